What follows belongs to an exercise in optimizing a design on an open flow for small area and a short achievable clock period; a production flow would make more cautious choices. Where RTL was checked, it was by simulation tests only, not by an equivalence proof against the original. The runs stand in the order in which they began. Some may have run side by side, so a run need not build on the results above it, and the first need not be the original design. Some runs may be left out. An edit can pass the tests and still lose a function that they never use. The RTL of runs 3 to 5, 7 to 9, 11, 12, 33, 34, 39 and 40 was laid out without a check of its function.

$ cat flow/config.mk
export PLATFORM = sky130hd
export DESIGN_NAME = divider
export DESIGN_NICKNAME = divider
export VERILOG_FILES = /design/flow/design.v
export SDC_FILE = /design/flow/constraint.sdc
export NUM_CORES = 4
export LEC_CHECK = 0
export CAP_MARGIN = 20
export CORE_MARGIN = 2
export CORE_UTILIZATION = 40
export SLEW_MARGIN = 20
$ cat flow/constraint.sdc
create_clock -name core_clock -period 18.0 [get_ports {clk}]
set_input_delay 3.6000 -clock core_clock [delete_from_list [all_inputs] [get_ports {clk}]]
set_output_delay 3.6000 -clock core_clock [all_outputs]
set_load 0.01 [all_outputs]
$ cat flow/design.v
module mux4(input  logic [15:0] d0, d1, d2, d3,
            input  logic [1:0] s,
            output logic [15:0] y);
   assign y = s[1] ? (s[0] ? d3 : d2)
                   : (s[0] ? d1 : d0);
endmodule
module mux2(input  logic [15:0] d0, d1,
            input  logic s,
            output logic [15:0] y);
   assign y = s ? d1 : d0;
endmodule
module reg16(input logic [15:0] D,
             input logic clk, reset, store,
             output logic [15:0] Y);
    always @(posedge clk)
      if (reset)
        Y <= 16'b0;
      else if (store)
        Y <= D;
endmodule
module onesComp(input logic [15:0] A, output logic [15:0] out);
    logic Cin, Cout;
    assign out = ~A;
endmodule
module half_adder (Cout, Sum, A, B);
   input logic A,B;
   output logic Sum,Cout;
   xor xor1(Sum,A,B);
   and and1(Cout,A,B);
endmodule  
module full_adder (Cout, Sum, A, B, Cin);
   input logic A,B,Cin;
   output logic Sum,Cout;
   wire S1,C1,C2;
   half_adder ha1(C1,S1,A,B);
   half_adder ha2(C2,Sum,S1,Cin);
   or or1(Cout,C1,C2);
endmodule  
module xor16(input logic [15:0] A, B, output logic [15:0] result);
  assign result[0] = A[0] ^ B[0];
  assign result[1] = A[1] ^ B[1];
  assign result[2] = A[2] ^ B[2];
  assign result[3] = A[3] ^ B[3];
  assign result[4] = A[4] ^ B[4];
  assign result[5] = A[5] ^ B[5];
  assign result[6] = A[6] ^ B[6];
  assign result[7] = A[7] ^ B[7];
  assign result[8] = A[8] ^ B[8];
  assign result[9] = A[9] ^ B[9];
  assign result[10] = A[10] ^ B[10];
  assign result[11] = A[11] ^ B[11];
  assign result[12] = A[12] ^ B[12];
  assign result[13] = A[13] ^ B[13];
  assign result[14] = A[14] ^ B[14];
  assign result[15] = A[15] ^ B[15];
endmodule
module sixteenbitrca (input logic [16:0] A, B, input logic Cin, output logic Cout, output logic [15:0] sum);
  logic c1,c2,c3,c4,c5,c6,c7,c8,c9,c10,c11,c12,c13,c14,c15, c16;
  full_adder add1(c1, sum[0],A[0],B[0],Cin);
  full_adder add2(c2, sum[1],A[1],B[1],c1);
  full_adder add3(c3, sum[2],A[2],B[2],c2);
  full_adder add4(c4, sum[3],A[3],B[3],c3);
  full_adder add5(c5, sum[4],A[4],B[4],c4);
  full_adder add6(c6, sum[5],A[5],B[5],c5);
  full_adder add7(c7, sum[6],A[6],B[6],c6);
  full_adder add8(c8, sum[7],A[7],B[7],c7);
  full_adder add9(c9, sum[8],A[8],B[8],c8);
  full_adder add10(c10, sum[9],A[9],B[9],c9);
  full_adder add11(c11, sum[10],A[10],B[10],c10);
  full_adder add12(c12, sum[11],A[11],B[11],c11);
  full_adder add13(c13, sum[12],A[12],B[12],c12);
  full_adder add14(c14, sum[13],A[13],B[13],c13);
  full_adder add15(c15, sum[14],A[14],B[14],c14);
  full_adder add16(c16, sum[15],A[15],B[15],c15);
  full_adder add17(Cout, sum[16],A[16],B[16],c16);
endmodule  
module multiplier (Z, X, Y);
	input logic [15:0] Y;
	input logic [15:0] X;
	output logic [31:0] Z;
	logic [15:0] P0;
	logic [15:0] carry1;
	logic [15:0] sum1;
	logic [15:0] P1;
	logic [15:0] carry2;
	logic [15:0] sum2;
	logic [15:0] P2;
	logic [15:0] carry3;
	logic [15:0] sum3;
	logic [15:0] P3;
	logic [15:0] carry4;
	logic [15:0] sum4;
	logic [15:0] P4;
	logic [15:0] carry5;
	logic [15:0] sum5;
	logic [15:0] P5;
	logic [15:0] carry6;
	logic [15:0] sum6;
	logic [15:0] P6;
	logic [15:0] carry7;
	logic [15:0] sum7;
	logic [15:0] P7;
	logic [15:0] carry8;
	logic [15:0] sum8;
	logic [15:0] P8;
	logic [15:0] carry9;
	logic [15:0] sum9;
	logic [15:0] P9;
	logic [15:0] carry10;
	logic [15:0] sum10;
	logic [15:0] P10;
	logic [15:0] carry11;
	logic [15:0] sum11;
	logic [15:0] P11;
	logic [15:0] carry12;
	logic [15:0] sum12;
	logic [15:0] P12;
	logic [15:0] carry13;
	logic [15:0] sum13;
	logic [15:0] P13;
	logic [15:0] carry14;
	logic [15:0] sum14;
	logic [15:0] P14;
	logic [15:0] carry15;
	logic [15:0] sum15;
	logic [15:0] P15;
	logic [15:0] carry16;
	logic [15:0] sum16;
	logic [30:0] carry17;
	and pp1(P0[15], X[15], Y[0]);
	and pp2(P0[14], X[14], Y[0]);
	and pp3(P0[13], X[13], Y[0]);
	and pp4(P0[12], X[12], Y[0]);
	and pp5(P0[11], X[11], Y[0]);
	and pp6(P0[10], X[10], Y[0]);
	and pp7(P0[9], X[9], Y[0]);
	and pp8(P0[8], X[8], Y[0]);
	and pp9(P0[7], X[7], Y[0]);
	and pp10(P0[6], X[6], Y[0]);
	and pp11(P0[5], X[5], Y[0]);
	and pp12(P0[4], X[4], Y[0]);
	and pp13(P0[3], X[3], Y[0]);
	and pp14(P0[2], X[2], Y[0]);
	and pp15(P0[1], X[1], Y[0]);
	and pp16(P0[0], X[0], Y[0]);
	and pp17(sum1[15], X[15], Y[1]);
	and pp18(P1[14], X[14], Y[1]);
	and pp19(P1[13], X[13], Y[1]);
	and pp20(P1[12], X[12], Y[1]);
	and pp21(P1[11], X[11], Y[1]);
	and pp22(P1[10], X[10], Y[1]);
	and pp23(P1[9], X[9], Y[1]);
	and pp24(P1[8], X[8], Y[1]);
	and pp25(P1[7], X[7], Y[1]);
	and pp26(P1[6], X[6], Y[1]);
	and pp27(P1[5], X[5], Y[1]);
	and pp28(P1[4], X[4], Y[1]);
	and pp29(P1[3], X[3], Y[1]);
	and pp30(P1[2], X[2], Y[1]);
	and pp31(P1[1], X[1], Y[1]);
	and pp32(P1[0], X[0], Y[1]);
	and pp33(sum2[15], X[15], Y[2]);
	and pp34(P2[14], X[14], Y[2]);
	and pp35(P2[13], X[13], Y[2]);
	and pp36(P2[12], X[12], Y[2]);
	and pp37(P2[11], X[11], Y[2]);
	and pp38(P2[10], X[10], Y[2]);
	and pp39(P2[9], X[9], Y[2]);
	and pp40(P2[8], X[8], Y[2]);
	and pp41(P2[7], X[7], Y[2]);
	and pp42(P2[6], X[6], Y[2]);
	and pp43(P2[5], X[5], Y[2]);
	and pp44(P2[4], X[4], Y[2]);
	and pp45(P2[3], X[3], Y[2]);
	and pp46(P2[2], X[2], Y[2]);
	and pp47(P2[1], X[1], Y[2]);
	and pp48(P2[0], X[0], Y[2]);
	and pp49(sum3[15], X[15], Y[3]);
	and pp50(P3[14], X[14], Y[3]);
	and pp51(P3[13], X[13], Y[3]);
	and pp52(P3[12], X[12], Y[3]);
	and pp53(P3[11], X[11], Y[3]);
	and pp54(P3[10], X[10], Y[3]);
	and pp55(P3[9], X[9], Y[3]);
	and pp56(P3[8], X[8], Y[3]);
	and pp57(P3[7], X[7], Y[3]);
	and pp58(P3[6], X[6], Y[3]);
	and pp59(P3[5], X[5], Y[3]);
	and pp60(P3[4], X[4], Y[3]);
	and pp61(P3[3], X[3], Y[3]);
	and pp62(P3[2], X[2], Y[3]);
	and pp63(P3[1], X[1], Y[3]);
	and pp64(P3[0], X[0], Y[3]);
	and pp65(sum4[15], X[15], Y[4]);
	and pp66(P4[14], X[14], Y[4]);
	and pp67(P4[13], X[13], Y[4]);
	and pp68(P4[12], X[12], Y[4]);
	and pp69(P4[11], X[11], Y[4]);
	and pp70(P4[10], X[10], Y[4]);
	and pp71(P4[9], X[9], Y[4]);
	and pp72(P4[8], X[8], Y[4]);
	and pp73(P4[7], X[7], Y[4]);
	and pp74(P4[6], X[6], Y[4]);
	and pp75(P4[5], X[5], Y[4]);
	and pp76(P4[4], X[4], Y[4]);
	and pp77(P4[3], X[3], Y[4]);
	and pp78(P4[2], X[2], Y[4]);
	and pp79(P4[1], X[1], Y[4]);
	and pp80(P4[0], X[0], Y[4]);
	and pp81(sum5[15], X[15], Y[5]);
	and pp82(P5[14], X[14], Y[5]);
	and pp83(P5[13], X[13], Y[5]);
	and pp84(P5[12], X[12], Y[5]);
	and pp85(P5[11], X[11], Y[5]);
	and pp86(P5[10], X[10], Y[5]);
	and pp87(P5[9], X[9], Y[5]);
	and pp88(P5[8], X[8], Y[5]);
	and pp89(P5[7], X[7], Y[5]);
	and pp90(P5[6], X[6], Y[5]);
	and pp91(P5[5], X[5], Y[5]);
	and pp92(P5[4], X[4], Y[5]);
	and pp93(P5[3], X[3], Y[5]);
	and pp94(P5[2], X[2], Y[5]);
	and pp95(P5[1], X[1], Y[5]);
	and pp96(P5[0], X[0], Y[5]);
	and pp97(sum6[15], X[15], Y[6]);
	and pp98(P6[14], X[14], Y[6]);
	and pp99(P6[13], X[13], Y[6]);
	and pp100(P6[12], X[12], Y[6]);
	and pp101(P6[11], X[11], Y[6]);
	and pp102(P6[10], X[10], Y[6]);
	and pp103(P6[9], X[9], Y[6]);
	and pp104(P6[8], X[8], Y[6]);
	and pp105(P6[7], X[7], Y[6]);
	and pp106(P6[6], X[6], Y[6]);
	and pp107(P6[5], X[5], Y[6]);
	and pp108(P6[4], X[4], Y[6]);
	and pp109(P6[3], X[3], Y[6]);
	and pp110(P6[2], X[2], Y[6]);
	and pp111(P6[1], X[1], Y[6]);
	and pp112(P6[0], X[0], Y[6]);
	and pp113(sum7[15], X[15], Y[7]);
	and pp114(P7[14], X[14], Y[7]);
	and pp115(P7[13], X[13], Y[7]);
	and pp116(P7[12], X[12], Y[7]);
	and pp117(P7[11], X[11], Y[7]);
	and pp118(P7[10], X[10], Y[7]);
	and pp119(P7[9], X[9], Y[7]);
	and pp120(P7[8], X[8], Y[7]);
	and pp121(P7[7], X[7], Y[7]);
	and pp122(P7[6], X[6], Y[7]);
	and pp123(P7[5], X[5], Y[7]);
	and pp124(P7[4], X[4], Y[7]);
	and pp125(P7[3], X[3], Y[7]);
	and pp126(P7[2], X[2], Y[7]);
	and pp127(P7[1], X[1], Y[7]);
	and pp128(P7[0], X[0], Y[7]);
	and pp129(sum8[15], X[15], Y[8]);
	and pp130(P8[14], X[14], Y[8]);
	and pp131(P8[13], X[13], Y[8]);
	and pp132(P8[12], X[12], Y[8]);
	and pp133(P8[11], X[11], Y[8]);
	and pp134(P8[10], X[10], Y[8]);
	and pp135(P8[9], X[9], Y[8]);
	and pp136(P8[8], X[8], Y[8]);
	and pp137(P8[7], X[7], Y[8]);
	and pp138(P8[6], X[6], Y[8]);
	and pp139(P8[5], X[5], Y[8]);
	and pp140(P8[4], X[4], Y[8]);
	and pp141(P8[3], X[3], Y[8]);
	and pp142(P8[2], X[2], Y[8]);
	and pp143(P8[1], X[1], Y[8]);
	and pp144(P8[0], X[0], Y[8]);
	and pp145(sum9[15], X[15], Y[9]);
	and pp146(P9[14], X[14], Y[9]);
	and pp147(P9[13], X[13], Y[9]);
	and pp148(P9[12], X[12], Y[9]);
	and pp149(P9[11], X[11], Y[9]);
	and pp150(P9[10], X[10], Y[9]);
	and pp151(P9[9], X[9], Y[9]);
	and pp152(P9[8], X[8], Y[9]);
	and pp153(P9[7], X[7], Y[9]);
	and pp154(P9[6], X[6], Y[9]);
	and pp155(P9[5], X[5], Y[9]);
	and pp156(P9[4], X[4], Y[9]);
	and pp157(P9[3], X[3], Y[9]);
	and pp158(P9[2], X[2], Y[9]);
	and pp159(P9[1], X[1], Y[9]);
	and pp160(P9[0], X[0], Y[9]);
	and pp161(sum10[15], X[15], Y[10]);
	and pp162(P10[14], X[14], Y[10]);
	and pp163(P10[13], X[13], Y[10]);
	and pp164(P10[12], X[12], Y[10]);
	and pp165(P10[11], X[11], Y[10]);
	and pp166(P10[10], X[10], Y[10]);
	and pp167(P10[9], X[9], Y[10]);
	and pp168(P10[8], X[8], Y[10]);
	and pp169(P10[7], X[7], Y[10]);
	and pp170(P10[6], X[6], Y[10]);
	and pp171(P10[5], X[5], Y[10]);
	and pp172(P10[4], X[4], Y[10]);
	and pp173(P10[3], X[3], Y[10]);
	and pp174(P10[2], X[2], Y[10]);
	and pp175(P10[1], X[1], Y[10]);
	and pp176(P10[0], X[0], Y[10]);
	and pp177(sum11[15], X[15], Y[11]);
	and pp178(P11[14], X[14], Y[11]);
	and pp179(P11[13], X[13], Y[11]);
	and pp180(P11[12], X[12], Y[11]);
	and pp181(P11[11], X[11], Y[11]);
	and pp182(P11[10], X[10], Y[11]);
	and pp183(P11[9], X[9], Y[11]);
	and pp184(P11[8], X[8], Y[11]);
	and pp185(P11[7], X[7], Y[11]);
	and pp186(P11[6], X[6], Y[11]);
	and pp187(P11[5], X[5], Y[11]);
	and pp188(P11[4], X[4], Y[11]);
	and pp189(P11[3], X[3], Y[11]);
	and pp190(P11[2], X[2], Y[11]);
	and pp191(P11[1], X[1], Y[11]);
	and pp192(P11[0], X[0], Y[11]);
	and pp193(sum12[15], X[15], Y[12]);
	and pp194(P12[14], X[14], Y[12]);
	and pp195(P12[13], X[13], Y[12]);
	and pp196(P12[12], X[12], Y[12]);
	and pp197(P12[11], X[11], Y[12]);
	and pp198(P12[10], X[10], Y[12]);
	and pp199(P12[9], X[9], Y[12]);
	and pp200(P12[8], X[8], Y[12]);
	and pp201(P12[7], X[7], Y[12]);
	and pp202(P12[6], X[6], Y[12]);
	and pp203(P12[5], X[5], Y[12]);
	and pp204(P12[4], X[4], Y[12]);
	and pp205(P12[3], X[3], Y[12]);
	and pp206(P12[2], X[2], Y[12]);
	and pp207(P12[1], X[1], Y[12]);
	and pp208(P12[0], X[0], Y[12]);
	and pp209(sum13[15], X[15], Y[13]);
	and pp210(P13[14], X[14], Y[13]);
	and pp211(P13[13], X[13], Y[13]);
	and pp212(P13[12], X[12], Y[13]);
	and pp213(P13[11], X[11], Y[13]);
	and pp214(P13[10], X[10], Y[13]);
	and pp215(P13[9], X[9], Y[13]);
	and pp216(P13[8], X[8], Y[13]);
	and pp217(P13[7], X[7], Y[13]);
	and pp218(P13[6], X[6], Y[13]);
	and pp219(P13[5], X[5], Y[13]);
	and pp220(P13[4], X[4], Y[13]);
	and pp221(P13[3], X[3], Y[13]);
	and pp222(P13[2], X[2], Y[13]);
	and pp223(P13[1], X[1], Y[13]);
	and pp224(P13[0], X[0], Y[13]);
	and pp225(sum14[15], X[15], Y[14]);
	and pp226(P14[14], X[14], Y[14]);
	and pp227(P14[13], X[13], Y[14]);
	and pp228(P14[12], X[12], Y[14]);
	and pp229(P14[11], X[11], Y[14]);
	and pp230(P14[10], X[10], Y[14]);
	and pp231(P14[9], X[9], Y[14]);
	and pp232(P14[8], X[8], Y[14]);
	and pp233(P14[7], X[7], Y[14]);
	and pp234(P14[6], X[6], Y[14]);
	and pp235(P14[5], X[5], Y[14]);
	and pp236(P14[4], X[4], Y[14]);
	and pp237(P14[3], X[3], Y[14]);
	and pp238(P14[2], X[2], Y[14]);
	and pp239(P14[1], X[1], Y[14]);
	and pp240(P14[0], X[0], Y[14]);
	and pp241(sum15[15], X[15], Y[15]);
	and pp242(P15[14], X[14], Y[15]);
	and pp243(P15[13], X[13], Y[15]);
	and pp244(P15[12], X[12], Y[15]);
	and pp245(P15[11], X[11], Y[15]);
	and pp246(P15[10], X[10], Y[15]);
	and pp247(P15[9], X[9], Y[15]);
	and pp248(P15[8], X[8], Y[15]);
	and pp249(P15[7], X[7], Y[15]);
	and pp250(P15[6], X[6], Y[15]);
	and pp251(P15[5], X[5], Y[15]);
	and pp252(P15[4], X[4], Y[15]);
	and pp253(P15[3], X[3], Y[15]);
	and pp254(P15[2], X[2], Y[15]);
	and pp255(P15[1], X[1], Y[15]);
	and pp256(P15[0], X[0], Y[15]);
	half_adder  HA1(carry1[14],sum1[14],P1[14],P0[15]);
	half_adder  HA2(carry1[13],sum1[13],P1[13],P0[14]);
	half_adder  HA3(carry1[12],sum1[12],P1[12],P0[13]);
	half_adder  HA4(carry1[11],sum1[11],P1[11],P0[12]);
	half_adder  HA5(carry1[10],sum1[10],P1[10],P0[11]);
	half_adder  HA6(carry1[9],sum1[9],P1[9],P0[10]);
	half_adder  HA7(carry1[8],sum1[8],P1[8],P0[9]);
	half_adder  HA8(carry1[7],sum1[7],P1[7],P0[8]);
	half_adder  HA9(carry1[6],sum1[6],P1[6],P0[7]);
	half_adder  HA10(carry1[5],sum1[5],P1[5],P0[6]);
	half_adder  HA11(carry1[4],sum1[4],P1[4],P0[5]);
	half_adder  HA12(carry1[3],sum1[3],P1[3],P0[4]);
	half_adder  HA13(carry1[2],sum1[2],P1[2],P0[3]);
	half_adder  HA14(carry1[1],sum1[1],P1[1],P0[2]);
	half_adder  HA15(carry1[0],sum1[0],P1[0],P0[1]);
	full_adder  FA1(carry2[14],sum2[14],P2[14],sum1[15],carry1[14]);
	full_adder  FA2(carry2[13],sum2[13],P2[13],sum1[14],carry1[13]);
	full_adder  FA3(carry2[12],sum2[12],P2[12],sum1[13],carry1[12]);
	full_adder  FA4(carry2[11],sum2[11],P2[11],sum1[12],carry1[11]);
	full_adder  FA5(carry2[10],sum2[10],P2[10],sum1[11],carry1[10]);
	full_adder  FA6(carry2[9],sum2[9],P2[9],sum1[10],carry1[9]);
	full_adder  FA7(carry2[8],sum2[8],P2[8],sum1[9],carry1[8]);
	full_adder  FA8(carry2[7],sum2[7],P2[7],sum1[8],carry1[7]);
	full_adder  FA9(carry2[6],sum2[6],P2[6],sum1[7],carry1[6]);
	full_adder  FA10(carry2[5],sum2[5],P2[5],sum1[6],carry1[5]);
	full_adder  FA11(carry2[4],sum2[4],P2[4],sum1[5],carry1[4]);
	full_adder  FA12(carry2[3],sum2[3],P2[3],sum1[4],carry1[3]);
	full_adder  FA13(carry2[2],sum2[2],P2[2],sum1[3],carry1[2]);
	full_adder  FA14(carry2[1],sum2[1],P2[1],sum1[2],carry1[1]);
	full_adder  FA15(carry2[0],sum2[0],P2[0],sum1[1],carry1[0]);
	full_adder  FA16(carry3[14],sum3[14],P3[14],sum2[15],carry2[14]);
	full_adder  FA17(carry3[13],sum3[13],P3[13],sum2[14],carry2[13]);
	full_adder  FA18(carry3[12],sum3[12],P3[12],sum2[13],carry2[12]);
	full_adder  FA19(carry3[11],sum3[11],P3[11],sum2[12],carry2[11]);
	full_adder  FA20(carry3[10],sum3[10],P3[10],sum2[11],carry2[10]);
	full_adder  FA21(carry3[9],sum3[9],P3[9],sum2[10],carry2[9]);
	full_adder  FA22(carry3[8],sum3[8],P3[8],sum2[9],carry2[8]);
	full_adder  FA23(carry3[7],sum3[7],P3[7],sum2[8],carry2[7]);
	full_adder  FA24(carry3[6],sum3[6],P3[6],sum2[7],carry2[6]);
	full_adder  FA25(carry3[5],sum3[5],P3[5],sum2[6],carry2[5]);
	full_adder  FA26(carry3[4],sum3[4],P3[4],sum2[5],carry2[4]);
	full_adder  FA27(carry3[3],sum3[3],P3[3],sum2[4],carry2[3]);
	full_adder  FA28(carry3[2],sum3[2],P3[2],sum2[3],carry2[2]);
	full_adder  FA29(carry3[1],sum3[1],P3[1],sum2[2],carry2[1]);
	full_adder  FA30(carry3[0],sum3[0],P3[0],sum2[1],carry2[0]);
	full_adder  FA31(carry4[14],sum4[14],P4[14],sum3[15],carry3[14]);
	full_adder  FA32(carry4[13],sum4[13],P4[13],sum3[14],carry3[13]);
	full_adder  FA33(carry4[12],sum4[12],P4[12],sum3[13],carry3[12]);
	full_adder  FA34(carry4[11],sum4[11],P4[11],sum3[12],carry3[11]);
	full_adder  FA35(carry4[10],sum4[10],P4[10],sum3[11],carry3[10]);
	full_adder  FA36(carry4[9],sum4[9],P4[9],sum3[10],carry3[9]);
	full_adder  FA37(carry4[8],sum4[8],P4[8],sum3[9],carry3[8]);
	full_adder  FA38(carry4[7],sum4[7],P4[7],sum3[8],carry3[7]);
	full_adder  FA39(carry4[6],sum4[6],P4[6],sum3[7],carry3[6]);
	full_adder  FA40(carry4[5],sum4[5],P4[5],sum3[6],carry3[5]);
	full_adder  FA41(carry4[4],sum4[4],P4[4],sum3[5],carry3[4]);
	full_adder  FA42(carry4[3],sum4[3],P4[3],sum3[4],carry3[3]);
	full_adder  FA43(carry4[2],sum4[2],P4[2],sum3[3],carry3[2]);
	full_adder  FA44(carry4[1],sum4[1],P4[1],sum3[2],carry3[1]);
	full_adder  FA45(carry4[0],sum4[0],P4[0],sum3[1],carry3[0]);
	full_adder  FA46(carry5[14],sum5[14],P5[14],sum4[15],carry4[14]);
	full_adder  FA47(carry5[13],sum5[13],P5[13],sum4[14],carry4[13]);
	full_adder  FA48(carry5[12],sum5[12],P5[12],sum4[13],carry4[12]);
	full_adder  FA49(carry5[11],sum5[11],P5[11],sum4[12],carry4[11]);
	full_adder  FA50(carry5[10],sum5[10],P5[10],sum4[11],carry4[10]);
	full_adder  FA51(carry5[9],sum5[9],P5[9],sum4[10],carry4[9]);
	full_adder  FA52(carry5[8],sum5[8],P5[8],sum4[9],carry4[8]);
	full_adder  FA53(carry5[7],sum5[7],P5[7],sum4[8],carry4[7]);
	full_adder  FA54(carry5[6],sum5[6],P5[6],sum4[7],carry4[6]);
	full_adder  FA55(carry5[5],sum5[5],P5[5],sum4[6],carry4[5]);
	full_adder  FA56(carry5[4],sum5[4],P5[4],sum4[5],carry4[4]);
	full_adder  FA57(carry5[3],sum5[3],P5[3],sum4[4],carry4[3]);
	full_adder  FA58(carry5[2],sum5[2],P5[2],sum4[3],carry4[2]);
	full_adder  FA59(carry5[1],sum5[1],P5[1],sum4[2],carry4[1]);
	full_adder  FA60(carry5[0],sum5[0],P5[0],sum4[1],carry4[0]);
	full_adder  FA61(carry6[14],sum6[14],P6[14],sum5[15],carry5[14]);
	full_adder  FA62(carry6[13],sum6[13],P6[13],sum5[14],carry5[13]);
	full_adder  FA63(carry6[12],sum6[12],P6[12],sum5[13],carry5[12]);
	full_adder  FA64(carry6[11],sum6[11],P6[11],sum5[12],carry5[11]);
	full_adder  FA65(carry6[10],sum6[10],P6[10],sum5[11],carry5[10]);
	full_adder  FA66(carry6[9],sum6[9],P6[9],sum5[10],carry5[9]);
	full_adder  FA67(carry6[8],sum6[8],P6[8],sum5[9],carry5[8]);
	full_adder  FA68(carry6[7],sum6[7],P6[7],sum5[8],carry5[7]);
	full_adder  FA69(carry6[6],sum6[6],P6[6],sum5[7],carry5[6]);
	full_adder  FA70(carry6[5],sum6[5],P6[5],sum5[6],carry5[5]);
	full_adder  FA71(carry6[4],sum6[4],P6[4],sum5[5],carry5[4]);
	full_adder  FA72(carry6[3],sum6[3],P6[3],sum5[4],carry5[3]);
	full_adder  FA73(carry6[2],sum6[2],P6[2],sum5[3],carry5[2]);
	full_adder  FA74(carry6[1],sum6[1],P6[1],sum5[2],carry5[1]);
	full_adder  FA75(carry6[0],sum6[0],P6[0],sum5[1],carry5[0]);
	full_adder  FA76(carry7[14],sum7[14],P7[14],sum6[15],carry6[14]);
	full_adder  FA77(carry7[13],sum7[13],P7[13],sum6[14],carry6[13]);
	full_adder  FA78(carry7[12],sum7[12],P7[12],sum6[13],carry6[12]);
	full_adder  FA79(carry7[11],sum7[11],P7[11],sum6[12],carry6[11]);
	full_adder  FA80(carry7[10],sum7[10],P7[10],sum6[11],carry6[10]);
	full_adder  FA81(carry7[9],sum7[9],P7[9],sum6[10],carry6[9]);
	full_adder  FA82(carry7[8],sum7[8],P7[8],sum6[9],carry6[8]);
	full_adder  FA83(carry7[7],sum7[7],P7[7],sum6[8],carry6[7]);
	full_adder  FA84(carry7[6],sum7[6],P7[6],sum6[7],carry6[6]);
	full_adder  FA85(carry7[5],sum7[5],P7[5],sum6[6],carry6[5]);
	full_adder  FA86(carry7[4],sum7[4],P7[4],sum6[5],carry6[4]);
	full_adder  FA87(carry7[3],sum7[3],P7[3],sum6[4],carry6[3]);
	full_adder  FA88(carry7[2],sum7[2],P7[2],sum6[3],carry6[2]);
	full_adder  FA89(carry7[1],sum7[1],P7[1],sum6[2],carry6[1]);
	full_adder  FA90(carry7[0],sum7[0],P7[0],sum6[1],carry6[0]);
	full_adder  FA91(carry8[14],sum8[14],P8[14],sum7[15],carry7[14]);
	full_adder  FA92(carry8[13],sum8[13],P8[13],sum7[14],carry7[13]);
	full_adder  FA93(carry8[12],sum8[12],P8[12],sum7[13],carry7[12]);
	full_adder  FA94(carry8[11],sum8[11],P8[11],sum7[12],carry7[11]);
	full_adder  FA95(carry8[10],sum8[10],P8[10],sum7[11],carry7[10]);
	full_adder  FA96(carry8[9],sum8[9],P8[9],sum7[10],carry7[9]);
	full_adder  FA97(carry8[8],sum8[8],P8[8],sum7[9],carry7[8]);
	full_adder  FA98(carry8[7],sum8[7],P8[7],sum7[8],carry7[7]);
	full_adder  FA99(carry8[6],sum8[6],P8[6],sum7[7],carry7[6]);
	full_adder  FA100(carry8[5],sum8[5],P8[5],sum7[6],carry7[5]);
	full_adder  FA101(carry8[4],sum8[4],P8[4],sum7[5],carry7[4]);
	full_adder  FA102(carry8[3],sum8[3],P8[3],sum7[4],carry7[3]);
	full_adder  FA103(carry8[2],sum8[2],P8[2],sum7[3],carry7[2]);
	full_adder  FA104(carry8[1],sum8[1],P8[1],sum7[2],carry7[1]);
	full_adder  FA105(carry8[0],sum8[0],P8[0],sum7[1],carry7[0]);
	full_adder  FA106(carry9[14],sum9[14],P9[14],sum8[15],carry8[14]);
	full_adder  FA107(carry9[13],sum9[13],P9[13],sum8[14],carry8[13]);
	full_adder  FA108(carry9[12],sum9[12],P9[12],sum8[13],carry8[12]);
	full_adder  FA109(carry9[11],sum9[11],P9[11],sum8[12],carry8[11]);
	full_adder  FA110(carry9[10],sum9[10],P9[10],sum8[11],carry8[10]);
	full_adder  FA111(carry9[9],sum9[9],P9[9],sum8[10],carry8[9]);
	full_adder  FA112(carry9[8],sum9[8],P9[8],sum8[9],carry8[8]);
	full_adder  FA113(carry9[7],sum9[7],P9[7],sum8[8],carry8[7]);
	full_adder  FA114(carry9[6],sum9[6],P9[6],sum8[7],carry8[6]);
	full_adder  FA115(carry9[5],sum9[5],P9[5],sum8[6],carry8[5]);
	full_adder  FA116(carry9[4],sum9[4],P9[4],sum8[5],carry8[4]);
	full_adder  FA117(carry9[3],sum9[3],P9[3],sum8[4],carry8[3]);
	full_adder  FA118(carry9[2],sum9[2],P9[2],sum8[3],carry8[2]);
	full_adder  FA119(carry9[1],sum9[1],P9[1],sum8[2],carry8[1]);
	full_adder  FA120(carry9[0],sum9[0],P9[0],sum8[1],carry8[0]);
	full_adder  FA121(carry10[14],sum10[14],P10[14],sum9[15],carry9[14]);
	full_adder  FA122(carry10[13],sum10[13],P10[13],sum9[14],carry9[13]);
	full_adder  FA123(carry10[12],sum10[12],P10[12],sum9[13],carry9[12]);
	full_adder  FA124(carry10[11],sum10[11],P10[11],sum9[12],carry9[11]);
	full_adder  FA125(carry10[10],sum10[10],P10[10],sum9[11],carry9[10]);
	full_adder  FA126(carry10[9],sum10[9],P10[9],sum9[10],carry9[9]);
	full_adder  FA127(carry10[8],sum10[8],P10[8],sum9[9],carry9[8]);
	full_adder  FA128(carry10[7],sum10[7],P10[7],sum9[8],carry9[7]);
	full_adder  FA129(carry10[6],sum10[6],P10[6],sum9[7],carry9[6]);
	full_adder  FA130(carry10[5],sum10[5],P10[5],sum9[6],carry9[5]);
	full_adder  FA131(carry10[4],sum10[4],P10[4],sum9[5],carry9[4]);
	full_adder  FA132(carry10[3],sum10[3],P10[3],sum9[4],carry9[3]);
	full_adder  FA133(carry10[2],sum10[2],P10[2],sum9[3],carry9[2]);
	full_adder  FA134(carry10[1],sum10[1],P10[1],sum9[2],carry9[1]);
	full_adder  FA135(carry10[0],sum10[0],P10[0],sum9[1],carry9[0]);
	full_adder  FA136(carry11[14],sum11[14],P11[14],sum10[15],carry10[14]);
	full_adder  FA137(carry11[13],sum11[13],P11[13],sum10[14],carry10[13]);
	full_adder  FA138(carry11[12],sum11[12],P11[12],sum10[13],carry10[12]);
	full_adder  FA139(carry11[11],sum11[11],P11[11],sum10[12],carry10[11]);
	full_adder  FA140(carry11[10],sum11[10],P11[10],sum10[11],carry10[10]);
	full_adder  FA141(carry11[9],sum11[9],P11[9],sum10[10],carry10[9]);
	full_adder  FA142(carry11[8],sum11[8],P11[8],sum10[9],carry10[8]);
	full_adder  FA143(carry11[7],sum11[7],P11[7],sum10[8],carry10[7]);
	full_adder  FA144(carry11[6],sum11[6],P11[6],sum10[7],carry10[6]);
	full_adder  FA145(carry11[5],sum11[5],P11[5],sum10[6],carry10[5]);
	full_adder  FA146(carry11[4],sum11[4],P11[4],sum10[5],carry10[4]);
	full_adder  FA147(carry11[3],sum11[3],P11[3],sum10[4],carry10[3]);
	full_adder  FA148(carry11[2],sum11[2],P11[2],sum10[3],carry10[2]);
	full_adder  FA149(carry11[1],sum11[1],P11[1],sum10[2],carry10[1]);
	full_adder  FA150(carry11[0],sum11[0],P11[0],sum10[1],carry10[0]);
	full_adder  FA151(carry12[14],sum12[14],P12[14],sum11[15],carry11[14]);
	full_adder  FA152(carry12[13],sum12[13],P12[13],sum11[14],carry11[13]);
	full_adder  FA153(carry12[12],sum12[12],P12[12],sum11[13],carry11[12]);
	full_adder  FA154(carry12[11],sum12[11],P12[11],sum11[12],carry11[11]);
	full_adder  FA155(carry12[10],sum12[10],P12[10],sum11[11],carry11[10]);
	full_adder  FA156(carry12[9],sum12[9],P12[9],sum11[10],carry11[9]);
	full_adder  FA157(carry12[8],sum12[8],P12[8],sum11[9],carry11[8]);
	full_adder  FA158(carry12[7],sum12[7],P12[7],sum11[8],carry11[7]);
	full_adder  FA159(carry12[6],sum12[6],P12[6],sum11[7],carry11[6]);
	full_adder  FA160(carry12[5],sum12[5],P12[5],sum11[6],carry11[5]);
	full_adder  FA161(carry12[4],sum12[4],P12[4],sum11[5],carry11[4]);
	full_adder  FA162(carry12[3],sum12[3],P12[3],sum11[4],carry11[3]);
	full_adder  FA163(carry12[2],sum12[2],P12[2],sum11[3],carry11[2]);
	full_adder  FA164(carry12[1],sum12[1],P12[1],sum11[2],carry11[1]);
	full_adder  FA165(carry12[0],sum12[0],P12[0],sum11[1],carry11[0]);
	full_adder  FA166(carry13[14],sum13[14],P13[14],sum12[15],carry12[14]);
	full_adder  FA167(carry13[13],sum13[13],P13[13],sum12[14],carry12[13]);
	full_adder  FA168(carry13[12],sum13[12],P13[12],sum12[13],carry12[12]);
	full_adder  FA169(carry13[11],sum13[11],P13[11],sum12[12],carry12[11]);
	full_adder  FA170(carry13[10],sum13[10],P13[10],sum12[11],carry12[10]);
	full_adder  FA171(carry13[9],sum13[9],P13[9],sum12[10],carry12[9]);
	full_adder  FA172(carry13[8],sum13[8],P13[8],sum12[9],carry12[8]);
	full_adder  FA173(carry13[7],sum13[7],P13[7],sum12[8],carry12[7]);
	full_adder  FA174(carry13[6],sum13[6],P13[6],sum12[7],carry12[6]);
	full_adder  FA175(carry13[5],sum13[5],P13[5],sum12[6],carry12[5]);
	full_adder  FA176(carry13[4],sum13[4],P13[4],sum12[5],carry12[4]);
	full_adder  FA177(carry13[3],sum13[3],P13[3],sum12[4],carry12[3]);
	full_adder  FA178(carry13[2],sum13[2],P13[2],sum12[3],carry12[2]);
	full_adder  FA179(carry13[1],sum13[1],P13[1],sum12[2],carry12[1]);
	full_adder  FA180(carry13[0],sum13[0],P13[0],sum12[1],carry12[0]);
	full_adder  FA181(carry14[14],sum14[14],P14[14],sum13[15],carry13[14]);
	full_adder  FA182(carry14[13],sum14[13],P14[13],sum13[14],carry13[13]);
	full_adder  FA183(carry14[12],sum14[12],P14[12],sum13[13],carry13[12]);
	full_adder  FA184(carry14[11],sum14[11],P14[11],sum13[12],carry13[11]);
	full_adder  FA185(carry14[10],sum14[10],P14[10],sum13[11],carry13[10]);
	full_adder  FA186(carry14[9],sum14[9],P14[9],sum13[10],carry13[9]);
	full_adder  FA187(carry14[8],sum14[8],P14[8],sum13[9],carry13[8]);
	full_adder  FA188(carry14[7],sum14[7],P14[7],sum13[8],carry13[7]);
	full_adder  FA189(carry14[6],sum14[6],P14[6],sum13[7],carry13[6]);
	full_adder  FA190(carry14[5],sum14[5],P14[5],sum13[6],carry13[5]);
	full_adder  FA191(carry14[4],sum14[4],P14[4],sum13[5],carry13[4]);
	full_adder  FA192(carry14[3],sum14[3],P14[3],sum13[4],carry13[3]);
	full_adder  FA193(carry14[2],sum14[2],P14[2],sum13[3],carry13[2]);
	full_adder  FA194(carry14[1],sum14[1],P14[1],sum13[2],carry13[1]);
	full_adder  FA195(carry14[0],sum14[0],P14[0],sum13[1],carry13[0]);
	full_adder  FA196(carry15[14],sum15[14],P15[14],sum14[15],carry14[14]);
	full_adder  FA197(carry15[13],sum15[13],P15[13],sum14[14],carry14[13]);
	full_adder  FA198(carry15[12],sum15[12],P15[12],sum14[13],carry14[12]);
	full_adder  FA199(carry15[11],sum15[11],P15[11],sum14[12],carry14[11]);
	full_adder  FA200(carry15[10],sum15[10],P15[10],sum14[11],carry14[10]);
	full_adder  FA201(carry15[9],sum15[9],P15[9],sum14[10],carry14[9]);
	full_adder  FA202(carry15[8],sum15[8],P15[8],sum14[9],carry14[8]);
	full_adder  FA203(carry15[7],sum15[7],P15[7],sum14[8],carry14[7]);
	full_adder  FA204(carry15[6],sum15[6],P15[6],sum14[7],carry14[6]);
	full_adder  FA205(carry15[5],sum15[5],P15[5],sum14[6],carry14[5]);
	full_adder  FA206(carry15[4],sum15[4],P15[4],sum14[5],carry14[4]);
	full_adder  FA207(carry15[3],sum15[3],P15[3],sum14[4],carry14[3]);
	full_adder  FA208(carry15[2],sum15[2],P15[2],sum14[3],carry14[2]);
	full_adder  FA209(carry15[1],sum15[1],P15[1],sum14[2],carry14[1]);
	full_adder  FA210(carry15[0],sum15[0],P15[0],sum14[1],carry14[0]);
	buf b1(Z[0], P0[0]);
	assign Z[1] = sum1[0];
	assign Z[2] = sum2[0];
	assign Z[3] = sum3[0];
	assign Z[4] = sum4[0];
	assign Z[5] = sum5[0];
	assign Z[6] = sum6[0];
	assign Z[7] = sum7[0];
	assign Z[8] = sum8[0];
	assign Z[9] = sum9[0];
	assign Z[10] = sum10[0];
	assign Z[11] = sum11[0];
	assign Z[12] = sum12[0];
	assign Z[13] = sum13[0];
	assign Z[14] = sum14[0];
	assign Z[15] = sum15[0];
	half_adder CPA1(carry16[0],Z[16],carry15[0],sum15[1]);
	full_adder CPA2(carry16[1],Z[17],carry15[1],carry16[0],sum15[2]);
	full_adder CPA3(carry16[2],Z[18],carry15[2],carry16[1],sum15[3]);
	full_adder CPA4(carry16[3],Z[19],carry15[3],carry16[2],sum15[4]);
	full_adder CPA5(carry16[4],Z[20],carry15[4],carry16[3],sum15[5]);
	full_adder CPA6(carry16[5],Z[21],carry15[5],carry16[4],sum15[6]);
	full_adder CPA7(carry16[6],Z[22],carry15[6],carry16[5],sum15[7]);
	full_adder CPA8(carry16[7],Z[23],carry15[7],carry16[6],sum15[8]);
	full_adder CPA9(carry16[8],Z[24],carry15[8],carry16[7],sum15[9]);
	full_adder CPA10(carry16[9],Z[25],carry15[9],carry16[8],sum15[10]);
	full_adder CPA11(carry16[10],Z[26],carry15[10],carry16[9],sum15[11]);
	full_adder CPA12(carry16[11],Z[27],carry15[11],carry16[10],sum15[12]);
	full_adder CPA13(carry16[12],Z[28],carry15[12],carry16[11],sum15[13]);
	full_adder CPA14(carry16[13],Z[29],carry15[13],carry16[12],sum15[14]);
	full_adder CPA15(Z[31],Z[30],carry15[14],carry16[13],sum15[15]);
endmodule
module divider (input logic [15:0] N,D,IA0,IA1,IA2,IA3,
                input logic clk, reset, kSave, nSave, dSave, kNextSel,
                input logic [1:0] muxSelB,
                output logic [15:0] quotient, remainder);
  logic [31:0] multOut;
  logic [15:0] kNext, IA, kn, multRight, nNext, dNext, onesOut;
  logic regA, regB, regC, muxSelA;
  mux4 iaMux(IA0, IA1, IA2, IA3, D[14:13], IA);
  mux2 knextMux(kNext, IA, kNextSel, kn);
  mux4 NorDSel(N, D, nNext, dNext, muxSelB, multRight);
  multiplier mult(multOut, kn, multRight);
  reg16 nNextReg(multOut[30:15], clk, reset, nSave, nNext);
  reg16 outputReg(nNext, clk, reset, nSave, quotient);
  reg16 dNextReg(multOut[30:15], clk, reset, dSave, dNext);
  onesComp onesConv(multOut[30:15],onesOut);
  assign remainder = 16'b0;
  reg16 kNextReg(onesOut, clk, reset, kSave, kNext);
endmodule  
$ cat flow/run.sh
#!/bin/bash
# synth_recipe.tcl (not shown) runs the flow's synth.tcl, then flattens the netlist and writes it again
# the make line also repeats each setting of config.mk as NAME=value (left out here)
make -C /OpenROAD-flow-scripts/flow DESIGN_CONFIG=/design/flow/config.mk WORK_HOME=/design/flow/orfs CLKGATE_MAP_FILE= SYNTH_SCRIPT=/design/flow/synth_recipe.tcl finish
==> results of run 1 <==
worst max-delay path, delay by kind of cell:
kind,cells,cell delay (ns)
buffers and inverters,5,0.62
AO/OA/AOI/OAI,3,0.66
XOR/XNOR,1,0.17
multiplexers,2,0.77
AND/OR/NAND/NOR,5,0.78
adder cells (fa/ha/maj),29,11.18
cells by family (layout without fill, tap and decap cells):
| kind of cell | count (synthesis) | after routing | share of synthesized area, % |
|---|---|---|---|
| other | 1 | 16 | 0.0393 |
| muxes | 86 | 87 | 13.5 |
| DFF | 64 | 64 | 13.4 |
| adders and majority gates | 238 | 238 | 47.8 |
| xor gates and xnor gates | 1 | 1 | 0.0919 |
| and+or+nand+nor | 332 | 332 | 15.1 |
| AOI/OAI and AO/OA | 46 | 46 | 3.44 |
| buffers and inverters | 122 | 241 | 6.61 |
cell usage after synthesis (all sizes together):
cell type	n
o21ai	6
nand4	1
mux2i	41
nor4b	1
xor2	1
nor3	1
o221ai	1
and2b	18
a2111oi	1
mux2	17
nand2	199
nand4b	1
a21oi	5
a211oi	27
mux4	28
conb	1
dfxtp	64
nor2	64
clkbuf	25
fa	210
o31ai	1
inv	47
nand3	4
a21o	3
ha	28
nand2b	6
a311oi	1
nor2b	37
a21boi	1
buf	50
through the flow:
step                      std cells  setup TNS [ns]  hold slack, ns
after floorplan                 905               0           0.443
after global placement         1317           -4.17           0.468
after detailed placement       1317           -5.24           0.469
after CTS                      1339               0           0.477
after global routing           1344        -0.00198           0.498
final                          1344               0           0.478
worst paths after layout:
check | start | to | slack [ns]
max | IA0[13] | kNextReg.Y[15] | 0.44
min | dNextReg.Y[7] | dNextReg.Y[7] | 0.48
max reg2reg | nNextReg.Y[0] | kNextReg.Y[15] | 3.82
min reg2reg | dNextReg.Y[7] | dNextReg.Y[7] | 0.48
repair_timing:
item                       4_1_cts  5_1_grt
setup endpoints to repair        6        6
resized for setup               27       19
hold buffers                     0        0
pin swaps                       20       41
gates cloned                     0        1
buffers inserted                 6        4
cell type report:
cell class | count | area [µm²] | share of cell area, %
clock inverter | 6 | 92.6 | 0.790
tap | 319 | 399 | 3.41
inverter | 47 | 176 | 1.51
sequential | 64 | 1280 | 10.9
timing repair buffer | 178 | 1690 | 14.4
clock buffer | 10 | 239 | 2.04
multi-input combinational | 720 | 7850 | 66.9
routing by layer:
metal  GRT usage [%]  part of all wire (%)  up-vias
met2            33.1                    52      101
li1                -                     -     3077
met1            23.7                    43     3559
met3            2.42                   3.7       13
met4            2.23                  0.74        0
met5               0                     0        -
cell usage in the layout (no fill, tap or decap), types with 16 or more instances in the layout:
master / n
a211oi_1: 26
and2b_1: 18
buf_4: 52
clkdlybuf4s50_1: 113
conb_1: 16
dfxtp_1: 64
fa_1: 183
fa_2: 27
ha_1: 25
inv_1: 47
mux2i_1: 40
mux4_2: 25
nand2_1: 198
nor2_1: 64
nor2b_1: 36
sequential cells by signal, summed over array words and instances (netlist names):
| register | flops |
|---|---|
| outputReg.Y | 16 |
| kNextReg.Y | 16 |
| nNextReg.Y | 16 |
| dNextReg.Y | 16 |
==> run summary, run 1 <==
average vias per placed instance 5.02; Clock Sinks 64; Avg Synthesized Cell Area between 10 and 15 µm²; final worst-path cycle share approximately 98%; maximum clock insertion buffer count 2; Routed WL roughly 22 mm; Rel. slew slack between 20% and 30%; Num CTS Buffers 9; DR pass1 iterations 6; Hold/Removal Path Class reg -> reg; Filler cells ~2200; drt wl/cell 16.1 µm; drt drc 0; hold path cells 2; CTS tree built; GP Congestion 0.802; Die Y ~160 µm; Slowest-stage cell, CP fa_2; largest net degree at the start of global routing 65; min Tclk post-route about 18 ns; post-DP HPWL ~18 mm; outcome finished clean; Synth top area share about 44%; Global Route Usage Sum 18.1%; share of cells above drive strength 1 around 16%; WP data arrival 17.81 ns; Netlist cell types 39; final slew viol count 0; CP most frequent cell fa_2; Clk Latency, worst-skew pair ~0.34 ns; CP endpoint kind flop; post-route cell area 0.0117 mm²; Die X approximately 160 µm; vias in the first global route between 7000 and 8000; Root Buffer clkbuf_16; critical path type in -> reg; Slew @ Worst Pin about 1.1 ns; cells on worst reg2reg path 46; H-tree depth 3; skew final between 0.01 and 0.015 ns; initial antenna violation count 0; register area share after synthesis between 10% and 20%; grt ovf 0; WP data required about 18 ns; maxcap violations 0; synth warn 1; Cell Area, Synth ~0.0095 mm²; global-route wire length before repair 35.2 mm; Place WS -0.942 ns; cell taking the most area after synthesis fa_1; CP Max Fanout 8; Starting Density 40.7%; setup violators final 0; row cnt 56; Placement Cell Area between 0.01 and 0.015 mm²; Ant. Diodes 0; Port Buffers 119; top achievable clock speed around 0.057 GHz; largest cells by area after synthesis fa_1 44%, dfxtp_1 13%, nand2_1 7.8%; final worst-path setup slack 0.445 ns; Critical Path Start Type input port; DIE AREA 0.0251 mm²; clock transition at the registers of the reported paths approximately 0.06 ns; Initial DRC Count ~240; Syn Inst Count 890; # IOs 136; final core occ 50.1%; Via Count 6750; final-stage net count ~1400; Antenna Nets Post-Route 0; P&R area growth vs syn 22.9%; CP peak stage delay 0.57 ns; core area ~0.023 mm²; Final Hold Fails 0; register bit total from synthesis between 60 and 70
Power of run 1 is not shown: default switching activity piles up to over one toggle a cycle in this logic, so the estimate is an artifact.
==> run 2: changes to the inputs <==
==> flow/design.v (replaced) <==
module multiplier (input logic [15:0] x, y, output logic [15:0] p);
  logic b1_1;
  logic b2_2;
  logic bn_3;
  logic pp4;
  logic pp5;
  logic pp6;
  logic pp7;
  logic pp8;
  logic pp9;
  logic pp10;
  logic pp11;
  logic pp12;
  logic pp13;
  logic pp14;
  logic pp15;
  logic pp16;
  logic pp17;
  logic pp18;
  logic pp19;
  logic pp20;
  logic pp21;
  logic b1_22;
  logic b2_23;
  logic bn_24;
  logic pp25;
  logic pp26;
  logic pp27;
  logic pp28;
  logic pp29;
  logic pp30;
  logic pp31;
  logic pp32;
  logic pp33;
  logic pp34;
  logic pp35;
  logic pp36;
  logic pp37;
  logic pp38;
  logic pp39;
  logic pp40;
  logic pp41;
  logic pp42;
  logic b1_43;
  logic b2_44;
  logic bn_45;
  logic pp46;
  logic pp47;
  logic pp48;
  logic pp49;
  logic pp50;
  logic pp51;
  logic pp52;
  logic pp53;
  logic pp54;
  logic pp55;
  logic pp56;
  logic pp57;
  logic pp58;
  logic pp59;
  logic pp60;
  logic pp61;
  logic pp62;
  logic pp63;
  logic b1_64;
  logic b2_65;
  logic bn_66;
  logic pp67;
  logic pp68;
  logic pp69;
  logic pp70;
  logic pp71;
  logic pp72;
  logic pp73;
  logic pp74;
  logic pp75;
  logic pp76;
  logic pp77;
  logic pp78;
  logic pp79;
  logic pp80;
  logic pp81;
  logic pp82;
  logic pp83;
  logic pp84;
  logic b1_85;
  logic b2_86;
  logic bn_87;
  logic pp88;
  logic pp89;
  logic pp90;
  logic pp91;
  logic pp92;
  logic pp93;
  logic pp94;
  logic pp95;
  logic pp96;
  logic pp97;
  logic pp98;
  logic pp99;
  logic pp100;
  logic pp101;
  logic pp102;
  logic pp103;
  logic pp104;
  logic pp105;
  logic b1_106;
  logic b2_107;
  logic bn_108;
  logic pp109;
  logic pp110;
  logic pp111;
  logic pp112;
  logic pp113;
  logic pp114;
  logic pp115;
  logic pp116;
  logic pp117;
  logic pp118;
  logic pp119;
  logic pp120;
  logic pp121;
  logic pp122;
  logic pp123;
  logic pp124;
  logic pp125;
  logic pp126;
  logic b1_127;
  logic b2_128;
  logic bn_129;
  logic pp130;
  logic pp131;
  logic pp132;
  logic pp133;
  logic pp134;
  logic pp135;
  logic pp136;
  logic pp137;
  logic pp138;
  logic pp139;
  logic pp140;
  logic pp141;
  logic pp142;
  logic pp143;
  logic pp144;
  logic pp145;
  logic pp146;
  logic pp147;
  logic b1_148;
  logic b2_149;
  logic bn_150;
  logic pp151;
  logic pp152;
  logic pp153;
  logic pp154;
  logic pp155;
  logic pp156;
  logic pp157;
  logic pp158;
  logic pp159;
  logic pp160;
  logic pp161;
  logic pp162;
  logic pp163;
  logic pp164;
  logic pp165;
  logic pp166;
  logic pp167;
  logic pp168;
  logic pp169;
  logic pp170;
  logic pp171;
  logic pp172;
  logic pp173;
  logic pp174;
  logic pp175;
  logic pp176;
  logic pp177;
  logic pp178;
  logic pp179;
  logic pp180;
  logic pp181;
  logic pp182;
  logic pp183;
  logic pp184;
  logic s185;
  logic c186;
  logic s187;
  logic c188;
  logic s189;
  logic c190;
  logic s191;
  logic c192;
  logic s193;
  logic c194;
  logic s195;
  logic c196;
  logic s197;
  logic c198;
  logic s199;
  logic c200;
  logic s201;
  logic c202;
  logic s203;
  logic c204;
  logic s205;
  logic c206;
  logic s207;
  logic c208;
  logic s209;
  logic c210;
  logic s211;
  logic c212;
  logic s213;
  logic c214;
  logic s215;
  logic c216;
  logic s217;
  logic c218;
  logic s219;
  logic c220;
  logic s221;
  logic c222;
  logic s223;
  logic c224;
  logic s225;
  logic c226;
  logic s227;
  logic c228;
  logic s229;
  logic c230;
  logic s231;
  logic c232;
  logic s233;
  logic c234;
  logic s235;
  logic c236;
  logic s237;
  logic c238;
  logic s239;
  logic c240;
  logic s241;
  logic c242;
  logic s243;
  logic c244;
  logic s245;
  logic c246;
  logic s247;
  logic c248;
  logic s249;
  logic c250;
  logic s251;
  logic c252;
  logic s253;
  logic c254;
  logic s255;
  logic c256;
  logic s257;
  logic c258;
  logic s259;
  logic c260;
  logic s261;
  logic c262;
  logic s263;
  logic c264;
  logic s265;
  logic c266;
  logic s267;
  logic c268;
  logic s269;
  logic c270;
  logic s271;
  logic c272;
  logic s273;
  logic c274;
  logic s275;
  logic c276;
  logic s277;
  logic c278;
  logic s279;
  logic c280;
  logic s281;
  logic c282;
  logic s283;
  logic c284;
  logic s285;
  logic c286;
  logic s287;
  logic c288;
  logic s289;
  logic c290;
  logic s291;
  logic c292;
  logic s293;
  logic c294;
  logic s295;
  logic c296;
  logic s297;
  logic c298;
  logic s299;
  logic c300;
  logic s301;
  logic c302;
  logic s303;
  logic c304;
  logic s305;
  logic c306;
  logic s307;
  logic c308;
  logic s309;
  logic c310;
  logic s311;
  logic c312;
  logic s313;
  logic c314;
  logic s315;
  logic c316;
  logic s317;
  logic c318;
  logic s319;
  logic c320;
  logic s321;
  logic c322;
  logic s323;
  logic c324;
  logic s325;
  logic c326;
  logic s327;
  logic c328;
  logic s329;
  logic c330;
  logic s331;
  logic c332;
  logic s333;
  logic c334;
  logic s335;
  logic c336;
  logic s337;
  logic c338;
  logic s339;
  logic c340;
  logic s341;
  logic c342;
  logic s343;
  logic c344;
  logic s345;
  logic c346;
  logic s347;
  logic c348;
  logic s349;
  logic c350;
  logic s351;
  logic c352;
  logic s353;
  logic c354;
  logic s355;
  logic c356;
  logic s357;
  logic c358;
  logic s359;
  logic c360;
  logic s361;
  logic c362;
  logic s363;
  logic c364;
  logic s365;
  logic c366;
  logic s367;
  logic c368;
  logic s369;
  logic c370;
  logic s371;
  logic c372;
  logic s373;
  logic c374;
  logic s375;
  logic c376;
  logic s377;
  logic c378;
  logic s379;
  logic c380;
  logic s381;
  logic c382;
  logic s383;
  logic c384;
  logic s385;
  logic c386;
  logic s387;
  logic c388;
  logic s389;
  logic c390;
  logic s391;
  logic c392;
  logic s393;
  logic c394;
  logic s395;
  logic c396;
  logic s397;
  logic c398;
  logic s399;
  logic c400;
  logic s401;
  logic c402;
  logic s403;
  logic c404;
  logic s405;
  logic c406;
  logic s407;
  logic c408;
  logic s409;
  logic c410;
  logic s411;
  logic c412;
  logic s413;
  logic c414;
  logic s415;
  logic c416;
  logic s417;
  logic c418;
  logic s419;
  logic c420;
  logic s421;
  logic c422;
  logic s423;
  logic c424;
  logic s425;
  logic c426;
  logic s427;
  logic c428;
  logic s429;
  logic c430;
  logic s431;
  logic c432;
  logic s433;
  logic c434;
  logic s435;
  logic c436;
  logic s437;
  logic c438;
  logic s439;
  logic c440;
  logic s441;
  logic c442;
  logic s443;
  logic c444;
  logic s445;
  logic c446;
  logic s447;
  logic c448;
  logic s449;
  logic c450;
  logic s451;
  logic c452;
  assign b1_1 = y[0] ^ 1'b0;
  assign b2_2 = (y[1] & ~y[0] & ~1'b0) | (~y[1] & y[0] & 1'b0);
  assign bn_3 = y[1];
  assign pp4 = ((b1_1 & x[0]) | (b2_2 & 1'b0)) ^ bn_3;
  assign pp5 = ((b1_1 & x[1]) | (b2_2 & x[0])) ^ bn_3;
  assign pp6 = ((b1_1 & x[2]) | (b2_2 & x[1])) ^ bn_3;
  assign pp7 = ((b1_1 & x[3]) | (b2_2 & x[2])) ^ bn_3;
  assign pp8 = ((b1_1 & x[4]) | (b2_2 & x[3])) ^ bn_3;
  assign pp9 = ((b1_1 & x[5]) | (b2_2 & x[4])) ^ bn_3;
  assign pp10 = ((b1_1 & x[6]) | (b2_2 & x[5])) ^ bn_3;
  assign pp11 = ((b1_1 & x[7]) | (b2_2 & x[6])) ^ bn_3;
  assign pp12 = ((b1_1 & x[8]) | (b2_2 & x[7])) ^ bn_3;
  assign pp13 = ((b1_1 & x[9]) | (b2_2 & x[8])) ^ bn_3;
  assign pp14 = ((b1_1 & x[10]) | (b2_2 & x[9])) ^ bn_3;
  assign pp15 = ((b1_1 & x[11]) | (b2_2 & x[10])) ^ bn_3;
  assign pp16 = ((b1_1 & x[12]) | (b2_2 & x[11])) ^ bn_3;
  assign pp17 = ((b1_1 & x[13]) | (b2_2 & x[12])) ^ bn_3;
  assign pp18 = ((b1_1 & x[14]) | (b2_2 & x[13])) ^ bn_3;
  assign pp19 = ((b1_1 & x[15]) | (b2_2 & x[14])) ^ bn_3;
  assign pp20 = ((b1_1 & 1'b0) | (b2_2 & x[15])) ^ bn_3;
  assign pp21 = ~bn_3;
  assign b1_22 = y[2] ^ y[1];
  assign b2_23 = (y[3] & ~y[2] & ~y[1]) | (~y[3] & y[2] & y[1]);
  assign bn_24 = y[3];
  assign pp25 = ((b1_22 & x[0]) | (b2_23 & 1'b0)) ^ bn_24;
  assign pp26 = ((b1_22 & x[1]) | (b2_23 & x[0])) ^ bn_24;
  assign pp27 = ((b1_22 & x[2]) | (b2_23 & x[1])) ^ bn_24;
  assign pp28 = ((b1_22 & x[3]) | (b2_23 & x[2])) ^ bn_24;
  assign pp29 = ((b1_22 & x[4]) | (b2_23 & x[3])) ^ bn_24;
  assign pp30 = ((b1_22 & x[5]) | (b2_23 & x[4])) ^ bn_24;
  assign pp31 = ((b1_22 & x[6]) | (b2_23 & x[5])) ^ bn_24;
  assign pp32 = ((b1_22 & x[7]) | (b2_23 & x[6])) ^ bn_24;
  assign pp33 = ((b1_22 & x[8]) | (b2_23 & x[7])) ^ bn_24;
  assign pp34 = ((b1_22 & x[9]) | (b2_23 & x[8])) ^ bn_24;
  assign pp35 = ((b1_22 & x[10]) | (b2_23 & x[9])) ^ bn_24;
  assign pp36 = ((b1_22 & x[11]) | (b2_23 & x[10])) ^ bn_24;
  assign pp37 = ((b1_22 & x[12]) | (b2_23 & x[11])) ^ bn_24;
  assign pp38 = ((b1_22 & x[13]) | (b2_23 & x[12])) ^ bn_24;
  assign pp39 = ((b1_22 & x[14]) | (b2_23 & x[13])) ^ bn_24;
  assign pp40 = ((b1_22 & x[15]) | (b2_23 & x[14])) ^ bn_24;
  assign pp41 = ((b1_22 & 1'b0) | (b2_23 & x[15])) ^ bn_24;
  assign pp42 = ~bn_24;
  assign b1_43 = y[4] ^ y[3];
  assign b2_44 = (y[5] & ~y[4] & ~y[3]) | (~y[5] & y[4] & y[3]);
  assign bn_45 = y[5];
  assign pp46 = ((b1_43 & x[0]) | (b2_44 & 1'b0)) ^ bn_45;
  assign pp47 = ((b1_43 & x[1]) | (b2_44 & x[0])) ^ bn_45;
  assign pp48 = ((b1_43 & x[2]) | (b2_44 & x[1])) ^ bn_45;
  assign pp49 = ((b1_43 & x[3]) | (b2_44 & x[2])) ^ bn_45;
  assign pp50 = ((b1_43 & x[4]) | (b2_44 & x[3])) ^ bn_45;
  assign pp51 = ((b1_43 & x[5]) | (b2_44 & x[4])) ^ bn_45;
  assign pp52 = ((b1_43 & x[6]) | (b2_44 & x[5])) ^ bn_45;
  assign pp53 = ((b1_43 & x[7]) | (b2_44 & x[6])) ^ bn_45;
  assign pp54 = ((b1_43 & x[8]) | (b2_44 & x[7])) ^ bn_45;
  assign pp55 = ((b1_43 & x[9]) | (b2_44 & x[8])) ^ bn_45;
  assign pp56 = ((b1_43 & x[10]) | (b2_44 & x[9])) ^ bn_45;
  assign pp57 = ((b1_43 & x[11]) | (b2_44 & x[10])) ^ bn_45;
  assign pp58 = ((b1_43 & x[12]) | (b2_44 & x[11])) ^ bn_45;
  assign pp59 = ((b1_43 & x[13]) | (b2_44 & x[12])) ^ bn_45;
  assign pp60 = ((b1_43 & x[14]) | (b2_44 & x[13])) ^ bn_45;
  assign pp61 = ((b1_43 & x[15]) | (b2_44 & x[14])) ^ bn_45;
  assign pp62 = ((b1_43 & 1'b0) | (b2_44 & x[15])) ^ bn_45;
  assign pp63 = ~bn_45;
  assign b1_64 = y[6] ^ y[5];
  assign b2_65 = (y[7] & ~y[6] & ~y[5]) | (~y[7] & y[6] & y[5]);
  assign bn_66 = y[7];
  assign pp67 = ((b1_64 & x[0]) | (b2_65 & 1'b0)) ^ bn_66;
  assign pp68 = ((b1_64 & x[1]) | (b2_65 & x[0])) ^ bn_66;
  assign pp69 = ((b1_64 & x[2]) | (b2_65 & x[1])) ^ bn_66;
  assign pp70 = ((b1_64 & x[3]) | (b2_65 & x[2])) ^ bn_66;
  assign pp71 = ((b1_64 & x[4]) | (b2_65 & x[3])) ^ bn_66;
  assign pp72 = ((b1_64 & x[5]) | (b2_65 & x[4])) ^ bn_66;
  assign pp73 = ((b1_64 & x[6]) | (b2_65 & x[5])) ^ bn_66;
  assign pp74 = ((b1_64 & x[7]) | (b2_65 & x[6])) ^ bn_66;
  assign pp75 = ((b1_64 & x[8]) | (b2_65 & x[7])) ^ bn_66;
  assign pp76 = ((b1_64 & x[9]) | (b2_65 & x[8])) ^ bn_66;
  assign pp77 = ((b1_64 & x[10]) | (b2_65 & x[9])) ^ bn_66;
  assign pp78 = ((b1_64 & x[11]) | (b2_65 & x[10])) ^ bn_66;
  assign pp79 = ((b1_64 & x[12]) | (b2_65 & x[11])) ^ bn_66;
  assign pp80 = ((b1_64 & x[13]) | (b2_65 & x[12])) ^ bn_66;
  assign pp81 = ((b1_64 & x[14]) | (b2_65 & x[13])) ^ bn_66;
  assign pp82 = ((b1_64 & x[15]) | (b2_65 & x[14])) ^ bn_66;
  assign pp83 = ((b1_64 & 1'b0) | (b2_65 & x[15])) ^ bn_66;
  assign pp84 = ~bn_66;
  assign b1_85 = y[8] ^ y[7];
  assign b2_86 = (y[9] & ~y[8] & ~y[7]) | (~y[9] & y[8] & y[7]);
  assign bn_87 = y[9];
  assign pp88 = ((b1_85 & x[0]) | (b2_86 & 1'b0)) ^ bn_87;
  assign pp89 = ((b1_85 & x[1]) | (b2_86 & x[0])) ^ bn_87;
  assign pp90 = ((b1_85 & x[2]) | (b2_86 & x[1])) ^ bn_87;
  assign pp91 = ((b1_85 & x[3]) | (b2_86 & x[2])) ^ bn_87;
  assign pp92 = ((b1_85 & x[4]) | (b2_86 & x[3])) ^ bn_87;
  assign pp93 = ((b1_85 & x[5]) | (b2_86 & x[4])) ^ bn_87;
  assign pp94 = ((b1_85 & x[6]) | (b2_86 & x[5])) ^ bn_87;
  assign pp95 = ((b1_85 & x[7]) | (b2_86 & x[6])) ^ bn_87;
  assign pp96 = ((b1_85 & x[8]) | (b2_86 & x[7])) ^ bn_87;
  assign pp97 = ((b1_85 & x[9]) | (b2_86 & x[8])) ^ bn_87;
  assign pp98 = ((b1_85 & x[10]) | (b2_86 & x[9])) ^ bn_87;
  assign pp99 = ((b1_85 & x[11]) | (b2_86 & x[10])) ^ bn_87;
  assign pp100 = ((b1_85 & x[12]) | (b2_86 & x[11])) ^ bn_87;
  assign pp101 = ((b1_85 & x[13]) | (b2_86 & x[12])) ^ bn_87;
  assign pp102 = ((b1_85 & x[14]) | (b2_86 & x[13])) ^ bn_87;
  assign pp103 = ((b1_85 & x[15]) | (b2_86 & x[14])) ^ bn_87;
  assign pp104 = ((b1_85 & 1'b0) | (b2_86 & x[15])) ^ bn_87;
  assign pp105 = ~bn_87;
  assign b1_106 = y[10] ^ y[9];
  assign b2_107 = (y[11] & ~y[10] & ~y[9]) | (~y[11] & y[10] & y[9]);
  assign bn_108 = y[11];
  assign pp109 = ((b1_106 & x[0]) | (b2_107 & 1'b0)) ^ bn_108;
  assign pp110 = ((b1_106 & x[1]) | (b2_107 & x[0])) ^ bn_108;
  assign pp111 = ((b1_106 & x[2]) | (b2_107 & x[1])) ^ bn_108;
  assign pp112 = ((b1_106 & x[3]) | (b2_107 & x[2])) ^ bn_108;
  assign pp113 = ((b1_106 & x[4]) | (b2_107 & x[3])) ^ bn_108;
  assign pp114 = ((b1_106 & x[5]) | (b2_107 & x[4])) ^ bn_108;
  assign pp115 = ((b1_106 & x[6]) | (b2_107 & x[5])) ^ bn_108;
  assign pp116 = ((b1_106 & x[7]) | (b2_107 & x[6])) ^ bn_108;
  assign pp117 = ((b1_106 & x[8]) | (b2_107 & x[7])) ^ bn_108;
  assign pp118 = ((b1_106 & x[9]) | (b2_107 & x[8])) ^ bn_108;
  assign pp119 = ((b1_106 & x[10]) | (b2_107 & x[9])) ^ bn_108;
  assign pp120 = ((b1_106 & x[11]) | (b2_107 & x[10])) ^ bn_108;
  assign pp121 = ((b1_106 & x[12]) | (b2_107 & x[11])) ^ bn_108;
  assign pp122 = ((b1_106 & x[13]) | (b2_107 & x[12])) ^ bn_108;
  assign pp123 = ((b1_106 & x[14]) | (b2_107 & x[13])) ^ bn_108;
  assign pp124 = ((b1_106 & x[15]) | (b2_107 & x[14])) ^ bn_108;
  assign pp125 = ((b1_106 & 1'b0) | (b2_107 & x[15])) ^ bn_108;
  assign pp126 = ~bn_108;
  assign b1_127 = y[12] ^ y[11];
  assign b2_128 = (y[13] & ~y[12] & ~y[11]) | (~y[13] & y[12] & y[11]);
  assign bn_129 = y[13];
  assign pp130 = ((b1_127 & x[0]) | (b2_128 & 1'b0)) ^ bn_129;
  assign pp131 = ((b1_127 & x[1]) | (b2_128 & x[0])) ^ bn_129;
  assign pp132 = ((b1_127 & x[2]) | (b2_128 & x[1])) ^ bn_129;
  assign pp133 = ((b1_127 & x[3]) | (b2_128 & x[2])) ^ bn_129;
  assign pp134 = ((b1_127 & x[4]) | (b2_128 & x[3])) ^ bn_129;
  assign pp135 = ((b1_127 & x[5]) | (b2_128 & x[4])) ^ bn_129;
  assign pp136 = ((b1_127 & x[6]) | (b2_128 & x[5])) ^ bn_129;
  assign pp137 = ((b1_127 & x[7]) | (b2_128 & x[6])) ^ bn_129;
  assign pp138 = ((b1_127 & x[8]) | (b2_128 & x[7])) ^ bn_129;
  assign pp139 = ((b1_127 & x[9]) | (b2_128 & x[8])) ^ bn_129;
  assign pp140 = ((b1_127 & x[10]) | (b2_128 & x[9])) ^ bn_129;
  assign pp141 = ((b1_127 & x[11]) | (b2_128 & x[10])) ^ bn_129;
  assign pp142 = ((b1_127 & x[12]) | (b2_128 & x[11])) ^ bn_129;
  assign pp143 = ((b1_127 & x[13]) | (b2_128 & x[12])) ^ bn_129;
  assign pp144 = ((b1_127 & x[14]) | (b2_128 & x[13])) ^ bn_129;
  assign pp145 = ((b1_127 & x[15]) | (b2_128 & x[14])) ^ bn_129;
  assign pp146 = ((b1_127 & 1'b0) | (b2_128 & x[15])) ^ bn_129;
  assign pp147 = ~bn_129;
  assign b1_148 = y[14] ^ y[13];
  assign b2_149 = (y[15] & ~y[14] & ~y[13]) | (~y[15] & y[14] & y[13]);
  assign bn_150 = y[15];
  assign pp151 = ((b1_148 & x[0]) | (b2_149 & 1'b0)) ^ bn_150;
  assign pp152 = ((b1_148 & x[1]) | (b2_149 & x[0])) ^ bn_150;
  assign pp153 = ((b1_148 & x[2]) | (b2_149 & x[1])) ^ bn_150;
  assign pp154 = ((b1_148 & x[3]) | (b2_149 & x[2])) ^ bn_150;
  assign pp155 = ((b1_148 & x[4]) | (b2_149 & x[3])) ^ bn_150;
  assign pp156 = ((b1_148 & x[5]) | (b2_149 & x[4])) ^ bn_150;
  assign pp157 = ((b1_148 & x[6]) | (b2_149 & x[5])) ^ bn_150;
  assign pp158 = ((b1_148 & x[7]) | (b2_149 & x[6])) ^ bn_150;
  assign pp159 = ((b1_148 & x[8]) | (b2_149 & x[7])) ^ bn_150;
  assign pp160 = ((b1_148 & x[9]) | (b2_149 & x[8])) ^ bn_150;
  assign pp161 = ((b1_148 & x[10]) | (b2_149 & x[9])) ^ bn_150;
  assign pp162 = ((b1_148 & x[11]) | (b2_149 & x[10])) ^ bn_150;
  assign pp163 = ((b1_148 & x[12]) | (b2_149 & x[11])) ^ bn_150;
  assign pp164 = ((b1_148 & x[13]) | (b2_149 & x[12])) ^ bn_150;
  assign pp165 = ((b1_148 & x[14]) | (b2_149 & x[13])) ^ bn_150;
  assign pp166 = ((b1_148 & x[15]) | (b2_149 & x[14])) ^ bn_150;
  assign pp167 = ((b1_148 & 1'b0) | (b2_149 & x[15])) ^ bn_150;
  assign pp168 = ~bn_150;
  assign pp169 = x[0] & y[15];
  assign pp170 = x[1] & y[15];
  assign pp171 = x[2] & y[15];
  assign pp172 = x[3] & y[15];
  assign pp173 = x[4] & y[15];
  assign pp174 = x[5] & y[15];
  assign pp175 = x[6] & y[15];
  assign pp176 = x[7] & y[15];
  assign pp177 = x[8] & y[15];
  assign pp178 = x[9] & y[15];
  assign pp179 = x[10] & y[15];
  assign pp180 = x[11] & y[15];
  assign pp181 = x[12] & y[15];
  assign pp182 = x[13] & y[15];
  assign pp183 = x[14] & y[15];
  assign pp184 = x[15] & y[15];
  assign s185 = 1'b1 ^ pp170;
  assign c186 = 1'b1 & pp170;
  assign s187 = 1'b1 ^ pp171;
  assign c188 = 1'b1 & pp171;
  assign s189 = bn_108 ^ pp109;
  assign c190 = bn_108 & pp109;
  assign s191 = pp110 ^ pp15;
  assign c192 = pp110 & pp15;
  assign s193 = bn_129 ^ pp111 ^ pp130;
  assign c194 = (bn_129 & pp111) | (bn_129 & pp130) | (pp111 & pp130);
  assign s195 = pp16 ^ pp35;
  assign c196 = pp16 & pp35;
  assign s197 = pp112 ^ pp131 ^ pp17;
  assign c198 = (pp112 & pp131) | (pp112 & pp17) | (pp131 & pp17);
  assign s199 = pp36 ^ pp55;
  assign c200 = pp36 & pp55;
  assign s201 = bn_150 ^ pp113 ^ pp132;
  assign c202 = (bn_150 & pp113) | (bn_150 & pp132) | (pp113 & pp132);
  assign s203 = pp151 ^ pp18 ^ pp37;
  assign c204 = (pp151 & pp18) | (pp151 & pp37) | (pp18 & pp37);
  assign s205 = pp56 ^ pp75;
  assign c206 = pp56 & pp75;
  assign s207 = pp114 ^ pp133 ^ pp152;
  assign c208 = (pp114 & pp133) | (pp114 & pp152) | (pp133 & pp152);
  assign s209 = pp19 ^ pp38 ^ pp57;
  assign c210 = (pp19 & pp38) | (pp19 & pp57) | (pp38 & pp57);
  assign s211 = pp76 ^ pp95;
  assign c212 = pp76 & pp95;
  assign s213 = pp169 ^ pp115 ^ pp134;
  assign c214 = (pp169 & pp115) | (pp169 & pp134) | (pp115 & pp134);
  assign s215 = pp153 ^ pp20 ^ pp39;
  assign c216 = (pp153 & pp20) | (pp153 & pp39) | (pp20 & pp39);
  assign s217 = pp58 ^ pp77 ^ pp96;
  assign c218 = (pp58 & pp77) | (pp58 & pp96) | (pp77 & pp96);
  assign s219 = pp21 ^ s185 ^ pp116;
  assign c220 = (pp21 & s185) | (pp21 & pp116) | (s185 & pp116);
  assign s221 = pp135 ^ pp154 ^ pp40;
  assign c222 = (pp135 & pp154) | (pp135 & pp40) | (pp154 & pp40);
  assign s223 = pp59 ^ pp78 ^ pp97;
  assign c224 = (pp59 & pp78) | (pp59 & pp97) | (pp78 & pp97);
  assign s225 = c186 ^ s187 ^ pp117;
  assign c226 = (c186 & s187) | (c186 & pp117) | (s187 & pp117);
  assign s227 = pp136 ^ pp155 ^ pp41;
  assign c228 = (pp136 & pp155) | (pp136 & pp41) | (pp155 & pp41);
  assign s229 = pp60 ^ pp79 ^ pp98;
  assign c230 = (pp60 & pp79) | (pp60 & pp98) | (pp79 & pp98);
  assign s231 = pp172 ^ pp42 ^ c188;
  assign c232 = (pp172 & pp42) | (pp172 & c188) | (pp42 & c188);
  assign s233 = pp118 ^ pp137 ^ pp156;
  assign c234 = (pp118 & pp137) | (pp118 & pp156) | (pp137 & pp156);
  assign s235 = pp61 ^ pp80 ^ pp99;
  assign c236 = (pp61 & pp80) | (pp61 & pp99) | (pp80 & pp99);
  assign s237 = 1'b1 ^ pp173 ^ pp100;
  assign c238 = (1'b1 & pp173) | (1'b1 & pp100) | (pp173 & pp100);
  assign s239 = pp119 ^ pp138 ^ pp157;
  assign c240 = (pp119 & pp138) | (pp119 & pp157) | (pp138 & pp157);
  assign s241 = pp62 ^ pp81;
  assign c242 = pp62 & pp81;
  assign s243 = pp174 ^ pp63 ^ pp101;
  assign c244 = (pp174 & pp63) | (pp174 & pp101) | (pp63 & pp101);
  assign s245 = pp120 ^ pp139 ^ pp158;
  assign c246 = (pp120 & pp139) | (pp120 & pp158) | (pp139 & pp158);
  assign s247 = 1'b1 ^ pp175 ^ pp102;
  assign c248 = (1'b1 & pp175) | (1'b1 & pp102) | (pp175 & pp102);
  assign s249 = pp121 ^ pp140;
  assign c250 = pp121 & pp140;
  assign s251 = pp176 ^ pp84 ^ pp103;
  assign c252 = (pp176 & pp84) | (pp176 & pp103) | (pp84 & pp103);
  assign s253 = 1'b1 ^ pp177;
  assign c254 = 1'b1 & pp177;
  assign s255 = bn_66 ^ pp10;
  assign c256 = bn_66 & pp10;
  assign s257 = pp11 ^ pp30;
  assign c258 = pp11 & pp30;
  assign s259 = bn_87 ^ pp12 ^ pp31;
  assign c260 = (bn_87 & pp12) | (bn_87 & pp31) | (pp12 & pp31);
  assign s261 = pp50 ^ pp69;
  assign c262 = pp50 & pp69;
  assign s263 = pp13 ^ pp32 ^ pp51;
  assign c264 = (pp13 & pp32) | (pp13 & pp51) | (pp32 & pp51);
  assign s265 = pp70 ^ pp89;
  assign c266 = pp70 & pp89;
  assign s267 = pp14 ^ pp33 ^ pp52;
  assign c268 = (pp14 & pp33) | (pp14 & pp52) | (pp33 & pp52);
  assign s269 = pp71 ^ pp90 ^ s189;
  assign c270 = (pp71 & pp90) | (pp71 & s189) | (pp90 & s189);
  assign s271 = pp34 ^ pp53 ^ pp72;
  assign c272 = (pp34 & pp53) | (pp34 & pp72) | (pp53 & pp72);
  assign s273 = pp91 ^ c190 ^ s191;
  assign c274 = (pp91 & c190) | (pp91 & s191) | (c190 & s191);
  assign s275 = pp54 ^ pp73 ^ pp92;
  assign c276 = (pp54 & pp73) | (pp54 & pp92) | (pp73 & pp92);
  assign s277 = c192 ^ s195 ^ s193;
  assign c278 = (c192 & s195) | (c192 & s193) | (s195 & s193);
  assign s279 = pp74 ^ pp93 ^ c196;
  assign c280 = (pp74 & pp93) | (pp74 & c196) | (pp93 & c196);
  assign s281 = s199 ^ c194 ^ s197;
  assign c282 = (s199 & c194) | (s199 & s197) | (c194 & s197);
  assign s283 = pp94 ^ c200 ^ s205;
  assign c284 = (pp94 & c200) | (pp94 & s205) | (c200 & s205);
  assign s285 = c198 ^ s201 ^ s203;
  assign c286 = (c198 & s201) | (c198 & s203) | (s201 & s203);
  assign s287 = c206 ^ s211 ^ c202;
  assign c288 = (c206 & s211) | (c206 & c202) | (s211 & c202);
  assign s289 = c204 ^ s207 ^ s209;
  assign c290 = (c204 & s207) | (c204 & s209) | (s207 & s209);
  assign s291 = c212 ^ c208 ^ c210;
  assign c292 = (c212 & c208) | (c212 & c210) | (c208 & c210);
  assign s293 = s213 ^ s215 ^ s217;
  assign c294 = (s213 & s215) | (s213 & s217) | (s215 & s217);
  assign s295 = c214 ^ c216 ^ c218;
  assign c296 = (c214 & c216) | (c214 & c218) | (c216 & c218);
  assign s297 = s219 ^ s221 ^ s223;
  assign c298 = (s219 & s221) | (s219 & s223) | (s221 & s223);
  assign s299 = c220 ^ c222 ^ c224;
  assign c300 = (c220 & c222) | (c220 & c224) | (c222 & c224);
  assign s301 = s225 ^ s227 ^ s229;
  assign c302 = (s225 & s227) | (s225 & s229) | (s227 & s229);
  assign s303 = s231 ^ c226 ^ c228;
  assign c304 = (s231 & c226) | (s231 & c228) | (c226 & c228);
  assign s305 = c230 ^ s233 ^ s235;
  assign c306 = (c230 & s233) | (c230 & s235) | (s233 & s235);
  assign s307 = c232 ^ s241 ^ c234;
  assign c308 = (c232 & s241) | (c232 & c234) | (s241 & c234);
  assign s309 = c236 ^ s237 ^ s239;
  assign c310 = (c236 & s237) | (c236 & s239) | (s237 & s239);
  assign s311 = pp82 ^ c242 ^ c238;
  assign c312 = (pp82 & c242) | (pp82 & c238) | (c242 & c238);
  assign s313 = c240 ^ s243 ^ s245;
  assign c314 = (c240 & s243) | (c240 & s245) | (s243 & s245);
  assign s315 = pp159 ^ pp83 ^ s249;
  assign c316 = (pp159 & pp83) | (pp159 & s249) | (pp83 & s249);
  assign s317 = c244 ^ c246 ^ s247;
  assign c318 = (c244 & c246) | (c244 & s247) | (c246 & s247);
  assign s319 = pp122 ^ pp141 ^ pp160;
  assign c320 = (pp122 & pp141) | (pp122 & pp160) | (pp141 & pp160);
  assign s321 = c250 ^ c248 ^ s251;
  assign c322 = (c250 & c248) | (c250 & s251) | (c248 & s251);
  assign s323 = s253 ^ pp104 ^ pp123;
  assign c324 = (s253 & pp104) | (s253 & pp123) | (pp104 & pp123);
  assign s325 = pp142 ^ pp161 ^ c252;
  assign c326 = (pp142 & pp161) | (pp142 & c252) | (pp161 & c252);
  assign s327 = pp178 ^ pp105 ^ c254;
  assign c328 = (pp178 & pp105) | (pp178 & c254) | (pp105 & c254);
  assign s329 = pp124 ^ pp143 ^ pp162;
  assign c330 = (pp124 & pp143) | (pp124 & pp162) | (pp143 & pp162);
  assign s331 = 1'b1 ^ pp179 ^ pp125;
  assign c332 = (1'b1 & pp179) | (1'b1 & pp125) | (pp179 & pp125);
  assign s333 = pp144 ^ pp163;
  assign c334 = pp144 & pp163;
  assign s335 = pp180 ^ pp126 ^ pp145;
  assign c336 = (pp180 & pp126) | (pp180 & pp145) | (pp126 & pp145);
  assign s337 = 1'b1 ^ pp181;
  assign c338 = 1'b1 & pp181;
  assign s339 = bn_45 ^ pp27;
  assign c340 = bn_45 & pp27;
  assign s341 = pp28 ^ pp47;
  assign c342 = pp28 & pp47;
  assign s343 = pp29 ^ pp48 ^ pp67;
  assign c344 = (pp29 & pp48) | (pp29 & pp67) | (pp48 & pp67);
  assign s345 = pp49 ^ pp68 ^ c256;
  assign c346 = (pp49 & pp68) | (pp49 & c256) | (pp68 & c256);
  assign s347 = pp88 ^ c258 ^ s261;
  assign c348 = (pp88 & c258) | (pp88 & s261) | (c258 & s261);
  assign s349 = c262 ^ s265 ^ c260;
  assign c350 = (c262 & s265) | (c262 & c260) | (s265 & c260);
  assign s351 = c266 ^ c264 ^ s267;
  assign c352 = (c266 & c264) | (c266 & s267) | (c264 & s267);
  assign s353 = c268 ^ s271 ^ c270;
  assign c354 = (c268 & s271) | (c268 & c270) | (s271 & c270);
  assign s355 = c272 ^ s275 ^ c274;
  assign c356 = (c272 & s275) | (c272 & c274) | (s275 & c274);
  assign s357 = c276 ^ s279 ^ c278;
  assign c358 = (c276 & s279) | (c276 & c278) | (s279 & c278);
  assign s359 = c280 ^ s283 ^ c282;
  assign c360 = (c280 & s283) | (c280 & c282) | (s283 & c282);
  assign s361 = c284 ^ c286 ^ s287;
  assign c362 = (c284 & c286) | (c284 & s287) | (c286 & s287);
  assign s363 = c288 ^ c290 ^ s291;
  assign c364 = (c288 & c290) | (c288 & s291) | (c290 & s291);
  assign s365 = c292 ^ c294 ^ s295;
  assign c366 = (c292 & c294) | (c292 & s295) | (c294 & s295);
  assign s367 = c296 ^ c298 ^ s299;
  assign c368 = (c296 & c298) | (c296 & s299) | (c298 & s299);
  assign s369 = c300 ^ c302 ^ s303;
  assign c370 = (c300 & c302) | (c300 & s303) | (c302 & s303);
  assign s371 = c304 ^ c306 ^ s307;
  assign c372 = (c304 & c306) | (c304 & s307) | (c306 & s307);
  assign s373 = c308 ^ c310 ^ s311;
  assign c374 = (c308 & c310) | (c308 & s311) | (c310 & s311);
  assign s375 = s315 ^ c312 ^ c314;
  assign c376 = (s315 & c312) | (s315 & c314) | (c312 & c314);
  assign s377 = s319 ^ c316 ^ c318;
  assign c378 = (s319 & c316) | (s319 & c318) | (c316 & c318);
  assign s379 = c320 ^ s323 ^ c322;
  assign c380 = (c320 & s323) | (c320 & c322) | (s323 & c322);
  assign s381 = s327 ^ c324 ^ s329;
  assign c382 = (s327 & c324) | (s327 & s329) | (c324 & s329);
  assign s383 = c328 ^ s333 ^ c330;
  assign c384 = (c328 & s333) | (c328 & c330) | (s333 & c330);
  assign s385 = pp164 ^ c334 ^ c332;
  assign c386 = (pp164 & c334) | (pp164 & c332) | (c334 & c332);
  assign s387 = s337 ^ pp146 ^ pp165;
  assign c388 = (s337 & pp146) | (s337 & pp165) | (pp146 & pp165);
  assign s389 = pp182 ^ pp147 ^ c338;
  assign c390 = (pp182 & pp147) | (pp182 & c338) | (pp147 & c338);
  assign s391 = 1'b1 ^ pp183;
  assign c392 = 1'b1 & pp183;
  assign s393 = bn_24 ^ pp25;
  assign c394 = bn_24 & pp25;
  assign s395 = pp26 ^ pp7;
  assign c396 = pp26 & pp7;
  assign s397 = pp46 ^ pp8 ^ s339;
  assign c398 = (pp46 & pp8) | (pp46 & s339) | (pp8 & s339);
  assign s399 = pp9 ^ c340 ^ s341;
  assign c400 = (pp9 & c340) | (pp9 & s341) | (c340 & s341);
  assign s401 = c342 ^ s255 ^ s343;
  assign c402 = (c342 & s255) | (c342 & s343) | (s255 & s343);
  assign s403 = s257 ^ c344 ^ s345;
  assign c404 = (s257 & c344) | (s257 & s345) | (c344 & s345);
  assign s405 = s259 ^ c346 ^ s347;
  assign c406 = (s259 & c346) | (s259 & s347) | (c346 & s347);
  assign s407 = s263 ^ c348 ^ s349;
  assign c408 = (s263 & c348) | (s263 & s349) | (c348 & s349);
  assign s409 = s269 ^ c350 ^ s351;
  assign c410 = (s269 & c350) | (s269 & s351) | (c350 & s351);
  assign s411 = s273 ^ c352 ^ s353;
  assign c412 = (s273 & c352) | (s273 & s353) | (c352 & s353);
  assign s413 = s277 ^ c354 ^ s355;
  assign c414 = (s277 & c354) | (s277 & s355) | (c354 & s355);
  assign s415 = s281 ^ c356 ^ s357;
  assign c416 = (s281 & c356) | (s281 & s357) | (c356 & s357);
  assign s417 = s285 ^ c358 ^ s359;
  assign c418 = (s285 & c358) | (s285 & s359) | (c358 & s359);
  assign s419 = s289 ^ c360 ^ s361;
  assign c420 = (s289 & c360) | (s289 & s361) | (c360 & s361);
  assign s421 = s293 ^ c362 ^ s363;
  assign c422 = (s293 & c362) | (s293 & s363) | (c362 & s363);
  assign s423 = s297 ^ c364 ^ s365;
  assign c424 = (s297 & c364) | (s297 & s365) | (c364 & s365);
  assign s425 = s301 ^ c366 ^ s367;
  assign c426 = (s301 & c366) | (s301 & s367) | (c366 & s367);
  assign s427 = s305 ^ c368 ^ s369;
  assign c428 = (s305 & c368) | (s305 & s369) | (c368 & s369);
  assign s429 = s309 ^ c370 ^ s371;
  assign c430 = (s309 & c370) | (s309 & s371) | (c370 & s371);
  assign s431 = s313 ^ c372 ^ s373;
  assign c432 = (s313 & c372) | (s313 & s373) | (c372 & s373);
  assign s433 = s317 ^ c374 ^ s375;
  assign c434 = (s317 & c374) | (s317 & s375) | (c374 & s375);
  assign s435 = s321 ^ c376 ^ s377;
  assign c436 = (s321 & c376) | (s321 & s377) | (c376 & s377);
  assign s437 = s325 ^ c378 ^ s379;
  assign c438 = (s325 & c378) | (s325 & s379) | (c378 & s379);
  assign s439 = c326 ^ s381 ^ c380;
  assign c440 = (c326 & s381) | (c326 & c380) | (s381 & c380);
  assign s441 = s331 ^ c382 ^ s383;
  assign c442 = (s331 & c382) | (s331 & s383) | (c382 & s383);
  assign s443 = s335 ^ c384 ^ s385;
  assign c444 = (s335 & c384) | (s335 & s385) | (c384 & s385);
  assign s445 = c336 ^ s387 ^ c386;
  assign c446 = (c336 & s387) | (c336 & c386) | (s387 & c386);
  assign s447 = pp166 ^ s389 ^ c388;
  assign c448 = (pp166 & s389) | (pp166 & c388) | (s389 & c388);
  assign s449 = s391 ^ pp167 ^ c390;
  assign c450 = (s391 & pp167) | (s391 & c390) | (pp167 & c390);
  assign s451 = pp184 ^ pp168 ^ c392;
  assign c452 = (pp184 & pp168) | (pp184 & c392) | (pp168 & c392);
  logic [31:0] ra, rb, sum;
  assign ra = {s451, s449, s447, s445, c442, s441, c438, c436, c434, c432, c430, c428, c426, c424, c422, c420, c418, c416, c414, c412, c410, c408, c406, c404, c402, c400, c398, c396, c394, pp6, pp5, bn_3};
  assign rb = {c450, c448, c446, c444, s443, c440, s439, s437, s435, s433, s431, s429, s427, s425, s423, s421, s419, s417, s415, s413, s411, s409, s407, s405, s403, s401, s399, s397, s395, s393, 1'b0, pp4};
  assign sum = ra + rb;
  assign p = sum[30:15];
endmodule
module divider (input logic [15:0] N,D,IA0,IA1,IA2,IA3,
                input logic clk, reset, kSave, nSave, dSave, kNextSel,
                input logic [1:0] muxSelB,
                output logic [15:0] quotient, remainder);
  logic [15:0] n, d, k, ia, left, right, p;
  logic [31:0] prod;
  always_comb begin
    case (D[14:13])
      2'd0: ia = IA0;
      2'd1: ia = IA1;
      2'd2: ia = IA2;
      default: ia = IA3;
    endcase
    left = kNextSel ? ia : k;
    case (muxSelB)
      2'd0: right = N;
      2'd1: right = D;
      2'd2: right = n;
      default: right = d;
    endcase
  end
  multiplier mult(.x(left), .y(right), .p(p));
  always_ff @(posedge clk) begin
    if (reset) begin
      n <= '0; quotient <= '0; d <= '0; k <= '0;
    end else begin
      if (nSave) begin n <= p; quotient <= n; end
      if (dSave) d <= p;
      if (kSave) k <= ~p;
    end
  end
  assign remainder = 16'b0;
endmodule
==> run 2 against run 1 <==
Still clean. Die area is 9.7% higher. Critical path depth is 23 lower. Count of clock-buffer cells in the layout is 1 lower. Critical endpoint is now d[10]. Largest cell class unchanged. Highest routed layer unchanged.
==> run summary, run 2 <==
Synth Area in Simple Gates roughly 9%; average vias per placed instance ~5.8; hold_buf cts 0; core area 0.0259 mm²; Clk Latency, worst-skew pair about 0.34 ns; Rel. slew slack around a quarter; Root Buffer clkbuf_16; CTS tree built; share of cells above drive strength 1 8.71%; Via Count ~9000; Avg Synthesized Cell Area between 9 and 10 µm²; DR pass1 iterations 5; top achievable clock speed 0.0898 GHz; Clock Sinks 64; cell taking the most area after synthesis fa_1; Port Buffers roughly 120; WP data arrival 11.32 ns; synth cell count leaders 144 x inv_1, 112 x xnor2_1, 109 x a22oi_1; Hold/Removal Path Class reg -> reg; compound-cell area share of the yosys netlist around a fifth; maxcap violations 0; Critical Path Start Type input port; CP most frequent cell fa_1; grt ovf 0; DIE AREA roughly 0.028 mm²; Initial DRC Count 715; Die X 166 µm; post-DP HPWL between 20 and 25 mm; Slew @ Worst Pin 1.12 ns; Starting Density 40.4%; register bit total from synthesis 64; Post-Synth Adder-Cell Area 25.8%; post-cts repair resize count 0; mux cell area share after synthesis about an eighth; final worst-path cycle share 61.9%; register area share after synthesis 12.2%; drt wl/cell approximately 21 µm; clock transition at the registers of the reported paths around 0.06 ns; # IOs about 140; largest net degree at the start of global routing 74; cells on worst reg2reg path 20; CP Cell Sequence clkdlybuf4s50_1 > buf_4 > mux4_2 > clkinv_1 > o22ai_1 > buf_2 > buf_4 > a22oi_1 > xnor2_1 > fa_1 > fa_1 > inv_1 > fa_1 > fa_1 > ha_1 > nand2_1 > o21ai_0 > o21bai_1 > o2111ai_1 > o211ai_2 > o311ai_0 > o22ai_1; outcome finished clean; vias in the first global route between 8000 and 9000; most frequent cells in the layout 144 x inv_1, 116 x clkdlybuf4s50_1, 112 x xnor2_1, 109 x a22oi_1, 104 x fa_1; skew final 0.00918 ns; count leader, synth inv_1; hold path cells 2; Die Y 166 µm; initial antenna violation count 0; Cell Area, Synth between 0.01 and 0.015 mm²; Routed WL between 30 and 40 mm; synth warn 1; final setup TNS 0 ns; Antenna Nets Post-Route 0; largest cells by area after synthesis fa_1 20%, dfxtp_1 12%, xnor2_1 9.4%; Netlist cell types between 80 and 90; WP data required 18.18 ns; RSZ-0062 raised after global routing false; critical path type in -> reg; GP Congestion 0.898; Setup Buffers After CTS 0; H-tree depth 3; Post-synth EDFFs 0; Synth top area share 19.9%; dominant synthesized flop cell dfxtp_1; Async SR Flop Fraction 0%; global-route wire length before repair just over 50 mm; Global Route Usage Sum between 20% and 30%; min Tclk post-route ~11 ns; CP endpoint kind flop; CP Max Fanout 17; main combinational cell family by area after synthesis adder cells; XOR/XNOR Fraction of Synth Area between 10 and 15%; final-stage net count 1480; Num CTS Buffers 9; drt drc 0; most common cell after layout, fill and taps aside inv_1; row cnt 59; P&R area growth vs syn 15.9%; Final Hold Fails 0; Ant. Diodes 0; Slowest-stage cell, CP o311ai_0; final slew viol count 0; Syn Inst Count roughly 1200; setup violators final 0; maximum clock insertion buffer count 2; CP peak stage delay between 0.7 and 0.8 ns
==> run 2: cell types whose count changed after synthesis, sizes merged, moves of 24 or more <==
cell / change
xnor2: +114
nand2: -155
fa: -106
a22oi: +110
inv: +102
a21oi: +33
nor2b: -36
o21ai: +24
==> run 2: area by class of cell <==
class | count | area, µm²
timing repair buffer | 137 | 1310
sequential | 64 | 1280
clock buffer | 9 | 225
tap | 335 | 419
clock inverter | 7 | 128
multi-input combinational | 861 | 8210
inverter | 150 | 571
fill | 2527 | 13800
==> run 2: worst max-delay path: cells and delay by family <==
family / cells / cell delay (ns)
adder cells (fa/ha/maj): 5 / 2.30
buffers and inverters: 6 / 1.89
multiplexers: 1 / 0.55
AND/OR/NAND/NOR: 1 / 0.08
XOR/XNOR: 1 / 0.23
AO/OA/AOI/OAI: 8 / 2.64
==> run 2: kinds of logic after synthesis <==
kind of cell | Yosys count
AO/OA/AOI/OAI | 286
AND/OR/NAND/NOR | 189
flip-flops | 64
multiplexers | 84
adder cells (fa/ha/maj) | 154
other | 1
buffers and inverters | 251
XOR/XNOR | 132
==> run 2: through the flow <==
step           worst slack (ns)  hold slack [ns]  utilization (%)  cell area, µm²  cells
2_1_floorplan              8.49            0.443                -           10500   1176
3_3_place_gp               6.35            0.457             45.5           11800   1545
3_5_place_dp               6.51            0.463             45.5           11800   1547
4_1_cts                    6.86            0.474             46.9           12100   1563
5_1_grt                    6.43            0.497             46.9           12100   1563
6_report                   6.86            0.473             46.9           12100   1563
==> run 2: per-layer routing <==
| layer | global-route usage, % | up-vias | share of wire (%) |
|---|---|---|---|
| li1 | - | 4119 | - |
| met1 | 32.4 | 4466 | 43 |
| met2 | 39.3 | 356 | 48 |
| met3 | 4.65 | 52 | 6.5 |
| met4 | 6.39 | 0 | 2.6 |
| met5 | 0 | - | 0 |
==> run 2: path summary, 6_finish.rpt <==
check	from	endpoint	slack (ns)
setup / recovery	muxSelB[0]	d[10]	6.86
setup reg to reg	n[11]	d[10]	10.56
hold reg to reg	d[5]	d[5]	0.47
hold / removal	d[5]	d[5]	0.47
Power of run 2 is left out for the same reason.
==> run 3: too many edits to list; what changed since run 2 <==
flow/design.v: 944 -> 818 lines; modules unchanged: 1
  fa: new, 4 lines
  ha: new, 4 lines
  multiplier: edited, 911 -> 777 lines, shown in part
==> module fa as of run 3 <==
module fa (input logic a, b, c, output logic s, co);
  assign s = a ^ b ^ c;
  assign co = (a & b) | (a & c) | (b & c);
endmodule
==> module ha as of run 3 <==
module ha (input logic a, b, output logic s, co);
  assign s = a ^ b;
  assign co = a & b;
endmodule
==> module multiplier as of run 3, first 122 of 777 lines <==
module multiplier (input logic [15:0] x, y, output logic [15:0] p);
  logic b1_1;
  logic b2_2;
  logic bn_3;
  logic pp4;
  logic pp5;
  logic pp6;
  logic pp7;
  logic pp8;
  logic pp9;
  logic pp10;
  logic pp11;
  logic pp12;
  logic pp13;
  logic pp14;
  logic pp15;
  logic pp16;
  logic pp17;
  logic pp18;
  logic pp19;
  logic pp20;
  logic pp21;
  logic b1_22;
  logic b2_23;
  logic bn_24;
  logic pp25;
  logic pp26;
  logic pp27;
  logic pp28;
  logic pp29;
  logic pp30;
  logic pp31;
  logic pp32;
  logic pp33;
  logic pp34;
  logic pp35;
  logic pp36;
  logic pp37;
  logic pp38;
  logic pp39;
  logic pp40;
  logic pp41;
  logic pp42;
  logic b1_43;
  logic b2_44;
  logic bn_45;
  logic pp46;
  logic pp47;
  logic pp48;
  logic pp49;
  logic pp50;
  logic pp51;
  logic pp52;
  logic pp53;
  logic pp54;
  logic pp55;
  logic pp56;
  logic pp57;
  logic pp58;
  logic pp59;
  logic pp60;
  logic pp61;
  logic pp62;
  logic pp63;
  logic b1_64;
  logic b2_65;
  logic bn_66;
  logic pp67;
  logic pp68;
  logic pp69;
  logic pp70;
  logic pp71;
  logic pp72;
  logic pp73;
  logic pp74;
  logic pp75;
  logic pp76;
  logic pp77;
  logic pp78;
  logic pp79;
  logic pp80;
  logic pp81;
  logic pp82;
  logic pp83;
  logic pp84;
  logic b1_85;
  logic b2_86;
  logic bn_87;
  logic pp88;
  logic pp89;
  logic pp90;
  logic pp91;
  logic pp92;
  logic pp93;
  logic pp94;
  logic pp95;
  logic pp96;
  logic pp97;
  logic pp98;
  logic pp99;
  logic pp100;
  logic pp101;
  logic pp102;
  logic pp103;
  logic pp104;
  logic pp105;
  logic b1_106;
  logic b2_107;
  logic bn_108;
  logic pp109;
  logic pp110;
  logic pp111;
  logic pp112;
  logic pp113;
  logic pp114;
  logic pp115;
  logic pp116;
  logic pp117;
  logic pp118;
  logic pp119;
  logic pp120;
  logic pp121;
removed: flow/run.sh
==> flow/flow/run.sh (new file) <==
#!/bin/bash
# Own layout flow: the standard flow (standard.sh) with two changes:
#  - the full-adder and half-adder modules (fa, ha) are kept as their own modules through
#    synthesis, so each becomes one sky130 fa/ha cell, and the netlist is flattened at the end
#    as the standard synthesis does;
#  - port buffers are buf_2 cells instead of the default delay-buffer cell.
set -euo pipefail
W=$PWD
export SYNTH_KEEP_MODULES="fa ha"
export BUFFER_PORTS_ARGS="-buffer_cell sky130_fd_sc_hd__buf_2"
bash "$W/standard.sh" > "$W/standard_flow.log" 2>&1
==> flow/standard.sh (new file) <==
#!/bin/bash
# synth_recipe.tcl (not shown) runs the flow's synth.tcl, then flattens the netlist and writes it again
# the make line also repeats each setting of config.mk as NAME=value (left out here)
make -C /OpenROAD-flow-scripts/flow DESIGN_CONFIG=/design/flow/config.mk WORK_HOME=/design/flow/orfs CLKGATE_MAP_FILE= SYNTH_SCRIPT=/design/flow/synth_recipe.tcl "${@:-finish}"
==> run 3 against run 2 <==
Critical endpoint is now d[8]. Count of clock-buffer cells in the layout increased by 1. Final area decreased by 6.4%. Die area decreased by 1.8%. Critical path depth decreased by 2. Sequential share of layout area increased by 0.72 points.
==> run summary, run 3 <==
Routed WL 33.6 mm; DR pass1 iterations 5; # IOs roughly 140; setup violators final 0; Clk Latency, worst-skew pair 0.34 ns; register bit total from synthesis 64; min Tclk post-route between 10 and 15 ns; hold_buf cts 0; Syn Inst Count 1109; Crit path max-delay family adder cells; drt wl/cell between 20 and 25 µm; Die X about 160 µm; CTS tree built; P&R area growth vs syn 10.5%; Slowest-stage cell, CP mux4_2; most frequent cells in the layout 119 x buf_2, 111 x fa_1, 100 x xnor2_1, 92 x a22oi_1, 69 x nor2_1; clock transition at the registers of the reported paths 0.06 ns; Post-synth EDFFs 0; Critical Path Start muxSelB[0]; drt drc 0; mux cell area share after synthesis roughly an eighth; grt ovf 0; post-route cell area ~0.011 mm²; CP Cell Sequence buf_2 > mux4_2 > inv_1 > or3_1 > o21ai_1 > a22oi_1 > xnor2_1 > fa_1 > fa_1 > fa_1 > fa_1 > ha_1 > a21oi_1 > nand2_1 > a21oi_1 > o32a_1 > nand2_1 > a311oi_1 > xor2_1 > o22ai_1; dominant synthesized flop cell dfxtp_1; share of cells above drive strength 1 18.1%; Post-Synth Adder-Cell Area between 20% and 30%; skew final between 0.007 and 0.008 ns; count leader, synth fa_1; CP endpoint kind flop; Synth top area share between 20% and 30%; maximum clock insertion buffer count 2; Critical Path Start Type input port; core area around 0.025 mm²; Synth Area in Simple Gates around 11%; largest cells by area after synthesis fa_1 22%, dfxtp_1 12%, xnor2_1 8.5%; Clock Sinks 64; GP Congestion 0.928; initial antenna violation count 1; Async SR Flop Fraction 0%; Port Buffers between 100 and 150; main combinational cell family by area after synthesis adder cells; Antenna Nets Post-Route 0; Rel. slew slack a little under a quarter; Filler cells 2438; cells on worst reg2reg path 19; final-stage net count between 1000 and 1500; Die Y between 150 and 200 µm; CP peak stage delay around 0.85 ns; Ant. Diodes 0; Final Hold Fails 0; Netlist cell types 59; cell taking the most area after synthesis fa_1; DIE AREA 0.0270 mm²; fin cells 1498; Initial DRC Count 714; maxcap violations 0; placed insts 1482; row cnt 58; CP Max Fanout 24; global-route wire length before repair between 50 and 60 mm; synth cell count leaders 111 x fa_1, 100 x xnor2_1, 92 x a22oi_1; register area share after synthesis approximately an eighth; worst reg2reg endpoint d[8]; CP most frequent cell fa_1; Via Count 9135; Hold Path Origin d[1]; Cell Area, Synth just over 0.01 mm²; crit path capture d[8]; Global Route Usage Sum 25.2%; outcome finished clean; synth warn 1; vias in the first global route about 8600; critical path type in -> reg; Hold/Removal Path Class reg -> reg; R2R setup slack 10.90 ns; final worst-path cycle share between 50% and 60%; CP Buf/Inv Count 2; Slew @ Worst Pin between 1 and 1.5 ns; Placement Cell Area ~0.011 mm²; post-cts repair resize count 0; WP data arrival ~11 ns; critical register-to-register path startpoint n[7]; average vias per placed instance between 6 and 7; largest net degree at the start of global routing 72; Avg Synthesized Cell Area 9.27 µm²; XOR/XNOR Fraction of Synth Area between 9 and 10%; most common cell after layout, fill and taps aside buf_2; compound-cell area share of the yosys netlist about 22%; final setup TNS 0 ns; WP depth 20; RSZ-0062 raised after global routing false; final slew viol count 0; H-tree depth 3; Root Buffer clkbuf_16; top achievable clock speed 0.0946 GHz; Starting Density roughly two fifths; post-DP HPWL between 20 and 30 mm; WP data required around 18 ns; Setup Buffers After CTS 0; Num CTS Buffers 9
## run 3: routing by layer
metal | vias up | track usage, % | share of wire [%]
met5 | - | 0 | 0
met4 | 0 | 5.78 | 1.9
met3 | 44 | 4.70 | 7.9
met2 | 420 | 38.5 | 45
met1 | 4543 | 36.8 | 45
li1 | 4128 | - | -
## run 3: final cells by class
type	instances	area (µm²)	share of cell area, %
clock inverter	6	92.6	0.815
sequential	64	1280	11.3
tap	330	413	3.63
multi-input combinational	943	8600	75.6
inverter	13	48.8	0.429
timing repair buffer	132	693	6.10
clock buffer	10	239	2.10
## run 3: worst min path at each step
stage	endpoint	slack [ns]	cells after the start
6_report	d[1]	0.47	2
5_1_grt	d[2]	0.49	2
4_1_cts	d[1]	0.48	2
3_5_place_dp	d[1]	0.46	2
3_3_place_gp	d[2]	0.46	2
2_1_floorplan	d[1]	0.44	2
## run 3: kinds of logic (layout without fill, tap and decap cells)
group                      Yosys count  in the layout
AOI/OAI and AO/OA                  340            340
and+or+nand+nor                    218            218
adders and majority gates          161            161
buffers and inverters              124            161
xor gates and xnor gates           115            115
muxes                               85             85
DFF                                 64             64
other                                2             24
## run 3: Yosys stat by module (local to each module, per instance)
module | times used | cells inside | area (µm²) | flops+latches
divider | 1 | 976 | 7790 | 64
fa | 111 | 1 | 20.0 | 0
ha | 22 | 1 | 12.5 | 0
## run 3: metrics by stage
step | hold WS (ns) | util [%] | setup WS (ns)
3_5_place_dp | 0.464 | 43.8 | 7.17
5_1_grt | 0.495 | 45.1 | 6.98
2_1_floorplan | 0.442 | - | 8.43
4_1_cts | 0.475 | 45.1 | 7.49
3_3_place_gp | 0.458 | 43.7 | 6.85
6_report | 0.466 | 45.1 | 7.43
## run 3: worst min-delay path, delay by kind of cell (launching register included)
family	cells	cell delay, ns
flip-flops	1	0.30
AND/OR/NAND/NOR	1	0.06
AO/OA/AOI/OAI	1	0.05
Power of run 3 is left out for the same reason.
==> run 4: changes to the inputs <==
--- a/flow/flow/run.sh
+++ b/flow/flow/run.sh
@@ -10,2 +10,3 @@
 export BUFFER_PORTS_ARGS="-buffer_cell sky130_fd_sc_hd__buf_2"
+export SETUP_SLACK_MARGIN=8
 bash "$W/standard.sh" > "$W/standard_flow.log" 2>&1
==> run 4 against run 3 <==
Sequential cell count did not move. Synthesized area unchanged. Critical endpoint is now n[8]. Non-clock buffer count grew 12. Highest routed layer is now met5. Die area unchanged. Hold slack got worse by 0.0011 ns. Still clean. Clock skew fell by 0.0013 ns. Maximum frequency rose by 8.9%. Via count increased by 3.3%. Setup slack improved by 0.87 ns.
==> run summary, run 4 <==
Num CTS Buffers 9; Cell Area, Synth ~0.01 mm²; min Tclk post-route around 9.7 ns; Placement Cell Area approximately 0.011 mm²; Global Route Usage Sum 27.3%; Via Count about 9400; Die X between 150 and 200 µm; CP Cell Sequence buf_6 > mux2_2 > mux2i_4 > buf_4 > nand2_1 > o22ai_1 > o21ai_0 > o221ai_1 > fa_1 > fa_1 > fa_1 > fa_1 > ha_1 > a21oi_1 > nand2_1 > a21oi_1 > o32a_1 > nand2_1 > a311oi_1 > xor2_1 > buf_4 > o22ai_1; Avg Synthesized Cell Area approximately 9.3 µm²; cell taking the most area after synthesis fa_1; Syn Inst Count roughly 1100; Critical Path Start Type input port; maximum clock insertion buffer count 2; dominant synthesized flop cell dfxtp_1; DIE AREA 0.0270 mm²; top achievable clock speed 0.103 GHz; Port Buffers approximately 120; Die Y ~160 µm; CP endpoint kind flop; drt drc 0; Routed WL approximately 37 mm; Hold/Removal Path Class reg -> reg; clock transition at the registers of the reported paths about 0.06 ns; row cnt 58; vias in the first global route 8861; Antenna Nets Post-Route 0; Post-synth EDFFs 0; hold_buf cts 0; skew final around 0.0065 ns; Clock Sinks 64; CP Max Fanout 36; largest net degree at the start of global routing a little over 70; register bit total from synthesis 64; share of cells above drive strength 1 around 19%; count leader, synth fa_1; final worst-path cycle share 53.9%; Slowest-stage cell, CP fa_1; setup violators final 0; most frequent cells in the layout 116 x buf_2, 111 x fa_1, 99 x xnor2_1, 92 x a22oi_1, 69 x nor2_1; critical path type in -> reg; H-tree depth 3; Initial DRC Count around 950; Rel. slew slack about 47%; drt wl/cell ~24 µm; P&R area growth vs syn 13.6%; average vias per placed instance 6.22; Slew @ Worst Pin 0.795 ns; maxcap violations 0; largest cells by area after synthesis fa_1 22%, dfxtp_1 12%, xnor2_1 8.5%; outcome finished clean; CTS tree built; register area share after synthesis approximately an eighth; Synth top area share roughly 22%; synth cell count leaders 111 x fa_1, 100 x xnor2_1, 92 x a22oi_1; post-DP HPWL around 25 mm; Clk Latency, worst-skew pair ~0.34 ns; final slew viol count 0; synth warn 1; Starting Density between 40% and 50%; CP peak stage delay about 0.55 ns; most common cell after layout, fill and taps aside buf_2; RSZ-0062 raised after global routing false; initial antenna violation count 2; # IOs between 100 and 150; WP data arrival roughly 10 ns; CP most frequent cell fa_1; final setup TNS 0 ns; tightest hold margin around 0.47 ns; Root Buffer clkbuf_16; Filler cells 2417; post-route cell area 0.0117 mm²; grt ovf 0; GP Congestion ~0.93; final-stage net count roughly 1400; DR pass1 iterations 6; Async SR Flop Fraction 0%; global-route wire length before repair between 50 and 60 mm; core area between 0.02 and 0.03 mm²; WP data required 18.18 ns; Final Hold Fails 0; Netlist cell types 59
==> run 4: cell families (layout without fill, tap and decap cells) <==
| family | after synthesis | in the layout | share of synthesized area (%) |
|---|---|---|---|
| fa+ha+maj | 161 | 161 | 27.7 |
| mux | 85 | 90 | 11.9 |
| simple gates | 218 | 218 | 10.9 |
| other cells | 2 | 25 | 0.0730 |
| flops | 64 | 64 | 12.5 |
| xor+xnor | 115 | 115 | 9.79 |
| compound gates | 340 | 340 | 22.0 |
| buf+inv | 124 | 173 | 5.26 |
==> run 4: stage by stage <==
stage,setup slack (ns),utilization [%],std cells
after floorplan,8.43,-,1131
after detailed placement,7.17,43.8,1482
after global placement,6.85,43.7,1482
final,8.29,46.4,1516
after global routing,8.01,46.4,1516
after CTS,8.06,45.9,1507
==> run 4: final timing paths <==
path              start  endpoint  slack [ns]  cells after the start
max          muxSelB[0]      n[8]        8.29                     22
min                d[1]      d[1]        0.47                      2
max reg2reg        n[7]      n[8]       11.52                     20
min reg2reg        d[1]      d[1]        0.47                      2
==> run 4: what timing repair did <==
action	4_1_cts	5_1_grt
resized for setup	6	11
setup endpoints to repair	41	39
gates cloned	5	0
pin swaps	0	1
setup buffers	4	8
==> run 4: area by class of cell <==
class,instances,area [µm²],area share [%]
diodes,1,2.50,0.0214
flip-flops and latches,64,1280,11.0
clock inverters,6,92.6,0.792
inverters,13,48.8,0.418
clock buffers,10,239,2.05
well taps,330,413,3.53
multi-input cells,948,8810,75.4
repair buffers,144,795,6.80
==> run 4: layer usage <==
layer | vias up | share of wire [%] | track usage [%]
met5 | - | 0.15 | 1.52
li1 | 4186 | - | -
met3 | 70 | 10 | 6.72
met2 | 507 | 44 | 41.3
met1 | 4667 | 43 | 39.0
met4 | 2 | 2.4 | 6.82
==> run 4: per-module statistics from Yosys, one instance, submodules excluded <==
module	area (µm²)	flip-flops and latches	copies in the design
divider	7790	64	1
fa	20.0	0	111
ha	12.5	0	22
==> run 4: worst max-delay path, delay by kind of cell <==
| family | cells | cell delay, ns |
|---|---|---|
| mux | 2 | 0.56 |
| xor+xnor | 1 | 0.18 |
| simple gates | 3 | 0.72 |
| compound gates | 8 | 1.62 |
| fa+ha+maj | 5 | 2.29 |
| buf+inv | 3 | 0.86 |
Power of run 4 is left out for the same reason.
==> run 5: changes to the inputs <==
--- a/flow/flow/run.sh
+++ b/flow/flow/run.sh
@@ -10,3 +10,3 @@
 export BUFFER_PORTS_ARGS="-buffer_cell sky130_fd_sc_hd__buf_2"
-export SETUP_SLACK_MARGIN=8
+export SETUP_SLACK_MARGIN=9
 bash "$W/standard.sh" > "$W/standard_flow.log" 2>&1
==> run 5 against run 4 <==
Still clean on timing, DRC and antenna. Synthesized area is the same. Count of clock-buffer cells in the layout down 1. Setup slack better by 0.62 ns. Non-clock buffer count increased by 59. Cell count is 4.0% higher. Maximum frequency rose by 6.8%. First-iteration DRC count rose by 1.7%. Global-route usage increased by 1.0 points. Clock skew is 0.0025 ns lower. Die area unchanged. Hold slack better by 0.010 ns. Wire length rose by 4.6%. Critical path type unchanged. Highest routed layer is now met4.
==> run summary, run 5 <==
initial antenna violation count 1; met2 WL about 18 mm; register bit total from synthesis 64; Die Y 164 µm; largest cells by area after synthesis fa_1 22%, dfxtp_1 12%, xnor2_1 8.5%; final worst-path cycle share 50.5%; met3 wire length between 4 and 5 mm; critical path type in -> reg; core area 0.0252 mm²; Cell Area, Synth about 0.01 mm²; row cnt just under 60; global-route wire length before repair 57.9 mm; CP Cell Sequence buf_16 > mux4_2 > buf_12 > or3_4 > o21ai_4 > a22oi_2 > xnor2_2 > fa_2 > fa_2 > fa_1 > fa_1 > ha_4 > a21oi_2 > nand2_1 > a21oi_2 > o32a_1 > buf_4 > nand3b_4 > a21oi_1 > xor2_2 > o22ai_1; Die X between 150 and 200 µm; DIE AREA ~0.027 mm²; Root Buffer clkbuf_16; Clk Latency, worst-skew pair 0.33 ns; Critical Path Start Type input port; Hold/Removal Path Class reg -> reg; final setup TNS 0 ns; WP data required between 15 and 20 ns; WP data arrival 9.27 ns; final-stage net count around 1500; R2R setup slack roughly 12 ns; Avg Synthesized Cell Area 9.27 µm²; Top Layer Used met4; CP peak stage delay approximately 0.63 ns; count leader, synth fa_1; share of cells above drive strength 1 29.7%; vias in the first global route roughly 9400; min Tclk post-route slightly above 9 ns; crit path capture d[7]; Syn Inst Count 1109; Final Hold Fails 0; Post-synth EDFFs 0; Routed WL between 30 and 40 mm; drt wl/cell roughly 24 µm; CP Max Fanout 7; Clock Sinks 64; Via Count 9912; post-DP HPWL about 25 mm; P&R area growth vs syn 26.1%; top achievable clock speed 0.110 GHz; synth cell count leaders 111 x fa_1, 100 x xnor2_1, 92 x a22oi_1; maximum clock insertion buffer count 2; dominant synthesized flop cell dfxtp_1; hold_buf cts 0; Rel. slew slack between 30% and 40%; Placement Cell Area about 0.011 mm²; drt drc 0; Global Route Usage Sum around 28%; cells on worst reg2reg path 20; CP endpoint kind flop; synth warn 1; Port Buffers about 120; RSZ-0062 raised after global routing true; Antenna Nets Post-Route 0; most common cell after layout, fill and taps aside buf_2; setup violators final 0; most frequent cells in the layout 114 x buf_2, 96 x xnor2_1, 90 x fa_1, 82 x a22oi_1, 69 x nor2_1; Async SR Flop Fraction 0%; cell taking the most area after synthesis fa_1; Slew @ Worst Pin between 0.9 and 1 ns; # IOs around 140; Critical Path Start muxSelB[0]; GP Congestion 0.893; H-tree depth 3; post-route cell area between 0.01 and 0.015 mm²; Ant. Diodes 0; DR pass1 iterations 5; Num CTS Buffers 9; post-route met1 wirelength between 15 and 20 mm; skew final between 0.003 and 0.004 ns; final slew viol count 0; clock transition at the registers of the reported paths approximately 0.06 ns; Synth top area share between 20% and 30%; register area share after synthesis between 10% and 20%; outcome finished clean; largest net degree at the start of global routing 72; critical register-to-register path startpoint d[11]; Netlist cell types between 50 and 60; Slowest-stage cell, CP mux4_2; Starting Density 40.8%; maxcap violations 0; average vias per placed instance ~6.3; CTS tree built; grt ovf 0; worst reg2reg endpoint d[7]; Initial DRC Count approximately 960
==> run 5: cell count changes in the layout (fill, tap and decap cells not counted), sizes merged <==
cell | before | now
inv | 12 | 13
clkbuf | 12 | 11
buf | 142 | 200
bufinv | 2 | 1
mux4 | 33 | 35
o21ai | 50 | 51
diode | 1 | 0
clkinvlp | 2 | 3
bufbuf | 0 | 1
==> run 5: final cells by class <==
class | instances | area [µm²]
Clock inverter | 7 | 71.3
Sequential cell | 64 | 1280
Tap cell | 330 | 413
Fill cell | 2247 | 12200
Timing Repair Buffer | 203 | 1470
Clock buffer | 9 | 225
Multi-Input combinational cell | 951 | 9460
Inverter | 13 | 48.8
==> run 5: worst min-delay path by stage <==
stage,start,to,slack (ns),cells after the start
finish,d[1],d[1],0.48,2
global route,d[1],d[1],0.49,2
CTS,d[1],d[1],0.48,2
detailed placement,d[1],d[1],0.47,2
global placement,d[1],d[1],0.46,2
floorplan,d[1],d[1],0.44,2
==> run 5: critical path: cells and delay by family <==
kind | cells | cell delay (ns)
multiplexers | 1 | 0.63
buffers and inverters | 3 | 0.47
adder cells (fa/ha/maj) | 5 | 2.17
XOR/XNOR | 2 | 0.49
AND/OR/NAND/NOR | 3 | 0.57
AO/OA/AOI/OAI | 7 | 1.32
==> run 5: Yosys stat by module (local to each module, per instance) <==
module / cells / flip-flops and latches / times used
divider: 976 / 64 / 1
ha: 1 / 0 / 22
fa: 1 / 0 / 111
==> run 5: cells by family after synthesis <==
logic type | count (synthesis) | synth area share, %
AO/OA/AOI/OAI | 340 | 22.0
XOR/XNOR | 115 | 9.79
adder cells (fa/ha/maj) | 161 | 27.7
buffers and inverters | 124 | 5.26
flip-flops | 64 | 12.5
multiplexers | 85 | 11.9
other | 2 | 0.0730
AND/OR/NAND/NOR | 218 | 10.9
==> run 5: routing by layer <==
layer,track usage (%),up-vias
li1,-,4327
met1,40.2,4902
met2,44.2,601
met3,5.83,82
met4,7.22,0
met5,0,-
==> run 5: through the flow <==
step	std cells	utilization, %	setup WS [ns]	hold WS, ns
floorplan	1131	-	8.93	0.442
global placement	1479	44.2	6.95	0.460
detailed placement	1479	44.2	7.05	0.471
CTS	1560	49.6	9.00	0.479
global route	1577	51.5	8.77	0.487
finish	1577	51.5	8.91	0.475
==> run 5: what timing repair did <==
action | in CTS | in global routing
setup endpoints to repair | 48 | 42
pin swaps | 23 | 39
gates resized for setup | 61 | 63
cloned | 9 | 2
setup buffers | 56 | 15
Power of run 5 is left out for the same reason.
==> run 6: changes to the inputs <==
--- a/flow/design.v
+++ b/flow/design.v
@@ -645,4 +645,6 @@
   assign pp184 = x[15] & y[15];
-  ha us185 (.a(1'b1), .b(pp170), .s(s185), .co(c186));
-  ha us187 (.a(1'b1), .b(pp171), .s(s187), .co(c188));
+  assign s185 = ~pp170;
+  assign c186 = pp170;
+  assign s187 = ~pp171;
+  assign c188 = pp171;
   ha us189 (.a(bn_108), .b(pp109), .s(s189), .co(c190));
@@ -671,3 +673,4 @@
   fa us235 (.a(pp61), .b(pp80), .c(pp99), .s(s235), .co(c236));
-  fa us237 (.a(1'b1), .b(pp173), .c(pp100), .s(s237), .co(c238));
+  assign s237 = ~(pp173 ^ pp100);
+  assign c238 = pp173 | pp100;
   fa us239 (.a(pp119), .b(pp138), .c(pp157), .s(s239), .co(c240));
@@ -676,6 +679,8 @@
   fa us245 (.a(pp120), .b(pp139), .c(pp158), .s(s245), .co(c246));
-  fa us247 (.a(1'b1), .b(pp175), .c(pp102), .s(s247), .co(c248));
+  assign s247 = ~(pp175 ^ pp102);
+  assign c248 = pp175 | pp102;
   ha us249 (.a(pp121), .b(pp140), .s(s249), .co(c250));
   fa us251 (.a(pp176), .b(pp84), .c(pp103), .s(s251), .co(c252));
-  ha us253 (.a(1'b1), .b(pp177), .s(s253), .co(c254));
+  assign s253 = ~pp177;
+  assign c254 = pp177;
   ha us255 (.a(bn_66), .b(pp10), .s(s255), .co(c256));
@@ -718,6 +723,8 @@
   fa us329 (.a(pp124), .b(pp143), .c(pp162), .s(s329), .co(c330));
-  fa us331 (.a(1'b1), .b(pp179), .c(pp125), .s(s331), .co(c332));
+  assign s331 = ~(pp179 ^ pp125);
+  assign c332 = pp179 | pp125;
   ha us333 (.a(pp144), .b(pp163), .s(s333), .co(c334));
   fa us335 (.a(pp180), .b(pp126), .c(pp145), .s(s335), .co(c336));
-  ha us337 (.a(1'b1), .b(pp181), .s(s337), .co(c338));
+  assign s337 = ~pp181;
+  assign c338 = pp181;
   ha us339 (.a(bn_45), .b(pp27), .s(s339), .co(c340));
@@ -748,3 +755,4 @@
   fa us389 (.a(pp182), .b(pp147), .c(c338), .s(s389), .co(c390));
-  ha us391 (.a(1'b1), .b(pp183), .s(s391), .co(c392));
+  assign s391 = ~pp183;
+  assign c392 = pp183;
   ha us393 (.a(bn_24), .b(pp25), .s(s393), .co(c394));
--- a/flow/flow/run.sh
+++ b/flow/flow/run.sh
@@ -10,3 +10,3 @@
 export BUFFER_PORTS_ARGS="-buffer_cell sky130_fd_sc_hd__buf_2"
-export SETUP_SLACK_MARGIN=9
+export SETUP_SLACK_MARGIN=8
 bash "$W/standard.sh" > "$W/standard_flow.log" 2>&1
==> run 6 against run 5 <==
Sequential share of layout area grew 1.3 points. Final area down 12%. Non-clock buffer count is 55 lower. Sequential cell count did not move. First-iteration DRC count down 7.6%. Register-to-register slack worse by 0.50 ns. Critical path depth did not move. Via count fell by 9.2%. Maximum frequency fell by 7.0%. Largest cell class unchanged.
==> run summary, run 6 <==
DR pass1 iterations 6; Ant. Diodes 0; register area share after synthesis between 10 and 15%; setup violators final 0; cell taking the most area after synthesis fa_1; Async SR Flop Fraction 0%; CP peak stage delay between 0.5 and 0.6 ns; clock transition at the registers of the reported paths 0.06 ns; CP most frequent cell fa_1; RSZ-0062 raised after global routing false; Critical Path Start Type input port; met2 WL 15.1 mm; Initial DRC Count 891; row cnt 57; WP data arrival 10.01 ns; Global Route Usage Sum 27.0%; Critical Path Start muxSelB[0]; Clk Latency, worst-skew pair between 0.3 and 0.4 ns; placed insts roughly 1400; top achievable clock speed approximately 0.10 GHz; CP Cell Sequence buf_8 > mux4_2 > buf_6 > or3_1 > o21ai_1 > buf_4 > a22oi_1 > xnor2_1 > ha_1 > fa_1 > fa_1 > fa_1 > ha_2 > and3_1 > and3_1 > inv_1 > a211o_1 > a211o_1 > a311oi_4 > o31ai_1 > a311oi_1; # IOs 136; CP Max Fanout 24; share of cells above drive strength 1 about a fifth; Port Buffers roughly 120; met3 wire length around 4.2 mm; drt drc 0; Synth top area share a little over a fifth; most frequent cells in the layout 127 x xnor2_1, 115 x buf_2, 108 x fa_1, 105 x a22oi_1, 64 x dfxtp_1; Die X about 160 µm; CP endpoint kind flop; most common cell after layout, fill and taps aside xnor2_1; largest cells by area after synthesis fa_1 22%, dfxtp_1 13%, xnor2_1 11%; count leader, synth xnor2_1; outcome finished clean; P&R area growth vs syn 14.0%; drt wl/cell roughly 24 µm; final slew viol count 0; average vias per placed instance ~6.1; largest net degree at the start of global routing 74; critical register-to-register path startpoint n[7]; critical path type in -> reg; vias in the first global route about 9000; post-route cell area around 0.011 mm²; min Tclk post-route a little under 10 ns; initial antenna violation count 0; Root Buffer clkbuf_16; CTS tree built; dominant synthesized flop cell dfxtp_1; Via Count approximately 9000; grt ovf 0; maxcap violations 0; Rel. slew slack 30.2%; Clock Sinks between 60 and 70; H-tree depth 3; WP data required 18.24 ns; final core occ 46.7%; Syn Inst Count ~1100; Starting Density between 40% and 50%; Top Layer Used met5; Hold Path Origin d[6]; Hold/Removal Path Class reg -> reg; register bit total from synthesis 64; Die Y ~160 µm; DIE AREA between 0.02 and 0.03 mm²; Avg Synthesized Cell Area 9.42 µm²; final-stage net count 1404; Slowest-stage cell, CP mux4_2; Placement Cell Area 0.0108 mm²; GP Congestion between 0.8 and 0.9; maximum clock insertion buffer count 2; synth cell count leaders 128 x xnor2_1, 108 x fa_1, 106 x a22oi_1; post-DP HPWL about 24 mm; Cell Area, Synth 0.0100 mm²; core area ~0.024 mm²; fin cells between 1000 and 1500; final setup TNS 0 ns; Routed WL 35.3 mm; Final Hold Fails 0; Netlist cell types approximately 70; final worst-path cycle share roughly 54%; Antenna Nets Post-Route 0; Num CTS Buffers 9; synth warn 1; skew final between 0.006 and 0.007 ns; post-route met1 wirelength 14.8 mm; global-route wire length before repair approximately 54 mm; Post-synth EDFFs 0; Slew @ Worst Pin between 1 and 1.5 ns
run 6: path summary, 6_finish.rpt:
kind	to	slack, ns	depth (start not counted)
setup / recovery	d[15]	8.23	21
hold / removal	d[6]	0.48	2
setup reg to reg	d[15]	11.42	20
hold reg to reg	d[6]	0.48	2
run 6: cell families (layout without fill, tap and decap cells):
family,count (synthesis),count (layout),synth area share (%)
AO/OA/AOI/OAI,279,279,19.6
XOR/XNOR,139,139,12.1
other,1,16,0.0374
multiplexers,73,79,11.3
AND/OR/NAND/NOR,211,211,10.5
flip-flops,64,64,12.8
buffers and inverters,141,205,6.09
adder cells (fa/ha/maj),156,156,27.6
run 6: layout make-up:
type	instances	area (µm²)
fillers	2358	13000
multi-input cells	880	8460
flip-flops and latches	64	1280
repair buffers	148	835
well taps	324	405
clock buffers	14	274
inverters	41	160
clock inverters	2	12.5
run 6: metal layers:
layer | global-route usage [%] | up-vias
li1 | - | 3989
met1 | 38.1 | 4407
met2 | 39.1 | 537
met3 | 7.94 | 70
met4 | 9.61 | 2
met5 | 2.08 | -
run 6: per-module statistics from Yosys, one instance, submodules excluded:
| module | flops+latches | cells inside |
|---|---|---|
| fa | 0 | 1 |
| ha | 0 | 1 |
| divider | 64 | 939 |
run 6: critical path, delay by kind of cell:
family                   cells  cell delay (ns)
AND/OR/NAND/NOR              3             0.85
AO/OA/AOI/OAI                7             1.77
buffers and inverters        4             0.79
adder cells (fa/ha/maj)      5             2.10
multiplexers                 1             0.57
XOR/XNOR                     1             0.27
run 6: through the flow:
step | setup slack, ns | hold WS [ns]
after global placement | 7.31 | 0.465
after detailed placement | 7.21 | 0.464
after CTS | 8.00 | 0.480
after floorplan | 8.02 | 0.447
after global routing | 8.01 | 0.501
final | 8.23 | 0.484
run 6: repair_timing:
item | CTS | global route
buffers inserted | 2 | 11
pin swaps | 0 | 0
setup endpoints to repair | 39 | 39
hold buffers | 0 | 0
gates resized for setup | 8 | 16
gates cloned | 5 | 1
Power of run 6 is left out for the same reason.
==> run 7: changes to the inputs <==
--- a/flow/design.v
+++ b/flow/design.v
@@ -797,12 +797,12 @@
                 output logic [15:0] quotient, remainder);
-  logic [15:0] n, d, k, ia, left, right, p;
-  logic [31:0] prod;
-  always_comb begin
-    case (D[14:13])
-      2'd0: ia = IA0;
-      2'd1: ia = IA1;
-      2'd2: ia = IA2;
-      default: ia = IA3;
-    endcase
-    left = kNextSel ? ia : k;
+  logic [15:0] n, d, k, left, right, p;
+  logic s0, s1, s2, s3, sk;
+  assign s0 = ~reset & kNextSel & (D[14:13] == 2'd0);
+  assign s1 = ~reset & kNextSel & (D[14:13] == 2'd1);
+  assign s2 = ~reset & kNextSel & (D[14:13] == 2'd2);
+  assign s3 = ~reset & kNextSel & (D[14:13] == 2'd3);
+  assign sk = ~reset & ~kNextSel;
+  assign left = ({16{s0}} & IA0) | ({16{s1}} & IA1) | ({16{s2}} & IA2) | ({16{s3}} & IA3)
+              | ({16{sk}} & k);
+  always_comb
     case (muxSelB)
@@ -813,12 +813,8 @@
     endcase
-  end
   multiplier mult(.x(left), .y(right), .p(p));
   always_ff @(posedge clk) begin
-    if (reset) begin
-      n <= '0; quotient <= '0; d <= '0; k <= '0;
-    end else begin
-      if (nSave) begin n <= p; quotient <= n; end
-      if (dSave) d <= p;
-      if (kSave) k <= ~p;
-    end
+    if (nSave | reset) n <= p;
+    if (dSave | reset) d <= p;
+    if (kSave | reset) k <= ~(p | {16{reset}});
+    if (nSave | reset) quotient <= n & {16{~reset}};
   end
--- a/flow/flow/run.sh
+++ b/flow/flow/run.sh
@@ -10,3 +10,4 @@
 export BUFFER_PORTS_ARGS="-buffer_cell sky130_fd_sc_hd__buf_2"
-export SETUP_SLACK_MARGIN=8
+export SETUP_SLACK_MARGIN=9
+export ABC_AREA=1
 bash "$W/standard.sh" > "$W/standard_flow.log" 2>&1
==> run 7 against run 6 <==
Critical path depth up 4. Hold slack better by 0.095 ns. Count of clock-buffer cells in the layout down 5. Critical path type unchanged.
==> run summary, run 7 <==
outcome finished clean; min Tclk post-route roughly 9 ns; Num CTS Buffers 9; Hold Path Origin n[12]; register bit total from synthesis between 60 and 70; Root Buffer clkbuf_16; Via Count 9732; CP endpoint kind flop; Async SR Flop Fraction 0%; vias in the first global route roughly 9000; hold worst-path end quotient[12]; initial antenna violation count 0; Global Route Usage Sum between 20% and 30%; global-route wire length before repair 52.2 mm; Slowest-stage cell, CP fa_1; Initial DRC Count 890; worst reg2reg endpoint n[5]; setup violators final 0; synth warn 1; Routed WL roughly 35 mm; Die X ~170 µm; tightest hold margin between 0.5 and 0.6 ns; drt drc 0; H-tree depth 3; Final Hold Fails 0; WP data required around 18 ns; Syn Inst Count about 1200; most frequent cells in the layout 201 x nand2_1, 126 x xor2_1, 116 x buf_2, 105 x fa_1, 104 x inv_1; hold path cells 2; final worst-path cycle share around half; Avg Synthesized Cell Area 8.35 µm²; drt wl/cell 20.0 µm; final-stage net count around 1700; core area 0.0258 mm²; R2R setup slack roughly 12 ns; register area share after synthesis between 10% and 20%; average vias per placed instance ~5.6; cells on worst reg2reg path 21; critical path type in -> reg; clock transition at the registers of the reported paths 0.05 ns; CP Max Fanout 19; skew final 0.00676 ns; Clock Sinks 64; Antenna Nets Post-Route 0; final worst-path setup slack 9.14 ns; final slew viol count 0; DR pass1 iterations 6; Place WS between 7 and 8 ns; Ant. Diodes 0; Die Y between 150 and 200 µm; grt ovf 0; Netlist cell types 55; Rel. slew slack around 47%; maxcap violations 0; final setup TNS 0 ns; DIE AREA between 0.02 and 0.03 mm²; # IOs 136; dominant synthesized flop cell edfxtp_1; largest cells by area after synthesis fa_1 21%, edfxtp_1 18%, xor2_1 11%; Port Buffers roughly 120; top achievable clock speed roughly 0.11 GHz; WP data arrival 8.96 ns; Cell Area, Synth 0.0104 mm²; Synth top area share 20.8%; post-DP HPWL approximately 26 mm; CP most frequent cell fa_1; row cnt a little under 60; hold_buf cts 0; RSZ-0062 raised after global routing false; critical register-to-register path startpoint n[13]; Slew @ Worst Pin 0.799 ns; most common cell after layout, fill and taps aside nand2_1; CP peak stage delay around 0.57 ns; share of cells above drive strength 1 26.5%; count leader, synth nand2_1; Clk Latency, worst-skew pair around 0.33 ns; largest net degree at the start of global routing 39; synth cell count leaders 213 x nand2_1, 133 x xor2_1, 117 x inv_1; Critical Path Start Type input port; Hold/Removal Path Class reg -> reg; Starting Density around two fifths; maximum clock insertion buffer count 2; GP Congestion about 0.94; P&R area growth vs syn 21.9%; cell taking the most area after synthesis fa_1; CTS tree built; Post-synth EDFFs 64
==> run 7: modules after synthesis (local to each module, per instance) <==
module,times used,cells inside
divider,1,1121
fa,108,1
ha,17,1
==> run 7: worst max-delay path by stage <==
| stage | cells after the start | endpoint | start |
|---|---|---|---|
| 2_1_floorplan | 26 | k[11] | muxSelB[0] |
| 3_3_place_gp | 23 | k[4] | muxSelB[1] |
| 3_5_place_dp | 23 | k[4] | muxSelB[1] |
| 4_1_cts | 25 | k[12] | reset |
| 5_1_grt | 24 | k[12] | kNextSel |
| 6_report | 25 | n[4] | muxSelB[1] |
==> run 7: worst max-delay path, delay by kind of cell <==
kind	cells	cell delay [ns]
adders and majority gates	5	2.27
and+or+nand+nor	4	0.46
xor gates and xnor gates	2	0.41
AOI/OAI and AO/OA	8	1.43
buffers and inverters	6	0.76
==> run 7: what timing repair did <==
| item | CTS | global route |
|---|---|---|
| endpoints found under the setup margin | 48 | 44 |
| pin swaps | 8 | 15 |
| buffers inserted | 48 | 32 |
| cloned | 2 | 4 |
| gates resized for setup | 78 | 76 |
==> run 7: per-stage QoR <==
| step | area [µm²] | util [%] | cells |
|---|---|---|---|
| after floorplan | 10500 | - | 1261 |
| after global placement | 11100 | 43.0 | 1650 |
| after detailed placement | 11100 | 43.0 | 1650 |
| after CTS | 12100 | 46.9 | 1716 |
| after global routing | 12700 | 49.2 | 1752 |
| final | 12700 | 49.2 | 1752 |
==> run 7: routing by layer <==
metal	track usage, %	up-vias	wire length (µm)
met1	34.4	4746	14800
met3	4.20	60	2850
met4	6.35	0	961
li1	-	4480	-
met5	0	-	0
met2	41.2	446	16400
==> run 7: cell type report <==
| class | count | area (µm²) |
|---|---|---|
| clock inverters | 7 | 72.6 |
| inverters | 125 | 554 |
| multi-input cells | 1001 | 8100 |
| repair buffers | 208 | 1380 |
| clock buffers | 9 | 225 |
| flip-flops and latches | 64 | 1920 |
| repair inverters | 3 | 15.0 |
| fillers | 2446 | 13100 |
| well taps | 335 | 419 |
==> run 7: cells by family (layout without fill, tap and decap cells) <==
logic type | count (synthesis) | after routing | synth area share (%)
compound gates | 257 | 258 | 16.1
xor+xnor | 134 | 134 | 11.3
fa+ha+maj | 156 | 156 | 26.5
buf+inv | 199 | 352 | 9.13
flops | 64 | 64 | 18.5
other cells | 1 | 16 | 0.0360
simple gates | 435 | 437 | 18.5
Power of run 7 is left out for the same reason.
==> run 8: changes to the inputs <==
--- a/flow/flow/run.sh
+++ b/flow/flow/run.sh
@@ -10,3 +10,3 @@
 export BUFFER_PORTS_ARGS="-buffer_cell sky130_fd_sc_hd__buf_2"
-export SETUP_SLACK_MARGIN=9
+export SETUP_SLACK_MARGIN=8
 export ABC_AREA=1
==> run 8 against run 7 <==
Critical path depth decreased by 4. Setup slack got worse by 0.85 ns. Sequential share of layout area increased by 1.6 points. Clock skew about the same. Hold slack about the same. Synthesized cell count unchanged. Cell count decreased by 4.7%. Maximum frequency decreased by 8.7%. Wire length decreased by 5.6%. Via count decreased by 4.8%. Non-clock buffer count decreased by 79. Utilization decreased by 4.8 points.
==> run summary, run 8 <==
Starting Density 40.4%; skew final around 0.007 ns; share of cells above drive strength 1 between 10% and 20%; most common cell after layout, fill and taps aside nand2_1; outcome finished clean; Via Count between 9000 and 10000; global-route wire length before repair a little over 50 mm; final core occ 44.5%; core area around 0.026 mm²; Initial DRC Count ~820; CP Max Fanout 38; vias in the first global route 8903; Avg Synthesized Cell Area between 8 and 9 µm²; clock transition at the registers of the reported paths 0.06 ns; average vias per placed instance 5.55; Post-Synth Adder-Cell Area 26.5%; final setup TNS 0 ns; Rel. slew slack 46.9%; WP data arrival roughly 9.8 ns; P&R area growth vs syn 10.1%; CTS tree built; GR met3 Demand/Resource under 10%; Most Crowded Layer GR met2; most frequent cells in the layout 210 x nand2_1, 133 x xor2_1, 118 x buf_2, 115 x inv_1, 109 x nor2_1; largest net degree at the start of global routing 38; initial antenna violation count 0; met2 usage between 30% and 40%; Hold/Removal Path Class reg -> reg; Die X approximately 170 µm; min Tclk post-route 9.71 ns; Netlist cell types between 50 and 60; Async SR Flop Fraction 0%; final worst-path cycle share between 50% and 60%; Post-synth EDFFs between 60 and 70; drt drc 0; top achievable clock speed between 0.1 and 0.15 GHz; cell taking the most area after synthesis fa_1; grt ovf 0; WP data required about 18 ns; Cell Area, Synth ~0.010 mm²; Die Y 165 µm; compound-cell area share of the yosys netlist between 10% and 20%; Num CTS Buffers 9; drt wl/cell between 15 and 20 µm; dominant synthesized flop cell edfxtp_1; final-stage net count roughly 1600; Ant. Diodes 0; largest cells by area after synthesis fa_1 21%, edfxtp_1 18%, xor2_1 11%; setup violators final 0; maximum clock insertion buffer count 2; Synth top area share around a fifth; main combinational cell family by area after synthesis adder cells; register area share after synthesis around 18%; RSZ-0062 raised after global routing true; Routed WL approximately 33 mm; # IOs approximately 140; DIE AREA between 0.02 and 0.03 mm²; GP Congestion about 0.94; synth warn 1; XOR/XNOR Fraction of Synth Area a little under an eighth; Root Buffer clkbuf_16; Global Route Usage Sum roughly a quarter; Antenna Nets Post-Route 0; H-tree depth 3; Port Buffers about 120; tightest hold margin approximately 0.58 ns; synth cell count leaders 213 x nand2_1, 133 x xor2_1, 117 x inv_1; Final Hold Fails 0; Filler cells ~2600; count leader, synth nand2_1; CP endpoint kind flop; Global Route met1 Usage 33.9%; row cnt 59; mux cell area share after synthesis 0%; maxcap violations 0; final slew viol count 0; post-DP HPWL between 20 and 30 mm; register bit total from synthesis 64; Syn Inst Count 1246; DR pass1 iterations 5; Critical Path Start Type input port; Clock Sinks 64; critical path type in -> reg; Synth Area in Simple Gates 18.5%; Clk Latency, worst-skew pair 0.33 ns; Slew @ Worst Pin 0.797 ns
run 8: cell counts after synthesis:
Identical to the previous run, type by type.
run 8: logic make-up after synthesis:
family	count (synthesis)
and+or+nand+nor	435
AOI/OAI and AO/OA	257
buffers and inverters	199
adders and majority gates	156
xor gates and xnor gates	134
DFF	64
other	1
run 8: routing by layer:
layer | vias up | share of wire (%) | wire [µm]
met5 | - | 0 | 0
met4 | 0 | 1.9 | 624
met3 | 50 | 8.8 | 2900
met2 | 421 | 46 | 15300
met1 | 4475 | 43 | 14200
li1 | 4316 | - | -
run 8: through the flow:
stage               cells  worst slack [ns]  cell area (µm²)
global route         1669              7.97            11500
floorplan            1261              9.48            10500
detailed placement   1650              7.61            11100
finish               1669              8.29            11500
global placement     1650              7.63            11100
CTS                  1666              8.00            11400
run 8: what timing repair did:
item | in CTS | in global routing
setup buffers | 0 | 1
cloned | 0 | 2
setup endpoints to repair | 2 | 41
resized for setup | 1 | 17
pin swaps | 0 | 1
hold buffers | 0 | 0
run 8: layout make-up:
| cell class | count | area [µm²] | area share (%) |
|---|---|---|---|
| clock inverter | 7 | 72.6 | 0.633 |
| timing repair buffer | 129 | 673 | 5.87 |
| multi-input combinational | 999 | 7660 | 66.8 |
| timing repair inverter | 1 | 5.00 | 0.0437 |
| clock buffer | 9 | 225 | 1.97 |
| tap | 335 | 419 | 3.66 |
| inverter | 125 | 488 | 4.26 |
| sequential | 64 | 1920 | 16.8 |
run 8: path summary, 6_finish.rpt:
kind / endpoint / slack, ns / cells past startpoint / from
worst min register to register: quotient[10] / 0.58 / 2 / n[10]
worst min-delay path: quotient[10] / 0.58 / 2 / n[10]
worst max-delay path: k[4] / 8.29 / 21 / reset
worst max register to register: k[4] / 11.80 / 20 / n[11]
run 8: Yosys stat by module, one instance, submodules excluded:
module   cells inside  times used
divider          1121           1
fa                  1         108
ha                  1          17
run 8: worst max-delay path: stages:
cell	delay [ns]
clkbuf_4	0.42
nor2_4	0.15
nand2_2	0.15
inv_1	0.19
a21oi_1	0.28
nand3_2	0.15
inv_1	0.58
o22ai_1	0.21
xor2_1	0.25
fa_1	0.47
fa_1	0.41
fa_1	0.56
fa_1	0.42
ha_1	0.37
a21oi_1	0.25
o21ai_0	0.22
a21oi_1	0.25
a21boi_0	0.20
o21ai_1	0.15
xor2_1	0.38
nor2_1	0.09
Power of run 8 is left out for the same reason.
==> run 9: too many edits to list; what changed since run 8 <==
flow/design.v: 822 -> 1094 lines; modules unchanged: 3
  multiplier: edited, 785 -> 1057 lines, shown in part
==> module multiplier, changes in run 9, first 118 of 1447 lines <==
@@ -4,23 +4,23 @@
   logic bn_3;
-  logic pp4;
-  logic pp5;
-  logic pp6;
-  logic pp7;
-  logic pp8;
-  logic pp9;
-  logic pp10;
-  logic pp11;
-  logic pp12;
-  logic pp13;
-  logic pp14;
-  logic pp15;
-  logic pp16;
-  logic pp17;
-  logic pp18;
-  logic pp19;
-  logic pp20;
+  logic xn4;
+  logic xn5;
+  logic xn6;
+  logic xn7;
+  logic xn8;
+  logic xn9;
+  logic xn10;
+  logic xn11;
+  logic xn12;
+  logic xn13;
+  logic xn14;
+  logic xn15;
+  logic xn16;
+  logic xn17;
+  logic xn18;
+  logic xn19;
+  logic xn20;
   logic pp21;
-  logic b1_22;
-  logic b2_23;
-  logic bn_24;
+  logic pp22;
+  logic pp23;
+  logic pp24;
   logic pp25;
@@ -39,22 +39,22 @@
   logic pp38;
-  logic pp39;
-  logic pp40;
-  logic pp41;
-  logic pp42;
-  logic b1_43;
-  logic b2_44;
-  logic bn_45;
-  logic pp46;
-  logic pp47;
-  logic pp48;
-  logic pp49;
-  logic pp50;
-  logic pp51;
-  logic pp52;
-  logic pp53;
-  logic pp54;
-  logic pp55;
-  logic pp56;
-  logic pp57;
-  logic pp58;
+  logic b1_39;
+  logic b2_40;
+  logic bn_41;
+  logic xn42;
+  logic xn43;
+  logic xn44;
+  logic xn45;
+  logic xn46;
+  logic xn47;
+  logic xn48;
+  logic xn49;
+  logic xn50;
+  logic xn51;
+  logic xn52;
+  logic xn53;
+  logic xn54;
+  logic xn55;
+  logic xn56;
+  logic xn57;
+  logic xn58;
   logic pp59;
@@ -64,5 +64,5 @@
   logic pp63;
-  logic b1_64;
-  logic b2_65;
-  logic bn_66;
+  logic pp64;
+  logic pp65;
+  logic pp66;
   logic pp67;
@@ -77,22 +77,22 @@
   logic pp76;
-  logic pp77;
-  logic pp78;
-  logic pp79;
-  logic pp80;
-  logic pp81;
-  logic pp82;
-  logic pp83;
-  logic pp84;
-  logic b1_85;
-  logic b2_86;
-  logic bn_87;
-  logic pp88;
-  logic pp89;
-  logic pp90;
-  logic pp91;
-  logic pp92;
-  logic pp93;
-  logic pp94;
-  logic pp95;
-  logic pp96;
==> run 9 against run 8 <==
Sequential cell count unchanged. Global-route usage grew 0.94 points. Synthesized cell count is 3.5% lower. Maximum frequency grew 1.1%.
==> run summary, run 9 <==
outcome finished clean; vias in the first global route 8864; core area roughly 0.025 mm²; Place WS approximately 7.3 ns; Critical Path Start muxSelB[1]; CP Max Fanout 18; synth cell count leaders 238 x nand2_1, 120 x o22ai_1, 108 x fa_1; final setup TNS 0 ns; Slowest-stage cell, CP nor2_4; P&R area growth vs syn 10.6%; CP peak stage delay between 0.5 and 0.6 ns; register bit total from synthesis 64; Post-synth EDFFs 64; Routed WL ~34 mm; Hold Path Origin n[4]; dominant synthesized flop cell edfxtp_1; most frequent cells in the layout 237 x nand2_1, 120 x o22ai_1, 118 x buf_2, 108 x fa_1, 89 x nor2_1; Filler cells between 2000 and 3000; setup violators final 0; critical register-to-register path startpoint n[6]; DR pass1 iterations 8; top achievable clock speed 0.104 GHz; Global Route Usage Sum between 20% and 30%; Antenna Nets Post-Route 0; CP endpoint kind flop; Initial DRC Count ~950; largest cells by area after synthesis fa_1 21%, edfxtp_1 19%, nand2_1 8.7%; Root Buffer clkbuf_16; DIE AREA around 0.027 mm²; synth warn 1; critical path type in -> reg; Avg Synthesized Cell Area 8.54 µm²; global-route wire length before repair just over 50 mm; drt drc 0; initial antenna violation count 0; maximum clock insertion buffer count 2; count leader, synth nand2_1; Slew @ Worst Pin between 0.9 and 1 ns; Hold/Removal Path Class reg -> reg; Multi-input gate area ~0.0077 mm²; min Tclk post-route ~9.6 ns; cell taking the most area after synthesis fa_1; average vias per placed instance roughly 5.7; most common cell after layout, fill and taps aside nand2_1; final worst-path setup slack about 8.4 ns; Placement Cell Area between 0.01 and 0.015 mm²; Clock Sinks 64; Critical Path Start Type input port; CTS tree built; final slew viol count 0; register area share after synthesis between 10% and 20%; grt ovf 0; # IOs around 140; Cell Area, Synth roughly 0.01 mm²; final-stage net count 1564; H-tree depth 3; Starting Density roughly two fifths; RSZ-0062 raised after global routing false; post-route cell area about 0.011 mm²; drt wl/cell a little over 20 µm; Async SR Flop Fraction 0%; Num CTS Buffers 9; Clk Latency, worst-skew pair 0.33 ns; maxcap violations 0; WP data arrival between 9 and 10 ns; Via Count just over 9000; Die X ~160 µm; Port Buffers ~120; Ant. Diodes 0; GP Congestion approximately 0.95; Register Area ~0.0019 mm²; largest net degree at the start of global routing 39; skew final roughly 0.0067 ns; Netlist cell types 48; final worst-path cycle share about 53%; Syn Inst Count between 1000 and 1500; clock transition at the registers of the reported paths ~0.05 ns; Synth top area share between 20% and 30%; Rel. slew slack between 30% and 40%; WP data required about 18 ns; row cnt 58; post-DP HPWL 27.6 mm; Die Y ~160 µm; Final Hold Fails 0; share of cells above drive strength 1 16.1%
run 9: changes by cell type in the layout (fill, tap and decap cells not counted), sizes merged, moves of 6 or more:
cell     previous run  this run
a21oi              37        56
a22oi              15         0
ha                 48        55
inv               121        97
nand2             220       245
nand3              60        42
nand4               1         7
nor2              127       105
o2111ai             2        11
o22ai              97       120
or2                10         4
xnor2               1        42
xor2              133        75
run 9: what timing repair did:
item / 4_1_cts / 5_1_grt
buffers inserted: 0 / 6
pin swaps: 0 / 1
gates resized for setup: 3 / 7
endpoints found under the setup margin: 31 / 28
hold buffers: 0 / 0
run 9: path summary, 6_finish.rpt:
| path | endpoint | slack [ns] | cells after the start |
|---|---|---|---|
| max | k[15] | 8.40 | 25 |
| min reg2reg | quotient[4] | 0.55 | 2 |
| max reg2reg | k[15] | 11.75 | 23 |
| min | quotient[4] | 0.55 | 2 |
run 9: per-module statistics from Yosys (local to each module, per instance):
module   flip-flops and latches  copies in the design
divider                      64                     1
ha                            0                    17
fa                            0                   108
run 9: cells by family (layout without fill, tap and decap cells):
family                   after synthesis  count (layout)  share of synthesized area, %
flip-flops                            64              64                          18.7
XOR/XNOR                             117             117                          9.98
AND/OR/NAND/NOR                      413             413                          18.1
buffers and inverters                161             245                          7.51
other                                  1              16                        0.0365
adder cells (fa/ha/maj)              163             163                          27.8
AO/OA/AOI/OAI                        284             284                          17.9
run 9: per-layer routing:
layer  GRT usage [%]  vias up  wire [µm]
met5               0        -          0
met4            9.53        0       1250
met3            4.04       66       2770
met2            41.0      445      15600
met1            33.5     4472      13900
li1                -     4299          -
run 9: worst max-delay path: cells and delay by family:
| family | cells | cell delay [ns] |
|---|---|---|
| AO/OA/AOI/OAI | 5 | 0.83 |
| XOR/XNOR | 1 | 0.25 |
| adder cells (fa/ha/maj) | 6 | 2.57 |
| buffers and inverters | 5 | 0.95 |
| AND/OR/NAND/NOR | 8 | 1.45 |
run 9: layout make-up:
class	instances	area share, %
sequential	64	16.9
timing repair buffer	126	5.84
clock buffer	12	2.08
multi-input combinational	993	67.5
tap	330	3.63
inverter	103	3.47
clock inverter	4	0.606
run 9: through the flow:
step           util, %  cells  hold WS, ns
4_1_cts           44.8   1626        0.558
3_3_place_gp      43.5   1610        0.536
6_report          45.1   1632        0.552
2_1_floorplan        -   1218        0.516
5_1_grt           45.1   1632        0.583
3_5_place_dp      43.5   1610        0.545
Power of run 9 is left out for the same reason.
==> run 10: changes to the inputs <==
==> flow/design.v: back to that of run 6 <==
--- a/flow/flow/run.sh
+++ b/flow/flow/run.sh
@@ -10,4 +10,4 @@
 export BUFFER_PORTS_ARGS="-buffer_cell sky130_fd_sc_hd__buf_2"
+export ABC_AREA=1
 export SETUP_SLACK_MARGIN=8
-export ABC_AREA=1
 bash "$W/standard.sh" > "$W/standard_flow.log" 2>&1
==> run 10 against run 9 <==
Synthesized area up 2.0%. Final area about the same. Synthesized cell count up 19%. Via count up 11%. Clock skew up 0.0034 ns. Register-to-register slack better by 0.13 ns. Global-route usage up 0.77 points. Sequential cell count unchanged. Wire length up 8.5%. Critical path depth down 6. Setup slack worse by 0.13 ns. Largest cell class unchanged. Cell count up 12%.
==> run summary, run 10 <==
setup violators final 0; Cell Area, Synth 0.0105 mm²; core area roughly 0.026 mm²; top achievable clock speed roughly 0.1 GHz; drt wl/cell approximately 20 µm; hold_buf cts 0; CP endpoint kind flop; WP data required between 15 and 20 ns; cells on worst reg2reg path 19; maximum clock insertion buffer count 2; Clock Sinks 64; maxcap violations 0; Starting Density between 40% and 50%; Ant. Diodes 0; final-stage net count between 1500 and 2000; final worst-path cycle share about 54%; Async SR Flop Fraction 0%; Setup Buffers After CTS 0; grt ovf 0; Critical Path Start Type input port; H-tree depth 3; Initial DRC Count ~870; DIE AREA 0.0275 mm²; fin cells ~1800; share of cells above drive strength 1 between 10% and 20%; dominant synthesized flop cell dfxtp_1; DR pass1 iterations 5; most common cell after layout, fill and taps aside nand2_1; most frequent cells in the layout 222 x nand2_1, 138 x inv_1, 129 x xor2_1, 119 x nor2_1, 119 x buf_2; RSZ-0062 raised after global routing false; final worst-path setup slack slightly above 8 ns; # IOs roughly 140; synth cell count leaders 222 x nand2_1, 138 x inv_1, 129 x xor2_1; GP Congestion a little under 1; Root Buffer clkbuf_16; crit path capture n[15]; Register Area ~0.0013 mm²; critical path type in -> reg; final slew viol count 0; vias in the first global route approximately 10000; Rel. slew slack ~36%; final setup TNS 0 ns; P&R area growth vs syn 8.37%; Via Count 10300; post-DP HPWL 28.2 mm; Antenna Nets Post-Route 0; largest net degree at the start of global routing 48; Clk Latency, worst-skew pair 0.33 ns; placed insts between 1500 and 2000; R2R setup slack between 10 and 15 ns; Netlist cell types 53; Critical Path Start muxSelB[0]; clock transition at the registers of the reported paths 0.06 ns; Avg Synthesized Cell Area between 7 and 8 µm²; drt drc 0; Multi-input gate area ~0.0081 mm²; CP Max Fanout 18; register bit total from synthesis between 60 and 70; CTS tree built; Hold/Removal Path Class reg -> reg; Die Y roughly 170 µm; outcome finished clean; cell taking the most area after synthesis fa_1; WP data arrival slightly below 10 ns; worst reg2reg endpoint n[15]; initial antenna violation count 0; Global Route Usage Sum about a quarter; post-cts repair resize count 0; Slew @ Worst Pin 0.962 ns; min Tclk post-route approximately 9.7 ns; global-route wire length before repair roughly 57 mm; average vias per placed instance 5.63; critical register-to-register path startpoint n[8]; Post-synth EDFFs 0; Num CTS Buffers 9; Routed WL roughly 36 mm; largest cells by area after synthesis fa_1 21%, dfxtp_1 12%, xor2_1 11%; synth warn 1; Port Buffers approximately 120; Place WS about 8 ns; skew final between 0.01 and 0.015 ns; count leader, synth nand2_1; row cnt roughly 60; Synth top area share approximately a fifth; register area share after synthesis between 10 and 15%; Die X 166 µm; Syn Inst Count around 1400; Filler cells 2689; tightest hold margin roughly 0.49 ns; Final Hold Fails 0
## run 10: changes by cell type after synthesis, sizes merged, moves of 35 or more
cell / before / now
nand3: 42 / 91
edfxtp: 64 / 0
dfxtp: 0 / 64
o21ai: 76 / 111
inv: 98 / 159
xor2: 75 / 129
xnor2: 42 / 1
## run 10: metrics by stage
| stage | utilization (%) | cell area (µm²) |
|---|---|---|
| finish | 43.8 | 11400 |
| CTS | 43.8 | 11400 |
| global route | 43.8 | 11400 |
| global placement | 42.7 | 11100 |
| floorplan | - | 10500 |
| detailed placement | 42.7 | 11100 |
## run 10: worst min path at each step
| stage | slack, ns | start | to | cells past startpoint |
|---|---|---|---|---|
| after global placement | 0.48 | n[6] | quotient[6] | 2 |
| after global routing | 0.51 | n[11] | quotient[11] | 2 |
| after floorplan | 0.45 | n[0] | quotient[0] | 2 |
| final | 0.49 | n[6] | quotient[6] | 2 |
| after detailed placement | 0.48 | n[6] | quotient[6] | 2 |
| after CTS | 0.49 | n[1] | quotient[1] | 2 |
## run 10: critical path, cell delays in order
cell	delay, ns
buf_2	0.35
nand2_4	0.27
o21ai_0	0.66
or2_1	0.23
nand2_1	0.39
o22ai_1	0.36
xor2_1	0.22
fa_1	0.46
fa_1	0.42
fa_1	0.51
fa_1	0.43
ha_1	0.42
nand4_1	0.22
nor4_1	0.57
nand4_1	0.38
nand3_1	0.20
nand3_1	0.11
nand2_1	0.10
inv_1	0.04
## run 10: cells by family (layout without fill, tap and decap cells)
logic type      Yosys count  in the layout  share of synthesized area (%)
other cells               1             16                         0.0358
flops                    64             64                           12.2
buf+inv                 258            303                           10.9
fa+ha+maj               156            156                           26.4
simple gates            465            465                           18.8
compound gates          358            358                           20.8
xor+xnor                130            130                           10.9
## run 10: per-layer routing
metal  wire (µm)  global-route usage (%)  part of all wire, %
met5           0                       0                    0
met4        1180                    8.39                  3.2
met3        2480                    1.98                  6.8
met2       16800                    41.5                   46
met1       16000                    37.1                   44
## run 10: Yosys stat by module (local to each module, per instance)
| module | cells inside | flip-flops and latches | cell area [µm²] |
|---|---|---|---|
| fa | 1 | 0 | 20.0 |
| divider | 1307 | 64 | 8100 |
| ha | 1 | 0 | 12.5 |
## run 10: cell type report
| type | instances | area share, % |
|---|---|---|
| multi-input combinational | 1125 | 71.5 |
| sequential | 64 | 11.3 |
| timing repair buffer | 125 | 5.64 |
| inverter | 162 | 5.40 |
| tap | 335 | 3.69 |
| clock buffer | 10 | 2.11 |
| clock inverter | 6 | 0.386 |
Power of run 10 is left out for the same reason.
## Run 11: large edit since run 10, in outline
flow/design.v: 826 -> 1269 lines; modules unchanged: 2
  multiplier: edited, 785 -> 1232 lines, shown in part
  divider: edited, 33 -> 29 lines
==> module multiplier, changes in run 11, first 118 of 1624 lines <==
@@ -4,23 +4,23 @@
   logic bn_3;
-  logic pp4;
-  logic pp5;
-  logic pp6;
-  logic pp7;
-  logic pp8;
-  logic pp9;
-  logic pp10;
-  logic pp11;
-  logic pp12;
-  logic pp13;
-  logic pp14;
-  logic pp15;
-  logic pp16;
-  logic pp17;
-  logic pp18;
-  logic pp19;
-  logic pp20;
+  logic xn4;
+  logic xn5;
+  logic xn6;
+  logic xn7;
+  logic xn8;
+  logic xn9;
+  logic xn10;
+  logic xn11;
+  logic xn12;
+  logic xn13;
+  logic xn14;
+  logic xn15;
+  logic xn16;
+  logic xn17;
+  logic xn18;
+  logic xn19;
+  logic xn20;
   logic pp21;
-  logic b1_22;
-  logic b2_23;
-  logic bn_24;
+  logic pp22;
+  logic pp23;
+  logic pp24;
   logic pp25;
@@ -39,22 +39,22 @@
   logic pp38;
-  logic pp39;
-  logic pp40;
-  logic pp41;
-  logic pp42;
-  logic b1_43;
-  logic b2_44;
-  logic bn_45;
-  logic pp46;
-  logic pp47;
-  logic pp48;
-  logic pp49;
-  logic pp50;
-  logic pp51;
-  logic pp52;
-  logic pp53;
-  logic pp54;
-  logic pp55;
-  logic pp56;
-  logic pp57;
-  logic pp58;
+  logic b1_39;
+  logic b2_40;
+  logic bn_41;
+  logic xn42;
+  logic xn43;
+  logic xn44;
+  logic xn45;
+  logic xn46;
+  logic xn47;
+  logic xn48;
+  logic xn49;
+  logic xn50;
+  logic xn51;
+  logic xn52;
+  logic xn53;
+  logic xn54;
+  logic xn55;
+  logic xn56;
+  logic xn57;
+  logic xn58;
   logic pp59;
@@ -64,5 +64,5 @@
   logic pp63;
-  logic b1_64;
-  logic b2_65;
-  logic bn_66;
+  logic pp64;
+  logic pp65;
+  logic pp66;
   logic pp67;
@@ -77,22 +77,22 @@
   logic pp76;
-  logic pp77;
-  logic pp78;
-  logic pp79;
-  logic pp80;
-  logic pp81;
-  logic pp82;
-  logic pp83;
-  logic pp84;
-  logic b1_85;
-  logic b2_86;
-  logic bn_87;
-  logic pp88;
-  logic pp89;
-  logic pp90;
-  logic pp91;
-  logic pp92;
-  logic pp93;
-  logic pp94;
-  logic pp95;
-  logic pp96;
==> module divider as of run 11 <==
module divider (input logic [15:0] N,D,IA0,IA1,IA2,IA3,
                input logic clk, reset, kSave, nSave, dSave, kNextSel,
                input logic [1:0] muxSelB,
                output logic [15:0] quotient, remainder);
  logic [15:0] n, d, k, left, right, p;
  logic s0, s1, s2, s3, sk;
  assign s0 = ~reset & kNextSel & (D[14:13] == 2'd0);
  assign s1 = ~reset & kNextSel & (D[14:13] == 2'd1);
  assign s2 = ~reset & kNextSel & (D[14:13] == 2'd2);
  assign s3 = ~reset & kNextSel & (D[14:13] == 2'd3);
  assign sk = ~reset & ~kNextSel;
  assign left = ({16{s0}} & IA0) | ({16{s1}} & IA1) | ({16{s2}} & IA2) | ({16{s3}} & IA3)
              | ({16{sk}} & k);
  always_comb
    case (muxSelB)
      2'd0: right = N;
      2'd1: right = D;
      2'd2: right = n;
      default: right = d;
    endcase
  multiplier mult(.x(left), .y(right), .p(p));
  always_ff @(posedge clk) begin
    if (nSave | reset) n <= p;
    if (dSave | reset) d <= p;
    if (kSave | reset) k <= ~(p | {16{reset}});
    if (nSave | reset) quotient <= n & {16{~reset}};
  end
  assign remainder = 16'b0;
endmodule
--- a/flow/flow/run.sh
+++ b/flow/flow/run.sh
@@ -10,4 +10,4 @@
 export BUFFER_PORTS_ARGS="-buffer_cell sky130_fd_sc_hd__buf_2"
+export SETUP_SLACK_MARGIN=8
 export ABC_AREA=1
-export SETUP_SLACK_MARGIN=8
 bash "$W/standard.sh" > "$W/standard_flow.log" 2>&1
==> run 11 against run 10 <==
Still clean. Count of clock-buffer cells in the layout grew 2. First-iteration DRC count shrank 39%. Clock skew shrank 0.0056 ns. Maximum frequency grew 0.67%. Register-to-register slack lost 0.15 ns. Setup slack gained 0.064 ns. Hold slack gained 0.062 ns. Synthesized area shrank 10%. Critical endpoint is now k[14].
==> run summary, run 11 <==
outcome finished clean; CP Max Fanout 16; Num CTS Buffers 9; Avg Synthesized Cell Area about 9.5 µm²; Die Y between 150 and 200 µm; global-route wire length before repair ~42 mm; Via Count 7859; Async SR Flop Fraction 0%; largest cells by area after synthesis fa_1 24%, edfxtp_1 20%, xor2_1 12%; post-DP HPWL 22.0 mm; Clk Latency, worst-skew pair roughly 0.32 ns; Slew @ Worst Pin just over 0.9 ns; maximum clock insertion buffer count 2; # IOs roughly 140; crit path capture k[14]; final-stage net count roughly 1400; clock transition at the registers of the reported paths 0.05 ns; initial antenna violation count 0; dominant synthesized flop cell edfxtp_1; Initial DRC Count around 530; Clock Sinks 64; critical register-to-register path startpoint n[5]; final setup TNS 0 ns; Port Buffers between 100 and 150; grt ovf 0; WP data required around 18 ns; Die X around 160 µm; synth warn 1; Post-synth EDFFs between 60 and 70; CP most frequent cell fa_1; most common cell after layout, fill and taps aside o22ai_1; largest net degree at the start of global routing 39; Global Route Usage Sum between 20 and 25%; worst reg2reg endpoint k[14]; RSZ-0062 raised after global routing false; Root Buffer clkbuf_16; average vias per placed instance between 5 and 6; CP peak stage delay between 0.5 and 0.6 ns; GP Congestion 0.871; Critical Path Start Type input port; Syn Inst Count between 900 and 1000; skew final ~0.0045 ns; top achievable clock speed around 0.10 GHz; Hold/Removal Path Class reg -> reg; final worst-path cycle share 53.7%; min Tclk post-route about 9.7 ns; maxcap violations 0; count leader, synth o22ai_1; DIE AREA around 0.025 mm²; critical path type in -> reg; Antenna Nets Post-Route 0; vias in the first global route a little under 8000; register area share after synthesis 20.4%; Slowest-stage cell, CP fa_1; Netlist cell types 41; Starting Density slightly above 40%; cell taking the most area after synthesis fa_1; drt wl/cell approximately 19 µm; Rel. slew slack 39.0%; Final Hold Fails 0; drt drc 0; share of cells above drive strength 1 between 20% and 30%; H-tree depth 3; most frequent cells in the layout 127 x o22ai_1, 125 x xor2_1, 124 x nand2_1, 116 x buf_2, 115 x fa_1; core area 0.0233 mm²; R2R setup slack ~12 ns; row cnt 56; final slew viol count 0; register bit total from synthesis 64; Synth top area share around a quarter; WP data arrival 9.72 ns; DR pass1 iterations 5; CP endpoint kind flop; Routed WL between 20 and 30 mm; synth cell count leaders 129 x o22ai_1, 127 x nand2_1, 127 x xor2_1; P&R area growth vs syn 15.3%; Ant. Diodes 0; CTS tree built; Critical Path Start muxSelB[1]; setup violators final 0; cells on worst reg2reg path 27; Cell Area, Synth 0.00943 mm²
[run 11: cell count changes after synthesis, moves of 48 or more]
cell	change
edfxtp_1	+64
nor2_1	-48
dfxtp_1	-64
a21oi_1	-61
nand2_1	-95
inv_1	-50
o21ai_0	-65
nand3_1	-70
[run 11: what timing repair did]
action / CTS / global route
gates cloned: 0 / 1
pin swaps: 2 / 7
endpoints found under the setup margin: 45 / 40
gates resized for setup: 10 / 39
setup buffers: 4 / 25
hold buffers: 0 / 0
[run 11: cells by family after synthesis]
group	share of synthesized area, %
compound gates	15.8
xor+xnor	11.9
fa+ha+maj	31.7
buf+inv	7.96
flops	20.4
other cells	0.0398
simple gates	12.2
[run 11: worst min path at each step]
stage	startpoint	end	cells past startpoint
floorplan	n[13]	quotient[13]	2
global placement	n[4]	quotient[4]	2
detailed placement	n[5]	quotient[5]	2
CTS	n[4]	quotient[4]	2
global route	n[4]	quotient[4]	2
finish	n[4]	quotient[4]	2
[run 11: area by class of cell]
cell class                 count  area (µm²)
clock inverter                 2        8.76
tap                          319         399
fill                        2222       12500
timing repair buffer         157         908
inverter                     109         453
sequential                    64        1920
clock buffer                  12         236
multi-input combinational    783        6940
[run 11: metrics by stage]
| step | setup slack (ns) | hold WS [ns] | util (%) | instance area (µm²) | instances |
|---|---|---|---|---|---|
| final | 8.34 | 0.547 | 46.6 | 10900 | 1446 |
| after global placement | 7.06 | 0.538 | 43.7 | 10200 | 1402 |
| after floorplan | 8.44 | 0.516 | - | 9490 | 1010 |
| after global routing | 7.97 | 0.572 | 46.6 | 10900 | 1446 |
| after detailed placement | 6.83 | 0.543 | 43.7 | 10200 | 1402 |
| after CTS | 8.01 | 0.553 | 45.1 | 10500 | 1420 |
[run 11: critical path, delay by kind of cell]
| family | cells | cell delay [ns] |
|---|---|---|
| compound gates | 6 | 1.07 |
| simple gates | 6 | 0.49 |
| fa+ha+maj | 7 | 2.97 |
| xor+xnor | 2 | 0.43 |
| buf+inv | 8 | 1.15 |
[run 11: Yosys stat by module, one instance, submodules excluded]
module	flops+latches	times used
fa	0	108
ha	0	17
divider	64	1
[run 11: per-layer routing]
layer / vias to the layer above / global-route usage (%) / wire length [µm]
li1: 3662 / - / -
met1: 3827 / 28.6 / 11500
met2: 317 / 38.1 / 13500
met3: 53 / 3.58 / 1890
met4: 0 / 7.23 / 779
met5: - / 0 / 0
Power of run 11 is left out for the same reason.
==> run 12: changes to the inputs <==
--- a/flow/design.v
+++ b/flow/design.v
@@ -1113,2 +1113,5 @@
   assign pp1_31 = p0[31] & p0[30];
+  logic gg2_2, pp2_2;
+  assign gg2_2 = g0[2] | (p0[2] & gg1_1);
+  assign pp2_2 = p0[2] & pp1_1;
   logic gg2_3, pp2_3;
@@ -1116,2 +1119,5 @@
   assign pp2_3 = pp1_3 & pp1_1;
+  logic gg2_6, pp2_6;
+  assign gg2_6 = g0[6] | (p0[6] & gg1_5);
+  assign pp2_6 = p0[6] & pp1_5;
   logic gg2_7, pp2_7;
@@ -1119,2 +1125,5 @@
   assign pp2_7 = pp1_7 & pp1_5;
+  logic gg2_10, pp2_10;
+  assign gg2_10 = g0[10] | (p0[10] & gg1_9);
+  assign pp2_10 = p0[10] & pp1_9;
   logic gg2_11, pp2_11;
@@ -1122,2 +1131,5 @@
   assign pp2_11 = pp1_11 & pp1_9;
+  logic gg2_14, pp2_14;
+  assign gg2_14 = g0[14] | (p0[14] & gg1_13);
+  assign pp2_14 = p0[14] & pp1_13;
   logic gg2_15, pp2_15;
@@ -1125,2 +1137,5 @@
   assign pp2_15 = pp1_15 & pp1_13;
+  logic gg2_18, pp2_18;
+  assign gg2_18 = g0[18] | (p0[18] & gg1_17);
+  assign pp2_18 = p0[18] & pp1_17;
   logic gg2_19, pp2_19;
@@ -1128,2 +1143,5 @@
   assign pp2_19 = pp1_19 & pp1_17;
+  logic gg2_22, pp2_22;
+  assign gg2_22 = g0[22] | (p0[22] & gg1_21);
+  assign pp2_22 = p0[22] & pp1_21;
   logic gg2_23, pp2_23;
@@ -1131,2 +1149,5 @@
   assign pp2_23 = pp1_23 & pp1_21;
+  logic gg2_26, pp2_26;
+  assign gg2_26 = g0[26] | (p0[26] & gg1_25);
+  assign pp2_26 = p0[26] & pp1_25;
   logic gg2_27, pp2_27;
@@ -1134,2 +1155,5 @@
   assign pp2_27 = pp1_27 & pp1_25;
+  logic gg2_30, pp2_30;
+  assign gg2_30 = g0[30] | (p0[30] & gg1_29);
+  assign pp2_30 = p0[30] & pp1_29;
   logic gg2_31, pp2_31;
@@ -1137,2 +1161,11 @@
   assign pp2_31 = pp1_31 & pp1_29;
+  logic gg3_4, pp3_4;
+  assign gg3_4 = g0[4] | (p0[4] & gg2_3);
+  assign pp3_4 = p0[4] & pp2_3;
+  logic gg3_5, pp3_5;
+  assign gg3_5 = gg1_5 | (pp1_5 & gg2_3);
+  assign pp3_5 = pp1_5 & pp2_3;
+  logic gg3_6, pp3_6;
+  assign gg3_6 = gg2_6 | (pp2_6 & gg2_3);
+  assign pp3_6 = pp2_6 & pp2_3;
   logic gg3_7, pp3_7;
@@ -1140,2 +1173,11 @@
   assign pp3_7 = pp2_7 & pp2_3;
+  logic gg3_12, pp3_12;
+  assign gg3_12 = g0[12] | (p0[12] & gg2_11);
+  assign pp3_12 = p0[12] & pp2_11;
+  logic gg3_13, pp3_13;
+  assign gg3_13 = gg1_13 | (pp1_13 & gg2_11);
+  assign pp3_13 = pp1_13 & pp2_11;
+  logic gg3_14, pp3_14;
+  assign gg3_14 = gg2_14 | (pp2_14 & gg2_11);
+  assign pp3_14 = pp2_14 & pp2_11;
   logic gg3_15, pp3_15;
@@ -1143,2 +1185,11 @@
   assign pp3_15 = pp2_15 & pp2_11;
+  logic gg3_20, pp3_20;
+  assign gg3_20 = g0[20] | (p0[20] & gg2_19);
+  assign pp3_20 = p0[20] & pp2_19;
+  logic gg3_21, pp3_21;
+  assign gg3_21 = gg1_21 | (pp1_21 & gg2_19);
+  assign pp3_21 = pp1_21 & pp2_19;
+  logic gg3_22, pp3_22;
+  assign gg3_22 = gg2_22 | (pp2_22 & gg2_19);
+  assign pp3_22 = pp2_22 & pp2_19;
   logic gg3_23, pp3_23;
@@ -1146,2 +1197,11 @@
   assign pp3_23 = pp2_23 & pp2_19;
+  logic gg3_28, pp3_28;
+  assign gg3_28 = g0[28] | (p0[28] & gg2_27);
+  assign pp3_28 = p0[28] & pp2_27;
+  logic gg3_29, pp3_29;
+  assign gg3_29 = gg1_29 | (pp1_29 & gg2_27);
+  assign pp3_29 = pp1_29 & pp2_27;
+  logic gg3_30, pp3_30;
+  assign gg3_30 = gg2_30 | (pp2_30 & gg2_27);
+  assign pp3_30 = pp2_30 & pp2_27;
   logic gg3_31, pp3_31;
@@ -1149,2 +1209,23 @@
   assign pp3_31 = pp2_31 & pp2_27;
+  logic gg4_8, pp4_8;
+  assign gg4_8 = g0[8] | (p0[8] & gg3_7);
+  assign pp4_8 = p0[8] & pp3_7;
+  logic gg4_9, pp4_9;
+  assign gg4_9 = gg1_9 | (pp1_9 & gg3_7);
+  assign pp4_9 = pp1_9 & pp3_7;
+  logic gg4_10, pp4_10;
+  assign gg4_10 = gg2_10 | (pp2_10 & gg3_7);
+  assign pp4_10 = pp2_10 & pp3_7;
+  logic gg4_11, pp4_11;
+  assign gg4_11 = gg2_11 | (pp2_11 & gg3_7);
+  assign pp4_11 = pp2_11 & pp3_7;
+  logic gg4_12, pp4_12;
+  assign gg4_12 = gg3_12 | (pp3_12 & gg3_7);
+  assign pp4_12 = pp3_12 & pp3_7;
+  logic gg4_13, pp4_13;
+  assign gg4_13 = gg3_13 | (pp3_13 & gg3_7);
+  assign pp4_13 = pp3_13 & pp3_7;
+  logic gg4_14, pp4_14;
+  assign gg4_14 = gg3_14 | (pp3_14 & gg3_7);
+  assign pp4_14 = pp3_14 & pp3_7;
   logic gg4_15, pp4_15;
@@ -1152,2 +1233,23 @@
   assign pp4_15 = pp3_15 & pp3_7;
+  logic gg4_24, pp4_24;
+  assign gg4_24 = g0[24] | (p0[24] & gg3_23);
+  assign pp4_24 = p0[24] & pp3_23;
+  logic gg4_25, pp4_25;
+  assign gg4_25 = gg1_25 | (pp1_25 & gg3_23);
+  assign pp4_25 = pp1_25 & pp3_23;
+  logic gg4_26, pp4_26;
+  assign gg4_26 = gg2_26 | (pp2_26 & gg3_23);
+  assign pp4_26 = pp2_26 & pp3_23;
+  logic gg4_27, pp4_27;
+  assign gg4_27 = gg2_27 | (pp2_27 & gg3_23);
+  assign pp4_27 = pp2_27 & pp3_23;
+  logic gg4_28, pp4_28;
+  assign gg4_28 = gg3_28 | (pp3_28 & gg3_23);
+  assign pp4_28 = pp3_28 & pp3_23;
+  logic gg4_29, pp4_29;
+  assign gg4_29 = gg3_29 | (pp3_29 & gg3_23);
+  assign pp4_29 = pp3_29 & pp3_23;
+  logic gg4_30, pp4_30;
+  assign gg4_30 = gg3_30 | (pp3_30 & gg3_23);
+  assign pp4_30 = pp3_30 & pp3_23;
   logic gg4_31, pp4_31;
@@ -1155,2 +1257,47 @@
   assign pp4_31 = pp3_31 & pp3_23;
+  logic gg5_16, pp5_16;
+  assign gg5_16 = g0[16] | (p0[16] & gg4_15);
+  assign pp5_16 = p0[16] & pp4_15;
+  logic gg5_17, pp5_17;
+  assign gg5_17 = gg1_17 | (pp1_17 & gg4_15);
+  assign pp5_17 = pp1_17 & pp4_15;
+  logic gg5_18, pp5_18;
+  assign gg5_18 = gg2_18 | (pp2_18 & gg4_15);
+  assign pp5_18 = pp2_18 & pp4_15;
+  logic gg5_19, pp5_19;
+  assign gg5_19 = gg2_19 | (pp2_19 & gg4_15);
+  assign pp5_19 = pp2_19 & pp4_15;
+  logic gg5_20, pp5_20;
+  assign gg5_20 = gg3_20 | (pp3_20 & gg4_15);
+  assign pp5_20 = pp3_20 & pp4_15;
+  logic gg5_21, pp5_21;
+  assign gg5_21 = gg3_21 | (pp3_21 & gg4_15);
+  assign pp5_21 = pp3_21 & pp4_15;
+  logic gg5_22, pp5_22;
+  assign gg5_22 = gg3_22 | (pp3_22 & gg4_15);
+  assign pp5_22 = pp3_22 & pp4_15;
+  logic gg5_23, pp5_23;
+  assign gg5_23 = gg3_23 | (pp3_23 & gg4_15);
+  assign pp5_23 = pp3_23 & pp4_15;
+  logic gg5_24, pp5_24;
+  assign gg5_24 = gg4_24 | (pp4_24 & gg4_15);
+  assign pp5_24 = pp4_24 & pp4_15;
+  logic gg5_25, pp5_25;
+  assign gg5_25 = gg4_25 | (pp4_25 & gg4_15);
+  assign pp5_25 = pp4_25 & pp4_15;
+  logic gg5_26, pp5_26;
+  assign gg5_26 = gg4_26 | (pp4_26 & gg4_15);
+  assign pp5_26 = pp4_26 & pp4_15;
+  logic gg5_27, pp5_27;
+  assign gg5_27 = gg4_27 | (pp4_27 & gg4_15);
+  assign pp5_27 = pp4_27 & pp4_15;
+  logic gg5_28, pp5_28;
+  assign gg5_28 = gg4_28 | (pp4_28 & gg4_15);
+  assign pp5_28 = pp4_28 & pp4_15;
+  logic gg5_29, pp5_29;
+  assign gg5_29 = gg4_29 | (pp4_29 & gg4_15);
+  assign pp5_29 = pp4_29 & pp4_15;
+  logic gg5_30, pp5_30;
+  assign gg5_30 = gg4_30 | (pp4_30 & gg4_15);
+  assign pp5_30 = pp4_30 & pp4_15;
   logic gg5_31, pp5_31;
@@ -1158,82 +1305,4 @@
   assign pp5_31 = pp4_31 & pp4_15;
-  logic gg7_23, pp7_23;
-  assign gg7_23 = gg3_23 | (pp3_23 & gg4_15);
-  assign pp7_23 = pp3_23 & pp4_15;
-  logic gg8_11, pp8_11;
-  assign gg8_11 = gg2_11 | (pp2_11 & gg3_7);
-  assign pp8_11 = pp2_11 & pp3_7;
-  logic gg8_19, pp8_19;
-  assign gg8_19 = gg2_19 | (pp2_19 & gg4_15);
-  assign pp8_19 = pp2_19 & pp4_15;
-  logic gg8_27, pp8_27;
-  assign gg8_27 = gg2_27 | (pp2_27 & gg7_23);
-  assign pp8_27 = pp2_27 & pp7_23;
-  logic gg9_5, pp9_5;
-  assign gg9_5 = gg1_5 | (pp1_5 & gg2_3);
-  assign pp9_5 = pp1_5 & pp2_3;
-  logic gg9_9, pp9_9;
-  assign gg9_9 = gg1_9 | (pp1_9 & gg3_7);
-  assign pp9_9 = pp1_9 & pp3_7;
-  logic gg9_13, pp9_13;
-  assign gg9_13 = gg1_13 | (pp1_13 & gg8_11);
-  assign pp9_13 = pp1_13 & pp8_11;
-  logic gg9_17, pp9_17;
-  assign gg9_17 = gg1_17 | (pp1_17 & gg4_15);
-  assign pp9_17 = pp1_17 & pp4_15;
-  logic gg9_21, pp9_21;
-  assign gg9_21 = gg1_21 | (pp1_21 & gg8_19);
-  assign pp9_21 = pp1_21 & pp8_19;
-  logic gg9_25, pp9_25;
-  assign gg9_25 = gg1_25 | (pp1_25 & gg7_23);
-  assign pp9_25 = pp1_25 & pp7_23;
-  logic gg9_29, pp9_29;
-  assign gg9_29 = gg1_29 | (pp1_29 & gg8_27);
-  assign pp9_29 = pp1_29 & pp8_27;
-  logic gg10_2, pp10_2;
-  assign gg10_2 = g0[2] | (p0[2] & gg1_1);
-  assign pp10_2 = p0[2] & pp1_1;
-  logic gg10_4, pp10_4;
-  assign gg10_4 = g0[4] | (p0[4] & gg2_3);
-  assign pp10_4 = p0[4] & pp2_3;
-  logic gg10_6, pp10_6;
-  assign gg10_6 = g0[6] | (p0[6] & gg9_5);
-  assign pp10_6 = p0[6] & pp9_5;
-  logic gg10_8, pp10_8;
-  assign gg10_8 = g0[8] | (p0[8] & gg3_7);
-  assign pp10_8 = p0[8] & pp3_7;
-  logic gg10_10, pp10_10;
-  assign gg10_10 = g0[10] | (p0[10] & gg9_9);
-  assign pp10_10 = p0[10] & pp9_9;
-  logic gg10_12, pp10_12;
-  assign gg10_12 = g0[12] | (p0[12] & gg8_11);
-  assign pp10_12 = p0[12] & pp8_11;
-  logic gg10_14, pp10_14;
-  assign gg10_14 = g0[14] | (p0[14] & gg9_13);
-  assign pp10_14 = p0[14] & pp9_13;
-  logic gg10_16, pp10_16;
-  assign gg10_16 = g0[16] | (p0[16] & gg4_15);
-  assign pp10_16 = p0[16] & pp4_15;
-  logic gg10_18, pp10_18;
-  assign gg10_18 = g0[18] | (p0[18] & gg9_17);
-  assign pp10_18 = p0[18] & pp9_17;
-  logic gg10_20, pp10_20;
-  assign gg10_20 = g0[20] | (p0[20] & gg8_19);
-  assign pp10_20 = p0[20] & pp8_19;
-  logic gg10_22, pp10_22;
-  assign gg10_22 = g0[22] | (p0[22] & gg9_21);
-  assign pp10_22 = p0[22] & pp9_21;
-  logic gg10_24, pp10_24;
-  assign gg10_24 = g0[24] | (p0[24] & gg7_23);
-  assign pp10_24 = p0[24] & pp7_23;
-  logic gg10_26, pp10_26;
-  assign gg10_26 = g0[26] | (p0[26] & gg9_25);
-  assign pp10_26 = p0[26] & pp9_25;
-  logic gg10_28, pp10_28;
-  assign gg10_28 = g0[28] | (p0[28] & gg8_27);
-  assign pp10_28 = p0[28] & pp8_27;
-  logic gg10_30, pp10_30;
-  assign gg10_30 = g0[30] | (p0[30] & gg9_29);
-  assign pp10_30 = p0[30] & pp9_29;
   assign sum[0] = p0[0];
-  assign sum[31:1] = p0[31:1] ^ {gg10_30, gg9_29, gg10_28, gg8_27, gg10_26, gg9_25, gg10_24, gg7_23, gg10_22, gg9_21, gg10_20, gg8_19, gg10_18, gg9_17, gg10_16, gg4_15, gg10_14, gg9_13, gg10_12, gg8_11, gg10_10, gg9_9, gg10_8, gg3_7, gg10_6, gg9_5, gg10_4, gg2_3, gg10_2, gg1_1, g0[0]};
+  assign sum[31:1] = p0[31:1] ^ {gg5_30, gg5_29, gg5_28, gg5_27, gg5_26, gg5_25, gg5_24, gg5_23, gg5_22, gg5_21, gg5_20, gg5_19, gg5_18, gg5_17, gg5_16, gg4_15, gg4_14, gg4_13, gg4_12, gg4_11, gg4_10, gg4_9, gg4_8, gg3_7, gg3_6, gg3_5, gg3_4, gg2_3, gg2_2, gg1_1, g0[0]};
   assign p = sum[30:15];
==> run 12 against run 11 <==
Still clean on timing, DRC and antenna. Synthesized area rose by 1.6%. Critical path depth fell by 3. Wire length rose by 8.5%. Die area rose by 1.6%. Clock skew barely moved.
==> run summary, run 12 <==
outcome finished clean; average vias per placed instance roughly 5.5; dominant synthesized flop cell edfxtp_1; final slew viol count 0; Rel. slew slack a little under half; main combinational cell family by area after synthesis adder cells; Synth top area share 22.8%; Netlist cell types 46; Critical Path Start Type input port; drt wl/cell 19.2 µm; Slowest-stage cell, CP fa_1; count leader, synth nand2_1; Antenna Nets Post-Route 0; share of cells above drive strength 1 around a fifth; maximum clock insertion buffer count 2; WP data arrival 9.68 ns; compound-cell area share of the yosys netlist 15.1%; # IOs between 100 and 150; fin cells approximately 1600; Critical Path Start muxSelB[1]; initial antenna violation count 0; Post-synth EDFFs between 60 and 70; Slew @ Worst Pin between 0.8 and 0.9 ns; Clock Sinks 64; final setup TNS 0 ns; cell taking the most area after synthesis fa_1; Num CTS Buffers 9; grt ovf 0; clock transition at the registers of the reported paths approximately 0.05 ns; Cell Area, Synth around 0.0096 mm²; drt drc 0; setup violators final 0; Hold/Removal Path Class reg -> reg; Post-Synth Adder-Cell Area approximately 30%; mux cell area share after synthesis 0%; skew final 0.00460 ns; RSZ-0062 raised after global routing false; Die Y ~160 µm; final worst-path cycle share a little over half; final-stage net count around 1500; CP peak stage delay about 0.54 ns; Synth Area in Simple Gates between 15 and 20%; H-tree depth 3; register area share after synthesis about 20%; critical path type in -> reg; Hold Path Origin n[9]; Crit path max-delay family adder cells; top achievable clock speed 0.104 GHz; Avg Synthesized Cell Area about 8.6 µm²; Port Buffers approximately 120; Filler cells ~2300; Syn Inst Count about 1100; vias in the first global route approximately 8300; most common cell after layout, fill and taps aside nand2_1; core area between 0.02 and 0.025 mm²; Async SR Flop Fraction 0%; synth warn 1; hold path cells 2; Global Route Usage Sum a little under a quarter; cells on worst reg2reg path 27; DIE AREA between 0.02 and 0.03 mm²; Initial DRC Count between 600 and 700; WP depth 26; CP most frequent cell nor2_1; Root Buffer clkbuf_16; critical register-to-register path startpoint n[1]; CP endpoint kind flop; CP Max Fanout 26; placed insts 1501; post-route cell area ~0.011 mm²; maxcap violations 0; Via Count 8549; CP Buf/Inv Count 5; P&R area growth vs syn 16.1%; post-DP HPWL about 24 mm; GP Congestion just over 0.9; most frequent cells in the layout 197 x nand2_1, 118 x buf_2, 116 x o22ai_1, 109 x fa_1, 91 x nor2_1; Routed WL roughly 30 mm; WP data required around 18 ns; DR pass1 iterations 6; Placement Cell Area approximately 0.01 mm²; hold_buf cts 0; XOR/XNOR Fraction of Synth Area a little over a tenth; row cnt 56; global-route wire length before repair about 45 mm; CTS tree built; largest cells by area after synthesis fa_1 23%, edfxtp_1 20%, nand2_1 7.8%; largest net degree at the start of global routing 39; register bit total from synthesis between 60 and 70; Clk Latency, worst-skew pair 0.33 ns; Starting Density 40.8%; Final Hold Fails 0; synth cell count leaders 199 x nand2_1, 116 x o22ai_1, 109 x fa_1; min Tclk post-route 9.61 ns; Ant. Diodes 0; Die X about 160 µm
[run 12: changes by cell type in the layout (fill, tap and decap cells not counted), sizes merged, moves of 12 or more]
cell,before,now
o22ai,129,116
nand2,136,211
xor2,127,29
nor2,83,103
o21ai,31,43
xnor2,1,85
nand3,18,38
a21oi,16,42
[run 12: per-module statistics from Yosys (local to each module, per instance)]
module   flops+latches  cells inside
divider             64           984
ha                   0             1
fa                   0             1
[run 12: routing by layer]
metal | track usage (%) | part of all wire, %
met4 | 8.01 | 3.1
met5 | 0 | 0
met1 | 30.4 | 42
met3 | 5.17 | 8.2
met2 | 37.5 | 47
[run 12: final cells by class]
class | count | area (µm²) | share of cell area (%)
multi-input combinational | 890 | 7030 | 63.2
sequential | 64 | 1920 | 17.3
timing repair buffer | 162 | 983 | 8.84
inverter | 107 | 423 | 3.80
tap | 319 | 399 | 3.59
clock buffer | 9 | 225 | 2.02
clock inverter | 7 | 144 | 1.29
[run 12: cells by family (layout without fill, tap and decap cells)]
group	Yosys count	after routing
flip-flops	64	64
XOR/XNOR	114	114
buffers and inverters	170	285
AND/OR/NAND/NOR	362	362
adder cells (fa/ha/maj)	164	164
other	1	16
AO/OA/AOI/OAI	234	234
[run 12: worst paths after layout]
| kind | to | slack, ns |
|---|---|---|
| setup / recovery | k[15] | 8.39 |
| hold / removal | quotient[9] | 0.54 |
| setup reg to reg | k[15] | 11.72 |
| hold reg to reg | quotient[9] | 0.54 |
[run 12: worst min-delay path: stages (launching register included)]
cell and delay [ns]:
edfxtp_1 0.31, inv_1 0.04, nor2_1 0.07
[run 12: per-stage QoR]
step           hold slack [ns]  utilization, %  setup slack (ns)
2_1_floorplan            0.516               -              8.87
3_3_place_gp             0.533            43.8              7.27
3_5_place_dp             0.532            43.8              7.07
4_1_cts                  0.545            45.9              8.05
5_1_grt                  0.579            47.4              8.00
6_report                 0.541            47.4              8.39
[run 12: timing repair]
action,CTS,global route
buffers inserted,11,30
pin swaps,2,6
resized for setup,5,22
endpoints found under the setup margin,39,38
hold endpoints to repair,0,0
Power of run 12 is left out for the same reason.
## Run 13: large edit since run 12, in outline
flow/design.v: 1338 -> 1261 lines; modules unchanged: 3
  multiplier: edited, 1301 -> 1224 lines, shown in part
==> module multiplier as of run 13, first 122 of 1224 lines <==
module multiplier (input logic [15:0] x, y, output logic [15:0] p);
  logic b1_1;
  logic b2_2;
  logic bn_3;
  logic xn4;
  logic xn5;
  logic xn6;
  logic xn7;
  logic xn8;
  logic xn9;
  logic xn10;
  logic xn11;
  logic xn12;
  logic xn13;
  logic xn14;
  logic xn15;
  logic xn16;
  logic xn17;
  logic xn18;
  logic xn19;
  logic xn20;
  logic pp21;
  logic pp22;
  logic pp23;
  logic pp24;
  logic pp25;
  logic pp26;
  logic pp27;
  logic pp28;
  logic pp29;
  logic pp30;
  logic pp31;
  logic pp32;
  logic pp33;
  logic pp34;
  logic pp35;
  logic pp36;
  logic pp37;
  logic pp38;
  logic b1_39;
  logic b2_40;
  logic bn_41;
  logic xn42;
  logic xn43;
  logic xn44;
  logic xn45;
  logic xn46;
  logic xn47;
  logic xn48;
  logic xn49;
  logic xn50;
  logic xn51;
  logic xn52;
  logic xn53;
  logic xn54;
  logic xn55;
  logic xn56;
  logic xn57;
  logic xn58;
  logic pp59;
  logic pp60;
  logic pp61;
  logic pp62;
  logic pp63;
  logic pp64;
  logic pp65;
  logic pp66;
  logic pp67;
  logic pp68;
  logic pp69;
  logic pp70;
  logic pp71;
  logic pp72;
  logic pp73;
  logic pp74;
  logic pp75;
  logic pp76;
  logic b1_77;
  logic b2_78;
  logic bn_79;
  logic xn80;
  logic xn81;
  logic xn82;
  logic xn83;
  logic xn84;
  logic xn85;
  logic xn86;
  logic xn87;
  logic xn88;
  logic xn89;
  logic xn90;
  logic xn91;
  logic xn92;
  logic xn93;
  logic xn94;
  logic xn95;
  logic xn96;
  logic pp97;
  logic pp98;
  logic pp99;
  logic pp100;
  logic pp101;
  logic pp102;
  logic pp103;
  logic pp104;
  logic pp105;
  logic pp106;
  logic pp107;
  logic pp108;
  logic pp109;
  logic pp110;
  logic pp111;
  logic pp112;
  logic pp113;
  logic pp114;
  logic b1_115;
  logic b2_116;
  logic bn_117;
  logic xn118;
  logic xn119;
  logic xn120;
  logic xn121;
--- a/flow/flow/run.sh
+++ b/flow/flow/run.sh
@@ -10,2 +10,3 @@
 export BUFFER_PORTS_ARGS="-buffer_cell sky130_fd_sc_hd__buf_2"
+export CTS_BUF_LIST=sky130_fd_sc_hd__clkbuf_4
 export SETUP_SLACK_MARGIN=8
==> run 13 against run 12 <==
Still clean on timing, DRC and antenna. Setup slack better by 0.011 ns. Cell count down 8.1%. Final area down 4.9%. Wire length down 7.2%. Highest routed layer unchanged.
==> run summary, run 13 <==
most common cell after layout, fill and taps aside o22ai_1; Slowest-stage cell, CP fa_1; Antenna Nets Post-Route 0; Cell Area, Synth about 0.0094 mm²; H-tree depth 3; min Tclk post-route 9.60 ns; GR met3 Demand/Resource ~4.5%; synth warn 1; Root Buffer clkbuf_4; skew final between 0.009 and 0.01 ns; Die X 157 µm; Initial DRC Count 548; setup violators final 0; synth cell count leaders 129 x o22ai_1, 127 x xor2_1, 123 x nand2_1; GP Congestion between 0.8 and 0.9; global-route wire length before repair ~42 mm; top achievable clock speed ~0.10 GHz; row cnt 56; Global Route met1 Usage between 20 and 30%; Critical Path Start Type input port; Netlist cell types 43; vias in the first global route about 8000; # IOs 136; outcome finished clean; final slew viol count 0; WP data required ~18 ns; dominant synthesized flop cell edfxtp_1; final setup TNS 0 ns; final-stage net count between 1000 and 1500; Ant. Diodes 0; WP data arrival around 9.8 ns; Most Crowded Layer GR met2; initial antenna violation count 0; placed insts 1393; CTS tree built; CP endpoint kind flop; critical path type in -> reg; Num CTS Buffers 9; Clk Latency, worst-skew pair ~0.4 ns; drt drc 0; post-DP HPWL between 20 and 25 mm; register bit total from synthesis 64; DR pass1 iterations 5; hold_buf cts 0; clock transition at the registers of the reported paths between 0.1 and 0.15 ns; Global Route Usage Sum a little under a quarter; final worst-path cycle share 53.3%; CP most frequent cell fa_1; Syn Inst Count between 900 and 1000; Post-synth EDFFs 64; grt ovf 0; register area share after synthesis slightly above 20%; P&R area growth vs syn 12.8%; average vias per placed instance 5.46; Filler cells 2296; Via Count just under 8000; Synth top area share roughly a quarter; Clock Sinks between 60 and 70; Die Y 157 µm; Rel. slew slack a little over two fifths; cell taking the most area after synthesis fa_1; share of cells above drive strength 1 a little over a fifth; Routed WL 27.8 mm; largest cells by area after synthesis fa_1 25%, edfxtp_1 20%, xor2_1 12%; Starting Density between 40 and 50%; Async SR Flop Fraction 0%; maximum clock insertion buffer count 2; RSZ-0062 raised after global routing false; most frequent cells in the layout 129 x o22ai_1, 127 x xor2_1, 119 x nand2_1, 117 x buf_2, 115 x fa_1; Port Buffers approximately 120; CP peak stage delay 0.53 ns; R2R setup slack about 12 ns; count leader, synth o22ai_1; Slew @ Worst Pin approximately 0.86 ns; Final Hold Fails 0; core area 0.0233 mm²; CP Max Fanout 15; met2 usage a little under two fifths; largest net degree at the start of global routing 39; DIE AREA 0.0247 mm²; fin cells between 1000 and 1500; Hold/Removal Path Class reg -> reg; drt wl/cell between 15 and 20 µm; maxcap violations 0; Avg Synthesized Cell Area between 9 and 10 µm²
==> run 13: per-layer routing <==
layer | vias to the layer above | share of wire [%]
li1 | 3621 | -
met1 | 3805 | 41
met2 | 334 | 48
met3 | 55 | 8.6
met4 | 0 | 2.6
met5 | - | 0
==> run 13: what timing repair did <==
| action | 4_1_cts | 5_1_grt |
|---|---|---|
| endpoints found under the setup margin | 43 | 38 |
| cloned | 0 | 1 |
| resized for setup | 4 | 24 |
| setup buffers | 4 | 18 |
| pin swaps | 1 | 5 |
==> run 13: worst paths after layout <==
check,start,endpoint,cells after the start
worst max-delay path,muxSelB[0],k[8],29
worst min-delay path,n[8],quotient[8],2
worst max register to register,n[5],k[8],27
worst min register to register,n[8],quotient[8],2
==> run 13: metrics by stage <==
| step | hold slack [ns] | instance area, µm² | setup slack (ns) | util (%) |
|---|---|---|---|---|
| after floorplan | 0.516 | 9440 | 8.50 | - |
| after global placement | 0.532 | 10200 | 7.22 | 43.7 |
| after detailed placement | 0.535 | 10200 | 6.98 | 43.7 |
| after CTS | 0.561 | 10300 | 8.03 | 44.5 |
| after global routing | 0.589 | 10600 | 8.02 | 45.5 |
| final | 0.562 | 10600 | 8.40 | 45.5 |
==> run 13: area by class of cell <==
type	count	area, µm²	share of cell area [%]
Tap cell	319	399	3.77
Sequential cell	64	1920	18.2
Clock inverter	7	62.6	0.591
Multi-Input combinational cell	780	6880	65.0
Timing Repair Buffer	149	838	7.92
Timing Repair inverter	1	7.51	0.0709
Clock buffer	9	67.6	0.638
Inverter	103	404	3.82
==> run 13: critical path: cells and delay by family <==
family | cells | cell delay [ns]
AO/OA/AOI/OAI | 5 | 0.74
adder cells (fa/ha/maj) | 7 | 2.86
AND/OR/NAND/NOR | 9 | 1.06
XOR/XNOR | 2 | 0.47
buffers and inverters | 6 | 0.99
==> run 13: Yosys stat by module, one instance, submodules excluded <==
module   times used  flops+latches
fa              108              0
ha               17              0
divider           1             64
==> run 13: cell families after synthesis <==
logic type	synth area share, %
other	0.0400
buffers and inverters	7.63
AOI/OAI and AO/OA	15.8
DFF	20.5
and+or+nand+nor	12.1
adders and majority gates	31.9
xor gates and xnor gates	12.1
Power of run 13 is left out for the same reason.
==> run 14: changes to the inputs <==
--- a/flow/flow/run.sh
+++ b/flow/flow/run.sh
@@ -9,3 +9,3 @@
 export SYNTH_KEEP_MODULES="fa ha"
-export BUFFER_PORTS_ARGS="-buffer_cell sky130_fd_sc_hd__buf_2"
+export BUFFER_PORTS_ARGS="-buffer_cell sky130_fd_sc_hd__buf_1"
 export CTS_BUF_LIST=sky130_fd_sc_hd__clkbuf_4
==> run 14 against run 13 <==
Hold slack gained 0.0069 ns. Non-clock buffer count shrank 4. Via count grew 0.15%. Still clean. Highest routed layer unchanged. First-iteration DRC count grew 30%. Cell count shrank 0.28%. Synthesized area is the same. Sequential share of layout area grew 0.30 points. Wire length shrank 0.97%.
==> run summary, run 14 <==
CP peak stage delay around 0.51 ns; CP most frequent cell fa_1; Slew @ Worst Pin 0.822 ns; Clk Latency, worst-skew pair approximately 0.43 ns; maxcap violations 0; count leader, synth o22ai_1; Final Hold Fails 0; P&R area growth vs syn 11.0%; final setup TNS 0 ns; largest net degree at the start of global routing 39; drt wl/cell just under 20 µm; hold_buf cts 0; Routed WL ~28 mm; top achievable clock speed 0.104 GHz; hold path cells 2; Slowest-stage cell, CP fa_1; Via Count between 7000 and 8000; Initial DRC Count 710; Crit path max-delay family adder cells; Antenna Nets Post-Route 0; average vias per placed instance around 5.5; synth cell count leaders 129 x o22ai_1, 127 x xor2_1, 123 x nand2_1; Num CTS Buffers 9; final worst-path cycle share 53.5%; most frequent cells in the layout 129 x o22ai_1, 127 x xor2_1, 120 x nand2_1, 116 x buf_1, 115 x fa_1; Async SR Flop Fraction 0%; Filler cells roughly 2300; cell taking the most area after synthesis fa_1; skew final 0.0123 ns; Ant. Diodes 0; initial antenna violation count 1; Global Route met1 Usage between 20% and 30%; critical register-to-register path startpoint n[5]; Netlist cell types 43; vias in the first global route between 7000 and 8000; outcome finished clean; synth warn 1; final-stage net count 1378; dominant synthesized flop cell edfxtp_1; CP Max Fanout 16; WP data arrival between 9 and 10 ns; Synth top area share between 20% and 30%; Critical Path Start Type input port; DIE AREA approximately 0.025 mm²; CP endpoint kind flop; Syn Inst Count 988; post-DP HPWL ~22 mm; Rel. slew slack a little under half; critical path type in -> reg; GR met3 Demand/Resource under 10%; CTS tree built; drt drc 0; Clock Sinks 64; clock transition at the registers of the reported paths about 0.11 ns; Global Route Usage Sum between 20% and 30%; Port Buffers around 120; Cell Area, Synth between 0.009 and 0.01 mm²; Most Crowded Layer GR met2; Hold/Removal Path Class reg -> reg; Avg Synthesized Cell Area roughly 9.5 µm²; final slew viol count 0; Post-synth EDFFs 64; most common cell after layout, fill and taps aside o22ai_1; met2 usage a little under two fifths; min Tclk post-route around 9.6 ns; R2R setup slack about 12 ns; DR pass1 iterations 5; row cnt 56; Starting Density 40.3%; grt ovf 0; Root Buffer clkbuf_4; cells on worst reg2reg path 27; # IOs between 100 and 150; worst reg2reg endpoint k[8]; register area share after synthesis a little over 20%; H-tree depth 3; hold worst-path end quotient[7]; setup violators final 0; global-route wire length before repair between 40 and 50 mm; Die X ~160 µm; core area between 0.02 and 0.025 mm²; maximum clock insertion buffer count 2; RSZ-0062 raised after global routing false; share of cells above drive strength 1 between 9 and 10%; Hold Path Origin n[7]; Die Y between 150 and 200 µm; largest cells by area after synthesis fa_1 25%, edfxtp_1 20%, xor2_1 12%; register bit total from synthesis 64; CP Buf/Inv Count 5; GP Congestion 0.911; WP data required around 18 ns
-- run 14: cell counts after synthesis --
Identical to the previous run, type by type.
-- run 14: per-layer routing --
metal  wire [µm]  vias up
li1            -     3635
met1       11500     3832
met5           0        -
met4         632        0
met2       13300      316
met3        2040       44
-- run 14: through the flow --
step / setup WS [ns] / cells / hold slack (ns) / instance area [µm²] / utilization, %
floorplan: 8.50 / 1003 / 0.516 / 9440 / -
global placement: 7.05 / 1393 / 0.534 / 10000 / 43.1
detailed placement: 6.80 / 1393 / 0.541 / 10000 / 43.1
CTS: 8.06 / 1412 / 0.567 / 10200 / 44.0
global route: 8.00 / 1428 / 0.589 / 10400 / 44.8
finish: 8.37 / 1428 / 0.569 / 10400 / 44.8
-- run 14: repair_timing --
action,4_1_cts,5_1_grt
endpoints found under the setup margin,45,36
gates resized for setup,8,17
pin swaps,1,5
buffers inserted,3,15
cloned,0,1
-- run 14: layout make-up --
cell class                      count  area, µm²  share of cell area [%]
Inverter                          103        398                    3.82
Tap cell                          319        399                    3.83
Sequential cell                    64       1920                    18.5
Timing Repair inverter              1       7.51                  0.0721
Timing Repair Buffer              145        654                    6.28
Multi-Input combinational cell    780       6870                    66.0
Clock buffer                        9       67.6                   0.649
Clock inverter                      7       96.3                   0.925
-- run 14: per-module statistics from Yosys (local to each module, per instance) --
module,cells,copies in the design,flops+latches,cell area [µm²]
ha,1,17,0,12.5
fa,1,108,0,20.0
divider,863,1,64,7010
-- run 14: kinds of logic (layout without fill, tap and decap cells) --
kind of cell / after synthesis / after routing / synth area share [%]
flip-flops: 64 / 64 / 20.5
AO/OA/AOI/OAI: 213 / 213 / 15.8
buffers and inverters: 159 / 265 / 7.63
AND/OR/NAND/NOR: 251 / 251 / 12.1
other: 1 / 16 / 0.0400
adder cells (fa/ha/maj): 170 / 170 / 31.9
XOR/XNOR: 130 / 130 / 12.1
-- run 14: worst max path at each step --
stage               startpoint    end  slack, ns  cells after the start
finish              muxSelB[0]   k[8]       8.37                     29
global route        muxSelB[0]  k[14]       8.00                     30
CTS                 muxSelB[1]   k[8]       8.06                     28
detailed placement  muxSelB[0]  k[12]       6.80                     27
global placement    muxSelB[0]  k[12]       7.05                     27
floorplan           muxSelB[1]  k[12]       8.50                     28
-- run 14: worst min-delay path, cell delays in order, from the launching register on --
cell and delay [ns]:
edfxtp_1 0.34, inv_1 0.05, nor2_1 0.07
Power of run 14 is left out for the same reason.
==> run 15: changes to the inputs <==
--- a/flow/flow/run.sh
+++ b/flow/flow/run.sh
@@ -10,3 +10,4 @@
 export BUFFER_PORTS_ARGS="-buffer_cell sky130_fd_sc_hd__buf_1"
-export CTS_BUF_LIST=sky130_fd_sc_hd__clkbuf_4
+export CORE_UTILIZATION=60
+export CTS_BUF_LIST="sky130_fd_sc_hd__clkbuf_4 sky130_fd_sc_hd__clkbuf_8"
 export SETUP_SLACK_MARGIN=8
==> run 15 against run 14 <==
Critical path depth stayed put. Register-to-register slack improved by 0.17 ns. Still clean. Setup slack better by 0.028 ns. Critical path type unchanged. Clock skew fell by 0.0049 ns. Largest cell class unchanged. Utilization increased by 0.66 points. Maximum frequency up 0.29%. Synthesized cell count unchanged. Synthesized area stayed put. Count of clock-buffer cells in the layout stayed put. Die area did not move. Final area is 1.5% higher. Wire length rose by 0.63%.
==> run summary, run 15 <==
synth cell count leaders 129 x o22ai_1, 127 x xor2_1, 123 x nand2_1; Clock Sinks 64; cell taking the most area after synthesis fa_1; Starting Density about 40%; Clk Latency, worst-skew pair approximately 0.35 ns; global-route wire length before repair ~42 mm; Die Y 157 µm; drt wl/cell ~19 µm; vias in the first global route approximately 8000; top achievable clock speed ~0.10 GHz; core area roughly 0.023 mm²; Hold/Removal Path Class reg -> reg; count leader, synth o22ai_1; clock transition at the registers of the reported paths ~0.070 ns; Critical Path Start Type input port; dominant synthesized flop cell edfxtp_1; Global Route Usage Sum between 20% and 30%; setup violators final 0; most frequent cells in the layout 128 x o22ai_1, 127 x xor2_1, 119 x nand2_1, 116 x buf_1, 115 x fa_1; Synth top area share 24.5%; outcome finished clean; Root Buffer clkbuf_8; synth warn 1; min Tclk post-route approximately 9.6 ns; Die X between 150 and 200 µm; initial antenna violation count 1; Netlist cell types 43; maxcap violations 0; share of cells above drive strength 1 10.9%; RSZ-0062 raised after global routing false; Num CTS Buffers 9; post-DP HPWL around 22 mm; maximum clock insertion buffer count 2; Rel. slew slack about 44%; DIE AREA approximately 0.025 mm²; Syn Inst Count just under 1000; Initial DRC Count between 600 and 700; final slew viol count 0; CTS tree built; largest cells by area after synthesis fa_1 25%, edfxtp_1 20%, xor2_1 12%; Slowest-stage cell, CP fa_1; Crit path max-delay family adder cells; final setup TNS 0 ns; grt ovf 0; P&R area growth vs syn 12.6%; row cnt 56; GP Congestion roughly 0.91; CP most frequent cell fa_1; most common cell after layout, fill and taps aside o22ai_1; Ant. Diodes 0; drt drc 0; Final Hold Fails 0; WP data arrival a little under 10 ns; CP endpoint kind flop; Async SR Flop Fraction 0%; Antenna Nets Post-Route 0; # IOs around 140; hold_buf cts 0; CP Max Fanout 16; largest net degree at the start of global routing 39; WP data required 18.09 ns; H-tree depth 3; Avg Synthesized Cell Area roughly 9.5 µm²; CP Buf/Inv Count 5; DR pass1 iterations 5; CP peak stage delay 0.51 ns; critical path type in -> reg; Port Buffers approximately 120; final-stage net count about 1400; Routed WL between 20 and 30 mm; Post-synth EDFFs between 60 and 70; tightest hold margin around 0.56 ns; Slew @ Worst Pin 0.837 ns; final worst-path cycle share 53.3%; register area share after synthesis roughly a fifth; Cell Area, Synth approximately 0.0094 mm²; register bit total from synthesis between 60 and 70; skew final between 0.007 and 0.008 ns; Via Count between 7000 and 8000; average vias per placed instance approximately 5.5
==> run 15: cell counts after synthesis <==
Identical to the previous run, type by type.
==> run 15: worst paths after layout <==
kind / endpoint / from / cells after the start / slack [ns]
min: quotient[13] / n[13] / 2 / 0.56
max reg2reg: k[8] / n[5] / 27 / 11.69
min reg2reg: quotient[13] / n[13] / 2 / 0.56
max: k[8] / muxSelB[1] / 29 / 8.40
==> run 15: per-layer routing <==
metal / up-vias / wire length [µm] / track usage [%]
met5: - / 0 / 0
met1: 3868 / 11600 / 29.3
li1: 3644 / - / -
met4: 0 / 591 / 5.97
met2: 333 / 13500 / 38.0
met3: 39 / 2000 / 4.10
==> run 15: metrics by stage <==
step	util [%]	cells	area [µm²]	worst slack [ns]
floorplan	-	1003	9440	8.50
global placement	43.1	1393	10000	7.05
detailed placement	43.1	1393	10000	6.80
CTS	44.3	1412	10300	8.12
global route	45.4	1434	10600	7.99
finish	45.4	1434	10600	8.40
==> run 15: kinds of logic (layout without fill, tap and decap cells) <==
group           count (synthesis)  after routing  synth area share [%]
simple gates                  251            252                  12.1
compound gates                213            213                  15.8
fa+ha+maj                     170            170                  31.9
buf+inv                       159            270                  7.63
xor+xnor                      130            130                  12.1
flops                          64             64                  20.5
other cells                     1             16                0.0400
==> run 15: final cells by class <==
class	instances	area [µm²]
timing repair buffer	151	724
sequential	64	1920
clock inverter	7	96.3
inverter	103	410
fill	2294	12700
multi-input combinational	781	6890
clock buffer	9	124
tap	319	399
==> run 15: per-module statistics from Yosys, one instance, submodules excluded <==
module,cell area [µm²],flip-flops and latches,times used,cells inside
fa,20.0,0,108,1
divider,7010,64,1,863
ha,12.5,0,17,1
==> run 15: worst reg2reg max path, delay by kind of cell (launching register included) <==
| family | cells | cell delay [ns] |
|---|---|---|
| compound gates | 6 | 0.99 |
| fa+ha+maj | 7 | 2.77 |
| simple gates | 7 | 0.80 |
| flops | 1 | 0.38 |
| buf+inv | 5 | 0.70 |
| xor+xnor | 2 | 0.43 |
==> run 15: what timing repair did <==
item,in CTS,in global routing
cloned,0,1
pin swaps,1,5
endpoints found under the setup margin,45,28
resized for setup,10,27
buffers inserted,3,21
Power of run 15 is left out for the same reason.
==> run 16: changes to the inputs <==
--- a/flow/flow/run.sh
+++ b/flow/flow/run.sh
@@ -10,4 +10,3 @@
 export BUFFER_PORTS_ARGS="-buffer_cell sky130_fd_sc_hd__buf_1"
-export CORE_UTILIZATION=60
-export CTS_BUF_LIST="sky130_fd_sc_hd__clkbuf_4 sky130_fd_sc_hd__clkbuf_8"
+export CTS_BUF_LIST=sky130_fd_sc_hd__clkbuf_8
 export SETUP_SLACK_MARGIN=8
==> run 16 against run 15 <==
Clock skew unchanged. Highest routed layer unchanged. Hold slack unchanged. Critical endpoint unchanged. Critical path depth unchanged. First-iteration DRC count unchanged. Synthesized area unchanged. Maximum frequency unchanged. Setup slack unchanged. Synthesized cell count unchanged. Via count unchanged. Wire length unchanged. Cell count unchanged.
==> run summary, run 16 <==
outcome finished clean; H-tree depth 3; RSZ-0062 raised after global routing false; largest cells by area after synthesis fa_1 25%, edfxtp_1 20%, xor2_1 12%; register bit total from synthesis 64; Via Count 7884; cell taking the most area after synthesis fa_1; Die Y about 160 µm; setup violators final 0; vias in the first global route 7951; largest net degree at the start of global routing 39; Placement Cell Area roughly 0.010 mm²; CTS tree built; CP Max Fanout 16; Synth top area share 24.5%; post-DP HPWL 22.1 mm; Hold/Removal Path Class reg -> reg; final worst-path setup slack 8.40 ns; drt wl/cell 19.3 µm; Port Buffers ~120; DIE AREA 0.0247 mm²; most frequent cells in the layout 128 x o22ai_1, 127 x xor2_1, 119 x nand2_1, 116 x buf_1, 115 x fa_1; Die X ~160 µm; grt ovf 0; Final Hold Fails 0; Slowest-stage cell, CP fa_1; Most Crowded Layer GR met2; DR pass1 iterations 5; register area share after synthesis around a fifth; WP data required 18.09 ns; share of cells above drive strength 1 10.9%; Clk Latency, worst-skew pair 0.35 ns; Slew @ Worst Pin about 0.84 ns; synth warn 1; Post-synth EDFFs 64; Clock Sinks 64; Routed WL 27.7 mm; Initial DRC Count 666; post-route cell area between 0.01 and 0.015 mm²; maxcap violations 0; top achievable clock speed 0.104 GHz; Rel. slew slack roughly 44%; # IOs around 140; clock transition at the registers of the reported paths about 0.07 ns; final setup TNS 0 ns; CP most frequent cell fa_1; P&R area growth vs syn 12.6%; CP peak stage delay slightly above 0.5 ns; hold_buf cts 0; initial antenna violation count 1; Netlist cell types 43; skew final about 0.0074 ns; count leader, synth o22ai_1; Critical Path Start Type input port; GR met3 Demand/Resource 4.10%; final-stage net count ~1400; Num CTS Buffers 9; final worst-path cycle share a little over half; final core occ ~45%; most common cell after layout, fill and taps aside o22ai_1; Place WS 6.80 ns; Global Route met1 Usage 29.3%; critical path type in -> reg; row cnt 56; dominant synthesized flop cell edfxtp_1; min Tclk post-route roughly 9.6 ns; WP data arrival 9.69 ns; core area 0.0233 mm²; Filler cells roughly 2300; CP endpoint kind flop; maximum clock insertion buffer count 2; Cell Area, Synth 0.00938 mm²; final slew viol count 0; synth cell count leaders 129 x o22ai_1, 127 x xor2_1, 123 x nand2_1; GP Congestion 0.911; Async SR Flop Fraction 0%; Ant. Diodes 0; average vias per placed instance 5.50; global-route wire length before repair between 40 and 50 mm; Starting Density roughly two fifths; drt drc 0; Avg Synthesized Cell Area about 9.5 µm²; Global Route Usage Sum between 20% and 30%; Root Buffer clkbuf_8; met2 usage a little under two fifths; Syn Inst Count 988; Antenna Nets Post-Route 0
## run 16: cell counts after synthesis
Identical to the previous run, type by type.
## run 16: worst paths after layout
check | from | slack, ns | endpoint | cells after the start
worst min-delay path | n[13] | 0.56 | quotient[13] | 2
worst max-delay path | muxSelB[1] | 8.40 | k[8] | 29
worst min register to register | n[13] | 0.56 | quotient[13] | 2
worst max register to register | n[5] | 11.69 | k[8] | 27
## run 16: area by class of cell
cell class	instances	area, µm²	share of cell area, %
clock buffers	9	124	1.17
multi-input cells	781	6890	65.2
flip-flops and latches	64	1920	18.2
well taps	319	399	3.78
repair buffers	151	724	6.86
inverters	103	410	3.88
clock inverters	7	96.3	0.912
## run 16: per-module statistics from Yosys, one instance, submodules excluded
module | cells inside | flip-flops and latches | times used | cell area, µm²
ha | 1 | 0 | 17 | 12.5
divider | 863 | 64 | 1 | 7010
fa | 1 | 0 | 108 | 20.0
## run 16: logic make-up after synthesis
group / synth area share (%)
AOI/OAI and AO/OA: 15.8
xor gates and xnor gates: 12.1
adders and majority gates: 31.9
buffers and inverters: 7.63
DFF: 20.5
other: 0.0400
and+or+nand+nor: 12.1
## run 16: through the flow
stage          hold WS, ns  instances
2_1_floorplan        0.516       1003
3_3_place_gp         0.534       1393
3_5_place_dp         0.541       1393
4_1_cts              0.558       1412
5_1_grt              0.579       1434
6_report             0.562       1434
## run 16: routing by layer
metal,vias to the layer above,share of wire (%)
met5,-,0
met4,0,2.1
met3,39,7.2
met2,333,49
met1,3868,42
li1,3644,-
## run 16: critical path, delay by kind of cell
family | cells | cell delay (ns)
compound gates | 6 | 0.99
buf+inv | 5 | 0.86
xor+xnor | 2 | 0.43
simple gates | 9 | 1.03
fa+ha+maj | 7 | 2.77
## run 16: what timing repair did
action | in CTS | in global routing
pin swaps | 1 | 5
endpoints found under the setup margin | 45 | 28
gates cloned | 0 | 1
buffers inserted | 3 | 21
resized for setup | 10 | 27
Power of run 16 is left out for the same reason.
==> run 17: changes to the inputs <==
--- a/flow/flow/run.sh
+++ b/flow/flow/run.sh
@@ -10,3 +10,2 @@
 export BUFFER_PORTS_ARGS="-buffer_cell sky130_fd_sc_hd__buf_1"
-export CTS_BUF_LIST=sky130_fd_sc_hd__clkbuf_8
 export SETUP_SLACK_MARGIN=8
--- a/flow/config.mk
+++ b/flow/config.mk
@@ -9,3 +9,4 @@
 export CORE_MARGIN = 2
-export CORE_UTILIZATION = 40
+export CORE_UTILIZATION = 60
+export CTS_BUF_LIST = sky130_fd_sc_hd__clkbuf_8
 export SLEW_MARGIN = 20
==> run 17 against run 16 <==
Critical path depth decreased by 4. Clock skew decreased by 0.0021 ns. Sequential cell count unchanged. Die area decreased by 33%. Global-route usage increased by 10 points. Via count increased by 0.47%. Register-to-register slack got worse by 0.03 ns. Final area decreased by 0.14%. Maximum frequency decreased by 0.78%. Non-clock buffer count increased by 13. Cell count decreased by 6.6%. Highest routed layer unchanged.
==> run summary, run 17 <==
DR pass1 iterations 5; Final Hold Fails 0; GP Congestion ~0.92; setup violators final 0; Synth top area share about 25%; Register Area 0.00192 mm²; final setup TNS 0 ns; hold_buf cts 0; core area 0.0153 mm²; cells on worst reg2reg path 27; row cnt between 40 and 50; Die Y ~130 µm; synth warn 1; Die X around 130 µm; Clk Latency, worst-skew pair between 0.3 and 0.4 ns; Starting Density approximately three fifths; final worst-path cycle share 53.8%; most frequent cells in the layout 129 x o22ai_1, 127 x xor2_1, 119 x nand2_1, 116 x buf_1, 115 x fa_1; P&R area growth vs syn 12.4%; Multi-input gate area around 0.0069 mm²; final slew viol count 0; CP Max Fanout 38; hold path cells 2; Via Count roughly 8000; Global Route Usage Sum 32.8%; Syn Inst Count 988; Antenna Nets Post-Route 0; largest net degree at the start of global routing 39; largest cells by area after synthesis fa_1 25%, edfxtp_1 20%, xor2_1 12%; maximum clock insertion buffer count 2; average vias per placed instance around 5.9; Rel. slew slack about 40%; Slew @ Worst Pin 0.899 ns; H-tree depth 3; outcome finished clean; Root Buffer clkbuf_8; Filler cells ~1300; register area share after synthesis 20.5%; Ant. Diodes 0; CTS tree built; Initial DRC Count 596; Clock Sinks 64; count leader, synth o22ai_1; Hold Path Origin n[7]; Post-synth EDFFs between 60 and 70; Hold/Removal Path Class reg -> reg; post-DP HPWL 21.0 mm; WP data arrival between 9 and 10 ns; WP data required roughly 18 ns; critical path type in -> reg; vias in the first global route 7597; Num CTS Buffers 9; DIE AREA ~0.017 mm²; Async SR Flop Fraction 0%; critical register-to-register path startpoint n[3]; initial antenna violation count 0; Netlist cell types between 40 and 50; skew final 0.00528 ns; register bit total from synthesis between 60 and 70; hold worst-path end quotient[7]; clock transition at the registers of the reported paths about 0.07 ns; CP endpoint kind flop; dominant synthesized flop cell edfxtp_1; final-stage net count around 1400; drt drc 0; Cell Area, Synth about 0.0094 mm²; share of cells above drive strength 1 12.0%; grt ovf 0; synth cell count leaders 129 x o22ai_1, 127 x xor2_1, 123 x nand2_1; worst reg2reg endpoint k[12]; drt wl/cell 20.0 µm; global-route wire length before repair ~41 mm; R2R setup slack 11.66 ns; top achievable clock speed approximately 0.10 GHz; Port Buffers 119; min Tclk post-route between 9 and 10 ns; Critical Path Start Type input port; RSZ-0062 raised after global routing false; maxcap violations 0; cell taking the most area after synthesis fa_1; most common cell after layout, fill and taps aside o22ai_1; # IOs around 140; Avg Synthesized Cell Area about 9.5 µm²; Routed WL approximately 27 mm
run 17: modules after synthesis, one instance, submodules excluded:
module | cells | flip-flops and latches
fa | 1 | 0
ha | 1 | 0
divider | 863 | 64
run 17: critical path: stages:
cell      delay (ns)
clkbuf_4        0.43
inv_2           0.06
nand2_2         0.13
nor3_4          0.08
buf_4           0.22
buf_4           0.17
a221oi_4        0.71
xor2_1          0.27
o22ai_1         0.14
fa_1            0.49
fa_1            0.46
fa_1            0.55
fa_1            0.44
ha_1            0.35
nand3_1         0.12
nor2_1          0.05
nor3_1          0.18
nand2_2         0.17
inv_1           0.08
o21ai_0         0.13
nand3_1         0.10
nand2_1         0.07
fa_1            0.43
xor2_1          0.23
nor2_1          0.07
run 17: kinds of logic after synthesis:
family | Yosys count | synth area share, %
buffers and inverters | 159 | 7.63
and+or+nand+nor | 251 | 12.1
AOI/OAI and AO/OA | 213 | 15.8
other | 1 | 0.0400
adders and majority gates | 170 | 31.9
DFF | 64 | 20.5
xor gates and xnor gates | 130 | 12.1
run 17: area by class of cell:
type | count | share of cell area (%)
repair buffers | 164 | 7.76
flip-flops and latches | 64 | 18.2
clock inverters | 7 | 0.818
multi-input cells | 781 | 65.6
inverters | 103 | 3.91
repair inverters | 1 | 0.0711
well taps | 211 | 2.50
clock buffers | 9 | 1.17
run 17: worst max path at each step:
stage,depth (start not counted),end,start,slack (ns)
after floorplan,28,k[12],muxSelB[1],8.50
after global placement,27,k[12],muxSelB[0],7.10
after detailed placement,27,k[12],muxSelB[0],6.83
after CTS,29,k[12],muxSelB[1],8.10
after global routing,27,k[12],muxSelB[1],7.98
final,25,k[8],reset,8.32
run 17: through the flow:
| step | utilization (%) | setup slack [ns] | instance area [µm²] | cells | hold slack, ns |
|---|---|---|---|---|---|
| 6_report | 69.2 | 8.32 | 10600 | 1340 | 0.549 |
| 3_3_place_gp | 64.8 | 7.10 | 9880 | 1284 | 0.539 |
| 3_5_place_dp | 64.8 | 6.83 | 9880 | 1284 | 0.535 |
| 5_1_grt | 69.2 | 7.98 | 10600 | 1340 | 0.585 |
| 4_1_cts | 66.7 | 8.10 | 10200 | 1306 | 0.552 |
| 2_1_floorplan | - | 8.50 | 9440 | 1003 | 0.516 |
run 17: timing repair:
action                                  in CTS  in global routing
pin swaps                                    4                  7
resized for setup                           13                 24
gates cloned                                 0                  2
endpoints found under the setup margin      45                 24
buffers inserted                             6                 32
run 17: layer usage:
| layer | track usage (%) | vias to the layer above | share of wire (%) |
|---|---|---|---|
| met5 | 0 | - | 0 |
| met4 | 10.8 | 0 | 3.8 |
| met3 | 5.70 | 66 | 8.8 |
| met2 | 53.5 | 404 | 47 |
| met1 | 44.9 | 3789 | 41 |
| li1 | - | 3662 | - |
Power of run 17 is left out for the same reason.
==> run 18: changes to the inputs <==
--- a/flow/flow/run.sh
+++ b/flow/flow/run.sh
@@ -10,3 +10,4 @@
 export BUFFER_PORTS_ARGS="-buffer_cell sky130_fd_sc_hd__buf_1"
-export SETUP_SLACK_MARGIN=8
+export CTS_BUF_LIST=sky130_fd_sc_hd__clkbuf_8
+export SETUP_SLACK_MARGIN=8.5
 export ABC_AREA=1
--- a/flow/config.mk
+++ b/flow/config.mk
@@ -9,4 +9,3 @@
 export CORE_MARGIN = 2
-export CORE_UTILIZATION = 60
-export CTS_BUF_LIST = sky130_fd_sc_hd__clkbuf_8
+export CORE_UTILIZATION = 40
 export SLEW_MARGIN = 20
==> run 18 against run 17 <==
Still clean. Setup slack better by 0.41 ns. Sequential cell count is the same. Hold slack improved by 0.0034 ns. Critical endpoint is now k[12].
==> run summary, run 18 <==
outcome finished clean; Initial DRC Count approximately 640; final-stage net count between 1000 and 1500; WP data required around 18 ns; Global Route Usage Sum between 20% and 30%; Die Y approximately 160 µm; vias in the first global route about 8000; Num CTS Buffers 9; Netlist cell types 43; Slowest-stage cell, CP fa_1; Crit path max-delay family adder cells; most common cell after layout, fill and taps aside o22ai_1; min Tclk post-route 9.27 ns; Routed WL about 28 mm; core area 0.0233 mm²; drt drc 0; skew final 0.00849 ns; share of cells above drive strength 1 approximately 17%; Placement Cell Area about 0.01 mm²; Syn Inst Count roughly 990; Place WS ~7 ns; CP Max Fanout 10; global-route wire length before repair between 40 and 50 mm; Starting Density between 40% and 50%; final slew viol count 0; Die X about 160 µm; RSZ-0062 raised after global routing true; Hold/Removal Path Class reg -> reg; Avg Synthesized Cell Area 9.50 µm²; fin cells 1477; placed insts between 1000 and 1500; final setup TNS 0 ns; Critical Path Start Type input port; GP Congestion between 0.9 and 1; drt wl/cell between 15 and 20 µm; final worst-path cycle share 51.5%; maximum clock insertion buffer count 2; register area share after synthesis about a fifth; CTS tree built; top achievable clock speed roughly 0.11 GHz; # IOs roughly 140; cell taking the most area after synthesis fa_1; most frequent cells in the layout 124 x o22ai_1, 118 x xor2_1, 116 x nand2_1, 114 x buf_1, 111 x fa_1; Slew @ Worst Pin 0.812 ns; row cnt between 50 and 60; P&R area growth vs syn 17.8%; maxcap violations 0; critical register-to-register path startpoint n[7]; Final Hold Fails 0; worst reg2reg endpoint k[12]; CP Buf/Inv Count 6; Post-synth EDFFs 64; hold worst-path end quotient[12]; critical path type in -> reg; Rel. slew slack roughly 46%; Hold Path Origin n[12]; largest cells by area after synthesis fa_1 25%, edfxtp_1 20%, xor2_1 12%; H-tree depth 3; synth warn 1; grt ovf 0; Ant. Diodes 0; post-route cell area between 0.01 and 0.015 mm²; CP peak stage delay around 0.5 ns; clock transition at the registers of the reported paths about 0.06 ns; WP data arrival 9.36 ns; DIE AREA 0.0247 mm²; DR pass1 iterations 5; R2R setup slack 12.01 ns; Synth top area share 24.5%; initial antenna violation count 0; Clk Latency, worst-skew pair approximately 0.34 ns; hold path cells 2; Port Buffers ~120; register bit total from synthesis 64; Antenna Nets Post-Route 0; Root Buffer clkbuf_8; Clock Sinks 64; dominant synthesized flop cell edfxtp_1; synth cell count leaders 129 x o22ai_1, 127 x xor2_1, 123 x nand2_1; post-DP HPWL roughly 22 mm; largest net degree at the start of global routing 39; average vias per placed instance roughly 5.4; setup violators final 0; Via Count 8009; cells on worst reg2reg path 26; Async SR Flop Fraction 0%; CP endpoint kind flop; count leader, synth o22ai_1; final worst-path setup slack ~8.7 ns; Cell Area, Synth about 0.0094 mm²
## run 18: cell counts after synthesis
Identical to the previous run, type by type.
## run 18: how the worst max path moves through the flow
stage | to | cells after the start | slack, ns | start
3_5_place_dp | k[12] | 26 | 6.97 | muxSelB[0]
4_1_cts | k[12] | 27 | 8.50 | D[14]
2_1_floorplan | k[12] | 27 | 8.53 | muxSelB[1]
6_report | k[12] | 31 | 8.73 | muxSelB[0]
3_3_place_gp | k[12] | 27 | 7.18 | muxSelB[0]
5_1_grt | k[12] | 31 | 8.47 | muxSelB[0]
## run 18: area by class of cell
cell class	count	area, µm²
fill	2211	12200
inverter	103	412
sequential	64	1920
multi-input combinational	781	7070
clock inverter	7	30.0
timing repair buffer	194	1100
tap	319	399
clock buffer	9	124
## run 18: worst register-to-register path: cells and delay by family (launching register included)
| family | cells | cell delay (ns) |
|---|---|---|
| buf+inv | 4 | 0.53 |
| simple gates | 10 | 1.08 |
| xor+xnor | 2 | 0.38 |
| fa+ha+maj | 7 | 2.87 |
| compound gates | 3 | 0.52 |
| flops | 1 | 0.36 |
## run 18: logic make-up after synthesis
kind of cell / synth area share (%)
XOR/XNOR: 12.1
other: 0.0400
buffers and inverters: 7.63
flip-flops: 20.5
adder cells (fa/ha/maj): 31.9
AO/OA/AOI/OAI: 15.8
AND/OR/NAND/NOR: 12.1
## run 18: metal layers
layer | share of wire (%) | vias to the layer above | GRT usage (%)
li1 | - | 3704 | -
met1 | 42 | 3903 | 30.7
met2 | 47 | 363 | 37.2
met3 | 8.5 | 39 | 4.24
met4 | 2.1 | 0 | 5.93
met5 | 0 | - | 0
## run 18: per-module statistics from Yosys (local to each module, per instance)
module / flip-flops and latches / cell area [µm²] / cells inside / times used
divider: 64 / 7010 / 863 / 1
fa: 0 / 20.0 / 1 / 108
ha: 0 / 12.5 / 1 / 17
## run 18: stage by stage
step	hold slack, ns	utilization [%]
global route	0.584	47.5
detailed placement	0.542	43.1
floorplan	0.516	-
CTS	0.556	45.4
global placement	0.528	43.1
finish	0.553	47.5
## run 18: timing repair
item	4_1_cts	5_1_grt
resized for setup	43	45
cloned	0	1
hold buffers	0	0
pin swaps	14	10
setup buffers	30	37
endpoints found under the setup margin	48	39
Power of run 18 is left out for the same reason.
==> run 19: changes to the inputs <==
==> flow/flow/run.sh (replaced) <==
#!/bin/bash
# Own layout flow: the standard flow (standard.sh) with these changes:
#  - synthesis keeps the full-adder and half-adder modules (fa, ha) as their own modules so
#    each becomes one sky130 fa/ha cell, and extracts adders only inside them (not in the rest
#    of the logic, e.g. the final carry-lookahead adder); the netlist is then flattened and
#    renamed exactly as the standard synthesis script does;
#  - port buffers are small buf cells instead of the default delay-buffer cell;
#  - timing repair aims for extra setup margin (SETUP_SLACK_MARGIN).
set -euo pipefail
W=$PWD
export SYNTH_KEEP_MODULES="fa ha"
export BUFFER_PORTS_ARGS="-buffer_cell sky130_fd_sc_hd__buf_1"
export ABC_AREA=1
export SETUP_SLACK_MARGIN=8
sed 's#^  extract_fa {\*}\[dont_use_extract_fa_args\]$#  extract_fa {*}[dont_use_extract_fa_args] fa ha#' \
  "$FLOW_HOME/scripts/synth.tcl" > "$W/synth_mod.tcl"
grep -q 'extract_fa {\*}\[dont_use_extract_fa_args\] fa ha' "$W/synth_mod.tcl"
sed "s#\$::env(SCRIPTS_DIR)/synth.tcl#$W/synth_mod.tcl#" "$W/synth_recipe.tcl" > "$W/own_synth.tcl"
grep -q "source $W/synth_mod.tcl" "$W/own_synth.tcl"
sed "s#SYNTH_SCRIPT=[^ ]*#SYNTH_SCRIPT=$W/own_synth.tcl#" "$W/standard.sh" > "$W/own_standard.sh"
grep -q "SYNTH_SCRIPT=$W/own_synth.tcl" "$W/own_standard.sh"
bash "$W/own_standard.sh" > "$W/standard_flow.log" 2>&1
--- a/flow/config.mk
+++ b/flow/config.mk
@@ -10,2 +10,3 @@
 export CORE_UTILIZATION = 40
+export CTS_BUF_LIST = sky130_fd_sc_hd__clkbuf_8
 export SLEW_MARGIN = 20
==> run 19 against run 18 <==
Cell count is 2.4% higher. Clock skew rose by 0.0020 ns. Non-clock buffer count down 59. Synthesized area increased by 1.5%. Wire length is 1.1% lower. Via count grew 1.2%. Final area down 5.4%. Synthesized cell count increased by 9.8%. Largest cell class unchanged. Highest routed layer unchanged.
==> run summary, run 19 <==
outcome finished clean; Cell Area, Synth between 0.009 and 0.01 mm²; hold path cells 2; GP Congestion about 0.90; Root Buffer clkbuf_8; hold_buf cts 0; most common cell after layout, fill and taps aside nand2_1; CP endpoint kind flop; Ant. Diodes 0; final-stage net count roughly 1400; P&R area growth vs syn 9.80%; Final Hold Fails 0; final slew viol count 0; DR pass1 iterations 5; setup violators final 0; Rel. slew slack between 20 and 30%; Netlist cell types 46; dominant synthesized flop cell edfxtp_1; Die Y 158 µm; critical register-to-register path startpoint n[9]; Async SR Flop Fraction 0%; register area share after synthesis approximately a fifth; skew final about 0.011 ns; drt wl/cell between 15 and 20 µm; row cnt 56; Filler cells roughly 2400; critical path type in -> reg; Num CTS Buffers 9; Clock Sinks 64; largest net degree at the start of global routing 39; final setup TNS 0 ns; synth cell count leaders 146 x nand2_1, 124 x o22ai_1, 124 x xor2_1; min Tclk post-route slightly below 10 ns; Routed WL roughly 28 mm; # IOs between 100 and 150; worst reg2reg endpoint k[15]; Port Buffers around 120; Clk Latency, worst-skew pair 0.34 ns; CP Max Fanout 26; H-tree depth 3; Syn Inst Count 1085; Multi-input gate area 0.00688 mm²; Avg Synthesized Cell Area between 8 and 9 µm²; Starting Density about 41%; WP data arrival between 9 and 10 ns; Via Count ~8100; RSZ-0062 raised after global routing false; initial antenna violation count 0; R2R setup slack 12.00 ns; WP data required approximately 18 ns; Hold/Removal Path Class reg -> reg; cells on worst reg2reg path 22; Synth top area share 22.7%; most frequent cells in the layout 145 x nand2_1, 124 x xor2_1, 124 x o22ai_1, 117 x inv_1, 117 x buf_1; Die X 158 µm; Initial DRC Count 600; Critical Path Start Type input port; largest cells by area after synthesis fa_1 23%, edfxtp_1 20%, xor2_1 11%; grt ovf 0; Global Route Usage Sum between 20% and 30%; cell taking the most area after synthesis fa_1; maximum clock insertion buffer count 2; core area about 0.023 mm²; CTS tree built; count leader, synth nand2_1; vias in the first global route between 8000 and 9000; Register Area between 0.0015 and 0.002 mm²; synth warn 1; drt drc 0; share of cells above drive strength 1 around a tenth; clock transition at the registers of the reported paths 0.07 ns; average vias per placed instance 5.36; DIE AREA 0.0251 mm²; register bit total from synthesis between 60 and 70; maxcap violations 0; top achievable clock speed 0.103 GHz; Slew @ Worst Pin 1.11 ns; final worst-path cycle share 54.0%; hold worst-path end quotient[7]; Antenna Nets Post-Route 0; Post-synth EDFFs 64; post-DP HPWL roughly 22 mm; Hold Path Origin n[7]; global-route wire length before repair roughly 42 mm
## run 19: changes by cell type in the layout (fill, tap and decap cells not counted), sizes merged, moves of 8 or more
cell and delta:
a22o +8, buf -59, clkinv -10, ha -38, inv +37, nand2 +39, nand3 +16, nor2 +40
nor4 +10, xnor2 +12
## run 19: area by class of cell
type / count / share of cell area (%)
repair buffers: 135 / 5.71
clock buffers: 9 / 1.18
clock inverters: 7 / 0.538
well taps: 319 / 3.82
inverters: 129 / 4.65
multi-input cells: 849 / 65.7
flip-flops and latches: 64 / 18.4
## run 19: how the worst max path moves through the flow
stage	start	slack (ns)	cells past startpoint	to
after floorplan	muxSelB[1]	9.31	27	k[12]
after global placement	muxSelB[1]	7.55	23	k[15]
after detailed placement	muxSelB[0]	7.51	23	k[15]
after CTS	reset	8.20	25	k[15]
after global routing	muxSelB[1]	8.01	24	k[4]
final	muxSelB[1]	8.28	22	k[15]
## run 19: metal layers
metal | GRT usage, % | up-vias | wire, µm
met4 | 7.72 | 0 | 907
met5 | 0 | - | 0
met1 | 28.6 | 3896 | 11800
met2 | 37.9 | 319 | 13200
met3 | 4.08 | 58 | 1920
li1 | - | 3835 | -
## run 19: what timing repair did
action	4_1_cts	5_1_grt
pin swaps	0	2
hold endpoints to repair	0	0
gates resized for setup	1	7
setup buffers	0	9
setup endpoints to repair	15	31
## run 19: logic make-up (layout without fill, tap and decap cells)
group	after synthesis	after routing	share of synthesized area, %
AO/OA/AOI/OAI	211	211	14.4
XOR/XNOR	139	139	12.8
adder cells (fa/ha/maj)	125	125	24.9
buffers and inverters	187	280	8.61
flip-flops	64	64	20.2
other	1	16	0.0394
AND/OR/NAND/NOR	358	358	19.1
## run 19: Yosys stat by module (local to each module, per instance)
module	flip-flops and latches	area (µm²)	copies in the design	cells inside
fa	0	20.0	108	1
ha	0	12.5	17	1
divider	64	7150	1	960
## run 19: critical path, cell delays in order
cell	delay [ns]
buf_1	0.46
nand2_4	0.32
o21ai_1	0.63
nor2_1	0.20
nor2_4	0.59
xor2_1	0.19
o22ai_1	0.33
fa_1	0.50
fa_1	0.44
fa_1	0.45
fa_1	0.50
xor2_1	0.22
a31oi_1	0.41
o221ai_1	0.19
nor2_1	0.19
nand2_4	0.11
nand2_4	0.07
nand2_4	0.06
nand2_2	0.07
nand3_1	0.07
nand2_2	0.12
nor2_2	0.03
## run 19: through the flow
stage / worst slack, ns / hold slack (ns) / cell area, µm² / instances / utilization (%)
3_3_place_gp: 7.55 / 0.533 / 10200 / 1487 / 43.5
6_report: 8.28 / 0.549 / 10500 / 1512 / 44.7
3_5_place_dp: 7.51 / 0.543 / 10200 / 1487 / 43.5
4_1_cts: 8.20 / 0.558 / 10400 / 1503 / 44.2
2_1_floorplan: 9.31 / 0.513 / 9580 / 1100 / -
5_1_grt: 8.01 / 0.562 / 10500 / 1512 / 44.7
Power of run 19 is left out for the same reason.
==> run 20: changes to the inputs <==
--- a/flow/flow/run.sh
+++ b/flow/flow/run.sh
@@ -13,3 +13,3 @@
 export ABC_AREA=1
-export SETUP_SLACK_MARGIN=8
+export SETUP_SLACK_MARGIN=8.7
 sed 's#^  extract_fa {\*}\[dont_use_extract_fa_args\]$#  extract_fa {*}[dont_use_extract_fa_args] fa ha#' \
==> run 20 against run 19 <==
Setup slack better by 0.69 ns. Utilization grew 2.6 points. Hold slack improved by 0.0011 ns. Count of clock-buffer cells in the layout is the same. Still clean. Synthesized area unchanged. Largest cell class unchanged. Sequential share of layout area decreased by 1.0 points. First-iteration DRC count grew 2.2%. Sequential cell count unchanged. Wire length is 3.3% higher.
==> run summary, run 20 <==
Die Y between 150 and 200 µm; Clock Sinks 64; Hold Path Origin n[7]; # IOs between 100 and 150; initial antenna violation count 0; Post-synth EDFFs 64; Num CTS Buffers 9; Port Buffers between 100 and 150; skew final around 0.012 ns; CP endpoint kind flop; final setup TNS 0 ns; core area around 0.023 mm²; DIE AREA between 0.02 and 0.03 mm²; Hold/Removal Path Class reg -> reg; synth cell count leaders 146 x nand2_1, 124 x o22ai_1, 124 x xor2_1; final slew viol count 0; CP Max Fanout 10; maxcap violations 0; post-DP HPWL roughly 22 mm; Starting Density ~40%; outcome finished clean; vias in the first global route between 8000 and 9000; WP data required between 15 and 20 ns; hold path cells 2; Clk Latency, worst-skew pair roughly 0.35 ns; Die X ~160 µm; Initial DRC Count approximately 610; count leader, synth nand2_1; Ant. Diodes 0; CP peak stage delay 0.53 ns; largest net degree at the start of global routing 39; Critical Path Start Type input port; CP Buf/Inv Count 2; maximum clock insertion buffer count 2; dominant synthesized flop cell edfxtp_1; share of cells above drive strength 1 16.0%; Cell Area, Synth roughly 0.0095 mm²; final worst-path cycle share 50.1%; setup violators final 0; Via Count around 8400; DR pass1 iterations 5; clock transition at the registers of the reported paths approximately 0.070 ns; final-stage net count 1471; drt drc 0; most frequent cells in the layout 138 x nand2_1, 124 x o22ai_1, 123 x xor2_1, 116 x buf_1, 111 x inv_1; critical path type in -> reg; Slowest-stage cell, CP fa_1; Async SR Flop Fraction 0%; global-route wire length before repair around 43 mm; GP Congestion approximately 0.90; drt wl/cell 18.3 µm; RSZ-0062 raised after global routing false; cell taking the most area after synthesis fa_1; register bit total from synthesis 64; R2R setup slack 12.43 ns; H-tree depth 3; row cnt 56; register area share after synthesis between 20% and 30%; Routed WL 28.7 mm; CTS tree built; min Tclk post-route 9.03 ns; critical register-to-register path startpoint n[5]; Critical Path Start D[13]; Rel. slew slack between 40% and 50%; Antenna Nets Post-Route 0; top achievable clock speed about 0.11 GHz; most common cell after layout, fill and taps aside nand2_1; Syn Inst Count around 1100; cells on worst reg2reg path 24; WP data arrival 9.12 ns; grt ovf 0; final core occ between 40% and 50%; synth warn 1; Netlist cell types 46; Slew @ Worst Pin 0.815 ns; CP most frequent cell fa_1; tightest hold margin roughly 0.55 ns; Avg Synthesized Cell Area approximately 8.8 µm²; Final Hold Fails 0; worst reg2reg endpoint k[15]; Synth top area share between 20% and 30%; Global Route Usage Sum between 20 and 25%; largest cells by area after synthesis fa_1 23%, edfxtp_1 20%, xor2_1 11%; Crit path max-delay family adder cells; P&R area growth vs syn 16.3%; hold worst-path end quotient[7]; average vias per placed instance ~5.4; Root Buffer clkbuf_8
run 20: cell counts after synthesis:
Identical to the previous run, type by type.
run 20: cells by family after synthesis:
kind of cell	synth area share, %
AOI/OAI and AO/OA	14.4
xor gates and xnor gates	12.8
other	0.0394
adders and majority gates	24.9
and+or+nand+nor	19.1
buffers and inverters	8.61
DFF	20.2
run 20: worst max-delay path by stage:
stage | cells past startpoint | end | slack [ns]
after global placement | 23 | k[15] | 7.55
after CTS | 26 | k[15] | 8.72
after detailed placement | 23 | k[15] | 7.51
final | 25 | k[15] | 8.97
after floorplan | 27 | k[12] | 9.31
after global routing | 32 | k[8] | 8.60
run 20: final cells by class:
type	instances	area (µm²)
clock buffers	9	124
clock inverters	7	56.3
fillers	2301	12300
inverters	129	494
multi-input cells	850	6970
flip-flops and latches	64	1920
well taps	319	399
repair buffers	188	1110
run 20: stage by stage:
step | cell area (µm²) | cells | worst slack [ns]
after floorplan | 9580 | 1100 | 9.31
after global placement | 10200 | 1487 | 7.55
after detailed placement | 10200 | 1487 | 7.51
after CTS | 10600 | 1523 | 8.72
after global routing | 11100 | 1566 | 8.60
final | 11100 | 1566 | 8.97
run 20: Yosys stat by module, one instance, submodules excluded:
module	flops+latches	times used
divider	64	1
fa	0	108
ha	0	17
run 20: worst reg2reg max path: cells and delay by family, from the launching register on:
| family | cells | cell delay (ns) |
|---|---|---|
| AO/OA/AOI/OAI | 6 | 1.48 |
| AND/OR/NAND/NOR | 9 | 0.92 |
| adder cells (fa/ha/maj) | 4 | 1.91 |
| flip-flops | 1 | 0.32 |
| XOR/XNOR | 1 | 0.22 |
| buffers and inverters | 4 | 0.46 |
run 20: routing by layer:
layer	up-vias	wire [µm]	global-route usage, %
li1	3945	-	-
met1	4058	12000	28.9
met2	358	13600	38.2
met3	61	2170	4.19
met4	0	964	8.32
met5	-	0	0
run 20: repair_timing:
item,CTS,global route
resized for setup,12,35
cloned,0,1
hold buffers,0,0
endpoints found under the hold margin,0,0
setup buffers,20,42
setup endpoints to repair,48,46
pin swaps,6,10
Power of run 20 is left out for the same reason.
==> run 21: changes to the inputs <==
--- a/flow/flow/run.sh
+++ b/flow/flow/run.sh
@@ -13,3 +13,3 @@
 export ABC_AREA=1
-export SETUP_SLACK_MARGIN=8.7
+export SETUP_SLACK_MARGIN=8.4
 sed 's#^  extract_fa {\*}\[dont_use_extract_fa_args\]$#  extract_fa {*}[dont_use_extract_fa_args] fa ha#' \
==> run 21 against run 20 <==
Utilization down 1.6 points. Clock skew up 0.00055 ns. Critical path depth shrank 2. Sequential share of layout area up 0.62 points. Sequential cell count is the same. Global-route usage down 0.27 points. Final area fell by 3.4%. Setup slack got worse by 0.18 ns. Critical path type unchanged. Critical endpoint unchanged. Highest routed layer unchanged.
==> run summary, run 21 <==
register area share after synthesis ~20%; average vias per placed instance between 5 and 6; register bit total from synthesis 64; post-route cell area ~0.011 mm²; largest cells by area after synthesis fa_1 23%, edfxtp_1 20%, xor2_1 11%; RSZ-0062 raised after global routing true; Via Count 8217; count leader, synth nand2_1; cell taking the most area after synthesis fa_1; outcome finished clean; Syn Inst Count approximately 1100; DIE AREA between 0.02 and 0.03 mm²; # IOs roughly 140; synth cell count leaders 146 x nand2_1, 124 x o22ai_1, 124 x xor2_1; P&R area growth vs syn 12.3%; worst reg2reg endpoint k[15]; Netlist cell types between 40 and 50; Post-synth EDFFs between 60 and 70; maxcap violations 0; WP data required 18.09 ns; Critical Path Start Type input port; vias in the first global route ~8000; synth warn 1; Die Y 158 µm; Initial DRC Count 626; final worst-path setup slack 8.79 ns; hold worst-path end quotient[7]; CTS tree built; Avg Synthesized Cell Area 8.78 µm²; setup violators final 0; post-DP HPWL about 22 mm; global-route wire length before repair ~42 mm; critical path type in -> reg; cells on worst reg2reg path 22; grt ovf 0; H-tree depth 3; Root Buffer clkbuf_8; top achievable clock speed around 0.11 GHz; critical register-to-register path startpoint n[15]; Ant. Diodes 0; dominant synthesized flop cell edfxtp_1; maximum clock insertion buffer count 2; Starting Density ~40%; Place WS between 7 and 8 ns; Rel. slew slack between 40 and 50%; drt wl/cell ~18 µm; Placement Cell Area 0.0102 mm²; final-stage net count 1444; R2R setup slack between 10 and 15 ns; most common cell after layout, fill and taps aside nand2_1; Cell Area, Synth 0.00953 mm²; Antenna Nets Post-Route 0; Hold/Removal Path Class reg -> reg; Async SR Flop Fraction 0%; Clock Sinks 64; Hold Path Origin n[7]; share of cells above drive strength 1 roughly an eighth; Slew @ Worst Pin 0.822 ns; fin cells about 1500; final slew viol count 0; Routed WL 28.2 mm; largest net degree at the start of global routing 39; hold path cells 2; Clk Latency, worst-skew pair between 0.3 and 0.4 ns; core area roughly 0.023 mm²; Port Buffers 119; most frequent cells in the layout 140 x nand2_1, 124 x xor2_1, 124 x o22ai_1, 116 x buf_1, 112 x inv_1; final worst-path cycle share between 50% and 60%; hold_buf cts 0; initial antenna violation count 0; Critical Path Start muxSelB[1]; clock transition at the registers of the reported paths 0.07 ns; skew final ~0.013 ns; Global Route Usage Sum around 22%; DR pass1 iterations 5; row cnt between 50 and 60; min Tclk post-route roughly 9.2 ns; placed insts 1487; Final Hold Fails 0; WP data arrival a little over 9 ns; CP endpoint kind flop; Synth top area share between 20% and 30%; Num CTS Buffers 9; drt drc 0; CP Max Fanout 26; Die X 158 µm; GP Congestion about 0.90; final setup TNS 0 ns
-- run 21: cell counts after synthesis --
No cell type changed its count.
-- run 21: worst max path at each step --
stage               endpoint  cells past startpoint
CTS                     k[8]                     27
finish                 k[15]                     23
floorplan              k[12]                     27
global placement       k[15]                     23
global route            k[4]                     28
detailed placement     k[15]                     23
-- run 21: final cells by class --
type / count / area [µm²]
clock buffer: 9 / 124
inverter: 129 / 494
timing repair buffer: 162 / 801
fill: 2351 / 12700
sequential: 64 / 1920
tap: 319 / 399
clock inverter: 7 / 56.3
multi-input combinational: 849 / 6900
-- run 21: Yosys stat by module (local to each module, per instance) --
module   area (µm²)  times used
fa             20.0         108
divider        7150           1
ha             12.5          17
-- run 21: kinds of logic after synthesis --
| logic type | count (synthesis) | synth area share (%) |
|---|---|---|
| buffers and inverters | 187 | 8.61 |
| DFF | 64 | 20.2 |
| and+or+nand+nor | 358 | 19.1 |
| adders and majority gates | 125 | 24.9 |
| AOI/OAI and AO/OA | 211 | 14.4 |
| other | 1 | 0.0394 |
| xor gates and xnor gates | 139 | 12.8 |
-- run 21: per-layer routing --
metal / vias up / part of all wire [%] / GRT usage [%]
li1: 3896 / - / -
met1: 3931 / 42 / 28.7
met2: 328 / 48 / 37.8
met3: 62 / 6.8 / 4.00
met4: 0 / 3.2 / 7.98
met5: - / 0 / 0
-- run 21: what timing repair did --
item / CTS / global route
setup buffers: 2 / 34
gates cloned: 0 / 0
setup endpoints to repair: 45 / 46
gates resized for setup: 4 / 20
pin swaps: 1 / 8
-- run 21: through the flow --
| step | util [%] | hold slack (ns) |
|---|---|---|
| global route | 45.7 | 0.562 |
| finish | 45.7 | 0.548 |
| global placement | 43.5 | 0.533 |
| CTS | 44.3 | 0.558 |
| detailed placement | 43.5 | 0.543 |
| floorplan | - | 0.513 |
-- run 21: worst max-delay path, cell delays in order --
cell and delay (ns):
clkbuf_2 0.20, nand2_4 0.29, o2111ai_1 0.21, o21ai_1 0.37, nor2_2 0.11, nor2_4 0.54, xor2_1 0.27, o22ai_1 0.13
fa_1 0.56, fa_1 0.43, fa_1 0.53, fa_1 0.44, xor2_1 0.22, a31oi_1 0.42, o221ai_1 0.19, nor2_1 0.19
nand2_4 0.11, nand2_4 0.07, nand2_4 0.06, nand2_2 0.07, nand3_1 0.07, nand2_2 0.11, nor2_2 0.03
Power of run 21 is left out for the same reason.
==> run 22: changes to the inputs <==
--- a/flow/flow/run.sh
+++ b/flow/flow/run.sh
@@ -13,3 +13,3 @@
 export ABC_AREA=1
-export SETUP_SLACK_MARGIN=8.4
+export SETUP_SLACK_MARGIN=9.3
 sed 's#^  extract_fa {\*}\[dont_use_extract_fa_args\]$#  extract_fa {*}[dont_use_extract_fa_args] fa ha#' \
==> run 22 against run 21 <==
Still clean. Critical endpoint unchanged. Maximum frequency up 7.0%. Synthesized area unchanged. Global-route usage is 0.93 points higher. Count of clock-buffer cells in the layout is the same. First-iteration DRC count down 2.6%. Die area stayed put. Register-to-register slack better by 0.49 ns. Setup slack gained 0.60 ns. Wire length is 9.6% higher. Via count grew 6.5%.
==> run summary, run 22 <==
outcome finished clean; average vias per placed instance ~5.4; Clk Latency, worst-skew pair ~0.35 ns; Final Hold Fails 0; Cell Area, Synth approximately 0.0095 mm²; Clock Sinks between 60 and 70; post-route cell area around 0.012 mm²; Place WS between 7 and 8 ns; synth cell count leaders 146 x nand2_1, 124 x o22ai_1, 124 x xor2_1; critical path type in -> reg; final worst-path cycle share 47.8%; CTS tree built; CP endpoint kind flop; GP Congestion approximately 0.90; CP Max Fanout 10; register area share after synthesis 20.2%; WP data arrival 8.71 ns; largest net degree at the start of global routing 39; RSZ-0062 raised after global routing true; Routed WL around 31 mm; Filler cells roughly 2100; Placement Cell Area 0.0102 mm²; count leader, synth nand2_1; Most Crowded Layer GR met2; Starting Density 40.7%; Slowest-stage cell, CP fa_1; maximum clock insertion buffer count 2; final slew viol count 0; DR pass1 iterations 5; share of cells above drive strength 1 between 20% and 30%; Via Count 8752; Post-synth EDFFs 64; grt ovf 0; top achievable clock speed between 0.1 and 0.15 GHz; Avg Synthesized Cell Area 8.78 µm²; CP peak stage delay 0.55 ns; Die Y 158 µm; hold_buf cts 0; cell taking the most area after synthesis fa_1; dominant synthesized flop cell edfxtp_1; Ant. Diodes 0; initial antenna violation count 0; Synth top area share a little under a quarter; GR met3 Demand/Resource 4.60%; # IOs about 140; Initial DRC Count 610; skew final about 0.0093 ns; Num CTS Buffers 9; vias in the first global route ~8600; core area between 0.02 and 0.025 mm²; register bit total from synthesis 64; most common cell after layout, fill and taps aside nand2_1; Netlist cell types 46; Antenna Nets Post-Route 0; drt drc 0; post-DP HPWL roughly 22 mm; maxcap violations 0; Hold/Removal Path Class reg -> reg; final-stage net count ~1500; Async SR Flop Fraction 0%; WP data required 18.11 ns; Multi-input gate area approximately 0.0078 mm²; Port Buffers around 120; Rel. slew slack between 40% and 50%; Syn Inst Count about 1100; Slew @ Worst Pin about 0.84 ns; most frequent cells in the layout 132 x nand2_1, 113 x buf_1, 105 x inv_1, 102 x o22ai_1, 97 x fa_1; final worst-path setup slack 9.39 ns; Global Route met1 Usage 28.8%; CP most frequent cell nand2_1; H-tree depth 3; row cnt 56; met2 usage between 40% and 50%; Root Buffer clkbuf_8; P&R area growth vs syn 30.7%; Register Area just under 0.002 mm²; setup violators final 0; global-route wire length before repair approximately 44 mm; DIE AREA approximately 0.025 mm²; min Tclk post-route roughly 8.6 ns; largest cells by area after synthesis fa_1 23%, edfxtp_1 20%, xor2_1 11%; Die X 158 µm; final setup TNS 0 ns; Critical Path Start Type input port; clock transition at the registers of the reported paths around 0.07 ns; synth warn 1; Global Route Usage Sum between 20% and 30%; drt wl/cell ~19 µm
==> run 22: cell counts after synthesis <==
No cell type changed its count.
==> run 22: cell type report <==
class,count,share of cell area (%)
multi-input cells,849,63.0
well taps,319,3.21
inverters,129,4.07
repair buffers,234,12.7
clock inverters,7,0.452
clock buffers,9,0.995
flip-flops and latches,64,15.4
repair inverters,2,0.100
==> run 22: per-module statistics from Yosys, one instance, submodules excluded <==
module,area [µm²],times used,flops+latches
ha,12.5,17,0
divider,7150,1,64
fa,20.0,108,0
==> run 22: critical path, delay by kind of cell <==
kind	cells	cell delay (ns)
adders and majority gates	4	1.94
and+or+nand+nor	17	1.64
buffers and inverters	7	0.84
AOI/OAI and AO/OA	3	0.45
xor gates and xnor gates	1	0.18
==> run 22: worst paths after layout <==
check / startpoint / endpoint / slack, ns / cells past startpoint
min reg2reg: n[14] / quotient[14] / 0.55 / 2
max: muxSelB[0] / k[15] / 9.39 / 32
min: n[14] / quotient[14] / 0.55 / 2
max reg2reg: n[5] / k[15] / 12.64 / 28
==> run 22: through the flow <==
step | hold WS, ns | util [%] | std cells
2_1_floorplan | 0.513 | - | 1100
3_3_place_gp | 0.533 | 43.5 | 1487
3_5_place_dp | 0.543 | 43.5 | 1487
4_1_cts | 0.558 | 47.6 | 1566
5_1_grt | 0.573 | 53.2 | 1613
6_report | 0.551 | 53.2 | 1613
==> run 22: kinds of logic (layout without fill, tap and decap cells) <==
logic type / Yosys count / count (layout) / share of synthesized area, %
fa+ha+maj: 125 / 125 / 24.9
xor+xnor: 139 / 139 / 12.8
compound gates: 211 / 211 / 14.4
simple gates: 358 / 358 / 19.1
other cells: 1 / 16 / 0.0394
buf+inv: 187 / 381 / 8.61
flops: 64 / 64 / 20.2
==> run 22: what timing repair did <==
item | 4_1_cts | 5_1_grt
pin swaps | 17 | 60
setup buffers | 62 | 45
setup endpoints to repair | 48 | 48
gates resized for setup | 58 | 181
gates cloned | 1 | 2
hold endpoints to repair | 0 | 0
==> run 22: layer usage <==
layer	vias up	part of all wire, %
met5	-	0
met1	4245	40
met3	84	7.9
met4	0	3.7
met2	401	49
li1	4022	-
Power of run 22 is left out for the same reason.
==> run 23: changes to the inputs <==
--- a/flow/flow/run.sh
+++ b/flow/flow/run.sh
@@ -6,2 +6,3 @@
 #    renamed exactly as the standard synthesis script does;
+#  - the remaining logic is mapped with flow/abc.script (area-oriented &nf mapping);
 #  - port buffers are small buf cells instead of the default delay-buffer cell;
@@ -13,3 +14,3 @@
 export ABC_AREA=1
-export SETUP_SLACK_MARGIN=9.3
+export SETUP_SLACK_MARGIN=8.7
 sed 's#^  extract_fa {\*}\[dont_use_extract_fa_args\]$#  extract_fa {*}[dont_use_extract_fa_args] fa ha#' \
@@ -17,2 +18,6 @@
 grep -q 'extract_fa {\*}\[dont_use_extract_fa_args\] fa ha' "$W/synth_mod.tcl"
+# abc: our own mapping script (flow/abc.script) in place of ORFS's
+sed -i 's#^  log_cmd abc {\*}\$abc_args$#  set abc_args [lreplace $abc_args 1 1 $::env(OWN_ABC_SCRIPT)]\n&#' "$W/synth_mod.tcl"
+grep -q 'OWN_ABC_SCRIPT' "$W/synth_mod.tcl"
+export OWN_ABC_SCRIPT="$W/flow/abc.script"
 sed "s#\$::env(SCRIPTS_DIR)/synth.tcl#$W/synth_mod.tcl#" "$W/synth_recipe.tcl" > "$W/own_synth.tcl"
==> flow/flow/abc.script (new file) <==
strash
&get -n
&dch -f
&nf -R 1000
&put
topo
stime -c
buffer -c
upsize -c
dnsize -c
==> run 23 against run 22 <==
Die area shrank 9.0%. Via count shrank 6.7%. First-iteration DRC count rose by 21%. Setup slack worse by 0.73 ns. Clock skew is 0.0033 ns lower. Register-to-register slack lost 0.90 ns. Synthesized area fell by 9.3%. Sequential cell count did not move.
==> run summary, run 23 <==
outcome finished clean; crit path capture k[14]; largest cells by area after synthesis fa_1 25%, edfxtp_1 22%, xnor2_1 15%; setup violators final 0; most common cell after layout, fill and taps aside buf_1; DR pass1 iterations 7; DIE AREA approximately 0.023 mm²; Clk Latency, worst-skew pair ~0.34 ns; hold_buf cts 0; GP Congestion 0.879; Num CTS Buffers 9; Synth top area share 25.0%; Final Hold Fails 0; Critical Path Start muxSelB[0]; initial antenna violation count 0; most frequent cells in the layout 116 x buf_1, 110 x o22ai_1, 108 x xnor2_1, 108 x buf_4, 81 x fa_1; final-stage net count approximately 1300; H-tree depth 3; synth warn 1; drt wl/cell ~23 µm; WP data required ~18 ns; post-DP HPWL 21.4 mm; WP data arrival between 9 and 10 ns; R2R setup slack around 12 ns; largest net degree at the start of global routing 33; register bit total from synthesis between 60 and 70; share of cells above drive strength 1 a little under a third; Post-synth EDFFs between 60 and 70; Clock Sinks between 60 and 70; Antenna Nets Post-Route 0; grt ovf 0; RSZ-0062 raised after global routing true; Avg Synthesized Cell Area roughly 10 µm²; Port Buffers 119; clock transition at the registers of the reported paths 0.07 ns; skew final 0.00604 ns; average vias per placed instance between 5 and 6; # IOs approximately 140; hold path cells 1; Rel. slew slack a little under half; core area 0.0211 mm²; count leader, synth xnor2_1; CTS tree built; worst reg2reg endpoint k[14]; Critical Path Start Type input port; Cell Area, Synth 0.00865 mm²; Die X 151 µm; dominant synthesized flop cell edfxtp_1; Slew @ Worst Pin 0.801 ns; synth cell count leaders 148 x xnor2_1, 136 x o22ai_1, 108 x fa_1; maxcap violations 0; Root Buffer clkbuf_8; min Tclk post-route a little over 9 ns; CP endpoint kind flop; Starting Density about two fifths; final slew viol count 0; global-route wire length before repair 43.7 mm; Global Route Usage Sum between 20 and 30%; Syn Inst Count roughly 870; vias in the first global route 7855; cells on worst reg2reg path 24; Netlist cell types 53; top achievable clock speed approximately 0.11 GHz; Hold/Removal Path Class reg -> reg; Routed WL between 30 and 40 mm; row cnt 53; Ant. Diodes 0; Die Y roughly 150 µm; critical register-to-register path startpoint n[5]; maximum clock insertion buffer count 2; CP Max Fanout 7; Via Count between 8000 and 9000; final setup TNS 0 ns; Filler cells ~1800; final worst-path cycle share 51.9%; cell taking the most area after synthesis fa_1; P&R area growth vs syn 38.3%; Initial DRC Count 738; critical path type in -> reg; drt drc 0; Async SR Flop Fraction 0%; register area share after synthesis between 20% and 30%
run 23: cell types whose count changed after synthesis, sizes merged, moves of 14 or more:
cell,change
buf,-14
xor2,-114
nor2b,+18
nand3,-29
inv,-117
xnor2,+133
nand2,-97
clkbuf,+23
a222oi,+30
a22oi,+18
nor2,-63
run 23: cells by family (layout without fill, tap and decap cells):
kind of cell / count (synthesis) / count (layout) / synth area share [%]
buf+inv: 78 / 279 / 4.23
xor+xnor: 158 / 158 / 16.0
fa+ha+maj: 128 / 128 / 27.8
simple gates: 186 / 189 / 9.74
flops: 64 / 64 / 22.2
compound gates: 253 / 254 / 19.9
other cells: 1 / 16 / 0.0434
run 23: repair_timing:
action,CTS,global route
gates resized for setup,97,120
setup endpoints to repair,48,24
endpoints found under the hold margin,0,0
cloned,3,3
buffers inserted,77,49
pin swaps,54,61
run 23: cell type report:
class,count,area [µm²],share of cell area [%]
Clock buffer,9,124,1.04
Tap cell,275,344,2.88
Sequential cell,64,1920,16.1
Timing Repair Buffer,255,1770,14.8
Clock inverter,4,15.0,0.126
Multi-Input combinational cell,745,7720,64.6
Inverter,11,56.3,0.471
run 23: stage by stage:
stage	utilization, %	hold WS [ns]	cell area (µm²)	setup WS [ns]	std cells
5_1_grt	56.7	0.594	12000	8.58	1363
4_1_cts	51.4	0.573	10800	8.61	1311
3_3_place_gp	45.0	0.541	9500	6.96	1218
6_report	56.7	0.569	12000	8.67	1363
2_1_floorplan	-	0.531	9140	8.66	883
3_5_place_dp	45.0	0.558	9500	6.81	1218
run 23: layer usage:
metal | wire length (µm) | track usage [%]
met1 | 12400 | 34.9
met2 | 15000 | 42.8
met3 | 2680 | 4.28
met4 | 963 | 7.52
met5 | 0 | 0
run 23: worst min-delay path by stage:
stage | start | endpoint | slack [ns]
CTS | n[9] | quotient[9] | 0.57
global placement | n[8] | quotient[8] | 0.54
floorplan | n[1] | quotient[1] | 0.53
global route | n[8] | quotient[8] | 0.59
finish | n[9] | quotient[9] | 0.57
detailed placement | n[8] | quotient[8] | 0.56
run 23: per-module statistics from Yosys (local to each module, per instance):
module / copies in the design / cell area, µm²
divider: 1 / 6270
fa: 108 / 20.0
ha: 17 / 12.5
run 23: worst max-delay path, cell delays in order:
cell	delay, ns
buf_12	0.12
nor2b_4	0.15
a222oi_1	0.48
nand2_1	0.19
o21ai_4	0.16
nor2_4	0.07
nor2_4	0.11
buf_12	0.13
buf_12	0.10
buf_12	0.10
xnor2_4	0.07
o22ai_2	0.24
fa_2	0.49
fa_2	0.41
fa_1	0.56
fa_2	0.51
xnor2_4	0.18
nor4_4	0.42
nand2b_4	0.09
o2111ai_4	0.08
a41oi_4	0.08
or4_4	0.47
o2111ai_4	0.09
maj3_2	0.25
xor2_2	0.18
nor2_1	0.07
Power of run 23 is left out for the same reason.
==> run 24: changes to the inputs <==
==> flow/flow/abc.script (replaced) <==
strash
dch
map -B 0.9
topo
stime -c
==> run 24 against run 23 <==
Hold slack better by 0.017 ns. Maximum frequency increased by 4.4%. Largest cell class unchanged. Synthesized cell count increased by 20%. Still clean. Global-route usage decreased by 0.91 points. Die area is 3.3% higher. Count of clock-buffer cells in the layout unchanged. Highest routed layer unchanged.
==> run summary, run 24 <==
outcome finished clean; post-DP HPWL between 20 and 25 mm; DR pass1 iterations 5; Most Crowded Layer GR met2; drt wl/cell slightly below 20 µm; cell taking the most area after synthesis fa_1; cells on worst reg2reg path 25; Placement Cell Area a little under 0.01 mm²; top achievable clock speed 0.112 GHz; Die X 153 µm; Num CTS Buffers 9; average vias per placed instance 5.59; dominant synthesized flop cell edfxtp_1; Global Route Usage Sum approximately 25%; R2R setup slack between 10 and 15 ns; setup violators final 0; Slew @ Worst Pin 0.812 ns; CP peak stage delay 0.54 ns; RSZ-0062 raised after global routing false; Via Count roughly 8500; Critical Path Start Type input port; GP Congestion around 0.91; vias in the first global route between 8000 and 9000; P&R area growth vs syn 21.9%; Cell Area, Synth slightly below 0.009 mm²; largest net degree at the start of global routing 39; synth cell count leaders 175 x nand2_1, 129 x clkinv_1, 124 x o22ai_1, 124 x xor2_1, 121 x nor2_1; most frequent cells in the layout 159 x nand2_1, 121 x o22ai_1, 120 x xor2_1, 116 x buf_1, 114 x clkinv_1; critical path type in -> reg; GR met3 Demand/Resource around 3.2%; WP data arrival 9.04 ns; Die Y 153 µm; final-stage net count between 1000 and 1500; clock transition at the registers of the reported paths 0.07 ns; initial antenna violation count 0; Routed WL about 30 mm; Avg Synthesized Cell Area 8.57 µm²; DIE AREA approximately 0.024 mm²; share of cells above drive strength 1 roughly 14%; hold path cells 2; maximum clock insertion buffer count 2; register area share after synthesis a little over a fifth; final slew viol count 0; Slowest-stage cell, CP fa_1; Initial DRC Count 748; Port Buffers around 120; Syn Inst Count roughly 1000; most common cell after layout, fill and taps aside nand2_1; Filler cells 2111; Async SR Flop Fraction 0%; Antenna Nets Post-Route 0; min Tclk post-route about 9 ns; hold_buf cts 0; core area around 0.022 mm²; WP data required between 15 and 20 ns; drt drc 0; CP most frequent cell nand2_1; Clock Sinks 64; met2 usage 42.2%; CTS tree built; # IOs approximately 140; final worst-path cycle share about half; synth warn 1; Starting Density 40.8%; global-route wire length before repair around 46 mm; CP endpoint kind flop; register bit total from synthesis 64; Ant. Diodes 0; CP Max Fanout 12; Clk Latency, worst-skew pair 0.35 ns; count leader, synth nand2_1; row cnt between 50 and 60; final setup TNS 0 ns; Global Route met1 Usage 33.7%; H-tree depth 3; Rel. slew slack between 40% and 50%; Netlist cell types 27; skew final 0.0114 ns; maxcap violations 0; largest cells by area after synthesis fa_1 24%, edfxtp_1 22%, xor2_1 12%; Post-synth EDFFs 64; Hold/Removal Path Class reg -> reg; post-route cell area ~0.011 mm²; grt ovf 0; Final Hold Fails 0; Synth top area share 24.2%; Root Buffer clkbuf_8
## run 24: cell types whose count changed after synthesis, sizes merged, moves of 18 or more
cell,change
nand3,+29
a222oi,-30
xnor2,-133
clkbuf,-44
clkinv,+129
a22oi,-18
nor2b,-18
nor2,+63
xor2,+114
nand2,+97
## run 24: what timing repair did
item	in CTS	in global routing
setup endpoints to repair	48	46
resized for setup	52	53
gates cloned	0	1
buffers inserted	26	23
pin swaps	6	4
## run 24: kinds of logic after synthesis
group,Yosys count,synth area share (%)
XOR/XNOR,139,13.6
other,1,0.0420
adder cells (fa/ha/maj),125,26.6
AO/OA/AOI/OAI,211,15.2
buffers and inverters,145,6.76
flip-flops,64,21.5
AND/OR/NAND/NOR,358,16.2
## run 24: metrics by stage
step	hold slack, ns	std cells	util, %	setup slack [ns]
global route	0.631	1527	49.8	8.69
floorplan	0.546	1058	-	8.70
finish	0.586	1527	49.8	9.06
CTS	0.591	1503	47.8	8.70
global placement	0.570	1460	45.2	7.24
detailed placement	0.574	1461	45.2	7.01
## run 24: worst paths after layout
kind	startpoint	end
worst max register to register	n[5]	k[4]
worst min register to register	n[10]	quotient[10]
worst max-delay path	muxSelB[0]	k[15]
worst min-delay path	n[10]	quotient[10]
## run 24: cell type report
cell class | count | area [µm²] | share of cell area, %
multi-input cells | 849 | 6770 | 62.1
flip-flops and latches | 64 | 1920 | 17.6
repair buffers | 189 | 1120 | 10.3
inverters | 129 | 552 | 5.06
well taps | 280 | 350 | 3.22
clock buffers | 9 | 124 | 1.14
clock inverters | 7 | 56.3 | 0.517
## run 24: metal layers
metal | vias up | wire, µm
met5 | - | 0
met4 | 0 | 713
met3 | 59 | 2120
met2 | 405 | 14400
met1 | 4116 | 12400
li1 | 3955 | -
## run 24: modules after synthesis (local to each module, per instance)
module,cells inside,flops+latches,area [µm²]
divider,918,64,6560
ha,1,0,12.5
fa,1,0,20.0
## run 24: worst max-delay path: cells and delay by family
kind                     cells  cell delay (ns)
AO/OA/AOI/OAI                4             0.78
adder cells (fa/ha/maj)      4             1.88
buffers and inverters        7             0.97
AND/OR/NAND/NOR             16             1.79
Power of run 24 is left out for the same reason.
==> run 25: changes to the inputs <==
--- a/flow/flow/run.sh
+++ b/flow/flow/run.sh
@@ -14,3 +14,3 @@
 export ABC_AREA=1
-export SETUP_SLACK_MARGIN=8.7
+export SETUP_SLACK_MARGIN=9.0
 sed 's#^  extract_fa {\*}\[dont_use_extract_fa_args\]$#  extract_fa {*}[dont_use_extract_fa_args] fa ha#' \
==> run 25 against run 24 <==
Maximum frequency is 1.3% higher. Die area stayed put. Highest routed layer unchanged. Critical endpoint is now k[10]. Hold slack better by 0.0076 ns. Still clean.
==> run summary, run 25 <==
outcome finished clean; Filler cells approximately 2000; cell taking the most area after synthesis fa_1; P&R area growth vs syn 30.2%; H-tree depth 3; Avg Synthesized Cell Area between 8 and 9 µm²; Crit path max-delay family adder cells; WP data required roughly 18 ns; global-route wire length before repair about 45 mm; synth cell count leaders 175 x nand2_1, 129 x clkinv_1, 124 x o22ai_1, 124 x xor2_1, 121 x nor2_1; CP Max Fanout 19; synth warn 1; Initial DRC Count slightly below 800; Synth top area share 24.2%; WP data arrival 8.92 ns; Via Count 8690; initial antenna violation count 0; Antenna Nets Post-Route 0; grt ovf 0; largest net degree at the start of global routing 39; final-stage net count around 1500; final worst-path cycle share slightly below 50%; Clock Sinks 64; Num CTS Buffers 9; core area 0.0219 mm²; row cnt between 50 and 60; share of cells above drive strength 1 roughly 22%; vias in the first global route around 8400; Final Hold Fails 0; Clk Latency, worst-skew pair 0.35 ns; Post-synth EDFFs between 60 and 70; Die Y about 150 µm; Hold/Removal Path Class reg -> reg; count leader, synth nand2_1; clock transition at the registers of the reported paths roughly 0.070 ns; Slew @ Worst Pin 0.798 ns; Cell Area, Synth around 0.009 mm²; Root Buffer clkbuf_8; Async SR Flop Fraction 0%; drt wl/cell ~19 µm; maximum clock insertion buffer count 2; Starting Density just over 40%; final slew viol count 0; Critical Path Start Type input port; Routed WL around 31 mm; # IOs between 100 and 150; final core occ 53.1%; Ant. Diodes 0; final setup TNS 0 ns; register area share after synthesis between 20 and 25%; Port Buffers ~120; average vias per placed instance 5.52; CP peak stage delay between 0.5 and 0.6 ns; Die X between 150 and 200 µm; CTS tree built; drt drc 0; most frequent cells in the layout 155 x nand2_1, 115 x buf_1, 109 x clkinv_1, 108 x o22ai_1; skew final between 0.01 and 0.015 ns; maxcap violations 0; register bit total from synthesis between 60 and 70; hold_buf cts 0; critical path type in -> reg; CP Buf/Inv Count 7; dominant synthesized flop cell edfxtp_1; Syn Inst Count 1043; CP endpoint kind flop; DIE AREA 0.0235 mm²; post-DP HPWL approximately 22 mm; Netlist cell types 27; setup violators final 0; min Tclk post-route between 8 and 9 ns; Rel. slew slack a little under half; largest cells by area after synthesis fa_1 24%, edfxtp_1 22%, xor2_1 12%; DR pass1 iterations 5; top achievable clock speed approximately 0.11 GHz; GP Congestion between 0.9 and 1; tightest hold margin roughly 0.59 ns; RSZ-0062 raised after global routing false; Slowest-stage cell, CP fa_1; Global Route Usage Sum between 20 and 25%; most common cell after layout, fill and taps aside nand2_1
run 25: area by class of cell:
| class | instances | area [µm²] | area share, % |
|---|---|---|---|
| Timing Repair Buffer | 232 | 1510 | 13.0 |
| Timing Repair inverter | 2 | 12.5 | 0.108 |
| Clock inverter | 7 | 63.8 | 0.549 |
| Tap cell | 280 | 350 | 3.01 |
| Clock buffer | 9 | 124 | 1.06 |
| Sequential cell | 64 | 1920 | 16.5 |
| Multi-Input combinational cell | 851 | 7110 | 61.1 |
| Inverter | 129 | 544 | 4.68 |
run 25: cell families (layout without fill, tap and decap cells):
family / Yosys count / count (layout) / share of synthesized area (%)
adder cells (fa/ha/maj): 125 / 125 / 26.6
flip-flops: 64 / 64 / 21.5
AO/OA/AOI/OAI: 211 / 211 / 15.2
buffers and inverters: 145 / 379 / 6.76
XOR/XNOR: 139 / 139 / 13.6
other: 1 / 16 / 0.0420
AND/OR/NAND/NOR: 358 / 360 / 16.2
run 25: path summary, 6_finish.rpt:
check                           cells past startpoint      endpoint  slack [ns]   from
worst max register to register                     25         k[10]       12.48  n[11]
worst min register to register                      2  quotient[13]        0.59  n[13]
worst max-delay path                               25         k[10]        9.17  reset
worst min-delay path                                2  quotient[13]        0.59  n[13]
run 25: per-layer routing:
layer  wire [µm]  vias up  GRT usage [%]
met3        2310       47           4.88
met2       14900      388           40.5
met4         728        0           6.29
met1       12600     4218           33.2
met5           0        -              0
li1            -     4037              -
run 25: modules after synthesis (local to each module, per instance):
module | cells inside | area (µm²)
divider | 918 | 6560
fa | 1 | 20.0
ha | 1 | 12.5
run 25: worst reg2reg max path, cell delays in order, from the launching register on:
cell and delay, ns:
edfxtp_1 0.33, clkinv_1 0.08, o2111ai_1 0.24, o21ai_2 0.16
nor2_1 0.18, buf_4 0.15, nor2_4 0.05, buf_4 0.17
xor2_2 0.19, o22ai_1 0.19, fa_1 0.47, fa_1 0.43
fa_1 0.54, fa_1 0.45, nand2_1 0.11, clkinv_1 0.06
nor2_1 0.16, inv_2 0.07, nor4_1 0.25, nor2_1 0.10
nand2_2 0.14, nand2_1 0.09, nand2_2 0.14, a21oi_1 0.10
xnor2_1 0.34, nor2_1 0.07
run 25: metrics by stage:
step / instances / setup slack [ns] / instance area [µm²]
global route: 1574 / 8.93 / 11600
CTS: 1518 / 9.00 / 10600
global placement: 1457 / 7.50 / 9900
detailed placement: 1458 / 7.39 / 9910
floorplan: 1058 / 9.01 / 9100
finish: 1574 / 9.17 / 11600
run 25: timing repair:
| action | 4_1_cts | 5_1_grt |
|---|---|---|
| pin swaps | 10 | 13 |
| setup buffers | 42 | 53 |
| gates cloned | 2 | 3 |
| resized for setup | 58 | 114 |
| setup endpoints to repair | 48 | 48 |
Power of run 25 is left out for the same reason.
==> run 26: changes to the inputs <==
--- a/flow/flow/run.sh
+++ b/flow/flow/run.sh
@@ -14,3 +14,3 @@
 export ABC_AREA=1
-export SETUP_SLACK_MARGIN=9.0
+export SETUP_SLACK_MARGIN=8.4
 sed 's#^  extract_fa {\*}\[dont_use_extract_fa_args\]$#  extract_fa {*}[dont_use_extract_fa_args] fa ha#' \
==> run 26 against run 25 <==
Non-clock buffer count decreased by 64. Cell count decreased by 4.3%. Register-to-register slack worse by 0.24 ns. Synthesized area unchanged. Via count shrank 5.5%. Sequential share of layout area up 1.7 points. Count of clock-buffer cells in the layout unchanged. Global-route usage shrank 1.0 points. Hold slack about the same. Critical path depth is 2 higher.
==> run summary, run 26 <==
Avg Synthesized Cell Area 8.57 µm²; final slew viol count 0; Root Buffer clkbuf_8; setup violators final 0; drt wl/cell ~18 µm; CTS tree built; final worst-path cycle share 51.0%; Async SR Flop Fraction 0%; Syn Inst Count 1043; min Tclk post-route about 9.2 ns; share of cells above drive strength 1 about 11%; # IOs approximately 140; WP depth 27; drt drc 0; critical register-to-register path startpoint n[4]; skew final between 0.015 and 0.02 ns; Netlist cell types 27; WP data arrival ~9.3 ns; H-tree depth 3; Cell Area, Synth around 0.009 mm²; core area roughly 0.022 mm²; DIE AREA around 0.024 mm²; Synth top area share between 20% and 30%; most common cell after layout, fill and taps aside nand2_1; synth cell count leaders 175 x nand2_1, 129 x clkinv_1, 124 x o22ai_1, 124 x xor2_1, 121 x nor2_1; Starting Density just over 40%; Ant. Diodes 0; worst reg2reg endpoint k[11]; largest cells by area after synthesis fa_1 24%, edfxtp_1 22%, xor2_1 12%; Num CTS Buffers 9; Clk Latency, worst-skew pair between 0.3 and 0.4 ns; Clock Sinks 64; Rel. slew slack 46.5%; CP Buf/Inv Count 7; maxcap violations 0; CP peak stage delay between 0.5 and 0.6 ns; Critical Path Start reset; GP Congestion just over 0.9; largest net degree at the start of global routing 39; critical path type in -> reg; Port Buffers 119; row cnt 54; hold_buf cts 0; most frequent cells in the layout 164 x nand2_1, 124 x xor2_1, 124 x o22ai_1, 117 x buf_1, 114 x clkinv_1; CP most frequent cell nand2_1; cell taking the most area after synthesis fa_1; Global Route Usage Sum about a quarter; CP Max Fanout 38; Slew @ Worst Pin 0.803 ns; tightest hold margin between 0.5 and 0.6 ns; post-DP HPWL roughly 22 mm; Crit path max-delay family adder cells; register area share after synthesis between 20% and 30%; Critical Path Start Type input port; Routed WL roughly 28 mm; Initial DRC Count approximately 640; Die X between 150 and 200 µm; dominant synthesized flop cell edfxtp_1; top achievable clock speed roughly 0.11 GHz; synth warn 1; count leader, synth nand2_1; average vias per placed instance 5.45; Post-synth EDFFs 64; crit path capture k[11]; RSZ-0062 raised after global routing false; Final Hold Fails 0; R2R setup slack ~12 ns; clock transition at the registers of the reported paths approximately 0.08 ns; maximum clock insertion buffer count 2; vias in the first global route between 8000 and 9000; outcome finished clean; Die Y approximately 150 µm; cells on worst reg2reg path 24; final-stage net count between 1000 and 1500; CP endpoint kind flop; Hold/Removal Path Class reg -> reg; Antenna Nets Post-Route 0; Slowest-stage cell, CP fa_1; grt ovf 0; P&R area growth vs syn 18.3%; Via Count 8208; WP data required ~18 ns; Filler cells approximately 2200; initial antenna violation count 0; register bit total from synthesis 64; final setup TNS 0 ns; global-route wire length before repair between 40 and 50 mm; DR pass1 iterations 5
## run 26: cell count changes in the layout (fill, tap and decap cells not counted), moves of 6 or more
cell and delta:
nor2_1 +6, o22ai_2 -16, buf_4 -50, nand2_1 +9, clkinv_2 -6, buf_6 -10, o22ai_1 +16, nor2_4 -8
o21ai_2 -7, xor2_1 +19, buf_12 -7, xor2_2 -18, nand2_2 -6, o21ai_0 +10
## run 26: per-stage QoR
step | instances | instance area [µm²] | util (%) | setup WS, ns
floorplan | 1058 | 8990 | - | 8.49
global placement | 1460 | 9890 | 45.2 | 7.34
detailed placement | 1461 | 9900 | 45.2 | 7.17
CTS | 1487 | 10300 | 47.0 | 8.47
global route | 1506 | 10600 | 48.3 | 8.39
finish | 1506 | 10600 | 48.3 | 8.83
## run 26: modules after synthesis (local to each module, per instance)
module	flops+latches	times used	cell area [µm²]	cells inside
divider	64	1	6560	918
fa	0	108	20.0	1
ha	0	17	12.5	1
## run 26: kinds of logic after synthesis
family                   share of synthesized area [%]
XOR/XNOR                                          13.6
adder cells (fa/ha/maj)                           26.6
AO/OA/AOI/OAI                                     15.2
flip-flops                                        21.5
buffers and inverters                             6.76
other                                           0.0420
AND/OR/NAND/NOR                                   16.2
## run 26: routing by layer
metal	GRT usage (%)	routed length, µm
met4	5.02	340
met3	4.28	2200
met5	0	0
met2	39.3	13500
met1	32.2	11800
## run 26: worst min path at each step
stage | from | endpoint | slack, ns | depth (start not counted)
5_1_grt | n[8] | quotient[8] | 0.63 | 2
3_3_place_gp | n[9] | quotient[9] | 0.56 | 2
4_1_cts | n[9] | quotient[9] | 0.60 | 2
2_1_floorplan | n[14] | quotient[14] | 0.55 | 2
6_report | n[3] | quotient[3] | 0.59 | 2
3_5_place_dp | n[9] | quotient[9] | 0.58 | 2
## run 26: area by class of cell
class,count,area (µm²),area share (%)
repair buffers,168,882,8.35
flip-flops and latches,64,1920,18.2
well taps,280,350,3.31
clock buffers,9,124,1.17
inverters,129,576,5.45
clock inverters,7,87.6,0.829
multi-input cells,849,6630,62.7
## run 26: worst register-to-register path, stage by stage, from the launching register on
cell	delay (ns)
edfxtp_1	0.34
clkinv_1	0.10
o2111ai_1	0.22
o21ai_1	0.18
nor2_2	0.20
clkinv_1	0.13
o21ai_0	0.18
bufinv_8	0.24
buf_4	0.16
o22ai_1	0.24
fa_1	0.47
fa_1	0.48
fa_1	0.55
fa_1	0.44
nand2_1	0.11
clkinv_1	0.09
nor2_1	0.27
nand2_1	0.12
nor3_1	0.18
nand2_1	0.09
nand2_1	0.18
nand2_1	0.08
nand2_1	0.10
xor2_1	0.30
nor2_1	0.06
## run 26: repair_timing
action,4_1_cts,5_1_grt
setup buffers,10,19
gates resized for setup,27,35
pin swaps,2,6
endpoints found under the setup margin,48,40
Power of run 26 is left out for the same reason.
==> run 27: changes to the inputs <==
--- a/flow/flow/run.sh
+++ b/flow/flow/run.sh
@@ -6,3 +6,4 @@
 #    renamed exactly as the standard synthesis script does;
-#  - the remaining logic is mapped with flow/abc.script (area-oriented &nf mapping);
+#  - the remaining logic is mapped with flow/abc.script (ABC map with area recovery, no
+#    buffering or sizing: the layout's repair sizes cells with real wire loads);
 #  - port buffers are small buf cells instead of the default delay-buffer cell;
--- a/flow/config.mk
+++ b/flow/config.mk
@@ -11,2 +11,4 @@
 export CTS_BUF_LIST = sky130_fd_sc_hd__clkbuf_8
+export CTS_CLUSTER_DIAMETER = 150
+export CTS_CLUSTER_SIZE = 32
 export SLEW_MARGIN = 20
==> run 27 against run 26 <==
Count of clock-buffer cells in the layout unchanged. Register-to-register slack about the same. Largest cell class unchanged. Global-route usage unchanged. Still clean. Hold slack did not move. Sequential cell count stayed put. Non-clock buffer count unchanged. First-iteration DRC count unchanged. Cell count stayed put. Die area is the same. Clock skew unchanged. Critical path depth unchanged. Maximum frequency did not move.
==> run summary, run 27 <==
outcome finished clean; row cnt between 50 and 60; H-tree depth 3; top achievable clock speed ~0.11 GHz; fin cells between 1500 and 2000; cell taking the most area after synthesis fa_1; final setup TNS 0 ns; DR pass1 iterations 5; core area ~0.022 mm²; average vias per placed instance approximately 5.5; register bit total from synthesis 64; largest cells by area after synthesis fa_1 24%, edfxtp_1 22%, xor2_1 12%; Initial DRC Count between 600 and 700; min Tclk post-route ~9 ns; Root Buffer clkbuf_8; placed insts 1461; dominant synthesized flop cell edfxtp_1; final slew viol count 0; global-route wire length before repair ~43 mm; Port Buffers ~120; GP Congestion between 0.9 and 1; skew final between 0.015 and 0.02 ns; final core occ 48.3%; CP endpoint kind flop; WP data required ~18 ns; P&R area growth vs syn 18.3%; Clock Sinks 64; setup violators final 0; hold_buf cts 0; Global Route Usage Sum between 20% and 30%; Slew @ Worst Pin 0.803 ns; Async SR Flop Fraction 0%; Antenna Nets Post-Route 0; met3 wire length ~2.2 mm; drt wl/cell 18.5 µm; CP most frequent cell nand2_1; most frequent cells in the layout 164 x nand2_1, 124 x xor2_1, 124 x o22ai_1, 117 x buf_1, 114 x clkinv_1; Critical Path Start Type input port; critical path type in -> reg; Rel. slew slack between 40% and 50%; CP Max Fanout 38; Starting Density between 40% and 50%; Hold/Removal Path Class reg -> reg; Die Y 153 µm; count leader, synth nand2_1; vias in the first global route 8148; Syn Inst Count around 1000; Netlist cell types 27; Via Count 8208; Post-synth EDFFs 64; DIE AREA approximately 0.024 mm²; CTS tree built; Slowest-stage cell, CP fa_1; # IOs between 100 and 150; tightest hold margin between 0.5 and 0.6 ns; synth warn 1; WP data arrival just over 9 ns; initial antenna violation count 0; RSZ-0062 raised after global routing false; maximum clock insertion buffer count 2; Num CTS Buffers 9; CP peak stage delay 0.53 ns; grt ovf 0; final-stage net count around 1500; share of cells above drive strength 1 approximately 11%; largest net degree at the start of global routing 39; R2R setup slack 12.24 ns; Ant. Diodes 0; Avg Synthesized Cell Area 8.57 µm²; maxcap violations 0; register area share after synthesis a little over a fifth; Final Hold Fails 0; synth cell count leaders 175 x nand2_1, 129 x clkinv_1, 124 x o22ai_1, 124 x xor2_1, 121 x nor2_1; Die X 153 µm; met2 WL around 13 mm; Routed WL 27.8 mm; Clk Latency, worst-skew pair between 0.3 and 0.4 ns; Synth top area share about a quarter; drt drc 0; final worst-path cycle share between 50 and 60%; post-route met1 wirelength approximately 12 mm; Cell Area, Synth between 0.008 and 0.009 mm²; Top Layer Used met4; most common cell after layout, fill and taps aside nand2_1; post-DP HPWL between 20 and 25 mm; clock transition at the registers of the reported paths about 0.080 ns
==> run 27: logic make-up (layout without fill, tap and decap cells) <==
logic type / after synthesis / count (layout) / synth area share (%)
flops: 64 / 64 / 21.5
compound gates: 211 / 211 / 15.2
simple gates: 358 / 358 / 16.2
buf+inv: 145 / 313 / 6.76
other cells: 1 / 16 / 0.0420
xor+xnor: 139 / 139 / 13.6
fa+ha+maj: 125 / 125 / 26.6
==> run 27: what timing repair did <==
| item | in CTS | in global routing |
|---|---|---|
| setup buffers | 10 | 19 |
| pin swaps | 2 | 6 |
| gates resized for setup | 27 | 35 |
| endpoints found under the setup margin | 48 | 40 |
==> run 27: worst paths after layout <==
path              start     endpoint  depth (start not counted)
setup / recovery  reset        k[11]                         27
hold / removal     n[3]  quotient[3]                          2
setup reg to reg   n[4]        k[11]                         24
hold reg to reg    n[3]  quotient[3]                          2
==> run 27: per-stage QoR <==
| stage | setup slack (ns) | instance area (µm²) |
|---|---|---|
| 2_1_floorplan | 8.49 | 8990 |
| 3_5_place_dp | 7.17 | 9900 |
| 5_1_grt | 8.39 | 10600 |
| 3_3_place_gp | 7.34 | 9890 |
| 6_report | 8.83 | 10600 |
| 4_1_cts | 8.47 | 10300 |
==> run 27: worst max-delay path: cells and delay by family <==
kind	cells	cell delay, ns
fa+ha+maj	4	1.91
compound gates	3	0.59
xor+xnor	2	0.54
buf+inv	7	1.19
simple gates	11	1.37
==> run 27: Yosys stat by module (local to each module, per instance) <==
module,copies in the design,cells inside
divider,1,918
ha,17,1
fa,108,1
==> run 27: metal layers <==
layer | GRT usage, % | up-vias
met3 | 4.28 | 23
met2 | 39.3 | 322
met4 | 5.02 | 0
met5 | 0 | -
li1 | - | 3908
met1 | 32.2 | 3955
==> run 27: area by class of cell <==
class                           instances  area [µm²]
Multi-Input combinational cell        849        6630
Tap cell                              280         350
Clock buffer                            9         124
Timing Repair Buffer                  168         882
Sequential cell                        64        1920
Fill cell                            2160       11300
Clock inverter                          7        87.6
Inverter                              129         576
Power of run 27 is left out for the same reason.
==> run 28: changes to the inputs <==
--- a/flow/config.mk
+++ b/flow/config.mk
@@ -11,4 +11,3 @@
 export CTS_BUF_LIST = sky130_fd_sc_hd__clkbuf_8
-export CTS_CLUSTER_DIAMETER = 150
-export CTS_CLUSTER_SIZE = 32
+export GPL_TIMING_DRIVEN = 1
 export SLEW_MARGIN = 20
==> run 28 against run 27 <==
Highest routed layer unchanged. Sequential cell count did not move. Largest cell class unchanged. Clock skew did not move. Maximum frequency stayed put. Synthesized cell count unchanged. Utilization unchanged. Non-clock buffer count did not move.
==> run summary, run 28 <==
outcome finished clean; largest cells by area after synthesis fa_1 24%, edfxtp_1 22%, xor2_1 12%; final worst-path cycle share 51.0%; core area between 0.02 and 0.025 mm²; Die X 153 µm; skew final approximately 0.015 ns; share of cells above drive strength 1 approximately 11%; Rel. slew slack 46.5%; synth cell count leaders 175 x nand2_1, 129 x clkinv_1, 124 x o22ai_1, 124 x xor2_1, 121 x nor2_1; placed insts 1461; maximum clock insertion buffer count 2; post-DP HPWL between 20 and 25 mm; top achievable clock speed about 0.11 GHz; Critical Path Start Type input port; Antenna Nets Post-Route 0; dominant synthesized flop cell edfxtp_1; DIE AREA 0.0235 mm²; most frequent cells in the layout 164 x nand2_1, 124 x xor2_1, 124 x o22ai_1, 117 x buf_1, 114 x clkinv_1; WP data arrival around 9.3 ns; Routed WL approximately 28 mm; vias in the first global route 8148; maxcap violations 0; CP endpoint kind flop; register area share after synthesis about 22%; final slew viol count 0; synth warn 1; Slew @ Worst Pin between 0.8 and 0.9 ns; final-stage net count 1450; fin cells 1506; grt ovf 0; Root Buffer clkbuf_8; initial antenna violation count 0; GP Congestion approximately 0.91; hold_buf cts 0; Starting Density 40.8%; critical register-to-register path startpoint n[4]; Netlist cell types 27; Global Route Usage Sum 23.5%; final setup TNS 0 ns; # IOs approximately 140; setup violators final 0; Die Y ~150 µm; Clock Sinks 64; Via Count 8208; Final Hold Fails 0; count leader, synth nand2_1; CTS tree built; DR pass1 iterations 5; clock transition at the registers of the reported paths around 0.080 ns; Cell Area, Synth 0.00893 mm²; row cnt 54; Async SR Flop Fraction 0%; Hold Path Origin n[3]; register bit total from synthesis 64; hold worst-path end quotient[3]; hold path cells 2; Ant. Diodes 0; global-route wire length before repair between 40 and 50 mm; CP Max Fanout 38; cell taking the most area after synthesis fa_1; most common cell after layout, fill and taps aside nand2_1; R2R setup slack between 10 and 15 ns; cells on worst reg2reg path 24; largest net degree at the start of global routing 39; average vias per placed instance 5.45; Initial DRC Count about 640; drt wl/cell approximately 18 µm; Avg Synthesized Cell Area 8.57 µm²; WP data required roughly 18 ns; Syn Inst Count between 1000 and 1500; Num CTS Buffers 9; H-tree depth 3; drt drc 0; min Tclk post-route just over 9 ns; worst reg2reg endpoint k[11]; Hold/Removal Path Class reg -> reg; P&R area growth vs syn 18.3%; Port Buffers roughly 120; Critical Path Start reset; Clk Latency, worst-skew pair roughly 0.35 ns; Post-synth EDFFs 64; RSZ-0062 raised after global routing false; Synth top area share about a quarter; critical path type in -> reg
-- run 28: routing by layer --
layer / routed length, µm / vias up / global-route usage, %
li1: - / 3908 / -
met1: 11800 / 3955 / 32.2
met2: 13500 / 322 / 39.3
met3: 2200 / 23 / 4.28
met4: 340 / 0 / 5.02
met5: 0 / - / 0
-- run 28: critical path: stages --
cell	delay [ns]
buf_1	0.09
clkbuf_8	0.29
clkinv_1	0.10
nand2_1	0.06
nor2_1	0.06
buf_4	0.20
nand2_1	0.07
o221ai_1	0.19
a221oi_1	0.27
buf_4	0.28
xor2_1	0.24
o22ai_1	0.13
fa_1	0.49
fa_1	0.44
fa_1	0.53
fa_1	0.45
nand2_1	0.14
clkinv_1	0.07
nor2_1	0.24
clkinv_1	0.16
nor4_1	0.30
nor2_1	0.08
nand2_1	0.18
nand2_1	0.08
nand2_1	0.10
xor2_1	0.30
nor2_1	0.06
-- run 28: area by class of cell --
cell class	instances	area, µm²
Timing Repair Buffer	168	882
Clock buffer	9	124
Tap cell	280	350
Inverter	129	576
Sequential cell	64	1920
Fill cell	2160	11300
Multi-Input combinational cell	849	6630
Clock inverter	7	87.6
-- run 28: repair_timing --
| action | 4_1_cts | 5_1_grt |
|---|---|---|
| endpoints found under the hold margin | 0 | 0 |
| resized for setup | 27 | 35 |
| setup endpoints to repair | 48 | 40 |
| pin swaps | 2 | 6 |
| setup buffers | 10 | 19 |
-- run 28: per-module statistics from Yosys (local to each module, per instance) --
| module | cells inside | flip-flops and latches |
|---|---|---|
| divider | 918 | 64 |
| fa | 1 | 0 |
| ha | 1 | 0 |
-- run 28: worst max-delay path by stage --
stage / slack (ns) / end
final: 8.83 / k[11]
after detailed placement: 7.17 / k[15]
after floorplan: 8.49 / k[14]
after CTS: 8.47 / k[15]
after global routing: 8.39 / k[14]
after global placement: 7.34 / k[14]
-- run 28: metrics by stage --
step | hold slack (ns) | util, % | area [µm²] | setup slack [ns]
2_1_floorplan | 0.546 | - | 8990 | 8.49
3_3_place_gp | 0.565 | 45.2 | 9890 | 7.34
3_5_place_dp | 0.578 | 45.2 | 9900 | 7.17
4_1_cts | 0.595 | 47.0 | 10300 | 8.47
5_1_grt | 0.632 | 48.3 | 10600 | 8.39
6_report | 0.594 | 48.3 | 10600 | 8.83
-- run 28: logic make-up after synthesis --
family / after synthesis / synth area share (%)
AOI/OAI and AO/OA: 211 / 15.2
xor gates and xnor gates: 139 / 13.6
DFF: 64 / 21.5
buffers and inverters: 145 / 6.76
other: 1 / 0.0420
and+or+nand+nor: 358 / 16.2
adders and majority gates: 125 / 26.6
Power of run 28 is left out for the same reason.
==> run 29: changes to the inputs <==
==> flow/flow/abc.script (replaced) <==
strash
dch -f
map -a
topo
stime -c
--- a/flow/config.mk
+++ b/flow/config.mk
@@ -11,3 +11,2 @@
 export CTS_BUF_LIST = sky130_fd_sc_hd__clkbuf_8
-export GPL_TIMING_DRIVEN = 1
 export SLEW_MARGIN = 20
==> run 29 against run 28 <==
Via count up 0.72%. Final area up 6.1%. Hold slack better by 0.0097 ns. Maximum frequency down 2.6%. Utilization up 4.7 points.
==> run summary, run 29 <==
outcome finished clean; Slowest-stage cell, CP fa_1; GP Congestion between 0.9 and 1; Initial DRC Count 676; most frequent cells in the layout 119 x xor2_1, 118 x o22ai_1, 114 x nand2_1, 114 x buf_1, 106 x fa_1; Port Buffers roughly 120; vias in the first global route between 8000 and 9000; Async SR Flop Fraction 0%; WP data arrival between 9 and 10 ns; CP most frequent cell fa_1; average vias per placed instance roughly 5.7; Antenna Nets Post-Route 0; largest net degree at the start of global routing 33; final worst-path cycle share around 52%; P&R area growth vs syn 29.5%; register area share after synthesis between 20% and 30%; critical path type in -> reg; Via Count just over 8000; CP peak stage delay just over 0.5 ns; setup violators final 0; Clock Sinks 64; row cnt between 50 and 60; core area 0.0212 mm²; min Tclk post-route ~9.4 ns; most common cell after layout, fill and taps aside xor2_1; CP Buf/Inv Count 5; initial antenna violation count 0; drt wl/cell roughly 21 µm; Netlist cell types 33; maximum clock insertion buffer count 2; Avg Synthesized Cell Area approximately 9 µm²; Post-synth EDFFs between 60 and 70; drt drc 0; Hold/Removal Path Class reg -> reg; CP Max Fanout 15; Routed WL about 30 mm; Syn Inst Count ~950; global-route wire length before repair 45.2 mm; top achievable clock speed roughly 0.11 GHz; CTS tree built; Final Hold Fails 0; RSZ-0062 raised after global routing false; final-stage net count 1402; Die X approximately 150 µm; hold_buf cts 0; DIE AREA 0.0229 mm²; skew final approximately 0.0076 ns; Rel. slew slack ~47%; # IOs 136; Ant. Diodes 0; Num CTS Buffers 9; Cell Area, Synth around 0.0087 mm²; Global Route Usage Sum 26.3%; largest cells by area after synthesis fa_1 25%, edfxtp_1 22%, xor2_1 13%; WP data required ~18 ns; clock transition at the registers of the reported paths around 0.070 ns; dominant synthesized flop cell edfxtp_1; H-tree depth 3; grt ovf 0; cell taking the most area after synthesis fa_1; final slew viol count 0; Critical Path Start Type input port; register bit total from synthesis 64; Die Y around 150 µm; maxcap violations 0; R2R setup slack 11.93 ns; synth warn 1; Starting Density about two fifths; Slew @ Worst Pin around 0.80 ns; Crit path max-delay family simple AND/OR/NAND/NOR gates; share of cells above drive strength 1 roughly a fifth; Clk Latency, worst-skew pair 0.35 ns; post-DP HPWL 21.7 mm; DR pass1 iterations 5; count leader, synth o22ai_1; synth cell count leaders 127 x o22ai_1, 126 x nor2_1, 126 x xor2_1; tightest hold margin between 0.6 and 0.7 ns; final setup TNS 0 ns; CP endpoint kind flop; Synth top area share 25.0%; Root Buffer clkbuf_8; Filler cells roughly 1900
-- run 29: cell count changes after synthesis, moves of 6 or more --
cell / delta
nand2_1: -55
clkinv_1: -52
nand3_1: -27
a22oi_1: +21
o21ai_0: -17
nor4_1: -13
a21oi_1: +11
o2111ai_1: -11
and2_2: +10
and3_2: +6
-- run 29: per-module statistics from Yosys (local to each module, per instance) --
module	copies in the design	cell area, µm²	flops+latches	cells inside
divider	1	6290	64	821
fa	108	20.0	0	1
ha	17	12.5	0	1
-- run 29: worst paths after layout --
kind               from  cells past startpoint          end
setup / recovery  reset                     30        d[15]
hold / removal     n[6]                      2  quotient[6]
setup reg to reg   n[5]                     27        k[15]
hold reg to reg    n[6]                      2  quotient[6]
-- run 29: per-stage QoR --
step / utilization (%) / cell area [µm²] / std cells / setup WS, ns
4_1_cts: 49.8 / 10500 / 1415 / 8.40
6_report: 53.0 / 11200 / 1453 / 8.58
5_1_grt: 53.0 / 11200 / 1453 / 8.33
3_3_place_gp: 45.3 / 9590 / 1350 / 6.67
3_5_place_dp: 45.3 / 9590 / 1350 / 6.55
2_1_floorplan: - / 8830 / 961 / 8.44
-- run 29: tightest hold or removal path, delay by kind of cell (launching register included) --
family / cells / cell delay, ns
flops: 1 / 0.35
simple gates: 1 / 0.07
buf+inv: 1 / 0.06
-- run 29: final cells by class --
| cell class | count | area (µm²) | area share (%) |
|---|---|---|---|
| Sequential cell | 64 | 1920 | 17.1 |
| Inverter | 77 | 328 | 2.92 |
| Tap cell | 275 | 344 | 3.07 |
| Timing Repair Buffer | 216 | 1400 | 12.5 |
| Multi-Input combinational cell | 805 | 7000 | 62.4 |
| Clock inverter | 7 | 95.1 | 0.848 |
| Clock buffer | 9 | 124 | 1.10 |
-- run 29: cell families (layout without fill, tap and decap cells) --
logic type / after synthesis / after routing / synth area share [%]
other: 1 / 16 / 0.0433
AND/OR/NAND/NOR: 291 / 292 / 13.9
XOR/XNOR: 145 / 145 / 14.7
AO/OA/AOI/OAI: 227 / 227 / 17.1
flip-flops: 64 / 64 / 22.2
adder cells (fa/ha/maj): 125 / 125 / 27.4
buffers and inverters: 93 / 309 / 4.72
-- run 29: timing repair --
action | 4_1_cts | 5_1_grt
setup buffers | 47 | 38
pin swaps | 20 | 31
resized for setup | 63 | 74
gates cloned | 2 | 0
setup endpoints to repair | 48 | 33
-- run 29: per-layer routing --
layer  vias to the layer above  track usage [%]  part of all wire, %
met5                         -                0                    0
met4                         0             8.64                  2.7
met3                        61             4.28                  5.8
met2                       339             43.0                   49
met1                      4087             35.6                   42
li1                       3780                -                    -
Power of run 29 is left out for the same reason.
==> run 30: changes to the inputs <==
==> flow/flow/abc.script (replaced) <==
strash
dch
map -D 2000
topo
stime -c
==> run 30 against run 29 <==
First-iteration DRC count is 20% higher. Count of clock-buffer cells in the layout unchanged. Wire length is 2.5% higher. Final area up 0.80%. Critical path depth down 2. Highest routed layer unchanged. Sequential cell count did not move. Die area up 4.5%. Utilization is 2.6 points lower. Non-clock buffer count fell by 11. Sequential share of layout area fell by 0.14 points.
==> run summary, run 30 <==
Rel. slew slack between 40 and 50%; outcome finished clean; Synth top area share 23.8%; Filler cells between 2000 and 2500; Initial DRC Count between 800 and 900; global-route wire length before repair approximately 46 mm; setup violators final 0; final worst-path cycle share a little over half; cell taking the most area after synthesis fa_1; dominant synthesized flop cell edfxtp_1; average vias per placed instance 5.55; Via Count approximately 8700; Async SR Flop Fraction 0%; Critical Path Start Type input port; Post-synth EDFFs 64; critical path type in -> reg; mux cell area share after synthesis 0%; Register Area about 0.0019 mm²; CTS tree built; DIE AREA 0.0239 mm²; Clock Sinks 64; Num CTS Buffers 9; H-tree depth 3; Multi-input gate area roughly 0.0070 mm²; Antenna Nets Post-Route 0; main combinational cell family by area after synthesis adder cells; synth warn 1; Clk Latency, worst-skew pair between 0.3 and 0.4 ns; share of cells above drive strength 1 between 10% and 20%; CP endpoint kind flop; Final Hold Fails 0; critical register-to-register path startpoint n[13]; Root Buffer clkbuf_8; Port Buffers about 120; maxcap violations 0; core area roughly 0.022 mm²; row cnt 55; most common cell after layout, fill and taps aside nand2_1; # IOs about 140; drt drc 0; register bit total from synthesis between 60 and 70; Cell Area, Synth 0.00907 mm²; Slew @ Worst Pin roughly 0.84 ns; Slowest-stage cell, CP fa_1; R2R setup slack 12.01 ns; CP most frequent cell fa_1; Hold/Removal Path Class reg -> reg; Starting Density 40.4%; Post-Synth Adder-Cell Area between 20% and 30%; Syn Inst Count about 1100; drt wl/cell between 15 and 20 µm; XOR/XNOR Fraction of Synth Area between 10 and 15%; Critical Path Start reset; skew final approximately 0.012 ns; RSZ-0062 raised after global routing false; Netlist cell types 32; post-DP HPWL about 23 mm; most frequent cells in the layout 128 x nand2_1, 122 x nor2_1, 118 x clkinv_1, 118 x o22ai_1, 116 x buf_1; WP data arrival 9.46 ns; crit path capture d[14]; register area share after synthesis a little over a fifth; compound-cell area share of the yosys netlist 17.5%; Synth Area in Simple Gates 15.7%; vias in the first global route just under 9000; worst reg2reg endpoint d[14]; Die Y around 150 µm; Die X 155 µm; P&R area growth vs syn 24.7%; CP peak stage delay 0.50 ns; Routed WL slightly above 30 mm; top achievable clock speed approximately 0.11 GHz; initial antenna violation count 0; grt ovf 0; WP data required roughly 18 ns; clock transition at the registers of the reported paths approximately 0.080 ns; count leader, synth nor2_1; GP Congestion just under 0.9; final slew viol count 0; cells on worst reg2reg path 24; largest net degree at the start of global routing 33; synth cell count leaders 143 x nor2_1, 136 x nand2_1, 135 x clkinv_1; final setup TNS 0 ns; Ant. Diodes 0; DR pass1 iterations 5; maximum clock insertion buffer count 2; min Tclk post-route ~9.4 ns; Global Route Usage Sum between 20% and 30%; final-stage net count 1502; largest cells by area after synthesis fa_1 24%, edfxtp_1 21%, xor2_1 11%; Avg Synthesized Cell Area roughly 8.6 µm²; CP Max Fanout 11
==> run 30: repair_timing <==
item,in CTS,in global routing
setup buffers,12,48
hold buffers,0,0
gates resized for setup,40,79
gates cloned,1,1
setup endpoints to repair,45,45
pin swaps,4,14
==> run 30: layout make-up <==
cell class	instances	area share, %
multi-input cells	858	62.3
well taps	285	3.15
inverters	135	4.79
flip-flops and latches	64	17.0
clock inverters	6	0.553
repair buffers	205	11.1
clock buffers	9	1.10
==> run 30: routing by layer <==
layer,GRT usage [%],up-vias,wire (µm)
met5,0,-,0
met4,8.47,0,898
met3,4.34,61,2290
met2,42.2,405,14500
met1,32.2,4171,13000
li1,-,4027,-
==> run 30: stage by stage <==
stage / hold WS, ns / setup WS (ns) / area (µm²) / utilization [%] / std cells
2_1_floorplan: 0.546 / 8.40 / 9180 / - / 1072
3_3_place_gp: 0.568 / 7.32 / 10100 / 44.9 / 1485
3_5_place_dp: 0.576 / 7.26 / 10100 / 44.9 / 1485
4_1_cts: 0.596 / 8.40 / 10600 / 47.1 / 1513
5_1_grt: 0.634 / 8.35 / 11300 / 50.4 / 1562
6_report: 0.594 / 8.64 / 11300 / 50.4 / 1562
==> run 30: critical path, delay by kind of cell <==
family / cells / cell delay [ns]
compound gates: 6 / 1.22
xor+xnor: 1 / 0.19
fa+ha+maj: 4 / 1.93
buf+inv: 6 / 0.97
simple gates: 11 / 1.52
==> run 30: worst min path at each step <==
stage                     startpoint            to  cells past startpoint
after global placement          n[0]   quotient[0]                      2
final                           n[5]   quotient[5]                      2
after global routing            n[8]   quotient[8]                      2
after CTS                       n[5]   quotient[5]                      2
after detailed placement        n[6]   quotient[6]                      2
after floorplan                n[14]  quotient[14]                      2
==> run 30: kinds of logic (layout without fill, tap and decap cells) <==
logic type,after synthesis,in the layout
buffers and inverters,151,355
xor gates and xnor gates,129,129
and+or+nand+nor,341,342
other,1,16
adders and majority gates,125,125
AOI/OAI and AO/OA,246,246
DFF,64,64
==> run 30: per-module statistics from Yosys, one instance, submodules excluded <==
module   flops+latches  times used  cell area, µm²  cells inside
fa                   0         108            20.0             1
divider             64           1            6700           932
ha                   0          17            12.5             1
Power of run 30 is left out for the same reason.
==> run 31: changes to the inputs <==
--- a/flow/flow/run.sh
+++ b/flow/flow/run.sh
@@ -15,3 +15,3 @@
 export ABC_AREA=1
-export SETUP_SLACK_MARGIN=8.4
+export SETUP_SLACK_MARGIN=8.2
 sed 's#^  extract_fa {\*}\[dont_use_extract_fa_args\]$#  extract_fa {*}[dont_use_extract_fa_args] fa ha#' \
==> flow/flow/abc.script (replaced) <==
strash
dch
map -B 0.9
topo
stime -c
==> run 31 against run 30 <==
Hold slack lost 0.0033 ns. Cell count fell by 3.7%. Sequential cell count unchanged. Register-to-register slack worse by 0.04 ns.
==> run summary, run 31 <==
outcome finished clean; clock transition at the registers of the reported paths 0.07 ns; WP data required ~18 ns; DR pass1 iterations 5; largest cells by area after synthesis fa_1 24%, edfxtp_1 22%, xor2_1 12%; Root Buffer clkbuf_8; register area share after synthesis a little over a fifth; grt ovf 0; final setup TNS 0 ns; Num CTS Buffers 9; Die Y 153 µm; Starting Density approximately 41%; maxcap violations 0; share of cells above drive strength 1 a little over a tenth; Hold/Removal Path Class reg -> reg; global-route wire length before repair approximately 44 mm; final-stage net count between 1000 and 1500; Clk Latency, worst-skew pair 0.35 ns; top achievable clock speed between 0.1 and 0.15 GHz; Cell Area, Synth slightly below 0.009 mm²; Final Hold Fails 0; final worst-path setup slack around 8.6 ns; Via Count 8219; Netlist cell types 27; drt wl/cell between 15 and 20 µm; core area 0.0219 mm²; WP data arrival 9.50 ns; Critical Path Start Type input port; final slew viol count 0; most frequent cells in the layout 165 x nand2_1, 124 x xor2_1, 124 x o22ai_1, 117 x buf_1, 116 x clkinv_1; CP endpoint kind flop; post-DP HPWL roughly 22 mm; synth warn 1; min Tclk post-route roughly 9.4 ns; Avg Synthesized Cell Area between 8 and 9 µm²; Port Buffers 119; vias in the first global route slightly above 8000; P&R area growth vs syn 17.8%; Antenna Nets Post-Route 0; RSZ-0062 raised after global routing false; drt drc 0; Post-synth EDFFs between 60 and 70; count leader, synth nand2_1; Syn Inst Count 1043; register bit total from synthesis 64; Ant. Diodes 0; Place WS between 7 and 8 ns; initial antenna violation count 0; Initial DRC Count 622; H-tree depth 3; CTS tree built; cell taking the most area after synthesis fa_1; Synth top area share roughly 24%; most common cell after layout, fill and taps aside nand2_1; CP Max Fanout 26; Clock Sinks 64; final worst-path cycle share a little over half; Rel. slew slack a little under half; row cnt between 50 and 60; Die X about 150 µm; skew final between 0.01 and 0.015 ns; synth cell count leaders 175 x nand2_1, 129 x clkinv_1, 124 x o22ai_1, 124 x xor2_1, 121 x nor2_1; # IOs between 100 and 150; DIE AREA around 0.024 mm²; Slew @ Worst Pin just over 0.8 ns; Global Route Usage Sum a little under a quarter; hold_buf cts 0; Async SR Flop Fraction 0%; Routed WL between 20 and 30 mm; largest net degree at the start of global routing 39; maximum clock insertion buffer count 2; average vias per placed instance between 5 and 6; dominant synthesized flop cell edfxtp_1; GP Congestion 0.966; setup violators final 0; critical path type in -> reg
[run 31: changes by cell type in the layout (fill, tap and decap cells not counted), moves of 16 or more]
cell / before / now
nand2_1: 128 / 165
buf_4: 71 / 43
xor2_1: 94 / 124
nand3_1: 9 / 36
and2_2: 16 / 0
a22oi_1: 19 / 0
xor2_2: 18 / 0
[run 31: cells by family after synthesis]
| kind of cell | count (synthesis) | synth area share, % |
|---|---|---|
| XOR/XNOR | 139 | 13.6 |
| AO/OA/AOI/OAI | 211 | 15.2 |
| flip-flops | 64 | 21.5 |
| other | 1 | 0.0420 |
| adder cells (fa/ha/maj) | 125 | 26.6 |
| AND/OR/NAND/NOR | 358 | 16.2 |
| buffers and inverters | 145 | 6.76 |
[run 31: cell type report]
type | count | area, µm²
flip-flops and latches | 64 | 1920
clock buffers | 9 | 124
fillers | 2151 | 11400
clock inverters | 7 | 119
repair buffers | 165 | 817
multi-input cells | 849 | 6610
well taps | 280 | 350
inverters | 129 | 571
repair inverters | 1 | 7.51
[run 31: metal layers]
metal	vias up	part of all wire, %	GRT usage [%]
met3	43	7.8	4.08
met5	-	0	0
met1	3896	43	32.8
met2	364	47	39.2
met4	0	2.6	6.95
li1	3916	-	-
[run 31: through the flow]
stage | std cells | hold slack (ns) | utilization, % | area, µm²
after floorplan | 1058 | 0.546 | - | 8990
after global placement | 1460 | 0.567 | 45.2 | 9890
after detailed placement | 1460 | 0.571 | 45.2 | 9890
after CTS | 1483 | 0.588 | 46.7 | 10200
after global routing | 1504 | 0.639 | 48.1 | 10500
final | 1504 | 0.591 | 48.1 | 10500
[run 31: worst max-delay path, cell delays in order]
cell and delay (ns):
clkbuf_2 0.24, nand2_4 0.24, or2_2 0.33, nand2_1 0.20, clkinv_1 0.16, nand2_1 0.35, clkinv_2 0.37, xor2_1 0.27
o22ai_1 0.20, ha_1 0.29, fa_1 0.57, fa_1 0.44, fa_1 0.46, nand2_1 0.10, clkinv_1 0.06, nor2_1 0.14
clkinv_1 0.14, nor4_1 0.27, nor2_1 0.11, nand2_2 0.16, nand2_1 0.08, nand2_1 0.18, a21oi_1 0.11, xnor2_1 0.35
nor2_1 0.07
[run 31: final timing paths]
check,startpoint,to,slack (ns),depth (start not counted)
setup / recovery,muxSelB[1],k[10],8.58,25
hold / removal,n[9],quotient[9],0.59,2
setup reg to reg,n[1],k[10],11.97,24
hold reg to reg,n[9],quotient[9],0.59,2
[run 31: timing repair]
action / in CTS / in global routing
pin swaps: 3 / 2
endpoints found under the setup margin: 47 / 43
buffers inserted: 7 / 20
cloned: 0 / 1
gates resized for setup: 24 / 29
[run 31: Yosys stat by module (local to each module, per instance)]
| module | copies in the design | flip-flops and latches |
|---|---|---|
| fa | 108 | 0 |
| divider | 1 | 64 |
| ha | 17 | 0 |
Power of run 31 is left out for the same reason.
==> run 32: changes to the inputs <==
--- a/flow/flow/run.sh
+++ b/flow/flow/run.sh
@@ -15,3 +15,3 @@
 export ABC_AREA=1
-export SETUP_SLACK_MARGIN=8.2
+export SETUP_SLACK_MARGIN=8.6
 sed 's#^  extract_fa {\*}\[dont_use_extract_fa_args\]$#  extract_fa {*}[dont_use_extract_fa_args] fa ha#' \
==> run 32 against run 31 <==
Still clean on timing, DRC and antenna. Utilization is 1.3 points higher. Final area is 2.7% higher. First-iteration DRC count is 24% higher. Clock skew is 0.0018 ns lower. Sequential share of layout area is 0.47 points lower. Global-route usage hardly changed. Critical path depth is 2 higher. Critical path type unchanged.
==> run summary, run 32 <==
grt ovf 0; Placement Cell Area roughly 0.01 mm²; clock transition at the registers of the reported paths roughly 0.070 ns; # IOs ~140; Antenna Nets Post-Route 0; Slew @ Worst Pin 0.803 ns; Avg Synthesized Cell Area roughly 8.6 µm²; Initial DRC Count roughly 770; critical path type in -> reg; vias in the first global route around 8300; final slew viol count 0; Clock Sinks 64; drt drc 0; final setup TNS 0 ns; Starting Density a little over 40%; initial antenna violation count 0; fin cells 1525; Routed WL around 29 mm; synth cell count leaders 175 x nand2_1, 129 x clkinv_1, 124 x o22ai_1, 124 x xor2_1, 121 x nor2_1; DIE AREA between 0.02 and 0.025 mm²; maxcap violations 0; WP data arrival 9.23 ns; Root Buffer clkbuf_8; Die Y approximately 150 µm; setup violators final 0; synth warn 1; drt wl/cell ~19 µm; Critical Path Start Type input port; outcome finished clean; placed insts 1461; register bit total from synthesis 64; Post-synth EDFFs 64; share of cells above drive strength 1 14.4%; DR pass1 iterations 5; register area share after synthesis 21.5%; met3 wire length between 1.5 and 2 mm; CP endpoint kind flop; largest net degree at the start of global routing 39; Final Hold Fails 0; post-route met1 wirelength between 10 and 15 mm; Die X approximately 150 µm; P&R area growth vs syn 20.9%; Via Count between 8000 and 9000; Num CTS Buffers 9; GP Congestion 0.916; Async SR Flop Fraction 0%; row cnt 54; cell taking the most area after synthesis fa_1; maximum clock insertion buffer count 2; skew final 0.0102 ns; H-tree depth 3; most frequent cells in the layout 159 x nand2_1, 123 x xor2_1, 121 x o22ai_1, 116 x buf_1, 115 x clkinv_1; dominant synthesized flop cell edfxtp_1; min Tclk post-route between 9 and 10 ns; most common cell after layout, fill and taps aside nand2_1; largest cells by area after synthesis fa_1 24%, edfxtp_1 22%, xor2_1 12%; CTS tree built; final-stage net count about 1500; post-route cell area about 0.011 mm²; WP data required ~18 ns; Syn Inst Count between 1000 and 1500; RSZ-0062 raised after global routing false; top achievable clock speed between 0.1 and 0.15 GHz; Ant. Diodes 0; final worst-path cycle share between 50% and 60%; final core occ 49.4%; global-route wire length before repair between 40 and 50 mm; Port Buffers around 120; average vias per placed instance 5.52; Synth top area share between 20 and 25%; CP Max Fanout 10; Rel. slew slack a little under half; Cell Area, Synth around 0.0089 mm²; met2 WL 14.1 mm; Hold/Removal Path Class reg -> reg; count leader, synth nand2_1; Clk Latency, worst-skew pair about 0.35 ns; core area about 0.022 mm²; Netlist cell types 27; Top Layer Used met4; Global Route Usage Sum 23.9%; post-DP HPWL roughly 21 mm
[run 32: cell counts after synthesis]
No cell type changed its count.
[run 32: path summary, 6_finish.rpt]
check	startpoint	endpoint	slack (ns)	cells past startpoint
min reg2reg	n[1]	quotient[1]	0.60	2
max	muxSelB[0]	k[13]	8.86	27
max reg2reg	n[1]	k[13]	12.36	25
min	n[1]	quotient[1]	0.60	2
[run 32: timing repair]
action	in CTS	in global routing
endpoints found under the hold margin	0	0
buffers inserted	25	22
hold buffers	0	0
resized for setup	40	62
pin swaps	4	4
cloned	0	1
setup endpoints to repair	48	46
[run 32: per-layer routing]
metal / up-vias / track usage (%)
met4: 0 / 4.63
met5: - / 0
met2: 343 / 40.5
met1: 4082 / 33.2
li1: 3957 / -
met3: 29 / 3.12
[run 32: final cells by class]
cell class | count | area [µm²]
sequential | 64 | 1920
multi-input combinational | 850 | 6760
timing repair buffer | 186 | 1010
clock buffer | 9 | 124
fill | 2145 | 11100
inverter | 129 | 549
tap | 280 | 350
clock inverter | 7 | 86.3
[run 32: modules after synthesis, one instance, submodules excluded]
module,flip-flops and latches,cells inside,cell area (µm²),times used
divider,64,918,6560,1
fa,0,1,20.0,108
ha,0,1,12.5,17
[run 32: worst max-delay path, stage by stage]
cell and delay (ns):
clkbuf_4 0.23, clkinvlp_4 0.21, nor2_4 0.19, buf_4 0.13, buf_4 0.10, nand2_1 0.05, o2111ai_1 0.10, o21ai_2 0.15
clkinv_1 0.08, nand3_1 0.15, o21ai_1 0.17, clkinv_2 0.17, buf_4 0.21, o22ai_1 0.28, fa_1 0.51, fa_1 0.43
fa_1 0.48, fa_1 0.58, xor2_2 0.28, a31oi_1 0.16, o221ai_1 0.20, nor2_1 0.08, nand2_2 0.15, nand2_1 0.07
nand2_1 0.11, xor2_1 0.26, nor2_1 0.08
[run 32: per-stage QoR]
step | hold WS [ns] | setup WS [ns]
5_1_grt | 0.637 | 8.54
2_1_floorplan | 0.546 | 8.62
6_report | 0.601 | 8.86
3_3_place_gp | 0.573 | 7.20
4_1_cts | 0.598 | 8.62
3_5_place_dp | 0.580 | 7.01
[run 32: cell families after synthesis]
logic type                 count (synthesis)  synth area share, %
and+or+nand+nor                          358                 16.2
AOI/OAI and AO/OA                        211                 15.2
buffers and inverters                    145                 6.76
xor gates and xnor gates                 139                 13.6
adders and majority gates                125                 26.6
DFF                                       64                 21.5
other                                      1               0.0420
Power of run 32 is left out for the same reason.
==> run 33: changes to the inputs <==
--- a/flow/design.v
+++ b/flow/design.v
@@ -1238,7 +1238,7 @@
   logic s0, s1, s2, s3, sk;
-  assign s0 = ~reset & kNextSel & (D[14:13] == 2'd0);
-  assign s1 = ~reset & kNextSel & (D[14:13] == 2'd1);
-  assign s2 = ~reset & kNextSel & (D[14:13] == 2'd2);
-  assign s3 = ~reset & kNextSel & (D[14:13] == 2'd3);
-  assign sk = ~reset & ~kNextSel;
+  assign s0 = kNextSel & (D[14:13] == 2'd0);
+  assign s1 = kNextSel & (D[14:13] == 2'd1);
+  assign s2 = kNextSel & (D[14:13] == 2'd2);
+  assign s3 = kNextSel & (D[14:13] == 2'd3);
+  assign sk = ~kNextSel;
   assign left = ({16{s0}} & IA0) | ({16{s1}} & IA1) | ({16{s2}} & IA2) | ({16{s3}} & IA3)
@@ -1254,4 +1254,4 @@
   always_ff @(posedge clk) begin
-    if (nSave | reset) n <= p;
-    if (dSave | reset) d <= p;
+    if (nSave | reset) n <= p & {16{~reset}};
+    if (dSave | reset) d <= p & {16{~reset}};
     if (kSave | reset) k <= ~(p | {16{reset}});
--- a/flow/flow/run.sh
+++ b/flow/flow/run.sh
@@ -15,3 +15,3 @@
 export ABC_AREA=1
-export SETUP_SLACK_MARGIN=8.6
+export SETUP_SLACK_MARGIN=8.4
 sed 's#^  extract_fa {\*}\[dont_use_extract_fa_args\]$#  extract_fa {*}[dont_use_extract_fa_args] fa ha#' \
==> run 33 against run 32 <==
Sequential cell count did not move. Utilization fell by 2.1 points. First-iteration DRC count fell by 16%. Clock skew rose by 0.0076 ns. Die area rose by 1.1%. Maximum frequency fell by 1.1%. Final area fell by 1.8%. Cell count fell by 0.52%. Hold slack got worse by 0.0024 ns. Critical path type unchanged. Largest cell class unchanged.
==> run summary, run 33 <==
most frequent cells in the layout 141 x nand2_1, 132 x o22ai_1, 128 x nor2_1, 121 x xor2_1, 119 x clkinv_1; WP data arrival 9.35 ns; Initial DRC Count between 600 and 700; DIE AREA around 0.024 mm²; cell taking the most area after synthesis fa_1; core area between 0.02 and 0.025 mm²; final-stage net count roughly 1500; min Tclk post-route between 9 and 10 ns; CP Max Fanout 16; final slew viol count 0; critical register-to-register path startpoint n[15]; Final Hold Fails 0; initial antenna violation count 0; Synth top area share 23.9%; grt ovf 0; Critical Path Start Type input port; Die Y roughly 150 µm; CP endpoint kind flop; Ant. Diodes 0; maxcap violations 0; Global Route Usage Sum ~24%; Netlist cell types 29; CP Buf/Inv Count 7; DR pass1 iterations 6; Clk Latency, worst-skew pair about 0.36 ns; register bit total from synthesis 64; R2R setup slack between 10 and 15 ns; Die X 154 µm; count leader, synth nand2_1; global-route wire length before repair roughly 45 mm; clock transition at the registers of the reported paths around 0.090 ns; Routed WL 29.0 mm; synth warn 1; dominant synthesized flop cell edfxtp_1; post-DP HPWL around 22 mm; cells on worst reg2reg path 29; Slowest-stage cell, CP fa_1; maximum clock insertion buffer count 2; drt drc 0; Slew @ Worst Pin 0.829 ns; Antenna Nets Post-Route 0; Syn Inst Count approximately 1100; hold path cells 2; Filler cells 2242; row cnt 55; GP Congestion about 0.92; top achievable clock speed around 0.11 GHz; Avg Synthesized Cell Area about 8.5 µm²; share of cells above drive strength 1 11.2%; worst reg2reg endpoint d[15]; hold worst-path end quotient[9]; average vias per placed instance approximately 5.6; Clock Sinks 64; Place WS a little over 7 ns; tightest hold margin approximately 0.6 ns; drt wl/cell 19.1 µm; vias in the first global route 8485; critical path type in -> reg; CTS tree built; Via Count about 8500; RSZ-0062 raised after global routing false; WP data required approximately 18 ns; final setup TNS 0 ns; Crit path max-delay family adder cells; final worst-path cycle share roughly half; CP most frequent cell nand2_1; Root Buffer clkbuf_8; register area share after synthesis 21.3%; skew final between 0.015 and 0.02 ns; # IOs approximately 140; Num CTS Buffers 9; Hold/Removal Path Class reg -> reg; synth cell count leaders 151 x nand2_1, 140 x nor2_1, 133 x clkinv_1, 133 x o22ai_1, 121 x xor2_1; CP peak stage delay 0.53 ns; largest net degree at the start of global routing 51; hold_buf cts 0; outcome finished clean; P&R area growth vs syn 17.3%; Post-synth EDFFs 64; Starting Density between 40% and 50%; final worst-path setup slack between 8 and 9 ns; Async SR Flop Fraction 0%; largest cells by area after synthesis fa_1 24%, edfxtp_1 21%, xor2_1 12%; Hold Path Origin n[9]; most common cell after layout, fill and taps aside nand2_1; Port Buffers between 100 and 150; Rel. slew slack 44.7%; setup violators final 0; Cell Area, Synth around 0.0090 mm²; H-tree depth 3
-- run 33: layout make-up --
cell class / count / area, µm² / area share [%]
flip-flops and latches: 64 / 1920 / 18.1
clock inverters: 7 / 55.1 / 0.519
repair buffers: 154 / 759 / 7.16
multi-input cells: 865 / 6780 / 64.0
clock buffers: 9 / 124 / 1.17
inverters: 133 / 606 / 5.71
well taps: 285 / 357 / 3.36
-- run 33: metrics by stage --
stage          cells  utilization, %  cell area (µm²)
2_1_floorplan   1078               -             9100
3_3_place_gp    1487            44.7            10000
3_5_place_dp    1487            44.7            10000
4_1_cts         1506            45.8            10300
5_1_grt         1517            47.3            10600
6_report        1517            47.3            10600
-- run 33: layer usage --
metal	wire [µm]	up-vias	share of wire, %	track usage [%]
li1	-	3989	-	-
met1	11600	4130	40	30.3
met2	14500	323	50	42.9
met3	1770	69	6.1	4.17
met4	1080	0	3.7	7.94
met5	0	-	0	0
-- run 33: kinds of logic after synthesis --
| logic type | synth area share, % |
|---|---|
| simple gates | 16.1 |
| compound gates | 16.4 |
| buf+inv | 6.85 |
| fa+ha+maj | 26.3 |
| other cells | 0.0415 |
| flops | 21.3 |
| xor+xnor | 13.1 |
-- run 33: tightest hold or removal path, cell delays in order, from the launching register on --
cell,delay [ns]
edfxtp_1,0.33
clkinv_1,0.07
nor2_1,0.08
-- run 33: worst max path at each step --
| stage | start | to | slack [ns] | cells after the start |
|---|---|---|---|---|
| floorplan | muxSelB[0] | k[10] | 8.40 | 23 |
| global placement | muxSelB[0] | d[15] | 7.27 | 31 |
| detailed placement | muxSelB[0] | k[15] | 7.09 | 31 |
| CTS | muxSelB[0] | d[15] | 8.41 | 31 |
| global route | muxSelB[0] | n[15] | 8.37 | 32 |
| finish | muxSelB[0] | d[15] | 8.75 | 32 |
-- run 33: modules after synthesis (local to each module, per instance) --
module	cells	times used	flip-flops and latches	cell area [µm²]
fa	1	108	0	20.0
ha	1	17	0	12.5
divider	938	1	64	6660
-- run 33: timing repair --
item | in CTS | in global routing
pin swaps | 0 | 4
hold endpoints to repair | 0 | 0
endpoints found under the setup margin | 48 | 42
setup buffers | 3 | 11
gates resized for setup | 28 | 46
Power of run 33 is left out for the same reason.
==> run 34: changes to the inputs <==
--- a/flow/flow/run.sh
+++ b/flow/flow/run.sh
@@ -15,3 +15,3 @@
 export ABC_AREA=1
-export SETUP_SLACK_MARGIN=8.4
+export SETUP_SLACK_MARGIN=8.6
 sed 's#^  extract_fa {\*}\[dont_use_extract_fa_args\]$#  extract_fa {*}[dont_use_extract_fa_args] fa ha#' \
==> run 34 against run 33 <==
Critical path depth increased by 2. Via count increased by 0.60%. Global-route usage about the same. Register-to-register slack improved by 0.14 ns. Maximum frequency increased by 2.6%. Hold slack about the same. Synthesized cell count unchanged. Sequential cell count unchanged. First-iteration DRC count decreased by 5.5%. Critical endpoint is now k[15]. Highest routed layer is now met5.
==> run summary, run 34 <==
outcome finished clean; Ant. Diodes 0; Cell Area, Synth about 0.009 mm²; vias in the first global route roughly 8400; most common cell after layout, fill and taps aside nand2_1; RSZ-0062 raised after global routing false; final slew viol count 0; Routed WL between 20 and 30 mm; critical path type in -> reg; Critical Path Start Type input port; maximum clock insertion buffer count 2; Via Count 8562; WP data required about 18 ns; CP most frequent cell nand2_1; core area roughly 0.022 mm²; crit path capture k[15]; final-stage net count 1485; critical register-to-register path startpoint n[12]; global-route wire length before repair 44.7 mm; clock transition at the registers of the reported paths ~0.08 ns; H-tree depth 3; CP endpoint kind flop; grt ovf 0; Async SR Flop Fraction 0%; Die X 154 µm; Register Area just under 0.002 mm²; Avg Synthesized Cell Area approximately 8.5 µm²; Critical Path Start muxSelB[0]; Starting Density between 40% and 50%; largest cells by area after synthesis fa_1 24%, edfxtp_1 21%, xor2_1 12%; register area share after synthesis between 20% and 30%; initial antenna violation count 1; Slowest-stage cell, CP fa_1; drt wl/cell around 19 µm; count leader, synth nand2_1; Rel. slew slack 44.1%; GP Congestion ~0.90; Multi-input gate area between 0.006 and 0.007 mm²; Initial DRC Count between 600 and 700; CP Max Fanout 15; Syn Inst Count roughly 1100; R2R setup slack about 12 ns; Slew @ Worst Pin approximately 0.84 ns; synth cell count leaders 151 x nand2_1, 140 x nor2_1, 133 x clkinv_1, 133 x o22ai_1, 121 x xor2_1; min Tclk post-route between 9 and 10 ns; Root Buffer clkbuf_8; maxcap violations 0; most frequent cells in the layout 142 x nand2_1, 129 x o22ai_1, 126 x nor2_1, 121 x xor2_1, 119 x clkinv_1; final setup TNS 0 ns; P&R area growth vs syn 22.0%; synth warn 1; share of cells above drive strength 1 14.0%; drt drc 0; Num CTS Buffers 9; Post-synth EDFFs 64; largest net degree at the start of global routing 51; DR pass1 iterations 5; Hold/Removal Path Class reg -> reg; # IOs 136; Netlist cell types 29; Die Y ~150 µm; CP peak stage delay ~0.53 ns; Clock Sinks 64; final worst-path cycle share 50.0%; dominant synthesized flop cell edfxtp_1; Final Hold Fails 0; setup violators final 0; top achievable clock speed 0.111 GHz; cells on worst reg2reg path 29; DIE AREA 0.0238 mm²; average vias per placed instance around 5.5; cell taking the most area after synthesis fa_1; Port Buffers around 120; Clk Latency, worst-skew pair between 0.3 and 0.4 ns; Global Route Usage Sum about a quarter; CTS tree built; worst reg2reg endpoint k[15]; register bit total from synthesis 64; row cnt 55; Filler cells approximately 2200; hold_buf cts 0; WP data arrival ~9.1 ns; Antenna Nets Post-Route 0; skew final 0.0169 ns; post-DP HPWL 22.1 mm; Synth top area share 23.9%
## run 34: cell counts after synthesis
No cell type changed its count.
## run 34: worst min-delay path by stage
stage / cells past startpoint / slack [ns] / end / start
floorplan: 2 / 0.55 / quotient[13] / n[13]
global placement: 2 / 0.57 / quotient[9] / n[9]
detailed placement: 2 / 0.59 / quotient[6] / n[6]
CTS: 2 / 0.60 / quotient[6] / n[6]
global route: 2 / 0.63 / quotient[9] / n[9]
finish: 2 / 0.60 / quotient[6] / n[6]
## run 34: cells by family (layout without fill, tap and decap cells)
family                   count (synthesis)  after routing  synth area share (%)
AND/OR/NAND/NOR                        358            359                  16.1
XOR/XNOR                               135            135                  13.1
flip-flops                              64             64                  21.3
other                                    1             16                0.0415
adder cells (fa/ha/maj)                125            125                  26.3
buffers and inverters                  149            331                  6.85
AO/OA/AOI/OAI                          231            231                  16.4
## run 34: final cells by class
type / count / share of cell area [%]
timing repair buffer: 182 / 9.27
multi-input combinational: 866 / 62.3
clock buffer: 9 / 1.12
tap: 285 / 3.23
inverter: 133 / 5.57
sequential: 64 / 17.4
clock inverter: 7 / 1.08
## run 34: worst max-delay path, delay by kind of cell
| kind | cells | cell delay, ns |
|---|---|---|
| buffers and inverters | 8 | 1.10 |
| xor gates and xnor gates | 1 | 0.17 |
| adders and majority gates | 4 | 1.92 |
| AOI/OAI and AO/OA | 5 | 0.71 |
| and+or+nand+nor | 16 | 1.58 |
## run 34: repair_timing
| action | CTS | global route |
|---|---|---|
| pin swaps | 1 | 7 |
| setup buffers | 15 | 30 |
| resized for setup | 35 | 63 |
| hold endpoints to repair | 0 | 0 |
| gates cloned | 0 | 1 |
| endpoints found under the setup margin | 48 | 42 |
## run 34: layer usage
layer | GRT usage (%) | part of all wire [%] | wire length, µm
met1 | 31.5 | 41 | 12100
met2 | 42.4 | 50 | 14800
met3 | 3.87 | 5.9 | 1740
met4 | 6.61 | 2.2 | 642
met5 | 0 | 0.031 | 9
## run 34: stage by stage
step / worst slack (ns) / cell area [µm²] / utilization (%) / hold WS (ns) / instances
global placement: 7.30 / 10000 / 44.6 / 0.572 / 1484
floorplan: 8.61 / 9120 / - / 0.551 / 1078
CTS: 8.60 / 10500 / 46.7 / 0.602 / 1515
global route: 8.56 / 11000 / 49.1 / 0.630 / 1546
finish: 8.99 / 11000 / 49.1 / 0.599 / 1546
detailed placement: 7.14 / 10000 / 44.6 / 0.586 / 1484
## run 34: modules after synthesis, one instance, submodules excluded
module | times used | cell area, µm²
divider | 1 | 6660
fa | 108 | 20.0
ha | 17 | 12.5
Power of run 34 is left out for the same reason.
==> run 35: changes to the inputs <==
--- a/flow/design.v
+++ b/flow/design.v
@@ -1238,7 +1238,7 @@
   logic s0, s1, s2, s3, sk;
-  assign s0 = kNextSel & (D[14:13] == 2'd0);
-  assign s1 = kNextSel & (D[14:13] == 2'd1);
-  assign s2 = kNextSel & (D[14:13] == 2'd2);
-  assign s3 = kNextSel & (D[14:13] == 2'd3);
-  assign sk = ~kNextSel;
+  assign s0 = ~reset & kNextSel & (D[14:13] == 2'd0);
+  assign s1 = ~reset & kNextSel & (D[14:13] == 2'd1);
+  assign s2 = ~reset & kNextSel & (D[14:13] == 2'd2);
+  assign s3 = ~reset & kNextSel & (D[14:13] == 2'd3);
+  assign sk = ~reset & ~kNextSel;
   assign left = ({16{s0}} & IA0) | ({16{s1}} & IA1) | ({16{s2}} & IA2) | ({16{s3}} & IA3)
@@ -1254,4 +1254,4 @@
   always_ff @(posedge clk) begin
-    if (nSave | reset) n <= p & {16{~reset}};
-    if (dSave | reset) d <= p & {16{~reset}};
+    if (nSave | reset) n <= p;
+    if (dSave | reset) d <= p;
     if (kSave | reset) k <= ~(p | {16{reset}});
--- a/flow/flow/run.sh
+++ b/flow/flow/run.sh
@@ -15,3 +15,3 @@
 export ABC_AREA=1
-export SETUP_SLACK_MARGIN=8.6
+export SETUP_SLACK_MARGIN=8.4
 sed 's#^  extract_fa {\*}\[dont_use_extract_fa_args\]$#  extract_fa {*}[dont_use_extract_fa_args] fa ha#' \
--- a/flow/config.mk
+++ b/flow/config.mk
@@ -12 +12,2 @@
 export SLEW_MARGIN = 20
+export TNS_END_PERCENT = 10
==> run 35 against run 34 <==
Largest cell class unchanged. Still clean on timing, DRC and antenna. Synthesized area fell by 1.1%. Global-route usage fell by 0.80 points. Setup slack got worse by 0.16 ns.
==> run summary, run 35 <==
Slew @ Worst Pin 0.803 ns; Avg Synthesized Cell Area about 8.6 µm²; Critical Path Start Type input port; Post-synth EDFFs between 60 and 70; maxcap violations 0; Routed WL 27.8 mm; Slowest-stage cell, CP fa_1; Num CTS Buffers 9; vias in the first global route between 8000 and 9000; Netlist cell types 27; grt ovf 0; post-route met1 wirelength around 12 mm; RSZ-0062 raised after global routing false; Cell Area, Synth a little under 0.009 mm²; post-DP HPWL 21.8 mm; met2 WL 13.5 mm; Place WS roughly 7.2 ns; final setup TNS 0 ns; Antenna Nets Post-Route 0; GP Congestion slightly above 0.9; Die X about 150 µm; final worst-path cycle share just over 50%; Final Hold Fails 0; skew final between 0.015 and 0.02 ns; register area share after synthesis between 20% and 30%; Syn Inst Count ~1000; met3 wire length about 2.2 mm; CP Max Fanout 38; Clock Sinks 64; Rel. slew slack 46.5%; initial antenna violation count 0; drt wl/cell around 18 µm; cell taking the most area after synthesis fa_1; Multi-input gate area roughly 0.0066 mm²; tightest hold margin 0.594 ns; Global Route Usage Sum a little under a quarter; Top Layer Used met4; CP most frequent cell nand2_1; CP endpoint kind flop; DIE AREA approximately 0.024 mm²; critical path type in -> reg; most frequent cells in the layout 164 x nand2_1, 124 x xor2_1, 124 x o22ai_1, 117 x buf_1, 114 x clkinv_1; Register Area slightly below 0.002 mm²; largest cells by area after synthesis fa_1 24%, edfxtp_1 22%, xor2_1 12%; maximum clock insertion buffer count 2; synth warn 1; most common cell after layout, fill and taps aside nand2_1; Async SR Flop Fraction 0%; final slew viol count 0; CP peak stage delay ~0.53 ns; setup violators final 0; count leader, synth nand2_1; H-tree depth 3; final core occ roughly half; core area around 0.022 mm²; largest net degree at the start of global routing 39; row cnt 54; WP data required between 15 and 20 ns; average vias per placed instance about 5.5; Ant. Diodes 0; drt drc 0; top achievable clock speed 0.109 GHz; synth cell count leaders 175 x nand2_1, 129 x clkinv_1, 124 x o22ai_1, 124 x xor2_1, 121 x nor2_1; final worst-path setup slack around 9 ns; DR pass1 iterations 5; Clk Latency, worst-skew pair 0.35 ns; Synth top area share 24.2%; global-route wire length before repair 43.5 mm; Initial DRC Count roughly 640; share of cells above drive strength 1 11.1%; CTS tree built; clock transition at the registers of the reported paths 0.08 ns; register bit total from synthesis between 60 and 70; Port Buffers around 120; final-stage net count between 1000 and 1500; Starting Density about two fifths; min Tclk post-route slightly above 9 ns; P&R area growth vs syn 18.3%; dominant synthesized flop cell edfxtp_1; WP data arrival slightly above 9 ns; Filler cells roughly 2200; # IOs around 140; outcome finished clean; Root Buffer clkbuf_8; Die Y 153 µm; Via Count between 8000 and 9000; Hold/Removal Path Class reg -> reg
==> run 35: cell count changes after synthesis, sizes merged, moves of 3 or more <==
cell,change
a21oi,-6
xor2,+3
clkinv,-4
a211oi,-9
o22ai,-9
nor2,-19
nor4,+9
nand3,-9
nand2,+24
o221ai,+3
==> run 35: cell type report <==
class,instances,area share (%)
Multi-Input combinational cell,849,62.7
Clock buffer,9,1.17
Tap cell,280,3.31
Inverter,129,5.45
Clock inverter,7,0.829
Timing Repair Buffer,168,8.35
Sequential cell,64,18.2
==> run 35: layer usage <==
layer,vias up,global-route usage (%)
li1,3908,-
met1,3955,32.2
met2,322,39.3
met3,23,4.28
met4,0,5.02
met5,-,0
==> run 35: cells by family (layout without fill, tap and decap cells) <==
kind of cell	count (synthesis)	in the layout	synth area share [%]
XOR/XNOR	139	139	13.6
AO/OA/AOI/OAI	211	211	15.2
adder cells (fa/ha/maj)	125	125	26.6
other	1	16	0.0420
flip-flops	64	64	21.5
AND/OR/NAND/NOR	358	358	16.2
buffers and inverters	145	313	6.76
==> run 35: through the flow <==
step,cells,area (µm²)
after floorplan,1058,8990
after global placement,1460,9890
after detailed placement,1461,9900
after CTS,1487,10300
after global routing,1506,10600
final,1506,10600
==> run 35: modules after synthesis (local to each module, per instance) <==
module | copies in the design | area (µm²) | flops+latches
fa | 108 | 20.0 | 0
ha | 17 | 12.5 | 0
divider | 1 | 6560 | 64
==> run 35: final timing paths <==
path	from	end	slack, ns	depth (start not counted)
setup / recovery	reset	k[11]	8.83	27
hold / removal	n[3]	quotient[3]	0.59	2
setup reg to reg	n[4]	k[11]	12.24	24
hold reg to reg	n[3]	quotient[3]	0.59	2
==> run 35: worst max-delay path, delay by kind of cell <==
family | cells | cell delay, ns
buffers and inverters | 7 | 1.19
adder cells (fa/ha/maj) | 4 | 1.91
XOR/XNOR | 2 | 0.54
AND/OR/NAND/NOR | 11 | 1.37
AO/OA/AOI/OAI | 3 | 0.59
==> run 35: repair_timing <==
item	in CTS	in global routing
setup endpoints to repair	48	40
pin swaps	2	6
setup buffers	10	19
gates resized for setup	27	35
hold endpoints to repair	0	0
hold buffers	0	0
Power of run 35 is left out for the same reason.
==> run 36: changes to the inputs <==
--- a/flow/config.mk
+++ b/flow/config.mk
@@ -7,3 +7,3 @@
 export LEC_CHECK = 0
-export CAP_MARGIN = 20
+export CAP_MARGIN = 0
 export CORE_MARGIN = 2
@@ -11,3 +11,2 @@
 export CTS_BUF_LIST = sky130_fd_sc_hd__clkbuf_8
-export SLEW_MARGIN = 20
-export TNS_END_PERCENT = 10
+export SLEW_MARGIN = 0
==> run 36 against run 35 <==
Final area grew 0.54%. Setup slack better by 0.023 ns. Maximum frequency grew 0.25%. Critical path depth did not move. Via count grew 1.3%. First-iteration DRC count rose by 6.7%. Cell count up 0.40%. Global-route usage is 0.14 points lower. Critical endpoint unchanged. Non-clock buffer count up 6. Die area did not move.
==> run summary, run 36 <==
critical path type in -> reg; Global Route met1 Usage approximately 32%; outcome finished clean; synth cell count leaders 175 x nand2_1, 129 x clkinv_1, 124 x o22ai_1, 124 x xor2_1, 121 x nor2_1; Multi-input gate area approximately 0.0067 mm²; Via Count 8318; # IOs around 140; Most Crowded Layer GR met2; Global Route Usage Sum a little under a quarter; Port Buffers roughly 120; CP most frequent cell nand2_1; Post-synth EDFFs 64; largest cells by area after synthesis fa_1 24%, edfxtp_1 22%, xor2_1 12%; Placement Cell Area approximately 0.0099 mm²; maxcap violations 0; final worst-path cycle share between 50% and 60%; drt drc 0; Antenna Nets Post-Route 0; initial antenna violation count 0; Rel. slew slack 46.3%; CP Max Fanout 38; DR pass1 iterations 8; Cell Area, Synth around 0.0089 mm²; vias in the first global route between 8000 and 9000; Clock Sinks between 60 and 70; Die X about 150 µm; skew final ~0.015 ns; Die Y 153 µm; final core occ approximately 49%; maximum clock insertion buffer count 2; Syn Inst Count around 1000; CTS tree built; DIE AREA between 0.02 and 0.025 mm²; most frequent cells in the layout 163 x nand2_1, 124 x xor2_1, 123 x o22ai_1, 117 x buf_1, 114 x clkinv_1; Avg Synthesized Cell Area between 8 and 9 µm²; Filler cells 2163; share of cells above drive strength 1 11.9%; register area share after synthesis 21.5%; WP data required 18.09 ns; Initial DRC Count approximately 700; average vias per placed instance roughly 5.5; Ant. Diodes 0; Crit path max-delay family adder cells; count leader, synth nand2_1; GR met3 Demand/Resource 3.54%; Register Area 0.00192 mm²; post-route cell area 0.0106 mm²; Netlist cell types 27; post-DP HPWL 21.7 mm; Slowest-stage cell, CP fa_1; WP data arrival slightly above 9 ns; CP Buf/Inv Count 7; final-stage net count ~1500; final slew viol count 0; register bit total from synthesis 64; CP endpoint kind flop; synth warn 1; grt ovf 0; Synth top area share around a quarter; Hold/Removal Path Class reg -> reg; top achievable clock speed 0.109 GHz; Slew @ Worst Pin a little over 0.8 ns; Num CTS Buffers 9; CP peak stage delay 0.51 ns; setup violators final 0; global-route wire length before repair about 43 mm; Clk Latency, worst-skew pair about 0.35 ns; met2 usage approximately 39%; Critical Path Start Type input port; core area roughly 0.022 mm²; drt wl/cell 18.6 µm; Async SR Flop Fraction 0%; min Tclk post-route 9.15 ns; final setup TNS 0 ns; row cnt 54; clock transition at the registers of the reported paths 0.07 ns; Final Hold Fails 0; cell taking the most area after synthesis fa_1; Root Buffer clkbuf_8; largest net degree at the start of global routing 39; P&R area growth vs syn 18.9%; H-tree depth 3; Routed WL between 20 and 30 mm; GP Congestion between 0.9 and 1; dominant synthesized flop cell edfxtp_1; Starting Density between 40% and 50%; most common cell after layout, fill and taps aside nand2_1; RSZ-0062 raised after global routing false
## run 36: per-layer routing
metal | routed length (µm) | share of wire, %
met3 | 2050 | 7.3
met2 | 13400 | 48
met1 | 12100 | 43
met5 | 0 | 0
met4 | 548 | 2.0
## run 36: per-module statistics from Yosys, one instance, submodules excluded
module   flip-flops and latches  cell area (µm²)
fa                            0             20.0
divider                      64             6560
ha                            0             12.5
## run 36: cell type report
type                    count  share of cell area [%]
clock buffers               9                    1.17
well taps                 280                    3.30
inverters                 129                    5.42
clock inverters             7                   0.824
flip-flops and latches     64                    18.1
multi-input cells         849                    62.7
repair buffers            174                    8.54
## run 36: repair_timing
action	CTS	global route
pin swaps	1	7
setup endpoints to repair	48	43
resized for setup	26	47
hold buffers	0	0
buffers inserted	4	32
## run 36: path summary, 6_finish.rpt
| check | startpoint | end | slack, ns | depth (start not counted) |
|---|---|---|---|---|
| setup / recovery | reset | k[11] | 8.85 | 27 |
| hold / removal | n[9] | quotient[9] | 0.59 | 2 |
| hold reg to reg | n[9] | quotient[9] | 0.59 | 2 |
| setup reg to reg | n[8] | k[11] | 12.30 | 23 |
## run 36: stage by stage
step | hold slack (ns) | worst slack [ns] | std cells
CTS | 0.596 | 8.41 | 1480
floorplan | 0.546 | 8.49 | 1058
detailed placement | 0.581 | 7.13 | 1460
global route | 0.631 | 8.40 | 1512
finish | 0.594 | 8.85 | 1512
global placement | 0.565 | 7.34 | 1460
## run 36: worst min-delay path, stage by stage (launching register included)
cell and delay, ns:
edfxtp_1 0.33, clkinv_1 0.07, nor2_1 0.08
## run 36: cells by family (layout without fill, tap and decap cells)
logic type | count (synthesis) | after routing | share of synthesized area (%)
AOI/OAI and AO/OA | 211 | 211 | 15.2
xor gates and xnor gates | 139 | 139 | 13.6
adders and majority gates | 125 | 125 | 26.6
buffers and inverters | 145 | 319 | 6.76
DFF | 64 | 64 | 21.5
other | 1 | 16 | 0.0420
and+or+nand+nor | 358 | 358 | 16.2
Power of run 36 is left out for the same reason.
==> run 37: changes to the inputs <==
--- a/flow/config.mk
+++ b/flow/config.mk
@@ -7,3 +7,3 @@
 export LEC_CHECK = 0
-export CAP_MARGIN = 0
+export CAP_MARGIN = 20
 export CORE_MARGIN = 2
@@ -11,2 +11,2 @@
 export CTS_BUF_LIST = sky130_fd_sc_hd__clkbuf_8
-export SLEW_MARGIN = 0
+export SLEW_MARGIN = 20
==> run 37 against run 36 <==
Critical path depth stayed put. Die area stayed put. Via count shrank 1.3%. Non-clock buffer count decreased by 6. Sequential cell count unchanged. Global-route usage rose by 0.14 points. Sequential share of layout area is 0.098 points higher. Maximum frequency shrank 0.25%. Hold slack about the same.
==> run summary, run 37 <==
core area 0.0219 mm²; DR pass1 iterations 5; drt wl/cell 18.5 µm; Slew @ Worst Pin around 0.80 ns; skew final between 0.015 and 0.02 ns; critical path type in -> reg; grt ovf 0; global-route wire length before repair about 43 mm; register bit total from synthesis 64; setup violators final 0; most common cell after layout, fill and taps aside nand2_1; maxcap violations 0; Place WS 7.17 ns; Critical Path Start reset; hold_buf cts 0; H-tree depth 3; Die X approximately 150 µm; Synth top area share between 20% and 30%; CTS tree built; initial antenna violation count 0; row cnt between 50 and 60; DIE AREA roughly 0.024 mm²; P&R area growth vs syn 18.3%; cell taking the most area after synthesis fa_1; critical register-to-register path startpoint n[4]; top achievable clock speed 0.109 GHz; CP endpoint kind flop; final-stage net count between 1000 and 1500; share of cells above drive strength 1 between 10% and 20%; Starting Density between 40% and 50%; tightest hold margin just under 0.6 ns; Clock Sinks 64; average vias per placed instance ~5.5; WP data arrival 9.27 ns; CP peak stage delay between 0.5 and 0.6 ns; Register Area between 0.0015 and 0.002 mm²; synth warn 1; vias in the first global route between 8000 and 9000; RSZ-0062 raised after global routing false; Routed WL roughly 28 mm; post-DP HPWL around 22 mm; Filler cells roughly 2200; CP Max Fanout 38; Post-synth EDFFs 64; fin cells ~1500; Via Count roughly 8200; Rel. slew slack between 40% and 50%; Slowest-stage cell, CP fa_1; Async SR Flop Fraction 0%; Syn Inst Count ~1000; Root Buffer clkbuf_8; Global Route Usage Sum roughly a quarter; Die Y around 150 µm; dominant synthesized flop cell edfxtp_1; largest net degree at the start of global routing 39; min Tclk post-route between 9 and 10 ns; Ant. Diodes 0; Antenna Nets Post-Route 0; GP Congestion between 0.9 and 1; Cell Area, Synth roughly 0.0089 mm²; Netlist cell types 27; Hold/Removal Path Class reg -> reg; CP most frequent cell nand2_1; Port Buffers 119; outcome finished clean; clock transition at the registers of the reported paths about 0.080 ns; WP data required between 15 and 20 ns; final setup TNS 0 ns; final worst-path setup slack just under 9 ns; final worst-path cycle share 51.0%; # IOs ~140; placed insts approximately 1500; synth cell count leaders 175 x nand2_1, 129 x clkinv_1, 124 x o22ai_1, 124 x xor2_1, 121 x nor2_1; maximum clock insertion buffer count 2; Multi-input gate area around 0.0066 mm²; final slew viol count 0; drt drc 0; Clk Latency, worst-skew pair roughly 0.35 ns; most frequent cells in the layout 164 x nand2_1, 124 x xor2_1, 124 x o22ai_1, 117 x buf_1, 114 x clkinv_1; register area share after synthesis about 22%; Final Hold Fails 0; Num CTS Buffers 9; Initial DRC Count roughly 640; Avg Synthesized Cell Area about 8.6 µm²; Critical Path Start Type input port; Hold Path Origin n[3]; count leader, synth nand2_1; largest cells by area after synthesis fa_1 24%, edfxtp_1 22%, xor2_1 12%
==> run 37: cell count changes in the layout (fill, tap and decap cells not counted), sizes merged <==
cell	before	now
buf	173	167
==> run 37: metrics by stage <==
stage | util, % | cell area, µm²
final | 48.3 | 10600
after global routing | 48.3 | 10600
after CTS | 47.0 | 10300
after detailed placement | 45.2 | 9900
after global placement | 45.2 | 9890
after floorplan | - | 8990
==> run 37: cell type report <==
type                            count  share of cell area (%)
Multi-Input combinational cell    849                    62.7
Timing Repair Buffer              168                    8.35
Clock buffer                        9                    1.17
Clock inverter                      7                   0.829
Inverter                          129                    5.45
Tap cell                          280                    3.31
Sequential cell                    64                    18.2
==> run 37: path summary, 6_finish.rpt <==
check | to | slack, ns | depth (start not counted)
setup / recovery | k[11] | 8.83 | 27
hold / removal | quotient[3] | 0.59 | 2
setup reg to reg | k[11] | 12.24 | 24
hold reg to reg | quotient[3] | 0.59 | 2
==> run 37: modules after synthesis (local to each module, per instance) <==
module / cells inside / flops+latches
divider: 918 / 64
fa: 1 / 0
ha: 1 / 0
==> run 37: cells by family after synthesis <==
kind of cell               count (synthesis)  share of synthesized area (%)
xor gates and xnor gates                 139                           13.6
DFF                                       64                           21.5
AOI/OAI and AO/OA                        211                           15.2
buffers and inverters                    145                           6.76
and+or+nand+nor                          358                           16.2
adders and majority gates                125                           26.6
other                                      1                         0.0420
==> run 37: layer usage <==
metal | GRT usage (%) | wire length (µm)
met5 | 0 | 0
met4 | 5.02 | 340
met3 | 4.28 | 2200
met2 | 39.3 | 13500
met1 | 32.2 | 11800
==> run 37: what timing repair did <==
| item | CTS | global route |
|---|---|---|
| pin swaps | 2 | 6 |
| hold endpoints to repair | 0 | 0 |
| setup endpoints to repair | 48 | 40 |
| resized for setup | 27 | 35 |
| setup buffers | 10 | 19 |
==> run 37: critical path, delay by kind of cell <==
family | cells | cell delay, ns
buffers and inverters | 7 | 1.19
AND/OR/NAND/NOR | 11 | 1.37
XOR/XNOR | 2 | 0.54
AO/OA/AOI/OAI | 3 | 0.59
adder cells (fa/ha/maj) | 4 | 1.91
Power of run 37 is left out for the same reason.
==> run 38: changes to the inputs <==
--- a/flow/config.mk
+++ b/flow/config.mk
@@ -9,3 +9,3 @@
 export CORE_MARGIN = 2
-export CORE_UTILIZATION = 40
+export CORE_UTILIZATION = 55
 export CTS_BUF_LIST = sky130_fd_sc_hd__clkbuf_8
==> run 38 against run 37 <==
Still clean on timing, DRC and antenna. Utilization up 18 points. Die area shrank 27%. Maximum frequency decreased by 1.5%. Cell count fell by 4.6%. Wire length is 1.6% higher. Non-clock buffer count fell by 6. Sequential share of layout area rose by 0.10 points. Synthesized area unchanged. Via count increased by 0.73%.
==> run summary, run 38 <==
outcome finished clean; P&R area growth vs syn 17.6%; Clk Latency, worst-skew pair approximately 0.35 ns; Die Y about 130 µm; R2R setup slack around 12 ns; clock transition at the registers of the reported paths 0.08 ns; initial antenna violation count 0; CP Max Fanout 16; final setup TNS 0 ns; hold worst-path end quotient[0]; Netlist cell types 27; Via Count around 8300; Critical Path Start Type input port; Filler cells 1403; cells on worst reg2reg path 28; Port Buffers 119; final worst-path cycle share around half; vias in the first global route slightly below 8000; CP most frequent cell nand2_1; maximum clock insertion buffer count 2; DIE AREA roughly 0.017 mm²; hold_buf cts 0; largest net degree at the start of global routing 39; Routed WL approximately 28 mm; Die X ~130 µm; final-stage net count 1445; Root Buffer clkbuf_8; Cell Area, Synth a little under 0.009 mm²; Initial DRC Count ~710; cell taking the most area after synthesis fa_1; share of cells above drive strength 1 roughly 11%; hold path cells 2; final slew viol count 0; DR pass1 iterations 5; Async SR Flop Fraction 0%; Antenna Nets Post-Route 0; Global Route Usage Sum about a third; WP data required ~18 ns; Ant. Diodes 0; dominant synthesized flop cell edfxtp_1; Slew @ Worst Pin roughly 0.81 ns; critical path type in -> reg; most frequent cells in the layout 164 x nand2_1, 124 x xor2_1, 124 x o22ai_1, 117 x buf_1, 112 x clkinv_1; global-route wire length before repair 42.9 mm; CTS tree built; synth cell count leaders 175 x nand2_1, 129 x clkinv_1, 124 x o22ai_1, 124 x xor2_1, 121 x nor2_1; Starting Density 56.2%; most common cell after layout, fill and taps aside nand2_1; maxcap violations 0; WP data arrival 9.40 ns; setup violators final 0; Avg Synthesized Cell Area between 8 and 9 µm²; Final Hold Fails 0; row cnt 46; GP Congestion ~0.94; core area ~0.016 mm²; top achievable clock speed approximately 0.11 GHz; RSZ-0062 raised after global routing false; Rel. slew slack between 40% and 50%; min Tclk post-route about 9.3 ns; critical register-to-register path startpoint n[4]; synth warn 1; Syn Inst Count around 1000; drt drc 0; grt ovf 0; average vias per placed instance approximately 5.8; CP peak stage delay 0.55 ns; Register Area 0.00192 mm²; CP endpoint kind flop; Post-synth EDFFs 64; worst reg2reg endpoint k[14]; Clock Sinks between 60 and 70; skew final ~0.013 ns; drt wl/cell 19.7 µm; Num CTS Buffers 9; post-DP HPWL approximately 22 mm; H-tree depth 3; largest cells by area after synthesis fa_1 24%, edfxtp_1 22%, xor2_1 12%; Hold Path Origin n[0]; Hold/Removal Path Class reg -> reg; Multi-input gate area approximately 0.0067 mm²; count leader, synth nand2_1; register area share after synthesis around 22%; # IOs roughly 140; Synth top area share between 20% and 30%; Slowest-stage cell, CP fa_1; register bit total from synthesis 64
[run 38: worst max-delay path: cells and delay by family]
kind / cells / cell delay, ns
AO/OA/AOI/OAI: 4 / 0.73
AND/OR/NAND/NOR: 17 / 2.12
adder cells (fa/ha/maj): 4 / 1.92
buffers and inverters: 6 / 1.02
[run 38: worst max path at each step]
stage                           from     to  slack [ns]  cells after the start
after floorplan           muxSelB[1]  k[14]        8.49                     27
after global placement    muxSelB[0]  k[14]        7.34                     25
after detailed placement  muxSelB[0]  k[14]        7.14                     28
after CTS                 muxSelB[1]  k[14]        8.42                     29
after global routing      muxSelB[0]  k[14]        8.35                     31
final                     muxSelB[0]  k[14]        8.69                     31
[run 38: Yosys stat by module (local to each module, per instance)]
module   copies in the design  flops+latches  cells
divider                     1             64    918
fa                        108              0      1
ha                         17              0      1
[run 38: metal layers]
metal  track usage [%]  part of all wire, %  wire, µm  up-vias
met1              44.8                   43     12100     3920
met2              50.5                   45     12800      402
met4              8.39                  2.3       642        2
li1                  -                    -         -     3896
met5              2.34                 0.18        50        -
met3              8.02                  9.7      2730       48
[run 38: cell type report]
class | instances | share of cell area, %
inverter | 129 | 5.54
tap | 216 | 2.57
clock inverter | 7 | 0.845
timing repair buffer | 162 | 8.07
sequential | 64 | 18.3
multi-input combinational | 850 | 63.5
clock buffer | 9 | 1.18
[run 38: kinds of logic (layout without fill, tap and decap cells)]
logic type	Yosys count	in the layout	synth area share (%)
flops	64	64	21.5
simple gates	358	359	16.2
buf+inv	145	307	6.76
other cells	1	16	0.0420
compound gates	211	211	15.2
xor+xnor	139	139	13.6
fa+ha+maj	125	125	26.6
[run 38: metrics by stage]
step / hold WS (ns) / cell area, µm² / std cells / util, % / setup WS [ns]
2_1_floorplan: 0.546 / 8990 / 1058 / - / 8.49
3_3_place_gp: 0.569 / 9820 / 1396 / 61.8 / 7.34
3_5_place_dp: 0.571 / 9820 / 1396 / 61.8 / 7.14
4_1_cts: 0.589 / 10100 / 1416 / 63.9 / 8.42
5_1_grt: 0.631 / 10500 / 1437 / 66.2 / 8.35
6_report: 0.585 / 10500 / 1437 / 66.2 / 8.69
[run 38: timing repair]
action | CTS | global route
cloned | 0 | 1
pin swaps | 2 | 5
endpoints found under the setup margin | 48 | 46
setup buffers | 4 | 20
resized for setup | 29 | 44
Power of run 38 is left out for the same reason.
==> run 39: changes to the inputs <==
--- a/flow/design.v
+++ b/flow/design.v
@@ -1105,2 +1105,5 @@
   assign pp1_31 = p0[31] & p0[30];
+  logic gg2_2, pp2_2;
+  assign gg2_2 = g0[2] | (p0[2] & gg1_1);
+  assign pp2_2 = p0[2] & pp1_1;
   logic gg2_3, pp2_3;
@@ -1108,2 +1111,5 @@
   assign pp2_3 = pp1_3 & pp1_1;
+  logic gg2_6, pp2_6;
+  assign gg2_6 = g0[6] | (p0[6] & gg1_5);
+  assign pp2_6 = p0[6] & pp1_5;
   logic gg2_7, pp2_7;
@@ -1111,2 +1117,5 @@
   assign pp2_7 = pp1_7 & pp1_5;
+  logic gg2_10, pp2_10;
+  assign gg2_10 = g0[10] | (p0[10] & gg1_9);
+  assign pp2_10 = p0[10] & pp1_9;
   logic gg2_11, pp2_11;
@@ -1114,2 +1123,5 @@
   assign pp2_11 = pp1_11 & pp1_9;
+  logic gg2_14, pp2_14;
+  assign gg2_14 = g0[14] | (p0[14] & gg1_13);
+  assign pp2_14 = p0[14] & pp1_13;
   logic gg2_15, pp2_15;
@@ -1117,2 +1129,5 @@
   assign pp2_15 = pp1_15 & pp1_13;
+  logic gg2_18, pp2_18;
+  assign gg2_18 = g0[18] | (p0[18] & gg1_17);
+  assign pp2_18 = p0[18] & pp1_17;
   logic gg2_19, pp2_19;
@@ -1120,2 +1135,5 @@
   assign pp2_19 = pp1_19 & pp1_17;
+  logic gg2_22, pp2_22;
+  assign gg2_22 = g0[22] | (p0[22] & gg1_21);
+  assign pp2_22 = p0[22] & pp1_21;
   logic gg2_23, pp2_23;
@@ -1123,2 +1141,5 @@
   assign pp2_23 = pp1_23 & pp1_21;
+  logic gg2_26, pp2_26;
+  assign gg2_26 = g0[26] | (p0[26] & gg1_25);
+  assign pp2_26 = p0[26] & pp1_25;
   logic gg2_27, pp2_27;
@@ -1126,2 +1147,5 @@
   assign pp2_27 = pp1_27 & pp1_25;
+  logic gg2_30, pp2_30;
+  assign gg2_30 = g0[30] | (p0[30] & gg1_29);
+  assign pp2_30 = p0[30] & pp1_29;
   logic gg2_31, pp2_31;
@@ -1129,2 +1153,11 @@
   assign pp2_31 = pp1_31 & pp1_29;
+  logic gg3_4, pp3_4;
+  assign gg3_4 = g0[4] | (p0[4] & gg2_3);
+  assign pp3_4 = p0[4] & pp2_3;
+  logic gg3_5, pp3_5;
+  assign gg3_5 = gg1_5 | (pp1_5 & gg2_3);
+  assign pp3_5 = pp1_5 & pp2_3;
+  logic gg3_6, pp3_6;
+  assign gg3_6 = gg2_6 | (pp2_6 & gg2_3);
+  assign pp3_6 = pp2_6 & pp2_3;
   logic gg3_7, pp3_7;
@@ -1132,2 +1165,11 @@
   assign pp3_7 = pp2_7 & pp2_3;
+  logic gg3_12, pp3_12;
+  assign gg3_12 = g0[12] | (p0[12] & gg2_11);
+  assign pp3_12 = p0[12] & pp2_11;
+  logic gg3_13, pp3_13;
+  assign gg3_13 = gg1_13 | (pp1_13 & gg2_11);
+  assign pp3_13 = pp1_13 & pp2_11;
+  logic gg3_14, pp3_14;
+  assign gg3_14 = gg2_14 | (pp2_14 & gg2_11);
+  assign pp3_14 = pp2_14 & pp2_11;
   logic gg3_15, pp3_15;
@@ -1135,2 +1177,11 @@
   assign pp3_15 = pp2_15 & pp2_11;
+  logic gg3_20, pp3_20;
+  assign gg3_20 = g0[20] | (p0[20] & gg2_19);
+  assign pp3_20 = p0[20] & pp2_19;
+  logic gg3_21, pp3_21;
+  assign gg3_21 = gg1_21 | (pp1_21 & gg2_19);
+  assign pp3_21 = pp1_21 & pp2_19;
+  logic gg3_22, pp3_22;
+  assign gg3_22 = gg2_22 | (pp2_22 & gg2_19);
+  assign pp3_22 = pp2_22 & pp2_19;
   logic gg3_23, pp3_23;
@@ -1138,2 +1189,11 @@
   assign pp3_23 = pp2_23 & pp2_19;
+  logic gg3_28, pp3_28;
+  assign gg3_28 = g0[28] | (p0[28] & gg2_27);
+  assign pp3_28 = p0[28] & pp2_27;
+  logic gg3_29, pp3_29;
+  assign gg3_29 = gg1_29 | (pp1_29 & gg2_27);
+  assign pp3_29 = pp1_29 & pp2_27;
+  logic gg3_30, pp3_30;
+  assign gg3_30 = gg2_30 | (pp2_30 & gg2_27);
+  assign pp3_30 = pp2_30 & pp2_27;
   logic gg3_31, pp3_31;
@@ -1141,2 +1201,23 @@
   assign pp3_31 = pp2_31 & pp2_27;
+  logic gg4_8, pp4_8;
+  assign gg4_8 = g0[8] | (p0[8] & gg3_7);
+  assign pp4_8 = p0[8] & pp3_7;
+  logic gg4_9, pp4_9;
+  assign gg4_9 = gg1_9 | (pp1_9 & gg3_7);
+  assign pp4_9 = pp1_9 & pp3_7;
+  logic gg4_10, pp4_10;
+  assign gg4_10 = gg2_10 | (pp2_10 & gg3_7);
+  assign pp4_10 = pp2_10 & pp3_7;
+  logic gg4_11, pp4_11;
+  assign gg4_11 = gg2_11 | (pp2_11 & gg3_7);
+  assign pp4_11 = pp2_11 & pp3_7;
+  logic gg4_12, pp4_12;
+  assign gg4_12 = gg3_12 | (pp3_12 & gg3_7);
+  assign pp4_12 = pp3_12 & pp3_7;
+  logic gg4_13, pp4_13;
+  assign gg4_13 = gg3_13 | (pp3_13 & gg3_7);
+  assign pp4_13 = pp3_13 & pp3_7;
+  logic gg4_14, pp4_14;
+  assign gg4_14 = gg3_14 | (pp3_14 & gg3_7);
+  assign pp4_14 = pp3_14 & pp3_7;
   logic gg4_15, pp4_15;
@@ -1144,2 +1225,23 @@
   assign pp4_15 = pp3_15 & pp3_7;
+  logic gg4_24, pp4_24;
+  assign gg4_24 = g0[24] | (p0[24] & gg3_23);
+  assign pp4_24 = p0[24] & pp3_23;
+  logic gg4_25, pp4_25;
+  assign gg4_25 = gg1_25 | (pp1_25 & gg3_23);
+  assign pp4_25 = pp1_25 & pp3_23;
+  logic gg4_26, pp4_26;
+  assign gg4_26 = gg2_26 | (pp2_26 & gg3_23);
+  assign pp4_26 = pp2_26 & pp3_23;
+  logic gg4_27, pp4_27;
+  assign gg4_27 = gg2_27 | (pp2_27 & gg3_23);
+  assign pp4_27 = pp2_27 & pp3_23;
+  logic gg4_28, pp4_28;
+  assign gg4_28 = gg3_28 | (pp3_28 & gg3_23);
+  assign pp4_28 = pp3_28 & pp3_23;
+  logic gg4_29, pp4_29;
+  assign gg4_29 = gg3_29 | (pp3_29 & gg3_23);
+  assign pp4_29 = pp3_29 & pp3_23;
+  logic gg4_30, pp4_30;
+  assign gg4_30 = gg3_30 | (pp3_30 & gg3_23);
+  assign pp4_30 = pp3_30 & pp3_23;
   logic gg4_31, pp4_31;
@@ -1147,2 +1249,47 @@
   assign pp4_31 = pp3_31 & pp3_23;
+  logic gg5_16, pp5_16;
+  assign gg5_16 = g0[16] | (p0[16] & gg4_15);
+  assign pp5_16 = p0[16] & pp4_15;
+  logic gg5_17, pp5_17;
+  assign gg5_17 = gg1_17 | (pp1_17 & gg4_15);
+  assign pp5_17 = pp1_17 & pp4_15;
+  logic gg5_18, pp5_18;
+  assign gg5_18 = gg2_18 | (pp2_18 & gg4_15);
+  assign pp5_18 = pp2_18 & pp4_15;
+  logic gg5_19, pp5_19;
+  assign gg5_19 = gg2_19 | (pp2_19 & gg4_15);
+  assign pp5_19 = pp2_19 & pp4_15;
+  logic gg5_20, pp5_20;
+  assign gg5_20 = gg3_20 | (pp3_20 & gg4_15);
+  assign pp5_20 = pp3_20 & pp4_15;
+  logic gg5_21, pp5_21;
+  assign gg5_21 = gg3_21 | (pp3_21 & gg4_15);
+  assign pp5_21 = pp3_21 & pp4_15;
+  logic gg5_22, pp5_22;
+  assign gg5_22 = gg3_22 | (pp3_22 & gg4_15);
+  assign pp5_22 = pp3_22 & pp4_15;
+  logic gg5_23, pp5_23;
+  assign gg5_23 = gg3_23 | (pp3_23 & gg4_15);
+  assign pp5_23 = pp3_23 & pp4_15;
+  logic gg5_24, pp5_24;
+  assign gg5_24 = gg4_24 | (pp4_24 & gg4_15);
+  assign pp5_24 = pp4_24 & pp4_15;
+  logic gg5_25, pp5_25;
+  assign gg5_25 = gg4_25 | (pp4_25 & gg4_15);
+  assign pp5_25 = pp4_25 & pp4_15;
+  logic gg5_26, pp5_26;
+  assign gg5_26 = gg4_26 | (pp4_26 & gg4_15);
+  assign pp5_26 = pp4_26 & pp4_15;
+  logic gg5_27, pp5_27;
+  assign gg5_27 = gg4_27 | (pp4_27 & gg4_15);
+  assign pp5_27 = pp4_27 & pp4_15;
+  logic gg5_28, pp5_28;
+  assign gg5_28 = gg4_28 | (pp4_28 & gg4_15);
+  assign pp5_28 = pp4_28 & pp4_15;
+  logic gg5_29, pp5_29;
+  assign gg5_29 = gg4_29 | (pp4_29 & gg4_15);
+  assign pp5_29 = pp4_29 & pp4_15;
+  logic gg5_30, pp5_30;
+  assign gg5_30 = gg4_30 | (pp4_30 & gg4_15);
+  assign pp5_30 = pp4_30 & pp4_15;
   logic gg5_31, pp5_31;
@@ -1150,82 +1297,4 @@
   assign pp5_31 = pp4_31 & pp4_15;
-  logic gg7_23, pp7_23;
-  assign gg7_23 = gg3_23 | (pp3_23 & gg4_15);
-  assign pp7_23 = pp3_23 & pp4_15;
-  logic gg8_11, pp8_11;
-  assign gg8_11 = gg2_11 | (pp2_11 & gg3_7);
-  assign pp8_11 = pp2_11 & pp3_7;
-  logic gg8_19, pp8_19;
-  assign gg8_19 = gg2_19 | (pp2_19 & gg4_15);
-  assign pp8_19 = pp2_19 & pp4_15;
-  logic gg8_27, pp8_27;
-  assign gg8_27 = gg2_27 | (pp2_27 & gg7_23);
-  assign pp8_27 = pp2_27 & pp7_23;
-  logic gg9_5, pp9_5;
-  assign gg9_5 = gg1_5 | (pp1_5 & gg2_3);
-  assign pp9_5 = pp1_5 & pp2_3;
-  logic gg9_9, pp9_9;
-  assign gg9_9 = gg1_9 | (pp1_9 & gg3_7);
-  assign pp9_9 = pp1_9 & pp3_7;
-  logic gg9_13, pp9_13;
-  assign gg9_13 = gg1_13 | (pp1_13 & gg8_11);
-  assign pp9_13 = pp1_13 & pp8_11;
-  logic gg9_17, pp9_17;
-  assign gg9_17 = gg1_17 | (pp1_17 & gg4_15);
-  assign pp9_17 = pp1_17 & pp4_15;
-  logic gg9_21, pp9_21;
-  assign gg9_21 = gg1_21 | (pp1_21 & gg8_19);
-  assign pp9_21 = pp1_21 & pp8_19;
-  logic gg9_25, pp9_25;
-  assign gg9_25 = gg1_25 | (pp1_25 & gg7_23);
-  assign pp9_25 = pp1_25 & pp7_23;
-  logic gg9_29, pp9_29;
-  assign gg9_29 = gg1_29 | (pp1_29 & gg8_27);
-  assign pp9_29 = pp1_29 & pp8_27;
-  logic gg10_2, pp10_2;
-  assign gg10_2 = g0[2] | (p0[2] & gg1_1);
-  assign pp10_2 = p0[2] & pp1_1;
-  logic gg10_4, pp10_4;
-  assign gg10_4 = g0[4] | (p0[4] & gg2_3);
-  assign pp10_4 = p0[4] & pp2_3;
-  logic gg10_6, pp10_6;
-  assign gg10_6 = g0[6] | (p0[6] & gg9_5);
-  assign pp10_6 = p0[6] & pp9_5;
-  logic gg10_8, pp10_8;
-  assign gg10_8 = g0[8] | (p0[8] & gg3_7);
-  assign pp10_8 = p0[8] & pp3_7;
-  logic gg10_10, pp10_10;
-  assign gg10_10 = g0[10] | (p0[10] & gg9_9);
-  assign pp10_10 = p0[10] & pp9_9;
-  logic gg10_12, pp10_12;
-  assign gg10_12 = g0[12] | (p0[12] & gg8_11);
-  assign pp10_12 = p0[12] & pp8_11;
-  logic gg10_14, pp10_14;
-  assign gg10_14 = g0[14] | (p0[14] & gg9_13);
-  assign pp10_14 = p0[14] & pp9_13;
-  logic gg10_16, pp10_16;
-  assign gg10_16 = g0[16] | (p0[16] & gg4_15);
-  assign pp10_16 = p0[16] & pp4_15;
-  logic gg10_18, pp10_18;
-  assign gg10_18 = g0[18] | (p0[18] & gg9_17);
-  assign pp10_18 = p0[18] & pp9_17;
-  logic gg10_20, pp10_20;
-  assign gg10_20 = g0[20] | (p0[20] & gg8_19);
-  assign pp10_20 = p0[20] & pp8_19;
-  logic gg10_22, pp10_22;
-  assign gg10_22 = g0[22] | (p0[22] & gg9_21);
-  assign pp10_22 = p0[22] & pp9_21;
-  logic gg10_24, pp10_24;
-  assign gg10_24 = g0[24] | (p0[24] & gg7_23);
-  assign pp10_24 = p0[24] & pp7_23;
-  logic gg10_26, pp10_26;
-  assign gg10_26 = g0[26] | (p0[26] & gg9_25);
-  assign pp10_26 = p0[26] & pp9_25;
-  logic gg10_28, pp10_28;
-  assign gg10_28 = g0[28] | (p0[28] & gg8_27);
-  assign pp10_28 = p0[28] & pp8_27;
-  logic gg10_30, pp10_30;
-  assign gg10_30 = g0[30] | (p0[30] & gg9_29);
-  assign pp10_30 = p0[30] & pp9_29;
   assign sum[0] = p0[0];
-  assign sum[31:1] = p0[31:1] ^ {gg10_30, gg9_29, gg10_28, gg8_27, gg10_26, gg9_25, gg10_24, gg7_23, gg10_22, gg9_21, gg10_20, gg8_19, gg10_18, gg9_17, gg10_16, gg4_15, gg10_14, gg9_13, gg10_12, gg8_11, gg10_10, gg9_9, gg10_8, gg3_7, gg10_6, gg9_5, gg10_4, gg2_3, gg10_2, gg1_1, g0[0]};
+  assign sum[31:1] = p0[31:1] ^ {gg5_30, gg5_29, gg5_28, gg5_27, gg5_26, gg5_25, gg5_24, gg5_23, gg5_22, gg5_21, gg5_20, gg5_19, gg5_18, gg5_17, gg5_16, gg4_15, gg4_14, gg4_13, gg4_12, gg4_11, gg4_10, gg4_9, gg4_8, gg3_7, gg3_6, gg3_5, gg3_4, gg2_3, gg2_2, gg1_1, g0[0]};
   assign p = sum[30:15];
--- a/flow/config.mk
+++ b/flow/config.mk
@@ -9,3 +9,3 @@
 export CORE_MARGIN = 2
-export CORE_UTILIZATION = 55
+export CORE_UTILIZATION = 40
 export CTS_BUF_LIST = sky130_fd_sc_hd__clkbuf_8
==> run 39 against run 38 <==
Still clean on timing, DRC and antenna. Utilization shrank 17 points. Sequential cell count is the same. Maximum frequency grew 0.56%. Synthesized cell count grew 6.1%. Clock skew is essentially flat. Largest cell class unchanged.
==> run summary, run 39 <==
outcome finished clean; largest net degree at the start of global routing 39; setup violators final 0; GR met3 Demand/Resource approximately 4.5%; dominant synthesized flop cell edfxtp_1; WP data required 18.10 ns; DR pass1 iterations 5; initial antenna violation count 0; post-DP HPWL around 23 mm; Avg Synthesized Cell Area about 8 µm²; critical path type in -> reg; grt ovf 0; Cell Area, Synth 0.00912 mm²; Clk Latency, worst-skew pair between 0.3 and 0.4 ns; hold worst-path end quotient[9]; row cnt 55; drt wl/cell 18.6 µm; Antenna Nets Post-Route 0; Final Hold Fails 0; R2R setup slack between 10 and 15 ns; Die Y approximately 150 µm; share of cells above drive strength 1 roughly 15%; Register Area between 0.0015 and 0.002 mm²; Starting Density a little over 40%; Post-synth EDFFs 64; global-route wire length before repair 45.8 mm; register bit total from synthesis 64; CP peak stage delay roughly 0.50 ns; Hold/Removal Path Class reg -> reg; Via Count roughly 8800; fin cells 1598; placed insts between 1500 and 2000; CP Max Fanout 19; most frequent cells in the layout 192 x nand2_1, 125 x clkinv_1, 116 x nor2_1, 115 x o22ai_1, 115 x buf_1; Num CTS Buffers 9; maxcap violations 0; Global Route Usage Sum about a quarter; most common cell after layout, fill and taps aside nand2_1; Global Route met1 Usage 32.6%; maximum clock insertion buffer count 2; Port Buffers approximately 120; Hold Path Origin n[9]; final slew viol count 0; Clock Sinks 64; critical register-to-register path startpoint n[1]; cells on worst reg2reg path 27; largest cells by area after synthesis fa_1 24%, edfxtp_1 21%, xor2_1 11%; Die X about 150 µm; Async SR Flop Fraction 0%; RSZ-0062 raised after global routing true; Most Crowded Layer GR met2; Ant. Diodes 0; worst reg2reg endpoint k[15]; CP most frequent cell nand2_1; Slowest-stage cell, CP fa_1; Rel. slew slack 45.3%; register area share after synthesis between 20% and 30%; met2 usage 41.0%; CP endpoint kind flop; average vias per placed instance 5.48; Initial DRC Count between 600 and 700; final-stage net count roughly 1500; Netlist cell types 27; H-tree depth 3; final setup TNS 0 ns; vias in the first global route 8529; skew final about 0.013 ns; clock transition at the registers of the reported paths ~0.080 ns; Syn Inst Count ~1100; Critical Path Start Type input port; Routed WL 29.7 mm; final worst-path cycle share between 50% and 60%; synth warn 1; top achievable clock speed around 0.11 GHz; Filler cells 2179; Synth top area share between 20% and 30%; CTS tree built; # IOs ~140; Multi-input gate area roughly 0.0070 mm²; core area 0.0225 mm²; synth cell count leaders 208 x nand2_1, 143 x clkinv_1, 136 x nor2_1; drt drc 0; hold path cells 2; GP Congestion between 0.9 and 1; DIE AREA roughly 0.024 mm²; cell taking the most area after synthesis fa_1; min Tclk post-route between 9 and 10 ns; P&R area growth vs syn 22.2%; count leader, synth nand2_1; WP data arrival approximately 9.4 ns; Root Buffer clkbuf_8; Slew @ Worst Pin about 0.82 ns
## run 39: changes by cell type after synthesis, sizes merged, moves of 6 or more
cell,before,now
clkinv,129,143
nand2,175,208
nor2,121,136
xor2,124,114
o21ai,36,42
nand3,36,43
## run 39: per-module statistics from Yosys, one instance, submodules excluded
| module | flops+latches | cells | area, µm² | copies in the design |
|---|---|---|---|---|
| ha | 0 | 1 | 12.5 | 17 |
| fa | 0 | 1 | 20.0 | 108 |
| divider | 64 | 982 | 6740 | 1 |
## run 39: worst max-delay path by stage
stage               startpoint    end  slack [ns]  cells after the start
CTS                 muxSelB[0]  k[15]        8.41                     33
detailed placement  muxSelB[0]  k[15]        6.78                     31
finish                   reset  k[15]        8.74                     33
floorplan           muxSelB[1]  k[15]        8.46                     28
global route        muxSelB[0]  k[15]        8.31                     33
global placement    muxSelB[0]  k[15]        6.91                     31
## run 39: cell families after synthesis
logic type | count (synthesis) | synth area share, %
other | 1 | 0.0411
DFF | 64 | 21.1
xor gates and xnor gates | 127 | 12.2
buffers and inverters | 159 | 7.21
and+or+nand+nor | 416 | 18.5
AOI/OAI and AO/OA | 215 | 15.0
adders and majority gates | 125 | 26.0
## run 39: critical path: cells and delay by family
family | cells | cell delay, ns
adders and majority gates | 4 | 1.83
AOI/OAI and AO/OA | 8 | 1.49
xor gates and xnor gates | 1 | 0.22
and+or+nand+nor | 11 | 0.90
buffers and inverters | 9 | 1.30
## run 39: per-stage QoR
| stage | utilization (%) | area, µm² | worst slack (ns) | hold WS [ns] |
|---|---|---|---|---|
| floorplan | - | 9260 | 8.46 | 0.546 |
| detailed placement | 44.8 | 10100 | 6.78 | 0.576 |
| global placement | 44.8 | 10100 | 6.91 | 0.573 |
| global route | 49.5 | 11100 | 8.31 | 0.643 |
| CTS | 47.1 | 10600 | 8.41 | 0.588 |
| finish | 49.5 | 11100 | 8.74 | 0.588 |
## run 39: repair_timing
action / 4_1_cts / 5_1_grt
setup endpoints to repair: 48 / 48
gates resized for setup: 54 / 64
pin swaps: 7 / 6
hold buffers: 0 / 0
gates cloned: 0 / 1
buffers inserted: 21 / 32
## run 39: cell type report
type	instances	share of cell area, %
flip-flops and latches	64	17.3
clock inverters	7	0.651
well taps	285	3.20
clock buffers	9	1.11
multi-input cells	899	62.7
inverters	143	5.46
repair buffers	191	9.59
## run 39: per-layer routing
metal	vias to the layer above	part of all wire, %
li1	4143	-
met1	4188	42
met2	360	48
met3	60	7.1
met4	0	3.4
met5	-	0
Power of run 39 is left out for the same reason.
==> run 40: changes to the inputs <==
--- a/flow/design.v
+++ b/flow/design.v
@@ -1060,2 +1060,5 @@
   assign pp1_1 = p0[1] & p0[0];
+  logic gg1_2, pp1_2;
+  assign gg1_2 = g0[2] | (p0[2] & g0[1]);
+  assign pp1_2 = p0[2] & p0[1];
   logic gg1_3, pp1_3;
@@ -1063,2 +1066,5 @@
   assign pp1_3 = p0[3] & p0[2];
+  logic gg1_4, pp1_4;
+  assign gg1_4 = g0[4] | (p0[4] & g0[3]);
+  assign pp1_4 = p0[4] & p0[3];
   logic gg1_5, pp1_5;
@@ -1066,2 +1072,5 @@
   assign pp1_5 = p0[5] & p0[4];
+  logic gg1_6, pp1_6;
+  assign gg1_6 = g0[6] | (p0[6] & g0[5]);
+  assign pp1_6 = p0[6] & p0[5];
   logic gg1_7, pp1_7;
@@ -1069,2 +1078,5 @@
   assign pp1_7 = p0[7] & p0[6];
+  logic gg1_8, pp1_8;
+  assign gg1_8 = g0[8] | (p0[8] & g0[7]);
+  assign pp1_8 = p0[8] & p0[7];
   logic gg1_9, pp1_9;
@@ -1072,2 +1084,5 @@
   assign pp1_9 = p0[9] & p0[8];
+  logic gg1_10, pp1_10;
+  assign gg1_10 = g0[10] | (p0[10] & g0[9]);
+  assign pp1_10 = p0[10] & p0[9];
   logic gg1_11, pp1_11;
@@ -1075,2 +1090,5 @@
   assign pp1_11 = p0[11] & p0[10];
+  logic gg1_12, pp1_12;
+  assign gg1_12 = g0[12] | (p0[12] & g0[11]);
+  assign pp1_12 = p0[12] & p0[11];
   logic gg1_13, pp1_13;
@@ -1078,2 +1096,5 @@
   assign pp1_13 = p0[13] & p0[12];
+  logic gg1_14, pp1_14;
+  assign gg1_14 = g0[14] | (p0[14] & g0[13]);
+  assign pp1_14 = p0[14] & p0[13];
   logic gg1_15, pp1_15;
@@ -1081,2 +1102,5 @@
   assign pp1_15 = p0[15] & p0[14];
+  logic gg1_16, pp1_16;
+  assign gg1_16 = g0[16] | (p0[16] & g0[15]);
+  assign pp1_16 = p0[16] & p0[15];
   logic gg1_17, pp1_17;
@@ -1084,2 +1108,5 @@
   assign pp1_17 = p0[17] & p0[16];
+  logic gg1_18, pp1_18;
+  assign gg1_18 = g0[18] | (p0[18] & g0[17]);
+  assign pp1_18 = p0[18] & p0[17];
   logic gg1_19, pp1_19;
@@ -1087,2 +1114,5 @@
   assign pp1_19 = p0[19] & p0[18];
+  logic gg1_20, pp1_20;
+  assign gg1_20 = g0[20] | (p0[20] & g0[19]);
+  assign pp1_20 = p0[20] & p0[19];
   logic gg1_21, pp1_21;
@@ -1090,2 +1120,5 @@
   assign pp1_21 = p0[21] & p0[20];
+  logic gg1_22, pp1_22;
+  assign gg1_22 = g0[22] | (p0[22] & g0[21]);
+  assign pp1_22 = p0[22] & p0[21];
   logic gg1_23, pp1_23;
@@ -1093,2 +1126,5 @@
   assign pp1_23 = p0[23] & p0[22];
+  logic gg1_24, pp1_24;
+  assign gg1_24 = g0[24] | (p0[24] & g0[23]);
+  assign pp1_24 = p0[24] & p0[23];
   logic gg1_25, pp1_25;
@@ -1096,2 +1132,5 @@
   assign pp1_25 = p0[25] & p0[24];
+  logic gg1_26, pp1_26;
+  assign gg1_26 = g0[26] | (p0[26] & g0[25]);
+  assign pp1_26 = p0[26] & p0[25];
   logic gg1_27, pp1_27;
@@ -1099,2 +1138,5 @@
   assign pp1_27 = p0[27] & p0[26];
+  logic gg1_28, pp1_28;
+  assign gg1_28 = g0[28] | (p0[28] & g0[27]);
+  assign pp1_28 = p0[28] & p0[27];
   logic gg1_29, pp1_29;
@@ -1102,2 +1144,5 @@
   assign pp1_29 = p0[29] & p0[28];
+  logic gg1_30, pp1_30;
+  assign gg1_30 = g0[30] | (p0[30] & g0[29]);
+  assign pp1_30 = p0[30] & p0[29];
   logic gg1_31, pp1_31;
@@ -1106,4 +1151,4 @@
   logic gg2_2, pp2_2;
-  assign gg2_2 = g0[2] | (p0[2] & gg1_1);
-  assign pp2_2 = p0[2] & pp1_1;
+  assign gg2_2 = gg1_2 | (pp1_2 & g0[0]);
+  assign pp2_2 = pp1_2 & p0[0];
   logic gg2_3, pp2_3;
@@ -1111,5 +1156,11 @@
   assign pp2_3 = pp1_3 & pp1_1;
+  logic gg2_4, pp2_4;
+  assign gg2_4 = gg1_4 | (pp1_4 & gg1_2);
+  assign pp2_4 = pp1_4 & pp1_2;
+  logic gg2_5, pp2_5;
+  assign gg2_5 = gg1_5 | (pp1_5 & gg1_3);
+  assign pp2_5 = pp1_5 & pp1_3;
   logic gg2_6, pp2_6;
-  assign gg2_6 = g0[6] | (p0[6] & gg1_5);
-  assign pp2_6 = p0[6] & pp1_5;
+  assign gg2_6 = gg1_6 | (pp1_6 & gg1_4);
+  assign pp2_6 = pp1_6 & pp1_4;
   logic gg2_7, pp2_7;
@@ -1117,5 +1168,11 @@
   assign pp2_7 = pp1_7 & pp1_5;
+  logic gg2_8, pp2_8;
+  assign gg2_8 = gg1_8 | (pp1_8 & gg1_6);
+  assign pp2_8 = pp1_8 & pp1_6;
+  logic gg2_9, pp2_9;
+  assign gg2_9 = gg1_9 | (pp1_9 & gg1_7);
+  assign pp2_9 = pp1_9 & pp1_7;
   logic gg2_10, pp2_10;
-  assign gg2_10 = g0[10] | (p0[10] & gg1_9);
-  assign pp2_10 = p0[10] & pp1_9;
+  assign gg2_10 = gg1_10 | (pp1_10 & gg1_8);
+  assign pp2_10 = pp1_10 & pp1_8;
   logic gg2_11, pp2_11;
@@ -1123,5 +1180,11 @@
   assign pp2_11 = pp1_11 & pp1_9;
+  logic gg2_12, pp2_12;
+  assign gg2_12 = gg1_12 | (pp1_12 & gg1_10);
+  assign pp2_12 = pp1_12 & pp1_10;
+  logic gg2_13, pp2_13;
+  assign gg2_13 = gg1_13 | (pp1_13 & gg1_11);
+  assign pp2_13 = pp1_13 & pp1_11;
   logic gg2_14, pp2_14;
-  assign gg2_14 = g0[14] | (p0[14] & gg1_13);
-  assign pp2_14 = p0[14] & pp1_13;
+  assign gg2_14 = gg1_14 | (pp1_14 & gg1_12);
+  assign pp2_14 = pp1_14 & pp1_12;
   logic gg2_15, pp2_15;
@@ -1129,5 +1192,11 @@
   assign pp2_15 = pp1_15 & pp1_13;
+  logic gg2_16, pp2_16;
+  assign gg2_16 = gg1_16 | (pp1_16 & gg1_14);
+  assign pp2_16 = pp1_16 & pp1_14;
+  logic gg2_17, pp2_17;
+  assign gg2_17 = gg1_17 | (pp1_17 & gg1_15);
+  assign pp2_17 = pp1_17 & pp1_15;
   logic gg2_18, pp2_18;
-  assign gg2_18 = g0[18] | (p0[18] & gg1_17);
-  assign pp2_18 = p0[18] & pp1_17;
+  assign gg2_18 = gg1_18 | (pp1_18 & gg1_16);
+  assign pp2_18 = pp1_18 & pp1_16;
   logic gg2_19, pp2_19;
@@ -1135,5 +1204,11 @@
   assign pp2_19 = pp1_19 & pp1_17;
+  logic gg2_20, pp2_20;
+  assign gg2_20 = gg1_20 | (pp1_20 & gg1_18);
+  assign pp2_20 = pp1_20 & pp1_18;
+  logic gg2_21, pp2_21;
+  assign gg2_21 = gg1_21 | (pp1_21 & gg1_19);
+  assign pp2_21 = pp1_21 & pp1_19;
   logic gg2_22, pp2_22;
-  assign gg2_22 = g0[22] | (p0[22] & gg1_21);
-  assign pp2_22 = p0[22] & pp1_21;
+  assign gg2_22 = gg1_22 | (pp1_22 & gg1_20);
+  assign pp2_22 = pp1_22 & pp1_20;
   logic gg2_23, pp2_23;
@@ -1141,5 +1216,11 @@
   assign pp2_23 = pp1_23 & pp1_21;
+  logic gg2_24, pp2_24;
+  assign gg2_24 = gg1_24 | (pp1_24 & gg1_22);
+  assign pp2_24 = pp1_24 & pp1_22;
+  logic gg2_25, pp2_25;
+  assign gg2_25 = gg1_25 | (pp1_25 & gg1_23);
+  assign pp2_25 = pp1_25 & pp1_23;
   logic gg2_26, pp2_26;
-  assign gg2_26 = g0[26] | (p0[26] & gg1_25);
-  assign pp2_26 = p0[26] & pp1_25;
+  assign gg2_26 = gg1_26 | (pp1_26 & gg1_24);
+  assign pp2_26 = pp1_26 & pp1_24;
   logic gg2_27, pp2_27;
@@ -1147,5 +1228,11 @@
   assign pp2_27 = pp1_27 & pp1_25;
+  logic gg2_28, pp2_28;
+  assign gg2_28 = gg1_28 | (pp1_28 & gg1_26);
+  assign pp2_28 = pp1_28 & pp1_26;
+  logic gg2_29, pp2_29;
+  assign gg2_29 = gg1_29 | (pp1_29 & gg1_27);
+  assign pp2_29 = pp1_29 & pp1_27;
   logic gg2_30, pp2_30;
-  assign gg2_30 = g0[30] | (p0[30] & gg1_29);
-  assign pp2_30 = p0[30] & pp1_29;
+  assign gg2_30 = gg1_30 | (pp1_30 & gg1_28);
+  assign pp2_30 = pp1_30 & pp1_28;
   logic gg2_31, pp2_31;
@@ -1154,10 +1241,10 @@
   logic gg3_4, pp3_4;
-  assign gg3_4 = g0[4] | (p0[4] & gg2_3);
-  assign pp3_4 = p0[4] & pp2_3;
+  assign gg3_4 = gg2_4 | (pp2_4 & g0[0]);
+  assign pp3_4 = pp2_4 & p0[0];
   logic gg3_5, pp3_5;
-  assign gg3_5 = gg1_5 | (pp1_5 & gg2_3);
-  assign pp3_5 = pp1_5 & pp2_3;
+  assign gg3_5 = gg2_5 | (pp2_5 & gg1_1);
+  assign pp3_5 = pp2_5 & pp1_1;
   logic gg3_6, pp3_6;
-  assign gg3_6 = gg2_6 | (pp2_6 & gg2_3);
-  assign pp3_6 = pp2_6 & pp2_3;
+  assign gg3_6 = gg2_6 | (pp2_6 & gg2_2);
+  assign pp3_6 = pp2_6 & pp2_2;
   logic gg3_7, pp3_7;
@@ -1165,11 +1252,23 @@
   assign pp3_7 = pp2_7 & pp2_3;
+  logic gg3_8, pp3_8;
+  assign gg3_8 = gg2_8 | (pp2_8 & gg2_4);
+  assign pp3_8 = pp2_8 & pp2_4;
+  logic gg3_9, pp3_9;
+  assign gg3_9 = gg2_9 | (pp2_9 & gg2_5);
+  assign pp3_9 = pp2_9 & pp2_5;
+  logic gg3_10, pp3_10;
+  assign gg3_10 = gg2_10 | (pp2_10 & gg2_6);
+  assign pp3_10 = pp2_10 & pp2_6;
+  logic gg3_11, pp3_11;
+  assign gg3_11 = gg2_11 | (pp2_11 & gg2_7);
+  assign pp3_11 = pp2_11 & pp2_7;
   logic gg3_12, pp3_12;
-  assign gg3_12 = g0[12] | (p0[12] & gg2_11);
-  assign pp3_12 = p0[12] & pp2_11;
+  assign gg3_12 = gg2_12 | (pp2_12 & gg2_8);
+  assign pp3_12 = pp2_12 & pp2_8;
   logic gg3_13, pp3_13;
-  assign gg3_13 = gg1_13 | (pp1_13 & gg2_11);
-  assign pp3_13 = pp1_13 & pp2_11;
+  assign gg3_13 = gg2_13 | (pp2_13 & gg2_9);
+  assign pp3_13 = pp2_13 & pp2_9;
   logic gg3_14, pp3_14;
-  assign gg3_14 = gg2_14 | (pp2_14 & gg2_11);
-  assign pp3_14 = pp2_14 & pp2_11;
+  assign gg3_14 = gg2_14 | (pp2_14 & gg2_10);
+  assign pp3_14 = pp2_14 & pp2_10;
   logic gg3_15, pp3_15;
@@ -1177,11 +1276,23 @@
   assign pp3_15 = pp2_15 & pp2_11;
+  logic gg3_16, pp3_16;
+  assign gg3_16 = gg2_16 | (pp2_16 & gg2_12);
+  assign pp3_16 = pp2_16 & pp2_12;
+  logic gg3_17, pp3_17;
+  assign gg3_17 = gg2_17 | (pp2_17 & gg2_13);
+  assign pp3_17 = pp2_17 & pp2_13;
+  logic gg3_18, pp3_18;
+  assign gg3_18 = gg2_18 | (pp2_18 & gg2_14);
+  assign pp3_18 = pp2_18 & pp2_14;
+  logic gg3_19, pp3_19;
+  assign gg3_19 = gg2_19 | (pp2_19 & gg2_15);
+  assign pp3_19 = pp2_19 & pp2_15;
   logic gg3_20, pp3_20;
-  assign gg3_20 = g0[20] | (p0[20] & gg2_19);
-  assign pp3_20 = p0[20] & pp2_19;
+  assign gg3_20 = gg2_20 | (pp2_20 & gg2_16);
+  assign pp3_20 = pp2_20 & pp2_16;
   logic gg3_21, pp3_21;
-  assign gg3_21 = gg1_21 | (pp1_21 & gg2_19);
-  assign pp3_21 = pp1_21 & pp2_19;
+  assign gg3_21 = gg2_21 | (pp2_21 & gg2_17);
+  assign pp3_21 = pp2_21 & pp2_17;
   logic gg3_22, pp3_22;
-  assign gg3_22 = gg2_22 | (pp2_22 & gg2_19);
-  assign pp3_22 = pp2_22 & pp2_19;
+  assign gg3_22 = gg2_22 | (pp2_22 & gg2_18);
+  assign pp3_22 = pp2_22 & pp2_18;
   logic gg3_23, pp3_23;
@@ -1189,11 +1300,23 @@
   assign pp3_23 = pp2_23 & pp2_19;
+  logic gg3_24, pp3_24;
+  assign gg3_24 = gg2_24 | (pp2_24 & gg2_20);
+  assign pp3_24 = pp2_24 & pp2_20;
+  logic gg3_25, pp3_25;
+  assign gg3_25 = gg2_25 | (pp2_25 & gg2_21);
+  assign pp3_25 = pp2_25 & pp2_21;
+  logic gg3_26, pp3_26;
+  assign gg3_26 = gg2_26 | (pp2_26 & gg2_22);
+  assign pp3_26 = pp2_26 & pp2_22;
+  logic gg3_27, pp3_27;
+  assign gg3_27 = gg2_27 | (pp2_27 & gg2_23);
+  assign pp3_27 = pp2_27 & pp2_23;
   logic gg3_28, pp3_28;
-  assign gg3_28 = g0[28] | (p0[28] & gg2_27);
-  assign pp3_28 = p0[28] & pp2_27;
+  assign gg3_28 = gg2_28 | (pp2_28 & gg2_24);
+  assign pp3_28 = pp2_28 & pp2_24;
   logic gg3_29, pp3_29;
-  assign gg3_29 = gg1_29 | (pp1_29 & gg2_27);
-  assign pp3_29 = pp1_29 & pp2_27;
+  assign gg3_29 = gg2_29 | (pp2_29 & gg2_25);
+  assign pp3_29 = pp2_29 & pp2_25;
   logic gg3_30, pp3_30;
-  assign gg3_30 = gg2_30 | (pp2_30 & gg2_27);
-  assign pp3_30 = pp2_30 & pp2_27;
+  assign gg3_30 = gg2_30 | (pp2_30 & gg2_26);
+  assign pp3_30 = pp2_30 & pp2_26;
   logic gg3_31, pp3_31;
@@ -1202,22 +1325,22 @@
   logic gg4_8, pp4_8;
-  assign gg4_8 = g0[8] | (p0[8] & gg3_7);
-  assign pp4_8 = p0[8] & pp3_7;
+  assign gg4_8 = gg3_8 | (pp3_8 & g0[0]);
+  assign pp4_8 = pp3_8 & p0[0];
   logic gg4_9, pp4_9;
-  assign gg4_9 = gg1_9 | (pp1_9 & gg3_7);
-  assign pp4_9 = pp1_9 & pp3_7;
+  assign gg4_9 = gg3_9 | (pp3_9 & gg1_1);
+  assign pp4_9 = pp3_9 & pp1_1;
   logic gg4_10, pp4_10;
-  assign gg4_10 = gg2_10 | (pp2_10 & gg3_7);
-  assign pp4_10 = pp2_10 & pp3_7;
+  assign gg4_10 = gg3_10 | (pp3_10 & gg2_2);
+  assign pp4_10 = pp3_10 & pp2_2;
   logic gg4_11, pp4_11;
-  assign gg4_11 = gg2_11 | (pp2_11 & gg3_7);
-  assign pp4_11 = pp2_11 & pp3_7;
+  assign gg4_11 = gg3_11 | (pp3_11 & gg2_3);
+  assign pp4_11 = pp3_11 & pp2_3;
   logic gg4_12, pp4_12;
-  assign gg4_12 = gg3_12 | (pp3_12 & gg3_7);
-  assign pp4_12 = pp3_12 & pp3_7;
+  assign gg4_12 = gg3_12 | (pp3_12 & gg3_4);
+  assign pp4_12 = pp3_12 & pp3_4;
   logic gg4_13, pp4_13;
-  assign gg4_13 = gg3_13 | (pp3_13 & gg3_7);
-  assign pp4_13 = pp3_13 & pp3_7;
+  assign gg4_13 = gg3_13 | (pp3_13 & gg3_5);
+  assign pp4_13 = pp3_13 & pp3_5;
   logic gg4_14, pp4_14;
-  assign gg4_14 = gg3_14 | (pp3_14 & gg3_7);
-  assign pp4_14 = pp3_14 & pp3_7;
+  assign gg4_14 = gg3_14 | (pp3_14 & gg3_6);
+  assign pp4_14 = pp3_14 & pp3_6;
   logic gg4_15, pp4_15;
@@ -1225,23 +1348,47 @@
   assign pp4_15 = pp3_15 & pp3_7;
+  logic gg4_16, pp4_16;
+  assign gg4_16 = gg3_16 | (pp3_16 & gg3_8);
+  assign pp4_16 = pp3_16 & pp3_8;
+  logic gg4_17, pp4_17;
+  assign gg4_17 = gg3_17 | (pp3_17 & gg3_9);
+  assign pp4_17 = pp3_17 & pp3_9;
+  logic gg4_18, pp4_18;
+  assign gg4_18 = gg3_18 | (pp3_18 & gg3_10);
+  assign pp4_18 = pp3_18 & pp3_10;
+  logic gg4_19, pp4_19;
+  assign gg4_19 = gg3_19 | (pp3_19 & gg3_11);
+  assign pp4_19 = pp3_19 & pp3_11;
+  logic gg4_20, pp4_20;
+  assign gg4_20 = gg3_20 | (pp3_20 & gg3_12);
+  assign pp4_20 = pp3_20 & pp3_12;
+  logic gg4_21, pp4_21;
+  assign gg4_21 = gg3_21 | (pp3_21 & gg3_13);
+  assign pp4_21 = pp3_21 & pp3_13;
+  logic gg4_22, pp4_22;
+  assign gg4_22 = gg3_22 | (pp3_22 & gg3_14);
+  assign pp4_22 = pp3_22 & pp3_14;
+  logic gg4_23, pp4_23;
+  assign gg4_23 = gg3_23 | (pp3_23 & gg3_15);
+  assign pp4_23 = pp3_23 & pp3_15;
   logic gg4_24, pp4_24;
-  assign gg4_24 = g0[24] | (p0[24] & gg3_23);
-  assign pp4_24 = p0[24] & pp3_23;
+  assign gg4_24 = gg3_24 | (pp3_24 & gg3_16);
+  assign pp4_24 = pp3_24 & pp3_16;
   logic gg4_25, pp4_25;
-  assign gg4_25 = gg1_25 | (pp1_25 & gg3_23);
-  assign pp4_25 = pp1_25 & pp3_23;
+  assign gg4_25 = gg3_25 | (pp3_25 & gg3_17);
+  assign pp4_25 = pp3_25 & pp3_17;
   logic gg4_26, pp4_26;
-  assign gg4_26 = gg2_26 | (pp2_26 & gg3_23);
-  assign pp4_26 = pp2_26 & pp3_23;
+  assign gg4_26 = gg3_26 | (pp3_26 & gg3_18);
+  assign pp4_26 = pp3_26 & pp3_18;
   logic gg4_27, pp4_27;
-  assign gg4_27 = gg2_27 | (pp2_27 & gg3_23);
-  assign pp4_27 = pp2_27 & pp3_23;
+  assign gg4_27 = gg3_27 | (pp3_27 & gg3_19);
+  assign pp4_27 = pp3_27 & pp3_19;
   logic gg4_28, pp4_28;
-  assign gg4_28 = gg3_28 | (pp3_28 & gg3_23);
-  assign pp4_28 = pp3_28 & pp3_23;
+  assign gg4_28 = gg3_28 | (pp3_28 & gg3_20);
+  assign pp4_28 = pp3_28 & pp3_20;
   logic gg4_29, pp4_29;
-  assign gg4_29 = gg3_29 | (pp3_29 & gg3_23);
-  assign pp4_29 = pp3_29 & pp3_23;
+  assign gg4_29 = gg3_29 | (pp3_29 & gg3_21);
+  assign pp4_29 = pp3_29 & pp3_21;
   logic gg4_30, pp4_30;
-  assign gg4_30 = gg3_30 | (pp3_30 & gg3_23);
-  assign pp4_30 = pp3_30 & pp3_23;
+  assign gg4_30 = gg3_30 | (pp3_30 & gg3_22);
+  assign pp4_30 = pp3_30 & pp3_22;
   logic gg4_31, pp4_31;
@@ -1250,46 +1397,46 @@
   logic gg5_16, pp5_16;
-  assign gg5_16 = g0[16] | (p0[16] & gg4_15);
-  assign pp5_16 = p0[16] & pp4_15;
+  assign gg5_16 = gg4_16 | (pp4_16 & g0[0]);
+  assign pp5_16 = pp4_16 & p0[0];
   logic gg5_17, pp5_17;
-  assign gg5_17 = gg1_17 | (pp1_17 & gg4_15);
-  assign pp5_17 = pp1_17 & pp4_15;
+  assign gg5_17 = gg4_17 | (pp4_17 & gg1_1);
+  assign pp5_17 = pp4_17 & pp1_1;
   logic gg5_18, pp5_18;
-  assign gg5_18 = gg2_18 | (pp2_18 & gg4_15);
-  assign pp5_18 = pp2_18 & pp4_15;
+  assign gg5_18 = gg4_18 | (pp4_18 & gg2_2);
+  assign pp5_18 = pp4_18 & pp2_2;
   logic gg5_19, pp5_19;
-  assign gg5_19 = gg2_19 | (pp2_19 & gg4_15);
-  assign pp5_19 = pp2_19 & pp4_15;
+  assign gg5_19 = gg4_19 | (pp4_19 & gg2_3);
+  assign pp5_19 = pp4_19 & pp2_3;
   logic gg5_20, pp5_20;
-  assign gg5_20 = gg3_20 | (pp3_20 & gg4_15);
-  assign pp5_20 = pp3_20 & pp4_15;
+  assign gg5_20 = gg4_20 | (pp4_20 & gg3_4);
+  assign pp5_20 = pp4_20 & pp3_4;
   logic gg5_21, pp5_21;
-  assign gg5_21 = gg3_21 | (pp3_21 & gg4_15);
-  assign pp5_21 = pp3_21 & pp4_15;
+  assign gg5_21 = gg4_21 | (pp4_21 & gg3_5);
+  assign pp5_21 = pp4_21 & pp3_5;
   logic gg5_22, pp5_22;
-  assign gg5_22 = gg3_22 | (pp3_22 & gg4_15);
-  assign pp5_22 = pp3_22 & pp4_15;
+  assign gg5_22 = gg4_22 | (pp4_22 & gg3_6);
+  assign pp5_22 = pp4_22 & pp3_6;
   logic gg5_23, pp5_23;
-  assign gg5_23 = gg3_23 | (pp3_23 & gg4_15);
-  assign pp5_23 = pp3_23 & pp4_15;
+  assign gg5_23 = gg4_23 | (pp4_23 & gg3_7);
+  assign pp5_23 = pp4_23 & pp3_7;
   logic gg5_24, pp5_24;
-  assign gg5_24 = gg4_24 | (pp4_24 & gg4_15);
-  assign pp5_24 = pp4_24 & pp4_15;
+  assign gg5_24 = gg4_24 | (pp4_24 & gg4_8);
+  assign pp5_24 = pp4_24 & pp4_8;
   logic gg5_25, pp5_25;
-  assign gg5_25 = gg4_25 | (pp4_25 & gg4_15);
-  assign pp5_25 = pp4_25 & pp4_15;
+  assign gg5_25 = gg4_25 | (pp4_25 & gg4_9);
+  assign pp5_25 = pp4_25 & pp4_9;
   logic gg5_26, pp5_26;
-  assign gg5_26 = gg4_26 | (pp4_26 & gg4_15);
-  assign pp5_26 = pp4_26 & pp4_15;
+  assign gg5_26 = gg4_26 | (pp4_26 & gg4_10);
+  assign pp5_26 = pp4_26 & pp4_10;
   logic gg5_27, pp5_27;
-  assign gg5_27 = gg4_27 | (pp4_27 & gg4_15);
-  assign pp5_27 = pp4_27 & pp4_15;
+  assign gg5_27 = gg4_27 | (pp4_27 & gg4_11);
+  assign pp5_27 = pp4_27 & pp4_11;
   logic gg5_28, pp5_28;
-  assign gg5_28 = gg4_28 | (pp4_28 & gg4_15);
-  assign pp5_28 = pp4_28 & pp4_15;
+  assign gg5_28 = gg4_28 | (pp4_28 & gg4_12);
+  assign pp5_28 = pp4_28 & pp4_12;
   logic gg5_29, pp5_29;
-  assign gg5_29 = gg4_29 | (pp4_29 & gg4_15);
-  assign pp5_29 = pp4_29 & pp4_15;
+  assign gg5_29 = gg4_29 | (pp4_29 & gg4_13);
+  assign pp5_29 = pp4_29 & pp4_13;
   logic gg5_30, pp5_30;
-  assign gg5_30 = gg4_30 | (pp4_30 & gg4_15);
-  assign pp5_30 = pp4_30 & pp4_15;
+  assign gg5_30 = gg4_30 | (pp4_30 & gg4_14);
+  assign pp5_30 = pp4_30 & pp4_14;
   logic gg5_31, pp5_31;
==> run 40 against run 39 <==
Wire length up 21%. Synthesized area up 9.8%. Register-to-register slack worse by 0.18 ns. Utilization up 0.77 points. Synthesized cell count up 19%. Critical endpoint is now k[6]. Largest cell class unchanged.
==> run summary, run 40 <==
Hold/Removal Path Class reg -> reg; Global Route Usage Sum between 20% and 30%; drt drc 0; Die Y around 160 µm; clock transition at the registers of the reported paths approximately 0.070 ns; Slew @ Worst Pin between 0.8 and 0.9 ns; final setup TNS 0 ns; post-DP HPWL 28.7 mm; Post-synth EDFFs 64; Starting Density 40.9%; global-route wire length before repair 53.7 mm; DR pass1 iterations 5; row cnt 57; count leader, synth nand2_1; DIE AREA ~0.026 mm²; maxcap violations 0; Port Buffers around 120; largest net degree at the start of global routing 39; vias in the first global route around 9800; Initial DRC Count 881; critical path type in -> reg; synth cell count leaders 231 x nand2_1, 208 x clkinv_1, 201 x nor2_1; Avg Synthesized Cell Area about 7.6 µm²; Netlist cell types 34; Via Count a little over 10000; Async SR Flop Fraction 0%; H-tree depth 3; Syn Inst Count between 1000 and 1500; Critical Path Start Type input port; register area share after synthesis between 10% and 20%; hold_buf cts 0; min Tclk post-route between 9 and 10 ns; CTS tree built; register bit total from synthesis 64; initial antenna violation count 0; tightest hold margin ~0.60 ns; top achievable clock speed 0.108 GHz; Clock Sinks between 60 and 70; Die X around 160 µm; # IOs 136; Filler cells about 2400; Final Hold Fails 0; RSZ-0062 raised after global routing false; WP data arrival between 9 and 10 ns; average vias per placed instance about 5.4; synth warn 1; Synth top area share between 20% and 30%; skew final ~0.012 ns; grt ovf 0; maximum clock insertion buffer count 2; cell taking the most area after synthesis fa_1; share of cells above drive strength 1 15.2%; Antenna Nets Post-Route 0; Root Buffer clkbuf_8; Cell Area, Synth ~0.010 mm²; Clk Latency, worst-skew pair 0.34 ns; setup violators final 0; drt wl/cell about 19 µm; outcome finished clean; Routed WL about 36 mm; GP Congestion 1.02; largest cells by area after synthesis fa_1 22%, edfxtp_1 19%, xor2_1 8.8%; Rel. slew slack about 44%; final-stage net count 1765; final worst-path cycle share between 50% and 60%; Num CTS Buffers 9; final slew viol count 0; Ant. Diodes 0; dominant synthesized flop cell edfxtp_1; P&R area growth vs syn 22.9%; CP endpoint kind flop; most common cell after layout, fill and taps aside nand2_1; core area 0.0245 mm²; WP data required ~18 ns; CP Max Fanout 19; most frequent cells in the layout 217 x nand2_1, 192 x clkinv_1, 170 x nor2_1, 116 x buf_1, 107 x fa_1
-- run 40: cell types whose count changed after synthesis, sizes merged, moves of 10 or more --
cell and change:
xor2 -14, a21oi +41, nand2 +23, nor2 +65
o21ai +10, clkinv +65, o22ai -12
-- run 40: critical path, stage by stage --
cell and delay (ns):
clkbuf_2 0.17, buf_12 0.19, nor2_1 0.10, nand2_1 0.18
inv_4 0.13, a221oi_2 0.46, nand2_4 0.25, xnor2_1 0.30
o22ai_2 0.15, fa_1 0.55, fa_1 0.45, fa_1 0.53
fa_1 0.42, nand2_1 0.12, clkinv_1 0.11, nor2_4 0.13
clkinv_1 0.12, nor2_2 0.15, clkinv_1 0.13, nor2_2 0.15
inv_2 0.06, nor2_2 0.13, clkinv_1 0.10, nor2_1 0.09
nand3_1 0.09, nand2_1 0.14, xor2_2 0.26, nor2_1 0.07
-- run 40: final cells by class --
class | instances | area [µm²] | area share, %
inverters | 208 | 850 | 6.91
multi-input cells | 1047 | 7720 | 62.8
clock buffers | 9 | 124 | 1.01
repair buffers | 206 | 1230 | 10.0
flip-flops and latches | 64 | 1920 | 15.6
well taps | 324 | 405 | 3.30
clock inverters | 7 | 41.3 | 0.336
-- run 40: per-stage QoR --
stage | instance area (µm²) | setup slack (ns) | util, % | std cells
after floorplan | 10100 | 8.50 | - | 1334
final | 12300 | 8.76 | 50.3 | 1865
after detailed placement | 11100 | 6.65 | 45.3 | 1786
after global routing | 12300 | 8.40 | 50.3 | 1865
after global placement | 11100 | 6.78 | 45.3 | 1786
after CTS | 11600 | 8.42 | 47.4 | 1826
-- run 40: final timing paths --
check | to | slack, ns | depth (start not counted) | from
min | quotient[9] | 0.60 | 2 | n[9]
min reg2reg | quotient[9] | 0.60 | 2 | n[9]
max reg2reg | k[13] | 12.02 | 26 | n[3]
max | k[6] | 8.76 | 28 | reset
-- run 40: repair_timing --
action                                  in CTS  in global routing
resized for setup                           56                 90
cloned                                       1                  1
endpoints found under the setup margin      48                 46
pin swaps                                    6                  6
setup buffers                               23                 38
-- run 40: Yosys stat by module, one instance, submodules excluded --
module | flip-flops and latches | cells inside
divider | 64 | 1194
fa | 0 | 1
ha | 0 | 1
-- run 40: routing by layer --
layer  global-route usage (%)  part of all wire (%)  vias to the layer above
li1                         -                     -                     4835
met3                     4.70                   6.7                       55
met4                     7.24                   2.3                        0
met2                     45.5                    48                      389
met1                     35.6                    43                     4862
met5                        0                     0                        -
-- run 40: logic make-up (layout without fill, tap and decap cells) --
family,after synthesis,after routing,share of synthesized area (%)
other,1,16,0.0375
AO/OA/AOI/OAI,270,270,16.8
buffers and inverters,224,430,9.00
adder cells (fa/ha/maj),125,125,23.7
flip-flops,64,64,19.2
AND/OR/NAND/NOR,516,517,20.8
XOR/XNOR,119,119,10.4
Power of run 40 is left out for the same reason.

afterwards: timing with drivers on the ports:
In the flow no input, the clock included, has a driving cell. The finished layouts below were timed again as built, in two steps.
Step 1: set_driving_cell puts a clkbuf_16 on clk and a buf_2 on each other input, an assumption about the parent block.
Step 2 adds t to the input delays and takes it off the output delays; t is the mean of the earliest and latest rising clock arrival at the registers after step 1. Input paths then give back, and output paths get back, about the clock's delay inside the block.
Slacks: no drivers / after step 1 / after step 2; pairs: no drivers / after step 1.
run | t, ns | slack for setup (ns) | worst hold slack (ns)
run 1 | 0.367 | 0.445 / 0.457 / 0.089 | 0.478 / 0.478 / 0.478
run 2 | 0.364 | 6.865 / 6.873 / 6.509 | 0.473 / 0.473 / 0.473
run 3 | 0.368 | 7.427 / 7.436 / 7.068 | 0.466 / 0.466 / 0.466
run 4 | 0.366 | 8.294 / 8.289 / 7.923 | 0.465 / 0.465 / 0.465
run 5 | 0.368 | 8.911 / 8.734 / 8.366 | 0.475 / 0.475 / 0.475
run 6 | 0.373 | 8.230 / 8.215 / 7.842 | 0.484 / 0.484 / 0.484
run 7 | 0.367 | 9.137 / 9.109 / 8.742 | 0.579 / 0.579 / 0.579
run 8 | 0.364 | 8.291 / 8.302 / 7.937 | 0.579 / 0.579 / 0.579
run 9 | 0.361 | 8.400 / 8.416 / 8.054 | 0.552 / 0.552 / 0.552
run 10 | 0.363 | 8.275 / 8.291 / 7.928 | 0.486 / 0.486 / 0.486
run 11 | 0.352 | 8.339 / 8.350 / 7.998 | 0.547 / 0.547 / 0.547
run 12 | 0.362 | 8.387 / 8.400 / 8.038 | 0.541 / 0.541 / 0.541
run 13 | 0.433 | 8.398 / 8.402 / 7.969 | 0.562 / 0.562 / 0.562
run 14 | 0.449 | 8.369 / 8.374 / 7.925 | 0.569 / 0.569 / 0.569
run 15 | 0.372 | 8.397 / 8.405 / 8.032 | 0.562 / 0.562 / 0.562
run 16 | 0.372 | 8.397 / 8.405 / 8.032 | 0.562 / 0.562 / 0.562
run 17 | 0.374 | 8.322 / 8.332 / 7.957 | 0.549 / 0.549 / 0.549
run 18 | 0.368 | 8.729 / 8.725 / 8.356 | 0.553 / 0.553 / 0.553
run 19 | 0.367 | 8.282 / 8.286 / 7.918 | 0.549 / 0.549 / 0.549
run 20 | 0.369 | 8.974 / 8.975 / 8.605 | 0.550 / 0.550 / 0.550
run 21 | 0.372 | 8.792 / 8.800 / 8.427 | 0.548 / 0.548 / 0.548
run 22 | 0.374 | 9.395 / 9.298 / 8.924 | 0.551 / 0.551 / 0.551
run 23 | 0.367 | 8.665 / 8.651 / 8.284 | 0.569 / 0.569 / 0.569
run 24 | 0.370 | 9.057 / 9.061 / 8.691 | 0.586 / 0.586 / 0.586
run 25 | 0.378 | 9.171 / 9.179 / 8.801 | 0.594 / 0.594 / 0.594
run 26 | 0.370 | 8.828 / 8.834 / 8.464 | 0.594 / 0.594 / 0.594
run 27 | 0.370 | 8.828 / 8.834 / 8.464 | 0.594 / 0.594 / 0.594
run 28 | 0.370 | 8.828 / 8.834 / 8.464 | 0.594 / 0.594 / 0.594
run 29 | 0.373 | 8.581 / 8.588 / 8.215 | 0.603 / 0.603 / 0.603
run 30 | 0.366 | 8.637 / 8.644 / 8.278 | 0.594 / 0.594 / 0.594
run 31 | 0.374 | 8.582 / 8.590 / 8.216 | 0.591 / 0.591 / 0.591
run 32 | 0.377 | 8.860 / 8.867 / 8.490 | 0.601 / 0.601 / 0.601
run 33 | 0.387 | 8.754 / 8.761 / 8.374 | 0.599 / 0.599 / 0.599
run 34 | 0.381 | 8.992 / 8.989 / 8.608 | 0.599 / 0.599 / 0.599
run 35 | 0.370 | 8.828 / 8.834 / 8.464 | 0.594 / 0.594 / 0.594
run 36 | 0.370 | 8.851 / 8.855 / 8.485 | 0.594 / 0.594 / 0.594
run 37 | 0.370 | 8.828 / 8.834 / 8.464 | 0.594 / 0.594 / 0.594
run 38 | 0.370 | 8.693 / 8.696 / 8.326 | 0.585 / 0.585 / 0.585
run 39 | 0.369 | 8.745 / 8.751 / 8.382 | 0.588 / 0.588 / 0.588
run 40 | 0.374 | 8.756 / 8.768 / 8.394 | 0.601 / 0.601 / 0.601
After both steps every run listed still meets setup and hold. For run 5, which loses most, drivers alone change the setup slack by -0.177 ns; drivers and shift together by -0.545 ns.
